From an optimization exercise on the open Yosys and OpenROAD flow, aimed at small area and a short achievable clock period; shortcuts taken in it are not production practice. RTL that was checked went through simulation tests only; none was proved equivalent to the original. Order is by start time. A run may have started before the one above it ended, and the first run may already hold edits. Some runs may be left out. An edit can pass the tests and still lose a function that they never use. No functional check of the RTL was part of runs 2, 5 and 19. Power figures rest on the tool's default switching activity, not on a simulated workload.

### flow/constraint.sdc
create_clock -name core_clock -period 150.0 [get_ports {clk}]
set_input_delay 30.0000 -clock core_clock [delete_from_list [all_inputs] [get_ports {clk}]]
set_output_delay 30.0000 -clock core_clock [all_outputs]
set_load 0.01 [all_outputs]
### flow/run.sh
#!/bin/bash
# synth_recipe.tcl (not shown) runs the flow's synth.tcl, then flattens the netlist and writes it again
# the make line also repeats each setting of config.mk as NAME=value (left out here)
make -C /OpenROAD-flow-scripts/flow DESIGN_CONFIG=/design/flow/config.mk WORK_HOME=/design/flow/orfs CLKGATE_MAP_FILE= SYNTH_SCRIPT=/design/flow/synth_recipe.tcl finish
### flow/config.mk
export PLATFORM = sky130hd
export DESIGN_NAME = cam_pixel_labeler
export DESIGN_NICKNAME = cam_pixel_labeler
export VERILOG_FILES = /design/flow/design.v
export SDC_FILE = /design/flow/constraint.sdc
export NUM_CORES = 4
export LEC_CHECK = 0
export CAP_MARGIN = 20
export CORE_MARGIN = 2
export CORE_UTILIZATION = 40
export SLEW_MARGIN = 20
### flow/design.v
`timescale 1ns / 1ps
module OV7670_MemController (
    input  logic        clk,
    input  logic        reset,
    input  logic        href,
    input  logic        vsync,
    input  logic [ 7:0] ov7670_data,
    output logic        we,
    output logic [16:0] wAddr,
    output logic [15:0] wData,
    output logic        camera_dp_en,
    output logic        v_finish_camera,
    output logic [ 9:0] x_pixel_camera,
    output logic [ 9:0] y_pixel_camera
);
    logic [15:0] pixel_data;
    logic [ 9:0] h_counter;   
    logic [ 9:0] v_counter;   
    assign wAddr = v_counter * 320 + h_counter[9:1];
    assign wData = pixel_data;
    assign x_pixel_camera = h_counter / 2;
    assign y_pixel_camera = v_counter;
    assign camera_dp_en = ((x_pixel_camera < 320) && (y_pixel_camera < 240));
    always_ff @(posedge clk, posedge reset) begin
        if (reset) begin
            h_counter  <= 0;
            pixel_data <= 0;
            we         <= 1'b0;
        end else begin
            if (href) begin
                h_counter <= h_counter + 1;
                if (h_counter[0] == 0) begin
                    pixel_data[15:8] <= ov7670_data;
                    we               <= 1'b0;
                end else begin
                    pixel_data[7:0] <= ov7670_data;
                    we              <= 1'b1;
                end
            end else begin
                h_counter <= 0;
                we        <= 1'b0;
            end
        end
    end
    always_ff @(posedge clk, posedge reset) begin
        if (reset) begin
            v_counter <= 0;
        end else begin
            if (vsync) begin
                v_counter <= 0;
            end else begin
                if (h_counter == (320 * 2 - 1)) begin
                    v_counter <= v_counter + 1;
                end
            end
        end
    end
    logic v_sync_flag;
    always_ff @(posedge clk or posedge reset) begin
        if (reset) begin
            v_sync_flag <= 0;
            v_finish_camera <= 0;
        end else if (vsync) begin
            if (!v_sync_flag) begin
                v_sync_flag <= 1;
                v_finish_camera <= 1;
            end else begin
                v_finish_camera <= 0;
            end
        end else begin
            v_sync_flag <= 0;
            v_finish_camera <= 0;
        end
    end
endmodule
module negedge_detect (
    input  logic clk,
    input  logic reset,
    input  logic x,
    output logic o_tick
);
    logic tmp_reg;
    always_ff @(posedge clk or posedge reset) begin
        if (reset) begin
            tmp_reg <= 0;
        end else begin
            tmp_reg <= x;
        end
    end
    assign o_tick = (~x) & tmp_reg;
endmodule
`timescale 1ns / 1ps
module rgb_to_hsv (
    input  logic [4:0] r_data,
    input  logic [5:0] g_data,
    input  logic [4:0] b_data,
    output logic [1:0] r_g_decision,     
    output logic [7:0] s_data,
    output logic [7:0] v_data
);
    localparam GREEN_R_MAX_THRESHOLD = 120;
    localparam GREEN_G_MIN_THRESHOLD = 180;
    localparam GREEN_B_MAX_THRESHOLD = 120;
    localparam RED_R_MIN_THRESHOLD = 190;
    localparam RED_G_MAX_THRESHOLD = 100;
    localparam RED_B_MAX_THRESHOLD = 100;
    logic [7:0] r_8b;
    logic [7:0] g_8b;
    logic [7:0] b_8b;
    logic [7:0] max_val;
    logic [7:0] min_val;
    assign r_8b = {r_data, r_data[4:2]};
    assign g_8b = {g_data, g_data[5:4]};
    assign b_8b = {b_data, b_data[4:2]};
    always_comb begin
        if ((g_8b >= GREEN_G_MIN_THRESHOLD) && (r_8b <= GREEN_R_MAX_THRESHOLD) && (b_8b <= GREEN_B_MAX_THRESHOLD)) begin
            r_g_decision = 1;
        end
        else if ((r_8b >= RED_R_MIN_THRESHOLD) && (g_8b <= RED_G_MAX_THRESHOLD) && (b_8b <= RED_B_MAX_THRESHOLD)) begin
            r_g_decision = 0;
        end else begin
            r_g_decision = 2;
        end
    end
    find_max_val U_MAX_VAL (
        .x1 (r_8b),
        .x2 (g_8b),
        .x3 (b_8b),
        .max(max_val)
    );
    find_min_val U_MIN_VAL (
        .x1 (r_8b),
        .x2 (g_8b),
        .x3 (b_8b),
        .min(min_val)
    );
    assign v_data = max_val;
    always_comb begin
        if (!max_val) begin
            s_data = 0;
        end else begin
            s_data = ((max_val - min_val) * 255) / max_val;
        end
    end
endmodule
module find_max_val (
    input  logic [7:0] x1,
    input  logic [7:0] x2,
    input  logic [7:0] x3,
    output logic [7:0] max
);
    logic [7:0] temp_max;
    assign temp_max = (x1 > x2) ? x1 : x2;
    assign max = (temp_max > x3) ? temp_max : x3;
endmodule
module find_min_val (
    input  logic [7:0] x1,
    input  logic [7:0] x2,
    input  logic [7:0] x3,
    output logic [7:0] min
);
    logic [7:0] temp_min;
    assign temp_min = (x1 < x2) ? x1 : x2;
    assign min = (temp_min < x3) ? temp_min : x3;
endmodule
`timescale 1ns / 1ps
module Label_Gen (
    input  logic [7:0] s_data,
    input  logic [7:0] v_data,
    input  logic [1:0] r_g_decision,
    output logic [2:0] label_data
);
    localparam ROAD = 0;
    localparam WALK_ROAD = 1;
    localparam BACKGROUND = 2;
    localparam CAR = 3;
    localparam HUMAN = 4;
    localparam ROAD_V_THRESHOLD = 38;
    localparam ROAD_S_THRESHOLD = 77;
    localparam WALK_V_THRESHOLD = 179;
    localparam WALK_S_THRESHOLD = 51;
    always_comb begin
        if (r_g_decision == 0) begin
            label_data = CAR;
        end 
        else if (r_g_decision == 1) begin
            label_data = HUMAN;
        end 
        else if ((v_data >= WALK_V_THRESHOLD) && (s_data <= WALK_S_THRESHOLD)) begin
            label_data = WALK_ROAD;
        end
        else if((v_data <= ROAD_V_THRESHOLD) && (s_data <= ROAD_S_THRESHOLD)) begin
            label_data = ROAD;
        end 
        else begin
            label_data = BACKGROUND;
        end
    end
endmodule
`timescale 1ns / 1ps
module cam_pixel_labeler (
    input  logic        clk,
    input  logic        reset,
    input  logic        href,
    input  logic        vsync,
    input  logic [ 7:0] ov7670_data,
    output logic        we,
    output logic [16:0] wAddr,
    output logic [ 2:0] label_data,
    output logic        camera_dp_en,
    output logic        v_finish_camera,
    output logic [ 9:0] x_pixel_camera,
    output logic [ 9:0] y_pixel_camera
);
    logic [15:0] ov7670_wData;
    logic [ 1:0] r_g_decision;
    logic [ 7:0] s_data;
    logic [ 7:0] v_data;
    OV7670_MemController U_OV7670_MemController (
        .clk            (clk),
        .reset          (reset),
        .href           (href),
        .vsync          (vsync),
        .ov7670_data    (ov7670_data),
        .we             (we),
        .wAddr          (wAddr),
        .wData          (ov7670_wData),
        .camera_dp_en   (camera_dp_en),
        .v_finish_camera(v_finish_camera),
        .x_pixel_camera (x_pixel_camera),
        .y_pixel_camera (y_pixel_camera)
    );
    rgb_to_hsv U_rgb_to_hsv (
        .r_data      (ov7670_wData[15:11]),
        .g_data      (ov7670_wData[10:5]),
        .b_data      (ov7670_wData[4:0]),
        .s_data      (s_data),
        .v_data      (v_data),
        .r_g_decision(r_g_decision)
    );
    Label_Gen U_Label_Gen (
        .r_g_decision(r_g_decision),
        .s_data      (s_data),
        .v_data      (v_data),
        .label_data  (label_data)
    );
endmodule
==> results of run 1 <==
## routing by layer
layer  vias up  track usage
met5         -            0
li1      12000            -
met4         0       0.0454
met3        98       0.0104
met2       497        0.367
met1     11100        0.282
## synth_stat cells, drive strengths merged (11+ instances only)
cell     count
a2111oi     13
a211o       14
a211oi      40
a21boi      12
a21o        63
a21oi      212
a31oi       52
and2        50
and3        42
and4        16
buf         56
clkbuf      38
dfrtp       39
fa          31
ha         301
inv        154
mux2        55
mux2i       53
nand2      285
nand2b      32
nand3       95
nand4       46
nor2       257
nor2b       19
nor3       200
nor3b       12
nor4        43
o211a       15
o211ai      31
o21a       161
o21ai      150
o21bai      18
o31a        11
o31ai       85
or2         46
or3         23
or4         14
xnor2      133
xor2        75
## registers in the layout, indices dropped and copies added, names as in the netlist
name                                    count
U_OV7670_MemController.pixel_data          16
U_OV7670_MemController.v_counter           10
U_OV7670_MemController.h_counter           10
U_OV7670_MemController.v_sync_flag          1
U_OV7670_MemController.v_finish_camera      1
U_OV7670_MemController.we                   1
## cells in the final DEF, fill, tap and decap left out, types with 31 or more instances in the layout
master                            synthesis  routed
sky130_fd_sc_hd__nor3_1                 183     183
sky130_fd_sc_hd__fa_1                    31      31
sky130_fd_sc_hd__mux2_2                  48      48
sky130_fd_sc_hd__and2_1                  35      35
sky130_fd_sc_hd__o31ai_1                 75      75
sky130_fd_sc_hd__xnor2_1                130     130
sky130_fd_sc_hd__o21ai_0                114     114
sky130_fd_sc_hd__a21oi_1                207     207
sky130_fd_sc_hd__a31oi_1                 42      42
sky130_fd_sc_hd__o21a_1                 154     154
sky130_fd_sc_hd__clkdlybuf4s50_1          0      53
sky130_fd_sc_hd__nand2b_1                31      31
sky130_fd_sc_hd__or2_2                   36      36
sky130_fd_sc_hd__nand4_1                 45      45
sky130_fd_sc_hd__nand3_1                 81      81
sky130_fd_sc_hd__inv_1                  149     149
sky130_fd_sc_hd__nand2_1                277     277
sky130_fd_sc_hd__ha_1                   301     301
sky130_fd_sc_hd__nor2_1                 248     248
sky130_fd_sc_hd__mux2i_1                 47      47
sky130_fd_sc_hd__xor2_1                  72      72
sky130_fd_sc_hd__a21o_1                  48      48
sky130_fd_sc_hd__dfrtp_1                 39      39
## worst max-delay path by stage
stage | from | end | cells past startpoint | slack, ns
after floorplan | U_OV7670_MemController.pixel_data[6] | label_data[1] | 456 | 32.63
after global placement | U_OV7670_MemController.pixel_data[10] | label_data[1] | 429 | 23.61
after detailed placement | U_OV7670_MemController.pixel_data[10] | label_data[1] | 431 | 22.23
after CTS | U_OV7670_MemController.pixel_data[10] | label_data[1] | 431 | 21.51
after global routing | U_OV7670_MemController.pixel_data[10] | label_data[1] | 436 | 12.39
final | U_OV7670_MemController.pixel_data[10] | label_data[1] | 435 | 20.92
## area by class of cell
type                            count  area share
Clock inverter                      3    0.000797
Multi-Input combinational cell   2894       0.866
Tap cell                          773      0.0385
Sequential cell                    39      0.0388
Clock buffer                        5     0.00498
Inverter                          156      0.0236
Timing Repair Buffer               74      0.0274
## logic make-up (layout without fill, tap and decap cells)
group	count (synthesis)	after routing	share of synthesized area
and+or+nand+nor	1226	1226	0.279
other	1	1	0.000156
AOI/OAI and AO/OA	1014	1014	0.313
DFF	39	39	0.0407
xor gates and xnor gates	208	208	0.0788
muxes	108	108	0.0499
buffers and inverters	252	238	0.0531
adders and majority gates	337	337	0.185
## through the flow
step | hold WS [ns] | instances | instance area (µm²) | setup slack (ns)
after floorplan | 0.378 | 3185 | 24000 | 32.63
after CTS | 0.395 | 3944 | 25100 | 21.51
after global routing | 0.400 | 3944 | 25100 | 12.39
final | 0.394 | 3944 | 25100 | 20.92
after detailed placement | 0.387 | 3936 | 25000 | 22.23
after global placement | 0.378 | 3936 | 25000 | 23.61
## worst max-delay path: cells and delay by family, from the launching register on
| kind | cells | cell delay (ns) |
|---|---|---|
| AOI/OAI and AO/OA | 228 | 48.63 |
| xor gates and xnor gates | 2 | 0.69 |
| adders and majority gates | 39 | 12.48 |
| buffers and inverters | 32 | 4.23 |
| DFF | 1 | 0.45 |
| muxes | 7 | 2.01 |
| and+or+nand+nor | 127 | 30.09 |
==> results.txt, run 1 <==
first-pass GRT wire length between 100000 and 150000 µm; final routed wire length divided by cell count between 15 and 20 µm; share of async-settable or async-resettable flops after synthesis 1.00; max-capacitance violation count 0; number of nets in the layout 3514; CTS buffer count 5; Die Span Y ~250 µm; CTS Root Buffer Type sky130_fd_sc_hd__clkbuf_16; source of the worst register-to-register timing path U_OV7670_MemController.h_counter[1]; Finish-stage setup viols 0; final weighted congestion in routability-driven placement approximately 0.9; reg2reg setup slack ~150 ns; router iterations before antenna repair 5; crit-path max cell delay around 0.74 ns; yosys synthesis warning count 3; EDFF count, synth 0; met1 wire length roughly 32000 µm; outcome complete, no violations; required time at the endpoint of the critical path between 100 and 150 ns; clock tree from TritonCTS yes; total number of H-tree levels 2; post-CTS clock slew at the launch and capture registers of the worst setup and hold paths about 0.060 ns; combined area of the multi-input logic cells 21800 µm²; Setup Crit Path Kind flop to output pin; routed via count between 20000 and 25000; number of buffers added for setup after CTS 0; worst hold path type flop to flop; uppermost layer routed met4; initial core utilization 0.406; synth-to-layout area growth 4.74%; Storage cell area roughly 1000 µm²; hold-critical path endpoint U_OV7670_MemController.v_finish_camera; area of the die just over 60000 µm²; routed wl met2 roughly 32000 µm; hold buffer count at CTS 0; # IOs 55; CP max FO 33; kind of end point of the critical path output pin; average cell area after synthesis roughly 7.5 µm²; min cycle time layout 129.08 ns; most frequent cell on the critical path sky130_fd_sc_hd__o21a_1; data arrival at the endpoint of the critical path 99.08 ns; die extent in x roughly 250 µm; number of cells traversed by the worst hold path 1; synthesized netlist cell count ~3200; summed instance area of the synthesized netlist roughly 24000 µm²; Yosys cell types ~170; initial antenna violation count 0; FF-to-FF End U_OV7670_MemController.v_counter[7]; IO Port Bufs 53; post-route fraction of the period consumed by the critical path 0.861; worst-case headroom to the max-slew limit 0.336; clock skew ~0.0037 ns; drt first-iter violations 1401; worst r2r path cells 7; Final Slew Violations 0; FF+latch count, synth 39; number of buffers on the longest clock path 2; via count of the first global-routing pass 22200; nets in the synthesized netlist about 3500; largest net degree at the start of global routing 40; slowest library cell on the worst path sky130_fd_sc_hd__and3_1; Post-Route Utilization 0.425; flip-flop cell with the highest count after synthesis sky130_fd_sc_hd__dfrtp_1; transition time at the pin with the least slew margin slightly below 1 ns; number of hold violations in the final report 0; top cells by area, synth sky130_fd_sc_hd__ha_1 (16%), sky130_fd_sc_hd__o21a_1 (4.8%), sky130_fd_sc_hd__xnor2_1 (4.7%); Worst-Skew Late Latency ~0.28 ns; met3 routed wirelength 2170 µm; fill cell instance count of the final layout just over 6000; launching element type of the critical path flop; cts repair resizes 0; Total Routed Length around 68000 µm; area share of the leading cell type in the synthesized netlist 0.157; Inserted Diodes 0; origin of the worst min-delay path U_OV7670_MemController.v_sync_flag; total half-perimeter wirelength after legalization and detailed placement 55300 µm; number of nets with antenna violations after detailed routing 0; total routing resource utilization after global routing 0.209; Fmax achieved 0.00775 GHz; cell type with the largest total area after synthesis sky130_fd_sc_hd__ha_1; final global-route overflow total 0; core area 59100 µm²; Vias per Instance 5.99; Setup TNS Final 0 ns; sequential element share of the synthesized area 0.0407; standard-cell row count between 80 and 90; fraction of final layout cells sized beyond drive strength 1 0.128; unrepaired setup endpoints after global routing no; drc violations 0; CTS sink count 39
Power of run 1 is left out: the tool's default activity adds up to more than one toggle a clock period on the data nets, which glitch-free logic cannot reach.
==> inputs of run 2 (changes only) <==
==> flow/design.v (replaced) <==
`timescale 1ns / 1ps
module Label_Gen (
    input  logic [15:0] pixel,
    output logic [ 2:0] label_data
);
    logic n20, n21, n22, n23, n24, n25, n26, n27, n28, n29, n30, n31, n32, n33, n34, n35, n36, n37, n38, n39, n40, n41, n42, n43, n44, n45, n46, n47, n48, n49, n50, n51, n52, n53, n54, n55, n56, n57, n58, n59, n60, n61, n62, n63, n64, n65, n66, n67, n68, n69, n70, n71, n72, n73, n74, n76, n77, n78, n79, n80, n81, n82, n83, n84, n85, n86, n87, n88, n89, n90, n91, n92, n93, n94, n95, n96, n97, n98, n99, n100, n101, n102, n103, n104, n105, n106, n107, n108, n109, n110, n111, n112, n113, n114, n115, n116, n117, n118, n119, n120, n121, n122, n123, n124, n125, n126, n127, n128, n129, n130, n131, n132, n133, n134, n135, n136, n137, n138, n139, n140, n141, n142, n143, n144, n145, n146, n147, n148, n149, n150, n151, n152, n153, n154, n155, n156, n157, n158, n159, n160, n161, n162, n163, n164, n165, n166, n167, n168, n169, n170, n171, n172, n173, n174, n175, n176, n177, n178, n179, n180, n181, n182, n183, n184, n185, n186, n187, n188, n189, n190, n191, n192, n193, n194, n195, n196, n197, n198, n199, n200, n201, n202, n203, n204, n205, n206, n207, n209, n210, n211, n212, n213, n214;
    assign n20 = pixel[13] & pixel[12];
    assign n21 = pixel[7] & pixel[6];
    assign n22 = ~pixel[7] & ~pixel[6];
    assign n23 = ~n21 & ~n22;
    assign n24 = ~pixel[2] & pixel[0];
    assign n25 = ~n23 & ~n24;
    assign n26 = pixel[1] & ~n25;
    assign n27 = ~pixel[1] & ~pixel[0];
    assign n28 = pixel[2] & n27;
    assign n29 = ~n26 & ~n28;
    assign n30 = ~n20 & ~n29;
    assign n31 = ~pixel[8] & ~pixel[7];
    assign n32 = ~pixel[13] & ~pixel[12];
    assign n33 = n31 & n32;
    assign n34 = ~n30 & ~n33;
    assign n35 = pixel[5] & ~pixel[0];
    assign n36 = pixel[1] & ~n35;
    assign n37 = ~n27 & ~n36;
    assign n38 = pixel[6] & ~n37;
    assign n39 = pixel[5] & ~pixel[2];
    assign n40 = ~pixel[1] & n39;
    assign n41 = pixel[11] & pixel[5];
    assign n42 = ~pixel[14] & ~n41;
    assign n43 = ~n40 & n42;
    assign n44 = ~n38 & n43;
    assign n45 = ~pixel[7] & ~n44;
    assign n46 = ~pixel[8] & ~pixel[6];
    assign n47 = ~pixel[13] & ~pixel[11];
    assign n48 = ~n46 & ~n47;
    assign n49 = pixel[11] & ~pixel[0];
    assign n50 = ~pixel[2] & ~pixel[0];
    assign n51 = ~n41 & ~n50;
    assign n52 = ~n49 & ~n51;
    assign n53 = ~n48 & ~n52;
    assign n54 = ~pixel[11] & pixel[0];
    assign n55 = ~pixel[12] & pixel[1];
    assign n56 = ~n54 & n55;
    assign n57 = ~pixel[10] & ~n56;
    assign n58 = ~n53 & n57;
    assign n59 = ~n45 & n58;
    assign n60 = ~n34 & n59;
    assign n61 = ~pixel[6] & ~pixel[5];
    assign n62 = pixel[8] & ~n61;
    assign n63 = pixel[7] & n62;
    assign n64 = ~pixel[9] & ~n63;
    assign n65 = ~n60 & n64;
    assign n66 = pixel[2] & pixel[1];
    assign n67 = pixel[0] & n66;
    assign n68 = pixel[3] & n67;
    assign n69 = pixel[11] & n20;
    assign n70 = pixel[14] & n69;
    assign n71 = ~n68 & ~n70;
    assign n72 = ~pixel[15] & n71;
    assign n73 = ~n65 & n72;
    assign n74 = pixel[10] & ~pixel[4];
    assign label_data[2] = n73 & n74;
    assign n76 = ~pixel[9] & ~pixel[8];
    assign n77 = pixel[6] & ~pixel[0];
    assign n78 = n76 & ~n77;
    assign n79 = pixel[3] & ~n78;
    assign n80 = ~pixel[5] & n22;
    assign n81 = pixel[9] & ~n80;
    assign n82 = ~pixel[14] & pixel[1];
    assign n83 = ~n81 & n82;
    assign n84 = ~pixel[2] & ~n83;
    assign n85 = pixel[9] & pixel[7];
    assign n86 = n27 & n85;
    assign n87 = pixel[8] & n21;
    assign n88 = ~n31 & ~n87;
    assign n89 = ~n69 & n88;
    assign n90 = n50 & ~n89;
    assign n91 = ~n86 & ~n90;
    assign n92 = ~n84 & n91;
    assign n93 = ~n79 & ~n92;
    assign n94 = pixel[1] & n54;
    assign n95 = ~pixel[3] & ~n94;
    assign n96 = ~pixel[11] & pixel[6];
    assign n97 = ~pixel[9] & ~n96;
    assign n98 = ~pixel[12] & ~n97;
    assign n99 = ~n95 & n98;
    assign n100 = pixel[14] & pixel[13];
    assign n101 = ~n99 & n100;
    assign n102 = pixel[3] & pixel[2];
    assign n103 = ~n77 & n102;
    assign n104 = ~n31 & ~n103;
    assign n105 = ~pixel[9] & ~n104;
    assign n106 = pixel[8] & n22;
    assign n107 = ~pixel[2] & ~n106;
    assign n108 = pixel[3] & pixel[1];
    assign n109 = ~n107 & n108;
    assign n110 = ~n105 & ~n109;
    assign n111 = ~n101 & n110;
    assign n112 = n31 & n61;
    assign n113 = pixel[9] & pixel[3];
    assign n114 = ~n112 & n113;
    assign n115 = ~n111 & ~n114;
    assign n116 = ~pixel[2] & n27;
    assign n117 = ~pixel[12] & n47;
    assign n118 = ~n116 & ~n117;
    assign n119 = n21 & ~n118;
    assign n120 = pixel[3] & ~n119;
    assign n121 = pixel[8] & n81;
    assign n122 = pixel[6] & pixel[5];
    assign n123 = ~pixel[7] & ~n122;
    assign n124 = pixel[0] & n123;
    assign n125 = n121 & ~n124;
    assign n126 = ~n120 & n125;
    assign n127 = pixel[9] & ~n20;
    assign n128 = ~n121 & ~n127;
    assign n129 = n69 & n123;
    assign n130 = ~pixel[12] & pixel[11];
    assign n131 = n46 & n130;
    assign n132 = ~pixel[14] & ~n31;
    assign n133 = ~n131 & n132;
    assign n134 = ~n129 & n133;
    assign n135 = ~n128 & n134;
    assign n136 = pixel[14] & pixel[12];
    assign n137 = ~n54 & n136;
    assign n138 = pixel[9] & ~n31;
    assign n139 = ~n46 & n138;
    assign n140 = ~n137 & ~n139;
    assign n141 = ~pixel[3] & ~n66;
    assign n142 = ~n140 & n141;
    assign n143 = n32 & n76;
    assign n144 = ~n122 & n143;
    assign n145 = pixel[4] & ~n144;
    assign n146 = ~n142 & n145;
    assign n147 = ~n135 & n146;
    assign n148 = ~n126 & n147;
    assign n149 = ~n115 & n148;
    assign n150 = ~n93 & n149;
    assign n151 = ~n73 & ~n150;
    assign n152 = pixel[8] & pixel[7];
    assign n153 = ~pixel[9] & ~n152;
    assign n154 = pixel[8] & n47;
    assign n155 = n122 & n154;
    assign n156 = pixel[14] & ~n155;
    assign n157 = pixel[2] & ~pixel[1];
    assign n158 = ~n156 & ~n157;
    assign n159 = ~n62 & n130;
    assign n160 = ~n158 & n159;
    assign n161 = ~n32 & n156;
    assign n162 = ~n67 & ~n69;
    assign n163 = n46 & ~n162;
    assign n164 = pixel[8] & ~pixel[2];
    assign n165 = ~pixel[6] & pixel[0];
    assign n166 = n164 & ~n165;
    assign n167 = ~n36 & n166;
    assign n168 = pixel[3] & ~n40;
    assign n169 = ~n167 & n168;
    assign n170 = ~n163 & ~n169;
    assign n171 = ~n161 & n170;
    assign n172 = ~n160 & n171;
    assign n173 = n153 & ~n172;
    assign n174 = pixel[5] & n164;
    assign n175 = ~pixel[4] & n153;
    assign n176 = ~n174 & n175;
    assign n177 = ~pixel[10] & ~n176;
    assign n178 = n31 & ~n122;
    assign n179 = n118 & ~n178;
    assign n180 = ~n71 & ~n179;
    assign n181 = ~n177 & ~n180;
    assign n182 = ~n173 & n181;
    assign n183 = ~n151 & n182;
    assign n184 = ~n67 & n88;
    assign n185 = n47 & ~n184;
    assign n186 = n27 & n69;
    assign n187 = ~pixel[3] & ~n32;
    assign n188 = ~n49 & n55;
    assign n189 = pixel[13] & ~pixel[2];
    assign n190 = ~n188 & n189;
    assign n191 = ~n187 & ~n190;
    assign n192 = ~pixel[3] & ~pixel[2];
    assign n193 = ~n31 & ~n157;
    assign n194 = ~pixel[11] & pixel[7];
    assign n195 = pixel[13] & ~pixel[8];
    assign n196 = ~n194 & n195;
    assign n197 = ~n193 & ~n196;
    assign n198 = ~n192 & ~n197;
    assign n199 = ~n20 & ~n112;
    assign n200 = ~n63 & n199;
    assign n201 = ~n198 & n200;
    assign n202 = ~n191 & ~n201;
    assign n203 = ~n186 & ~n202;
    assign n204 = ~n185 & ~n203;
    assign n205 = ~pixel[14] & ~n204;
    assign n206 = pixel[15] & ~n205;
    assign n207 = pixel[4] & ~n206;
    assign label_data[1] = ~n183 | n207;
    assign n209 = ~n27 & n102;
    assign n210 = pixel[14] & ~pixel[10];
    assign n211 = ~pixel[4] & n210;
    assign n212 = ~n209 & n211;
    assign n213 = ~n121 & n212;
    assign n214 = ~n183 & ~n213;
    assign label_data[0] = n206 & ~n214;
endmodule
`timescale 1ns / 1ps
module cam_pixel_labeler (
    input  logic        clk,
    input  logic        reset,
    input  logic        href,
    input  logic        vsync,
    input  logic [ 7:0] ov7670_data,
    output logic        we,
    output logic [16:0] wAddr,
    output logic [ 2:0] label_data,
    output logic        camera_dp_en,
    output logic        v_finish_camera,
    output logic [ 9:0] x_pixel_camera,
    output logic [ 9:0] y_pixel_camera
);
    logic [9:0] h_counter;
    logic [9:0] v_counter;
    logic       v_sync_flag;
    logic [7:0] hi_byte;
    logic [2:0] label_next;
    assign x_pixel_camera = h_counter[9:1];
    assign y_pixel_camera = v_counter;
    assign camera_dp_en = ~(h_counter[9] & (h_counter[8] | h_counter[7])) &
                          ~(v_counter[9] | v_counter[8] | (&v_counter[7:4]));
    assign wAddr[5:0]  = h_counter[6:1];
    assign wAddr[16:6] = {1'b0, v_counter} + {v_counter[8:0], 2'b00} + h_counter[9:7];
    always_ff @(posedge clk, posedge reset) begin
        if (reset) begin
            h_counter       <= 0;
            v_counter       <= 0;
            we              <= 1'b0;
            v_sync_flag     <= 1'b0;
            v_finish_camera <= 1'b0;
        end else begin
            h_counter       <= href ? h_counter + 1'b1 : 10'd0;
            we              <= href & h_counter[0];
            v_sync_flag     <= vsync;
            v_finish_camera <= vsync & ~v_sync_flag;
            if (vsync) v_counter <= 0;
            else if (h_counter == 639) v_counter <= v_counter + 1'b1;
        end
    end
    always_ff @(posedge clk) begin
        hi_byte    <= ov7670_data;
        label_data <= label_next;
    end
    Label_Gen U_Label_Gen (
        .pixel     ({hi_byte, ov7670_data}),
        .label_data(label_next)
    );
endmodule
==> results.txt, run 2 <==
outcome complete, no violations; number of buffers on the longest clock path 2; transition time at the pin with the least slew margin about 0.88 ns; initial core utilization 0.412; area share of the leading cell type in the synthesized netlist 0.207; post-route fraction of the period consumed by the critical path 0.223; worst r2r path cells 6; min cycle time layout 33.41 ns; worst setup margin 116.59 ns; cell with the most instances after synthesis sky130_fd_sc_hd__nor2_1; post-CTS clock slew at the launch and capture registers of the worst setup and hold paths ~0.070 ns; total number of cells along the worst setup path 9; final global-route overflow total 0; worst slack after detailed placement ~120 ns; Inserted Diodes 0; core area around 6800 µm²; source of the worst register-to-register timing path hi_byte[0]; synthesized netlist cell count between 300 and 400; drc violations 0; Final Slew Violations 0; post-detailed-placement cell area 3210 µm²; # IOs 55; fill cell instance count of the final layout around 670; fraction of final layout cells sized beyond drive strength 1 0.0531; total routing resource utilization after global routing 0.184; standard-cell row count 30; Setup Crit Path Kind flop to output pin; Storage cell area 796 µm²; Max rail drop VDD 3.65 µV; cts repair resizes 0; data arrival at the endpoint of the critical path 3.41 ns; via count of the first global-routing pass around 2300; die extent in x 87.4 µm; FF-to-FF End label_data[1]; power per unit of standard cell area between 6 and 7 nW/µm²; summed instance area of the synthesized netlist 2790 µm²; most used cells in the layout excluding fill and tap cells sky130_fd_sc_hd__clkdlybuf4s50_1 (53), sky130_fd_sc_hd__nor2_1 (26), sky130_fd_sc_hd__dfrtp_1 (23); number of nets in the layout between 300 and 400; critical path, cell by cell fa_1, ha_1, a21o_1, a21oi_1, o21ai_0, or4_1, and3_1, a211oi_1, clkdlybuf4s50_1; Die Span Y 87.4 µm; Vias per Instance approximately 5.5; clock skew slightly above 0.007 ns; FF+latch count, synth 34; EDFF count, synth 0; first-pass GRT wire length 11300 µm; max-capacitance violation count 0; CP max FO 6; Total Routed Length 6470 µm; slowest library cell on the worst path sky130_fd_sc_hd__clkdlybuf4s50_1; Worst-Skew Late Latency ~0.28 ns; area of the die roughly 7600 µm²; Yosys cell types between 60 and 70; worst hold path type flop to flop; kind of end point of the critical path output pin; CTS Root Buffer Type sky130_fd_sc_hd__clkbuf_8; Overall Power ~20 µW; beginning of the critical path v_counter[0]; router iterations before antenna repair 4; IO Port Bufs 53; top flop regs h_counter (10), v_counter (10), hi_byte (8); launching element type of the critical path flop; final cell area excluding filler cells roughly 3300 µm²; number of buffers added for setup after CTS 0; hold buffer count at CTS 0; routed via count approximately 2400; final routed wire length divided by cell count 14.8 µm; Finish-stage setup viols 0; CTS buffer count 5; number of hold violations in the final report 0; Setup TNS Final 0 ns; leakage power total 1.44 nW; gate family responsible for the most delay along the worst path adder cells; flip-flop cell with the highest count after synthesis sky130_fd_sc_hd__dfrtp_1; yosys synthesis warning count 1; leading cell type in the layout, fill and taps excluded sky130_fd_sc_hd__clkdlybuf4s50_1; commonest cells in the netlist sky130_fd_sc_hd__nor2_1 (26), sky130_fd_sc_hd__dfrtp_1 (23), sky130_fd_sc_hd__ha_1 (22), sky130_fd_sc_hd__nand2_1 (22), sky130_fd_sc_hd__o21ai_0 (18); required time at the endpoint of the critical path 120.00 ns; initial antenna violation count 0; total number of H-tree levels 2; drt first-iter violations 118; largest net degree at the start of global routing 24; synth-to-layout area growth 18.6%; share of async-settable or async-resettable flops after synthesis 0.676; buffers plus inverters on the worst setup path 1; final weighted congestion in routability-driven placement approximately 0.85; capture point of the worst path wAddr[16]; average cell area after synthesis 8.47 µm²; number of nets with antenna violations after detailed routing 0; origin of the worst min-delay path v_sync_flag; cell type with the largest total area after synthesis sky130_fd_sc_hd__dfrtp_1; crit-path max cell delay around 0.56 ns; Fmax achieved 0.0299 GHz; Final Hold Slack about 0.4 ns; reg2reg setup slack approximately 150 ns; sequential element share of the synthesized area 0.286; total half-perimeter wirelength after legalization and detailed placement roughly 4700 µm; clock tree from TritonCTS yes; worst-case headroom to the max-slew limit 0.411; nets in the synthesized netlist between 300 and 400; CTS sink count 34; top cells by area, synth sky130_fd_sc_hd__dfrtp_1 (21%), sky130_fd_sc_hd__ha_1 (9.9%), sky130_fd_sc_hd__dfxtp_1 (7.9%); combined area of the multi-input logic cells about 1700 µm²; unrepaired setup endpoints after global routing no
-- run 2: cell types whose count changed after synthesis, moves of 96 or more --
cell	previous run	this run
sky130_fd_sc_hd__a21oi_1	207	11
sky130_fd_sc_hd__ha_1	301	22
sky130_fd_sc_hd__inv_1	149	13
sky130_fd_sc_hd__nand2_1	277	22
sky130_fd_sc_hd__nor2_1	248	26
sky130_fd_sc_hd__nor3_1	183	7
sky130_fd_sc_hd__o21a_1	154	1
sky130_fd_sc_hd__o21ai_0	114	18
sky130_fd_sc_hd__xnor2_1	130	10
-- run 2: where the power goes --
| group | leakage [nW] | switching, mW | internal [mW] |
|---|---|---|---|
| clock | 0.0482 | 0.00328 | 0.00370 |
| combinational | 0.986 | 0.00173 | 0.00147 |
| sequential | 0.407 | 0.000470 | 0.00939 |
| total | 1.44 | 0.00548 | 0.0146 |
-- run 2: per-stage QoR --
stage / utilization / instances
4_1_cts: 0.489 / 438
6_report: 0.489 / 438
5_1_grt: 0.489 / 438
2_1_floorplan: - / 329
3_3_place_gp: 0.476 / 430
3_5_place_dp: 0.476 / 430
-- run 2: worst register-to-register path, delay by kind of cell, from the launching register on --
family	cells	cell delay [ns]
DFF	1	0.77
AOI/OAI and AO/OA	3	0.60
and+or+nand+nor	3	0.73
-- run 2: worst min-delay path by stage --
stage,end,cells after the start
after global routing,v_finish_camera,1
after detailed placement,v_finish_camera,1
after global placement,v_finish_camera,1
after CTS,v_finish_camera,1
after floorplan,v_finish_camera,1
final,v_finish_camera,1
-- run 2: logic make-up (layout without fill, tap and decap cells) --
family	Yosys count	in the layout	synth area share
AOI/OAI and AO/OA	71	71	0.177
xor gates and xnor gates	22	22	0.0692
adders and majority gates	24	24	0.113
buffers and inverters	45	74	0.0903
DFF	34	34	0.286
muxes	1	1	0.00359
other	1	1	0.00135
and+or+nand+nor	131	131	0.260
-- run 2: area by class of cell --
type | instances | area share
Multi-Input combinational cell | 250 | 0.526
Sequential cell | 34 | 0.241
Timing Repair Buffer | 53 | 0.161
Tap cell | 80 | 0.0303
Clock buffer | 7 | 0.0261
Inverter | 13 | 0.0148
Clock inverter | 1 | 0.00151
-- run 2: per-layer routing --
layer,vias up,track usage,share of wire
met3,8,0.0284,0.057
met4,0,0.0434,0.013
met1,1141,0.268,0.48
met5,-,0,0
met2,74,0.286,0.45
li1,1207,-,-
==> inputs of run 3 (changes only) <==
--- a/flow/design.v
+++ b/flow/design.v
@@ -221,12 +221,40 @@
     logic       v_sync_flag;
     logic [7:0] hi_byte;
     logic [2:0] label_next;
+    logic [9:0] h_next, v_next;
+    logic [9:0] h_carry, v_carry;
+    logic       line_end;
+    logic [10:0] addr_hi, addr_sum;
+    logic [11:0] addr_carry;
     assign x_pixel_camera = h_counter[9:1];
     assign y_pixel_camera = v_counter;
     assign camera_dp_en = ~(h_counter[9] & (h_counter[8] | h_counter[7])) &
                           ~(v_counter[9] | v_counter[8] | (&v_counter[7:4]));
+    logic [10:0] op_a, op_b, cs_sum, cs_carry;
+    assign op_a = {1'b0, v_counter};
+    assign op_b = {v_counter[8:0], h_counter[8:7]};
+    assign cs_sum   = op_a ^ op_b ^ {8'd0, h_counter[9], 2'b00};
+    assign cs_carry = (op_a & op_b) | ((op_a ^ op_b) & {8'd0, h_counter[9], 2'b00});
+    assign addr_hi  = cs_sum;
+    assign addr_carry[0] = 1'b0;
+    for (genvar i = 0; i < 11; i++) begin : g_addr
+        logic y;
+        if (i == 0) assign y = 1'b0;
+        else        assign y = cs_carry[i-1];
+        assign addr_sum[i]     = addr_hi[i] ^ y ^ addr_carry[i];
+        assign addr_carry[i+1] = (addr_hi[i] & y) | (addr_carry[i] & (addr_hi[i] ^ y));
+    end
     assign wAddr[5:0]  = h_counter[6:1];
-    assign wAddr[16:6] = {1'b0, v_counter} + {v_counter[8:0], 2'b00} + h_counter[9:7];
+    assign wAddr[16:6] = addr_sum;
+    assign h_carry[0] = 1'b1;
+    assign v_carry[0] = line_end;
+    for (genvar i = 1; i < 10; i++) begin : g_carry
+        assign h_carry[i] = h_carry[i-1] & h_counter[i-1];
+        assign v_carry[i] = v_carry[i-1] & v_counter[i-1];
+    end
+    assign line_end = (h_counter == 10'd639);
+    assign h_next = {10{href}} & (h_counter ^ h_carry);
+    assign v_next = {10{~vsync}} & (v_counter ^ v_carry);
     always_ff @(posedge clk, posedge reset) begin
         if (reset) begin
             h_counter       <= 0;
@@ -235,12 +263,11 @@
             v_sync_flag     <= 1'b0;
             v_finish_camera <= 1'b0;
         end else begin
-            h_counter       <= href ? h_counter + 1'b1 : 10'd0;
+            h_counter       <= h_next;
+            v_counter       <= v_next;
             we              <= href & h_counter[0];
             v_sync_flag     <= vsync;
             v_finish_camera <= vsync & ~v_sync_flag;
-            if (vsync) v_counter <= 0;
-            else if (h_counter == 639) v_counter <= v_counter + 1'b1;
         end
     end
     always_ff @(posedge clk) begin
==> flow/flow/run.sh (new file) <==
#!/bin/bash
# Layout flow: the standard synthesis, then the combinational logic between the
# registers is re-synthesised for area with ABC (registers, their names and cell types
# untouched, equivalence checked), then the standard layout from that netlist, with
# the port buffers made from the smallest buffer cell.
set -euo pipefail
WORK=$PWD
FLOW=$WORK/flow
RES=$WORK/orfs/results/$FLOW_PLATFORM/cam_pixel_labeler/base
YOSYS=$(command -v yosys || echo "$FLOW_HOME/../tools/install/yosys/bin/yosys")
export LIBERTY=$FLOW_HOME/platforms/sky130hd/lib/sky130_fd_sc_hd__tt_025C_1v80.lib
export FLOWDIR=$FLOW

bash standard.sh synth > 1_standard_synth.log 2>&1
cp "$RES/1_2_yosys.v" std_synth.v

NET=std_synth.v
if "$YOSYS" -c "$FLOW/reopt.tcl" > 2_reopt.log 2>&1 && [[ -s reopt.v ]]; then
  if "$YOSYS" -c "$FLOW/equiv.tcl" > 3_equiv.log 2>&1; then
    NET=reopt.v
  fi
fi
echo "netlist used: $NET" > netlist_choice.txt

bash standard.sh clean_synth > 4_clean_synth.log 2>&1
bash standard.sh "SYNTH_NETLIST_FILES=$WORK/$NET" \
  "BUFFER_PORTS_ARGS=-buffer_cell sky130_fd_sc_hd__buf_1" finish > 5_layout.log 2>&1
==> flow/flow/area.abc (new file) <==
strash
&get -n
&deepsyn -T 20 -S 1
&put
dch -f
amap
topo
==> flow/flow/equiv.tcl (new file) <==
yosys -import
read_liberty -ignore_miss_func $::env(LIBERTY)
read_verilog std_synth.v
rename cam_pixel_labeler gold
read_verilog reopt.v
rename cam_pixel_labeler gate
flatten gold gate
opt_clean
async2sync
equiv_make gold gate eq
hierarchy -top eq
equiv_simple -seq 2
equiv_induct
equiv_status -assert
==> flow/flow/reopt.tcl (new file) <==
yosys -import
set lib $::env(LIBERTY)
set flow $::env(FLOWDIR)
read_liberty -ignore_miss_func $lib
read_verilog std_synth.v
hierarchy -top cam_pixel_labeler
# registers and tie cells stay as they are; everything else becomes plain gates
setattr -mod -set keep_hierarchy 1 sky130_fd_sc_hd__df*
setattr -mod -set keep_hierarchy 1 sky130_fd_sc_hd__conb_1
flatten
opt_clean
abc -script $flow/area.abc -liberty $lib -dont_use sky130_fd_sc_hd__lpflow_bleeder_1 -dont_use sky130_fd_sc_hd__lpflow_clkbufkapwr_1 -dont_use sky130_fd_sc_hd__lpflow_clkbufkapwr_16 -dont_use sky130_fd_sc_hd__lpflow_clkbufkapwr_2 -dont_use sky130_fd_sc_hd__lpflow_clkbufkapwr_4 -dont_use sky130_fd_sc_hd__lpflow_clkbufkapwr_8 -dont_use sky130_fd_sc_hd__lpflow_clkinvkapwr_1 -dont_use sky130_fd_sc_hd__lpflow_clkinvkapwr_16 -dont_use sky130_fd_sc_hd__lpflow_clkinvkapwr_2 -dont_use sky130_fd_sc_hd__lpflow_clkinvkapwr_4 -dont_use sky130_fd_sc_hd__lpflow_clkinvkapwr_8 -dont_use sky130_fd_sc_hd__lpflow_decapkapwr_12 -dont_use sky130_fd_sc_hd__lpflow_decapkapwr_3 -dont_use sky130_fd_sc_hd__lpflow_decapkapwr_4 -dont_use sky130_fd_sc_hd__lpflow_decapkapwr_6 -dont_use sky130_fd_sc_hd__lpflow_decapkapwr_8 -dont_use sky130_fd_sc_hd__lpflow_inputiso0n_1 -dont_use sky130_fd_sc_hd__lpflow_inputiso0p_1 -dont_use sky130_fd_sc_hd__lpflow_inputiso1n_1 -dont_use sky130_fd_sc_hd__lpflow_inputiso1p_1 -dont_use sky130_fd_sc_hd__lpflow_inputisolatch_1 -dont_use sky130_fd_sc_hd__lpflow_isobufsrc_1 -dont_use sky130_fd_sc_hd__lpflow_isobufsrc_16 -dont_use sky130_fd_sc_hd__lpflow_isobufsrc_2 -dont_use sky130_fd_sc_hd__lpflow_isobufsrc_4 -dont_use sky130_fd_sc_hd__lpflow_isobufsrc_8 -dont_use sky130_fd_sc_hd__lpflow_isobufsrckapwr_16 -dont_use sky130_fd_sc_hd__lpflow_lsbuf_lh_hl_isowell_tap_1 -dont_use sky130_fd_sc_hd__lpflow_lsbuf_lh_hl_isowell_tap_2 -dont_use sky130_fd_sc_hd__lpflow_lsbuf_lh_hl_isowell_tap_4 -dont_use sky130_fd_sc_hd__lpflow_lsbuf_lh_isowell_4 -dont_use sky130_fd_sc_hd__lpflow_lsbuf_lh_isowell_tap_1 -dont_use sky130_fd_sc_hd__lpflow_lsbuf_lh_isowell_tap_2 -dont_use sky130_fd_sc_hd__lpflow_lsbuf_lh_isowell_tap_4 -dont_use sky130_fd_sc_hd__probe_p_8 -dont_use sky130_fd_sc_hd__probec_p_8 
opt_clean -purge
hilomap -singleton -hicell sky130_fd_sc_hd__conb_1 HI -locell sky130_fd_sc_hd__conb_1 LO
select cam_pixel_labeler
write_verilog -noattr -selected reopt.v
==> flow/standard.sh (new file) <==
#!/bin/bash
# synth_recipe.tcl (not shown) runs the flow's synth.tcl, then flattens the netlist and writes it again
# the make line also repeats each setting of config.mk as NAME=value (left out here)
make -C /OpenROAD-flow-scripts/flow DESIGN_CONFIG=/design/flow/config.mk WORK_HOME=/design/flow/orfs CLKGATE_MAP_FILE= SYNTH_SCRIPT=/design/flow/synth_recipe.tcl "${@:-finish}"
removed: flow/run.sh
==> results.txt, run 3 <==
non-filler cells, final 385; total number of H-tree levels 2; placed insts 377; min cycle time layout 34.52 ns; number of nets with antenna violations after detailed routing 0; router iterations before antenna repair 4; die extent in x around 80 µm; cts repair resizes 0; number of nets in the layout approximately 360; top flop regs h_counter (10), v_counter (10), hi_byte (8); nets in the synthesized netlist roughly 320; average cell area after synthesis about 9 µm²; final global-route overflow total 0; fill cell instance count of the final layout between 500 and 600; largest net degree at the start of global routing 24; Worst-Skew Late Latency approximately 0.3 ns; initial core utilization 0.415; number of hold violations in the final report 0; # IOs between 50 and 60; CTS buffer count 5; transition time at the pin with the least slew margin between 0.8 and 0.9 ns; Setup Crit Path Kind flop to output pin; core area roughly 5900 µm²; total routing resource utilization after global routing 0.179; Die Span Y between 80 and 90 µm; Overall Power roughly 23 µW; launching element type of the critical path flop; worst-case headroom to the max-slew limit 0.434; outcome complete, no violations; Fmax achieved 0.0290 GHz; unrepaired setup endpoints after global routing no; data arrival at the endpoint of the critical path about 4.5 ns; leakage power total approximately 1.3 nW; Final Hold Slack 0.400 ns; IO Port Bufs between 50 and 60; Post-Route Utilization 0.467; number of buffers on the longest clock path 2; synth-to-layout area growth 12.5%; clock skew 0.0114 ns; final cell area excluding filler cells 2760 µm²; leading cell type in the layout, fill and taps excluded sky130_fd_sc_hd__buf_1; hold buffer count at CTS 0; Setup TNS Final 0 ns; summed instance area of the synthesized netlist ~2500 µm²; area of the die 6780 µm²; standard-cell row count 28; Vias per Instance ~5.4; first-pass GRT wire length roughly 9400 µm; worst hold path type flop to flop; power per unit of standard cell area a little over 8 nW/µm²; fraction of final layout cells sized beyond drive strength 1 0.0452; via count of the first global-routing pass a little over 2000; Inserted Diodes 0; kind of end point of the critical path output pin; final routed wire length divided by cell count around 14 µm; post-detailed-placement cell area 2630 µm²; worst slack after detailed placement about 120 ns; number of buffers added for setup after CTS 0; routed via count between 2000 and 2500; yosys synthesis warning count 0; Max rail drop VDD around 4 µV; clock tree from TritonCTS yes; CP max FO 5; Finish-stage setup viols 0; drt first-iter violations 186; CTS sink count 34; combined area of the multi-input logic cells between 1000 and 1500 µm²; synthesized netlist cell count between 200 and 300; initial antenna violation count 0; required time at the endpoint of the critical path ~120 ns; final weighted congestion in routability-driven placement a little over 0.9; post-route fraction of the period consumed by the critical path 0.230; drc violations 0; post-CTS clock slew at the launch and capture registers of the worst setup and hold paths roughly 0.070 ns; worst setup margin about 120 ns; max-capacitance violation count 0; total half-perimeter wirelength after legalization and detailed placement just under 4000 µm; Final Slew Violations 0; Total Routed Length 5520 µm; CTS Root Buffer Type sky130_fd_sc_hd__clkbuf_8; most used cells in the layout excluding fill and tap cells sky130_fd_sc_hd__buf_1 (53), sky130_fd_sc_hd__ha_1 (29), sky130_fd_sc_hd__inv_1 (24); Storage cell area just under 800 µm²
==> run 3: changes by cell type in the layout (fill, tap and decap cells not counted), moves of 6 or more <==
cell                              delta
sky130_fd_sc_hd__buf_1              +53
sky130_fd_sc_hd__clkdlybuf4s50_1    -53
sky130_fd_sc_hd__inv_1              +11
sky130_fd_sc_hd__nor2_1             -11
sky130_fd_sc_hd__xor2_1             -10
sky130_fd_sc_hd__nand2_1             -8
sky130_fd_sc_hd__xnor2_1             -8
sky130_fd_sc_hd__fa_1                +7
sky130_fd_sc_hd__ha_1                +7
sky130_fd_sc_hd__nand3_1             -6
sky130_fd_sc_hd__o21ai_0             -6
==> run 3: final cells by class <==
class | instances | area share
clock buffers | 5 | 0.0249
clock inverters | 3 | 0.0249
inverters | 28 | 0.0380
multi-input cells | 187 | 0.518
flip-flops and latches | 34 | 0.288
well taps | 75 | 0.0340
repair buffers | 53 | 0.0720
==> run 3: final timing paths <==
| kind | cells after the start | slack (ns) | from | to |
|---|---|---|---|---|
| setup / recovery | 13 | 115.48 | h_counter[9] | wAddr[16] |
| hold / removal | 1 | 0.40 | v_sync_flag | v_finish_camera |
| setup reg to reg | 13 | 147.24 | h_counter[1] | v_counter[8] |
| hold reg to reg | 1 | 0.40 | v_sync_flag | v_finish_camera |
| max in group asynchronous | 2 | 119.63 | reset | v_counter[3] |
| min in group asynchronous | 2 | 29.85 | reset | v_counter[4] |
==> run 3: power breakdown <==
| part | switching, mW | total (mW) | internal [mW] |
|---|---|---|---|
| clock | 0.00367 | 0.0103 | 0.00666 |
| combinational | 0.00171 | 0.00263 | 0.000919 |
| sequential | 0.000386 | 0.00977 | 0.00939 |
| total | 0.00576 | 0.0227 | 0.0170 |
==> run 3: critical path, stage by stage (launching register included) <==
cell,delay [ns]
sky130_fd_sc_hd__dfrtp_1,0.45
sky130_fd_sc_hd__fa_1,0.58
sky130_fd_sc_hd__fa_1,0.19
sky130_fd_sc_hd__fa_1,0.17
sky130_fd_sc_hd__inv_1,0.05
sky130_fd_sc_hd__fa_1,0.37
sky130_fd_sc_hd__fa_1,0.40
sky130_fd_sc_hd__fa_1,0.39
sky130_fd_sc_hd__fa_1,0.39
sky130_fd_sc_hd__fa_1,0.40
sky130_fd_sc_hd__fa_1,0.38
sky130_fd_sc_hd__xor2_1,0.17
sky130_fd_sc_hd__xnor2_1,0.13
sky130_fd_sc_hd__buf_1,0.16
==> run 3: per-layer routing <==
layer  share of wire  wire length (µm)  track usage  vias to the layer above
met4           0.014                79       0.0733                        0
met5               0                 0            0                        -
met3           0.082               454       0.0402                        8
li1                -                 -            -                     1004
met2            0.47              2570        0.284                      102
met1            0.44              2420        0.235                      966
==> inputs of run 4 (changes only) <==
==> flow/flow/equiv.tcl (replaced) <==
yosys -import
read_liberty -ignore_miss_func $::env(LIBERTY)
read_verilog std_synth.v
yosys rename cam_pixel_labeler gold
read_verilog reopt.v
yosys rename cam_pixel_labeler gate
flatten gold gate
opt_clean
async2sync
equiv_make gold gate eq
hierarchy -top eq
equiv_simple -seq 2
equiv_induct
equiv_status -assert
==> results.txt, run 4 <==
outcome complete, no violations; leakage power total just over 0.9 nW; Max rail drop VDD 5.55 µV; placed insts approximately 430; nets in the synthesized netlist between 300 and 400; router iterations before antenna repair 4; Setup TNS Final 0 ns; worst hold path type flop to flop; number of cells traversed by the worst hold path 1; Finish-stage setup viols 0; standard-cell row count 26; number of buffers on the longest clock path 2; post-CTS clock slew at the launch and capture registers of the worst setup and hold paths around 0.080 ns; CTS buffer count 5; worst slack after detailed placement ~120 ns; data arrival at the endpoint of the critical path 4.09 ns; drc violations 0; Fmax achieved ~0.029 GHz; synth-to-layout area growth 17.8%; launching element type of the critical path flop; Inserted Diodes 0; worst setup margin between 100 and 150 ns; crit-path max cell delay between 0.3 and 0.4 ns; total number of cells along the worst setup path 26; number of nets in the layout about 380; synthesized netlist cell count ~300; final routed wire length divided by cell count 13.0 µm; most frequent cell on the critical path sky130_fd_sc_hd__nand2_1; average cell area after synthesis 6.96 µm²; kind of end point of the critical path output pin; Die Span Y about 77 µm; fill cell instance count of the final layout 537; most used cells in the layout excluding fill and tap cells sky130_fd_sc_hd__nor2_1 (67), sky130_fd_sc_hd__buf_1 (53), sky130_fd_sc_hd__clkinv_1 (42); leading cell type in the layout, fill and taps excluded sky130_fd_sc_hd__nor2_1; required time at the endpoint of the critical path 120.00 ns; Setup Crit Path Kind flop to output pin; largest net degree at the start of global routing 24; IO Port Bufs between 50 and 60; total half-perimeter wirelength after legalization and detailed placement between 4000 and 5000 µm; worst-case headroom to the max-slew limit 0.449; source of the worst register-to-register timing path hi_byte[3]; hold buffer count at CTS 0; area of the die between 5000 and 6000 µm²; drt first-iter violations approximately 170; Total Routed Length roughly 5700 µm; # IOs 55; total routing resource utilization after global routing 0.200; final global-route overflow total 0; max-capacitance violation count 0; Worst-Skew Late Latency just under 0.3 ns; initial core utilization 0.415; gate family responsible for the most delay along the worst path simple AND/OR/NAND/NOR gates; Vias per Instance roughly 5.4; routed via count between 2000 and 2500; buffers plus inverters on the worst setup path 5; reg2reg setup slack between 100 and 150 ns; via count of the first global-routing pass 2147; initial antenna violation count 0; non-filler cells, final 436; summed instance area of the synthesized netlist about 2100 µm²; number of nets with antenna violations after detailed routing 0; fraction of final layout cells sized beyond drive strength 1 0.0191; total number of H-tree levels 2; CTS Root Buffer Type sky130_fd_sc_hd__clkbuf_8; clock tree from TritonCTS yes; unrepaired setup endpoints after global routing no; Final Slew Violations 0; origin of the worst min-delay path v_sync_flag; CP max FO 5; power per unit of standard cell area about 7.7 nW/µm²; first-pass GRT wire length 9700 µm; hold-critical path endpoint v_finish_camera; min cycle time layout ~34 ns; beginning of the critical path v_counter[0]; slowest library cell on the worst path sky130_fd_sc_hd__dfrtp_1; core area approximately 5100 µm²; post-route fraction of the period consumed by the critical path 0.227; yosys synthesis warning count 0; CTS sink count 34; number of buffers added for setup after CTS 0; top flop regs h_counter (10), v_counter (10), hi_byte (8); clock skew approximately 0.011 ns; cts repair resizes 0; number of hold violations in the final report 0; worst r2r path cells 12; FF-to-FF End label_data[1]; die extent in x 76.8 µm; final weighted congestion in routability-driven placement 0.997; transition time at the pin with the least slew margin around 0.82 ns
## run 4: worst max-delay path by stage
stage                            to  slack, ns
after floorplan           wAddr[16]     116.59
after global placement    wAddr[16]     116.40
after detailed placement  wAddr[16]     116.23
after CTS                 wAddr[16]     115.91
after global routing      wAddr[16]     115.33
final                     wAddr[16]     115.91
## run 4: routing by layer
layer / up-vias / track usage / wire [µm]
li1: 1187 / - / -
met1: 1062 / 0.260 / 2580
met2: 87 / 0.327 / 2670
met3: 14 / 0.0412 / 309
met4: 0 / 0.0782 / 114
met5: - / 0 / 0
## run 4: through the flow
step                hold slack [ns]   util  cell area (µm²)  total power, mW
floorplan                     0.373      -             2120           0.0114
global placement              0.375  0.472             2410           0.0124
detailed placement            0.387  0.472             2410           0.0123
CTS                           0.389  0.489             2500           0.0195
global route                  0.409  0.489             2500           0.0203
finish                        0.381  0.489             2500           0.0193
## run 4: layout make-up
| type | count | area [µm²] | share of cell area |
|---|---|---|---|
| clock inverter | 1 | 5.00 | 0.00200 |
| tap | 70 | 87.6 | 0.0350 |
| multi-input combinational | 229 | 1170 | 0.467 |
| sequential | 34 | 796 | 0.318 |
| timing repair buffer | 53 | 199 | 0.0796 |
| clock buffer | 7 | 86.3 | 0.0345 |
| inverter | 42 | 158 | 0.0631 |
## run 4: power by group
group | leakage [nW] | switching (mW) | internal [mW]
registers | 0.407 | 0.000251 | 0.00939
logic | 0.476 | 0.00176 | 0.000828
clock network | 0.0482 | 0.00333 | 0.00370
==> inputs of run 5 (changes only) <==
--- a/flow/design.v
+++ b/flow/design.v
@@ -224,26 +224,12 @@
     logic [9:0] h_next, v_next;
     logic [9:0] h_carry, v_carry;
     logic       line_end;
-    logic [10:0] addr_hi, addr_sum;
-    logic [11:0] addr_carry;
+    logic [10:0] addr_sum;
     assign x_pixel_camera = h_counter[9:1];
     assign y_pixel_camera = v_counter;
     assign camera_dp_en = ~(h_counter[9] & (h_counter[8] | h_counter[7])) &
                           ~(v_counter[9] | v_counter[8] | (&v_counter[7:4]));
-    logic [10:0] op_a, op_b, cs_sum, cs_carry;
-    assign op_a = {1'b0, v_counter};
-    assign op_b = {v_counter[8:0], h_counter[8:7]};
-    assign cs_sum   = op_a ^ op_b ^ {8'd0, h_counter[9], 2'b00};
-    assign cs_carry = (op_a & op_b) | ((op_a ^ op_b) & {8'd0, h_counter[9], 2'b00});
-    assign addr_hi  = cs_sum;
-    assign addr_carry[0] = 1'b0;
-    for (genvar i = 0; i < 11; i++) begin : g_addr
-        logic y;
-        if (i == 0) assign y = 1'b0;
-        else        assign y = cs_carry[i-1];
-        assign addr_sum[i]     = addr_hi[i] ^ y ^ addr_carry[i];
-        assign addr_carry[i+1] = (addr_hi[i] & y) | (addr_carry[i] & (addr_hi[i] ^ y));
-    end
+    assign addr_sum = {1'b0, v_counter} + {v_counter[8:0], 2'b00} + h_counter[9:7];
     assign wAddr[5:0]  = h_counter[6:1];
     assign wAddr[16:6] = addr_sum;
     assign h_carry[0] = 1'b1;
==> results.txt, run 5 <==
power per unit of standard cell area 8.12 nW/µm²; Die Span Y around 77 µm; yosys synthesis warning count 0; final global-route overflow total 0; router iterations before antenna repair 4; CTS buffer count 5; kind of end point of the critical path output pin; average cell area after synthesis between 6 and 7 µm²; min cycle time layout around 34 ns; CTS Root Buffer Type sky130_fd_sc_hd__clkbuf_8; CP max FO 5; drc violations 0; final routed wire length divided by cell count 13.5 µm; data arrival at the endpoint of the critical path ~4.0 ns; Setup Crit Path Kind flop to output pin; worst hold path type flop to flop; post-route fraction of the period consumed by the critical path 0.226; GR met3 Demand/Resource 0.0353; number of hold violations in the final report 0; fraction of final layout cells sized beyond drive strength 1 0.0219; post-CTS clock slew at the launch and capture registers of the worst setup and hold paths 0.07 ns; largest net degree at the start of global routing 24; transition time at the pin with the least slew margin between 0.7 and 0.8 ns; Finish-stage setup viols 0; # IOs 55; leakage power total slightly above 0.9 nW; launching element type of the critical path flop; Inserted Diodes 0; unrepaired setup endpoints after global routing no; initial core utilization 0.415; standard-cell row count 26; total half-perimeter wirelength after legalization and detailed placement roughly 4500 µm; outcome complete, no violations; global-route track usage on met1 0.260; via count of the first global-routing pass roughly 2200; worst slack after detailed placement between 100 and 150 ns; Vias per Instance approximately 5.5; synthesized netlist cell count about 310; total number of H-tree levels 2; summed instance area of the synthesized netlist roughly 2100 µm²; synth-to-layout area growth 18.7%; source of the worst register-to-register timing path hi_byte[0]; drt first-iter violations approximately 150; number of buffers on the longest clock path 2; beginning of the critical path v_counter[0]; Fmax achieved 0.0294 GHz; leading cell type in the layout, fill and taps excluded sky130_fd_sc_hd__nor2_1; nets in the synthesized netlist 317; worst setup margin between 100 and 150 ns; cts repair resizes 0; number of nets with antenna violations after detailed routing 0; number of nets in the layout around 380; max-capacitance violation count 0; Post-Route Utilization 0.492; final weighted congestion in routability-driven placement 0.953; Max rail drop VDD slightly above 4 µV; IO Port Bufs between 50 and 60; Final Slew Violations 0; clock skew 0.00624 ns; most used cells in the layout excluding fill and tap cells sky130_fd_sc_hd__nor2_1 (69), sky130_fd_sc_hd__buf_1 (53), sky130_fd_sc_hd__clkinv_1 (46); critical path, cell by cell clkinv_1, nor2_1, clkinv_1, nand2_1, nand2_1, nor3_1, clkinv_1, o21ai_0, nor2_1, nor3_1, o22ai_1, nand2_1, o21ai_0, o32ai_1, nor2_1, a22oi_1, a21oi_1, o21ai_0, nand2_1, o21ai_0, nor2_1, a21oi_1, buf_1; total routing resource utilization after global routing 0.209; die extent in x about 77 µm; worst-case headroom to the max-slew limit 0.468; peak-usage layer in the global routing report met2; Total Routed Length about 6000 µm; required time at the endpoint of the critical path between 100 and 150 ns; Final Hold Slack approximately 0.40 ns; Worst-Skew Late Latency around 0.28 ns; CTS sink count 34; non-filler cells, final 436; hold buffer count at CTS 0; origin of the worst min-delay path v_sync_flag; slowest library cell on the worst path sky130_fd_sc_hd__dfrtp_1; first-pass GRT wire length between 10000 and 15000 µm; core area slightly above 5000 µm²; area of the die a little under 6000 µm²; crit-path max cell delay about 0.39 ns; clock tree from TritonCTS yes; initial antenna violation count 0; number of buffers added for setup after CTS 0; placed insts approximately 430; Setup TNS Final 0 ns; routed via count 2396; met2 demand-to-capacity share in global routing 0.344; top flop regs h_counter (10), v_counter (10), hi_byte (8)
## run 5: final cells by class
type,instances,area [µm²]
well taps,70,87.6
clock inverters,3,40.0
multi-input cells,225,1150
repair buffers,53,199
fillers,544,2590
clock buffers,5,68.8
flip-flops and latches,34,796
inverters,46,173
## run 5: final timing paths
| check | cells past startpoint | slack, ns | endpoint |
|---|---|---|---|
| max in group asynchronous | 2 | 119.88 | v_counter[8] |
| worst min-delay path | 1 | 0.40 | v_finish_camera |
| min in group asynchronous | 2 | 29.74 | we |
| worst min register to register | 1 | 0.40 | v_finish_camera |
| worst max register to register | 12 | 147.32 | label_data[2] |
| worst max-delay path | 23 | 116.04 | wAddr[16] |
## run 5: per-stage QoR
| stage | power (mW) | cell area [µm²] |
|---|---|---|
| CTS | 0.0206 | 2510 |
| finish | 0.0204 | 2510 |
| global placement | 0.0125 | 2410 |
| floorplan | 0.0114 | 2120 |
| global route | 0.0214 | 2510 |
| detailed placement | 0.0124 | 2410 |
## run 5: power breakdown
group / switching (mW) / internal (mW)
Clock: 0.00326 / 0.00489
Combinational: 0.00181 / 0.000840
Sequential: 0.000243 / 0.00938
## run 5: critical path: cells and delay by family (launching register included)
kind / cells / cell delay [ns]
buf+inv: 4 / 0.56
flops: 1 / 0.39
simple gates: 10 / 1.17
compound gates: 9 / 1.54
## run 5: routing by layer
layer	up-vias	wire length, µm
met5	-	0
met4	0	173
met3	17	339
met2	96	2750
met1	1096	2610
li1	1187	-
==> inputs of run 6 (changes only) <==
--- a/flow/design.v
+++ b/flow/design.v
@@ -224,12 +224,26 @@
     logic [9:0] h_next, v_next;
     logic [9:0] h_carry, v_carry;
     logic       line_end;
-    logic [10:0] addr_sum;
+    logic [10:0] addr_hi, addr_sum;
+    logic [11:0] addr_carry;
     assign x_pixel_camera = h_counter[9:1];
     assign y_pixel_camera = v_counter;
     assign camera_dp_en = ~(h_counter[9] & (h_counter[8] | h_counter[7])) &
                           ~(v_counter[9] | v_counter[8] | (&v_counter[7:4]));
-    assign addr_sum = {1'b0, v_counter} + {v_counter[8:0], 2'b00} + h_counter[9:7];
+    logic [10:0] op_a, op_b, cs_sum, cs_carry;
+    assign op_a = {1'b0, v_counter};
+    assign op_b = {v_counter[8:0], h_counter[8:7]};
+    assign cs_sum   = op_a ^ op_b ^ {8'd0, h_counter[9], 2'b00};
+    assign cs_carry = (op_a & op_b) | ((op_a ^ op_b) & {8'd0, h_counter[9], 2'b00});
+    assign addr_hi  = cs_sum;
+    assign addr_carry[0] = 1'b0;
+    for (genvar i = 0; i < 11; i++) begin : g_addr
+        logic y;
+        if (i == 0) assign y = 1'b0;
+        else        assign y = cs_carry[i-1];
+        assign addr_sum[i]     = addr_hi[i] ^ y ^ addr_carry[i];
+        assign addr_carry[i+1] = (addr_hi[i] & y) | (addr_carry[i] & (addr_hi[i] ^ y));
+    end
     assign wAddr[5:0]  = h_counter[6:1];
     assign wAddr[16:6] = addr_sum;
     assign h_carry[0] = 1'b1;
==> flow/flow/delay.abc (new file) <==
strash
dch -f
map -D 1500
topo
stime -p
==> flow/flow/reopt.tcl (replaced) <==
yosys -import
set lib $::env(LIBERTY)
set flow $::env(FLOWDIR)
read_liberty -ignore_miss_func $lib
read_verilog std_synth.v
hierarchy -top cam_pixel_labeler
# registers and tie cells stay as they are; everything else becomes plain gates
setattr -mod -set keep_hierarchy 1 sky130_fd_sc_hd__df*
setattr -mod -set keep_hierarchy 1 sky130_fd_sc_hd__conb_1
flatten
opt_clean
cd cam_pixel_labeler
# logic that feeds output ports only (wAddr, camera_dp_en) is mapped for delay,
# the rest for area
select -set oc o:wAddr o:camera_dp_en %u %ci*:-sky130_fd_sc_hd__dfrtp_1
abc -script $flow/delay.abc -liberty $lib -dont_use sky130_fd_sc_hd__lpflow_bleeder_1 -dont_use sky130_fd_sc_hd__lpflow_clkbufkapwr_1 -dont_use sky130_fd_sc_hd__lpflow_clkbufkapwr_16 -dont_use sky130_fd_sc_hd__lpflow_clkbufkapwr_2 -dont_use sky130_fd_sc_hd__lpflow_clkbufkapwr_4 -dont_use sky130_fd_sc_hd__lpflow_clkbufkapwr_8 -dont_use sky130_fd_sc_hd__lpflow_clkinvkapwr_1 -dont_use sky130_fd_sc_hd__lpflow_clkinvkapwr_16 -dont_use sky130_fd_sc_hd__lpflow_clkinvkapwr_2 -dont_use sky130_fd_sc_hd__lpflow_clkinvkapwr_4 -dont_use sky130_fd_sc_hd__lpflow_clkinvkapwr_8 -dont_use sky130_fd_sc_hd__lpflow_decapkapwr_12 -dont_use sky130_fd_sc_hd__lpflow_decapkapwr_3 -dont_use sky130_fd_sc_hd__lpflow_decapkapwr_4 -dont_use sky130_fd_sc_hd__lpflow_decapkapwr_6 -dont_use sky130_fd_sc_hd__lpflow_decapkapwr_8 -dont_use sky130_fd_sc_hd__lpflow_inputiso0n_1 -dont_use sky130_fd_sc_hd__lpflow_inputiso0p_1 -dont_use sky130_fd_sc_hd__lpflow_inputiso1n_1 -dont_use sky130_fd_sc_hd__lpflow_inputiso1p_1 -dont_use sky130_fd_sc_hd__lpflow_inputisolatch_1 -dont_use sky130_fd_sc_hd__lpflow_isobufsrc_1 -dont_use sky130_fd_sc_hd__lpflow_isobufsrc_16 -dont_use sky130_fd_sc_hd__lpflow_isobufsrc_2 -dont_use sky130_fd_sc_hd__lpflow_isobufsrc_4 -dont_use sky130_fd_sc_hd__lpflow_isobufsrc_8 -dont_use sky130_fd_sc_hd__lpflow_isobufsrckapwr_16 -dont_use sky130_fd_sc_hd__lpflow_lsbuf_lh_hl_isowell_tap_1 -dont_use sky130_fd_sc_hd__lpflow_lsbuf_lh_hl_isowell_tap_2 -dont_use sky130_fd_sc_hd__lpflow_lsbuf_lh_hl_isowell_tap_4 -dont_use sky130_fd_sc_hd__lpflow_lsbuf_lh_isowell_4 -dont_use sky130_fd_sc_hd__lpflow_lsbuf_lh_isowell_tap_1 -dont_use sky130_fd_sc_hd__lpflow_lsbuf_lh_isowell_tap_2 -dont_use sky130_fd_sc_hd__lpflow_lsbuf_lh_isowell_tap_4 -dont_use sky130_fd_sc_hd__probe_p_8 -dont_use sky130_fd_sc_hd__probec_p_8  @oc
select -set oc2 o:wAddr o:camera_dp_en %u %ci*:-sky130_fd_sc_hd__dfrtp_1
select -clear
abc -script $flow/area.abc -liberty $lib -dont_use sky130_fd_sc_hd__lpflow_bleeder_1 -dont_use sky130_fd_sc_hd__lpflow_clkbufkapwr_1 -dont_use sky130_fd_sc_hd__lpflow_clkbufkapwr_16 -dont_use sky130_fd_sc_hd__lpflow_clkbufkapwr_2 -dont_use sky130_fd_sc_hd__lpflow_clkbufkapwr_4 -dont_use sky130_fd_sc_hd__lpflow_clkbufkapwr_8 -dont_use sky130_fd_sc_hd__lpflow_clkinvkapwr_1 -dont_use sky130_fd_sc_hd__lpflow_clkinvkapwr_16 -dont_use sky130_fd_sc_hd__lpflow_clkinvkapwr_2 -dont_use sky130_fd_sc_hd__lpflow_clkinvkapwr_4 -dont_use sky130_fd_sc_hd__lpflow_clkinvkapwr_8 -dont_use sky130_fd_sc_hd__lpflow_decapkapwr_12 -dont_use sky130_fd_sc_hd__lpflow_decapkapwr_3 -dont_use sky130_fd_sc_hd__lpflow_decapkapwr_4 -dont_use sky130_fd_sc_hd__lpflow_decapkapwr_6 -dont_use sky130_fd_sc_hd__lpflow_decapkapwr_8 -dont_use sky130_fd_sc_hd__lpflow_inputiso0n_1 -dont_use sky130_fd_sc_hd__lpflow_inputiso0p_1 -dont_use sky130_fd_sc_hd__lpflow_inputiso1n_1 -dont_use sky130_fd_sc_hd__lpflow_inputiso1p_1 -dont_use sky130_fd_sc_hd__lpflow_inputisolatch_1 -dont_use sky130_fd_sc_hd__lpflow_isobufsrc_1 -dont_use sky130_fd_sc_hd__lpflow_isobufsrc_16 -dont_use sky130_fd_sc_hd__lpflow_isobufsrc_2 -dont_use sky130_fd_sc_hd__lpflow_isobufsrc_4 -dont_use sky130_fd_sc_hd__lpflow_isobufsrc_8 -dont_use sky130_fd_sc_hd__lpflow_isobufsrckapwr_16 -dont_use sky130_fd_sc_hd__lpflow_lsbuf_lh_hl_isowell_tap_1 -dont_use sky130_fd_sc_hd__lpflow_lsbuf_lh_hl_isowell_tap_2 -dont_use sky130_fd_sc_hd__lpflow_lsbuf_lh_hl_isowell_tap_4 -dont_use sky130_fd_sc_hd__lpflow_lsbuf_lh_isowell_4 -dont_use sky130_fd_sc_hd__lpflow_lsbuf_lh_isowell_tap_1 -dont_use sky130_fd_sc_hd__lpflow_lsbuf_lh_isowell_tap_2 -dont_use sky130_fd_sc_hd__lpflow_lsbuf_lh_isowell_tap_4 -dont_use sky130_fd_sc_hd__probe_p_8 -dont_use sky130_fd_sc_hd__probec_p_8  * @oc2 %d
cd
opt_clean -purge
hilomap -singleton -hicell sky130_fd_sc_hd__conb_1 HI -locell sky130_fd_sc_hd__conb_1 LO
select cam_pixel_labeler
write_verilog -noattr -selected reopt.v
==> results.txt, run 6 <==
worst-case headroom to the max-slew limit 0.434; Worst-Skew Late Latency roughly 0.30 ns; number of buffers on the longest clock path 2; first-pass GRT wire length 9380 µm; Fmax achieved just under 0.03 GHz; CTS buffer count 5; router iterations before antenna repair 4; standard-cell row count 28; nets in the synthesized netlist around 320; hold buffer count at CTS 0; cts repair resizes 0; power per unit of standard cell area just over 8 nW/µm²; area of the die roughly 6800 µm²; kind of end point of the critical path output pin; Setup Crit Path Kind flop to output pin; Finish-stage setup viols 0; hold-critical path endpoint v_finish_camera; number of nets in the layout 359; CTS sink count 34; yosys synthesis warning count 0; origin of the worst min-delay path v_sync_flag; total number of H-tree levels 2; clock tree from TritonCTS yes; worst slack after detailed placement 115.76 ns; number of nets with antenna violations after detailed routing 0; most used cells in the layout excluding fill and tap cells sky130_fd_sc_hd__buf_1 (53), sky130_fd_sc_hd__ha_1 (29), sky130_fd_sc_hd__inv_1 (24); IO Port Bufs between 50 and 60; number of hold violations in the final report 0; top flop regs h_counter (10), v_counter (10), hi_byte (8); worst hold path type flop to flop; fill cell instance count of the final layout a little under 600; post-route fraction of the period consumed by the critical path 0.230; Post-Route Utilization 0.467; average cell area after synthesis about 9.1 µm²; Setup TNS Final 0 ns; routed via count 2080; CP max FO 5; drt first-iter violations about 190; CTS Root Buffer Type sky130_fd_sc_hd__clkbuf_8; reg2reg setup slack 147.24 ns; Vias per Instance 5.40; drc violations 0; worst setup margin approximately 120 ns; core area 5920 µm²; Die Span Y around 82 µm; largest net degree at the start of global routing 24; outcome complete, no violations; clock skew 0.0114 ns; max-capacitance violation count 0; number of cells traversed by the worst hold path 1; launching element type of the critical path flop; final global-route overflow total 0; unrepaired setup endpoints after global routing no; Final Slew Violations 0; # IOs 55; Inserted Diodes 0; Max rail drop VDD between 4 and 5 µV; total routing resource utilization after global routing 0.179; Overall Power ~23 µW; FF-to-FF End v_counter[8]; worst r2r path cells 13; min cycle time layout roughly 35 ns; Total Routed Length 5520 µm; synth-to-layout area growth 12.5%; final weighted congestion in routability-driven placement between 0.9 and 1; synthesized netlist cell count ~270; summed instance area of the synthesized netlist approximately 2500 µm²; required time at the endpoint of the critical path roughly 120 ns; via count of the first global-routing pass roughly 2000; total half-perimeter wirelength after legalization and detailed placement around 4000 µm; post-CTS clock slew at the launch and capture registers of the worst setup and hold paths roughly 0.07 ns; fraction of final layout cells sized beyond drive strength 1 0.0452; final routed wire length divided by cell count around 14 µm; transition time at the pin with the least slew margin 0.848 ns; leakage power total 1.31 nW; source of the worst register-to-register timing path h_counter[1]; initial core utilization 0.415; die extent in x between 80 and 90 µm; leading cell type in the layout, fill and taps excluded sky130_fd_sc_hd__buf_1; initial antenna violation count 0; data arrival at the endpoint of the critical path around 4.5 ns; number of buffers added for setup after CTS 0
==> run 6: cell types whose count changed in the layout (fill, tap and decap cells not counted), moves of 9 or more <==
cell	delta
sky130_fd_sc_hd__and2_1	+11
sky130_fd_sc_hd__clkinv_1	-46
sky130_fd_sc_hd__fa_1	+9
sky130_fd_sc_hd__ha_1	+29
sky130_fd_sc_hd__inv_1	+24
sky130_fd_sc_hd__nand2_1	-10
sky130_fd_sc_hd__nor2_1	-54
sky130_fd_sc_hd__nor2b_1	+13
sky130_fd_sc_hd__nor3_1	-19
sky130_fd_sc_hd__o21ai_0	-12
==> run 6: stage by stage <==
stage	hold WS [ns]	instances	cell area, µm²
finish	0.400	385	2760
global route	0.417	385	2760
CTS	0.400	385	2760
detailed placement	0.383	377	2630
global placement	0.381	377	2630
floorplan	0.378	269	2450
==> run 6: final cells by class <==
cell class	instances	area, µm²	share of cell area
flip-flops and latches	34	796	0.288
inverters	28	105	0.0380
clock buffers	5	68.8	0.0249
multi-input cells	187	1430	0.518
clock inverters	3	68.8	0.0249
repair buffers	53	199	0.0720
well taps	75	93.8	0.0340
==> run 6: worst max path at each step <==
stage / start / end / slack [ns]
floorplan: h_counter[9] / wAddr[16] / 115.94
global placement: h_counter[9] / wAddr[16] / 115.83
detailed placement: h_counter[9] / wAddr[16] / 115.76
CTS: h_counter[9] / wAddr[16] / 115.43
global route: h_counter[9] / wAddr[16] / 115.25
finish: h_counter[9] / wAddr[16] / 115.48
==> run 6: critical path, cell delays in order, from the launching register on <==
cell,delay [ns]
sky130_fd_sc_hd__dfrtp_1,0.45
sky130_fd_sc_hd__fa_1,0.58
sky130_fd_sc_hd__fa_1,0.19
sky130_fd_sc_hd__fa_1,0.17
sky130_fd_sc_hd__inv_1,0.05
sky130_fd_sc_hd__fa_1,0.37
sky130_fd_sc_hd__fa_1,0.40
sky130_fd_sc_hd__fa_1,0.39
sky130_fd_sc_hd__fa_1,0.39
sky130_fd_sc_hd__fa_1,0.40
sky130_fd_sc_hd__fa_1,0.38
sky130_fd_sc_hd__xor2_1,0.17
sky130_fd_sc_hd__xnor2_1,0.13
sky130_fd_sc_hd__buf_1,0.16
==> run 6: where the power goes <==
part	total [mW]	leakage [nW]	switching (mW)	internal, mW
sequential	0.00977	0.407	0.000386	0.00939
combinational	0.00263	0.837	0.00171	0.000919
clock	0.0103	0.0683	0.00367	0.00666
==> run 6: layer usage <==
layer	routed length, µm	global-route usage	vias to the layer above
li1	-	-	1004
met1	2420	0.235	966
met2	2570	0.284	102
met3	454	0.0402	8
met4	79	0.0733	0
met5	0	0	-
==> inputs of run 7 (changes only) <==
==> flow/flow/area.abc (replaced) <==
strash
dch -f
amap
topo
stime -p
==> flow/flow/delay_label.abc (new file) <==
strash
dch -f
map -D 1600
topo
stime -p
==> flow/flow/delay_out.abc (new file) <==
strash
dch -f
map -D 1500
topo
stime -p
==> flow/flow/reopt.tcl (replaced) <==
yosys -import
set lib $::env(LIBERTY)
set flow $::env(FLOWDIR)
read_liberty -ignore_miss_func $lib
read_verilog std_synth.v
hierarchy -top cam_pixel_labeler
# registers and tie cells stay as they are; everything else becomes plain gates
setattr -mod -set keep_hierarchy 1 sky130_fd_sc_hd__df*
setattr -mod -set keep_hierarchy 1 sky130_fd_sc_hd__conb_1
flatten
opt_clean
yosys cd cam_pixel_labeler
# the logic that drives output ports (wAddr, camera_dp_en) and the label registers
# is mapped for delay, the rest for area
set regs ":-sky130_fd_sc_hd__dfrtp_1:-sky130_fd_sc_hd__dfxtp_1"
select -set oc o:wAddr o:camera_dp_en %u %ci*$regs
abc -script $flow/delay_out.abc -liberty $lib -dont_use sky130_fd_sc_hd__lpflow_bleeder_1 -dont_use sky130_fd_sc_hd__lpflow_clkbufkapwr_1 -dont_use sky130_fd_sc_hd__lpflow_clkbufkapwr_16 -dont_use sky130_fd_sc_hd__lpflow_clkbufkapwr_2 -dont_use sky130_fd_sc_hd__lpflow_clkbufkapwr_4 -dont_use sky130_fd_sc_hd__lpflow_clkbufkapwr_8 -dont_use sky130_fd_sc_hd__lpflow_clkinvkapwr_1 -dont_use sky130_fd_sc_hd__lpflow_clkinvkapwr_16 -dont_use sky130_fd_sc_hd__lpflow_clkinvkapwr_2 -dont_use sky130_fd_sc_hd__lpflow_clkinvkapwr_4 -dont_use sky130_fd_sc_hd__lpflow_clkinvkapwr_8 -dont_use sky130_fd_sc_hd__lpflow_decapkapwr_12 -dont_use sky130_fd_sc_hd__lpflow_decapkapwr_3 -dont_use sky130_fd_sc_hd__lpflow_decapkapwr_4 -dont_use sky130_fd_sc_hd__lpflow_decapkapwr_6 -dont_use sky130_fd_sc_hd__lpflow_decapkapwr_8 -dont_use sky130_fd_sc_hd__lpflow_inputiso0n_1 -dont_use sky130_fd_sc_hd__lpflow_inputiso0p_1 -dont_use sky130_fd_sc_hd__lpflow_inputiso1n_1 -dont_use sky130_fd_sc_hd__lpflow_inputiso1p_1 -dont_use sky130_fd_sc_hd__lpflow_inputisolatch_1 -dont_use sky130_fd_sc_hd__lpflow_isobufsrc_1 -dont_use sky130_fd_sc_hd__lpflow_isobufsrc_16 -dont_use sky130_fd_sc_hd__lpflow_isobufsrc_2 -dont_use sky130_fd_sc_hd__lpflow_isobufsrc_4 -dont_use sky130_fd_sc_hd__lpflow_isobufsrc_8 -dont_use sky130_fd_sc_hd__lpflow_isobufsrckapwr_16 -dont_use sky130_fd_sc_hd__lpflow_lsbuf_lh_hl_isowell_tap_1 -dont_use sky130_fd_sc_hd__lpflow_lsbuf_lh_hl_isowell_tap_2 -dont_use sky130_fd_sc_hd__lpflow_lsbuf_lh_hl_isowell_tap_4 -dont_use sky130_fd_sc_hd__lpflow_lsbuf_lh_isowell_4 -dont_use sky130_fd_sc_hd__lpflow_lsbuf_lh_isowell_tap_1 -dont_use sky130_fd_sc_hd__lpflow_lsbuf_lh_isowell_tap_2 -dont_use sky130_fd_sc_hd__lpflow_lsbuf_lh_isowell_tap_4 -dont_use sky130_fd_sc_hd__probe_p_8 -dont_use sky130_fd_sc_hd__probec_p_8  @oc
select -set lc c:label_data* %x:+\[D\] c:label_data* %d %ci*$regs
abc -script $flow/delay_label.abc -liberty $lib -dont_use sky130_fd_sc_hd__lpflow_bleeder_1 -dont_use sky130_fd_sc_hd__lpflow_clkbufkapwr_1 -dont_use sky130_fd_sc_hd__lpflow_clkbufkapwr_16 -dont_use sky130_fd_sc_hd__lpflow_clkbufkapwr_2 -dont_use sky130_fd_sc_hd__lpflow_clkbufkapwr_4 -dont_use sky130_fd_sc_hd__lpflow_clkbufkapwr_8 -dont_use sky130_fd_sc_hd__lpflow_clkinvkapwr_1 -dont_use sky130_fd_sc_hd__lpflow_clkinvkapwr_16 -dont_use sky130_fd_sc_hd__lpflow_clkinvkapwr_2 -dont_use sky130_fd_sc_hd__lpflow_clkinvkapwr_4 -dont_use sky130_fd_sc_hd__lpflow_clkinvkapwr_8 -dont_use sky130_fd_sc_hd__lpflow_decapkapwr_12 -dont_use sky130_fd_sc_hd__lpflow_decapkapwr_3 -dont_use sky130_fd_sc_hd__lpflow_decapkapwr_4 -dont_use sky130_fd_sc_hd__lpflow_decapkapwr_6 -dont_use sky130_fd_sc_hd__lpflow_decapkapwr_8 -dont_use sky130_fd_sc_hd__lpflow_inputiso0n_1 -dont_use sky130_fd_sc_hd__lpflow_inputiso0p_1 -dont_use sky130_fd_sc_hd__lpflow_inputiso1n_1 -dont_use sky130_fd_sc_hd__lpflow_inputiso1p_1 -dont_use sky130_fd_sc_hd__lpflow_inputisolatch_1 -dont_use sky130_fd_sc_hd__lpflow_isobufsrc_1 -dont_use sky130_fd_sc_hd__lpflow_isobufsrc_16 -dont_use sky130_fd_sc_hd__lpflow_isobufsrc_2 -dont_use sky130_fd_sc_hd__lpflow_isobufsrc_4 -dont_use sky130_fd_sc_hd__lpflow_isobufsrc_8 -dont_use sky130_fd_sc_hd__lpflow_isobufsrckapwr_16 -dont_use sky130_fd_sc_hd__lpflow_lsbuf_lh_hl_isowell_tap_1 -dont_use sky130_fd_sc_hd__lpflow_lsbuf_lh_hl_isowell_tap_2 -dont_use sky130_fd_sc_hd__lpflow_lsbuf_lh_hl_isowell_tap_4 -dont_use sky130_fd_sc_hd__lpflow_lsbuf_lh_isowell_4 -dont_use sky130_fd_sc_hd__lpflow_lsbuf_lh_isowell_tap_1 -dont_use sky130_fd_sc_hd__lpflow_lsbuf_lh_isowell_tap_2 -dont_use sky130_fd_sc_hd__lpflow_lsbuf_lh_isowell_tap_4 -dont_use sky130_fd_sc_hd__probe_p_8 -dont_use sky130_fd_sc_hd__probec_p_8  @lc
select -set done o:wAddr o:camera_dp_en %u %ci*$regs c:label_data* %x:+\[D\] c:label_data* %d %ci*$regs %u
select -clear
abc -script $flow/area.abc -liberty $lib -dont_use sky130_fd_sc_hd__lpflow_bleeder_1 -dont_use sky130_fd_sc_hd__lpflow_clkbufkapwr_1 -dont_use sky130_fd_sc_hd__lpflow_clkbufkapwr_16 -dont_use sky130_fd_sc_hd__lpflow_clkbufkapwr_2 -dont_use sky130_fd_sc_hd__lpflow_clkbufkapwr_4 -dont_use sky130_fd_sc_hd__lpflow_clkbufkapwr_8 -dont_use sky130_fd_sc_hd__lpflow_clkinvkapwr_1 -dont_use sky130_fd_sc_hd__lpflow_clkinvkapwr_16 -dont_use sky130_fd_sc_hd__lpflow_clkinvkapwr_2 -dont_use sky130_fd_sc_hd__lpflow_clkinvkapwr_4 -dont_use sky130_fd_sc_hd__lpflow_clkinvkapwr_8 -dont_use sky130_fd_sc_hd__lpflow_decapkapwr_12 -dont_use sky130_fd_sc_hd__lpflow_decapkapwr_3 -dont_use sky130_fd_sc_hd__lpflow_decapkapwr_4 -dont_use sky130_fd_sc_hd__lpflow_decapkapwr_6 -dont_use sky130_fd_sc_hd__lpflow_decapkapwr_8 -dont_use sky130_fd_sc_hd__lpflow_inputiso0n_1 -dont_use sky130_fd_sc_hd__lpflow_inputiso0p_1 -dont_use sky130_fd_sc_hd__lpflow_inputiso1n_1 -dont_use sky130_fd_sc_hd__lpflow_inputiso1p_1 -dont_use sky130_fd_sc_hd__lpflow_inputisolatch_1 -dont_use sky130_fd_sc_hd__lpflow_isobufsrc_1 -dont_use sky130_fd_sc_hd__lpflow_isobufsrc_16 -dont_use sky130_fd_sc_hd__lpflow_isobufsrc_2 -dont_use sky130_fd_sc_hd__lpflow_isobufsrc_4 -dont_use sky130_fd_sc_hd__lpflow_isobufsrc_8 -dont_use sky130_fd_sc_hd__lpflow_isobufsrckapwr_16 -dont_use sky130_fd_sc_hd__lpflow_lsbuf_lh_hl_isowell_tap_1 -dont_use sky130_fd_sc_hd__lpflow_lsbuf_lh_hl_isowell_tap_2 -dont_use sky130_fd_sc_hd__lpflow_lsbuf_lh_hl_isowell_tap_4 -dont_use sky130_fd_sc_hd__lpflow_lsbuf_lh_isowell_4 -dont_use sky130_fd_sc_hd__lpflow_lsbuf_lh_isowell_tap_1 -dont_use sky130_fd_sc_hd__lpflow_lsbuf_lh_isowell_tap_2 -dont_use sky130_fd_sc_hd__lpflow_lsbuf_lh_isowell_tap_4 -dont_use sky130_fd_sc_hd__probe_p_8 -dont_use sky130_fd_sc_hd__probec_p_8  * @done %d
yosys cd
opt_clean -purge
hilomap -singleton -hicell sky130_fd_sc_hd__conb_1 HI -locell sky130_fd_sc_hd__conb_1 LO
select cam_pixel_labeler
write_verilog -noattr -selected reopt.v
==> results.txt, run 7 <==
outcome complete, no violations; max-capacitance violation count 0; # IOs 55; final routed wire length divided by cell count between 10 and 15 µm; Max rail drop VDD approximately 4.5 µV; router iterations before antenna repair 5; initial antenna violation count 0; area of the die 6160 µm²; cell internal power dissipation 16.1 µW; clock network fraction of design power 0.440; beginning of the critical path v_counter[1]; Switching Fraction 0.262; Setup Crit Path Kind flop to output pin; worst-case headroom to the max-slew limit 0.458; Total Routed Length ~6000 µm; power share of the combinational group 0.116; Vias per Instance around 5.3; fraction of power consumed by sequential logic 0.443; non-filler cells, final around 460; kind of end point of the critical path output pin; drt first-iter violations around 120; post-route fraction of the period consumed by the critical path 0.221; leakage power total roughly 1 nW; clock skew between 0.006 and 0.007 ns; Setup TNS Final 0 ns; number of nets with antenna violations after detailed routing 0; source of the worst register-to-register timing path h_counter[1]; die extent in x around 79 µm; min cycle time layout 33.08 ns; unrepaired setup endpoints after global routing no; hold buffer count at CTS 0; yosys synthesis warning count 0; core area ~5400 µm²; total half-perimeter wirelength after legalization and detailed placement 4560 µm; required time at the endpoint of the critical path between 100 and 150 ns; leading cell type in the layout, fill and taps excluded sky130_fd_sc_hd__nor2_1; capture point of the worst path wAddr[16]; data arrival at the endpoint of the critical path ~3 ns; final global-route overflow total 0; worst r2r path cells 10; initial core utilization 0.408; most used cells in the layout excluding fill and tap cells sky130_fd_sc_hd__nor2_1 (72), sky130_fd_sc_hd__clkinv_1 (54), sky130_fd_sc_hd__buf_1 (53); cts repair resizes 0; number of buffers added for setup after CTS 0; net switching power 5.71 µW; transition time at the pin with the least slew margin between 0.8 and 0.9 ns; clock tree from TritonCTS yes; power per unit of standard cell area between 8 and 9 nW/µm²; Finish-stage setup viols 0; synthesized netlist cell count between 300 and 400; Overall Power 21.8 µW; final weighted congestion in routability-driven placement 1.01; FF-to-FF End v_counter[9]; launching element type of the critical path flop; CTS Root Buffer Type sky130_fd_sc_hd__clkbuf_8; Die Span Y between 70 and 80 µm; number of hold violations in the final report 0; worst hold path type flop to flop; post-CTS clock slew at the launch and capture registers of the worst setup and hold paths around 0.080 ns; standard-cell row count 27; fraction of final layout cells sized beyond drive strength 1 0.0283; total routing resource utilization after global routing 0.201; nets in the synthesized netlist 340; number of nets in the layout 400; Fmax achieved a little over 0.03 GHz; Final Slew Violations 0; drc violations 0; total number of H-tree levels 2; CTS buffer count 5; first-pass GRT wire length about 10000 µm; CP max FO 9; Inserted Diodes 0; reg2reg setup slack ~150 ns; CTS sink count 34; via count of the first global-routing pass 2270; IO Port Bufs 53; number of buffers on the longest clock path 2; average cell area after synthesis 6.77 µm²; routed via count around 2400; top flop regs h_counter (10), v_counter (10), hi_byte (8); Worst-Skew Late Latency ~0.28 ns; summed instance area of the synthesized netlist 2220 µm²; placed insts around 450; largest net degree at the start of global routing 24; synth-to-layout area growth 19.0%
## run 7: cell type report
cell class / count / area, µm²
clock buffers: 6 / 93.8
flip-flops and latches: 34 / 796
inverters: 54 / 203
clock inverters: 2 / 38.8
well taps: 72 / 90.1
fillers: 585 / 2800
multi-input cells: 240 / 1220
repair buffers: 53 / 199
## run 7: stage by stage
stage	util	area, µm²	hold WS, ns	worst slack, ns
6_report	0.486	2640	0.398	116.92
5_1_grt	0.486	2640	0.410	116.42
4_1_cts	0.486	2640	0.398	116.89
3_5_place_dp	0.461	2510	0.390	117.20
3_3_place_gp	0.461	2510	0.381	117.39
2_1_floorplan	-	2220	0.378	117.61
## run 7: layer usage
| layer | global-route usage | wire [µm] | vias to the layer above |
|---|---|---|---|
| li1 | - | - | 1245 |
| met3 | 0.0448 | 477 | 17 |
| met4 | 0.116 | 155 | 0 |
| met2 | 0.315 | 2820 | 122 |
| met1 | 0.254 | 2650 | 1060 |
| met5 | 0 | 0 | - |
## run 7: power by group through the flow
stage               Combinational, mW  Sequential (mW)  Clock, mW
finish                        0.00254          0.00968    0.00962
global route                  0.00281          0.00970     0.0102
CTS                           0.00248          0.00966    0.00990
detailed placement            0.00246          0.00985          0
floorplan                     0.00150          0.00985          0
global placement              0.00253          0.00988          0
## run 7: worst min path at each step
| stage | cells after the start | from | end | slack [ns] |
|---|---|---|---|---|
| after floorplan | 1 | v_sync_flag | v_finish_camera | 0.38 |
| after global placement | 1 | v_sync_flag | v_finish_camera | 0.38 |
| after detailed placement | 1 | v_sync_flag | v_finish_camera | 0.39 |
| after CTS | 1 | v_sync_flag | v_finish_camera | 0.40 |
| after global routing | 1 | v_sync_flag | v_finish_camera | 0.41 |
| final | 1 | v_sync_flag | v_finish_camera | 0.40 |
## run 7: worst max-delay path, cell delays in order, from the launching register on
cell and delay, ns:
sky130_fd_sc_hd__dfrtp_1 0.51, sky130_fd_sc_hd__xor2_1 0.24, sky130_fd_sc_hd__nand2_1 0.09, sky130_fd_sc_hd__a21oi_1 0.25
sky130_fd_sc_hd__a21oi_1 0.15, sky130_fd_sc_hd__a21boi_0 0.30, sky130_fd_sc_hd__a21oi_1 0.14, sky130_fd_sc_hd__o21bai_1 0.22
sky130_fd_sc_hd__o21bai_1 0.11, sky130_fd_sc_hd__o21bai_1 0.31, sky130_fd_sc_hd__nand2_1 0.11, sky130_fd_sc_hd__a21boi_0 0.19
sky130_fd_sc_hd__nor2_1 0.06, sky130_fd_sc_hd__buf_1 0.12
==> inputs of run 8 (changes only) <==
==> flow/flow/area.abc (replaced) <==
strash
&get -n
&deepsyn -T 20 -S 1
&dch -f
&nf -a -R 1000
&put
topo
==> flow/flow/reopt.tcl (replaced) <==
yosys -import
set lib $::env(LIBERTY)
set flow $::env(FLOWDIR)
read_liberty -ignore_miss_func $lib
read_verilog std_synth.v
hierarchy -top cam_pixel_labeler
# registers and tie cells stay as they are; everything else becomes plain gates
setattr -mod -set keep_hierarchy 1 sky130_fd_sc_hd__df*
setattr -mod -set keep_hierarchy 1 sky130_fd_sc_hd__conb_1
flatten
opt_clean
abc -script $flow/area.abc -liberty $lib -dont_use sky130_fd_sc_hd__lpflow_bleeder_1 -dont_use sky130_fd_sc_hd__lpflow_clkbufkapwr_1 -dont_use sky130_fd_sc_hd__lpflow_clkbufkapwr_16 -dont_use sky130_fd_sc_hd__lpflow_clkbufkapwr_2 -dont_use sky130_fd_sc_hd__lpflow_clkbufkapwr_4 -dont_use sky130_fd_sc_hd__lpflow_clkbufkapwr_8 -dont_use sky130_fd_sc_hd__lpflow_clkinvkapwr_1 -dont_use sky130_fd_sc_hd__lpflow_clkinvkapwr_16 -dont_use sky130_fd_sc_hd__lpflow_clkinvkapwr_2 -dont_use sky130_fd_sc_hd__lpflow_clkinvkapwr_4 -dont_use sky130_fd_sc_hd__lpflow_clkinvkapwr_8 -dont_use sky130_fd_sc_hd__lpflow_decapkapwr_12 -dont_use sky130_fd_sc_hd__lpflow_decapkapwr_3 -dont_use sky130_fd_sc_hd__lpflow_decapkapwr_4 -dont_use sky130_fd_sc_hd__lpflow_decapkapwr_6 -dont_use sky130_fd_sc_hd__lpflow_decapkapwr_8 -dont_use sky130_fd_sc_hd__lpflow_inputiso0n_1 -dont_use sky130_fd_sc_hd__lpflow_inputiso0p_1 -dont_use sky130_fd_sc_hd__lpflow_inputiso1n_1 -dont_use sky130_fd_sc_hd__lpflow_inputiso1p_1 -dont_use sky130_fd_sc_hd__lpflow_inputisolatch_1 -dont_use sky130_fd_sc_hd__lpflow_isobufsrc_1 -dont_use sky130_fd_sc_hd__lpflow_isobufsrc_16 -dont_use sky130_fd_sc_hd__lpflow_isobufsrc_2 -dont_use sky130_fd_sc_hd__lpflow_isobufsrc_4 -dont_use sky130_fd_sc_hd__lpflow_isobufsrc_8 -dont_use sky130_fd_sc_hd__lpflow_isobufsrckapwr_16 -dont_use sky130_fd_sc_hd__lpflow_lsbuf_lh_hl_isowell_tap_1 -dont_use sky130_fd_sc_hd__lpflow_lsbuf_lh_hl_isowell_tap_2 -dont_use sky130_fd_sc_hd__lpflow_lsbuf_lh_hl_isowell_tap_4 -dont_use sky130_fd_sc_hd__lpflow_lsbuf_lh_isowell_4 -dont_use sky130_fd_sc_hd__lpflow_lsbuf_lh_isowell_tap_1 -dont_use sky130_fd_sc_hd__lpflow_lsbuf_lh_isowell_tap_2 -dont_use sky130_fd_sc_hd__lpflow_lsbuf_lh_isowell_tap_4 -dont_use sky130_fd_sc_hd__probe_p_8 -dont_use sky130_fd_sc_hd__probec_p_8 
opt_clean -purge
hilomap -singleton -hicell sky130_fd_sc_hd__conb_1 HI -locell sky130_fd_sc_hd__conb_1 LO
select cam_pixel_labeler
write_verilog -noattr -selected reopt.v
--- a/flow/config.mk
+++ b/flow/config.mk
@@ -8,4 +8,5 @@
 export CAP_MARGIN = 20
 export CORE_MARGIN = 2
 export CORE_UTILIZATION = 40
+export CTS_BUF_LIST = sky130_fd_sc_hd__clkbuf_4
 export SLEW_MARGIN = 20
removed: flow/flow/delay.abc
removed: flow/flow/delay_label.abc
removed: flow/flow/delay_out.abc
==> results.txt, run 8 <==
outcome complete, no violations; global-route track usage on met1 0.242; max-capacitance violation count 0; fill cell instance count of the final layout 534; number of buffers added for setup after CTS 0; first-pass GRT wire length 8830 µm; fraction of final layout cells sized beyond drive strength 1 0.0243; total routing resource utilization after global routing 0.182; min cycle time layout roughly 35 ns; combined area of the multi-input logic cells roughly 1300 µm²; Max rail drop VDD around 5.4 µV; transition time at the pin with the least slew margin around 0.82 ns; Total Routed Length 5330 µm; Final Slew Violations 0; reg2reg setup slack 147.20 ns; FF-to-FF End v_counter[9]; origin of the worst min-delay path v_sync_flag; Post-Route Utilization 0.491; total half-perimeter wirelength after legalization and detailed placement about 3800 µm; required time at the endpoint of the critical path roughly 120 ns; number of nets in the layout 340; number of buffers on the longest clock path 2; Inserted Diodes 0; CTS sink count 34; Final Hold Slack approximately 0.40 ns; average cell area after synthesis 7.89 µm²; Die Span Y 76.7 µm; cts repair resizes 0; number of nets with antenna violations after detailed routing 0; clock skew approximately 0.015 ns; Finish-stage setup viols 0; # IOs 55; die extent in x 76.7 µm; Setup TNS Final 0 ns; largest net degree at the start of global routing 24; CTS buffer count 5; final routed wire length divided by cell count about 13 µm; worst hold path type flop to flop; kind of end point of the critical path output pin; CP max FO 11; CTS Root Buffer Type sky130_fd_sc_hd__clkbuf_4; leading cell type in the layout, fill and taps excluded sky130_fd_sc_hd__buf_1; yosys synthesis warning count 0; synthesized netlist cell count 268; drc violations 0; nets in the synthesized netlist 280; via count of the first global-routing pass just under 2000; number of cells traversed by the worst hold path 1; source of the worst register-to-register timing path h_counter[0]; area of the die 5880 µm²; most used cells in the layout excluding fill and tap cells sky130_fd_sc_hd__buf_1 (53), sky130_fd_sc_hd__nor2_1 (32), sky130_fd_sc_hd__a21oi_1 (30); final global-route overflow total 0; data arrival at the endpoint of the critical path about 4.5 ns; top flop regs h_counter (10), v_counter (10), hi_byte (8); post-route fraction of the period consumed by the critical path 0.230; power per unit of standard cell area 8.21 nW/µm²; Worst-Skew Late Latency approximately 0.34 ns; core area between 5000 and 6000 µm²; Fmax achieved a little under 0.03 GHz; leakage power total between 0.9 and 1 nW; Storage cell area 796 µm²; drt first-iter violations between 150 and 200; Vias per Instance between 5 and 6; Setup Crit Path Kind flop to output pin; hold buffer count at CTS 0; summed instance area of the synthesized netlist approximately 2100 µm²; post-CTS clock slew at the launch and capture registers of the worst setup and hold paths between 0.1 and 0.15 ns; clock tree from TritonCTS yes; total number of H-tree levels 2; peak-usage layer in the global routing report met2; standard-cell row count 26; synth-to-layout area growth 18.6%; Overall Power 20.6 µW; IO Port Bufs 53; worst-case headroom to the max-slew limit 0.449; unrepaired setup endpoints after global routing no; launching element type of the critical path flop; final weighted congestion in routability-driven placement about 0.94; hold-critical path endpoint v_finish_camera; initial antenna violation count 0; routed via count approximately 2300; worst r2r path cells 9; initial core utilization 0.414; met2 demand-to-capacity share in global routing 0.286; GR met3 Demand/Resource 0.0353; router iterations before antenna repair 5; number of hold violations in the final report 0
run 8: worst max-delay path by stage:
stage	startpoint	slack [ns]	endpoint	depth (start not counted)
detailed placement	v_counter[1]	115.91	wAddr[16]	19
finish	v_counter[1]	115.46	wAddr[16]	19
global placement	v_counter[1]	116.04	wAddr[16]	19
global route	v_counter[1]	115.01	wAddr[16]	19
floorplan	v_counter[1]	116.17	wAddr[16]	18
CTS	v_counter[1]	115.48	wAddr[16]	19
run 8: layer usage:
layer / vias up / wire length (µm)
met5: - / 0
met4: 0 / 119
met3: 14 / 375
met2: 107 / 2460
met1: 1041 / 2380
li1: 1118 / -
run 8: through the flow:
| stage | setup slack, ns | cells | cell area (µm²) |
|---|---|---|---|
| global placement | 116.04 | 391 | 2400 |
| CTS | 115.48 | 399 | 2510 |
| finish | 115.46 | 399 | 2510 |
| global route | 115.01 | 399 | 2510 |
| detailed placement | 115.91 | 391 | 2400 |
| floorplan | 116.17 | 268 | 2110 |
run 8: area by class of cell:
type / count / share of cell area
Multi-Input combinational cell: 227 / 0.515
Sequential cell: 34 / 0.318
Timing Repair Buffer: 53 / 0.0794
Tap cell: 70 / 0.0349
Clock inverter: 3 / 0.0275
Clock buffer: 5 / 0.0150
Inverter: 7 / 0.0105
run 8: worst max-delay path: stages (launching register included):
cell                       delay (ns)
sky130_fd_sc_hd__dfrtp_1         0.52
sky130_fd_sc_hd__and2_0          0.23
sky130_fd_sc_hd__nor2_1          0.08
sky130_fd_sc_hd__a21oi_1         0.23
sky130_fd_sc_hd__nor2b_1         0.34
sky130_fd_sc_hd__a21o_1          0.14
sky130_fd_sc_hd__nand3_1         0.11
sky130_fd_sc_hd__nand2_1         0.10
sky130_fd_sc_hd__xor2_1          0.20
sky130_fd_sc_hd__o21ai_0         0.14
sky130_fd_sc_hd__maj3_1          0.38
sky130_fd_sc_hd__a21oi_1         0.21
sky130_fd_sc_hd__nor2_1          0.10
sky130_fd_sc_hd__o21ai_0         0.37
sky130_fd_sc_hd__and3_1          0.25
sky130_fd_sc_hd__a21oi_1         0.07
sky130_fd_sc_hd__mux2i_1         0.18
sky130_fd_sc_hd__a21oi_1         0.06
sky130_fd_sc_hd__o311ai_0        0.29
sky130_fd_sc_hd__buf_1           0.19
run 8: where the power goes:
group / total [mW] / switching (mW) / internal (mW) / leakage (nW)
sequential: 0.00973 / 0.000349 / 0.00938 / 0.407
combinational: 0.00232 / 0.00150 / 0.000817 / 0.536
clock: 0.00851 / 0.00330 / 0.00521 / 0.0554
==> inputs of run 9 (changes only) <==
==> flow/flow/area.abc (replaced) <==
strash
&get -n
&deepsyn -T 20 -S 1
&put
dch -f
amap
topo
--- a/flow/flow/reopt.tcl
+++ b/flow/flow/reopt.tcl
@@ -7,6 +7,8 @@
 # registers and tie cells stay as they are; everything else becomes plain gates
 setattr -mod -set keep_hierarchy 1 sky130_fd_sc_hd__df*
 setattr -mod -set keep_hierarchy 1 sky130_fd_sc_hd__conb_1
+# full-adder cells from the adder mapping are kept too
+setattr -mod -set keep_hierarchy 1 sky130_fd_sc_hd__fa_*
 flatten
 opt_clean
 abc -script $flow/area.abc -liberty $lib -dont_use sky130_fd_sc_hd__lpflow_bleeder_1 -dont_use sky130_fd_sc_hd__lpflow_clkbufkapwr_1 -dont_use sky130_fd_sc_hd__lpflow_clkbufkapwr_16 -dont_use sky130_fd_sc_hd__lpflow_clkbufkapwr_2 -dont_use sky130_fd_sc_hd__lpflow_clkbufkapwr_4 -dont_use sky130_fd_sc_hd__lpflow_clkbufkapwr_8 -dont_use sky130_fd_sc_hd__lpflow_clkinvkapwr_1 -dont_use sky130_fd_sc_hd__lpflow_clkinvkapwr_16 -dont_use sky130_fd_sc_hd__lpflow_clkinvkapwr_2 -dont_use sky130_fd_sc_hd__lpflow_clkinvkapwr_4 -dont_use sky130_fd_sc_hd__lpflow_clkinvkapwr_8 -dont_use sky130_fd_sc_hd__lpflow_decapkapwr_12 -dont_use sky130_fd_sc_hd__lpflow_decapkapwr_3 -dont_use sky130_fd_sc_hd__lpflow_decapkapwr_4 -dont_use sky130_fd_sc_hd__lpflow_decapkapwr_6 -dont_use sky130_fd_sc_hd__lpflow_decapkapwr_8 -dont_use sky130_fd_sc_hd__lpflow_inputiso0n_1 -dont_use sky130_fd_sc_hd__lpflow_inputiso0p_1 -dont_use sky130_fd_sc_hd__lpflow_inputiso1n_1 -dont_use sky130_fd_sc_hd__lpflow_inputiso1p_1 -dont_use sky130_fd_sc_hd__lpflow_inputisolatch_1 -dont_use sky130_fd_sc_hd__lpflow_isobufsrc_1 -dont_use sky130_fd_sc_hd__lpflow_isobufsrc_16 -dont_use sky130_fd_sc_hd__lpflow_isobufsrc_2 -dont_use sky130_fd_sc_hd__lpflow_isobufsrc_4 -dont_use sky130_fd_sc_hd__lpflow_isobufsrc_8 -dont_use sky130_fd_sc_hd__lpflow_isobufsrckapwr_16 -dont_use sky130_fd_sc_hd__lpflow_lsbuf_lh_hl_isowell_tap_1 -dont_use sky130_fd_sc_hd__lpflow_lsbuf_lh_hl_isowell_tap_2 -dont_use sky130_fd_sc_hd__lpflow_lsbuf_lh_hl_isowell_tap_4 -dont_use sky130_fd_sc_hd__lpflow_lsbuf_lh_isowell_4 -dont_use sky130_fd_sc_hd__lpflow_lsbuf_lh_isowell_tap_1 -dont_use sky130_fd_sc_hd__lpflow_lsbuf_lh_isowell_tap_2 -dont_use sky130_fd_sc_hd__lpflow_lsbuf_lh_isowell_tap_4 -dont_use sky130_fd_sc_hd__probe_p_8 -dont_use sky130_fd_sc_hd__probec_p_8 
--- a/flow/config.mk
+++ b/flow/config.mk
@@ -8,5 +8,4 @@
 export CAP_MARGIN = 20
 export CORE_MARGIN = 2
 export CORE_UTILIZATION = 40
-export CTS_BUF_LIST = sky130_fd_sc_hd__clkbuf_4
 export SLEW_MARGIN = 20
==> results.txt, run 9 <==
final routed wire length divided by cell count roughly 13 µm; buffers plus inverters on the worst setup path 2; Die Span Y ~76 µm; area of the die between 5000 and 6000 µm²; leading cell type in the layout, fill and taps excluded sky130_fd_sc_hd__nor2_1; average cell area after synthesis around 7.7 µm²; Fmax achieved 0.0289 GHz; launching element type of the critical path flop; total number of H-tree levels 2; number of nets with antenna violations after detailed routing 0; transition time at the pin with the least slew margin just over 0.8 ns; leakage power total about 0.90 nW; most used cells in the layout excluding fill and tap cells sky130_fd_sc_hd__nor2_1 (55), sky130_fd_sc_hd__buf_1 (53), sky130_fd_sc_hd__clkinv_1 (38); initial core utilization 0.410; max-capacitance violation count 0; combined area of the multi-input logic cells 1130 µm²; synth-to-layout area growth 19.0%; cts repair resizes 0; Post-Route Utilization 0.488; kind of end point of the critical path output pin; number of buffers on the longest clock path 2; Max rail drop VDD about 4.7 µV; Inserted Diodes 0; fill cell instance count of the final layout about 520; critical path, cell by cell fa_1, fa_1, fa_1, clkinv_1, fa_1, fa_1, fa_1, fa_1, fa_1, fa_1, a21oi_1, nor2_1, a21oi_1, buf_1; number of buffers added for setup after CTS 0; nets in the synthesized netlist 290; post-CTS clock slew at the launch and capture registers of the worst setup and hold paths 0.07 ns; fraction of final layout cells sized beyond drive strength 1 0.0182; worst hold path type flop to flop; top flop regs h_counter (10), v_counter (10), hi_byte (8); synthesized netlist cell count around 270; total half-perimeter wirelength after legalization and detailed placement about 4000 µm; slowest library cell on the worst path sky130_fd_sc_hd__fa_1; first-pass GRT wire length 8720 µm; final cell area excluding filler cells ~2500 µm²; die extent in x around 76 µm; via count of the first global-routing pass 1932; core area 5040 µm²; Setup Crit Path Kind flop to output pin; IO Port Bufs between 50 and 60; crit-path max cell delay roughly 0.57 ns; router iterations before antenna repair 5; post-detailed-placement cell area ~2400 µm²; Final Slew Violations 0; CP max FO 7; Vias per Instance 5.29; hold buffer count at CTS 0; yosys synthesis warning count 0; unrepaired setup endpoints after global routing no; standard-cell row count 26; Worst-Skew Late Latency approximately 0.28 ns; summed instance area of the synthesized netlist between 2000 and 2500 µm²; routed wl met2 2340 µm; met1 wire length approximately 2200 µm; most frequent cell on the critical path sky130_fd_sc_hd__fa_1; outcome complete, no violations; # IOs 55; drc violations 0; required time at the endpoint of the critical path roughly 120 ns; routed via count about 2100; gate family responsible for the most delay along the worst path adder cells; final global-route overflow total 0; power per unit of standard cell area 8.14 nW/µm²; number of nets in the layout 350; data arrival at the endpoint of the critical path 4.61 ns; min cycle time layout around 35 ns; CTS buffer count 5; final weighted congestion in routability-driven placement between 0.9 and 1; clock skew about 0.0053 ns; CTS Root Buffer Type sky130_fd_sc_hd__clkbuf_8; post-route fraction of the period consumed by the critical path 0.231; uppermost layer routed met4; Finish-stage setup viols 0; initial antenna violation count 0; total routing resource utilization after global routing 0.185; met3 routed wirelength around 330 µm; CTS sink count 34; Storage cell area just under 800 µm²; drt first-iter violations roughly 120; Setup TNS Final 0 ns; number of hold violations in the final report 0; worst-case headroom to the max-slew limit 0.458; Total Routed Length ~5100 µm; clock tree from TritonCTS yes; largest net degree at the start of global routing 24
-- run 9: cell count changes in the layout (fill, tap and decap cells not counted), sizes merged, moves of 7 or more --
| cell | delta |
|---|---|
| fa | +9 |
| a21oi | -10 |
| xor2 | -8 |
| clkinv | +30 |
| nor2 | +23 |
| nor2b | -7 |
-- run 9: final timing paths --
check                        startpoint               to  slack, ns  depth (start not counted)
max reg2reg                h_counter[0]     v_counter[9]     146.76                         16
min                         v_sync_flag  v_finish_camera       0.40                          1
min in group asynchronous         reset     h_counter[3]      29.74                          2
min reg2reg                 v_sync_flag  v_finish_camera       0.40                          1
max in group asynchronous         reset     v_counter[6]     119.87                          2
max                        v_counter[0]        wAddr[16]     115.39                         14
-- run 9: worst reg2reg max path: stages, from the launching register on --
cell	delay (ns)
sky130_fd_sc_hd__dfrtp_1	0.40
sky130_fd_sc_hd__and2_0	0.20
sky130_fd_sc_hd__and3_1	0.23
sky130_fd_sc_hd__and3_1	0.24
sky130_fd_sc_hd__nand2_1	0.12
sky130_fd_sc_hd__nor4_1	0.36
sky130_fd_sc_hd__nand2_1	0.13
sky130_fd_sc_hd__nor2_1	0.21
sky130_fd_sc_hd__nand2_1	0.10
sky130_fd_sc_hd__nor2_1	0.20
sky130_fd_sc_hd__nand2_1	0.10
sky130_fd_sc_hd__nor2_1	0.21
sky130_fd_sc_hd__nand2_1	0.10
sky130_fd_sc_hd__nor2_1	0.16
sky130_fd_sc_hd__and2_0	0.20
sky130_fd_sc_hd__o21ai_0	0.09
sky130_fd_sc_hd__a21oi_1	0.12
-- run 9: per-stage QoR --
| stage | power (mW) | hold slack [ns] | cells | setup slack (ns) |
|---|---|---|---|---|
| 6_report | 0.0200 | 0.395 | 400 | 115.39 |
| 4_1_cts | 0.0203 | 0.400 | 400 | 115.38 |
| 3_5_place_dp | 0.0121 | 0.391 | 392 | 115.69 |
| 5_1_grt | 0.0212 | 0.415 | 400 | 115.15 |
| 2_1_floorplan | 0.0113 | 0.373 | 269 | 115.88 |
| 3_3_place_gp | 0.0122 | 0.394 | 392 | 115.76 |
-- run 9: area by class of cell --
type,instances,area share
Clock buffer,7,0.0310
Tap cell,70,0.0356
Timing Repair Buffer,53,0.0808
Multi-Input combinational cell,197,0.459
Inverter,38,0.0579
Clock inverter,1,0.0122
Sequential cell,34,0.323
-- run 9: routing by layer --
| metal | track usage | vias up |
|---|---|---|
| met4 | 0.0945 | 0 |
| met1 | 0.234 | 926 |
| met2 | 0.303 | 106 |
| met5 | 0 | - |
| li1 | - | 1054 |
| met3 | 0.0345 | 28 |
-- run 9: where the power goes --
| part | switching, mW | total [mW] | internal, mW |
|---|---|---|---|
| clock network | 0.00306 | 0.00802 | 0.00497 |
| registers | 0.000252 | 0.00963 | 0.00938 |
| logic | 0.00165 | 0.00238 | 0.000738 |
==> inputs of run 10 (changes only) <==
--- a/flow/flow/run.sh
+++ b/flow/flow/run.sh
@@ -2,7 +2,7 @@
 # Layout flow: the standard synthesis, then the combinational logic between the
 # registers is re-synthesised for area with ABC (registers, their names and cell types
 # untouched, equivalence checked), then the standard layout from that netlist, with
-# the port buffers made from the smallest buffer cell.
+# the port buffers made from the smallest buffer cell and a small clock tree.
 set -euo pipefail
 WORK=$PWD
 FLOW=$WORK/flow
@@ -24,4 +24,6 @@
 
 bash standard.sh clean_synth > 4_clean_synth.log 2>&1
 bash standard.sh "SYNTH_NETLIST_FILES=$WORK/$NET" \
-  "BUFFER_PORTS_ARGS=-buffer_cell sky130_fd_sc_hd__buf_1" finish > 5_layout.log 2>&1
+  "BUFFER_PORTS_ARGS=-buffer_cell sky130_fd_sc_hd__buf_1" \
+  "CTS_ARGS=-sink_clustering_enable -repair_clock_nets -dont_use_dummy_load -sink_clustering_size 40 -sink_clustering_max_diameter 300 -buf_list sky130_fd_sc_hd__clkbuf_8 -root_buf sky130_fd_sc_hd__clkbuf_8" \
+  finish > 5_layout.log 2>&1
==> results.txt, run 10 <==
outcome complete, no violations; launching element type of the critical path flop; Inserted Diodes 0; core area about 5000 µm²; summed instance area of the synthesized netlist about 2100 µm²; Finish-stage setup viols 0; nets in the synthesized netlist a little under 300; Max rail drop VDD approximately 3.9 µV; Fmax achieved between 0.02 and 0.03 GHz; max-capacitance violation count 0; # IOs 55; Setup TNS Final 0 ns; final weighted congestion in routability-driven placement 0.924; via count of the first global-routing pass around 2000; IO Port Bufs 53; net switching power around 4.7 µW; unrepaired setup endpoints after global routing no; leading cell type in the layout, fill and taps excluded sky130_fd_sc_hd__nor2_1; power share of the combinational group 0.133; fill cell instance count of the final layout 518; most used cells in the layout excluding fill and tap cells sky130_fd_sc_hd__nor2_1 (55), sky130_fd_sc_hd__buf_1 (53), sky130_fd_sc_hd__clkinv_1 (38); CTS buffer count 5; leakage power total a little under 0.9 nW; peak-usage layer in the global routing report met2; total routing resource utilization after global routing 0.187; clock network fraction of design power 0.327; CTS Root Buffer Type sky130_fd_sc_hd__clkbuf_8; Worst-Skew Late Latency roughly 0.28 ns; worst-case headroom to the max-slew limit 0.457; GR met3 Demand/Resource 0.0381; fraction of final layout cells sized beyond drive strength 1 0.0153; kind of end point of the critical path output pin; min cycle time layout 34.60 ns; largest net degree at the start of global routing 24; CTS sink count 34; total number of H-tree levels 2; hold buffer count at CTS 0; area of the die about 5800 µm²; combined area of the multi-input logic cells around 1100 µm²; first-pass GRT wire length about 8800 µm; power per unit of standard cell area ~7.4 nW/µm²; total half-perimeter wirelength after legalization and detailed placement around 4000 µm; top flop regs h_counter (10), v_counter (10), hi_byte (8); required time at the endpoint of the critical path around 120 ns; die extent in x 75.9 µm; initial core utilization 0.410; Storage cell area 796 µm²; Total Routed Length slightly above 5000 µm; Setup Crit Path Kind flop to output pin; cell internal power dissipation 13.1 µW; final global-route overflow total 0; routed via count between 2000 and 2500; clock skew ~0.014 ns; average cell area after synthesis 7.69 µm²; standard-cell row count 26; global-route track usage on met1 0.236; number of hold violations in the final report 0; fraction of power consumed by sequential logic 0.540; drc violations 0; number of nets with antenna violations after detailed routing 0; Die Span Y between 70 and 80 µm; post-CTS clock slew at the launch and capture registers of the worst setup and hold paths 0.07 ns; cts repair resizes 0; router iterations before antenna repair 5; Final Slew Violations 0; Post-Route Utilization 0.481; yosys synthesis warning count 0; worst hold path type flop to flop; transition time at the pin with the least slew margin slightly above 0.8 ns; number of buffers on the longest clock path 2; clock tree from TritonCTS yes; CP max FO 7; met2 demand-to-capacity share in global routing 0.305; post-route fraction of the period consumed by the critical path 0.231; final routed wire length divided by cell count around 13 µm; initial antenna violation count 0; drt first-iter violations 142; synthesized netlist cell count between 200 and 300; data arrival at the endpoint of the critical path 4.60 ns; number of buffers added for setup after CTS 0; synth-to-layout area growth 17.2%; number of nets in the layout between 300 and 400; Switching Fraction 0.266; Vias per Instance roughly 5.3
-- run 10: changes by cell type in the layout (fill, tap and decap cells not counted) --
| cell | change |
|---|---|
| sky130_fd_sc_hd__clkbuf_1 | -2 |
| sky130_fd_sc_hd__bufinv_16 | -1 |
-- run 10: worst paths after layout --
path / from / to / slack (ns) / depth (start not counted)
max: v_counter[0] / wAddr[16] / 115.40 / 14
min: v_sync_flag / v_finish_camera / 0.39 / 1
max reg2reg: h_counter[0] / v_counter[9] / 146.72 / 16
min reg2reg: v_sync_flag / v_finish_camera / 0.39 / 1
max in group asynchronous: reset / v_counter[8] / 119.85 / 2
min in group asynchronous: reset / h_counter[3] / 29.75 / 2
-- run 10: cell type report --
class	count	share of cell area
multi-input combinational	197	0.466
sequential	34	0.328
timing repair buffer	53	0.0820
inverter	38	0.0588
tap	70	0.0361
clock buffer	5	0.0284
-- run 10: per-stage QoR --
step / cell area [µm²] / hold WS [ns] / instances / setup WS, ns / power [mW]
2_1_floorplan: 2070 / 0.373 / 269 / 115.88 / 0.0113
4_1_cts: 2420 / 0.400 / 397 / 115.38 / 0.0181
3_3_place_gp: 2360 / 0.394 / 392 / 115.76 / 0.0122
6_report: 2420 / 0.395 / 397 / 115.40 / 0.0178
3_5_place_dp: 2360 / 0.391 / 392 / 115.69 / 0.0121
5_1_grt: 2420 / 0.415 / 397 / 115.15 / 0.0190
-- run 10: layer usage --
layer / vias to the layer above / share of wire
li1: 1051 / -
met1: 930 / 0.43
met2: 101 / 0.47
met3: 24 / 0.063
met4: 0 / 0.038
met5: - / 0
-- run 10: worst max-delay path, cell delays in order, from the launching register on --
cell and delay [ns]:
sky130_fd_sc_hd__dfrtp_1 0.46, sky130_fd_sc_hd__fa_1 0.57, sky130_fd_sc_hd__fa_1 0.20, sky130_fd_sc_hd__fa_1 0.17
sky130_fd_sc_hd__clkinv_1 0.07, sky130_fd_sc_hd__fa_1 0.38, sky130_fd_sc_hd__fa_1 0.39, sky130_fd_sc_hd__fa_1 0.39
sky130_fd_sc_hd__fa_1 0.39, sky130_fd_sc_hd__fa_1 0.39, sky130_fd_sc_hd__fa_1 0.39, sky130_fd_sc_hd__a21oi_1 0.19
sky130_fd_sc_hd__nor2_1 0.06, sky130_fd_sc_hd__a21oi_1 0.11, sky130_fd_sc_hd__buf_1 0.16
-- run 10: power groups by stage --
stage	Clock [mW]	Sequential [mW]	Combinational, mW
after floorplan	0	0.00981	0.00147
after global placement	0	0.00981	0.00241
after detailed placement	0	0.00980	0.00233
after CTS	0.00610	0.00963	0.00234
after global routing	0.00665	0.00966	0.00265
final	0.00583	0.00963	0.00238
==> inputs of run 11 (changes only) <==
--- a/flow/flow/run.sh
+++ b/flow/flow/run.sh
@@ -25,5 +25,5 @@
 bash standard.sh clean_synth > 4_clean_synth.log 2>&1
 bash standard.sh "SYNTH_NETLIST_FILES=$WORK/$NET" \
   "BUFFER_PORTS_ARGS=-buffer_cell sky130_fd_sc_hd__buf_1" \
-  "CTS_ARGS=-sink_clustering_enable -repair_clock_nets -dont_use_dummy_load -sink_clustering_size 40 -sink_clustering_max_diameter 300 -buf_list sky130_fd_sc_hd__clkbuf_8 -root_buf sky130_fd_sc_hd__clkbuf_8" \
+  "CTS_ARGS=-repair_clock_nets -dont_use_dummy_load -buf_list sky130_fd_sc_hd__clkbuf_16 -root_buf sky130_fd_sc_hd__clkbuf_16" \
   finish > 5_layout.log 2>&1
==> results.txt, run 11 <==
power per unit of standard cell area between 8 and 9 nW/µm²; worst hold path type flop to flop; largest net degree at the start of global routing 24; Finish-stage setup viols 0; CP max FO 7; fraction of final layout cells sized beyond drive strength 1 0.0153; required time at the endpoint of the critical path around 120 ns; worst setup margin 115.41 ns; via count of the first global-routing pass 1921; area of the die 5770 µm²; post-route fraction of the period consumed by the critical path 0.231; buffers plus inverters on the worst setup path 2; CTS sink count 34; number of buffers added for setup after CTS 0; routed via count 2109; cts repair resizes 0; drt first-iter violations ~120; combined area of the multi-input logic cells between 1000 and 1500 µm²; clock tree from TritonCTS yes; core area ~5000 µm²; transition time at the pin with the least slew margin around 0.8 ns; clock skew about 0.0099 ns; unrepaired setup endpoints after global routing no; Die Span Y 75.9 µm; Inserted Diodes 0; CTS Root Buffer Type sky130_fd_sc_hd__clkbuf_16; summed instance area of the synthesized netlist 2070 µm²; Setup TNS Final 0 ns; leading cell type in the layout, fill and taps excluded sky130_fd_sc_hd__nor2_1; most frequent cell on the critical path sky130_fd_sc_hd__fa_1; outcome complete, no violations; initial antenna violation count 0; number of hold violations in the final report 0; average cell area after synthesis between 7 and 8 µm²; post-CTS clock slew at the launch and capture registers of the worst setup and hold paths 0.05 ns; total routing resource utilization after global routing 0.184; final global-route overflow total 0; fill cell instance count of the final layout between 500 and 600; synthesized netlist cell count 269; crit-path max cell delay 0.57 ns; Fmax achieved ~0.029 GHz; peak-usage layer in the global routing report met2; standard-cell row count 26; final routed wire length divided by cell count approximately 13 µm; Max rail drop VDD 3.96 µV; number of nets in the layout 350; synth-to-layout area growth 19.9%; first-pass GRT wire length between 8000 and 9000 µm; total number of H-tree levels 2; gate family responsible for the most delay along the worst path adder cells; Worst-Skew Late Latency approximately 0.27 ns; number of nets with antenna violations after detailed routing 0; # IOs 55; Storage cell area 796 µm²; slowest library cell on the worst path sky130_fd_sc_hd__fa_1; leakage power total about 0.9 nW; yosys synthesis warning count 0; hold buffer count at CTS 0; IO Port Bufs between 50 and 60; most used cells in the layout excluding fill and tap cells sky130_fd_sc_hd__nor2_1 (55), sky130_fd_sc_hd__buf_1 (53), sky130_fd_sc_hd__clkinv_1 (38); max-capacitance violation count 0; Total Routed Length approximately 5000 µm; nets in the synthesized netlist slightly below 300; data arrival at the endpoint of the critical path 4.59 ns; top flop regs h_counter (10), v_counter (10), hi_byte (8); Vias per Instance 5.31; initial core utilization 0.410; number of buffers on the longest clock path 2; worst slack after detailed placement approximately 120 ns; global-route track usage on met1 0.230; met2 demand-to-capacity share in global routing 0.303; worst-case headroom to the max-slew limit 0.453; CTS buffer count 5; kind of end point of the critical path output pin; Final Slew Violations 0; die extent in x about 76 µm; router iterations before antenna repair 6; critical path, cell by cell fa_1, fa_1, fa_1, clkinv_1, fa_1, fa_1, fa_1, fa_1, fa_1, fa_1, a21oi_1, nor2_1, a21oi_1, buf_1; Setup Crit Path Kind flop to output pin; drc violations 0; GR met3 Demand/Resource 0.0381; total half-perimeter wirelength after legalization and detailed placement ~4000 µm; final weighted congestion in routability-driven placement 0.924; min cycle time layout 34.59 ns; launching element type of the critical path flop
## run 11: changes by cell type in the layout (fill, tap and decap cells not counted)
cell | before | now
sky130_fd_sc_hd__clkbuf_8 | 5 | 0
sky130_fd_sc_hd__clkbuf_16 | 0 | 5
## run 11: worst paths after layout
path | startpoint | to | slack [ns] | depth (start not counted)
max | v_counter[0] | wAddr[16] | 115.41 | 14
min | v_sync_flag | v_finish_camera | 0.39 | 1
max reg2reg | h_counter[0] | v_counter[9] | 146.77 | 16
min reg2reg | v_sync_flag | v_finish_camera | 0.39 | 1
max in group asynchronous | reset | v_counter[8] | 119.84 | 2
min in group asynchronous | reset | h_counter[5] | 29.76 | 2
## run 11: where the power goes
| part | leakage [nW] | switching [mW] | total (mW) | internal [mW] |
|---|---|---|---|---|
| Sequential | 0.407 | 0.000252 | 0.00965 | 0.00940 |
| Clock | 0.0616 | 0.00319 | 0.00903 | 0.00584 |
| Combinational | 0.446 | 0.00165 | 0.00239 | 0.000738 |
| Total | 0.914 | 0.00510 | 0.0211 | 0.0160 |
## run 11: stage by stage
stage | hold slack, ns | total power [mW] | utilization | std cells | instance area [µm²]
2_1_floorplan | 0.373 | 0.0113 | - | 269 | 2070
3_3_place_gp | 0.394 | 0.0122 | 0.467 | 392 | 2360
3_5_place_dp | 0.391 | 0.0121 | 0.467 | 392 | 2360
4_1_cts | 0.397 | 0.0212 | 0.492 | 397 | 2480
5_1_grt | 0.412 | 0.0221 | 0.492 | 397 | 2480
6_report | 0.392 | 0.0211 | 0.492 | 397 | 2480
## run 11: cell type report
cell class | instances | area share
multi-input combinational | 197 | 0.456
tap | 70 | 0.0353
sequential | 34 | 0.321
inverter | 38 | 0.0575
timing repair buffer | 53 | 0.0802
clock buffer | 5 | 0.0504
## run 11: worst reg2reg max path, cell delays in order (launching register included)
cell                      delay, ns
sky130_fd_sc_hd__dfrtp_1       0.39
sky130_fd_sc_hd__and2_0        0.20
sky130_fd_sc_hd__and3_1        0.22
sky130_fd_sc_hd__and3_1        0.24
sky130_fd_sc_hd__nand2_1       0.11
sky130_fd_sc_hd__nor4_1        0.36
sky130_fd_sc_hd__nand2_1       0.13
sky130_fd_sc_hd__nor2_1        0.21
sky130_fd_sc_hd__nand2_1       0.10
sky130_fd_sc_hd__nor2_1        0.20
sky130_fd_sc_hd__nand2_1       0.10
sky130_fd_sc_hd__nor2_1        0.20
sky130_fd_sc_hd__nand2_1       0.10
sky130_fd_sc_hd__nor2_1        0.16
sky130_fd_sc_hd__and2_0        0.20
sky130_fd_sc_hd__o21ai_0       0.09
sky130_fd_sc_hd__a21oi_1       0.12
## run 11: routing by layer
metal / vias to the layer above / part of all wire
met5: - / 0
met4: 0 / 0.038
met3: 23 / 0.065
met2: 104 / 0.47
met1: 930 / 0.43
li1: 1052 / -
==> inputs of run 12 (changes only) <==
--- a/flow/flow/run.sh
+++ b/flow/flow/run.sh
@@ -25,5 +25,5 @@
 bash standard.sh clean_synth > 4_clean_synth.log 2>&1
 bash standard.sh "SYNTH_NETLIST_FILES=$WORK/$NET" \
   "BUFFER_PORTS_ARGS=-buffer_cell sky130_fd_sc_hd__buf_1" \
-  "CTS_ARGS=-repair_clock_nets -dont_use_dummy_load -buf_list sky130_fd_sc_hd__clkbuf_16 -root_buf sky130_fd_sc_hd__clkbuf_16" \
+  "CTS_ARGS=-sink_clustering_enable -repair_clock_nets -dont_use_dummy_load -sink_clustering_size 50 -sink_clustering_max_diameter 500 -sink_clustering_levels 1 -buf_list sky130_fd_sc_hd__clkbuf_16 -root_buf sky130_fd_sc_hd__clkbuf_16" \
   finish > 5_layout.log 2>&1
==> results.txt, run 12 <==
launching element type of the critical path flop; power share of the combinational group 0.113; final routed wire length divided by cell count approximately 13 µm; total routing resource utilization after global routing 0.184; post-route fraction of the period consumed by the critical path 0.231; clock skew about 0.0099 ns; leakage power total 0.914 nW; synthesized netlist cell count around 270; first-pass GRT wire length 8670 µm; min cycle time layout between 30 and 40 ns; die extent in x 75.9 µm; power per unit of standard cell area ~8.5 nW/µm²; final global-route overflow total 0; transition time at the pin with the least slew margin roughly 0.8 ns; total half-perimeter wirelength after legalization and detailed placement ~4000 µm; kind of end point of the critical path output pin; Post-Route Utilization 0.492; fraction of power consumed by sequential logic 0.458; average cell area after synthesis between 7 and 8 µm²; via count of the first global-routing pass 1921; cell internal power dissipation roughly 16 µW; post-CTS clock slew at the launch and capture registers of the worst setup and hold paths 0.05 ns; total number of H-tree levels 2; CTS buffer count 5; CP max FO 7; Setup TNS Final 0 ns; yosys synthesis warning count 0; synth-to-layout area growth 19.9%; clock network fraction of design power 0.428; worst-case headroom to the max-slew limit 0.453; Vias per Instance between 5 and 6; IO Port Bufs 53; Setup Crit Path Kind flop to output pin; CTS sink count 34; Final Slew Violations 0; top flop regs h_counter (10), v_counter (10), hi_byte (8); fraction of final layout cells sized beyond drive strength 1 0.0153; fill cell instance count of the final layout 512; Switching Fraction 0.242; number of nets with antenna violations after detailed routing 0; worst hold path type flop to flop; nets in the synthesized netlist 290; cts repair resizes 0; required time at the endpoint of the critical path about 120 ns; area of the die approximately 5800 µm²; standard-cell row count 26; unrepaired setup endpoints after global routing no; largest net degree at the start of global routing 24; final weighted congestion in routability-driven placement slightly above 0.9; Fmax achieved around 0.029 GHz; CTS Root Buffer Type sky130_fd_sc_hd__clkbuf_16; data arrival at the endpoint of the critical path 4.59 ns; Max rail drop VDD between 3 and 4 µV; Finish-stage setup viols 0; routed via count between 2000 and 2500; clock tree from TritonCTS yes; drt first-iter violations around 120; number of buffers added for setup after CTS 0; hold buffer count at CTS 0; number of hold violations in the final report 0; Inserted Diodes 0; router iterations before antenna repair 6; net switching power roughly 5.1 µW; drc violations 0; max-capacitance violation count 0; initial core utilization 0.410; most used cells in the layout excluding fill and tap cells sky130_fd_sc_hd__nor2_1 (55), sky130_fd_sc_hd__buf_1 (53), sky130_fd_sc_hd__clkinv_1 (38); Worst-Skew Late Latency 0.27 ns; core area between 5000 and 6000 µm²; # IOs 55; number of buffers on the longest clock path 2; Die Span Y about 76 µm; initial antenna violation count 0; leading cell type in the layout, fill and taps excluded sky130_fd_sc_hd__nor2_1; number of nets in the layout 350; summed instance area of the synthesized netlist a little over 2000 µm²; outcome complete, no violations; Total Routed Length 5090 µm
[run 12: critical path, cell delays in order (launching register included)]
cell and delay [ns]:
sky130_fd_sc_hd__dfrtp_1 0.46, sky130_fd_sc_hd__fa_1 0.57, sky130_fd_sc_hd__fa_1 0.20, sky130_fd_sc_hd__fa_1 0.17, sky130_fd_sc_hd__clkinv_1 0.07, sky130_fd_sc_hd__fa_1 0.38, sky130_fd_sc_hd__fa_1 0.39, sky130_fd_sc_hd__fa_1 0.39
sky130_fd_sc_hd__fa_1 0.39, sky130_fd_sc_hd__fa_1 0.39, sky130_fd_sc_hd__fa_1 0.39, sky130_fd_sc_hd__a21oi_1 0.19, sky130_fd_sc_hd__nor2_1 0.06, sky130_fd_sc_hd__a21oi_1 0.11, sky130_fd_sc_hd__buf_1 0.16
[run 12: layer usage]
layer | GRT usage | part of all wire | vias to the layer above
met5 | 0 | 0 | -
met2 | 0.303 | 0.47 | 104
met4 | 0.0945 | 0.038 | 0
met3 | 0.0381 | 0.065 | 23
li1 | - | - | 1052
met1 | 0.230 | 0.43 | 930
[run 12: metrics by stage]
step | setup WS, ns | cell area, µm² | total power [mW] | cells | hold slack (ns)
2_1_floorplan | 115.88 | 2070 | 0.0113 | 269 | 0.373
3_3_place_gp | 115.76 | 2360 | 0.0122 | 392 | 0.394
3_5_place_dp | 115.69 | 2360 | 0.0121 | 392 | 0.391
4_1_cts | 115.40 | 2480 | 0.0212 | 397 | 0.397
5_1_grt | 115.18 | 2480 | 0.0221 | 397 | 0.412
6_report | 115.41 | 2480 | 0.0211 | 397 | 0.392
[run 12: final timing paths]
check / from / end / slack, ns / depth (start not counted)
worst min-delay path: v_sync_flag / v_finish_camera / 0.39 / 1
worst min register to register: v_sync_flag / v_finish_camera / 0.39 / 1
max in group asynchronous: reset / v_counter[8] / 119.84 / 2
worst max register to register: h_counter[0] / v_counter[9] / 146.77 / 16
worst max-delay path: v_counter[0] / wAddr[16] / 115.41 / 14
min in group asynchronous: reset / h_counter[5] / 29.76 / 2
[run 12: cell type report]
class                   instances  area (µm²)  share of cell area
well taps                      70        87.6              0.0353
flip-flops and latches         34         796               0.321
inverters                      38         143              0.0575
repair buffers                 53         199              0.0802
multi-input cells             197        1130               0.456
clock buffers                   5         125              0.0504
[run 12: power by group through the flow]
stage | Combinational (mW) | Sequential, mW | Clock, mW
2_1_floorplan | 0.00147 | 0.00981 | 0
3_3_place_gp | 0.00241 | 0.00981 | 0
3_5_place_dp | 0.00233 | 0.00980 | 0
4_1_cts | 0.00234 | 0.00965 | 0.00922
5_1_grt | 0.00265 | 0.00968 | 0.00981
6_report | 0.00239 | 0.00965 | 0.00903
==> inputs of run 13 (changes only) <==
--- a/flow/flow/run.sh
+++ b/flow/flow/run.sh
@@ -25,5 +25,5 @@
 bash standard.sh clean_synth > 4_clean_synth.log 2>&1
 bash standard.sh "SYNTH_NETLIST_FILES=$WORK/$NET" \
   "BUFFER_PORTS_ARGS=-buffer_cell sky130_fd_sc_hd__buf_1" \
-  "CTS_ARGS=-sink_clustering_enable -repair_clock_nets -dont_use_dummy_load -sink_clustering_size 50 -sink_clustering_max_diameter 500 -sink_clustering_levels 1 -buf_list sky130_fd_sc_hd__clkbuf_16 -root_buf sky130_fd_sc_hd__clkbuf_16" \
+  "CTS_ARGS=-sink_clustering_enable -repair_clock_nets -dont_use_dummy_load -buf_list sky130_fd_sc_hd__clkbuf_2 -root_buf sky130_fd_sc_hd__clkbuf_8" \
   finish > 5_layout.log 2>&1
==> results.txt, run 13 <==
Max rail drop VDD a little under 4 µV; area of the die approximately 5800 µm²; average cell area after synthesis 7.69 µm²; synth-to-layout area growth 17.2%; min cycle time layout 34.60 ns; clock skew roughly 0.014 ns; reg2reg setup slack roughly 150 ns; kind of end point of the critical path output pin; nets in the synthesized netlist 290; Inserted Diodes 0; core area 5040 µm²; combined area of the multi-input logic cells approximately 1100 µm²; number of buffers on the longest clock path 2; initial antenna violation count 0; number of hold violations in the final report 0; worst r2r path cells 16; worst-case headroom to the max-slew limit 0.457; beginning of the critical path v_counter[0]; cts repair resizes 0; # IOs 55; drc violations 0; data arrival at the endpoint of the critical path ~4.6 ns; Die Span Y 75.9 µm; CTS sink count 34; top flop regs h_counter (10), v_counter (10), hi_byte (8); IO Port Bufs 53; worst hold path type flop to flop; via count of the first global-routing pass 1946; final weighted congestion in routability-driven placement roughly 0.9; number of buffers added for setup after CTS 0; summed instance area of the synthesized netlist about 2100 µm²; Post-Route Utilization 0.481; post-CTS clock slew at the launch and capture registers of the worst setup and hold paths roughly 0.070 ns; number of cells traversed by the worst hold path 1; largest net degree at the start of global routing 24; leakage power total 0.888 nW; Finish-stage setup viols 0; Vias per Instance 5.30; Setup Crit Path Kind flop to output pin; standard-cell row count 26; hold-critical path endpoint v_finish_camera; most used cells in the layout excluding fill and tap cells sky130_fd_sc_hd__nor2_1 (55), sky130_fd_sc_hd__buf_1 (53), sky130_fd_sc_hd__clkinv_1 (38); Storage cell area between 700 and 800 µm²; fraction of final layout cells sized beyond drive strength 1 0.0153; launching element type of the critical path flop; Fmax achieved 0.0289 GHz; final global-route overflow total 0; Setup TNS Final 0 ns; yosys synthesis warning count 0; Worst-Skew Late Latency roughly 0.28 ns; first-pass GRT wire length about 8800 µm; number of nets with antenna violations after detailed routing 0; Final Slew Violations 0; Total Routed Length just over 5000 µm; max-capacitance violation count 0; hold buffer count at CTS 0; CTS buffer count 5; outcome complete, no violations; CTS Root Buffer Type sky130_fd_sc_hd__clkbuf_8; fill cell instance count of the final layout 518; unrepaired setup endpoints after global routing no; synthesized netlist cell count 269; initial core utilization 0.410; power per unit of standard cell area between 7 and 8 nW/µm²; origin of the worst min-delay path v_sync_flag; source of the worst register-to-register timing path h_counter[0]; total routing resource utilization after global routing 0.187; FF-to-FF End v_counter[9]; total half-perimeter wirelength after legalization and detailed placement between 3000 and 4000 µm; clock tree from TritonCTS yes; die extent in x approximately 76 µm; post-route fraction of the period consumed by the critical path 0.231; router iterations before antenna repair 5; leading cell type in the layout, fill and taps excluded sky130_fd_sc_hd__nor2_1; total number of H-tree levels 2; number of nets in the layout 350; routed via count roughly 2100; required time at the endpoint of the critical path between 100 and 150 ns; transition time at the pin with the least slew margin slightly above 0.8 ns; final routed wire length divided by cell count 12.8 µm; CP max FO 7; drt first-iter violations 142
run 13: changes by cell type in the layout (fill, tap and decap cells not counted):
cell                        change
sky130_fd_sc_hd__clkbuf_16      -5
sky130_fd_sc_hd__clkbuf_8       +5
run 13: area by class of cell:
class	count	share of cell area
multi-input combinational	197	0.466
timing repair buffer	53	0.0820
tap	70	0.0361
sequential	34	0.328
clock buffer	5	0.0284
inverter	38	0.0588
run 13: stage by stage:
step / setup WS [ns] / power (mW) / instance area, µm² / hold slack [ns] / instances
final: 115.40 / 0.0178 / 2420 / 0.395 / 397
after global routing: 115.15 / 0.0190 / 2420 / 0.415 / 397
after CTS: 115.38 / 0.0181 / 2420 / 0.400 / 397
after detailed placement: 115.69 / 0.0121 / 2360 / 0.391 / 392
after global placement: 115.76 / 0.0122 / 2360 / 0.394 / 392
after floorplan: 115.88 / 0.0113 / 2070 / 0.373 / 269
run 13: worst max-delay path, cell delays in order (launching register included):
cell	delay, ns
sky130_fd_sc_hd__dfrtp_1	0.46
sky130_fd_sc_hd__fa_1	0.57
sky130_fd_sc_hd__fa_1	0.20
sky130_fd_sc_hd__fa_1	0.17
sky130_fd_sc_hd__clkinv_1	0.07
sky130_fd_sc_hd__fa_1	0.38
sky130_fd_sc_hd__fa_1	0.39
sky130_fd_sc_hd__fa_1	0.39
sky130_fd_sc_hd__fa_1	0.39
sky130_fd_sc_hd__fa_1	0.39
sky130_fd_sc_hd__fa_1	0.39
sky130_fd_sc_hd__a21oi_1	0.19
sky130_fd_sc_hd__nor2_1	0.06
sky130_fd_sc_hd__a21oi_1	0.11
sky130_fd_sc_hd__buf_1	0.16
run 13: how the worst max path moves through the flow:
stage                 to  slack (ns)  depth (start not counted)
2_1_floorplan  wAddr[16]      115.88                         13
3_3_place_gp   wAddr[16]      115.76                         14
3_5_place_dp   wAddr[16]      115.69                         14
4_1_cts        wAddr[16]      115.38                         14
5_1_grt        wAddr[16]      115.15                         14
6_report       wAddr[16]      115.40                         14
run 13: layer usage:
metal | GRT usage | part of all wire
met4 | 0.0945 | 0.038
met5 | 0 | 0
met1 | 0.236 | 0.43
met3 | 0.0381 | 0.063
met2 | 0.305 | 0.47
run 13: where the power goes:
part | internal, mW | switching (mW) | leakage [nW] | total, mW
Clock | 0.00298 | 0.00285 | 0.0359 | 0.00583
Combinational | 0.000738 | 0.00164 | 0.446 | 0.00238
Sequential | 0.00938 | 0.000252 | 0.407 | 0.00963
Total | 0.0131 | 0.00474 | 0.888 | 0.0178
==> inputs of run 14 (changes only) <==
--- a/flow/flow/run.sh
+++ b/flow/flow/run.sh
@@ -25,5 +25,5 @@
 bash standard.sh clean_synth > 4_clean_synth.log 2>&1
 bash standard.sh "SYNTH_NETLIST_FILES=$WORK/$NET" \
   "BUFFER_PORTS_ARGS=-buffer_cell sky130_fd_sc_hd__buf_1" \
-  "CTS_ARGS=-sink_clustering_enable -repair_clock_nets -dont_use_dummy_load -buf_list sky130_fd_sc_hd__clkbuf_2 -root_buf sky130_fd_sc_hd__clkbuf_8" \
+  "CTS_ARGS=-sink_clustering_enable -repair_clock_nets -dont_use_dummy_load -buf_list sky130_fd_sc_hd__clkbuf_4 -root_buf sky130_fd_sc_hd__clkbuf_4" \
   finish > 5_layout.log 2>&1
==> results.txt, run 14 <==
source of the worst register-to-register timing path h_counter[0]; top flop regs h_counter (10), v_counter (10), hi_byte (8); number of nets with antenna violations after detailed routing 0; clock tree from TritonCTS yes; die extent in x between 70 and 80 µm; final routed wire length divided by cell count between 10 and 15 µm; post-detailed-placement cell area ~2400 µm²; largest net degree at the start of global routing 24; CTS buffer count 5; launching element type of the critical path flop; most used cells in the layout excluding fill and tap cells sky130_fd_sc_hd__nor2_1 (55), sky130_fd_sc_hd__buf_1 (53), sky130_fd_sc_hd__clkinv_1 (38); FF-to-FF End v_counter[9]; clock skew between 0.02 and 0.025 ns; unrepaired setup endpoints after global routing no; Final Slew Violations 0; nets in the synthesized netlist a little under 300; number of nets in the layout between 300 and 400; transition time at the pin with the least slew margin 0.810 ns; total number of H-tree levels 2; synthesized netlist cell count between 200 and 300; Final Hold Slack 0.399 ns; routed via count 2101; worst hold path type flop to flop; data arrival at the endpoint of the critical path about 4.7 ns; hold buffer count at CTS 0; Finish-stage setup viols 0; fraction of final layout cells sized beyond drive strength 1 0.0153; min cycle time layout 34.66 ns; required time at the endpoint of the critical path 120.00 ns; power per unit of standard cell area slightly below 7 nW/µm²; via count of the first global-routing pass between 1500 and 2000; initial core utilization 0.410; standard-cell row count 26; worst-case headroom to the max-slew limit 0.457; Max rail drop VDD 3.52 µV; yosys synthesis warning count 0; kind of end point of the critical path output pin; max-capacitance violation count 0; capture point of the worst path wAddr[16]; CTS Root Buffer Type sky130_fd_sc_hd__clkbuf_4; average cell area after synthesis 7.69 µm²; IO Port Bufs between 50 and 60; number of hold violations in the final report 0; # IOs 55; Setup Crit Path Kind flop to output pin; total routing resource utilization after global routing 0.186; post-CTS clock slew at the launch and capture registers of the worst setup and hold paths about 0.10 ns; total half-perimeter wirelength after legalization and detailed placement between 3000 and 4000 µm; drt first-iter violations 130; Worst-Skew Late Latency 0.33 ns; router iterations before antenna repair 4; leading cell type in the layout, fill and taps excluded sky130_fd_sc_hd__nor2_1; summed instance area of the synthesized netlist between 2000 and 2500 µm²; beginning of the critical path v_counter[0]; Total Routed Length approximately 5100 µm; number of buffers on the longest clock path 2; first-pass GRT wire length just under 9000 µm; leakage power total 0.875 nW; fill cell instance count of the final layout ~520; final weighted congestion in routability-driven placement approximately 0.92; CTS sink count 34; final cell area excluding filler cells 2390 µm²; post-route fraction of the period consumed by the critical path 0.231; synth-to-layout area growth 15.7%; drc violations 0; Setup TNS Final 0 ns; final global-route overflow total 0; Inserted Diodes 0; core area just over 5000 µm²; Vias per Instance ~5.3; outcome complete, no violations; worst r2r path cells 16; Fmax achieved ~0.029 GHz; CP max FO 7; Die Span Y about 76 µm; initial antenna violation count 0; area of the die 5770 µm²; number of buffers added for setup after CTS 0; Overall Power around 16 µW; reg2reg setup slack 146.73 ns; cts repair resizes 0
==> run 14: where the power goes <==
part	switching, mW	total, mW	internal [mW]
sequential	0.000252	0.00962	0.00936
combinational	0.00165	0.00239	0.000739
clock	0.00268	0.00424	0.00157
==> run 14: worst min path at each step <==
stage / start / to / slack (ns) / depth (start not counted)
3_3_place_gp: v_sync_flag / v_finish_camera / 0.39 / 1
6_report: v_sync_flag / v_finish_camera / 0.40 / 1
2_1_floorplan: v_sync_flag / v_finish_camera / 0.37 / 1
5_1_grt: v_sync_flag / v_finish_camera / 0.42 / 1
3_5_place_dp: v_sync_flag / v_finish_camera / 0.39 / 1
4_1_cts: v_sync_flag / v_finish_camera / 0.40 / 1
==> run 14: worst max-delay path: stages (launching register included) <==
cell and delay [ns]:
sky130_fd_sc_hd__dfrtp_1 0.48, sky130_fd_sc_hd__fa_1 0.57, sky130_fd_sc_hd__fa_1 0.20, sky130_fd_sc_hd__fa_1 0.17, sky130_fd_sc_hd__clkinv_1 0.07, sky130_fd_sc_hd__fa_1 0.38
sky130_fd_sc_hd__fa_1 0.39, sky130_fd_sc_hd__fa_1 0.39, sky130_fd_sc_hd__fa_1 0.39, sky130_fd_sc_hd__fa_1 0.39, sky130_fd_sc_hd__fa_1 0.39, sky130_fd_sc_hd__a21oi_1 0.19
sky130_fd_sc_hd__nor2_1 0.06, sky130_fd_sc_hd__a21oi_1 0.11, sky130_fd_sc_hd__buf_1 0.16
==> run 14: layout make-up <==
class | count | area [µm²] | area share
multi-input cells | 197 | 1130 | 0.473
well taps | 70 | 87.6 | 0.0366
clock buffers | 5 | 37.5 | 0.0157
flip-flops and latches | 34 | 796 | 0.332
inverters | 38 | 143 | 0.0596
repair buffers | 53 | 199 | 0.0831
==> run 14: metrics by stage <==
stage | cells | util | setup WS, ns
5_1_grt | 397 | 0.475 | 115.06
3_3_place_gp | 392 | 0.467 | 115.76
2_1_floorplan | 269 | - | 115.88
4_1_cts | 397 | 0.475 | 115.31
3_5_place_dp | 392 | 0.467 | 115.69
6_report | 397 | 0.475 | 115.34
==> run 14: metal layers <==
metal  GRT usage  vias to the layer above  part of all wire  wire [µm]
li1            -                     1053                 -          -
met1       0.234                      936              0.44       2240
met2       0.299                       92              0.47       2390
met3      0.0393                       20             0.058        293
met4       0.102                        0             0.034        171
met5           0                        -                 0          0
==> inputs of run 15 (changes only) <==
--- a/flow/flow/run.sh
+++ b/flow/flow/run.sh
@@ -25,5 +25,5 @@
 bash standard.sh clean_synth > 4_clean_synth.log 2>&1
 bash standard.sh "SYNTH_NETLIST_FILES=$WORK/$NET" \
   "BUFFER_PORTS_ARGS=-buffer_cell sky130_fd_sc_hd__buf_1" \
-  "CTS_ARGS=-sink_clustering_enable -repair_clock_nets -dont_use_dummy_load -buf_list sky130_fd_sc_hd__clkbuf_4 -root_buf sky130_fd_sc_hd__clkbuf_4" \
+  "CTS_ARGS=-sink_clustering_enable -repair_clock_nets -dont_use_dummy_load -buf_list sky130_fd_sc_hd__clkbuf_2 -root_buf sky130_fd_sc_hd__clkbuf_4" \
   finish > 5_layout.log 2>&1
==> results.txt, run 15 <==
top flop regs h_counter (10), v_counter (10), hi_byte (8); leakage power total around 0.88 nW; Vias per Instance roughly 5.3; peak-usage layer in the global routing report met2; max-capacitance violation count 0; Fmax achieved approximately 0.029 GHz; largest net degree at the start of global routing 24; worst setup margin roughly 120 ns; standard-cell row count 26; yosys synthesis warning count 0; router iterations before antenna repair 4; launching element type of the critical path flop; most used cells in the layout excluding fill and tap cells sky130_fd_sc_hd__nor2_1 (55), sky130_fd_sc_hd__buf_1 (53), sky130_fd_sc_hd__clkinv_1 (38); worst-case headroom to the max-slew limit 0.457; via count of the first global-routing pass ~1900; initial core utilization 0.410; number of hold violations in the final report 0; clock skew 0.0218 ns; Storage cell area approximately 800 µm²; Die Span Y 75.9 µm; post-route fraction of the period consumed by the critical path 0.231; Setup Crit Path Kind flop to output pin; worst slack after detailed placement between 100 and 150 ns; number of buffers added for setup after CTS 0; cts repair resizes 0; drc violations 0; final global-route overflow total 0; Inserted Diodes 0; reg2reg setup slack approximately 150 ns; drt first-iter violations 130; global-route track usage on met1 0.234; unrepaired setup endpoints after global routing no; final routed wire length divided by cell count ~13 µm; average cell area after synthesis 7.69 µm²; power per unit of standard cell area between 6 and 7 nW/µm²; routed via count 2101; synth-to-layout area growth 15.7%; Total Routed Length 5090 µm; number of buffers on the longest clock path 2; non-filler cells, final 397; required time at the endpoint of the critical path ~120 ns; Worst-Skew Late Latency 0.33 ns; placed insts about 400; core area between 5000 and 6000 µm²; CP max FO 7; Final Slew Violations 0; CTS Root Buffer Type sky130_fd_sc_hd__clkbuf_4; total routing resource utilization after global routing 0.186; # IOs 55; area of the die ~5800 µm²; GR met3 Demand/Resource 0.0393; transition time at the pin with the least slew margin approximately 0.8 ns; number of nets in the layout 350; clock tree from TritonCTS yes; leading cell type in the layout, fill and taps excluded sky130_fd_sc_hd__nor2_1; post-CTS clock slew at the launch and capture registers of the worst setup and hold paths approximately 0.1 ns; data arrival at the endpoint of the critical path between 4 and 5 ns; CTS buffer count 5; min cycle time layout about 35 ns; final weighted congestion in routability-driven placement between 0.9 and 1; fill cell instance count of the final layout 521; first-pass GRT wire length 8710 µm; IO Port Bufs between 50 and 60; combined area of the multi-input logic cells between 1000 and 1500 µm²; Overall Power 16.3 µW; hold buffer count at CTS 0; Setup TNS Final 0 ns; fraction of final layout cells sized beyond drive strength 1 0.0153; met2 demand-to-capacity share in global routing 0.299; kind of end point of the critical path output pin; Max rail drop VDD 3.52 µV; synthesized netlist cell count about 270; total half-perimeter wirelength after legalization and detailed placement 3990 µm; nets in the synthesized netlist just under 300; total number of H-tree levels 2; worst hold path type flop to flop; CTS sink count 34; summed instance area of the synthesized netlist roughly 2100 µm²; number of nets with antenna violations after detailed routing 0; outcome complete, no violations; initial antenna violation count 0; die extent in x approximately 76 µm; Finish-stage setup viols 0
## run 15: worst max-delay path, cell delays in order (launching register included)
cell and delay, ns:
sky130_fd_sc_hd__dfrtp_1 0.48, sky130_fd_sc_hd__fa_1 0.57, sky130_fd_sc_hd__fa_1 0.20, sky130_fd_sc_hd__fa_1 0.17, sky130_fd_sc_hd__clkinv_1 0.07, sky130_fd_sc_hd__fa_1 0.38
sky130_fd_sc_hd__fa_1 0.39, sky130_fd_sc_hd__fa_1 0.39, sky130_fd_sc_hd__fa_1 0.39, sky130_fd_sc_hd__fa_1 0.39, sky130_fd_sc_hd__fa_1 0.39, sky130_fd_sc_hd__a21oi_1 0.19
sky130_fd_sc_hd__nor2_1 0.06, sky130_fd_sc_hd__a21oi_1 0.11, sky130_fd_sc_hd__buf_1 0.16
## run 15: stage by stage
step / utilization / hold slack [ns] / area [µm²]
after CTS: 0.475 / 0.404 / 2390
after detailed placement: 0.467 / 0.391 / 2360
after global routing: 0.475 / 0.420 / 2390
after floorplan: - / 0.373 / 2070
final: 0.475 / 0.399 / 2390
after global placement: 0.467 / 0.394 / 2360
## run 15: cell type report
| type | instances | area share |
|---|---|---|
| tap | 70 | 0.0366 |
| sequential | 34 | 0.332 |
| clock buffer | 5 | 0.0157 |
| timing repair buffer | 53 | 0.0831 |
| multi-input combinational | 197 | 0.473 |
| inverter | 38 | 0.0596 |
## run 15: power breakdown
group	internal, mW	leakage [nW]	total [mW]	switching, mW
Combinational	0.000739	0.446	0.00239	0.00165
Clock	0.00157	0.0230	0.00424	0.00268
Sequential	0.00936	0.407	0.00962	0.000252
## run 15: per-layer routing
layer | wire (µm) | vias up
met1 | 2240 | 936
met2 | 2390 | 92
met3 | 293 | 20
met4 | 171 | 0
li1 | - | 1053
met5 | 0 | -
## run 15: path summary, 6_finish.rpt
check                           cells after the start    startpoint         endpoint
worst max-delay path                               14  v_counter[0]        wAddr[16]
max in group asynchronous                           2         reset     v_counter[8]
worst min-delay path                                1   v_sync_flag  v_finish_camera
worst max register to register                     16  h_counter[0]     v_counter[9]
min in group asynchronous                           2         reset     h_counter[3]
worst min register to register                      1   v_sync_flag  v_finish_camera
==> inputs of run 16 (changes only) <==
==> flow/design.v (replaced) <==
`timescale 1ns / 1ps
module Label_Gen (
    input  logic [15:0] pixel,
    output logic [ 2:0] label_data
);
    logic n20, n21, n22, n23, n24, n25, n26, n27, n28, n29, n30, n31, n32, n33, n34, n35, n36, n37, n38, n39, n40, n41, n42, n43, n44, n45, n46, n47, n48, n49, n50, n51, n52, n53, n54, n55, n56, n57, n58, n59, n60, n61, n62, n63, n64, n65, n66, n67, n68, n69, n70, n71, n73, n74, n75, n76, n77, n78, n79, n80, n81, n82, n83, n84, n85, n86, n87, n88, n89, n90, n91, n92, n93, n94, n95, n96, n97, n98, n99, n100, n101, n102, n103, n104, n105, n106, n107, n108, n109, n110, n111, n112, n113, n114, n115, n116, n117, n118, n119, n120, n121, n122, n123, n124, n125, n126, n127, n128, n129, n130, n131, n132, n133, n134, n135, n136, n137, n138, n139, n140, n141, n142, n143, n144, n145, n146, n147, n148, n149, n150, n151, n152, n153, n154, n155, n156, n157, n158, n159, n160, n161, n162, n163, n164, n165, n166, n167, n168, n169, n170, n171, n172, n173, n174, n175, n176, n177, n178, n179, n180, n181, n182, n183, n184, n185, n186, n187, n188, n189, n190, n192, n193, n194, n195, n196;
    assign n20 = pixel[1] & ~pixel[0];
    assign n21 = ~pixel[6] & ~n20;
    assign n22 = ~pixel[1] & pixel[0];
    assign n23 = pixel[6] & pixel[5];
    assign n24 = n20 & n23;
    assign n25 = ~n22 & ~n24;
    assign n26 = ~n21 & n25;
    assign n27 = ~pixel[8] & ~pixel[6];
    assign n28 = ~pixel[11] & ~n27;
    assign n29 = pixel[5] & ~n28;
    assign n30 = ~pixel[14] & ~n29;
    assign n31 = ~n26 & n30;
    assign n32 = ~pixel[7] & ~n31;
    assign n33 = ~pixel[8] & ~pixel[7];
    assign n34 = pixel[12] & ~pixel[1];
    assign n35 = ~pixel[13] & ~n34;
    assign n36 = n33 & n35;
    assign n37 = pixel[6] & n20;
    assign n38 = ~pixel[2] & ~pixel[1];
    assign n39 = pixel[2] & pixel[0];
    assign n40 = ~n38 & ~n39;
    assign n41 = ~n37 & n40;
    assign n42 = ~n36 & ~n41;
    assign n43 = ~pixel[13] & ~pixel[11];
    assign n44 = ~n27 & ~n43;
    assign n45 = ~pixel[11] & pixel[0];
    assign n46 = ~pixel[11] & ~pixel[2];
    assign n47 = pixel[5] & pixel[0];
    assign n48 = ~n46 & ~n47;
    assign n49 = ~n45 & ~n48;
    assign n50 = ~n44 & ~n49;
    assign n51 = ~pixel[12] & pixel[1];
    assign n52 = ~n45 & n51;
    assign n53 = pixel[13] & pixel[12];
    assign n54 = ~pixel[10] & ~n53;
    assign n55 = ~n52 & n54;
    assign n56 = ~n50 & n55;
    assign n57 = ~n42 & n56;
    assign n58 = ~n32 & n57;
    assign n59 = ~pixel[6] & ~pixel[5];
    assign n60 = pixel[8] & ~n59;
    assign n61 = pixel[7] & n60;
    assign n62 = ~pixel[9] & ~n61;
    assign n63 = ~n58 & n62;
    assign n64 = pixel[1] & n39;
    assign n65 = pixel[3] & n64;
    assign n66 = pixel[11] & n53;
    assign n67 = pixel[14] & n66;
    assign n68 = ~n65 & ~n67;
    assign n69 = ~pixel[15] & n68;
    assign n70 = ~n63 & n69;
    assign n71 = pixel[10] & ~pixel[4];
    assign label_data[2] = n70 & n71;
    assign n73 = pixel[8] & pixel[7];
    assign n74 = ~pixel[9] & ~n73;
    assign n75 = ~n25 & n60;
    assign n76 = ~pixel[8] & ~n23;
    assign n77 = ~pixel[0] & n38;
    assign n78 = ~n76 & n77;
    assign n79 = pixel[3] & ~n78;
    assign n80 = ~n75 & n79;
    assign n81 = ~pixel[12] & pixel[11];
    assign n82 = ~pixel[1] & n81;
    assign n83 = pixel[2] & n82;
    assign n84 = ~pixel[12] & n43;
    assign n85 = pixel[14] & ~n84;
    assign n86 = ~n83 & ~n85;
    assign n87 = ~n59 & n81;
    assign n88 = pixel[12] & ~pixel[11];
    assign n89 = n23 & n88;
    assign n90 = ~n87 & ~n89;
    assign n91 = pixel[8] & ~n90;
    assign n92 = ~n86 & ~n91;
    assign n93 = ~n64 & ~n66;
    assign n94 = n27 & ~n93;
    assign n95 = ~n92 & ~n94;
    assign n96 = ~n80 & n95;
    assign n97 = n74 & ~n96;
    assign n98 = pixel[14] & n53;
    assign n99 = pixel[3] & pixel[2];
    assign n100 = pixel[1] & n99;
    assign n101 = ~n98 & ~n100;
    assign n102 = n59 & ~n101;
    assign n103 = n68 & ~n102;
    assign n104 = ~n23 & ~n103;
    assign n105 = n33 & ~n104;
    assign n106 = pixel[2] & pixel[1];
    assign n107 = ~pixel[3] & ~n106;
    assign n108 = ~n33 & ~n107;
    assign n109 = pixel[7] & pixel[0];
    assign n110 = n27 & n109;
    assign n111 = ~n108 & ~n110;
    assign n112 = ~pixel[7] & n59;
    assign n113 = pixel[9] & ~n112;
    assign n114 = pixel[8] & n113;
    assign n115 = n53 & ~n114;
    assign n116 = ~pixel[7] & ~n23;
    assign n117 = n66 & n116;
    assign n118 = n27 & n81;
    assign n119 = ~pixel[14] & ~n118;
    assign n120 = ~n117 & n119;
    assign n121 = ~n115 & n120;
    assign n122 = ~n111 & ~n121;
    assign n123 = pixel[9] & ~n122;
    assign n124 = ~n105 & n123;
    assign n125 = pixel[6] & n73;
    assign n126 = pixel[9] & n125;
    assign n127 = n68 & ~n126;
    assign n128 = ~n77 & ~n86;
    assign n129 = ~n127 & ~n128;
    assign n130 = pixel[10] & pixel[4];
    assign n131 = ~n129 & n130;
    assign n132 = ~n124 & n131;
    assign n133 = ~pixel[11] & pixel[6];
    assign n134 = pixel[13] & ~n133;
    assign n135 = ~n53 & ~n76;
    assign n136 = ~n134 & n135;
    assign n137 = pixel[14] & ~n136;
    assign n138 = ~pixel[1] & ~pixel[0];
    assign n139 = n99 & ~n138;
    assign n140 = ~pixel[6] & n99;
    assign n141 = ~n139 & ~n140;
    assign n142 = ~n137 & n141;
    assign n143 = ~n105 & n142;
    assign n144 = ~pixel[9] & ~n143;
    assign n145 = ~n33 & ~n125;
    assign n146 = ~n66 & n145;
    assign n147 = ~pixel[0] & ~n146;
    assign n148 = pixel[1] & ~n113;
    assign n149 = ~n147 & n148;
    assign n150 = ~pixel[2] & ~n149;
    assign n151 = pixel[0] & n116;
    assign n152 = n114 & ~n151;
    assign n153 = pixel[11] & ~pixel[0];
    assign n154 = n51 & ~n153;
    assign n155 = pixel[13] & ~n154;
    assign n156 = ~n35 & ~n45;
    assign n157 = pixel[2] & ~n156;
    assign n158 = ~n155 & n157;
    assign n159 = pixel[14] & ~n158;
    assign n160 = ~n152 & ~n159;
    assign n161 = ~n150 & n160;
    assign n162 = ~pixel[3] & ~n161;
    assign n163 = ~n144 & ~n162;
    assign n164 = n132 & n163;
    assign n165 = pixel[8] & n47;
    assign n166 = n74 & ~n165;
    assign n167 = ~pixel[10] & ~n166;
    assign n168 = n70 & ~n167;
    assign n169 = ~n164 & ~n168;
    assign n170 = ~n97 & ~n169;
    assign n171 = ~pixel[2] & n155;
    assign n172 = ~n64 & n145;
    assign n173 = ~pixel[11] & ~n172;
    assign n174 = n33 & ~n59;
    assign n175 = pixel[12] & ~n174;
    assign n176 = ~n173 & n175;
    assign n177 = ~pixel[13] & ~n176;
    assign n178 = ~pixel[3] & ~n177;
    assign n179 = ~n171 & ~n178;
    assign n180 = ~pixel[8] & n82;
    assign n181 = ~n33 & ~n53;
    assign n182 = n107 & n181;
    assign n183 = ~n61 & n182;
    assign n184 = ~n180 & n183;
    assign n185 = ~n179 & ~n184;
    assign n186 = n66 & n138;
    assign n187 = ~pixel[14] & ~n186;
    assign n188 = ~n185 & n187;
    assign n189 = pixel[15] & ~n188;
    assign n190 = pixel[4] & ~n189;
    assign label_data[1] = ~n170 | n190;
    assign n192 = pixel[14] & ~pixel[10];
    assign n193 = ~pixel[4] & n192;
    assign n194 = ~n139 & n193;
    assign n195 = ~n114 & n194;
    assign n196 = ~n170 & ~n195;
    assign label_data[0] = n189 & ~n196;
endmodule
`timescale 1ns / 1ps
module cam_pixel_labeler (
    input  logic        clk,
    input  logic        reset,
    input  logic        href,
    input  logic        vsync,
    input  logic [ 7:0] ov7670_data,
    output logic        we,
    output logic [16:0] wAddr,
    output logic [ 2:0] label_data,
    output logic        camera_dp_en,
    output logic        v_finish_camera,
    output logic [ 9:0] x_pixel_camera,
    output logic [ 9:0] y_pixel_camera
);
    logic [9:0] h_counter;
    logic [9:0] v_counter;
    logic       v_sync_flag;
    logic [7:0] hi_byte;
    logic [2:0] label_next;
    logic [9:0] h_next, v_next;
    logic [9:0] h_carry, v_carry;
    logic       line_end;
    logic [10:0] addr_hi, addr_sum;
    logic [11:0] addr_carry;
    assign x_pixel_camera = h_counter[9:1];
    assign y_pixel_camera = v_counter;
    assign camera_dp_en = ~(h_counter[9] & (h_counter[8] | h_counter[7])) &
                          ~(v_counter[9] | v_counter[8] | (&v_counter[7:4]));
    logic [10:0] op_a, op_b, cs_sum, cs_carry;
    assign op_a = {1'b0, v_counter};
    assign op_b = {v_counter[8:0], h_counter[8:7]};
    assign cs_sum   = op_a ^ op_b ^ {8'd0, h_counter[9], 2'b00};
    assign cs_carry = (op_a & op_b) | ((op_a ^ op_b) & {8'd0, h_counter[9], 2'b00});
    assign addr_hi  = cs_sum;
    assign addr_carry[0] = 1'b0;
    for (genvar i = 0; i < 11; i++) begin : g_addr
        logic y;
        if (i == 0) assign y = 1'b0;
        else        assign y = cs_carry[i-1];
        assign addr_sum[i]     = addr_hi[i] ^ y ^ addr_carry[i];
        assign addr_carry[i+1] = (addr_hi[i] & y) | (addr_carry[i] & (addr_hi[i] ^ y));
    end
    assign wAddr[5:0]  = h_counter[6:1];
    assign wAddr[16:6] = addr_sum;
    assign h_carry[0] = 1'b1;
    assign v_carry[0] = line_end;
    for (genvar i = 1; i < 10; i++) begin : g_carry
        assign h_carry[i] = h_carry[i-1] & h_counter[i-1];
        assign v_carry[i] = v_carry[i-1] & v_counter[i-1];
    end
    assign line_end = (h_counter == 10'd639);
    assign h_next = {10{href}} & (h_counter ^ h_carry);
    assign v_next = {10{~vsync}} & (v_counter ^ v_carry);
    always_ff @(posedge clk, posedge reset) begin
        if (reset) begin
            h_counter       <= 0;
            v_counter       <= 0;
            we              <= 1'b0;
            v_sync_flag     <= 1'b0;
            v_finish_camera <= 1'b0;
        end else begin
            h_counter       <= h_next;
            v_counter       <= v_next;
            we              <= href & h_counter[0];
            v_sync_flag     <= vsync;
            v_finish_camera <= vsync & ~v_sync_flag;
        end
    end
    always_ff @(posedge clk) begin
        hi_byte    <= ov7670_data;
        label_data <= label_next;
    end
    Label_Gen U_Label_Gen (
        .pixel     ({hi_byte, ov7670_data}),
        .label_data(label_next)
    );
endmodule
--- a/flow/flow/run.sh
+++ b/flow/flow/run.sh
@@ -25,5 +25,5 @@
 bash standard.sh clean_synth > 4_clean_synth.log 2>&1
 bash standard.sh "SYNTH_NETLIST_FILES=$WORK/$NET" \
   "BUFFER_PORTS_ARGS=-buffer_cell sky130_fd_sc_hd__buf_1" \
-  "CTS_ARGS=-sink_clustering_enable -repair_clock_nets -dont_use_dummy_load -buf_list sky130_fd_sc_hd__clkbuf_2 -root_buf sky130_fd_sc_hd__clkbuf_4" \
+  "CTS_ARGS=-sink_clustering_enable -repair_clock_nets -dont_use_dummy_load -buf_list sky130_fd_sc_hd__clkbuf_4 -root_buf sky130_fd_sc_hd__clkbuf_4" \
   finish > 5_layout.log 2>&1
==> flow/flow/delay_out.abc (new file) <==
strash
dch -f
map -D 1500
topo
stime -p
==> flow/flow/reopt.tcl (replaced) <==
yosys -import
set lib $::env(LIBERTY)
set flow $::env(FLOWDIR)
read_liberty -ignore_miss_func $lib
read_verilog std_synth.v
hierarchy -top cam_pixel_labeler
# registers and tie cells stay as they are; everything else becomes plain gates
setattr -mod -set keep_hierarchy 1 sky130_fd_sc_hd__df*
setattr -mod -set keep_hierarchy 1 sky130_fd_sc_hd__conb_1
flatten
opt_clean
yosys cd cam_pixel_labeler
# the logic that drives the output ports wAddr and camera_dp_en is mapped for delay,
# the rest for area
set regs ":-sky130_fd_sc_hd__dfrtp_1:-sky130_fd_sc_hd__dfxtp_1"
select -set oc o:wAddr o:camera_dp_en %u %ci*$regs
abc -script $flow/delay_out.abc -liberty $lib -dont_use sky130_fd_sc_hd__lpflow_bleeder_1 -dont_use sky130_fd_sc_hd__lpflow_clkbufkapwr_1 -dont_use sky130_fd_sc_hd__lpflow_clkbufkapwr_16 -dont_use sky130_fd_sc_hd__lpflow_clkbufkapwr_2 -dont_use sky130_fd_sc_hd__lpflow_clkbufkapwr_4 -dont_use sky130_fd_sc_hd__lpflow_clkbufkapwr_8 -dont_use sky130_fd_sc_hd__lpflow_clkinvkapwr_1 -dont_use sky130_fd_sc_hd__lpflow_clkinvkapwr_16 -dont_use sky130_fd_sc_hd__lpflow_clkinvkapwr_2 -dont_use sky130_fd_sc_hd__lpflow_clkinvkapwr_4 -dont_use sky130_fd_sc_hd__lpflow_clkinvkapwr_8 -dont_use sky130_fd_sc_hd__lpflow_decapkapwr_12 -dont_use sky130_fd_sc_hd__lpflow_decapkapwr_3 -dont_use sky130_fd_sc_hd__lpflow_decapkapwr_4 -dont_use sky130_fd_sc_hd__lpflow_decapkapwr_6 -dont_use sky130_fd_sc_hd__lpflow_decapkapwr_8 -dont_use sky130_fd_sc_hd__lpflow_inputiso0n_1 -dont_use sky130_fd_sc_hd__lpflow_inputiso0p_1 -dont_use sky130_fd_sc_hd__lpflow_inputiso1n_1 -dont_use sky130_fd_sc_hd__lpflow_inputiso1p_1 -dont_use sky130_fd_sc_hd__lpflow_inputisolatch_1 -dont_use sky130_fd_sc_hd__lpflow_isobufsrc_1 -dont_use sky130_fd_sc_hd__lpflow_isobufsrc_16 -dont_use sky130_fd_sc_hd__lpflow_isobufsrc_2 -dont_use sky130_fd_sc_hd__lpflow_isobufsrc_4 -dont_use sky130_fd_sc_hd__lpflow_isobufsrc_8 -dont_use sky130_fd_sc_hd__lpflow_isobufsrckapwr_16 -dont_use sky130_fd_sc_hd__lpflow_lsbuf_lh_hl_isowell_tap_1 -dont_use sky130_fd_sc_hd__lpflow_lsbuf_lh_hl_isowell_tap_2 -dont_use sky130_fd_sc_hd__lpflow_lsbuf_lh_hl_isowell_tap_4 -dont_use sky130_fd_sc_hd__lpflow_lsbuf_lh_isowell_4 -dont_use sky130_fd_sc_hd__lpflow_lsbuf_lh_isowell_tap_1 -dont_use sky130_fd_sc_hd__lpflow_lsbuf_lh_isowell_tap_2 -dont_use sky130_fd_sc_hd__lpflow_lsbuf_lh_isowell_tap_4 -dont_use sky130_fd_sc_hd__probe_p_8 -dont_use sky130_fd_sc_hd__probec_p_8  @oc
select -set done o:wAddr o:camera_dp_en %u %ci*$regs
select -clear
abc -script $flow/area.abc -liberty $lib -dont_use sky130_fd_sc_hd__lpflow_bleeder_1 -dont_use sky130_fd_sc_hd__lpflow_clkbufkapwr_1 -dont_use sky130_fd_sc_hd__lpflow_clkbufkapwr_16 -dont_use sky130_fd_sc_hd__lpflow_clkbufkapwr_2 -dont_use sky130_fd_sc_hd__lpflow_clkbufkapwr_4 -dont_use sky130_fd_sc_hd__lpflow_clkbufkapwr_8 -dont_use sky130_fd_sc_hd__lpflow_clkinvkapwr_1 -dont_use sky130_fd_sc_hd__lpflow_clkinvkapwr_16 -dont_use sky130_fd_sc_hd__lpflow_clkinvkapwr_2 -dont_use sky130_fd_sc_hd__lpflow_clkinvkapwr_4 -dont_use sky130_fd_sc_hd__lpflow_clkinvkapwr_8 -dont_use sky130_fd_sc_hd__lpflow_decapkapwr_12 -dont_use sky130_fd_sc_hd__lpflow_decapkapwr_3 -dont_use sky130_fd_sc_hd__lpflow_decapkapwr_4 -dont_use sky130_fd_sc_hd__lpflow_decapkapwr_6 -dont_use sky130_fd_sc_hd__lpflow_decapkapwr_8 -dont_use sky130_fd_sc_hd__lpflow_inputiso0n_1 -dont_use sky130_fd_sc_hd__lpflow_inputiso0p_1 -dont_use sky130_fd_sc_hd__lpflow_inputiso1n_1 -dont_use sky130_fd_sc_hd__lpflow_inputiso1p_1 -dont_use sky130_fd_sc_hd__lpflow_inputisolatch_1 -dont_use sky130_fd_sc_hd__lpflow_isobufsrc_1 -dont_use sky130_fd_sc_hd__lpflow_isobufsrc_16 -dont_use sky130_fd_sc_hd__lpflow_isobufsrc_2 -dont_use sky130_fd_sc_hd__lpflow_isobufsrc_4 -dont_use sky130_fd_sc_hd__lpflow_isobufsrc_8 -dont_use sky130_fd_sc_hd__lpflow_isobufsrckapwr_16 -dont_use sky130_fd_sc_hd__lpflow_lsbuf_lh_hl_isowell_tap_1 -dont_use sky130_fd_sc_hd__lpflow_lsbuf_lh_hl_isowell_tap_2 -dont_use sky130_fd_sc_hd__lpflow_lsbuf_lh_hl_isowell_tap_4 -dont_use sky130_fd_sc_hd__lpflow_lsbuf_lh_isowell_4 -dont_use sky130_fd_sc_hd__lpflow_lsbuf_lh_isowell_tap_1 -dont_use sky130_fd_sc_hd__lpflow_lsbuf_lh_isowell_tap_2 -dont_use sky130_fd_sc_hd__lpflow_lsbuf_lh_isowell_tap_4 -dont_use sky130_fd_sc_hd__probe_p_8 -dont_use sky130_fd_sc_hd__probec_p_8  * @done %d
yosys cd
opt_clean -purge
hilomap -singleton -hicell sky130_fd_sc_hd__conb_1 HI -locell sky130_fd_sc_hd__conb_1 LO
select cam_pixel_labeler
write_verilog -noattr -selected reopt.v
==> results.txt, run 16 <==
Overall Power 16.5 µW; number of nets with antenna violations after detailed routing 0; CTS buffer count 5; total number of H-tree levels 2; critical path, cell by cell nor2_1, a21oi_1, o21ai_0, nand2_1, a21oi_1, a21oi_1, a21boi_0, a21oi_1, o21bai_1, o21bai_1, o21bai_1, nand2_1, a21boi_0, nor2_1, buf_1; transition time at the pin with the least slew margin roughly 0.83 ns; drc violations 0; routed via count between 2000 and 2500; synth-to-layout area growth 14.8%; CTS Root Buffer Type sky130_fd_sc_hd__clkbuf_4; # IOs 55; Max rail drop VDD between 6 and 7 µV; number of buffers on the longest clock path 2; CTS sink count 34; min cycle time layout approximately 33 ns; area of the die around 6100 µm²; Final Slew Violations 0; summed instance area of the synthesized netlist about 2200 µm²; required time at the endpoint of the critical path between 100 and 150 ns; outcome complete, no violations; Total Routed Length between 5000 and 6000 µm; most used cells in the layout excluding fill and tap cells sky130_fd_sc_hd__nor2_1 (91), sky130_fd_sc_hd__buf_1 (53), sky130_fd_sc_hd__clkinv_1 (51); CP max FO 8; number of hold violations in the final report 0; final global-route overflow total 0; router iterations before antenna repair 4; most frequent cell on the critical path sky130_fd_sc_hd__a21oi_1; total half-perimeter wirelength after legalization and detailed placement between 4000 and 5000 µm; yosys synthesis warning count 0; cts repair resizes 0; Worst-Skew Late Latency approximately 0.33 ns; top flop regs h_counter (10), v_counter (10), hi_byte (8); Fmax achieved between 0.03 and 0.04 GHz; fraction of final layout cells sized beyond drive strength 1 0.0184; worst-case headroom to the max-slew limit 0.446; worst hold path type flop to flop; first-pass GRT wire length approximately 9400 µm; largest net degree at the start of global routing 24; number of buffers added for setup after CTS 0; Finish-stage setup viols 0; launching element type of the critical path flop; kind of end point of the critical path output pin; post-CTS clock slew at the launch and capture registers of the worst setup and hold paths around 0.10 ns; Vias per Instance roughly 5.2; slowest library cell on the worst path sky130_fd_sc_hd__dfrtp_1; clock tree from TritonCTS yes; power per unit of standard cell area 6.55 nW/µm²; leading cell type in the layout, fill and taps excluded sky130_fd_sc_hd__nor2_1; Final Hold Slack ~0.40 ns; fill cell instance count of the final layout 550; leakage power total around 1 nW; post-route fraction of the period consumed by the critical path 0.221; synthesized netlist cell count about 320; final routed wire length divided by cell count 12.3 µm; Inserted Diodes 0; initial antenna violation count 0; data arrival at the endpoint of the critical path 3.08 ns; hold buffer count at CTS 0; drt first-iter violations 140; final weighted congestion in routability-driven placement 0.938; Die Span Y 78.0 µm; final cell area excluding filler cells 2510 µm²; die extent in x 78.0 µm; core area 5200 µm²; Setup TNS Final 0 ns; unrepaired setup endpoints after global routing no; nets in the synthesized netlist approximately 340; average cell area after synthesis 6.78 µm²; Setup Crit Path Kind flop to output pin; clock skew around 0.016 ns; max-capacitance violation count 0; number of nets in the layout around 400; standard-cell row count 26; initial core utilization 0.421; via count of the first global-routing pass 2118; crit-path max cell delay 0.45 ns; post-detailed-placement cell area about 2500 µm²; total routing resource utilization after global routing 0.190; IO Port Bufs 53
## run 16: changes by cell type in the layout (fill, tap and decap cells not counted), moves of 3 or more
cell                       delta
sky130_fd_sc_hd__nor2_1      +36
sky130_fd_sc_hd__clkinv_1    +13
sky130_fd_sc_hd__a21oi_1      -9
sky130_fd_sc_hd__and3_1       +9
sky130_fd_sc_hd__fa_1         -9
sky130_fd_sc_hd__nor3_1       +9
sky130_fd_sc_hd__o22ai_1      +5
sky130_fd_sc_hd__a211oi_1     -4
sky130_fd_sc_hd__a31oi_1      -4
sky130_fd_sc_hd__xor2_1       +4
sky130_fd_sc_hd__o21ai_0      -3
sky130_fd_sc_hd__o21bai_1     +3
## run 16: worst paths after layout
check                      cells after the start         start              end  slack [ns]
setup / recovery                              15  v_counter[0]        wAddr[16]      116.92
hold / removal                                 1   v_sync_flag  v_finish_camera        0.40
setup reg to reg                              13  h_counter[2]     v_counter[9]      147.02
hold reg to reg                                1   v_sync_flag  v_finish_camera        0.40
max in group asynchronous                      2         reset     v_counter[6]      119.91
min in group asynchronous                      2         reset     h_counter[4]       29.68
## run 16: where the power goes
group	switching [mW]	internal (mW)
Combinational	0.00162	0.000763
Sequential	0.000254	0.00937
Clock	0.00288	0.00157
Total	0.00476	0.0117
## run 16: metal layers
metal  wire (µm)  GRT usage  share of wire  vias up
li1            -          -              -     1208
met1        2440      0.234           0.44     1015
met2        2570      0.323           0.46       84
met3         372     0.0442          0.067       19
met4         152     0.0684          0.027        0
met5           0          0              0        -
## run 16: layout make-up
type                            count  area [µm²]  share of cell area
Multi-Input combinational cell    238        1200               0.478
Sequential cell                    34         796               0.317
Timing Repair Buffer               53         199              0.0791
Inverter                           51         191              0.0762
Tap cell                           70        87.6              0.0348
Clock buffer                        5        37.5              0.0149
## run 16: metrics by stage
stage | util | worst slack (ns) | cells
2_1_floorplan | - | 117.63 | 323
3_3_place_gp | 0.476 | 117.39 | 446
3_5_place_dp | 0.476 | 117.27 | 446
4_1_cts | 0.483 | 116.87 | 451
5_1_grt | 0.483 | 116.38 | 451
6_report | 0.483 | 116.92 | 451
## run 16: worst max-delay path: cells and delay by family (launching register included)
| family | cells | cell delay (ns) |
|---|---|---|
| AOI/OAI and AO/OA | 10 | 1.75 |
| DFF | 1 | 0.45 |
| and+or+nand+nor | 4 | 0.41 |
| buffers and inverters | 1 | 0.12 |
==> inputs of run 17 (changes only) <==
==> flow/flow/reopt.tcl (replaced) <==
yosys -import
set lib $::env(LIBERTY)
set flow $::env(FLOWDIR)
read_liberty -ignore_miss_func $lib
read_verilog std_synth.v
hierarchy -top cam_pixel_labeler
# registers and tie cells stay as they are; everything else becomes plain gates
setattr -mod -set keep_hierarchy 1 sky130_fd_sc_hd__df*
setattr -mod -set keep_hierarchy 1 sky130_fd_sc_hd__conb_1
# full-adder cells from the adder mapping are kept too
setattr -mod -set keep_hierarchy 1 sky130_fd_sc_hd__fa_*
flatten
opt_clean
abc -script $flow/area.abc -liberty $lib -dont_use sky130_fd_sc_hd__lpflow_bleeder_1 -dont_use sky130_fd_sc_hd__lpflow_clkbufkapwr_1 -dont_use sky130_fd_sc_hd__lpflow_clkbufkapwr_16 -dont_use sky130_fd_sc_hd__lpflow_clkbufkapwr_2 -dont_use sky130_fd_sc_hd__lpflow_clkbufkapwr_4 -dont_use sky130_fd_sc_hd__lpflow_clkbufkapwr_8 -dont_use sky130_fd_sc_hd__lpflow_clkinvkapwr_1 -dont_use sky130_fd_sc_hd__lpflow_clkinvkapwr_16 -dont_use sky130_fd_sc_hd__lpflow_clkinvkapwr_2 -dont_use sky130_fd_sc_hd__lpflow_clkinvkapwr_4 -dont_use sky130_fd_sc_hd__lpflow_clkinvkapwr_8 -dont_use sky130_fd_sc_hd__lpflow_decapkapwr_12 -dont_use sky130_fd_sc_hd__lpflow_decapkapwr_3 -dont_use sky130_fd_sc_hd__lpflow_decapkapwr_4 -dont_use sky130_fd_sc_hd__lpflow_decapkapwr_6 -dont_use sky130_fd_sc_hd__lpflow_decapkapwr_8 -dont_use sky130_fd_sc_hd__lpflow_inputiso0n_1 -dont_use sky130_fd_sc_hd__lpflow_inputiso0p_1 -dont_use sky130_fd_sc_hd__lpflow_inputiso1n_1 -dont_use sky130_fd_sc_hd__lpflow_inputiso1p_1 -dont_use sky130_fd_sc_hd__lpflow_inputisolatch_1 -dont_use sky130_fd_sc_hd__lpflow_isobufsrc_1 -dont_use sky130_fd_sc_hd__lpflow_isobufsrc_16 -dont_use sky130_fd_sc_hd__lpflow_isobufsrc_2 -dont_use sky130_fd_sc_hd__lpflow_isobufsrc_4 -dont_use sky130_fd_sc_hd__lpflow_isobufsrc_8 -dont_use sky130_fd_sc_hd__lpflow_isobufsrckapwr_16 -dont_use sky130_fd_sc_hd__lpflow_lsbuf_lh_hl_isowell_tap_1 -dont_use sky130_fd_sc_hd__lpflow_lsbuf_lh_hl_isowell_tap_2 -dont_use sky130_fd_sc_hd__lpflow_lsbuf_lh_hl_isowell_tap_4 -dont_use sky130_fd_sc_hd__lpflow_lsbuf_lh_isowell_4 -dont_use sky130_fd_sc_hd__lpflow_lsbuf_lh_isowell_tap_1 -dont_use sky130_fd_sc_hd__lpflow_lsbuf_lh_isowell_tap_2 -dont_use sky130_fd_sc_hd__lpflow_lsbuf_lh_isowell_tap_4 -dont_use sky130_fd_sc_hd__probe_p_8 -dont_use sky130_fd_sc_hd__probec_p_8 
opt_clean -purge
hilomap -singleton -hicell sky130_fd_sc_hd__conb_1 HI -locell sky130_fd_sc_hd__conb_1 LO
select cam_pixel_labeler
write_verilog -noattr -selected reopt.v
removed: flow/flow/delay_out.abc
==> results.txt, run 17 <==
initial antenna violation count 0; number of nets with antenna violations after detailed routing 0; worst slack after detailed placement about 120 ns; most frequent cell on the critical path sky130_fd_sc_hd__fa_1; gate family responsible for the most delay along the worst path adder cells; final global-route overflow total 0; fraction of final layout cells sized beyond drive strength 1 0.0157; final weighted congestion in routability-driven placement roughly 0.95; core area around 4800 µm²; Overall Power between 15 and 20 µW; post-route fraction of the period consumed by the critical path 0.231; critical path, cell by cell fa_1, fa_1, fa_1, clkinv_1, fa_1, fa_1, fa_1, fa_1, fa_1, fa_1, a21oi_1, nor2_1, a21oi_1, buf_1; synthesized netlist cell count about 260; number of hold violations in the final report 0; Finish-stage setup viols 0; crit-path max cell delay about 0.57 ns; leakage power total about 0.9 nW; drt first-iter violations roughly 140; final routed wire length divided by cell count about 13 µm; max-capacitance violation count 0; router iterations before antenna repair 5; hold buffer count at CTS 0; fill cell instance count of the final layout roughly 500; kind of end point of the critical path output pin; Setup TNS Final 0 ns; Setup Crit Path Kind flop to output pin; initial core utilization 0.422; number of buffers on the longest clock path 2; routed via count ~2100; IO Port Bufs 53; beginning of the critical path v_counter[0]; buffers plus inverters on the worst setup path 2; area of the die ~5700 µm²; number of cells traversed by the worst hold path 1; FF-to-FF End v_counter[9]; worst r2r path cells 16; data arrival at the endpoint of the critical path between 4 and 5 ns; outcome complete, no violations; most used cells in the layout excluding fill and tap cells sky130_fd_sc_hd__buf_1 (53), sky130_fd_sc_hd__nor2_1 (52), sky130_fd_sc_hd__clkinv_1 (37); largest net degree at the start of global routing 24; clock tree from TritonCTS yes; reg2reg setup slack 146.80 ns; Fmax achieved between 0.02 and 0.03 GHz; non-filler cells, final about 390; slowest library cell on the worst path sky130_fd_sc_hd__fa_1; yosys synthesis warning count 0; source of the worst register-to-register timing path h_counter[1]; Max rail drop VDD ~4.4 µV; CTS sink count 34; Inserted Diodes 0; die extent in x around 75 µm; total half-perimeter wirelength after legalization and detailed placement slightly below 4000 µm; Die Span Y about 75 µm; post-CTS clock slew at the launch and capture registers of the worst setup and hold paths roughly 0.1 ns; cts repair resizes 0; Worst-Skew Late Latency roughly 0.32 ns; min cycle time layout ~35 ns; first-pass GRT wire length 8250 µm; nets in the synthesized netlist between 200 and 300; Post-Route Utilization 0.489; unrepaired setup endpoints after global routing no; worst-case headroom to the max-slew limit 0.458; Total Routed Length approximately 5000 µm; total number of H-tree levels 2; required time at the endpoint of the critical path 120.00 ns; Vias per Instance between 5 and 6; total number of cells along the worst setup path 14; Final Slew Violations 0; synth-to-layout area growth 15.8%; # IOs 55; CTS Root Buffer Type sky130_fd_sc_hd__clkbuf_4; number of buffers added for setup after CTS 0; drc violations 0; via count of the first global-routing pass 1817; average cell area after synthesis 7.79 µm²; clock skew around 0.0097 ns; transition time at the pin with the least slew margin just over 0.8 ns; CTS buffer count 5; top flop regs h_counter (10), v_counter (10), hi_byte (8); standard-cell row count 25; number of nets in the layout about 340; leading cell type in the layout, fill and taps excluded sky130_fd_sc_hd__buf_1; total routing resource utilization after global routing 0.191; launching element type of the critical path flop; summed instance area of the synthesized netlist 2030 µm²; worst setup margin between 100 and 150 ns; power per unit of standard cell area between 6 and 7 nW/µm²; capture point of the worst path wAddr[16]; CP max FO 7; placed insts about 380; worst hold path type flop to flop
-- run 17: cell count changes in the layout (fill, tap and decap cells not counted), sizes merged, moves of 4 or more --
cell / delta
and3: -10
nand2: +4
fa: +9
nor3: -9
o22ai: -5
xor2: -4
nand3: +4
a21oi: +4
o21a: -4
clkinv: -14
nor2: -39
-- run 17: worst min-delay path by stage --
stage	from	end	slack [ns]
after detailed placement	v_sync_flag	v_finish_camera	0.38
after global routing	v_sync_flag	v_finish_camera	0.41
after global placement	v_sync_flag	v_finish_camera	0.38
after floorplan	v_sync_flag	v_finish_camera	0.37
final	v_sync_flag	v_finish_camera	0.39
after CTS	v_sync_flag	v_finish_camera	0.40
-- run 17: layout make-up --
type                    count  area, µm²  area share
well taps                  67       83.8      0.0356
clock buffers               5       37.5      0.0159
inverters                  37        139      0.0590
repair buffers             53        199      0.0845
multi-input cells         190       1100       0.467
flip-flops and latches     34        796       0.338
-- run 17: metrics by stage --
| stage | hold slack, ns | cell area (µm²) |
|---|---|---|
| after floorplan | 0.373 | 2030 |
| after global placement | 0.383 | 2320 |
| after detailed placement | 0.383 | 2320 |
| after CTS | 0.397 | 2350 |
| after global routing | 0.407 | 2350 |
| final | 0.393 | 2350 |
-- run 17: per-layer routing --
layer	global-route usage	routed length [µm]	up-vias
met4	0.0819	105	0
li1	-	-	1027
met2	0.296	2210	117
met3	0.0344	436	13
met5	0	0	-
met1	0.264	2270	944
-- run 17: power breakdown --
group / switching (mW) / internal [mW] / total (mW)
clock: 0.00280 / 0.00157 / 0.00436
sequential: 0.000230 / 0.00937 / 0.00960
combinational: 0.00164 / 0.000755 / 0.00239
total: 0.00466 / 0.0117 / 0.0164
==> inputs of run 18 (changes only) <==
==> flow/flow/fastfa.v (new file) <==
// Full-adder cells of the address adder, rebuilt from two-input gates so that the
// carry ripples through two nand2 gates per bit instead of a full-adder cell.
(* techmap_celltype = "sky130_fd_sc_hd__fa_1" *)
module fast_fa (A, B, CIN, COUT, SUM);
  input A, B, CIN;
  output COUT, SUM;
  wire p, g_n, t_n;
  sky130_fd_sc_hd__xor2_1  x_p (.A(A), .B(B), .X(p));
  sky130_fd_sc_hd__nand2_1 n_g (.A(A), .B(B), .Y(g_n));
  sky130_fd_sc_hd__nand2_1 n_t (.A(p), .B(CIN), .Y(t_n));
  sky130_fd_sc_hd__nand2_1 n_c (.A(g_n), .B(t_n), .Y(COUT));
  sky130_fd_sc_hd__xor2_1  x_s (.A(p), .B(CIN), .X(SUM));
endmodule
--- a/flow/flow/reopt.tcl
+++ b/flow/flow/reopt.tcl
@@ -12,6 +12,8 @@
 flatten
 opt_clean
 abc -script $flow/area.abc -liberty $lib -dont_use sky130_fd_sc_hd__lpflow_bleeder_1 -dont_use sky130_fd_sc_hd__lpflow_clkbufkapwr_1 -dont_use sky130_fd_sc_hd__lpflow_clkbufkapwr_16 -dont_use sky130_fd_sc_hd__lpflow_clkbufkapwr_2 -dont_use sky130_fd_sc_hd__lpflow_clkbufkapwr_4 -dont_use sky130_fd_sc_hd__lpflow_clkbufkapwr_8 -dont_use sky130_fd_sc_hd__lpflow_clkinvkapwr_1 -dont_use sky130_fd_sc_hd__lpflow_clkinvkapwr_16 -dont_use sky130_fd_sc_hd__lpflow_clkinvkapwr_2 -dont_use sky130_fd_sc_hd__lpflow_clkinvkapwr_4 -dont_use sky130_fd_sc_hd__lpflow_clkinvkapwr_8 -dont_use sky130_fd_sc_hd__lpflow_decapkapwr_12 -dont_use sky130_fd_sc_hd__lpflow_decapkapwr_3 -dont_use sky130_fd_sc_hd__lpflow_decapkapwr_4 -dont_use sky130_fd_sc_hd__lpflow_decapkapwr_6 -dont_use sky130_fd_sc_hd__lpflow_decapkapwr_8 -dont_use sky130_fd_sc_hd__lpflow_inputiso0n_1 -dont_use sky130_fd_sc_hd__lpflow_inputiso0p_1 -dont_use sky130_fd_sc_hd__lpflow_inputiso1n_1 -dont_use sky130_fd_sc_hd__lpflow_inputiso1p_1 -dont_use sky130_fd_sc_hd__lpflow_inputisolatch_1 -dont_use sky130_fd_sc_hd__lpflow_isobufsrc_1 -dont_use sky130_fd_sc_hd__lpflow_isobufsrc_16 -dont_use sky130_fd_sc_hd__lpflow_isobufsrc_2 -dont_use sky130_fd_sc_hd__lpflow_isobufsrc_4 -dont_use sky130_fd_sc_hd__lpflow_isobufsrc_8 -dont_use sky130_fd_sc_hd__lpflow_isobufsrckapwr_16 -dont_use sky130_fd_sc_hd__lpflow_lsbuf_lh_hl_isowell_tap_1 -dont_use sky130_fd_sc_hd__lpflow_lsbuf_lh_hl_isowell_tap_2 -dont_use sky130_fd_sc_hd__lpflow_lsbuf_lh_hl_isowell_tap_4 -dont_use sky130_fd_sc_hd__lpflow_lsbuf_lh_isowell_4 -dont_use sky130_fd_sc_hd__lpflow_lsbuf_lh_isowell_tap_1 -dont_use sky130_fd_sc_hd__lpflow_lsbuf_lh_isowell_tap_2 -dont_use sky130_fd_sc_hd__lpflow_lsbuf_lh_isowell_tap_4 -dont_use sky130_fd_sc_hd__probe_p_8 -dont_use sky130_fd_sc_hd__probec_p_8 
+# the kept full adders become a faster gate form
+techmap -map $flow/fastfa.v t:sky130_fd_sc_hd__fa_1
 opt_clean -purge
 hilomap -singleton -hicell sky130_fd_sc_hd__conb_1 HI -locell sky130_fd_sc_hd__conb_1 LO
 select cam_pixel_labeler
==> results.txt, run 18 <==
clock tree from TritonCTS yes; nets in the synthesized netlist approximately 310; min cycle time layout 33.22 ns; source of the worst register-to-register timing path h_counter[1]; Total Routed Length 5120 µm; Max rail drop VDD 5.10 µV; final global-route overflow total 0; average cell area after synthesis slightly above 7 µm²; launching element type of the critical path flop; worst-case headroom to the max-slew limit 0.461; Finish-stage setup viols 0; total half-perimeter wirelength after legalization and detailed placement between 3000 and 4000 µm; largest net degree at the start of global routing 24; leakage power total approximately 1.0 nW; # IOs 55; number of hold violations in the final report 0; total routing resource utilization after global routing 0.181; most used cells in the layout excluding fill and tap cells sky130_fd_sc_hd__nand2_1 (55), sky130_fd_sc_hd__buf_1 (53), sky130_fd_sc_hd__nor2_1 (52); critical path, cell by cell xor2_1, xor2_1, xor2_1, nand2_1, nand2_1, nand2_1, nand2_1, clkinv_1, nand2_1, nand2_1, nand2_1, nand2_1, nand2_1, nand2_1, nand2_1, nand2_1, nand2_1, nand2_1, nand2_1, nand2_1, a21oi_1, nor2_1, a21oi_1, buf_1; router iterations before antenna repair 4; fill cell instance count of the final layout 540; fraction of final layout cells sized beyond drive strength 1 0.0141; post-CTS clock slew at the launch and capture registers of the worst setup and hold paths around 0.11 ns; kind of end point of the critical path output pin; number of buffers added for setup after CTS 0; drt first-iter violations 149; Die Span Y between 70 and 80 µm; top flop regs h_counter (10), v_counter (10), hi_byte (8); initial antenna violation count 0; unrepaired setup endpoints after global routing no; slowest library cell on the worst path sky130_fd_sc_hd__dfrtp_1; summed instance area of the synthesized netlist around 2100 µm²; Vias per Instance around 5.3; Setup Crit Path Kind flop to output pin; CTS Root Buffer Type sky130_fd_sc_hd__clkbuf_4; crit-path max cell delay about 0.48 ns; transition time at the pin with the least slew margin about 0.8 ns; routed via count approximately 2200; cts repair resizes 0; hold buffer count at CTS 0; required time at the endpoint of the critical path 120.00 ns; data arrival at the endpoint of the critical path approximately 3.2 ns; clock skew 0.0332 ns; drc violations 0; Storage cell area a little under 800 µm²; worst hold path type flop to flop; first-pass GRT wire length 8820 µm; Fmax achieved 0.0301 GHz; CTS sink count 34; number of nets with antenna violations after detailed routing 0; synth-to-layout area growth 15.3%; initial core utilization 0.414; origin of the worst min-delay path v_sync_flag; outcome complete, no violations; CTS buffer count 5; synthesized netlist cell count approximately 300; FF-to-FF End v_counter[9]; reg2reg setup slack 146.77 ns; number of cells traversed by the worst hold path 1; post-route fraction of the period consumed by the critical path 0.221; combined area of the multi-input logic cells about 1200 µm²; IO Port Bufs 53; core area a little over 5000 µm²; total number of H-tree levels 2; worst r2r path cells 16; yosys synthesis warning count 0; hold-critical path endpoint v_finish_camera; die extent in x roughly 77 µm; leading cell type in the layout, fill and taps excluded sky130_fd_sc_hd__nand2_1; Overall Power around 16 µW; number of nets in the layout 369; final routed wire length divided by cell count 12.0 µm; standard-cell row count 26; Final Slew Violations 0; number of buffers on the longest clock path 2; CP max FO 8; Setup TNS Final 0 ns; area of the die roughly 5900 µm²; Worst-Skew Late Latency about 0.34 ns; power per unit of standard cell area between 6 and 7 nW/µm²; via count of the first global-routing pass roughly 1900; most frequent cell on the critical path sky130_fd_sc_hd__nand2_1; Inserted Diodes 0; max-capacitance violation count 0; final weighted congestion in routability-driven placement approximately 1
run 18: changes by cell type in the layout (fill, tap and decap cells not counted):
cell,change
sky130_fd_sc_hd__xor2_1,+18
sky130_fd_sc_hd__fa_1,-9
sky130_fd_sc_hd__nand2_1,+27
run 18: metrics by stage:
step	std cells	instance area, µm²	hold slack [ns]	util	setup slack (ns)
4_1_cts	425	2440	0.404	0.477	116.74
6_report	425	2440	0.399	0.477	116.78
3_5_place_dp	420	2400	0.389	0.470	117.14
5_1_grt	425	2440	0.431	0.477	116.24
2_1_floorplan	297	2110	0.373	-	117.35
3_3_place_gp	420	2400	0.399	0.470	117.21
run 18: power breakdown:
| group | total [mW] | internal, mW | leakage (nW) | switching (mW) |
|---|---|---|---|---|
| clock | 0.00440 | 0.00157 | 0.0230 | 0.00283 |
| sequential | 0.00962 | 0.00938 | 0.407 | 0.000240 |
| combinational | 0.00235 | 0.000755 | 0.567 | 0.00160 |
run 18: layout make-up:
type                    instances  share of cell area
clock buffers                   5              0.0154
repair buffers                 53              0.0817
multi-input cells             226               0.483
flip-flops and latches         34               0.327
inverters                      37              0.0570
well taps                      70              0.0360
run 18: worst max-delay path, delay by kind of cell, from the launching register on:
family,cells,cell delay [ns]
compound gates,2,0.29
xor+xnor,3,0.69
buf+inv,2,0.24
flops,1,0.48
simple gates,17,1.18
run 18: per-layer routing:
layer / track usage / routed length, µm
met5: 0 / 0
met4: 0.0582 / 104
met3: 0.0471 / 412
met2: 0.287 / 2300
met1: 0.240 / 2300
run 18: how the worst max path moves through the flow:
| stage | slack [ns] | to | depth (start not counted) | start |
|---|---|---|---|---|
| floorplan | 117.35 | wAddr[16] | 23 | v_counter[0] |
| global route | 116.24 | wAddr[16] | 24 | v_counter[0] |
| finish | 116.78 | wAddr[16] | 24 | v_counter[0] |
| global placement | 117.21 | wAddr[16] | 24 | v_counter[0] |
| detailed placement | 117.14 | wAddr[16] | 24 | v_counter[0] |
| CTS | 116.74 | wAddr[16] | 24 | v_counter[0] |
==> inputs of run 19 (changes only) <==
--- a/flow/design.v
+++ b/flow/design.v
@@ -206,25 +206,26 @@
     logic [9:0] h_next, v_next;
     logic [9:0] h_carry, v_carry;
     logic       line_end;
-    logic [10:0] addr_hi, addr_sum;
+    logic [10:0] addr_sum;
     logic [11:0] addr_carry;
     assign x_pixel_camera = h_counter[9:1];
     assign y_pixel_camera = v_counter;
     assign camera_dp_en = ~(h_counter[9] & (h_counter[8] | h_counter[7])) &
                           ~(v_counter[9] | v_counter[8] | (&v_counter[7:4]));
-    logic [10:0] op_a, op_b, cs_sum, cs_carry;
-    assign op_a = {1'b0, v_counter};
-    assign op_b = {v_counter[8:0], h_counter[8:7]};
-    assign cs_sum   = op_a ^ op_b ^ {8'd0, h_counter[9], 2'b00};
-    assign cs_carry = (op_a & op_b) | ((op_a ^ op_b) & {8'd0, h_counter[9], 2'b00});
-    assign addr_hi  = cs_sum;
+    logic [10:0] addr_w, addr_b;
+    logic [10:2] addr_e;
+    assign addr_w[1:0] = v_counter[1:0];
+    assign addr_e[2]   = h_counter[9];
+    for (genvar i = 2; i < 10; i++) begin : g_addr_inc
+        assign addr_w[i]   = v_counter[i] ^ addr_e[i];
+        assign addr_e[i+1] = v_counter[i] & addr_e[i];
+    end
+    assign addr_w[10] = addr_e[10];
+    assign addr_b = {v_counter[8:0], h_counter[8:7]};
     assign addr_carry[0] = 1'b0;
     for (genvar i = 0; i < 11; i++) begin : g_addr
-        logic y;
-        if (i == 0) assign y = 1'b0;
-        else        assign y = cs_carry[i-1];
-        assign addr_sum[i]     = addr_hi[i] ^ y ^ addr_carry[i];
-        assign addr_carry[i+1] = (addr_hi[i] & y) | (addr_carry[i] & (addr_hi[i] ^ y));
+        assign addr_sum[i]     = addr_w[i] ^ addr_b[i] ^ addr_carry[i];
+        assign addr_carry[i+1] = (addr_w[i] & addr_b[i]) | (addr_carry[i] & (addr_w[i] ^ addr_b[i]));
     end
     assign wAddr[5:0]  = h_counter[6:1];
     assign wAddr[16:6] = addr_sum;
==> results.txt, run 19 <==
CP max FO 5; top flop regs h_counter (10), v_counter (10), hi_byte (8); synthesized netlist cell count between 300 and 400; via count of the first global-routing pass between 2000 and 2500; summed instance area of the synthesized netlist roughly 2100 µm²; IO Port Bufs 53; CTS Root Buffer Type sky130_fd_sc_hd__clkbuf_4; total half-perimeter wirelength after legalization and detailed placement between 4000 and 5000 µm; post-detailed-placement cell area 2430 µm²; Switching Fraction 0.291; non-filler cells, final about 430; post-CTS clock slew at the launch and capture registers of the worst setup and hold paths between 0.1 and 0.15 ns; power share of the combinational group 0.151; clock network fraction of design power 0.268; crit-path max cell delay about 0.44 ns; buffers plus inverters on the worst setup path 6; worst r2r path cells 12; average cell area after synthesis between 7 and 8 µm²; number of buffers on the longest clock path 2; placed insts roughly 420; FF-to-FF End label_data[1]; die extent in x between 70 and 80 µm; first-pass GRT wire length just over 9000 µm; Vias per Instance roughly 5.4; leakage power total 0.956 nW; final routed wire length divided by cell count approximately 13 µm; initial antenna violation count 0; worst-case headroom to the max-slew limit 0.449; critical path, cell by cell clkinv_1, nor2_1, clkinv_1, nor2_1, clkinv_1, nor2_1, clkinv_1, nor2_1, clkinv_1, o22ai_1, xor2_1, nand2_1, nand2_1, nand2_1, nand2_1, nand2_1, nand2_1, nand2_1, nand2_1, nor2_1, a21oi_1, buf_1; worst hold path type flop to flop; beginning of the critical path v_counter[2]; max-capacitance violation count 0; final weighted congestion in routability-driven placement roughly 0.94; Final Slew Violations 0; gate family responsible for the most delay along the worst path simple AND/OR/NAND/NOR gates; most used cells in the layout excluding fill and tap cells sky130_fd_sc_hd__clkinv_1 (57), sky130_fd_sc_hd__nor2_1 (56), sky130_fd_sc_hd__buf_1 (53); drc violations 0; final global-route overflow total 0; clock tree from TritonCTS yes; standard-cell row count 26; Finish-stage setup viols 0; hold buffer count at CTS 0; Worst-Skew Late Latency about 0.34 ns; cell internal power dissipation around 12 µW; router iterations before antenna repair 5; power per unit of standard cell area about 6.7 nW/µm²; nets in the synthesized netlist around 310; total number of cells along the worst setup path 22; area of the die between 5000 and 6000 µm²; reg2reg setup slack approximately 150 ns; initial core utilization 0.417; total routing resource utilization after global routing 0.196; data arrival at the endpoint of the critical path approximately 3.5 ns; synth-to-layout area growth 15.1%; most frequent cell on the critical path sky130_fd_sc_hd__nand2_1; source of the worst register-to-register timing path hi_byte[5]; cts repair resizes 0; launching element type of the critical path flop; kind of end point of the critical path output pin; fraction of power consumed by sequential logic 0.581; Inserted Diodes 0; leading cell type in the layout, fill and taps excluded sky130_fd_sc_hd__clkinv_1; number of hold violations in the final report 0; outcome complete, no violations; CTS sink count 34; Setup Crit Path Kind flop to output pin; post-route fraction of the period consumed by the critical path 0.223; Setup TNS Final 0 ns; Die Span Y 77.2 µm; min cycle time layout 33.51 ns; drt first-iter violations roughly 250; total number of H-tree levels 2; Max rail drop VDD 4.39 µV; capture point of the worst path wAddr[16]; core area between 5000 and 6000 µm²; required time at the endpoint of the critical path 120.00 ns; net switching power 4.82 µW; final cell area excluding filler cells approximately 2500 µm²; largest net degree at the start of global routing 24; routed via count 2299; clock skew 0.0250 ns; transition time at the pin with the least slew margin 0.821 ns; unrepaired setup endpoints after global routing no; fraction of final layout cells sized beyond drive strength 1 0.0139; CTS buffer count 5; number of buffers added for setup after CTS 0; yosys synthesis warning count 0; number of nets in the layout approximately 370; # IOs 55; number of nets with antenna violations after detailed routing 0; Total Routed Length approximately 5600 µm; slowest library cell on the worst path sky130_fd_sc_hd__dfrtp_1; Fmax achieved a little under 0.03 GHz
==> run 19: cell count changes in the layout (fill, tap and decap cells not counted), sizes merged, moves of 3 or more <==
cell    change
a211oi      -3
a21oi       -4
a31oi       +4
clkinv     +20
nand2      -19
nand3       -4
nor2        +4
o21a        +4
o21ai       -7
o22ai       +6
==> run 19: area by class of cell <==
class	count	area [µm²]
sequential	34	796
tap	70	87.6
fill	569	2670
inverter	57	214
clock buffer	5	37.5
multi-input combinational	210	1130
timing repair buffer	53	199
==> run 19: worst min-delay path by stage <==
stage	from	end	slack, ns	cells after the start
2_1_floorplan	v_sync_flag	v_finish_camera	0.37	1
3_3_place_gp	v_sync_flag	v_finish_camera	0.38	1
3_5_place_dp	v_sync_flag	v_finish_camera	0.38	1
4_1_cts	v_sync_flag	v_finish_camera	0.40	1
5_1_grt	v_sync_flag	v_finish_camera	0.41	1
6_report	v_sync_flag	v_finish_camera	0.40	1
==> run 19: routing by layer <==
| layer | global-route usage | part of all wire | vias to the layer above |
|---|---|---|---|
| met5 | 0 | 0 | - |
| met4 | 0.116 | 0.045 | 0 |
| met3 | 0.0459 | 0.076 | 26 |
| met2 | 0.303 | 0.46 | 107 |
| met1 | 0.247 | 0.42 | 1021 |
| li1 | - | - | 1145 |
==> run 19: power by group through the flow <==
stage / registers (mW) / clock network [mW] / logic (mW)
floorplan: 0.00981 / 0 / 0.00154
CTS: 0.00960 / 0.00471 / 0.00244
detailed placement: 0.00979 / 0 / 0.00242
global route: 0.00964 / 0.00520 / 0.00277
global placement: 0.00979 / 0 / 0.00248
finish: 0.00961 / 0.00443 / 0.00250
==> run 19: per-stage QoR <==
stage               total power [mW]   util  setup slack (ns)  hold slack, ns
finish                        0.0165  0.480            116.49           0.396
floorplan                     0.0113      -            117.20           0.373
global route                  0.0176  0.480            115.88           0.413
CTS                           0.0168  0.480            116.46           0.398
detailed placement            0.0122  0.473            116.88           0.382
global placement              0.0123  0.473            117.02           0.380
==> inputs of run 20 (changes only) <==
--- a/flow/design.v
+++ b/flow/design.v
@@ -206,26 +206,25 @@
     logic [9:0] h_next, v_next;
     logic [9:0] h_carry, v_carry;
     logic       line_end;
-    logic [10:0] addr_sum;
+    logic [10:0] addr_hi, addr_sum;
     logic [11:0] addr_carry;
     assign x_pixel_camera = h_counter[9:1];
     assign y_pixel_camera = v_counter;
     assign camera_dp_en = ~(h_counter[9] & (h_counter[8] | h_counter[7])) &
                           ~(v_counter[9] | v_counter[8] | (&v_counter[7:4]));
-    logic [10:0] addr_w, addr_b;
-    logic [10:2] addr_e;
-    assign addr_w[1:0] = v_counter[1:0];
-    assign addr_e[2]   = h_counter[9];
-    for (genvar i = 2; i < 10; i++) begin : g_addr_inc
-        assign addr_w[i]   = v_counter[i] ^ addr_e[i];
-        assign addr_e[i+1] = v_counter[i] & addr_e[i];
-    end
-    assign addr_w[10] = addr_e[10];
-    assign addr_b = {v_counter[8:0], h_counter[8:7]};
+    logic [10:0] op_a, op_b, cs_sum, cs_carry;
+    assign op_a = {1'b0, v_counter};
+    assign op_b = {v_counter[8:0], h_counter[8:7]};
+    assign cs_sum   = op_a ^ op_b ^ {8'd0, h_counter[9], 2'b00};
+    assign cs_carry = (op_a & op_b) | ((op_a ^ op_b) & {8'd0, h_counter[9], 2'b00});
+    assign addr_hi  = cs_sum;
     assign addr_carry[0] = 1'b0;
     for (genvar i = 0; i < 11; i++) begin : g_addr
-        assign addr_sum[i]     = addr_w[i] ^ addr_b[i] ^ addr_carry[i];
-        assign addr_carry[i+1] = (addr_w[i] & addr_b[i]) | (addr_carry[i] & (addr_w[i] ^ addr_b[i]));
+        logic y;
+        if (i == 0) assign y = 1'b0;
+        else        assign y = cs_carry[i-1];
+        assign addr_sum[i]     = addr_hi[i] ^ y ^ addr_carry[i];
+        assign addr_carry[i+1] = (addr_hi[i] & y) | (addr_carry[i] & (addr_hi[i] ^ y));
     end
     assign wAddr[5:0]  = h_counter[6:1];
     assign wAddr[16:6] = addr_sum;
==> flow/flow/run.sh (replaced) <==
#!/bin/bash
# Layout flow:
#  1. the standard synthesis (standard.sh synth);
#  2. fa_cin.py puts the latest input of each full adder on its carry-in pin;
#  3. reopt.tcl re-synthesises the logic between the registers for area with ABC
#     (registers, their names and cell types untouched) and rebuilds the full adders
#     from two-input gates (fastfa.v); equiv.tcl checks the result against step 1,
#     and step 1's netlist is used if that check fails;
#  4. the standard layout of that netlist, with port buffers of the smallest
#     buffer cell and a clock tree of small buffers without dummy loads.
# Each tool's output goes to a numbered log file in the work folder.
set -euo pipefail
WORK=$PWD
FLOW=$WORK/flow
RES=$WORK/orfs/results/$FLOW_PLATFORM/cam_pixel_labeler/base
YOSYS=$(command -v yosys || echo "$FLOW_HOME/../tools/install/yosys/bin/yosys")
export LIBERTY=$FLOW_HOME/platforms/sky130hd/lib/sky130_fd_sc_hd__tt_025C_1v80.lib
export FLOWDIR=$FLOW

bash standard.sh synth > 1_standard_synth.log 2>&1
cp "$RES/1_2_yosys.v" std_synth.v

python3 "$FLOW/fa_cin.py" std_synth.v std_prep.v > 2_fa_cin.log 2>&1 || cp std_synth.v std_prep.v

NET=std_synth.v
if "$YOSYS" -c "$FLOW/reopt.tcl" > 3_reopt.log 2>&1 && [[ -s reopt.v ]]; then
  if "$YOSYS" -c "$FLOW/equiv.tcl" > 4_equiv.log 2>&1; then
    NET=reopt.v
  fi
fi
echo "netlist used: $NET" > netlist_choice.txt

bash standard.sh clean_synth > 5_clean_synth.log 2>&1
bash standard.sh "SYNTH_NETLIST_FILES=$WORK/$NET" \
  "BUFFER_PORTS_ARGS=-buffer_cell sky130_fd_sc_hd__buf_1" \
  "CTS_ARGS=-sink_clustering_enable -repair_clock_nets -dont_use_dummy_load -buf_list sky130_fd_sc_hd__clkbuf_4 -root_buf sky130_fd_sc_hd__clkbuf_4" \
  finish > 6_layout.log 2>&1
==> flow/flow/fa_cin.py (new file) <==
#!/usr/bin/env python3
"""Put the latest input of each full adder on its carry-in pin.

A full adder is symmetric in its three inputs, and in the gate form the address
adder is built from (flow/fastfa.v) the carry-in reaches both outputs through
fewer gates than A and B do. An adder whose A or B comes from another adder, while
its carry-in does not, gets those two inputs swapped. Reads and writes a flat
Verilog netlist of sky130 cells.
"""
import re
import sys

src, dst = sys.argv[1], sys.argv[2]
text = open(src).read()
inst_re = re.compile(r'^(\s*)(sky130_fd_sc_hd__\w+)\s+(\S+)\s*\((.*?)\);\s*$', re.M | re.S)
pin_re = re.compile(r'\.(\w+)\(([^()]*)\)')

cells = []
for m in inst_re.finditer(text):
    pins = {k: v.strip() for k, v in pin_re.findall(m.group(4))}
    cells.append({'type': m.group(2), 'name': m.group(3), 'pins': pins, 'span': m.span()})

from_adder = set()
for c in cells:
    if c['type'].startswith('sky130_fd_sc_hd__fa_'):
        from_adder.add(c['pins']['SUM'])
        from_adder.add(c['pins']['COUT'])

swaps = 0
for c in cells:
    if not c['type'].startswith('sky130_fd_sc_hd__fa_'):
        continue
    p = c['pins']
    if p['CIN'] in from_adder:
        continue
    for pin in ('A', 'B'):
        if p[pin] in from_adder:
            p[pin], p['CIN'] = p['CIN'], p[pin]
            c['swapped'] = True
            swaps += 1
            break

def fmt(t, n, pins):
    body = ',\n'.join('    .%s(%s)' % (k, v) for k, v in pins.items())
    return '  %s %s (\n%s\n  );' % (t, n, body)

out = []
last = 0
for c in cells:
    s, e = c['span']
    out.append(text[last:s])
    out.append(fmt(c['type'], c['name'] + '_cin', c['pins']) if c.get('swapped') else text[s:e])
    last = e
out.append(text[last:])
open(dst, 'w').write(''.join(out))
print('swapped inputs of %d full adders' % swaps)
--- a/flow/flow/reopt.tcl
+++ b/flow/flow/reopt.tcl
@@ -2,7 +2,7 @@
 set lib $::env(LIBERTY)
 set flow $::env(FLOWDIR)
 read_liberty -ignore_miss_func $lib
-read_verilog std_synth.v
+read_verilog std_prep.v
 hierarchy -top cam_pixel_labeler
 # registers and tie cells stay as they are; everything else becomes plain gates
 setattr -mod -set keep_hierarchy 1 sky130_fd_sc_hd__df*
==> results.txt, run 20 <==
initial antenna violation count 0; Post-Route Utilization 0.477; clock skew roughly 0.035 ns; most used cells in the layout excluding fill and tap cells sky130_fd_sc_hd__nand2_1 (55), sky130_fd_sc_hd__buf_1 (53), sky130_fd_sc_hd__nor2_1 (52); Worst-Skew Late Latency 0.34 ns; Storage cell area ~800 µm²; largest net degree at the start of global routing 24; worst setup margin 116.60 ns; Setup TNS Final 0 ns; Fmax achieved about 0.03 GHz; worst hold path type flop to flop; worst slack after detailed placement between 100 and 150 ns; number of buffers added for setup after CTS 0; CTS buffer count 5; min cycle time layout ~33 ns; outcome complete, no violations; number of hold violations in the final report 0; number of cells traversed by the worst hold path 1; post-CTS clock slew at the launch and capture registers of the worst setup and hold paths 0.12 ns; crit-path max cell delay about 0.41 ns; required time at the endpoint of the critical path between 100 and 150 ns; CTS sink count 34; launching element type of the critical path flop; core area slightly above 5000 µm²; nets in the synthesized netlist 309; synth-to-layout area growth 15.3%; CP max FO 5; first-pass GRT wire length between 8000 and 9000 µm; data arrival at the endpoint of the critical path between 3 and 4 ns; Finish-stage setup viols 0; area of the die 5880 µm²; buffers plus inverters on the worst setup path 3; synthesized netlist cell count ~300; die extent in x 76.7 µm; hold buffer count at CTS 0; power per unit of standard cell area between 6 and 7 nW/µm²; post-route fraction of the period consumed by the critical path 0.223; worst-case headroom to the max-slew limit 0.449; leading cell type in the layout, fill and taps excluded sky130_fd_sc_hd__nand2_1; cts repair resizes 0; kind of end point of the critical path output pin; most frequent cell on the critical path sky130_fd_sc_hd__nand2_1; gate family responsible for the most delay along the worst path simple AND/OR/NAND/NOR gates; IO Port Bufs 53; drc violations 0; total routing resource utilization after global routing 0.177; Final Slew Violations 0; clock tree from TritonCTS yes; Overall Power around 16 µW; number of buffers on the longest clock path 2; Final Hold Slack 0.434 ns; Total Routed Length about 5200 µm; Vias per Instance between 5 and 6; worst r2r path cells 16; # IOs 55; drt first-iter violations 198; yosys synthesis warning count 0; Die Span Y ~77 µm; standard-cell row count 26; top flop regs h_counter (10), v_counter (10), hi_byte (8); fill cell instance count of the final layout around 550; number of nets in the layout 369; leakage power total around 1.0 nW; number of nets with antenna violations after detailed routing 0; final routed wire length divided by cell count around 12 µm; CTS Root Buffer Type sky130_fd_sc_hd__clkbuf_4; average cell area after synthesis around 7.1 µm²; Max rail drop VDD between 4 and 5 µV; total number of H-tree levels 2; combined area of the multi-input logic cells roughly 1200 µm²; transition time at the pin with the least slew margin 0.821 ns; Setup Crit Path Kind flop to output pin; total number of cells along the worst setup path 27; routed via count ~2200; via count of the first global-routing pass approximately 1900; summed instance area of the synthesized netlist roughly 2100 µm²; fraction of final layout cells sized beyond drive strength 1 0.0141; max-capacitance violation count 0; initial core utilization 0.414; unrepaired setup endpoints after global routing no; slowest library cell on the worst path sky130_fd_sc_hd__dfrtp_1; total half-perimeter wirelength after legalization and detailed placement about 4000 µm; Inserted Diodes 0; router iterations before antenna repair 4; final global-route overflow total 0; final weighted congestion in routability-driven placement ~0.94
run 20: changes by cell type in the layout (fill, tap and decap cells not counted), moves of 3 or more:
cell and delta:
sky130_fd_sc_hd__clkinv_1 -20, sky130_fd_sc_hd__nand2_1 +19, sky130_fd_sc_hd__o21ai_0 +7, sky130_fd_sc_hd__o22ai_1 -6, sky130_fd_sc_hd__a21oi_1 +4, sky130_fd_sc_hd__a31oi_1 -4, sky130_fd_sc_hd__nand3_1 +4, sky130_fd_sc_hd__nor2_1 -4
sky130_fd_sc_hd__o21a_1 -4, sky130_fd_sc_hd__a211oi_1 +3
run 20: metrics by stage:
stage | area, µm² | std cells
after floorplan | 2110 | 297
after global routing | 2440 | 425
after detailed placement | 2400 | 420
after CTS | 2440 | 425
after global placement | 2400 | 420
final | 2440 | 425
run 20: final cells by class:
| class | count | share of cell area |
|---|---|---|
| flip-flops and latches | 34 | 0.327 |
| clock buffers | 5 | 0.0154 |
| multi-input cells | 226 | 0.483 |
| inverters | 37 | 0.0570 |
| repair buffers | 53 | 0.0817 |
| well taps | 70 | 0.0360 |
run 20: path summary, 6_finish.rpt:
path                               from               to  slack, ns
setup / recovery           v_counter[1]        wAddr[16]     116.60
hold / removal              v_sync_flag  v_finish_camera       0.43
setup reg to reg           h_counter[1]     v_counter[9]     146.77
hold reg to reg             v_sync_flag  v_finish_camera       0.43
max in group asynchronous         reset     v_counter[7]     119.89
min in group asynchronous         reset     h_counter[4]      29.67
run 20: power breakdown:
part / internal [mW] / total [mW] / switching [mW]
Combinational: 0.000755 / 0.00237 / 0.00161
Clock: 0.00157 / 0.00423 / 0.00266
Sequential: 0.00937 / 0.00961 / 0.000232
run 20: routing by layer:
metal / GRT usage / part of all wire / wire (µm)
met2: 0.266 / 0.45 / 2320
met4: 0.0582 / 0.0078 / 40
met1: 0.251 / 0.49 / 2520
met3: 0.0400 / 0.056 / 288
met5: 0 / 0 / 0
==> inputs of run 21 (changes only) <==
==> flow/flow/run.sh (replaced) <==
#!/bin/bash
# Layout flow: the standard synthesis, then the combinational logic between the
# registers is re-synthesised for area with ABC (registers, their names and cell types
# untouched, equivalence checked), then the standard layout from that netlist, with
# the port buffers made from the smallest buffer cell and a small clock tree.
set -euo pipefail
WORK=$PWD
FLOW=$WORK/flow
RES=$WORK/orfs/results/$FLOW_PLATFORM/cam_pixel_labeler/base
YOSYS=$(command -v yosys || echo "$FLOW_HOME/../tools/install/yosys/bin/yosys")
export LIBERTY=$FLOW_HOME/platforms/sky130hd/lib/sky130_fd_sc_hd__tt_025C_1v80.lib
export FLOWDIR=$FLOW

bash standard.sh synth > 1_standard_synth.log 2>&1
cp "$RES/1_2_yosys.v" std_synth.v

NET=std_synth.v
if "$YOSYS" -c "$FLOW/reopt.tcl" > 2_reopt.log 2>&1 && [[ -s reopt.v ]]; then
  if "$YOSYS" -c "$FLOW/equiv.tcl" > 3_equiv.log 2>&1; then
    NET=reopt.v
  fi
fi
echo "netlist used: $NET" > netlist_choice.txt

bash standard.sh clean_synth > 4_clean_synth.log 2>&1
bash standard.sh "SYNTH_NETLIST_FILES=$WORK/$NET" \
  "BUFFER_PORTS_ARGS=-buffer_cell sky130_fd_sc_hd__buf_1" \
  "CTS_ARGS=-sink_clustering_enable -repair_clock_nets -dont_use_dummy_load -buf_list sky130_fd_sc_hd__clkbuf_4 -root_buf sky130_fd_sc_hd__clkbuf_4" \
  finish > 5_layout.log 2>&1
==> flow/flow/delay_out.abc (new file) <==
strash
dch -f
map -D 800
topo
stime -p
==> flow/flow/reopt.tcl (replaced) <==
yosys -import
set lib $::env(LIBERTY)
set flow $::env(FLOWDIR)
read_liberty -ignore_miss_func $lib
read_verilog std_synth.v
hierarchy -top cam_pixel_labeler
# registers and tie cells stay as they are; everything else becomes plain gates
setattr -mod -set keep_hierarchy 1 sky130_fd_sc_hd__df*
setattr -mod -set keep_hierarchy 1 sky130_fd_sc_hd__conb_1
# full-adder cells from the adder mapping are kept too
setattr -mod -set keep_hierarchy 1 sky130_fd_sc_hd__fa_*
flatten
opt_clean
yosys cd cam_pixel_labeler
# the gates that drive the output ports wAddr and camera_dp_en are mapped for
# delay, the rest for area
set stop ":-sky130_fd_sc_hd__dfrtp_1:-sky130_fd_sc_hd__dfxtp_1"
select -set oc o:wAddr o:camera_dp_en %u %ci*$stop
abc -script $flow/delay_out.abc -liberty $lib -dont_use sky130_fd_sc_hd__lpflow_bleeder_1 -dont_use sky130_fd_sc_hd__lpflow_clkbufkapwr_1 -dont_use sky130_fd_sc_hd__lpflow_clkbufkapwr_16 -dont_use sky130_fd_sc_hd__lpflow_clkbufkapwr_2 -dont_use sky130_fd_sc_hd__lpflow_clkbufkapwr_4 -dont_use sky130_fd_sc_hd__lpflow_clkbufkapwr_8 -dont_use sky130_fd_sc_hd__lpflow_clkinvkapwr_1 -dont_use sky130_fd_sc_hd__lpflow_clkinvkapwr_16 -dont_use sky130_fd_sc_hd__lpflow_clkinvkapwr_2 -dont_use sky130_fd_sc_hd__lpflow_clkinvkapwr_4 -dont_use sky130_fd_sc_hd__lpflow_clkinvkapwr_8 -dont_use sky130_fd_sc_hd__lpflow_decapkapwr_12 -dont_use sky130_fd_sc_hd__lpflow_decapkapwr_3 -dont_use sky130_fd_sc_hd__lpflow_decapkapwr_4 -dont_use sky130_fd_sc_hd__lpflow_decapkapwr_6 -dont_use sky130_fd_sc_hd__lpflow_decapkapwr_8 -dont_use sky130_fd_sc_hd__lpflow_inputiso0n_1 -dont_use sky130_fd_sc_hd__lpflow_inputiso0p_1 -dont_use sky130_fd_sc_hd__lpflow_inputiso1n_1 -dont_use sky130_fd_sc_hd__lpflow_inputiso1p_1 -dont_use sky130_fd_sc_hd__lpflow_inputisolatch_1 -dont_use sky130_fd_sc_hd__lpflow_isobufsrc_1 -dont_use sky130_fd_sc_hd__lpflow_isobufsrc_16 -dont_use sky130_fd_sc_hd__lpflow_isobufsrc_2 -dont_use sky130_fd_sc_hd__lpflow_isobufsrc_4 -dont_use sky130_fd_sc_hd__lpflow_isobufsrc_8 -dont_use sky130_fd_sc_hd__lpflow_isobufsrckapwr_16 -dont_use sky130_fd_sc_hd__lpflow_lsbuf_lh_hl_isowell_tap_1 -dont_use sky130_fd_sc_hd__lpflow_lsbuf_lh_hl_isowell_tap_2 -dont_use sky130_fd_sc_hd__lpflow_lsbuf_lh_hl_isowell_tap_4 -dont_use sky130_fd_sc_hd__lpflow_lsbuf_lh_isowell_4 -dont_use sky130_fd_sc_hd__lpflow_lsbuf_lh_isowell_tap_1 -dont_use sky130_fd_sc_hd__lpflow_lsbuf_lh_isowell_tap_2 -dont_use sky130_fd_sc_hd__lpflow_lsbuf_lh_isowell_tap_4 -dont_use sky130_fd_sc_hd__probe_p_8 -dont_use sky130_fd_sc_hd__probec_p_8  @oc
select -set done o:wAddr o:camera_dp_en %u %ci*$stop
select -clear
abc -script $flow/area.abc -liberty $lib -dont_use sky130_fd_sc_hd__lpflow_bleeder_1 -dont_use sky130_fd_sc_hd__lpflow_clkbufkapwr_1 -dont_use sky130_fd_sc_hd__lpflow_clkbufkapwr_16 -dont_use sky130_fd_sc_hd__lpflow_clkbufkapwr_2 -dont_use sky130_fd_sc_hd__lpflow_clkbufkapwr_4 -dont_use sky130_fd_sc_hd__lpflow_clkbufkapwr_8 -dont_use sky130_fd_sc_hd__lpflow_clkinvkapwr_1 -dont_use sky130_fd_sc_hd__lpflow_clkinvkapwr_16 -dont_use sky130_fd_sc_hd__lpflow_clkinvkapwr_2 -dont_use sky130_fd_sc_hd__lpflow_clkinvkapwr_4 -dont_use sky130_fd_sc_hd__lpflow_clkinvkapwr_8 -dont_use sky130_fd_sc_hd__lpflow_decapkapwr_12 -dont_use sky130_fd_sc_hd__lpflow_decapkapwr_3 -dont_use sky130_fd_sc_hd__lpflow_decapkapwr_4 -dont_use sky130_fd_sc_hd__lpflow_decapkapwr_6 -dont_use sky130_fd_sc_hd__lpflow_decapkapwr_8 -dont_use sky130_fd_sc_hd__lpflow_inputiso0n_1 -dont_use sky130_fd_sc_hd__lpflow_inputiso0p_1 -dont_use sky130_fd_sc_hd__lpflow_inputiso1n_1 -dont_use sky130_fd_sc_hd__lpflow_inputiso1p_1 -dont_use sky130_fd_sc_hd__lpflow_inputisolatch_1 -dont_use sky130_fd_sc_hd__lpflow_isobufsrc_1 -dont_use sky130_fd_sc_hd__lpflow_isobufsrc_16 -dont_use sky130_fd_sc_hd__lpflow_isobufsrc_2 -dont_use sky130_fd_sc_hd__lpflow_isobufsrc_4 -dont_use sky130_fd_sc_hd__lpflow_isobufsrc_8 -dont_use sky130_fd_sc_hd__lpflow_isobufsrckapwr_16 -dont_use sky130_fd_sc_hd__lpflow_lsbuf_lh_hl_isowell_tap_1 -dont_use sky130_fd_sc_hd__lpflow_lsbuf_lh_hl_isowell_tap_2 -dont_use sky130_fd_sc_hd__lpflow_lsbuf_lh_hl_isowell_tap_4 -dont_use sky130_fd_sc_hd__lpflow_lsbuf_lh_isowell_4 -dont_use sky130_fd_sc_hd__lpflow_lsbuf_lh_isowell_tap_1 -dont_use sky130_fd_sc_hd__lpflow_lsbuf_lh_isowell_tap_2 -dont_use sky130_fd_sc_hd__lpflow_lsbuf_lh_isowell_tap_4 -dont_use sky130_fd_sc_hd__probe_p_8 -dont_use sky130_fd_sc_hd__probec_p_8  * @done %d
yosys cd
# the kept full adders become a faster gate form
techmap -map $flow/fastfa.v t:sky130_fd_sc_hd__fa_1
opt_clean -purge
hilomap -singleton -hicell sky130_fd_sc_hd__conb_1 HI -locell sky130_fd_sc_hd__conb_1 LO
select cam_pixel_labeler
write_verilog -noattr -selected reopt.v
removed: flow/flow/fa_cin.py
==> results.txt, run 21 <==
outcome complete, no violations; average cell area after synthesis 7.43 µm²; number of nets with antenna violations after detailed routing 0; hold buffer count at CTS 0; transition time at the pin with the least slew margin slightly above 0.8 ns; router iterations before antenna repair 5; launching element type of the critical path flop; fill cell instance count of the final layout around 520; area of the die roughly 6000 µm²; total half-perimeter wirelength after legalization and detailed placement between 3000 and 4000 µm; # IOs 55; Setup Crit Path Kind flop to output pin; routed via count roughly 2100; slowest library cell on the worst path sky130_fd_sc_hd__dfrtp_1; Finish-stage setup viols 0; leading cell type in the layout, fill and taps excluded sky130_fd_sc_hd__buf_1; beginning of the critical path v_counter[0]; crit-path max cell delay ~0.5 ns; number of hold violations in the final report 0; cell internal power dissipation around 12 µW; summed instance area of the synthesized netlist 2150 µm²; final global-route overflow total 0; first-pass GRT wire length ~8800 µm; Inserted Diodes 0; post-route fraction of the period consumed by the critical path 0.221; worst-case headroom to the max-slew limit 0.454; max-capacitance violation count 0; Setup TNS Final 0 ns; via count of the first global-routing pass ~1900; post-CTS clock slew at the launch and capture registers of the worst setup and hold paths approximately 0.11 ns; clock tree from TritonCTS yes; fraction of final layout cells sized beyond drive strength 1 0.0173; Die Span Y between 70 and 80 µm; number of nets in the layout ~360; die extent in x 77.3 µm; final weighted congestion in routability-driven placement about 0.96; data arrival at the endpoint of the critical path between 3 and 4 ns; total routing resource utilization after global routing 0.182; Fmax achieved 0.0301 GHz; synthesized netlist cell count 289; Switching Fraction 0.286; initial antenna violation count 0; core area between 5000 and 6000 µm²; worst hold path type flop to flop; yosys synthesis warning count 0; min cycle time layout 33.20 ns; number of buffers added for setup after CTS 0; Worst-Skew Late Latency between 0.3 and 0.4 ns; final routed wire length divided by cell count roughly 12 µm; required time at the endpoint of the critical path between 100 and 150 ns; CTS buffer count 5; net switching power around 4.7 µW; standard-cell row count 26; buffers plus inverters on the worst setup path 2; Total Routed Length about 5200 µm; drt first-iter violations 120; leakage power total between 1 and 1.5 nW; clock skew between 0.015 and 0.02 ns; power per unit of standard cell area around 6.6 nW/µm²; cts repair resizes 0; total number of H-tree levels 2; number of buffers on the longest clock path 2; clock network fraction of design power 0.266; worst setup margin 116.80 ns; power share of the combinational group 0.146; IO Port Bufs 53; Max rail drop VDD roughly 4.1 µV; nets in the synthesized netlist between 300 and 400; CTS Root Buffer Type sky130_fd_sc_hd__clkbuf_4; unrepaired setup endpoints after global routing no; CP max FO 8; worst slack after detailed placement between 100 and 150 ns; top flop regs h_counter (10), v_counter (10), hi_byte (8); gate family responsible for the most delay along the worst path simple AND/OR/NAND/NOR gates; largest net degree at the start of global routing 24; drc violations 0; fraction of power consumed by sequential logic 0.587; most frequent cell on the critical path sky130_fd_sc_hd__nand2_1; Final Slew Violations 0; origin of the worst min-delay path v_sync_flag; initial core utilization 0.418; source of the worst register-to-register timing path h_counter[2]; most used cells in the layout excluding fill and tap cells sky130_fd_sc_hd__buf_1 (53), sky130_fd_sc_hd__nor2_1 (51), sky130_fd_sc_hd__nand2_1 (42); Overall Power approximately 16 µW; CTS sink count 34; critical path, cell by cell xor2_1, xor2_1, xor2_1, nand2_1, nand2_1, nand2_1, nand2_1, clkinv_1, nand2_1, nand2_1, nand2_1, nand2_1, nand2_1, nand2_1, nand2_1, nand2_1, nand2_1, nand2_1, nand2_1, nand2_1, xnor2_1, xnor2_1, buf_1; synth-to-layout area growth 15.1%; kind of end point of the critical path output pin; Vias per Instance 5.10
[run 21: changes by cell type in the layout (fill, tap and decap cells not counted), sizes merged, moves of 3 or more]
cell / before / now
a21oi: 15 / 11
nor3: 12 / 26
clkinv: 37 / 26
a31oi: 5 / 2
and3: 4 / 13
xnor2: 0 / 9
o21a: 1 / 5
o21ai: 23 / 9
nand2: 55 / 42
xor2: 18 / 21
[run 21: final timing paths]
path                                        end  cells after the start  slack [ns]
max in group asynchronous          v_counter[7]                      2      119.92
worst max register to register     v_counter[9]                     13      147.03
worst min register to register  v_finish_camera                      1        0.39
min in group asynchronous          h_counter[2]                      2       29.68
worst min-delay path            v_finish_camera                      1        0.39
worst max-delay path                  wAddr[16]                     23      116.80
[run 21: per-stage QoR]
step / area (µm²) / std cells / util / hold slack [ns]
after floorplan: 2150 / 289 / - / 0.378
after global placement: 2430 / 412 / 0.474 / 0.385
after detailed placement: 2430 / 412 / 0.474 / 0.386
after CTS: 2470 / 417 / 0.481 / 0.398
after global routing: 2470 / 417 / 0.481 / 0.410
final: 2470 / 417 / 0.481 / 0.394
[run 21: metal layers]
| layer | GRT usage | share of wire | vias to the layer above |
|---|---|---|---|
| li1 | - | - | 1098 |
| met4 | 0.0786 | 0.021 | 0 |
| met5 | 0 | 0 | - |
| met3 | 0.0388 | 0.057 | 10 |
| met2 | 0.301 | 0.47 | 67 |
| met1 | 0.230 | 0.45 | 950 |
[run 21: power groups by stage]
stage / logic (mW) / clock network [mW] / registers, mW
after global routing: 0.00271 / 0.00496 / 0.00968
after floorplan: 0.00147 / 0 / 0.00984
after CTS: 0.00237 / 0.00462 / 0.00964
after global placement: 0.00241 / 0 / 0.00984
after detailed placement: 0.00236 / 0 / 0.00983
final: 0.00240 / 0.00437 / 0.00964
[run 21: final cells by class]
cell class              instances  area (µm²)  area share
clock buffers                   5        37.5      0.0152
inverters                      26        97.6      0.0395
multi-input cells             229        1250       0.508
flip-flops and latches         34         796       0.322
well taps                      70        87.6      0.0354
repair buffers                 53         199      0.0805
==> inputs of run 22 (changes only) <==
==> flow/design.v (replaced) <==
`timescale 1ns / 1ps
module Label_Gen (
    input  logic [15:0] pixel,
    output logic [ 2:0] label_data
);
    logic n20, n21, n22, n23, n24, n25, n26, n27, n28, n29, n30, n31, n32, n33, n34, n35, n36, n37, n38, n39, n40, n41, n42, n43, n44, n45, n46, n47, n48, n49, n50, n51, n52, n53, n54, n55, n56, n57, n58, n59, n60, n61, n62, n63, n64, n65, n66, n67, n68, n69, n70, n71, n72, n73, n74, n75, n76, n77, n78, n79, n80, n81, n82, n83, n84, n85, n86, n87, n88, n89, n90, n91, n92, n93, n94, n95, n96, n97, n98, n99, n100, n101, n102, n103, n104, n105, n106, n107, n108, n109, n110, n111, n112, n113, n114, n115, n116, n117, n118, n119, n120, n121, n122, n123, n124, n125, n126, n127, n128, n129, n130, n131, n132, n133, n134, n135, n136, n137, n138, n139, n140, n141, n142, n143, n144, n145, n146, n147, n148, n149, n151, n152, n153, n154, n155, n156, n157, n158, n159, n160, n161, n162, n163, n164, n165, n166, n167, n168, n169, n170, n171, n172, n173, n174, n175, n176, n177, n178, n179, n180, n181, n182, n183, n185;
    assign n20 = pixel[5] & pixel[6];
    assign n21 = ~pixel[7] & ~n20;
    assign n22 = pixel[12] & pixel[13];
    assign n23 = pixel[11] & n22;
    assign n24 = pixel[1] & pixel[2];
    assign n25 = pixel[0] & n24;
    assign n26 = pixel[3] & n25;
    assign n27 = ~n23 & ~n26;
    assign n28 = n21 & ~n27;
    assign n29 = ~pixel[11] & ~pixel[13];
    assign n30 = ~pixel[12] & n29;
    assign n31 = ~pixel[9] & ~n30;
    assign n32 = pixel[3] & n24;
    assign n33 = ~n22 & ~n32;
    assign n34 = ~pixel[5] & ~pixel[6];
    assign n35 = ~pixel[7] & n34;
    assign n36 = ~n33 & n35;
    assign n37 = ~n31 & ~n36;
    assign n38 = ~n28 & n37;
    assign n39 = ~pixel[13] & ~n34;
    assign n40 = pixel[11] & ~n39;
    assign n41 = ~pixel[6] & ~pixel[8];
    assign n42 = ~pixel[7] & pixel[11];
    assign n43 = ~pixel[13] & ~n42;
    assign n44 = n41 & ~n43;
    assign n45 = n40 & n44;
    assign n46 = ~pixel[7] & ~pixel[8];
    assign n47 = ~pixel[8] & pixel[12];
    assign n48 = ~n46 & ~n47;
    assign n49 = pixel[13] & ~n48;
    assign n50 = ~n45 & ~n49;
    assign n51 = n38 & n50;
    assign n52 = ~pixel[0] & ~pixel[1];
    assign n53 = n23 & n52;
    assign n54 = pixel[3] & ~n53;
    assign n55 = pixel[6] & pixel[7];
    assign n56 = pixel[8] & n55;
    assign n57 = ~n25 & ~n56;
    assign n58 = n29 & ~n57;
    assign n59 = ~n54 & ~n58;
    assign n60 = pixel[1] & ~pixel[12];
    assign n61 = ~pixel[0] & pixel[11];
    assign n62 = n60 & ~n61;
    assign n63 = pixel[13] & ~n62;
    assign n64 = ~pixel[2] & n63;
    assign n65 = ~n59 & ~n64;
    assign n66 = ~pixel[12] & ~pixel[13];
    assign n67 = ~pixel[14] & ~n66;
    assign n68 = ~n65 & n67;
    assign n69 = ~n51 & n68;
    assign n70 = ~n21 & n43;
    assign n71 = ~pixel[11] & ~n55;
    assign n72 = ~pixel[12] & ~n71;
    assign n73 = ~n40 & n72;
    assign n74 = ~n70 & ~n73;
    assign n75 = ~pixel[9] & n74;
    assign n76 = pixel[8] & ~n75;
    assign n77 = ~n38 & ~n76;
    assign n78 = pixel[0] & ~pixel[11];
    assign n79 = ~n63 & n78;
    assign n80 = ~pixel[3] & ~n66;
    assign n81 = pixel[1] & ~pixel[13];
    assign n82 = n80 & ~n81;
    assign n83 = ~n79 & n82;
    assign n84 = ~pixel[2] & n52;
    assign n85 = n23 & n84;
    assign n86 = pixel[14] & ~n85;
    assign n87 = ~n83 & n86;
    assign n88 = ~n77 & n87;
    assign n89 = ~n69 & ~n88;
    assign n90 = ~n23 & ~n56;
    assign n91 = ~pixel[0] & ~n90;
    assign n92 = pixel[1] & ~pixel[14];
    assign n93 = ~n91 & n92;
    assign n94 = ~pixel[2] & ~n93;
    assign n95 = pixel[0] & n34;
    assign n96 = ~pixel[2] & ~n95;
    assign n97 = n46 & ~n96;
    assign n98 = pixel[0] & pixel[2];
    assign n99 = n41 & n98;
    assign n100 = pixel[9] & ~n99;
    assign n101 = ~n97 & n100;
    assign n102 = pixel[7] & pixel[8];
    assign n103 = ~n34 & n102;
    assign n104 = ~pixel[9] & ~n103;
    assign n105 = ~pixel[14] & ~n22;
    assign n106 = n104 & n105;
    assign n107 = ~n101 & ~n106;
    assign n108 = ~n94 & n107;
    assign n109 = pixel[8] & pixel[9];
    assign n110 = ~n35 & n109;
    assign n111 = n24 & ~n110;
    assign n112 = n21 & n25;
    assign n113 = ~pixel[3] & ~n112;
    assign n114 = ~n111 & n113;
    assign n115 = ~n108 & n114;
    assign n116 = ~pixel[1] & ~n95;
    assign n117 = ~pixel[0] & n20;
    assign n118 = ~pixel[7] & ~n117;
    assign n119 = ~n116 & n118;
    assign n120 = ~pixel[2] & ~n119;
    assign n121 = n52 & n56;
    assign n122 = pixel[3] & ~n121;
    assign n123 = ~n120 & n122;
    assign n124 = ~n23 & ~n25;
    assign n125 = ~pixel[6] & ~n124;
    assign n126 = ~n20 & ~n80;
    assign n127 = pixel[3] & ~n52;
    assign n128 = pixel[7] & ~n127;
    assign n129 = ~n126 & n128;
    assign n130 = ~n125 & n129;
    assign n131 = ~pixel[8] & ~n130;
    assign n132 = ~n123 & ~n131;
    assign n133 = ~pixel[9] & ~n132;
    assign n134 = ~n30 & ~n84;
    assign n135 = pixel[3] & pixel[9];
    assign n136 = ~n57 & n135;
    assign n137 = ~n134 & n136;
    assign n138 = pixel[4] & pixel[10];
    assign n139 = pixel[15] & n138;
    assign n140 = ~n137 & n139;
    assign n141 = ~n133 & n140;
    assign n142 = ~n115 & n141;
    assign n143 = ~n89 & n142;
    assign n144 = pixel[2] & n127;
    assign n145 = ~pixel[4] & ~pixel[10];
    assign n146 = pixel[14] & pixel[15];
    assign n147 = n145 & n146;
    assign n148 = ~n110 & n147;
    assign n149 = ~n144 & n148;
    assign label_data[0] = n143 | n149;
    assign n151 = ~pixel[6] & ~n47;
    assign n152 = n74 & ~n151;
    assign n153 = ~pixel[5] & ~pixel[7];
    assign n154 = ~pixel[1] & ~n153;
    assign n155 = ~n55 & ~n78;
    assign n156 = ~n154 & n155;
    assign n157 = n96 & n156;
    assign n158 = pixel[0] & ~pixel[1];
    assign n159 = ~n29 & ~n41;
    assign n160 = ~n158 & n159;
    assign n161 = ~n157 & ~n160;
    assign n162 = ~pixel[5] & pixel[12];
    assign n163 = ~n47 & n61;
    assign n164 = ~n162 & n163;
    assign n165 = n60 & ~n78;
    assign n166 = ~pixel[3] & ~pixel[15];
    assign n167 = ~n24 & n166;
    assign n168 = ~n102 & n145;
    assign n169 = n167 & n168;
    assign n170 = ~n165 & n169;
    assign n171 = ~n164 & n170;
    assign n172 = ~pixel[0] & ~n29;
    assign n173 = ~pixel[8] & ~n172;
    assign n174 = n96 & ~n173;
    assign n175 = n106 & ~n174;
    assign n176 = n171 & n175;
    assign n177 = ~n161 & n176;
    assign n178 = ~n152 & n177;
    assign n179 = ~pixel[4] & pixel[10];
    assign n180 = ~pixel[15] & n179;
    assign n181 = ~n26 & n180;
    assign n182 = pixel[14] & n23;
    assign n183 = ~n104 & ~n182;
    assign label_data[2] = n181 & n183;
    assign n185 = ~n178 & ~label_data[2];
    assign label_data[1] = ~n143 & n185;
endmodule
`timescale 1ns / 1ps
module cam_pixel_labeler (
    input  logic        clk,
    input  logic        reset,
    input  logic        href,
    input  logic        vsync,
    input  logic [ 7:0] ov7670_data,
    output logic        we,
    output logic [16:0] wAddr,
    output logic [ 2:0] label_data,
    output logic        camera_dp_en,
    output logic        v_finish_camera,
    output logic [ 9:0] x_pixel_camera,
    output logic [ 9:0] y_pixel_camera
);
    logic [9:0] h_counter;
    logic [9:0] v_counter;
    logic       v_sync_flag;
    logic [7:0] hi_byte;
    logic [2:0] label_next;
    logic [9:0] h_next, v_next;
    logic [9:0] h_carry, v_carry;
    logic       line_end;
    logic [10:0] addr_hi, addr_sum;
    logic [11:0] addr_carry;
    assign x_pixel_camera = h_counter[9:1];
    assign y_pixel_camera = v_counter;
    assign camera_dp_en = ~(h_counter[9] & (h_counter[8] | h_counter[7])) &
                          ~(v_counter[9] | v_counter[8] | (&v_counter[7:4]));
    logic [10:0] op_a, op_b, cs_sum, cs_carry;
    assign op_a = {1'b0, v_counter};
    assign op_b = {v_counter[8:0], h_counter[8:7]};
    assign cs_sum   = op_a ^ op_b ^ {8'd0, h_counter[9], 2'b00};
    assign cs_carry = (op_a & op_b) | ((op_a ^ op_b) & {8'd0, h_counter[9], 2'b00});
    assign addr_hi  = cs_sum;
    assign addr_carry[0] = 1'b0;
    for (genvar i = 0; i < 11; i++) begin : g_addr
        logic y;
        if (i == 0) assign y = 1'b0;
        else        assign y = cs_carry[i-1];
        assign addr_sum[i]     = addr_hi[i] ^ y ^ addr_carry[i];
        assign addr_carry[i+1] = (addr_hi[i] & y) | (addr_carry[i] & (addr_hi[i] ^ y));
    end
    assign wAddr[5:0]  = h_counter[6:1];
    assign wAddr[16:6] = addr_sum;
    assign h_carry[0] = 1'b1;
    assign v_carry[0] = line_end;
    for (genvar i = 1; i < 10; i++) begin : g_carry
        assign h_carry[i] = h_carry[i-1] & h_counter[i-1];
        assign v_carry[i] = v_carry[i-1] & v_counter[i-1];
    end
    assign line_end = (h_counter == 10'd639);
    assign h_next = {10{href}} & (h_counter ^ h_carry);
    assign v_next = {10{~vsync}} & (v_counter ^ v_carry);
    always_ff @(posedge clk, posedge reset) begin
        if (reset) begin
            h_counter       <= 0;
            v_counter       <= 0;
            we              <= 1'b0;
            v_sync_flag     <= 1'b0;
            v_finish_camera <= 1'b0;
        end else begin
            h_counter       <= h_next;
            v_counter       <= v_next;
            we              <= href & h_counter[0];
            v_sync_flag     <= vsync;
            v_finish_camera <= vsync & ~v_sync_flag;
        end
    end
    always_ff @(posedge clk) begin
        hi_byte    <= ov7670_data;
        label_data <= label_next;
    end
    Label_Gen U_Label_Gen (
        .pixel     ({hi_byte, ov7670_data}),
        .label_data(label_next)
    );
endmodule
==> flow/flow/reopt.tcl: back to that of run 18 <==
removed: flow/flow/delay_out.abc
==> results.txt, run 22 <==
outcome complete, no violations; worst-case headroom to the max-slew limit 0.456; hold buffer count at CTS 0; worst r2r path cells 15; core area ~5000 µm²; transition time at the pin with the least slew margin between 0.8 and 0.9 ns; drt first-iter violations around 90; Die Span Y 76.1 µm; final weighted congestion in routability-driven placement 0.932; cts repair resizes 0; post-route fraction of the period consumed by the critical path 0.221; cell internal power dissipation around 12 µW; Vias per Instance around 5; beginning of the critical path h_counter[9]; CTS Root Buffer Type sky130_fd_sc_hd__clkbuf_4; Setup TNS Final 0 ns; fraction of final layout cells sized beyond drive strength 1 0.0144; clock tree from TritonCTS yes; synthesized netlist cell count between 200 and 300; final global-route overflow total 0; Worst-Skew Late Latency about 0.34 ns; yosys synthesis warning count 0; fraction of power consumed by sequential logic 0.597; launching element type of the critical path flop; data arrival at the endpoint of the critical path around 3.2 ns; # IOs 55; Total Routed Length 5020 µm; average cell area after synthesis roughly 7 µm²; most frequent cell on the critical path sky130_fd_sc_hd__nand2_1; slowest library cell on the worst path sky130_fd_sc_hd__dfrtp_1; critical path, cell by cell xor2_1, xor2_1, xor2_1, nand2_1, nand2_1, nand2_1, nand2_1, clkinv_1, nand2_1, nand2_1, nand2_1, nand2_1, nand2_1, nand2_1, nand2_1, nand2_1, nand2_1, nand2_1, nand2_1, nand2_1, o21ai_0, nor2_1, a21oi_1, buf_1; CP max FO 5; non-filler cells, final around 420; total number of cells along the worst setup path 24; initial core utilization 0.410; leading cell type in the layout, fill and taps excluded sky130_fd_sc_hd__buf_1; unrepaired setup endpoints after global routing no; area of the die around 5800 µm²; leakage power total about 0.97 nW; Setup Crit Path Kind flop to output pin; most used cells in the layout excluding fill and tap cells sky130_fd_sc_hd__buf_1 (53), sky130_fd_sc_hd__nand2_1 (52), sky130_fd_sc_hd__nor2_1 (46); max-capacitance violation count 0; Final Slew Violations 0; fill cell instance count of the final layout around 570; combined area of the multi-input logic cells approximately 1100 µm²; Finish-stage setup viols 0; capture point of the worst path wAddr[16]; Final Hold Slack a little under 0.4 ns; crit-path max cell delay between 0.4 and 0.5 ns; kind of end point of the critical path output pin; buffers plus inverters on the worst setup path 2; standard-cell row count 26; number of buffers on the longest clock path 2; power per unit of standard cell area 6.69 nW/µm²; initial antenna violation count 0; top flop regs h_counter (10), v_counter (10), hi_byte (8); net switching power about 4.5 µW; largest net degree at the start of global routing 24; reg2reg setup slack roughly 150 ns; clock skew ~0.033 ns; post-CTS clock slew at the launch and capture registers of the worst setup and hold paths between 0.1 and 0.15 ns; drc violations 0; total half-perimeter wirelength after legalization and detailed placement 3950 µm; number of hold violations in the final report 0; number of nets with antenna violations after detailed routing 0; summed instance area of the synthesized netlist approximately 2100 µm²; required time at the endpoint of the critical path around 120 ns; FF-to-FF End v_counter[9]; GR met3 Demand/Resource 0.0403; peak-usage layer in the global routing report met2; source of the worst register-to-register timing path h_counter[1]; Storage cell area 796 µm²; CTS sink count 34; Inserted Diodes 0; Fmax achieved ~0.03 GHz; global-route track usage on met1 0.239; die extent in x between 70 and 80 µm; min cycle time layout roughly 33 ns; IO Port Bufs between 50 and 60; first-pass GRT wire length approximately 9000 µm; nets in the synthesized netlist 301; via count of the first global-routing pass 1955; met2 demand-to-capacity share in global routing 0.306; number of buffers added for setup after CTS 0; router iterations before antenna repair 4; worst hold path type flop to flop; number of nets in the layout 361; clock network fraction of design power 0.271; gate family responsible for the most delay along the worst path simple AND/OR/NAND/NOR gates; total routing resource utilization after global routing 0.184; power share of the combinational group 0.131; Post-Route Utilization 0.474; Max rail drop VDD 4.91 µV; CTS buffer count 5; Switching Fraction 0.279; placed insts between 400 and 500; synth-to-layout area growth 15.6%; total number of H-tree levels 2; routed via count 2113; final routed wire length divided by cell count 12.0 µm
## run 22: power by group through the flow
stage | registers [mW] | logic, mW | clock network, mW
2_1_floorplan | 0.00980 | 0.00129 | 0
3_3_place_gp | 0.00980 | 0.00214 | 0
3_5_place_dp | 0.00980 | 0.00209 | 0
4_1_cts | 0.00961 | 0.00210 | 0.00456
5_1_grt | 0.00966 | 0.00237 | 0.00505
6_report | 0.00961 | 0.00211 | 0.00436
## run 22: cell type report
cell class,instances,share of cell area
multi-input cells,217,0.475
flip-flops and latches,34,0.331
repair buffers,53,0.0828
well taps,70,0.0364
clock buffers,5,0.0156
inverters,38,0.0593
## run 22: worst min-delay path by stage
stage / slack, ns / start / to / cells after the start
floorplan: 0.37 / v_sync_flag / v_finish_camera / 1
global placement: 0.37 / v_sync_flag / v_finish_camera / 1
detailed placement: 0.38 / v_sync_flag / v_finish_camera / 1
CTS: 0.38 / v_sync_flag / v_finish_camera / 1
global route: 0.41 / v_sync_flag / v_finish_camera / 1
finish: 0.39 / v_sync_flag / v_finish_camera / 1
## run 22: per-layer routing
layer | part of all wire | up-vias | routed length, µm
li1 | - | 1103 | -
met1 | 0.46 | 938 | 2290
met2 | 0.47 | 66 | 2380
met3 | 0.059 | 6 | 296
met4 | 0.012 | 0 | 61
met5 | 0 | - | 0
## run 22: through the flow
| step | cell area, µm² | worst slack [ns] | power [mW] |
|---|---|---|---|
| global placement | 2370 | 117.19 | 0.0119 |
| finish | 2400 | 116.78 | 0.0161 |
| CTS | 2400 | 116.72 | 0.0163 |
| global route | 2400 | 116.29 | 0.0171 |
| floorplan | 2080 | 117.33 | 0.0111 |
| detailed placement | 2370 | 117.09 | 0.0119 |
==> inputs of run 23 (changes only) <==
==> flow/design.v (replaced) <==
`timescale 1ns / 1ps
module Label_Gen (
    input  logic [15:0] pixel,
    output logic [ 2:0] label_data
);
    logic n20, n21, n22, n23, n24, n25, n26, n27, n28, n29, n30, n31, n32, n33, n34, n35, n36, n37, n38, n39, n40, n41, n42, n43, n44, n45, n46, n47, n48, n49, n50, n51, n52, n53, n54, n55, n56, n57, n58, n59, n60, n61, n62, n63, n64, n65, n66, n67, n68, n69, n70, n71, n72, n73, n74, n75, n76, n77, n78, n79, n80, n81, n82, n83, n84, n85, n86, n87, n88, n89, n90, n91, n92, n93, n94, n95, n96, n97, n98, n99, n100, n101, n102, n103, n104, n105, n106, n107, n108, n109, n110, n111, n112, n113, n114, n115, n116, n117, n118, n119, n120, n121, n122, n123, n124, n125, n126, n127, n128, n129, n130, n131, n132, n133, n134, n135, n136, n137, n138, n139, n140, n141, n142, n143, n144, n145, n147, n148, n149, n150, n151, n152, n153, n154, n155, n156, n157, n158, n159, n160, n161, n162, n163, n164, n165, n166, n167, n168, n169, n170, n171, n172, n173, n174, n175, n177;
    assign n20 = ~pixel[5] & ~pixel[7];
    assign n21 = ~pixel[6] & n20;
    assign n22 = ~pixel[7] & pixel[12];
    assign n23 = ~pixel[13] & ~n22;
    assign n24 = pixel[7] & ~pixel[12];
    assign n25 = pixel[13] & ~n24;
    assign n26 = pixel[6] & ~pixel[11];
    assign n27 = ~n20 & n26;
    assign n28 = ~n25 & n27;
    assign n29 = ~n23 & ~n28;
    assign n30 = ~n21 & ~n29;
    assign n31 = ~pixel[9] & ~n30;
    assign n32 = pixel[8] & ~n31;
    assign n33 = ~pixel[13] & ~n20;
    assign n34 = ~pixel[6] & pixel[11];
    assign n35 = ~n33 & n34;
    assign n36 = ~n25 & ~n35;
    assign n37 = ~n32 & ~n36;
    assign n38 = pixel[5] & pixel[6];
    assign n39 = ~pixel[7] & ~n38;
    assign n40 = pixel[12] & pixel[13];
    assign n41 = pixel[11] & n40;
    assign n42 = pixel[1] & pixel[2];
    assign n43 = pixel[0] & n42;
    assign n44 = pixel[3] & n43;
    assign n45 = ~n41 & ~n44;
    assign n46 = n39 & ~n45;
    assign n47 = ~pixel[11] & ~pixel[13];
    assign n48 = ~pixel[12] & n47;
    assign n49 = ~pixel[9] & ~n48;
    assign n50 = pixel[3] & n42;
    assign n51 = ~n40 & ~n50;
    assign n52 = n21 & ~n51;
    assign n53 = ~n49 & ~n52;
    assign n54 = ~n46 & n53;
    assign n55 = ~n37 & n54;
    assign n56 = ~pixel[0] & pixel[11];
    assign n57 = pixel[1] & ~pixel[12];
    assign n58 = ~n56 & n57;
    assign n59 = pixel[13] & ~n58;
    assign n60 = ~pixel[2] & n59;
    assign n61 = ~pixel[0] & ~pixel[1];
    assign n62 = n41 & n61;
    assign n63 = ~pixel[12] & ~pixel[13];
    assign n64 = ~pixel[3] & ~n63;
    assign n65 = ~n62 & ~n64;
    assign n66 = ~n60 & n65;
    assign n67 = pixel[7] & pixel[8];
    assign n68 = pixel[6] & n67;
    assign n69 = ~n43 & ~n68;
    assign n70 = n47 & ~n69;
    assign n71 = ~pixel[14] & ~n70;
    assign n72 = ~n66 & n71;
    assign n73 = ~n55 & n72;
    assign n74 = ~n32 & ~n54;
    assign n75 = pixel[0] & ~pixel[11];
    assign n76 = ~n59 & n75;
    assign n77 = pixel[1] & ~pixel[13];
    assign n78 = n64 & ~n77;
    assign n79 = ~n76 & n78;
    assign n80 = pixel[14] & ~n79;
    assign n81 = ~n74 & n80;
    assign n82 = ~n73 & ~n81;
    assign n83 = ~pixel[2] & n61;
    assign n84 = ~n48 & ~n83;
    assign n85 = ~pixel[14] & ~n44;
    assign n86 = ~n45 & ~n85;
    assign n87 = ~n68 & ~n86;
    assign n88 = ~n84 & ~n87;
    assign n89 = ~pixel[3] & ~n42;
    assign n90 = pixel[0] & n21;
    assign n91 = ~pixel[2] & ~n90;
    assign n92 = pixel[0] & ~pixel[6];
    assign n93 = pixel[7] & ~n92;
    assign n94 = ~pixel[8] & ~n93;
    assign n95 = ~n91 & n94;
    assign n96 = n89 & ~n95;
    assign n97 = pixel[9] & ~n96;
    assign n98 = ~n88 & n97;
    assign n99 = pixel[1] & ~pixel[7];
    assign n100 = ~pixel[0] & n38;
    assign n101 = n99 & ~n100;
    assign n102 = n91 & ~n101;
    assign n103 = n61 & n68;
    assign n104 = pixel[3] & ~n103;
    assign n105 = ~n102 & n104;
    assign n106 = ~n41 & ~n43;
    assign n107 = ~pixel[6] & ~n106;
    assign n108 = ~n38 & ~n64;
    assign n109 = pixel[3] & ~n61;
    assign n110 = pixel[7] & ~n109;
    assign n111 = ~n108 & n110;
    assign n112 = ~n107 & n111;
    assign n113 = ~pixel[8] & ~n112;
    assign n114 = ~pixel[9] & ~n113;
    assign n115 = ~n105 & n114;
    assign n116 = ~n98 & ~n115;
    assign n117 = pixel[0] & n39;
    assign n118 = pixel[8] & pixel[9];
    assign n119 = ~n21 & n118;
    assign n120 = ~n117 & n119;
    assign n121 = ~n41 & ~n68;
    assign n122 = ~pixel[0] & ~n121;
    assign n123 = pixel[1] & ~pixel[14];
    assign n124 = ~n122 & n123;
    assign n125 = ~pixel[2] & ~n124;
    assign n126 = ~n120 & ~n125;
    assign n127 = ~pixel[3] & ~n126;
    assign n128 = ~pixel[5] & ~pixel[6];
    assign n129 = n67 & ~n128;
    assign n130 = ~pixel[9] & ~n129;
    assign n131 = ~pixel[14] & ~n40;
    assign n132 = n89 & n131;
    assign n133 = n130 & n132;
    assign n134 = pixel[4] & pixel[10];
    assign n135 = pixel[15] & n134;
    assign n136 = ~n133 & n135;
    assign n137 = ~n127 & n136;
    assign n138 = ~n116 & n137;
    assign n139 = ~n82 & n138;
    assign n140 = pixel[2] & n109;
    assign n141 = ~pixel[4] & ~pixel[10];
    assign n142 = pixel[14] & pixel[15];
    assign n143 = n141 & n142;
    assign n144 = ~n119 & n143;
    assign n145 = ~n140 & n144;
    assign label_data[0] = n139 | n145;
    assign n147 = pixel[1] & ~pixel[11];
    assign n148 = ~n20 & ~n147;
    assign n149 = ~pixel[8] & ~n148;
    assign n150 = pixel[1] & pixel[5];
    assign n151 = ~pixel[6] & ~n150;
    assign n152 = n36 & n151;
    assign n153 = ~pixel[0] & ~pixel[2];
    assign n154 = pixel[0] & ~pixel[1];
    assign n155 = ~n153 & ~n154;
    assign n156 = ~n152 & n155;
    assign n157 = ~n149 & ~n156;
    assign n158 = pixel[6] & ~n99;
    assign n159 = ~pixel[0] & ~n158;
    assign n160 = n47 & ~n159;
    assign n161 = ~pixel[1] & ~n56;
    assign n162 = ~pixel[12] & ~n75;
    assign n163 = ~n161 & n162;
    assign n164 = ~pixel[15] & n141;
    assign n165 = ~n163 & n164;
    assign n166 = n133 & n165;
    assign n167 = ~n160 & n166;
    assign n168 = pixel[8] & n151;
    assign n169 = n29 & ~n168;
    assign n170 = ~n95 & ~n169;
    assign n171 = n167 & n170;
    assign n172 = ~n157 & n171;
    assign n173 = ~pixel[4] & pixel[10];
    assign n174 = ~pixel[15] & n173;
    assign n175 = ~n130 & n174;
    assign label_data[2] = ~n86 & n175;
    assign n177 = ~n172 & ~label_data[2];
    assign label_data[1] = ~n139 & n177;
endmodule
`timescale 1ns / 1ps
module cam_pixel_labeler (
    input  logic        clk,
    input  logic        reset,
    input  logic        href,
    input  logic        vsync,
    input  logic [ 7:0] ov7670_data,
    output logic        we,
    output logic [16:0] wAddr,
    output logic [ 2:0] label_data,
    output logic        camera_dp_en,
    output logic        v_finish_camera,
    output logic [ 9:0] x_pixel_camera,
    output logic [ 9:0] y_pixel_camera
);
    logic [9:0] h_counter;
    logic [9:0] v_counter;
    logic       v_sync_flag;
    logic [7:0] hi_byte;
    logic [2:0] label_next;
    logic [9:0] h_next, v_next;
    logic [9:0] h_carry, v_carry;
    logic       line_end;
    logic [10:0] addr_hi, addr_sum;
    logic [11:0] addr_carry;
    assign x_pixel_camera = h_counter[9:1];
    assign y_pixel_camera = v_counter;
    assign camera_dp_en = ~(h_counter[9] & (h_counter[8] | h_counter[7])) &
                          ~(v_counter[9] | v_counter[8] | (&v_counter[7:4]));
    logic [10:0] op_a, op_b, cs_sum, cs_carry;
    assign op_a = {1'b0, v_counter};
    assign op_b = {v_counter[8:0], h_counter[8:7]};
    assign cs_sum   = op_a ^ op_b ^ {8'd0, h_counter[9], 2'b00};
    assign cs_carry = (op_a & op_b) | ((op_a ^ op_b) & {8'd0, h_counter[9], 2'b00});
    assign addr_hi  = cs_sum;
    assign addr_carry[0] = 1'b0;
    for (genvar i = 0; i < 11; i++) begin : g_addr
        logic y;
        if (i == 0) assign y = 1'b0;
        else        assign y = cs_carry[i-1];
        assign addr_sum[i]     = addr_hi[i] ^ y ^ addr_carry[i];
        assign addr_carry[i+1] = (addr_hi[i] & y) | (addr_carry[i] & (addr_hi[i] ^ y));
    end
    assign wAddr[5:0]  = h_counter[6:1];
    assign wAddr[16:6] = addr_sum;
    assign h_carry[0] = 1'b1;
    assign v_carry[0] = line_end;
    for (genvar i = 1; i < 10; i++) begin : g_carry
        assign h_carry[i] = h_carry[i-1] & h_counter[i-1];
        assign v_carry[i] = v_carry[i-1] & v_counter[i-1];
    end
    assign line_end = (h_counter == 10'd639);
    assign h_next = {10{href}} & (h_counter ^ h_carry);
    assign v_next = {10{~vsync}} & (v_counter ^ v_carry);
    always_ff @(posedge clk, posedge reset) begin
        if (reset) begin
            h_counter       <= 0;
            v_counter       <= 0;
            we              <= 1'b0;
            v_sync_flag     <= 1'b0;
            v_finish_camera <= 1'b0;
        end else begin
            h_counter       <= h_next;
            v_counter       <= v_next;
            we              <= href & h_counter[0];
            v_sync_flag     <= vsync;
            v_finish_camera <= vsync & ~v_sync_flag;
        end
    end
    always_ff @(posedge clk) begin
        hi_byte    <= ov7670_data;
        label_data <= label_next;
    end
    Label_Gen U_Label_Gen (
        .pixel     ({hi_byte, ov7670_data}),
        .label_data(label_next)
    );
endmodule
==> results.txt, run 23 <==
CTS sink count 34; Max rail drop VDD 3.86 µV; leading cell type in the layout, fill and taps excluded sky130_fd_sc_hd__buf_1; # IOs 55; initial core utilization 0.409; via count of the first global-routing pass ~1800; synth-to-layout area growth 15.8%; Overall Power approximately 16 µW; gate family responsible for the most delay along the worst path simple AND/OR/NAND/NOR gates; leakage power total 0.964 nW; synthesized netlist cell count 282; average cell area after synthesis roughly 7.3 µm²; Worst-Skew Late Latency between 0.3 and 0.4 ns; most used cells in the layout excluding fill and tap cells sky130_fd_sc_hd__buf_1 (53), sky130_fd_sc_hd__nand2_1 (49), sky130_fd_sc_hd__nor2_1 (44); Inserted Diodes 0; slowest library cell on the worst path sky130_fd_sc_hd__dfrtp_1; total half-perimeter wirelength after legalization and detailed placement 3910 µm; number of nets in the layout 354; summed instance area of the synthesized netlist 2050 µm²; min cycle time layout 33.21 ns; IO Port Bufs 53; number of hold violations in the final report 0; number of buffers added for setup after CTS 0; Die Span Y 75.6 µm; worst hold path type flop to flop; initial antenna violation count 0; fraction of final layout cells sized beyond drive strength 1 0.0147; required time at the endpoint of the critical path between 100 and 150 ns; power per unit of standard cell area ~6.7 nW/µm²; number of buffers on the longest clock path 2; clock skew 0.0221 ns; Setup Crit Path Kind flop to output pin; standard-cell row count 26; fill cell instance count of the final layout roughly 540; worst-case headroom to the max-slew limit 0.438; router iterations before antenna repair 4; nets in the synthesized netlist approximately 290; CTS Root Buffer Type sky130_fd_sc_hd__clkbuf_4; total routing resource utilization after global routing 0.188; Fmax achieved between 0.03 and 0.04 GHz; largest net degree at the start of global routing 24; yosys synthesis warning count 0; Storage cell area between 700 and 800 µm²; final weighted congestion in routability-driven placement about 1.1; core area about 5000 µm²; routed via count just over 2000; combined area of the multi-input logic cells approximately 1100 µm²; CTS buffer count 5; drc violations 0; launching element type of the critical path flop; area of the die approximately 5700 µm²; die extent in x around 76 µm; most frequent cell on the critical path sky130_fd_sc_hd__nand2_1; data arrival at the endpoint of the critical path between 3 and 4 ns; clock tree from TritonCTS yes; transition time at the pin with the least slew margin 0.838 ns; kind of end point of the critical path output pin; Finish-stage setup viols 0; top flop regs h_counter (10), v_counter (10), hi_byte (8); first-pass GRT wire length 8250 µm; post-route fraction of the period consumed by the critical path 0.221; final routed wire length divided by cell count roughly 12 µm; total number of H-tree levels 2; crit-path max cell delay approximately 0.47 ns; critical path, cell by cell xor2_1, xor2_1, xor2_1, nand2_1, nand2_1, nand2_1, nand2_1, clkinv_1, nand2_1, nand2_1, nand2_1, nand2_1, nand2_1, nand2_1, nand2_1, nand2_1, nand2_1, nand2_1, nand2_1, nand2_1, a21oi_1, nor2_1, a21oi_1, buf_1; drt first-iter violations ~170; CP max FO 8; Vias per Instance between 5 and 6; Total Routed Length slightly above 5000 µm; final global-route overflow total 0; hold buffer count at CTS 0; outcome complete, no violations; cts repair resizes 0; number of nets with antenna violations after detailed routing 0; unrepaired setup endpoints after global routing no; max-capacitance violation count 0; post-CTS clock slew at the launch and capture registers of the worst setup and hold paths 0.12 ns; Setup TNS Final 0 ns; Final Slew Violations 0; buffers plus inverters on the worst setup path 2
-- run 23: worst paths after layout --
path / from / to / slack [ns] / depth (start not counted)
min in group asynchronous: reset / v_finish_camera / 29.67 / 2
worst max register to register: h_counter[1] / v_counter[9] / 146.83 / 16
max in group asynchronous: reset / h_counter[7] / 119.90 / 2
worst min register to register: v_sync_flag / v_finish_camera / 0.39 / 1
worst max-delay path: v_counter[0] / wAddr[16] / 116.79 / 24
worst min-delay path: v_sync_flag / v_finish_camera / 0.39 / 1
-- run 23: per-layer routing --
layer	routed length (µm)	share of wire	track usage	up-vias
li1	-	-	-	1082
met2	2050	0.41	0.272	75
met1	2480	0.49	0.279	897
met3	448	0.089	0.0529	6
met4	57	0.011	0.0409	0
met5	0	0	0	-
-- run 23: final cells by class --
class,count,area share
clock buffers,5,0.0158
flip-flops and latches,34,0.335
well taps,70,0.0369
inverters,34,0.0538
multi-input cells,214,0.474
repair buffers,53,0.0839
-- run 23: where the power goes --
| part | internal [mW] | switching (mW) | leakage [nW] | total, mW |
|---|---|---|---|---|
| combinational | 0.000646 | 0.00141 | 0.534 | 0.00206 |
| clock | 0.00157 | 0.00272 | 0.0230 | 0.00428 |
| sequential | 0.00936 | 0.000240 | 0.407 | 0.00960 |
| total | 0.0116 | 0.00437 | 0.964 | 0.0159 |
-- run 23: stage by stage --
stage / area (µm²) / util / hold slack [ns] / cells / setup slack, ns
after floorplan: 2050 / - / 0.373 / 282 / 117.35
after global placement: 2330 / 0.466 / 0.377 / 405 / 117.21
after detailed placement: 2330 / 0.466 / 0.379 / 405 / 117.13
after CTS: 2370 / 0.474 / 0.395 / 410 / 116.74
after global routing: 2370 / 0.474 / 0.423 / 410 / 116.32
final: 2370 / 0.474 / 0.394 / 410 / 116.79
==> inputs of run 24 (changes only) <==
==> flow/flow/run.sh (replaced) <==
#!/bin/bash
# Layout flow:
#  1. the standard synthesis (standard.sh synth);
#  2. reopt.tcl re-synthesises the logic between the registers for area with ABC
#     (registers, their names and cell types untouched, full-adder cells kept);
#  3. fa_chain.py rebuilds the full adders from simple gates with a fast carry chain
#     (fastfa.tcl if it fails); equiv.tcl checks the result against step 1, whose
#     netlist is used instead if that check fails;
#  4. the standard layout of that netlist, with port buffers of the smallest
#     buffer cell and a clock tree of small buffers without dummy loads.
# Each tool's output goes to a numbered log file in the work folder.
set -euo pipefail
WORK=$PWD
FLOW=$WORK/flow
RES=$WORK/orfs/results/$FLOW_PLATFORM/cam_pixel_labeler/base
YOSYS=$(command -v yosys || echo "$FLOW_HOME/../tools/install/yosys/bin/yosys")
export LIBERTY=$FLOW_HOME/platforms/sky130hd/lib/sky130_fd_sc_hd__tt_025C_1v80.lib
export FLOWDIR=$FLOW

bash standard.sh synth > 1_standard_synth.log 2>&1
cp "$RES/1_2_yosys.v" std_synth.v

NET=std_synth.v
if "$YOSYS" -c "$FLOW/reopt.tcl" > 2_reopt.log 2>&1 && [[ -s reopt_fa.v ]]; then
  python3 "$FLOW/fa_chain.py" reopt_fa.v reopt.v > 3_fa_chain.log 2>&1 ||
    "$YOSYS" -c "$FLOW/fastfa.tcl" > 3_fastfa.log 2>&1 || true
  if [[ -s reopt.v ]] && "$YOSYS" -c "$FLOW/equiv.tcl" > 4_equiv.log 2>&1; then
    NET=reopt.v
  fi
fi
echo "netlist used: $NET" > netlist_choice.txt

bash standard.sh clean_synth > 5_clean_synth.log 2>&1
bash standard.sh "SYNTH_NETLIST_FILES=$WORK/$NET" \
  "BUFFER_PORTS_ARGS=-buffer_cell sky130_fd_sc_hd__buf_1" \
  "CTS_ARGS=-sink_clustering_enable -repair_clock_nets -dont_use_dummy_load -buf_list sky130_fd_sc_hd__clkbuf_4 -root_buf sky130_fd_sc_hd__clkbuf_4" \
  finish > 6_layout.log 2>&1
==> flow/flow/fa_chain.py (new file) <==
#!/usr/bin/env python3
"""Rebuild the full-adder cells of a netlist from simple gates, with a fast carry chain.

Full adders whose carry-out feeds only the next adder's carry-in, directly or through
one inverter, form a chain. Each stage's carry-out is one inverting gate, so the
carry alternates polarity along the chain and the inverters between stages go away:
  true carry-in c:        p = A ^ B,   ~co = a22oi(A, B, p, c),      S = p ^ c
  inverted carry-in ~c:  ~p = A ~^ B,   co = o2bb2ai(A, B, ~p, ~c),  S = ~p ^ ~c
A stage that ends a chain gives a true carry-out:
  p = A ^ B, co = nand(nand(A, B), nand(p, c)), S = p ^ c
  (from an inverted carry-in: ~p = A ~^ B, co = o2bb2ai(A, B, ~p, ~c), S = ~p ^ ~c)
An adder that starts a chain takes on its carry-in the input that comes from another
adder (inputs of a full adder can be swapped). Reads and writes a flat Verilog netlist
of sky130 cells.
"""
import re
import sys

src, dst = sys.argv[1], sys.argv[2]
text = open(src).read()
inst_re = re.compile(r'^(\s*)(sky130_fd_sc_hd__\w+)\s+(\S+)\s*\((.*?)\);[ \t]*\n?', re.M | re.S)
pin_re = re.compile(r'\.(\w+)\(([^()]*)\)')
OUTS = ('X', 'Y', 'Q', 'SUM', 'COUT', 'HI', 'LO')

cells = []
for m in inst_re.finditer(text):
    pins = {k: v.strip() for k, v in pin_re.findall(m.group(4))}
    cells.append({'type': m.group(2), 'name': m.group(3), 'pins': pins, 'span': m.span()})
byname = {c['name']: c for c in cells}

loads = {}
for c in cells:
    for k, v in c['pins'].items():
        if k not in OUTS:
            loads.setdefault(v, []).append((c['name'], k))
other_text = ' '.join(re.findall(r'(?:assign|output)\s+[^;]+;', text))


def used_elsewhere(net):
    return re.search(r'(?<![\w\\])' + re.escape(net) + r'(?![\w\[])', other_text) is not None


fas = {c['name']: c for c in cells if c['type'] == 'sky130_fd_sc_hd__fa_1'}
is_inv = lambda c: re.fullmatch(r'sky130_fd_sc_hd__(clk)?inv_\d+', c['type']) is not None


def link(fa):
    """(next adder, inverter between or None) if fa's carry-out only feeds next's carry-in."""
    net = fa['pins']['COUT']
    ls = loads.get(net, [])
    if len(ls) != 1 or used_elsewhere(net):
        return None, None
    cname, pin = ls[0]
    if cname in fas and pin == 'CIN':
        return fas[cname], None
    c = byname[cname]
    if is_inv(c):
        y = c['pins']['Y']
        ls2 = loads.get(y, [])
        if len(ls2) == 1 and not used_elsewhere(y) and ls2[0][0] in fas and ls2[0][1] == 'CIN':
            return fas[ls2[0][0]], c
    return None, None


nexts = {}
for fa in fas.values():
    nxt, inv = link(fa)
    if nxt is not None:
        nexts[fa['name']] = (nxt, inv)
has_prev = {n[0]['name'] for n in nexts.values()}

from_adder = set()
for fa in fas.values():
    from_adder.add(fa['pins']['SUM'])
    from_adder.add(fa['pins']['COUT'])
for fa in fas.values():
    if fa['name'] in has_prev:
        continue
    p = fa['pins']
    if p['CIN'] not in from_adder:
        for pin in ('A', 'B'):
            if p[pin] in from_adder:
                p[pin], p['CIN'] = p['CIN'], p[pin]
                break

plan = {}        # fa name -> (input polarity, output polarity, output net)
removed = set()  # inverters absorbed
for fa in fas.values():
    if fa['name'] in has_prev:
        continue
    cur, pos_in = fa, True
    while cur is not None:
        nxt, inv = nexts.get(cur['name'], (None, None))
        if nxt is None:
            plan[cur['name']] = (pos_in, True, cur['pins']['COUT'])
            break
        out_pos = not pos_in          # one inverting gate per stage
        if inv is not None:
            removed.add(inv['name'])
            out_net = inv['pins']['Y']
            # the next adder expects ~COUT on its carry-in
            nxt_pos = not out_pos
        else:
            out_net = cur['pins']['COUT']
            nxt_pos = out_pos
        plan[cur['name']] = (pos_in, out_pos, out_net)
        cur, pos_in = nxt, nxt_pos


def base(name):
    return 'fa' + re.sub(r'\W', '_', name.lstrip('\\').strip())


new_wires = []


def cell(t, n, pins):
    body = ', '.join('.%s(%s)' % (k, v + ' ' if v.startswith('\\') else v) for k, v in pins.items())
    return '  sky130_fd_sc_hd__%s %s (%s);\n' % (t, n, body)


def build(fa):
    p = fa['pins']
    b = base(fa['name'])
    a, bb, ci, su = p['A'], p['B'], p['CIN'], p['SUM']
    pos_in, out_pos, co = plan[fa['name']]
    s = ''
    if pos_in:
        new_wires.append(b + '_p')
        s += cell('xor2_1', b + '_xp', {'A': a, 'B': bb, 'X': b + '_p'})
        s += cell('xor2_1', b + '_xs', {'A': b + '_p', 'B': ci, 'X': su})
        if not out_pos:
            s += cell('a22oi_1', b + '_co', {'A1': a, 'A2': bb, 'B1': b + '_p', 'B2': ci, 'Y': co})
        else:
            new_wires.extend([b + '_gn', b + '_tn'])
            s += cell('nand2_1', b + '_ng', {'A': a, 'B': bb, 'Y': b + '_gn'})
            s += cell('nand2_1', b + '_nt', {'A': b + '_p', 'B': ci, 'Y': b + '_tn'})
            s += cell('nand2_1', b + '_nc', {'A': b + '_gn', 'B': b + '_tn', 'Y': co})
    else:
        new_wires.append(b + '_pn')
        s += cell('xnor2_1', b + '_xp', {'A': a, 'B': bb, 'Y': b + '_pn'})
        s += cell('xor2_1', b + '_xs', {'A': b + '_pn', 'B': ci, 'X': su})
        if out_pos:
            s += cell('o2bb2ai_1', b + '_co', {'A1_N': a, 'A2_N': bb, 'B1': b + '_pn', 'B2': ci, 'Y': co})
        else:
            s += cell('o2bb2a_1', b + '_co', {'A1_N': a, 'A2_N': bb, 'B1': b + '_pn', 'B2': ci, 'X': co})
    return s


out = []
last = 0
for c in cells:
    s, e = c['span']
    out.append(text[last:s])
    last = e
    if c['name'] in fas:
        out.append(build(c))
    elif c['name'] in removed:
        pass
    else:
        out.append(text[s:e])
tail = text[last:]
i = tail.rindex('endmodule')
out.append(tail[:i] + ''.join('  wire %s;\n' % w for w in new_wires) + tail[i:])
open(dst, 'w').write(''.join(out))
print('full adders rebuilt:', ' '.join('%s:%s%s' % (n.strip(), 'p' if plan[n][0] else 'n', 'p' if plan[n][1] else 'n')
                                       for n in fas), '; inverters removed:', len(removed))
==> flow/flow/fastfa.tcl (new file) <==
# Fallback for fa_chain.py: rebuild the full adders from gates with fastfa.v.
yosys -import
read_liberty -lib $::env(LIBERTY)
read_verilog reopt_fa.v
hierarchy -top cam_pixel_labeler
techmap -map $::env(FLOWDIR)/fastfa.v t:sky130_fd_sc_hd__fa_1
opt_clean -purge
select cam_pixel_labeler
write_verilog -noattr -selected reopt.v
--- a/flow/flow/reopt.tcl
+++ b/flow/flow/reopt.tcl
@@ -12,9 +12,8 @@
 flatten
 opt_clean
 abc -script $flow/area.abc -liberty $lib -dont_use sky130_fd_sc_hd__lpflow_bleeder_1 -dont_use sky130_fd_sc_hd__lpflow_clkbufkapwr_1 -dont_use sky130_fd_sc_hd__lpflow_clkbufkapwr_16 -dont_use sky130_fd_sc_hd__lpflow_clkbufkapwr_2 -dont_use sky130_fd_sc_hd__lpflow_clkbufkapwr_4 -dont_use sky130_fd_sc_hd__lpflow_clkbufkapwr_8 -dont_use sky130_fd_sc_hd__lpflow_clkinvkapwr_1 -dont_use sky130_fd_sc_hd__lpflow_clkinvkapwr_16 -dont_use sky130_fd_sc_hd__lpflow_clkinvkapwr_2 -dont_use sky130_fd_sc_hd__lpflow_clkinvkapwr_4 -dont_use sky130_fd_sc_hd__lpflow_clkinvkapwr_8 -dont_use sky130_fd_sc_hd__lpflow_decapkapwr_12 -dont_use sky130_fd_sc_hd__lpflow_decapkapwr_3 -dont_use sky130_fd_sc_hd__lpflow_decapkapwr_4 -dont_use sky130_fd_sc_hd__lpflow_decapkapwr_6 -dont_use sky130_fd_sc_hd__lpflow_decapkapwr_8 -dont_use sky130_fd_sc_hd__lpflow_inputiso0n_1 -dont_use sky130_fd_sc_hd__lpflow_inputiso0p_1 -dont_use sky130_fd_sc_hd__lpflow_inputiso1n_1 -dont_use sky130_fd_sc_hd__lpflow_inputiso1p_1 -dont_use sky130_fd_sc_hd__lpflow_inputisolatch_1 -dont_use sky130_fd_sc_hd__lpflow_isobufsrc_1 -dont_use sky130_fd_sc_hd__lpflow_isobufsrc_16 -dont_use sky130_fd_sc_hd__lpflow_isobufsrc_2 -dont_use sky130_fd_sc_hd__lpflow_isobufsrc_4 -dont_use sky130_fd_sc_hd__lpflow_isobufsrc_8 -dont_use sky130_fd_sc_hd__lpflow_isobufsrckapwr_16 -dont_use sky130_fd_sc_hd__lpflow_lsbuf_lh_hl_isowell_tap_1 -dont_use sky130_fd_sc_hd__lpflow_lsbuf_lh_hl_isowell_tap_2 -dont_use sky130_fd_sc_hd__lpflow_lsbuf_lh_hl_isowell_tap_4 -dont_use sky130_fd_sc_hd__lpflow_lsbuf_lh_isowell_4 -dont_use sky130_fd_sc_hd__lpflow_lsbuf_lh_isowell_tap_1 -dont_use sky130_fd_sc_hd__lpflow_lsbuf_lh_isowell_tap_2 -dont_use sky130_fd_sc_hd__lpflow_lsbuf_lh_isowell_tap_4 -dont_use sky130_fd_sc_hd__probe_p_8 -dont_use sky130_fd_sc_hd__probec_p_8 
-# the kept full adders become a faster gate form
-techmap -map $flow/fastfa.v t:sky130_fd_sc_hd__fa_1
+# the kept full adders are rebuilt afterwards by fa_chain.py (or fastfa.tcl)
 opt_clean -purge
 hilomap -singleton -hicell sky130_fd_sc_hd__conb_1 HI -locell sky130_fd_sc_hd__conb_1 LO
 select cam_pixel_labeler
-write_verilog -noattr -selected reopt.v
+write_verilog -noattr -selected reopt_fa.v
==> results.txt, run 24 <==
drt first-iter violations 96; Switching Fraction 0.276; total routing resource utilization after global routing 0.189; launching element type of the critical path flop; standard-cell row count 25; clock tree from TritonCTS yes; CTS sink count 34; reg2reg setup slack 146.68 ns; Setup TNS Final 0 ns; CTS buffer count 5; transition time at the pin with the least slew margin ~0.85 ns; number of nets with antenna violations after detailed routing 0; initial core utilization 0.423; clock skew between 0.03 and 0.04 ns; clock network fraction of design power 0.270; leakage power total a little over 0.9 nW; fraction of final layout cells sized beyond drive strength 1 0.0154; uppermost layer routed met4; power per unit of standard cell area around 7 nW/µm²; cts repair resizes 0; leading cell type in the layout, fill and taps excluded sky130_fd_sc_hd__buf_1; initial antenna violation count 0; met3 routed wirelength ~440 µm; drc violations 0; worst hold path type flop to flop; routed via count ~2100; Post-Route Utilization 0.490; top flop regs h_counter (10), v_counter (10), hi_byte (8); number of hold violations in the final report 0; kind of end point of the critical path output pin; net switching power around 4.4 µW; number of nets in the layout around 340; area of the die 5640 µm²; die extent in x 75.1 µm; nets in the synthesized netlist between 200 and 300; final weighted congestion in routability-driven placement ~0.98; fraction of power consumed by sequential logic 0.600; number of buffers on the longest clock path 2; Inserted Diodes 0; Finish-stage setup viols 0; router iterations before antenna repair 4; Final Slew Violations 0; Die Span Y roughly 75 µm; CTS Root Buffer Type sky130_fd_sc_hd__clkbuf_4; min cycle time layout 33.56 ns; unrepaired setup endpoints after global routing no; number of buffers added for setup after CTS 0; summed instance area of the synthesized netlist between 2000 and 2500 µm²; first-pass GRT wire length between 8000 and 9000 µm; final global-route overflow total 0; synthesized netlist cell count roughly 270; routed wl met2 around 2100 µm; power share of the combinational group 0.129; Max rail drop VDD 3.82 µV; IO Port Bufs 53; data arrival at the endpoint of the critical path 3.56 ns; worst-case headroom to the max-slew limit 0.429; core area 4790 µm²; Overall Power between 15 and 20 µW; total half-perimeter wirelength after legalization and detailed placement 3780 µm; yosys synthesis warning count 0; required time at the endpoint of the critical path about 120 ns; largest net degree at the start of global routing 24; average cell area after synthesis between 7 and 8 µm²; final routed wire length divided by cell count between 10 and 15 µm; met1 wire length 2340 µm; # IOs between 50 and 60; CP max FO 5; Fmax achieved ~0.03 GHz; via count of the first global-routing pass ~1800; outcome complete, no violations; total number of H-tree levels 2; synth-to-layout area growth 15.8%; post-route fraction of the period consumed by the critical path 0.224; max-capacitance violation count 0; most used cells in the layout excluding fill and tap cells sky130_fd_sc_hd__buf_1 (53), sky130_fd_sc_hd__nor2_1 (44), sky130_fd_sc_hd__clkinv_1 (33); Setup Crit Path Kind flop to output pin; Vias per Instance roughly 5.3; cell internal power dissipation 11.6 µW; Total Routed Length about 5000 µm; post-CTS clock slew at the launch and capture registers of the worst setup and hold paths about 0.090 ns; hold buffer count at CTS 0; Worst-Skew Late Latency between 0.3 and 0.4 ns
-- run 24: changes by cell type in the layout (fill, tap and decap cells not counted) --
cell                        delta
sky130_fd_sc_hd__a22oi_1       +3
sky130_fd_sc_hd__clkinv_1      -1
sky130_fd_sc_hd__nand2_1      -21
sky130_fd_sc_hd__o2bb2ai_1     +4
sky130_fd_sc_hd__xnor2_1       +4
sky130_fd_sc_hd__xor2_1        -4
-- run 24: cell type report --
type / instances / area [µm²]
flip-flops and latches: 34 / 796
well taps: 67 / 83.8
fillers: 492 / 2440
inverters: 33 / 124
multi-input cells: 200 / 1100
clock buffers: 5 / 37.5
repair buffers: 53 / 199
-- run 24: per-layer routing --
metal	track usage	vias to the layer above
met4	0.0556	0
met5	0	-
met1	0.268	902
met3	0.0469	11
met2	0.285	110
li1	-	1050
-- run 24: final timing paths --
| check | cells after the start | startpoint | to |
|---|---|---|---|
| setup / recovery | 19 | v_counter[1] | wAddr[16] |
| hold / removal | 1 | v_sync_flag | v_finish_camera |
| setup reg to reg | 16 | h_counter[0] | v_counter[9] |
| hold reg to reg | 1 | v_sync_flag | v_finish_camera |
| max in group asynchronous | 2 | reset | v_counter[3] |
| min in group asynchronous | 2 | reset | h_counter[3] |
-- run 24: stage by stage --
stage | instance area [µm²] | cells | setup WS (ns) | hold slack [ns]
floorplan | 2020 | 267 | 117.05 | 0.373
global placement | 2310 | 387 | 116.87 | 0.376
finish | 2340 | 392 | 116.44 | 0.395
CTS | 2340 | 392 | 116.40 | 0.399
detailed placement | 2310 | 387 | 116.77 | 0.385
global route | 2340 | 392 | 116.00 | 0.406
-- run 24: power groups by stage --
stage	registers (mW)	logic (mW)	clock network [mW]
global placement	0.00979	0.00204	0
finish	0.00960	0.00206	0.00433
detailed placement	0.00978	0.00202	0
CTS	0.00960	0.00202	0.00450
global route	0.00965	0.00233	0.00486
floorplan	0.00979	0.00124	0
-- run 24: worst max-delay path, stage by stage, from the launching register on --
cell	delay, ns
sky130_fd_sc_hd__dfrtp_1	0.40
sky130_fd_sc_hd__clkinv_1	0.16
sky130_fd_sc_hd__nor2_1	0.23
sky130_fd_sc_hd__a21oi_1	0.08
sky130_fd_sc_hd__and3_1	0.22
sky130_fd_sc_hd__xor2_1	0.18
sky130_fd_sc_hd__a22oi_1	0.24
sky130_fd_sc_hd__o2bb2ai_1	0.13
sky130_fd_sc_hd__o2bb2ai_1	0.23
sky130_fd_sc_hd__a22oi_1	0.14
sky130_fd_sc_hd__o2bb2ai_1	0.22
sky130_fd_sc_hd__a22oi_1	0.13
sky130_fd_sc_hd__o2bb2ai_1	0.22
sky130_fd_sc_hd__nand2_1	0.08
sky130_fd_sc_hd__nand2_1	0.08
sky130_fd_sc_hd__nor2_1	0.04
sky130_fd_sc_hd__a21oi_1	0.15
sky130_fd_sc_hd__nor2_1	0.06
sky130_fd_sc_hd__a21oi_1	0.11
sky130_fd_sc_hd__buf_1	0.16
==> inputs of run 25 (changes only) <==
==> flow/flow/fa_chain.py (replaced) <==
#!/usr/bin/env python3
"""Rebuild the full-adder cells of a netlist from simple gates, with a fast carry chain.

Full adders whose carry-out feeds only the next adder's carry-in form a chain. Along a
chain the carry alternates polarity, so that each stage's carry is one inverting gate:
  stage with a true carry-in c:       p = A ^ B,  ~co = a22oi(A, B, p, c),    S = p ^ c
  stage with an inverted carry-in ~c: ~p = A ~^ B, co = o2bb2ai(A, B, ~p, ~c), S = ~p ^ ~c
A stage whose carry-out goes elsewhere too keeps a true carry-out:
  p = A ^ B, co = nand(nand(A, B), nand(p, c)), S = p ^ c
Reads and writes a flat Verilog netlist of sky130 cells.
"""
import re
import sys

src, dst = sys.argv[1], sys.argv[2]
text = open(src).read()
inst_re = re.compile(r'^(\s*)(sky130_fd_sc_hd__\w+)\s+(\S+)\s*\((.*?)\);[ \t]*\n?', re.M | re.S)
pin_re = re.compile(r'\.(\w+)\(([^()]*)\)')

cells = []
for m in inst_re.finditer(text):
    pins = {k: v.strip() for k, v in pin_re.findall(m.group(4))}
    cells.append({'type': m.group(2), 'name': m.group(3), 'pins': pins, 'span': m.span()})

loads = {}
for c in cells:
    for k, v in c['pins'].items():
        if k not in ('X', 'Y', 'Q', 'SUM', 'COUT', 'HI', 'LO'):
            loads.setdefault(v, []).append((c['name'], k))
# output ports also load nets
for m in re.finditer(r'^\s*output\s+(?:\[[^\]]*\]\s*)?([^;]+);', text, re.M):
    pass

fas = {c['name']: c for c in cells if c['type'] == 'sky130_fd_sc_hd__fa_1'}
assign_loads = set(re.findall(r'assign\s+[^=]+=\s*([^;]+);', text))
assign_text = ' '.join(re.findall(r'assign\s+[^;]+;', text))

def only_next(fa):
    """The adder whose carry-in is fa's carry-out, if that is the carry-out's only load."""
    net = fa['pins']['COUT']
    ls = loads.get(net, [])
    if len(ls) == 1 and ls[0][1] == 'CIN' and ls[0][0] in fas:
        # the net must not also be used by an assign statement or be a port
        if re.search(r'(?<![\w\\])' + re.escape(net) + r'(?![\w\[])', assign_text):
            return None
        return fas[ls[0][0]]
    return None

prev = {}
for fa in fas.values():
    nxt = only_next(fa)
    if nxt is not None:
        prev[nxt['name']] = fa

kind = {}
for fa in fas.values():
    if fa['name'] in prev:
        continue
    cur, inverted_in = fa, False
    while cur is not None:
        nxt = only_next(cur)
        if inverted_in:
            kind[cur['name']] = 'O'
            inverted_in = False
        elif nxt is not None:
            kind[cur['name']] = 'E'
            inverted_in = True
        else:
            kind[cur['name']] = 'N'
        cur = nxt

def base(name):
    return re.sub(r'\W', '_', name.lstrip('\\').strip())

new_wires = []
def cell(t, n, pins):
    body = ', '.join('.%s(%s)' % (k, v + ' ' if v.startswith('\\') else v) for k, v in pins.items())
    return '  sky130_fd_sc_hd__%s %s (%s);\n' % (t, n, body)

out = []
last = 0
for c in cells:
    s, e = c['span']
    out.append(text[last:s])
    last = e
    if c['name'] not in fas:
        out.append(text[s:e])
        continue
    p = c['pins']
    b = 'fa' + base(c['name'])
    a, bb, ci, co, su = p['A'], p['B'], p['CIN'], p['COUT'], p['SUM']
    k = kind[c['name']]
    if k == 'E':
        new_wires.append(b + '_p')
        out.append(cell('xor2_1', b + '_xp', {'A': a, 'B': bb, 'X': b + '_p'}))
        out.append(cell('a22oi_1', b + '_co', {'A1': a, 'A2': bb, 'B1': b + '_p', 'B2': ci, 'Y': co}))
        out.append(cell('xor2_1', b + '_xs', {'A': b + '_p', 'B': ci, 'X': su}))
    elif k == 'O':
        new_wires.append(b + '_pn')
        out.append(cell('xnor2_1', b + '_xp', {'A': a, 'B': bb, 'Y': b + '_pn'}))
        out.append(cell('o2bb2ai_1', b + '_co', {'A1_N': a, 'A2_N': bb, 'B1': b + '_pn', 'B2': ci, 'Y': co}))
        out.append(cell('xor2_1', b + '_xs', {'A': b + '_pn', 'B': ci, 'X': su}))
    else:
        new_wires += [b + '_p', b + '_gn', b + '_tn']
        out.append(cell('xor2_1', b + '_xp', {'A': a, 'B': bb, 'X': b + '_p'}))
        out.append(cell('nand2_1', b + '_ng', {'A': a, 'B': bb, 'Y': b + '_gn'}))
        out.append(cell('nand2_1', b + '_nt', {'A': b + '_p', 'B': ci, 'Y': b + '_tn'}))
        out.append(cell('nand2_1', b + '_nc', {'A': b + '_gn', 'B': b + '_tn', 'Y': co}))
        out.append(cell('xor2_1', b + '_xs', {'A': b + '_p', 'B': ci, 'X': su}))
tail = text[last:]
i = tail.rindex('endmodule')
out.append(tail[:i] + ''.join('  wire %s;\n' % w for w in new_wires) + tail[i:])
open(dst, 'w').write(''.join(out))
print('full adders rebuilt:', ' '.join('%s:%s' % (n.strip(), kind[n]) for n in fas))
==> results.txt, run 25 <==
min cycle time layout around 34 ns; cts repair resizes 0; via count of the first global-routing pass 1804; hold buffer count at CTS 0; Final Slew Violations 0; Total Routed Length about 5200 µm; top flop regs h_counter (10), v_counter (10), hi_byte (8); launching element type of the critical path flop; post-route fraction of the period consumed by the critical path 0.224; die extent in x roughly 75 µm; CTS buffer count 5; Fmax achieved 0.0298 GHz; final routed wire length divided by cell count 13.2 µm; Worst-Skew Late Latency between 0.3 and 0.4 ns; number of hold violations in the final report 0; router iterations before antenna repair 4; Inserted Diodes 0; clock tree from TritonCTS yes; Die Span Y about 75 µm; worst hold path type flop to flop; non-filler cells, final ~390; standard-cell row count 25; largest net degree at the start of global routing 24; final weighted congestion in routability-driven placement between 0.9 and 1; initial antenna violation count 0; Finish-stage setup viols 0; worst-case headroom to the max-slew limit 0.443; outcome complete, no violations; CTS Root Buffer Type sky130_fd_sc_hd__clkbuf_4; nets in the synthesized netlist between 200 and 300; drt first-iter violations 166; unrepaired setup endpoints after global routing no; slowest library cell on the worst path sky130_fd_sc_hd__dfrtp_1; Overall Power roughly 16 µW; drc violations 0; CP max FO 8; number of buffers on the longest clock path 2; critical path, cell by cell xor2_1, xor2_1, xor2_1, a22oi_1, o2bb2ai_1, clkinv_1, a22oi_1, o2bb2ai_1, a22oi_1, o2bb2ai_1, a22oi_1, o2bb2ai_1, a21oi_1, nor2_1, a21oi_1, buf_1; kind of end point of the critical path output pin; crit-path max cell delay between 0.4 and 0.5 ns; fraction of final layout cells sized beyond drive strength 1 0.0154; Setup Crit Path Kind flop to output pin; CTS sink count 34; Max rail drop VDD between 4 and 5 µV; most used cells in the layout excluding fill and tap cells sky130_fd_sc_hd__buf_1 (53), sky130_fd_sc_hd__nor2_1 (44), sky130_fd_sc_hd__clkinv_1 (34); core area about 4800 µm²; clock skew between 0.015 and 0.02 ns; leading cell type in the layout, fill and taps excluded sky130_fd_sc_hd__buf_1; placed insts about 390; final global-route overflow total 0; total number of H-tree levels 2; Setup TNS Final 0 ns; synth-to-layout area growth 15.8%; first-pass GRT wire length approximately 8500 µm; average cell area after synthesis roughly 7.6 µm²; summed instance area of the synthesized netlist roughly 2000 µm²; power per unit of standard cell area 6.85 nW/µm²; synthesized netlist cell count 266; required time at the endpoint of the critical path ~120 ns; initial core utilization 0.423; routed via count 2108; post-CTS clock slew at the launch and capture registers of the worst setup and hold paths between 0.1 and 0.15 ns; max-capacitance violation count 0; leakage power total around 0.90 nW; Vias per Instance 5.39; buffers plus inverters on the worst setup path 2; IO Port Bufs 53; total routing resource utilization after global routing 0.196; total half-perimeter wirelength after legalization and detailed placement 3990 µm; gate family responsible for the most delay along the worst path compound AO/OA/AOI/OAI gates; number of buffers added for setup after CTS 0; post-detailed-placement cell area ~2300 µm²; number of nets with antenna violations after detailed routing 0; final cell area excluding filler cells 2340 µm²; number of nets in the layout around 340; transition time at the pin with the least slew margin between 0.8 and 0.9 ns; yosys synthesis warning count 0; # IOs 55; area of the die 5640 µm²; data arrival at the endpoint of the critical path between 3 and 4 ns
run 25: where the power goes:
part           internal [mW]  switching, mW  leakage (nW)  total, mW
clock                0.00157        0.00280        0.0230    0.00437
combinational       0.000646        0.00145         0.471    0.00210
sequential           0.00936       0.000228         0.407    0.00959
total                 0.0116        0.00448         0.901     0.0161
run 25: worst paths after layout:
check | startpoint | end | slack, ns | cells past startpoint
worst min-delay path | v_sync_flag | v_finish_camera | 0.41 | 1
worst max register to register | h_counter[0] | v_counter[9] | 146.78 | 16
worst min register to register | v_sync_flag | v_finish_camera | 0.41 | 1
worst max-delay path | v_counter[0] | wAddr[16] | 116.47 | 16
min in group asynchronous | reset | v_sync_flag | 29.69 | 2
max in group asynchronous | reset | v_counter[3] | 119.90 | 2
run 25: layout make-up:
type,count,area (µm²)
fill,489,2440
timing repair buffer,53,199
sequential,34,796
tap,67,83.8
clock buffer,5,37.5
inverter,34,128
multi-input combinational,198,1100
run 25: through the flow:
step                hold WS [ns]  utilization  setup WS [ns]
finish                     0.410        0.490         116.47
global route               0.416        0.490         116.00
CTS                        0.410        0.490         116.45
detailed placement         0.377        0.482         116.83
global placement           0.386        0.482         116.92
floorplan                  0.373            -         117.10
run 25: per-layer routing:
| layer | vias to the layer above | track usage | part of all wire | routed length (µm) |
|---|---|---|---|---|
| li1 | 1052 | - | - | - |
| met1 | 936 | 0.293 | 0.49 | 2510 |
| met2 | 108 | 0.271 | 0.39 | 2030 |
| met3 | 12 | 0.0576 | 0.10 | 538 |
| met4 | 0 | 0.0635 | 0.016 | 82 |
| met5 | - | 0 | 0 | 0 |
run 25: worst reg2reg max path, stage by stage (launching register included):
cell                      delay [ns]
sky130_fd_sc_hd__dfrtp_1        0.41
sky130_fd_sc_hd__and2_0         0.20
sky130_fd_sc_hd__and3_1         0.23
sky130_fd_sc_hd__and3_1         0.23
sky130_fd_sc_hd__nand2_1        0.11
sky130_fd_sc_hd__nor4_1         0.32
sky130_fd_sc_hd__nand2_1        0.14
sky130_fd_sc_hd__nor2_1         0.21
sky130_fd_sc_hd__nand2_1        0.11
sky130_fd_sc_hd__nor2_1         0.22
sky130_fd_sc_hd__nand2_1        0.10
sky130_fd_sc_hd__nor2_1         0.22
sky130_fd_sc_hd__nand2_1        0.10
sky130_fd_sc_hd__nor2_1         0.16
sky130_fd_sc_hd__and2_0         0.20
sky130_fd_sc_hd__o21ai_0        0.09
sky130_fd_sc_hd__a21oi_1        0.11

[afterwards: timing with drivers on the ports]
In the flow no input, the clock included, has a driving cell. The finished layouts below were timed again as built, in two steps. Step 1 assumes that a clkbuf_16 drives the clock port and a buf_2 every other input. Step 2 times the ports against the registers' clock, not the clock port: input delays grow and output delays shrink by t, the midpoint of the rising clock arrivals with the driver on. a / b / c = ideal / step 1 / step 2; a / b = the first two.
run | t, ns | slack for setup (ns) | worst register clock-pin slew, ns | worst slew at a driven data input, ns
run 1 | 0.307 | 20.923 / 20.897 / 21.204 | 0.06 / 0.06 | 0.05
run 2 | 0.309 | 116.590 / 116.560 / 116.869 | 0.07 / 0.07 | 0.03
run 3 | 0.318 | 115.479 / 115.451 / 115.769 | 0.08 / 0.08 | 0.03
run 4 | 0.312 | 115.905 / 115.875 / 116.187 | 0.08 / 0.08 | 0.03
run 5 | 0.305 | 116.040 / 116.011 / 116.316 | 0.07 / 0.07 | 0.03
run 6 | 0.318 | 115.479 / 115.451 / 115.769 | 0.08 / 0.08 | 0.03
run 7 | 0.309 | 116.919 / 116.890 / 117.199 | 0.08 / 0.08 | 0.03
run 8 | 0.360 | 115.456 / 115.432 / 115.792 | 0.12 / 0.12 | 0.03
run 9 | 0.304 | 115.393 / 115.366 / 115.670 | 0.07 / 0.07 | 0.03
run 10 | 0.298 | 115.400 / 115.373 / 115.671 | 0.07 / 0.07 | 0.03
run 11 | 0.296 | 115.414 / 115.383 / 115.679 | 0.05 / 0.05 | 0.03
run 12 | 0.296 | 115.414 / 115.383 / 115.679 | 0.05 / 0.05 | 0.03
run 13 | 0.298 | 115.400 / 115.373 / 115.671 | 0.07 / 0.07 | 0.03
run 14 | 0.344 | 115.337 / 115.311 / 115.655 | 0.10 / 0.10 | 0.03
run 15 | 0.344 | 115.337 / 115.311 / 115.655 | 0.10 / 0.10 | 0.03
run 16 | 0.351 | 116.916 / 116.892 / 117.243 | 0.10 / 0.10 | 0.03
run 17 | 0.345 | 115.286 / 115.260 / 115.605 | 0.10 / 0.10 | 0.03
run 18 | 0.346 | 116.776 / 116.750 / 117.095 | 0.11 / 0.11 | 0.03
run 19 | 0.358 | 116.493 / 116.466 / 116.824 | 0.12 / 0.12 | 0.03
run 20 | 0.347 | 116.604 / 116.577 / 116.923 | 0.12 / 0.12 | 0.03
run 21 | 0.347 | 116.797 / 116.772 / 117.118 | 0.11 / 0.11 | 0.03
run 22 | 0.347 | 116.779 / 116.753 / 117.099 | 0.12 / 0.12 | 0.03
run 23 | 0.345 | 116.793 / 116.770 / 117.115 | 0.12 / 0.12 | 0.03
run 24 | 0.351 | 116.441 / 116.417 / 116.768 | 0.12 / 0.12 | 0.03
run 25 | 0.348 | 116.470 / 116.444 / 116.792 | 0.11 / 0.11 | 0.03
After both steps every run listed still meets setup and hold.
